Background: an optimization exercise with open tools, aiming at small area and a short achievable clock period. Do not read the settings as production practice. Where RTL was checked, it was by simulation tests only, not by an equivalence proof against the original. Order is by start time. A run may have started before the one above it ended, and the first run may already hold edits. The series may have gaps, and a smaller design here may also do less where the tests do not look. Function not checked in runs 3 to 15, 28 and 29: the RTL went through the layout flow alone.

`run.sh`:
```
#!/bin/bash
# synth_recipe.tcl (not shown) runs the flow's synth.tcl, then flattens the netlist and writes it again
# the make line also repeats each setting of config.mk as NAME=value (left out here)
make -C /OpenROAD-flow-scripts/flow DESIGN_CONFIG=/design/flow/config.mk WORK_HOME=/design/flow/orfs CLKGATE_MAP_FILE= SYNTH_SCRIPT=/design/flow/synth_recipe.tcl finish
```
`constraint.sdc`:
```
create_clock -name core_clock -period 8.0 [get_ports {clk}]
set_input_delay 1.6000 -clock core_clock [delete_from_list [all_inputs] [get_ports {clk}]]
set_output_delay 1.6000 -clock core_clock [all_outputs]
set_load 0.01 [all_outputs]
```
`config.mk`:
```
export PLATFORM = sky130hd
export DESIGN_NAME = accelerator
export DESIGN_NICKNAME = accelerator
export VERILOG_FILES = /design/flow/design.v
export SDC_FILE = /design/flow/constraint.sdc
export NUM_CORES = 4
export LEC_CHECK = 0
export CAP_MARGIN = 20
export CORE_MARGIN = 2
export CORE_UTILIZATION = 40
export SLEW_MARGIN = 20
```
`tanh_data.mem`:
```
11110000
11110000
11110000
11110000
11110000
11110000
11110000
11110000
11110000
11110000
11110000
11110000
11110000
11110000
11110000
11110000
11110000
11110000
11110000
11110000
11110000
11110000
11110000
11110000
11110000
11110000
11110000
11110000
11110000
11110000
11110000
11110000
11110000
11110000
11110000
11110000
11110000
11110000
11110000
11110000
11110001
11110001
11110001
11110001
11110001
11110001
11110001
11110001
11110001
11110001
11110001
11110001
11110001
11110001
11110001
11110001
11110001
11110001
11110001
11110001
11110001
11110001
11110001
11110001
11110010
11110010
11110010
11110010
11110010
11110010
11110010
11110010
11110010
11110010
11110010
11110010
11110011
11110011
11110011
11110011
11110011
11110011
11110011
11110100
11110100
11110100
11110100
11110100
11110100
11110100
11110101
11110101
11110101
11110101
11110101
11110110
11110110
11110110
11110110
11110111
11110111
11110111
11110111
11111000
11111000
11111000
11111001
11111001
11111001
11111001
11111010
11111010
11111010
11111011
11111011
11111011
11111100
11111100
11111100
11111101
11111101
11111110
11111110
11111110
11111111
11111111
11111111
00000000
00000000
00000001
00000001
00000001
00000010
00000010
00000010
00000011
00000011
00000100
00000100
00000100
00000101
00000101
00000101
00000110
00000110
00000110
00000111
00000111
00000111
00000111
00001000
00001000
00001000
00001001
00001001
00001001
00001001
00001010
00001010
00001010
00001010
00001011
00001011
00001011
00001011
00001011
00001100
00001100
00001100
00001100
00001100
00001100
00001100
00001101
00001101
00001101
00001101
00001101
00001101
00001101
00001110
00001110
00001110
00001110
00001110
00001110
00001110
00001110
00001110
00001110
00001110
00001110
00001111
00001111
00001111
00001111
00001111
00001111
00001111
00001111
00001111
00001111
00001111
00001111
00001111
00001111
00001111
00001111
00001111
00001111
00001111
00001111
00001111
00001111
00001111
00001111
00010000
00010000
00010000
00010000
00010000
00010000
00010000
00010000
00010000
00010000
00010000
00010000
00010000
00010000
00010000
00010000
00010000
00010000
00010000
00010000
00010000
00010000
00010000
00010000
00010000
00010000
00010000
00010000
00010000
00010000
00010000
00010000
00010000
00010000
00010000
00010000
00010000
00010000
00010000
00010000
```
`design.v`:
```
`timescale 1ns / 1ps
module accelerator #(
    parameter MAP_SIZE = 9'h00a,   
    parameter k = 9'h003,   
    parameter p = 9'h002,   
    parameter s = 1,        
    parameter ptype = 1,   
    parameter act_type = 0, 
    parameter N = 8,      
    parameter Q = 4,      
    parameter AW = 8,     
    parameter DW = 8,     
	 parameter [N-1:0] p_sqr_inv = 8'b00000100
    )(
    input clk,
    input global_rst,
    input ce,
    input [N-1:0] activation,
    input [(k*k)*N-1:0] weight1,
    output [N-1:0] data_out,
    output valid_op,
    output end_op,
    output [N-1:0] conv_out,
    output conv_valid,
    output conv_end
    );
    wire valid_ip;
    wire [N-1:0] relu_op;
    wire [N-1:0] tanh_op;
    wire [N-1:0] pooler_ip;
    wire [N-1:0] pooler_op;
    reg [N-1:0] pooler_op_reg;
	 wire [N-1:0] conv_out_0, conv_out_1;
	 wire valid_0, valid_1;
	 wire end_0, end_1;
	 reg [N-1:0] linebuf [0:k-1];
	 integer y;
	 always @(posedge clk or posedge global_rst) if (global_rst) begin
		for (y=0; y<k-1; y=y+1)
			linebuf[y] <= {N{1'b0}};
	 end else if (ce) begin
		linebuf[0] <= activation;
		for (y=1; y<k-1; y=y+1)
			linebuf[y] <= linebuf[y-1];
	 end
	 wire [N*k-1:0] window0 = {linebuf[2], linebuf[1], linebuf[0]};
	 wire [N*k-1:0] window1 = {linebuf[1], linebuf[0], activation};
	 convolver #(
		.MAP_SIZE(MAP_SIZE),
		.k(k),
		.s(s),
		.N(N),
		.Q(Q)
		) conv0 (
		.clk       (clk),
		.ce        (ce),
		.global_rst(global_rst),
		.activation(window0),     
		.weight1   (weight1),
		.conv_op   (conv_out_0),
		.valid_conv(valid_0),
		.end_conv  (end_0)
		);
		convolver #(
		.MAP_SIZE(MAP_SIZE),
		.k(k),
		.s(s),
		.N(N),
		.Q(Q)
		) conv1 (
		.clk       (clk),
		.ce        (ce),
		.global_rst(global_rst),
		.activation(window1),     
		.weight1   (weight1),
		.conv_op   (conv_out_1),
		.valid_conv(valid_1),
		.end_conv  (end_1)
		);
	   reg toggle;               
		always @(posedge clk or posedge global_rst) begin
			if (global_rst) begin
				toggle <= 0;
			end else if (valid_0 & valid_1) begin
				toggle <= ~toggle;
			end
		end
		wire [N-1:0] conv_op  = toggle ? conv_out_1  : conv_out_0;
		wire         conv_vld = toggle ? valid_1     : valid_0;
		wire         con_end = toggle ? end_1       : end_0;
		assign conv_out   = conv_op;
		assign conv_valid = conv_vld;
		assign conv_end   = con_end;     
		assign valid_ip = conv_valid && (!conv_end);
    relu #(.N(N)) act(                              
            .din_relu(conv_op),
            .dout_relu(relu_op)
        );
    tanh_lut #(.AW(AW),.DW(DW),.N(N),.Q(Q)) tanh(   
            .clk(clk),
            .rst(global_rst),
            .phase(conv_op),
            .tanh(tanh_op)
        );
    assign pooler_ip = act_type ? tanh_op : relu_op;
    pooler #(.N(N),.Q(Q),.m(MAP_SIZE-k+1),.p(p),.ptype(ptype),.p_sqr_inv(p_sqr_inv)) pool(  
            .clk(clk),
            .ce(valid_ip),
            .master_rst(global_rst),
            .data_in(pooler_ip),
            .data_out(pooler_op),
            .valid_op(valid_op),
            .end_op(end_op)
        );
    assign data_out = pooler_op;
endmodule
`timescale 1ns / 1ps
module convolver #(
  parameter MAP_SIZE = 9'h00a,         
  parameter k = 9'h003,         
  parameter s = 1,              
  parameter N = 8,             
  parameter Q = 4              
)(
  input          clk,
  input          ce,
  input          global_rst,
  input [N-1:0]  activation,
  input [(k*k)*N-1:0] weight1,
  output [N-1:0]  conv_op,
  output          valid_conv,
  output          end_conv
);
  wire [N-1:0] weight [0:k*k-1];
  wire [N-1:0] tmp    [0:k*k];
  genvar l;
  generate
    for (l = 0; l < k*k; l = l + 1) begin : UNP
      assign weight[l] = weight1[N*l +: N];
    end
  endgenerate
  assign tmp[0] = 'd0;
  genvar i;
  generate
    for (i = 0; i < k*k; i = i + 1) begin : MAC
      if ((i+1) % k == 0) begin
        if (i == k*k-1) begin
          mac_manual #(.N(N)) mac_end (
            .clk(clk), .ce(ce), .sclr(global_rst),
            .a(activation), .b(weight[i]), .c(tmp[i]),
            .p(conv_op)
          );
        end else begin
          wire [N-1:0] tmp2;
          mac_manual #(.N(N)) mac_mid (
            .clk(clk), .ce(ce), .sclr(global_rst),
            .a(activation), .b(weight[i]), .c(tmp[i]),
            .p(tmp2)
          );
          variable_shift_reg #(.WIDTH(N), .SIZE(MAP_SIZE-k)) SR (
            .clk(clk), .ce(ce), .rst(global_rst),
            .d(tmp2), .out(tmp[i+1])
          );
        end
      end else begin
        mac_manual #(.N(N), .Q(Q)) mac_core (
          .clk(clk), .ce(ce), .sclr(global_rst),
          .a(activation), .b(weight[i]), .c(tmp[i]),
          .p(tmp[i+1])
        );
      end
    end
  endgenerate
  localparam integer OUT_H     = (MAP_SIZE - k)/s + 1;
  localparam integer OUT_W     = (MAP_SIZE - k)/s + 1;
  localparam integer TOTAL_OUT = OUT_H * OUT_W;
  localparam integer FILL_CYCLES = (k-1)*MAP_SIZE + (k-1);
  reg [$clog2(FILL_CYCLES+1)-1:0] count;
  reg [$clog2(TOTAL_OUT)-1:0]     out_cnt;
  wire pipeline_ready = (count >= FILL_CYCLES);
  wire valid_here    = pipeline_ready && (((count - FILL_CYCLES) % s) == 0);
  always @(posedge clk or posedge global_rst) begin
    if (global_rst) begin
      count   <= 0;
      out_cnt <= 0;
    end else if (ce) begin
      count <= count + 1;
      if (valid_here)
        out_cnt <= out_cnt + 1;
    end
  end
  assign valid_conv = valid_here;
  assign end_conv   = valid_here && (out_cnt == TOTAL_OUT-1);
endmodule
module mac_manual #(parameter N = 8,parameter Q = 4)(
    input clk,sclr,ce,
    input [N-1:0] a,
    input [N-1:0] b,
    input [N-1:0] c,
    output [N-1:0] p
    );
    wire [N-1:0] mult,add;
    reg [N-1:0] tmp;
    wire ovr;
    qmult #(N,Q) mul (
                .clk(clk),
                .rst(sclr),
                .a(a),
                .b(b),
                .q_result(mult),
                .overflow(ovr)
                );
    qadd #(N,Q) add1 (
                .a(mult),
                .b(c),
                .c(add)
                );
    always@(posedge clk,posedge sclr)
           begin
               if(sclr)
               begin
                   tmp <= 0;
               end
               else if(ce)
               begin
                   tmp <= add;
               end
           end
           assign p = tmp;
endmodule
`timescale 1ns / 1ps
module qmult #(
	parameter N = 8,
	parameter Q = 4
	)
	(
	 input                  clk,
	 input                  rst,
	 input			[N-1:0]	a,
	 input			[N-1:0]	b,
	 output         [N-1:0] q_result,     
     output			overflow              
	 );
	wire [2*N-1:0]	f_result;		 
	wire [N-1:0]   multiplicand;
	wire [N-1:0]	multiplier;
	wire [N-1:0]    a_2cmp, b_2cmp;
	wire [N-2:0]    quantized_result,quantized_result_2cmp;
	assign a_2cmp = {~a[N-1],~a[N-2:0]+ 1'b1};   
	assign b_2cmp = {~b[N-1],~b[N-2:0]+ 1'b1};   
    assign multiplicand = (a[N-1]) ? a_2cmp : a;              
    assign multiplier   = (b[N-1]) ? b_2cmp : b;
     assign f_result = multiplicand[N-2:0] * multiplier[N-2:0];   
    assign q_result[N-1] = a[N-1]^b[N-1];                      
    assign quantized_result = f_result[N-2+Q:Q];               
    assign quantized_result_2cmp = ~quantized_result[N-2:0] + 1'b1;   
    assign q_result[N-2:0] = (a[N-1]^b[N-1]) ? quantized_result_2cmp : quantized_result;  
    assign overflow = (f_result[2*N-2:N-1+Q] > 0) ? 1'b1 : 1'b0;
endmodule
`timescale 1ns / 1ps
module qadd #(
	parameter N = 8,
	parameter Q = 4
	)
	(
    input [N-1:0] a,
    input [N-1:0] b,
    output [N-1:0] c
    );
assign c = a + b;
endmodule
`timescale 1ns / 1ps
module variable_shift_reg #(
  parameter WIDTH = 8,
  parameter SIZE  = 3
)(
  input               clk,
  input               ce,
  input               rst,
  input  [WIDTH-1:0]  d,
  output [WIDTH-1:0]  out
);
  reg [WIDTH-1:0] sr [0:SIZE-1];
  genvar i;
  generate
    for (i = 0; i < SIZE; i = i + 1) begin : SR_LOOP
      always @(posedge clk or posedge rst) begin
        if (rst)
          sr[i] <= {WIDTH{1'b0}};
        else if (ce)
          sr[i] <= (i == 0 ? d : sr[i-1]);
      end
    end
  endgenerate
  assign out = sr[SIZE-1];
endmodule
`timescale 1ns / 1ps
module relu #(parameter N = 8) (
    input  [N-1:0] din_relu,
    output [N-1:0] dout_relu
);
    assign dout_relu = din_relu[N-1] ? {N{1'b0}} : din_relu;
endmodule
`timescale 1ns / 1ps
module tanh_lut #(
    parameter AW = 8,          
    parameter DW = 8,          
    parameter N  = 8,          
    parameter Q  = 4           
)(
    input                 clk,
    input                 rst,
    input  [N-1:0]        phase,
    output [DW-1:0]       tanh
);
    (* ram_style = "block" *) reg [DW-1:0] mem [(1<<AW)-1:0];
    initial begin
        $readmemb("tanh_data.mem", mem);
    end
    reg [AW-1:0] addra_reg;
    reg [AW-1:0] addrb_reg;
    always @(posedge clk) begin
        if (rst) begin
            addra_reg <= 0;
            addrb_reg <= 0;
        end else begin
            addra_reg <= phase[AW-1:0];
            addrb_reg <= phase[AW-1:0] + 1'b1;
        end
    end
    wire [DW-1:0] tanh_a = mem[addra_reg];
    wire [DW-1:0] tanh_b = mem[addrb_reg];
    wire [Q-1:0] frac           = phase[Q-1:0];
    localparam [Q-1:0] ONE_Q   = {1'b1, {(Q-1){1'b0}}};
    wire [Q-1:0] one_minus_frac = ONE_Q - frac;
    wire [N-1:0] p1, p2;
    wire         ov1, ov2;
    qmult #( .N(N), .Q(Q) ) mul1 (
        .clk(clk), .rst(rst),
        .a(tanh_a), .b(frac),
        .q_result(p1), .overflow(ov1)
    );
    qmult #( .N(N), .Q(Q) ) mul2 (
        .clk(clk), .rst(rst),
        .a(tanh_b), .b(one_minus_frac),
        .q_result(p2), .overflow(ov2)
    );
    wire [DW-1:0] tanh_temp = p1 + p2;
    localparam [DW-1:0] SAT_POS = { 1'b0, {(DW-Q-1){1'b0}}, 1'b1, {(Q-1){1'b0}} };
    localparam [DW-1:0] SAT_NEG = { 1'b1, {(DW-Q-1){1'b1}}, 1'b0, {(Q-1){1'b0}} };
    assign tanh = phase[N-1]
        ? ( phase[N-2] ? SAT_NEG    
                        : (~tanh_temp + 1'b1) )  
        : ( phase[N-2] ? SAT_POS    
                        : tanh_temp );  
endmodule
`timescale 1ns / 1ps
module pooler #(
    parameter m = 9'h00c,
    parameter p = 9'h003,
    parameter N = 8,
    parameter Q = 4,
    parameter ptype = 1,  
    parameter [N-1:0] p_sqr_inv = 8'b00000100
    )(
    input clk,
    input ce,
    input master_rst,
    input [N-1:0] data_in,
    output [N-1:0] data_out,
    output valid_op,                
    output end_op                   
    );
    wire rst_m,load_sr,global_rst; 
    wire [1:0] sel;
    wire [N-1:0] comp_op;
    wire [N-1:0] sr_op;
    wire [N-1:0] max_reg_op;
    wire [N-1:0] div_op;
    wire ovr;
    wire [N-1:0] mux_out;
    control_logic2 #(m,p) log(     
	    clk,
	    master_rst,
	    ce,
	    sel,
	    rst_m,
	    valid_op,
	    load_sr,
	    global_rst,
	    end_op
      );
    comparator2 #(.N(N),.ptype(ptype)) cmp(
        ce,         
	    data_in,
	    mux_out,
	    comp_op
      );
    max_reg #(.N(N)) m1(               
    	clk,
    	ce,
	    comp_op,
	    rst_m,
	    master_rst,
	    max_reg_op
      );
    variable_shift_reg #(.WIDTH(N),.SIZE((m/p))) SR (
         .d(comp_op),                 
         .clk(clk),                 
         .ce(load_sr),                 
         .rst(global_rst && master_rst),         
         .out(sr_op)             
         );
   input_mux #(.N(N)) mux(sr_op,max_reg_op,sel,mux_out);
   qmult #(N,Q) mul (clk,rst_m,max_reg_op,p_sqr_inv,div_op,ovr); 
   assign data_out = ptype ? max_reg_op : div_op;  
endmodule
`timescale 1ns / 1ps
module control_logic2(
    input clk,
    input master_rst,
    input ce,
    output reg [1:0] sel,
    output reg rst_m,
    output reg op_en,
    output reg load_sr,
    output reg global_rst,
    output reg end_op
    );
    parameter m = 9'h01a;
    parameter p = 9'h002;
    integer row_count;
    integer col_count;
    integer count;
    integer nbgh_row_count;
    always@(posedge clk) begin 
        if(master_rst) begin
        sel <=0;
        load_sr <=0;
        rst_m <=0;
        op_en <=0;
        global_rst <=0;
        end_op <=0;
        end
        else begin
        if(((col_count+1)%p !=0)&&(row_count == p-1)&&(col_count == p*count + (p-2))&&ce)    
        begin     
        op_en <=1;
        end 
        else begin
        op_en <=0;
        end
            if(ce) 
            begin
                if(nbgh_row_count == m/p)     
                begin     
                    end_op <=1;
                end
                else 
                begin
                    end_op <=0;
                end
                if(((col_count+1) % p != 0)&&(col_count == m-2)&&(row_count == p-1))  
                begin   
                    global_rst <= 1;                            
                end
                else 
                begin
                    global_rst <= 0;
                end  
                if((((col_count+1) % p == 0)&&(count != m/p-1)&&(row_count != p-1))||((col_count == m-1)&&(row_count == p-1)))      
                begin    
                  rst_m <= 1;              
                end  
                else 
                begin
                    rst_m <= 0;
                end   
                if(((col_count+1) % p != 0)&&(col_count == m-2)&&(row_count == p-1)) 
                begin
                    sel <= 2'b10;
                end
                else 
                begin
                    if((((col_count) % p == 0)&&(count == m/p-1)&&(row_count != p-1))|| (((col_count) % p == 0)&&(count != m/p-1)&&(row_count == p-1))) begin      
                        sel<=2'b01;
                    end 
                    else 
                    begin
                        sel <= 2'b00;
                    end
                end
                if((((col_count+1) % p == 0)&&((count == m/p-1)))||((col_count+1) % p == 0)&&((count != m/p-1)))  
                begin     
                    load_sr <= 1;                                  
                end 
                else 
                begin
                    load_sr <= 0;
                end
            end
        end 
    end 
    always@(posedge clk) begin             
        if(master_rst) begin
            row_count <=0;
            col_count <=32'hffffffff;
            count <=32'hffffffff;
            nbgh_row_count <=0;
        end
        else 
        begin
            if(ce) 
            begin
                if(global_rst)
                begin
                   row_count <=0;
                   col_count <=32'h0; 
                   count <=32'h0; 
                   nbgh_row_count <= nbgh_row_count + 1'b1; 
                end
                else
                begin
                    if(((col_count+1) % p == 0)&&(count == m/p-1)&&(row_count != p-1))  
                    begin
                        col_count <= 0;
                        row_count <= row_count + 1'b1;
                        count <=0;
                    end
                    else 
                    begin
                        col_count<=col_count+1'b1;
                        if(((col_count+1) % p == 0)&&(count != m/p-1)) 
                        begin
                            count <= count+ 1'b1;
                        end 
                    end
                end
            end
        end  
    end 
    endmodule
`timescale 1ns / 1ps
module comparator2 #(
    parameter N = 8,
    parameter Q = 4,
    parameter ptype = 1
    )(
    input ce,
    input [N-1:0] ip1,
    input [N-1:0] ip2,
    output [N-1:0] comp_op
    );
    wire [N-1:0] ip1_2cmp, ip2_2cmp;   
    reg [N-1:0] temp;
    assign ip1_2cmp = {~ip1[N-1],~ip1[N-2:0] + 1'b1};
    assign ip2_2cmp = {~ip2[N-1],~ip2[N-2:0] + 1'b1};
    assign comp_op = ce ? temp : 'd0;
    always@(*)
    begin
        if(ptype == 0)
        begin
            temp = ip1 + ip2;         
        end
        else
        begin
            if( (ip1[N-1] == 0) & (ip2[N-1] == 0) )
            begin
                temp = (ip1>ip2) ? ip1:ip2;
            end
            else if ( (ip1[N-1] == 1) & (ip2[N-1] == 1) )
            begin
                temp = (ip1_2cmp > ip2_2cmp) ? ip2 : ip1;    
            end
            else if ( (ip1[N-1] == 1) & (ip2[N-1] == 0) )
            begin
                temp = ip2;
            end            
            else  
            begin
                temp = ip1;
            end
        end
    end
endmodule
`timescale 1ns / 1ps
module max_reg #(parameter N = 8) (
    input clk,
    input ce,
    input [N-1:0] din,
    input rst_m,
    input master_rst,
    output reg [N-1:0] reg_op
    );
    always@(posedge clk) 
    begin
    	if(master_rst)
    		reg_op <= 0;
    	else 
        begin
            if(ce) 
            begin
		   	  if(rst_m) begin
		    	 reg_op <=0;
		      end
		      else begin
		    	 reg_op <= din;
			 end
		    end
		end
	end
endmodule
`timescale 1ns / 1ps
module input_mux #(parameter N = 8)(
    input [N-1:0] ip1,
    input [N-1:0] ip2,
    input [1:0] sel,
    output [N-1:0] op
    );
    assign op = (sel == 2'b01) ? ip1 : ((sel == 2'b00) ? ip2: 0);
endmodule
```
==> impl_metrics.toml, run 1 <==
[run_status]
run_status = "complete, no violations"

[global_route]
grt_start_max_net_pins = 180
grt_pass1_wl_um = 232500
grt_remaining_overflow = 0
grt_use_total_pct = 21.08
first_global_vias = 42980
antenna_violations_before_repair = 5

[finish]
final_design_area_no_fill_mm2 = 0.06407
regArea_mm2 = 0.01351
layout.filler_cells = 12530
post_route_cells_drive_above_1_share_pct = 19.30
multiInputGateArea_mm2 = 0.03781
final_nets = 7309
area_delta_synth_final_pct = 18.97

[clocking]
tritoncts.num_buffers = 70
tritoncts = "done"
clockBufferDepth = 3
clock_sinks = 568
htree_levels = 3
cts.root.buffer_cell = "sky130_fd_sc_hd__clkbuf_16"
clk-insertion-delay-late_ps = 670
clk_pin_slew_worst_paths_ps = 60
hold_buffers = 0
post-cts-setup-buffer-count = 0

[routing]
routedWlPerCell_um = 17.44
firstDrtPassIters = 5
via_count = 42040
detailedRoute.firstIterationViolations = 2689
drt.antenna.violating_nets = 0
drt_wl_total_um = 142200
remaining_drc_errors = 0
vias_per_cell = 5.157

[synthesis]
syn-instance-count = 5777
synth_top_cells_by_area = "sky130_fd_sc_hd__dfrtp_1 20%, sky130_fd_sc_hd__fa_1 15%, sky130_fd_sc_hd__ha_1 12%, sky130_fd_sc_hd__mux2_2 8.1%, sky130_fd_sc_hd__xnor2_1 7.8%"
yosys.cell_count.top_type = "sky130_fd_sc_hd__nor2_1"
synth_largest_type_area_fraction_pct = 19.84
synth_seq_cells = 568
synth_top_cells_by_count = "633 x sky130_fd_sc_hd__nor2_1, 532 x sky130_fd_sc_hd__inv_1, 509 x sky130_fd_sc_hd__nand2_1"
synth.cell_area_mm2 = 0.05385
synth.avg_cell_area_um2 = 9.322
most_used_flip_flop_cell_after_synthesis = "sky130_fd_sc_hd__dfrtp_1"
syn_nets = 6758
synth_cell_type_count = 93
post-synth-top-area-cell = "sky130_fd_sc_hd__dfrtp_1"
yosysWarningCount = 17
yosysSeqAreaShare_pct = 25.08
postSynth.asyncResetShare_pct = 75.18
synth-edff-count = 0

[timing]
layout_setup_ws_ps = 331.8
fin_skew_ps = 43.62
timing.final.setup_violations = 0
hold_violations = 0
timing.slew.headroom_pct = 28.61
final_number_of_max_transition_violations = 0
fin_crit_ps = 7668
rsz0062_at_grt = "yes"
max_freq_mhz = 130.4
worst-slew-pin-transition_ps = 1071
period_share_pct = 95.85

[critical_path]
crit_fanout = 11
timing.reg2reg.setup_slack_ps = 610
worst_reg2reg_path_endpoint = "conv0.MAC[5].genblk1.genblk1.mac_mid.tmp[7]"
worstPathBufferInverterCount = 7
stages_on_the_worst_setup_path = 27
cell_class_contributing_the_biggest_share_of_worst_path_delay = "adder cells"
setup.worst_path.class = "in -> reg"
endpoint_kind_of_the_worst_setup_timing_path = "flop"
arrival_ps = 8200
cp_slowest_stage_delay_ps = 560
timing.critical_path.required_ps = 8530
reg2reg_from = "linebuf[0][2]"
critical-path-slowest-cell = "sky130_fd_sc_hd__fa_1"
setup.worst_path.start_class = "primary input"
r2r.worst_path.cells = 26

[placed_design]
place_worst_setup_slack_ps = -469.0
place_congestion = 0.8947
dp_hpwl_um = 109700
port-buffer-count = 101
dpl-instance-area_mm2 = 0.06149

[die]
floorplan.die_area_mm2 = 0.1376
dieWidth_um = 370.9
core_region_area_mm2 = 0.1336
initial_util_pct = 40.30
rows = 134
dieHeight_um = 370.9
num_io_pins = 103

[min_path]
min_from = "conv1.out_cnt[4]"
holdCritPathClass = "reg -> reg"
capture_endpoint_of_the_worst_hold_path = "conv1.out_cnt[4]"
holdPathStages = 1

[flow_run]
max_cap_viol_count = 0
## registers in the layout (all words and copies together), names as in the netlist, 2 cells and up
name,cells
pool.log.nbgh_row_count,32
conv0.count,5
pool.log.sel,2
conv1.count,5
conv1.MAC.genblk1.genblk1.SR.sr,112
pool.log.col_count,32
conv0.MAC.genblk1.mac_core.tmp,48
conv0.out_cnt,6
conv0.MAC.genblk1.genblk1.mac_mid.tmp,16
conv1.MAC.genblk1.mac_core.tmp,48
pool.m1.reg_op,7
pool.log.count,32
linebuf,8
conv0.MAC.genblk1.genblk1.mac_end.tmp,8
conv0.MAC.genblk1.genblk1.SR.sr,112
conv1.MAC.genblk1.genblk1.mac_mid.tmp,16
conv1.MAC.genblk1.genblk1.mac_end.tmp,8
pool.log.row_count,32
conv1.out_cnt,6
pool.SR.sr,28
## kinds of logic (layout without fill, tap and decap cells)
group	count (synthesis)	in the layout	synth area share [%]
AND/OR/NAND/NOR	1729	1729	14.74
adder cells (fa/ha/maj)	898	898	26.36
buffers and inverters	782	1389	5.502
AO/OA/AOI/OAI	693	693	8.341
XOR/XNOR	679	679	11.09
flip-flops	568	568	25.08
multiplexers	427	427	8.878
other	1	2	0.006963
## what timing repair did
item,in CTS,in global routing
hold endpoints to repair,0,0
setup endpoints to repair,0,8
resized for setup,0,12
## worst max-delay path by stage
| stage | to | slack (ps) | start |
|---|---|---|---|
| 5_1_grt | conv1.MAC[4].genblk1.mac_core.tmp[7] | -30 | activation[2] |
| 2_1_floorplan | conv1.MAC[2].genblk1.genblk1.mac_mid.tmp[7] | -20 | activation[7] |
| 3_3_place_gp | conv1.MAC[4].genblk1.mac_core.tmp[7] | -380 | activation[1] |
| 4_1_cts | conv1.MAC[4].genblk1.mac_core.tmp[7] | 240 | activation[1] |
| 3_5_place_dp | conv1.MAC[8].genblk1.genblk1.mac_end.tmp[7] | -470 | activation[1] |
| 6_report | conv1.MAC[1].genblk1.mac_core.tmp[7] | 330 | activation[2] |
## layer usage
| layer | part of all wire (%) | wire length, µm | global-route usage [%] |
|---|---|---|---|
| met4 | 2.5 | 3546 | 5.567 |
| met2 | 46 | 65540 | 34.46 |
| met3 | 4.6 | 6552 | 2.919 |
| met1 | 47 | 66490 | 29.22 |
| met5 | 0.030 | 42 | 0 |
## per-stage QoR
stage / hold slack [ps] / instances / utilization (%) / setup TNS [ps]
2_1_floorplan: 442.3 / 5777 / - / -20.39
3_5_place_dp: 460.9 / 8024 / 46.02 / -10670
4_1_cts: 475.1 / 8152 / 47.89 / 0
6_report: 468.9 / 8153 / 47.95 / 0
3_3_place_gp: 459.0 / 8023 / 45.99 / -6515
5_1_grt: 490.0 / 8152 / 47.95 / -30.00
## final cells by class
class	count	area share (%)
Inverter	536	3.160
Tap cell	1768	3.453
Timing Repair Buffer	725	9.377
Clock inverter	33	0.8573
Multi-Input combinational cell	4427	59.01
Antenna cell	1	0.003906
Clock buffer	95	3.052
Sequential cell	568	21.08
## worst reg2reg max path, cell delays in order, from the launching register on
cell and delay, ps:
sky130_fd_sc_hd__dfrtp_1 530, sky130_fd_sc_hd__or3_1 430, sky130_fd_sc_hd__o31ai_1 530, sky130_fd_sc_hd__xnor2_2 360
sky130_fd_sc_hd__buf_4 360, sky130_fd_sc_hd__nand2_1 110, sky130_fd_sc_hd__fa_1 450, sky130_fd_sc_hd__fa_1 490
sky130_fd_sc_hd__inv_1 60, sky130_fd_sc_hd__fa_1 530, sky130_fd_sc_hd__inv_1 50, sky130_fd_sc_hd__fa_1 520
sky130_fd_sc_hd__inv_1 40, sky130_fd_sc_hd__ha_1 340, sky130_fd_sc_hd__xor2_1 170, sky130_fd_sc_hd__nor2_1 90
sky130_fd_sc_hd__mux2i_1 90, sky130_fd_sc_hd__or4_1 520, sky130_fd_sc_hd__a21bo_2 230, sky130_fd_sc_hd__a31o_2 240
sky130_fd_sc_hd__xnor2_1 130, sky130_fd_sc_hd__ha_1 350, sky130_fd_sc_hd__inv_1 70, sky130_fd_sc_hd__o21bai_1 70
sky130_fd_sc_hd__a21oi_1 170, sky130_fd_sc_hd__xnor2_1 90, sky130_fd_sc_hd__mux2_2 260
## placed cells by master, fill, tap and decap left out, types with 24 or more instances in the layout
cell / count
sky130_fd_sc_hd__a21o_1: 42
sky130_fd_sc_hd__a21oi_1: 224
sky130_fd_sc_hd__and2_1: 63
sky130_fd_sc_hd__and3_1: 55
sky130_fd_sc_hd__buf_12: 24
sky130_fd_sc_hd__buf_4: 599
sky130_fd_sc_hd__clkbuf_16: 70
sky130_fd_sc_hd__clkdlybuf4s50_1: 96
sky130_fd_sc_hd__dfrtp_1: 426
sky130_fd_sc_hd__dfxtp_1: 141
sky130_fd_sc_hd__fa_1: 394
sky130_fd_sc_hd__ha_1: 504
sky130_fd_sc_hd__inv_1: 530
sky130_fd_sc_hd__mux2_2: 387
sky130_fd_sc_hd__mux2i_1: 35
sky130_fd_sc_hd__nand2_1: 508
sky130_fd_sc_hd__nand2b_1: 26
sky130_fd_sc_hd__nand3_1: 83
sky130_fd_sc_hd__nand4_1: 65
sky130_fd_sc_hd__nor2_1: 632
sky130_fd_sc_hd__nor2b_1: 28
sky130_fd_sc_hd__nor3_1: 59
sky130_fd_sc_hd__nor4_1: 60
sky130_fd_sc_hd__o21ai_0: 142
sky130_fd_sc_hd__o21bai_1: 63
sky130_fd_sc_hd__o31ai_1: 36
sky130_fd_sc_hd__or2_2: 27
sky130_fd_sc_hd__or3_1: 49
sky130_fd_sc_hd__xnor2_1: 466
sky130_fd_sc_hd__xor2_1: 185
Power of run 1 is not shown: default switching activity piles up to over one toggle a cycle in this logic, so the estimate is an artifact.
==> run 2, diff against run 1 <==
==> design.v (replaced) <==
`timescale 1ns / 1ps
module qmul8 (
    input  [7:0] a,
    input  [7:0] b,
    output [7:0] q
);
    wire [6:0] am = a[7] ? (~a[6:0] + 7'd1) : a[6:0];
    wire [6:0] bm = b[7] ? (~b[6:0] + 7'd1) : b[6:0];
    wire [13:0] f = am * bm;
    wire [6:0] m = f[10:4];
    wire s = a[7] ^ b[7];
    assign q = {s, s ? (~m + 7'd1) : m};
endmodule
module accelerator #(
    parameter MAP_SIZE = 9'h00a,
    parameter k = 9'h003,
    parameter p = 9'h002,
    parameter s = 1,
    parameter ptype = 1,
    parameter act_type = 0,
    parameter N = 8,
    parameter Q = 4,
    parameter AW = 8,
    parameter DW = 8,
    parameter [N-1:0] p_sqr_inv = 8'b00000100
    )(
    input clk,
    input global_rst,
    input ce,
    input [N-1:0] activation,
    input [(k*k)*N-1:0] weight1,
    output [N-1:0] data_out,
    output valid_op,
    output end_op,
    output [N-1:0] conv_out,
    output conv_valid,
    output conv_end
    );
    wire [7:0] w [0:8];
    wire [7:0] prod [0:8];
    genvar gi;
    generate
        for (gi = 0; gi < 9; gi = gi + 1) begin : MUL
            assign w[gi] = weight1[8*gi +: 8];
            qmul8 mul (.a(activation), .b(w[gi]), .q(prod[gi]));
        end
    endgenerate
    reg [7:0] mac [0:8];
    reg [7:0] sr1 [0:6];
    reg [7:0] sr2 [0:6];
    integer i;
    always @(posedge clk or posedge global_rst) begin
        if (global_rst) begin
            for (i = 0; i < 9; i = i + 1) mac[i] <= 8'd0;
            for (i = 0; i < 7; i = i + 1) begin sr1[i] <= 8'd0; sr2[i] <= 8'd0; end
        end else if (ce) begin
            mac[0] <= prod[0];
            mac[1] <= prod[1] + mac[0];
            mac[2] <= prod[2] + mac[1];
            sr1[0] <= mac[2];
            for (i = 1; i < 7; i = i + 1) sr1[i] <= sr1[i-1];
            mac[3] <= prod[3] + sr1[6];
            mac[4] <= prod[4] + mac[3];
            mac[5] <= prod[5] + mac[4];
            sr2[0] <= mac[5];
            for (i = 1; i < 7; i = i + 1) sr2[i] <= sr2[i-1];
            mac[6] <= prod[6] + sr2[6];
            mac[7] <= prod[7] + mac[6];
            mac[8] <= prod[8] + mac[7];
        end
    end
    reg [7:0] prev;
    always @(posedge clk or posedge global_rst) begin
        if (global_rst) prev <= 8'd0;
        else if (ce) prev <= mac[8];
    end
    reg [4:0] count;
    reg [5:0] out_cnt;
    reg first;       
    reg toggle;
    wire valid = count[4] & (count[3] | (count[2] & count[1]));    
    wire cend = valid & (&out_cnt);
    always @(posedge clk or posedge global_rst) begin
        if (global_rst) begin
            count <= 5'd0;
            out_cnt <= 6'd0;
            first <= 1'b1;
        end else if (ce) begin
            count <= count + 5'd1;
            if (valid) out_cnt <= out_cnt + 6'd1;
            if (&count) first <= 1'b0;
        end
    end
    always @(posedge clk or posedge global_rst) begin
        if (global_rst) toggle <= 1'b0;
        else if (valid) toggle <= ~toggle;
    end
    wire fix = first & ((count == 5'd22 & w[1][7]) | (count == 5'd23 & w[0][7]));
    wire [7:0] conv0 = {prev[7] ^ fix, prev[6:0]};
    assign conv_out = toggle ? mac[8] : conv0;
    assign conv_valid = valid;
    assign conv_end = cend;
    wire pce = valid & ~cend;
    wire [7:0] relu = conv_out[7] ? 8'd0 : conv_out;
    reg [3:0] pos;
    reg [2:0] nb;
    reg g;
    reg [1:0] sel;
    reg rst_m, op_en, load_sr, end_r;
    always @(posedge clk) begin
        if (global_rst) begin
            pos <= 4'd15;
            nb <= 3'd0;
            g <= 1'b0;
            sel <= 2'd0;
            rst_m <= 1'b0;
            op_en <= 1'b0;
            load_sr <= 1'b0;
            end_r <= 1'b0;
        end else begin
            op_en <= pce & pos[3] & ~pos[0];
            if (pce) begin
                pos <= pos + 4'd1;
                if (g && nb != 3'd5) nb <= nb + 3'd1;
                end_r <= (nb == 3'd4);
                g <= (pos == 4'd14);
                rst_m <= (pos == 4'd1) | (pos == 4'd3) | (pos == 4'd5) | (pos == 4'd15);
                sel <= (pos == 4'd14) ? 2'b10 :
                       ((pos == 4'd6) | (pos == 4'd8) | (pos == 4'd10) | (pos == 4'd12)) ? 2'b01 : 2'b00;
                load_sr <= pos[0];
            end
        end
    end
    reg [7:0] maxr;
    reg [7:0] psr [0:3];
    wire [7:0] mux_out = (sel == 2'b01) ? psr[3] : ((sel == 2'b00) ? maxr : 8'd0);
    wire [7:0] comp = pce ? ((mux_out[7] | (relu > mux_out)) ? relu : mux_out) : 8'd0;
    always @(posedge clk) begin
        if (global_rst) maxr <= 8'd0;
        else if (pce) maxr <= rst_m ? 8'd0 : comp;
    end
    wire psr_rst = g && global_rst;
    always @(posedge clk or posedge psr_rst) begin
        if (psr_rst) begin
            psr[0] <= 8'd0; psr[1] <= 8'd0; psr[2] <= 8'd0; psr[3] <= 8'd0;
        end else if (load_sr) begin
            psr[0] <= comp; psr[1] <= psr[0]; psr[2] <= psr[1]; psr[3] <= psr[2];
        end
    end
    assign data_out = maxr;
    assign valid_op = op_en;
    assign end_op = end_r;
endmodule
removed: tanh_data.mem
==> run 2 against run 1 <==
Compared with the run above:
- still clean
- sequential share of layout area decreased by 1.3 points
- first-iteration DRC count decreased by 65%
- sequential cell count decreased by 310
- worst hold slack got worse by 13 ps
- cell area decreased by 50%
- clock-buffer cell count decreased by 62
==> impl_metrics.toml, run 2 <==
[run_status]
run_status = "complete, no violations"

[synthesis]
yosysSeqAreaShare_pct = 24.17
synth.avg_cell_area_um2 = 9.540
synth_top_cells_by_area = "sky130_fd_sc_hd__dfrtp_1 22%, sky130_fd_sc_hd__fa_1 15%, sky130_fd_sc_hd__ha_1 13%, sky130_fd_sc_hd__mux2_2 9.8%, sky130_fd_sc_hd__xnor2_1 7.8%"
syn-instance-count = 2755
synth.cell_area_mm2 = 0.02628
yosys.cell_count.top_type = "sky130_fd_sc_hd__inv_1"
yosysWarningCount = 9
synth_top_cells_by_count = "293 x sky130_fd_sc_hd__inv_1, 263 x sky130_fd_sc_hd__ha_1, 254 x sky130_fd_sc_hd__nand2_1"
synth_cell_type_count = 77
syn_nets = 3298
synth_seq_cells = 258
synth_largest_type_area_fraction_pct = 22.47
synth-edff-count = 0
most_used_flip_flop_cell_after_synthesis = "sky130_fd_sc_hd__dfrtp_1"
postSynth.asyncResetShare_pct = 91.86
post-synth-top-area-cell = "sky130_fd_sc_hd__dfrtp_1"

[timing]
fin_crit_ps = 7682
max_freq_mhz = 130.2
timing.final.setup_violations = 0
hold_violations = 0
final_number_of_max_transition_violations = 0
rsz0062_at_grt = "yes"
fin_skew_ps = 12.39
period_share_pct = 96.03
fin_hold_ws_ps = 456.1
worst-slew-pin-transition_ps = 997.9
fin_tns_setup_ps = 0
timing.slew.headroom_pct = 33.48

[routing]
routedWlPerCell_um = 15.68
drt_wl_total_um = 63320
vias_per_cell = 5.036
remaining_drc_errors = 0
via_count = 20330
detailedRoute.firstIterationViolations = 934
drt.antenna.violating_nets = 0
firstDrtPassIters = 5

[finish]
post_route_cells_drive_above_1_share_pct = 23.48
final_nets = 3703
biggestRegsByFlops = "mac: 72 flops, sr1: 56 flops, sr2: 56 flops"
regMostFlops = "mac"
final_cell_mix = "371 x sky130_fd_sc_hd__buf_4, 291 x sky130_fd_sc_hd__inv_1, 262 x sky130_fd_sc_hd__ha_1"
max_reg_flops = 72
fin_util_pct = 49.70
fin_cells = 4038
most_common_cell_after_layout_fill_and_taps_aside = "sky130_fd_sc_hd__buf_4"
area_delta_synth_final_pct = 22.33

[global_route]
grt_start_max_net_pins = 142
grt_remaining_overflow = 0
antenna_violations_before_repair = 1
grt_use_total_pct = 19.07
grt_pass1_wl_um = 106000
first_global_vias = 21530

[clocking]
clockBufferDepth = 3
clock_sinks = 258
clk-insertion-delay-late_ps = 560
hold_buffers = 0
clk_pin_slew_worst_paths_ps = 60
tritoncts = "done"
tritoncts.num_buffers = 29
htree_levels = 1
cts.root.buffer_cell = "sky130_fd_sc_hd__clkbuf_16"

[die]
dieHeight_um = 260.3
num_io_pins = 103
rows = 93
initial_util_pct = 40.63
dieWidth_um = 260.3
core_region_area_mm2 = 0.06470
floorplan.die_area_mm2 = 0.06778

[min_path]
holdCritPathClass = "reg -> reg"
capture_endpoint_of_the_worst_hold_path = "end_r"
min_from = "end_r"
holdPathStages = 2

[critical_path]
timing.reg2reg.setup_slack_ps = 3980
timing.critical_path.required_ps = 8440
worst_reg2reg_path_endpoint = "psr[0][6]"
arrival_ps = 8120
critical-path-slowest-cell = "sky130_fd_sc_hd__fa_1"
crit_fanout = 12
setup.worst_path.start_class = "primary input"
cp_slowest_stage_delay_ps = 530
r2r.worst_path.cells = 15
setup.worst_path.class = "in -> reg"
reg2reg_from = "count[0]"
endpoint_kind_of_the_worst_setup_timing_path = "flop"

[placed_design]
placed_cells = 3981
port-buffer-count = 102
dp_hpwl_um = 51310
place_congestion = 0.8938

[flow_run]
max_cap_viol_count = 0
[run 2: worst max-delay path by stage]
stage | startpoint | endpoint | cells after the start
6_report | activation[1] | mac[2][6] | 30
2_1_floorplan | activation[0] | mac[1][7] | 31
3_5_place_dp | activation[1] | mac[6][7] | 28
4_1_cts | activation[1] | mac[6][7] | 28
5_1_grt | activation[1] | mac[7][7] | 34
3_3_place_gp | activation[1] | mac[6][6] | 27
[run 2: kinds of logic after synthesis]
logic type | count (synthesis) | share of synthesized area, %
mux | 258 | 10.99
xor+xnor | 291 | 9.749
simple gates | 769 | 13.48
buf+inv | 402 | 5.836
flops | 258 | 24.17
compound gates | 317 | 8.255
fa+ha+maj | 460 | 27.52
[run 2: per-layer routing]
| metal | vias up | GRT usage (%) | wire (µm) |
|---|---|---|---|
| met1 | 10020 | 25.48 | 29520 |
| met5 | - | 0 | 0 |
| met2 | 290 | 32.90 | 30280 |
| met4 | 0 | 4.794 | 1384 |
| met3 | 78 | 2.146 | 2137 |
| li1 | 9947 | - | - |
[run 2: what timing repair did]
action	in CTS	in global routing
gates resized for setup	0	20
endpoints found under the setup margin	0	15
setup buffers	0	3
[run 2: critical path, delay by kind of cell]
family | cells | cell delay (ps)
fa+ha+maj | 7 | 2800
xor+xnor | 4 | 520
buf+inv | 9 | 1450
simple gates | 4 | 560
compound gates | 4 | 680
mux | 2 | 470
[run 2: final cells by class]
type | count | area, µm²
clock inverters | 20 | 267.8
well taps | 855 | 1070
flip-flops and latches | 258 | 6352
inverters | 293 | 1107
multi-input cells | 2095 | 18600
repair buffers | 483 | 3991
diodes | 1 | 2.502
clock buffers | 33 | 760.7
fillers | 5985 | 32550
[run 2: through the flow]
step                      area [µm²]  worst slack [ps]
after CTS                      32020             176.5
after detailed placement       30990            -436.5
final                          32150             317.9
after global placement         30990            -250.8
after floorplan                26370             15.10
after global routing           32150            -7.801
Power of run 2 is not shown: the default activity estimate is doubtful for this run.
==> run 3, diff against run 2 <==
==> design.v (replaced) <==
`timescale 1ns / 1ps
module accelerator #(
    parameter MAP_SIZE = 9'h00a,
    parameter k = 9'h003,
    parameter p = 9'h002,
    parameter s = 1,
    parameter ptype = 1,
    parameter act_type = 0,
    parameter N = 8,
    parameter Q = 4,
    parameter AW = 8,
    parameter DW = 8,
    parameter [N-1:0] p_sqr_inv = 8'b00000100
    )(
    input clk,
    input global_rst,
    input ce,
    input [N-1:0] activation,
    input [(k*k)*N-1:0] weight1,
    output [N-1:0] data_out,
    output valid_op,
    output end_op,
    output [N-1:0] conv_out,
    output conv_valid,
    output conv_end
    );
    integer i;
    reg [7:0] wv [0:8];      
    reg [8:0] ws;            
    always @(posedge clk) begin
        for (i = 0; i < 9; i = i + 1) begin
            wv[i] <= (weight1[8*i +: 8] == 8'h80) ? 8'h00 : weight1[8*i +: 8];
            ws[i] <= weight1[8*i+7];
        end
    end
    wire x80 = activation[7] & ~|activation[6:0];
    wire [8:0] xb = {activation, 1'b0};
    wire [3:0] e_one, e_two, e_neg;
    genvar gk;
    generate
        for (gk = 0; gk < 4; gk = gk + 1) begin : ENC
            assign e_one[gk] = xb[2*gk+1] ^ xb[2*gk];
            assign e_two[gk] = ((xb[2*gk+2] & ~xb[2*gk+1] & ~xb[2*gk]) |
                                (~xb[2*gk+2] & xb[2*gk+1] & xb[2*gk])) & ~(gk == 3 && x80);
            assign e_neg[gk] = xb[2*gk+2];
        end
    endgenerate
    reg [3:0] l_one, l_two, l_neg;
    reg l_sgn;
    always @(posedge clk or posedge global_rst) begin
        if (global_rst) begin
            l_one <= 4'd0;
            l_two <= 4'd0;
            l_neg <= 4'd0;
            l_sgn <= 1'b0;
        end else if (ce) begin
            l_one <= e_one;
            l_two <= e_two;
            l_neg <= e_neg;
            l_sgn <= activation[7];
        end
    end
    reg [7:0] mac [0:7];
    reg [7:0] sr1 [0:6];
    reg [7:0] sr2 [0:6];
    wire [7:0] cin_t [0:7];
    wire [7:0] res_t [0:7];
    assign cin_t[0] = 8'd0;
    assign cin_t[1] = mac[0];
    assign cin_t[2] = mac[1];
    assign cin_t[3] = sr1[6];
    assign cin_t[4] = mac[3];
    assign cin_t[5] = mac[4];
    assign cin_t[6] = sr2[6];
    assign cin_t[7] = mac[6];
    genvar gt;
    generate
        for (gt = 0; gt < 8; gt = gt + 1) begin : TAP
            tap_mac t (.one(l_one), .two(l_two), .neg(l_neg), .wv(wv[gt]),
                       .s(l_sgn ^ ws[gt]), .c(cin_t[gt]), .r(res_t[gt]));
        end
    endgenerate
    always @(posedge clk or posedge global_rst) begin
        if (global_rst) mac[0] <= 8'd0;
        else if (ce) mac[0] <= res_t[0];
    end
    always @(posedge clk) begin
        if (ce) begin
            for (i = 1; i < 8; i = i + 1) mac[i] <= res_t[i];
            sr1[0] <= mac[2];
            sr2[0] <= mac[5];
            for (i = 1; i < 7; i = i + 1) begin
                sr1[i] <= sr1[i-1];
                sr2[i] <= sr2[i-1];
            end
        end
    end
    wire s8 = activation[7] ^ ws[8];
    wire [6:0] f_ah, f_bh;
    wire f_cin;
    tap_front tf (.one(e_one), .two(e_two), .neg(e_neg), .wv(wv[8]), .s(s8),
                  .ah(f_ah), .bh(f_bh), .cin(f_cin));
    reg [6:0] p_ah, p_bh;
    reg p_cin, p_s;
    always @(posedge clk) begin
        if (ce) begin
            p_ah <= f_ah;
            p_bh <= f_bh;
            p_cin <= f_cin;
            p_s <= s8;
        end
    end
    wire [7:0] res;
    tap_add ta (.ah(p_ah), .bh(p_bh), .cin(p_cin), .s(p_s), .c(mac[7]), .r(res));
    reg [7:0] prev;
    always @(posedge clk) begin
        if (ce) prev <= res;
    end
    reg [4:0] count;
    reg [5:0] out_cnt;
    reg first;       
    reg toggle;
    wire valid = count[4] & (count[3] | (count[2] & count[1]));    
    wire cend = valid & (&out_cnt);
    always @(posedge clk or posedge global_rst) begin
        if (global_rst) begin
            count <= 5'd0;
            out_cnt <= 6'd0;
            first <= 1'b1;
        end else if (ce) begin
            count <= count + 5'd1;
            if (valid) out_cnt <= out_cnt + 6'd1;
            if (&count) first <= 1'b0;
        end
    end
    always @(posedge clk or posedge global_rst) begin
        if (global_rst) toggle <= 1'b0;
        else if (valid) toggle <= ~toggle;
    end
    wire fix = first & (count == 5'd22) & ws[0];
    assign conv_out = toggle ? {res[7] ^ fix, res[6:0]} : prev;
    assign conv_valid = valid;
    assign conv_end = cend;
    wire pce = valid & ~cend;
    wire [6:0] relu = conv_out[7] ? 7'd0 : conv_out[6:0];
    reg [3:0] pos;
    reg [2:0] nb;
    reg g;
    reg [1:0] sel;
    reg rst_m, op_en, load_sr, end_r;
    always @(posedge clk) begin
        if (global_rst) begin
            pos <= 4'd15;
            nb <= 3'd0;
            g <= 1'b0;
            sel <= 2'd0;
            rst_m <= 1'b0;
            op_en <= 1'b0;
            load_sr <= 1'b0;
            end_r <= 1'b0;
        end else begin
            op_en <= pce & pos[3] & ~pos[0];
            if (pce) begin
                pos <= pos + 4'd1;
                if (g && nb != 3'd5) nb <= nb + 3'd1;
                end_r <= (nb == 3'd4);
                g <= (pos == 4'd14);
                rst_m <= (pos == 4'd1) | (pos == 4'd3) | (pos == 4'd5) | (pos == 4'd15);
                sel <= (pos == 4'd14) ? 2'b10 :
                       ((pos == 4'd6) | (pos == 4'd8) | (pos == 4'd10) | (pos == 4'd12)) ? 2'b01 : 2'b00;
                load_sr <= pos[0];
            end
        end
    end
    reg [6:0] maxr;
    reg [7:0] psr [0:3];
    wire [7:0] mux_out = (sel == 2'b01) ? psr[3] : ((sel == 2'b00) ? {1'b0, maxr} : 8'd0);
    wire [6:0] comp = pce ? ((mux_out[7] | (relu > mux_out[6:0])) ? relu : mux_out[6:0]) : 7'd0;
    always @(posedge clk) begin
        if (global_rst) maxr <= 7'd0;
        else if (pce) maxr <= rst_m ? 7'd0 : comp;
    end
    wire psr_rst = g && global_rst;
    always @(posedge clk or posedge psr_rst) begin
        if (psr_rst) begin
            for (i = 0; i < 4; i = i + 1) psr[i] <= 8'd0;
        end else if (load_sr) begin
            psr[0] <= {1'b0, comp};
            for (i = 1; i < 4; i = i + 1) psr[i] <= psr[i-1];
        end
    end
    assign data_out = {1'b0, maxr};
    assign valid_op = op_en;
    assign end_op = end_r;
endmodule
module tap_mac (
    input  [3:0] one,
    input  [3:0] two,
    input  [3:0] neg,
    input  [7:0] wv,
    input        s,
    input  [7:0] c,
    output [7:0] r
);
    wire p_t0 = (((one[0] & wv[6]) | (two[0] & wv[5])) ^ neg[0]) ^ (((one[1] & wv[4]) | (two[1] & wv[3])) ^ neg[1]);
    wire p_t1 = (((one[0] & wv[6]) | (two[0] & wv[5])) ^ neg[0]) & (((one[1] & wv[4]) | (two[1] & wv[3])) ^ neg[1]);
    wire p_t2 = (((one[0] & wv[7]) | (two[0] & wv[6])) ^ neg[0]) ^ (((one[1] & wv[5]) | (two[1] & wv[4])) ^ neg[1]);
    wire p_t3 = (((one[0] & wv[7]) | (two[0] & wv[6])) ^ neg[0]) & (((one[1] & wv[5]) | (two[1] & wv[4])) ^ neg[1]);
    wire p_t4 = ~(((one[0] & wv[7]) | (two[0] & wv[7])) ^ neg[0]) ^ (((one[1] & wv[6]) | (two[1] & wv[5])) ^ neg[1]) ^ (((one[2] & wv[4]) | (two[2] & wv[3])) ^ neg[2]);
    wire p_t5 = (~(((one[0] & wv[7]) | (two[0] & wv[7])) ^ neg[0]) & (((one[1] & wv[6]) | (two[1] & wv[5])) ^ neg[1])) | (~(((one[0] & wv[7]) | (two[0] & wv[7])) ^ neg[0]) & (((one[2] & wv[4]) | (two[2] & wv[3])) ^ neg[2])) | ((((one[1] & wv[6]) | (two[1] & wv[5])) ^ neg[1]) & (((one[2] & wv[4]) | (two[2] & wv[3])) ^ neg[2]));
    wire p_t6 = (((one[1] & wv[7]) | (two[1] & wv[6])) ^ neg[1]) ^ (((one[2] & wv[5]) | (two[2] & wv[4])) ^ neg[2]);
    wire p_t7 = (((one[1] & wv[7]) | (two[1] & wv[6])) ^ neg[1]) & (((one[2] & wv[5]) | (two[2] & wv[4])) ^ neg[2]);
    wire p_t8 = (((one[1] & wv[7]) | (two[1] & wv[7])) ^ neg[1]) ^ (((one[2] & wv[6]) | (two[2] & wv[5])) ^ neg[2]);
    wire p_t9 = (((one[1] & wv[7]) | (two[1] & wv[7])) ^ neg[1]) & (((one[2] & wv[6]) | (two[2] & wv[5])) ^ neg[2]);
    wire p_t10 = (((one[0] & wv[2]) | (two[0] & wv[1])) ^ neg[0]) ^ ((one[1] & wv[0]) ^ neg[1]);
    wire p_t11 = (((one[0] & wv[2]) | (two[0] & wv[1])) ^ neg[0]) & ((one[1] & wv[0]) ^ neg[1]);
    wire p_t12 = (((one[0] & wv[3]) | (two[0] & wv[2])) ^ neg[0]) ^ (((one[1] & wv[1]) | (two[1] & wv[0])) ^ neg[1]);
    wire p_t13 = (((one[0] & wv[3]) | (two[0] & wv[2])) ^ neg[0]) & (((one[1] & wv[1]) | (two[1] & wv[0])) ^ neg[1]);
    wire p_t14 = (((one[0] & wv[4]) | (two[0] & wv[3])) ^ neg[0]) ^ (((one[1] & wv[2]) | (two[1] & wv[1])) ^ neg[1]) ^ ((one[2] & wv[0]) ^ neg[2]);
    wire p_t15 = ((((one[0] & wv[4]) | (two[0] & wv[3])) ^ neg[0]) & (((one[1] & wv[2]) | (two[1] & wv[1])) ^ neg[1])) | ((((one[0] & wv[4]) | (two[0] & wv[3])) ^ neg[0]) & ((one[2] & wv[0]) ^ neg[2])) | ((((one[1] & wv[2]) | (two[1] & wv[1])) ^ neg[1]) & ((one[2] & wv[0]) ^ neg[2]));
    wire p_t16 = (((one[0] & wv[5]) | (two[0] & wv[4])) ^ neg[0]) ^ (((one[1] & wv[3]) | (two[1] & wv[2])) ^ neg[1]);
    wire p_t17 = (((one[0] & wv[5]) | (two[0] & wv[4])) ^ neg[0]) & (((one[1] & wv[3]) | (two[1] & wv[2])) ^ neg[1]);
    wire p_t18 = p_t0 ^ (((one[2] & wv[2]) | (two[2] & wv[1])) ^ neg[2]) ^ ((one[3] & wv[0]) ^ neg[3]);
    wire p_t19 = (p_t0 & (((one[2] & wv[2]) | (two[2] & wv[1])) ^ neg[2])) | (p_t0 & ((one[3] & wv[0]) ^ neg[3])) | ((((one[2] & wv[2]) | (two[2] & wv[1])) ^ neg[2]) & ((one[3] & wv[0]) ^ neg[3]));
    wire p_t20 = p_t1 ^ p_t2 ^ (((one[2] & wv[3]) | (two[2] & wv[2])) ^ neg[2]);
    wire p_t21 = (p_t1 & p_t2) | (p_t1 & (((one[2] & wv[3]) | (two[2] & wv[2])) ^ neg[2])) | (p_t2 & (((one[2] & wv[3]) | (two[2] & wv[2])) ^ neg[2]));
    wire p_t22 = p_t3 ^ p_t4 ^ (((one[3] & wv[2]) | (two[3] & wv[1])) ^ neg[3]);
    wire p_t23 = (p_t3 & p_t4) | (p_t3 & (((one[3] & wv[2]) | (two[3] & wv[1])) ^ neg[3])) | (p_t4 & (((one[3] & wv[2]) | (two[3] & wv[1])) ^ neg[3]));
    wire p_t24 = p_t5 ^ p_t6 ^ (((one[3] & wv[3]) | (two[3] & wv[2])) ^ neg[3]);
    wire p_t25 = (p_t5 & p_t6) | (p_t5 & (((one[3] & wv[3]) | (two[3] & wv[2])) ^ neg[3])) | (p_t6 & (((one[3] & wv[3]) | (two[3] & wv[2])) ^ neg[3]));
    wire p_t26 = p_t7 ^ p_t8 ^ (((one[3] & wv[4]) | (two[3] & wv[3])) ^ neg[3]);
    wire p_t27 = (p_t7 & p_t8) | (p_t7 & (((one[3] & wv[4]) | (two[3] & wv[3])) ^ neg[3])) | (p_t8 & (((one[3] & wv[4]) | (two[3] & wv[3])) ^ neg[3]));
    wire p_t28 = ((one[0] & wv[0]) ^ neg[0]) ^ neg[0];
    wire p_t29 = ((one[0] & wv[0]) ^ neg[0]) & neg[0];
    wire p_t30 = (((one[0] & wv[1]) | (two[0] & wv[0])) ^ neg[0]) ^ s;
    wire p_t31 = (((one[0] & wv[1]) | (two[0] & wv[0])) ^ neg[0]) & s;
    wire p_t32 = p_t10 ^ neg[1] ^ s;
    wire p_t33 = (p_t10 & neg[1]) | (p_t10 & s) | (neg[1] & s);
    wire p_t34 = p_t11 ^ p_t12 ^ s;
    wire p_t35 = (p_t11 & p_t12) | (p_t11 & s) | (p_t12 & s);
    wire p_t36 = p_t13 ^ p_t14 ^ neg[2];
    wire p_t37 = (p_t13 & p_t14) | (p_t13 & neg[2]) | (p_t14 & neg[2]);
    wire p_t38 = p_t15 ^ p_t16 ^ (((one[2] & wv[1]) | (two[2] & wv[0])) ^ neg[2]);
    wire p_t39 = (p_t15 & p_t16) | (p_t15 & (((one[2] & wv[1]) | (two[2] & wv[0])) ^ neg[2])) | (p_t16 & (((one[2] & wv[1]) | (two[2] & wv[0])) ^ neg[2]));
    wire p_t40 = p_t17 ^ p_t18 ^ neg[3];
    wire p_t41 = (p_t17 & p_t18) | (p_t17 & neg[3]) | (p_t18 & neg[3]);
    wire p_t42 = p_t19 ^ p_t20 ^ (((one[3] & wv[1]) | (two[3] & wv[0])) ^ neg[3]);
    wire p_t43 = (p_t19 & p_t20) | (p_t19 & (((one[3] & wv[1]) | (two[3] & wv[0])) ^ neg[3])) | (p_t20 & (((one[3] & wv[1]) | (two[3] & wv[0])) ^ neg[3]));
    wire p_t44 = p_t21 ^ p_t22 ^ 1'b1;
    wire p_t45 = (p_t21 & p_t22) | (p_t21 & 1'b1) | (p_t22 & 1'b1);
    wire p_t46 = p_t23 ^ p_t24 ^ 1'b1;
    wire p_t47 = (p_t23 & p_t24) | (p_t23 & 1'b1) | (p_t24 & 1'b1);
    wire p_t48 = p_t25 ^ p_t26 ^ 1'b1;
    wire p_t49 = (p_t25 & p_t26) | (p_t25 & 1'b1) | (p_t26 & 1'b1);
    wire [10:0] a = {p_t47, p_t45, p_t43, p_t41, p_t39, p_t37, p_t35, p_t33, p_t31, p_t29, p_t28};
    wire [10:0] b = {p_t48, p_t46, p_t44, p_t42, p_t40, p_t38, p_t36, p_t34, p_t32, p_t30, s};
    wire [4:0] lo = a[3:0] + b[3:0];
    wire cin = lo[4];
    tap_add add (.ah(a[10:4]), .bh(b[10:4]), .cin(cin), .s(s), .c(c), .r(r));
endmodule
module tap_front (
    input  [3:0] one,
    input  [3:0] two,
    input  [3:0] neg,
    input  [7:0] wv,
    input        s,
    output [6:0] ah,
    output [6:0] bh,
    output cin
);
    wire p_t0 = (((one[0] & wv[6]) | (two[0] & wv[5])) ^ neg[0]) ^ (((one[1] & wv[4]) | (two[1] & wv[3])) ^ neg[1]);
    wire p_t1 = (((one[0] & wv[6]) | (two[0] & wv[5])) ^ neg[0]) & (((one[1] & wv[4]) | (two[1] & wv[3])) ^ neg[1]);
    wire p_t2 = (((one[0] & wv[7]) | (two[0] & wv[6])) ^ neg[0]) ^ (((one[1] & wv[5]) | (two[1] & wv[4])) ^ neg[1]);
    wire p_t3 = (((one[0] & wv[7]) | (two[0] & wv[6])) ^ neg[0]) & (((one[1] & wv[5]) | (two[1] & wv[4])) ^ neg[1]);
    wire p_t4 = ~(((one[0] & wv[7]) | (two[0] & wv[7])) ^ neg[0]) ^ (((one[1] & wv[6]) | (two[1] & wv[5])) ^ neg[1]) ^ (((one[2] & wv[4]) | (two[2] & wv[3])) ^ neg[2]);
    wire p_t5 = (~(((one[0] & wv[7]) | (two[0] & wv[7])) ^ neg[0]) & (((one[1] & wv[6]) | (two[1] & wv[5])) ^ neg[1])) | (~(((one[0] & wv[7]) | (two[0] & wv[7])) ^ neg[0]) & (((one[2] & wv[4]) | (two[2] & wv[3])) ^ neg[2])) | ((((one[1] & wv[6]) | (two[1] & wv[5])) ^ neg[1]) & (((one[2] & wv[4]) | (two[2] & wv[3])) ^ neg[2]));
    wire p_t6 = (((one[1] & wv[7]) | (two[1] & wv[6])) ^ neg[1]) ^ (((one[2] & wv[5]) | (two[2] & wv[4])) ^ neg[2]);
    wire p_t7 = (((one[1] & wv[7]) | (two[1] & wv[6])) ^ neg[1]) & (((one[2] & wv[5]) | (two[2] & wv[4])) ^ neg[2]);
    wire p_t8 = (((one[1] & wv[7]) | (two[1] & wv[7])) ^ neg[1]) ^ (((one[2] & wv[6]) | (two[2] & wv[5])) ^ neg[2]);
    wire p_t9 = (((one[1] & wv[7]) | (two[1] & wv[7])) ^ neg[1]) & (((one[2] & wv[6]) | (two[2] & wv[5])) ^ neg[2]);
    wire p_t10 = (((one[0] & wv[2]) | (two[0] & wv[1])) ^ neg[0]) ^ ((one[1] & wv[0]) ^ neg[1]);
    wire p_t11 = (((one[0] & wv[2]) | (two[0] & wv[1])) ^ neg[0]) & ((one[1] & wv[0]) ^ neg[1]);
    wire p_t12 = (((one[0] & wv[3]) | (two[0] & wv[2])) ^ neg[0]) ^ (((one[1] & wv[1]) | (two[1] & wv[0])) ^ neg[1]);
    wire p_t13 = (((one[0] & wv[3]) | (two[0] & wv[2])) ^ neg[0]) & (((one[1] & wv[1]) | (two[1] & wv[0])) ^ neg[1]);
    wire p_t14 = (((one[0] & wv[4]) | (two[0] & wv[3])) ^ neg[0]) ^ (((one[1] & wv[2]) | (two[1] & wv[1])) ^ neg[1]) ^ ((one[2] & wv[0]) ^ neg[2]);
    wire p_t15 = ((((one[0] & wv[4]) | (two[0] & wv[3])) ^ neg[0]) & (((one[1] & wv[2]) | (two[1] & wv[1])) ^ neg[1])) | ((((one[0] & wv[4]) | (two[0] & wv[3])) ^ neg[0]) & ((one[2] & wv[0]) ^ neg[2])) | ((((one[1] & wv[2]) | (two[1] & wv[1])) ^ neg[1]) & ((one[2] & wv[0]) ^ neg[2]));
    wire p_t16 = (((one[0] & wv[5]) | (two[0] & wv[4])) ^ neg[0]) ^ (((one[1] & wv[3]) | (two[1] & wv[2])) ^ neg[1]);
    wire p_t17 = (((one[0] & wv[5]) | (two[0] & wv[4])) ^ neg[0]) & (((one[1] & wv[3]) | (two[1] & wv[2])) ^ neg[1]);
    wire p_t18 = p_t0 ^ (((one[2] & wv[2]) | (two[2] & wv[1])) ^ neg[2]) ^ ((one[3] & wv[0]) ^ neg[3]);
    wire p_t19 = (p_t0 & (((one[2] & wv[2]) | (two[2] & wv[1])) ^ neg[2])) | (p_t0 & ((one[3] & wv[0]) ^ neg[3])) | ((((one[2] & wv[2]) | (two[2] & wv[1])) ^ neg[2]) & ((one[3] & wv[0]) ^ neg[3]));
    wire p_t20 = p_t1 ^ p_t2 ^ (((one[2] & wv[3]) | (two[2] & wv[2])) ^ neg[2]);
    wire p_t21 = (p_t1 & p_t2) | (p_t1 & (((one[2] & wv[3]) | (two[2] & wv[2])) ^ neg[2])) | (p_t2 & (((one[2] & wv[3]) | (two[2] & wv[2])) ^ neg[2]));
    wire p_t22 = p_t3 ^ p_t4 ^ (((one[3] & wv[2]) | (two[3] & wv[1])) ^ neg[3]);
    wire p_t23 = (p_t3 & p_t4) | (p_t3 & (((one[3] & wv[2]) | (two[3] & wv[1])) ^ neg[3])) | (p_t4 & (((one[3] & wv[2]) | (two[3] & wv[1])) ^ neg[3]));
    wire p_t24 = p_t5 ^ p_t6 ^ (((one[3] & wv[3]) | (two[3] & wv[2])) ^ neg[3]);
    wire p_t25 = (p_t5 & p_t6) | (p_t5 & (((one[3] & wv[3]) | (two[3] & wv[2])) ^ neg[3])) | (p_t6 & (((one[3] & wv[3]) | (two[3] & wv[2])) ^ neg[3]));
    wire p_t26 = p_t7 ^ p_t8 ^ (((one[3] & wv[4]) | (two[3] & wv[3])) ^ neg[3]);
    wire p_t27 = (p_t7 & p_t8) | (p_t7 & (((one[3] & wv[4]) | (two[3] & wv[3])) ^ neg[3])) | (p_t8 & (((one[3] & wv[4]) | (two[3] & wv[3])) ^ neg[3]));
    wire p_t28 = ((one[0] & wv[0]) ^ neg[0]) ^ neg[0];
    wire p_t29 = ((one[0] & wv[0]) ^ neg[0]) & neg[0];
    wire p_t30 = (((one[0] & wv[1]) | (two[0] & wv[0])) ^ neg[0]) ^ s;
    wire p_t31 = (((one[0] & wv[1]) | (two[0] & wv[0])) ^ neg[0]) & s;
    wire p_t32 = p_t10 ^ neg[1] ^ s;
    wire p_t33 = (p_t10 & neg[1]) | (p_t10 & s) | (neg[1] & s);
    wire p_t34 = p_t11 ^ p_t12 ^ s;
    wire p_t35 = (p_t11 & p_t12) | (p_t11 & s) | (p_t12 & s);
    wire p_t36 = p_t13 ^ p_t14 ^ neg[2];
    wire p_t37 = (p_t13 & p_t14) | (p_t13 & neg[2]) | (p_t14 & neg[2]);
    wire p_t38 = p_t15 ^ p_t16 ^ (((one[2] & wv[1]) | (two[2] & wv[0])) ^ neg[2]);
    wire p_t39 = (p_t15 & p_t16) | (p_t15 & (((one[2] & wv[1]) | (two[2] & wv[0])) ^ neg[2])) | (p_t16 & (((one[2] & wv[1]) | (two[2] & wv[0])) ^ neg[2]));
    wire p_t40 = p_t17 ^ p_t18 ^ neg[3];
    wire p_t41 = (p_t17 & p_t18) | (p_t17 & neg[3]) | (p_t18 & neg[3]);
    wire p_t42 = p_t19 ^ p_t20 ^ (((one[3] & wv[1]) | (two[3] & wv[0])) ^ neg[3]);
    wire p_t43 = (p_t19 & p_t20) | (p_t19 & (((one[3] & wv[1]) | (two[3] & wv[0])) ^ neg[3])) | (p_t20 & (((one[3] & wv[1]) | (two[3] & wv[0])) ^ neg[3]));
    wire p_t44 = p_t21 ^ p_t22 ^ 1'b1;
    wire p_t45 = (p_t21 & p_t22) | (p_t21 & 1'b1) | (p_t22 & 1'b1);
    wire p_t46 = p_t23 ^ p_t24 ^ 1'b1;
    wire p_t47 = (p_t23 & p_t24) | (p_t23 & 1'b1) | (p_t24 & 1'b1);
    wire p_t48 = p_t25 ^ p_t26 ^ 1'b1;
    wire p_t49 = (p_t25 & p_t26) | (p_t25 & 1'b1) | (p_t26 & 1'b1);
    wire [10:0] a = {p_t47, p_t45, p_t43, p_t41, p_t39, p_t37, p_t35, p_t33, p_t31, p_t29, p_t28};
    wire [10:0] b = {p_t48, p_t46, p_t44, p_t42, p_t40, p_t38, p_t36, p_t34, p_t32, p_t30, s};
    wire [4:0] lo = a[3:0] + b[3:0];
    assign cin = lo[4];
    assign ah = a[10:4];
    assign bh = b[10:4];
endmodule
module tap_add (
    input  [6:0] ah,
    input  [6:0] bh,
    input        cin,
    input        s,
    input  [7:0] c,
    output [7:0] r
);
    wire [7:0] hs = ah + bh + cin;         
    wire [6:0] x = c[6:0] ^ ah ^ bh;
    wire [6:0] y = (c[6:0] & ah) | (c[6:0] & bh) | (ah & bh);
    wire [7:0] w = {1'b0, x} + {y, 1'b0} + cin;
    assign r = {c[7] ^ s ^ w[7] ^ hs[7], w[6:0]};
endmodule
--- a/config.mk
+++ b/config.mk
@@ -8,4 +8,5 @@
 export CAP_MARGIN = 20
 export CORE_MARGIN = 2
 export CORE_UTILIZATION = 40
+export SETUP_SLACK_MARGIN = 3.0
 export SLEW_MARGIN = 20
==> run 3 against run 2 <==
Compared with the run above:
- clock skew is 28 ps higher
- sequential cell count up 96
- first-iteration DRC count is 12% higher
- cell count fell by 16%
- sequential share of layout area up 11 points
- register-to-register slack worse by 780 ps
- critical path depth shrank 20
- global-route usage is 1.1 points lower
- fmax grew 54%
- utilization down 4.0 points
- worst hold slack lost 150 ps
- via count is 11% lower
- critical path type is now reg -> out
- largest cell class unchanged
- highest routed layer unchanged
==> impl_metrics.toml, run 3 <==
[synthesis]
synth_largest_type_area_fraction_pct = 21.51
yosysSeqAreaShare_pct = 34.75
synth.avg_cell_area_um2 = 10.61
synth_cell_type_count = 69
synth_seq_cells = 354
post-synth-top-area-cell = "sky130_fd_sc_hd__edfxtp_1"
synth-edff-count = 192
yosys.cell_count.top_type = "sky130_fd_sc_hd__xnor2_1"
syn-instance-count = 2527
synth.cell_area_mm2 = 0.02681
syn_nets = 3046
postSynth.asyncResetShare_pct = 17.23
most_used_flip_flop_cell_after_synthesis = "sky130_fd_sc_hd__edfxtp_1"
synth_top_cells_by_count = "307 x sky130_fd_sc_hd__xnor2_1, 288 x sky130_fd_sc_hd__inv_1, 259 x sky130_fd_sc_hd__ha_1"
yosysWarningCount = 11
synth_top_cells_by_area = "sky130_fd_sc_hd__edfxtp_1 22%, sky130_fd_sc_hd__fa_1 13%, sky130_fd_sc_hd__ha_1 12%, sky130_fd_sc_hd__xnor2_1 10%, sky130_fd_sc_hd__dfxtp_1 7.5%"

[finish]
final_cell_mix = "306 x sky130_fd_sc_hd__xnor2_1, 288 x sky130_fd_sc_hd__inv_1, 257 x sky130_fd_sc_hd__ha_1"
regMostFlops = "wv"
post_route_cells_drive_above_1_share_pct = 8.041
final_nets = 3022
area_delta_synth_final_pct = 12.64
layout.filler_cells = 6110
regArea_mm2 = 0.009348
max_reg_flops = 72
multiInputGateArea_mm2 = 0.01564
most_common_cell_after_layout_fill_and_taps_aside = "sky130_fd_sc_hd__xnor2_1"
biggestRegsByFlops = "wv: 72 flops, mac: 64 flops"

[clocking]
clk-insertion-delay-late_ps = 600
clockBufferDepth = 3
htree_levels = 2
clk_pin_slew_worst_paths_ps = 60
hold_buffers = 0
tritoncts.num_buffers = 42
tritoncts = "done"
clock_sinks = 354
cts.root.buffer_cell = "sky130_fd_sc_hd__clkbuf_16"

[critical_path]
crit_path_cell_trace = "fa_1 -> ha_4 -> a211o_1 -> a21oi_4 -> o21ai_4 -> and3_4 -> o21a_4 -> nor3b_4 -> inv_2 -> buf_6"
setup.worst_path.start_class = "flop"
setup.worst_path.class = "reg -> out"
endpoint_kind_of_the_worst_setup_timing_path = "output port"
cp_slowest_stage_delay_ps = 650
crit_fanout = 4
critical-path-slowest-cell = "sky130_fd_sc_hd__fa_1"
timing.critical_path.required_ps = 6400
arrival_ps = 3390

[placed_design]
place_congestion = 0.8553
dp_hpwl_um = 44200
port-buffer-count = 101

[routing]
routedWlPerCell_um = 18.55
via_count = 18090
remaining_drc_errors = 0
detailedRoute.firstIterationViolations = 1050
drt_wl_total_um = 63130
firstDrtPassIters = 5
drt.antenna.violating_nets = 0
vias_per_cell = 5.317

[die]
initial_util_pct = 40.55
dieHeight_um = 262.9
dieWidth_um = 262.9
floorplan.die_area_mm2 = 0.06910
core_region_area_mm2 = 0.06610
rows = 94
num_io_pins = 103

[timing]
max_freq_mhz = 200.6
hold_violations = 0
timing.slew.headroom_pct = 34.02
final_number_of_max_transition_violations = 0
period_share_pct = 62.31
fin_tns_setup_ps = 0
fin_crit_ps = 4985
timing.final.setup_violations = 0
fin_skew_ps = 40.09
worst-slew-pin-transition_ps = 989.7
rsz0062_at_grt = "yes"

[global_route]
grt_remaining_overflow = 0
first_global_vias = 18730
grt_pass1_wl_um = 100500
antenna_violations_before_repair = 0
grt_use_total_pct = 18.01
grt_start_max_net_pins = 102

[run_status]
run_status = "complete, no violations"

[flow_run]
max_cap_viol_count = 0

[min_path]
holdCritPathClass = "reg -> async"
[run 3: timing repair]
item | 4_1_cts | 5_1_grt
hold endpoints to repair | 0 | 0
setup buffers | 10 | 13
pin swaps | 9 | 10
cloned | 0 | 0
resized for setup | 21 | 21
setup endpoints to repair | 16 | 18
[run 3: cell families (layout without fill, tap and decap cells)]
family          Yosys count  in the layout  share of synthesized area, %
flops                   354            354                         34.75
buf+inv                 504            514                         7.244
other cells               1              3                       0.01399
mux                      46             46                         1.867
fa+ha+maj               446            446                         25.68
simple gates            327            327                         5.816
xor+xnor                370            370                         12.15
compound gates          479            479                         12.48
[run 3: per-layer routing]
layer	global-route usage [%]	part of all wire [%]
met5	0	0
met4	5.205	2.6
met3	2.577	5.3
met2	31.23	49
met1	23.38	43
[run 3: critical path, delay by kind of cell, from the launching register on]
kind | cells | cell delay (ps)
buffers and inverters | 2 | 220
AOI/OAI and AO/OA | 4 | 820
DFF | 1 | 420
adders and majority gates | 2 | 880
and+or+nand+nor | 2 | 430
[run 3: worst paths after layout]
check | startpoint | endpoint | slack [ps] | cells past startpoint
hold reg to reg | g | psr[2][6] | 300 | 1
hold / removal | g | psr[2][6] | 300 | 1
max in group asynchronous | global_rst | l_one[0] | 5690 | 3
setup reg to reg | l_two[2] | mac[2][7] | 3200 | 14
setup / recovery | mac[7][1] | conv_out[7] | 3010 | 10
min in group core_clock | sr1[5][1] | sr1[6][1] | 420 | 0
[run 3: final cells by class]
cell class / count / share of cell area (%)
Clock inverter: 22 / 1.127
Clock buffer: 56 / 3.999
Multi-Input combinational cell: 1669 / 51.79
Antenna cell: 2 / 0.01658
Inverter: 293 / 3.659
Timing Repair Buffer: 143 / 4.865
Sequential cell: 354 / 30.96
Tap cell: 864 / 3.580
[run 3: stage by stage]
step | hold WS (ps) | setup WS [ps] | area (µm²) | utilization (%) | instances
5_1_grt | 362.5 | 2866 | 30190 | 45.67 | 3401
4_1_cts | 318.6 | 2929 | 29910 | 45.26 | 3388
3_5_place_dp | 312.7 | 2796 | 28220 | 42.69 | 3300
2_1_floorplan | 400.3 | 3059 | 26810 | - | 2527
3_3_place_gp | 327.3 | 2818 | 28220 | 42.69 | 3300
6_report | 302.0 | 3015 | 30190 | 45.68 | 3403
Power of run 3 is not shown: the default activity estimate is doubtful for this run.
==> run 4, diff against run 3 <==
--- a/config.mk
+++ b/config.mk
@@ -8,5 +8,5 @@
 export CAP_MARGIN = 20
 export CORE_MARGIN = 2
 export CORE_UTILIZATION = 40
-export SETUP_SLACK_MARGIN = 3.0
+export SETUP_SLACK_MARGIN = 4.0
 export SLEW_MARGIN = 20
==> run 4 against run 3 <==
Compared with the run above:
- still clean
- area after synthesis unchanged
- die area stayed put
- register-to-register slack improved by 200 ps
- clock-buffer cell count decreased by 2
- critical path depth is 1 higher
- fmax increased by 2.7%
- via count rose by 4.2%
==> impl_metrics.toml, run 4 <==
[routing]
via_count = 18850
drt.antenna.violating_nets = 0
drt_wl_total_um = 67760
firstDrtPassIters = 7
detailedRoute.firstIterationViolations = 1387
routedWlPerCell_um = 19.26
vias_per_cell = 5.357
remaining_drc_errors = 0

[critical_path]
setup.worst_path.class = "reg -> out"
timing.reg2reg.setup_slack_ps = 3400
worst_reg2reg_path_endpoint = "mac[7][7]"
crit_path_cell_trace = "fa_2 -> ha_4 -> buf_4 -> a211o_1 -> a21oi_2 -> o21ai_2 -> and3_4 -> o21a_1 -> nor3b_2 -> inv_2 -> buf_2"
cp_slowest_stage_delay_ps = 500
critical-path-slowest-cell = "sky130_fd_sc_hd__fa_2"
reg2reg_from = "l_one[1]"
endpoint_kind_of_the_worst_setup_timing_path = "output port"
crit_fanout = 5
arrival_ps = 3250
setup.worst_path.start_class = "flop"
timing.critical_path.required_ps = 6400
r2r.worst_path.cells = 19

[clocking]
clk-insertion-delay-late_ps = 600
clk_pin_slew_worst_paths_ps = 60
clock_sinks = 354
htree_levels = 2
cts.root.buffer_cell = "sky130_fd_sc_hd__clkbuf_16"
hold_buffers = 0
tritoncts.num_buffers = 41
tritoncts = "done"
clockBufferDepth = 3

[synthesis]
synth.avg_cell_area_um2 = 10.61
syn_nets = 3046
synth_top_cells_by_count = "307 x sky130_fd_sc_hd__xnor2_1, 288 x sky130_fd_sc_hd__inv_1, 259 x sky130_fd_sc_hd__ha_1"
combinational_family_with_the_most_area_after_synthesis = "adder cells"
postSynth.asyncResetShare_pct = 17.23
yosys.cell_count.top_type = "sky130_fd_sc_hd__xnor2_1"
post-synth-top-area-cell = "sky130_fd_sc_hd__edfxtp_1"
synth_seq_cells = 354
yosysWarningCount = 11
compound_gate_portion_of_the_synthesized_area_pct = 12.48
synth_cell_type_count = 69
syn-instance-count = 2527
yosysSeqAreaShare_pct = 34.75
synth_top_cells_by_area = "sky130_fd_sc_hd__edfxtp_1 22%, sky130_fd_sc_hd__fa_1 13%, sky130_fd_sc_hd__ha_1 12%, sky130_fd_sc_hd__xnor2_1 10%, sky130_fd_sc_hd__dfxtp_1 7.5%"
most_used_flip_flop_cell_after_synthesis = "sky130_fd_sc_hd__edfxtp_1"
synth.cell_area_mm2 = 0.02681
synthXorXnorAreaFrac_pct = 12.15
synth_largest_type_area_fraction_pct = 21.51
synthMuxAreaShare_pct = 1.867
synth-edff-count = 192
yosys.area_share.adder_pct = 25.68
synthSimpleGateAreaFrac_pct = 5.816

[timing]
fin_tns_setup_ps = 0
fin_skew_ps = 36.76
max_freq_mhz = 206.0
timing.slew.headroom_pct = 9.613
timing.final.setup_violations = 0
fin_hold_ws_ps = 347.3
period_share_pct = 60.69
final_number_of_max_transition_violations = 0
fin_crit_ps = 4855
hold_violations = 0
rsz0062_at_grt = "yes"
worst-slew-pin-transition_ps = 1349

[die]
dieHeight_um = 262.9
floorplan.die_area_mm2 = 0.06910
rows = 94
initial_util_pct = 40.55
dieWidth_um = 262.9
core_region_area_mm2 = 0.06610
num_io_pins = 103

[finish]
biggestRegsByFlops = "wv: 72 flops, mac: 64 flops"
regArea_mm2 = 0.009345
final_cell_mix = "286 x sky130_fd_sc_hd__xnor2_1, 247 x sky130_fd_sc_hd__inv_1, 211 x sky130_fd_sc_hd__ha_1"
post_route_cells_drive_above_1_share_pct = 22.75
layout.filler_cells = 5826
area_delta_synth_final_pct = 22.47
final_nets = 3141
max_reg_flops = 72
most_common_cell_after_layout_fill_and_taps_aside = "sky130_fd_sc_hd__xnor2_1"
multiInputGateArea_mm2 = 0.01714
regMostFlops = "wv"
n_antenna_cell = 0

[placed_design]
dp_hpwl_um = 43260
place_congestion = 0.8657
port-buffer-count = 101

[run_status]
run_status = "complete, no violations"

[global_route]
antenna_violations_before_repair = 0
grt_start_max_net_pins = 119
globalRouteMet2Util_pct = 33.85
grtUsageMet1_pct = 24.49
grt_most_used_layer = "met2"
first_global_vias = 19650
grt_use_total_pct = 19.45
grt_pass1_wl_um = 106900
groute.layer.met3.usage_pct = 3.205
grt_remaining_overflow = 0

[min_path]
holdCritPathClass = "reg -> async"

[flow_run]
max_cap_viol_count = 0
## run 4: worst max path at each step
stage | from | end | depth (start not counted)
finish | p_bh[0] | conv_out[7] | 11
global route | mac[7][1] | conv_out[7] | 10
floorplan | l_neg[1] | mac[1][7] | 18
detailed placement | l_neg[2] | mac[1][7] | 15
global placement | l_neg[2] | mac[2][7] | 14
CTS | p_ah[0] | conv_out[6] | 10
## run 4: final cells by class
type	count	share of cell area [%]
inverter	293	3.415
timing repair buffer	263	8.430
clock inverter	22	0.6060
tap	864	3.293
multi-input combinational	1669	52.20
clock buffer	54	3.586
sequential	354	28.47
## run 4: critical path: cells and delay by family, from the launching register on
kind | cells | cell delay (ps)
adders and majority gates | 2 | 680
AOI/OAI and AO/OA | 4 | 820
buffers and inverters | 3 | 350
DFF | 1 | 430
and+or+nand+nor | 2 | 380
## run 4: metal layers
metal	part of all wire, %	wire length (µm)
met5	0	0
met2	50	33710
met1	41	27980
met4	3.2	2190
met3	5.7	3877
## run 4: what timing repair did
item | CTS | global route
gates cloned | 7 | 1
setup endpoints to repair | 96 | 67
pin swaps | 196 | 109
resized for setup | 291 | 117
setup buffers | 104 | 35
## run 4: cell families (layout without fill, tap and decap cells)
kind of cell | count (synthesis) | count (layout)
other | 1 | 1
xor gates and xnor gates | 370 | 370
buffers and inverters | 504 | 632
adders and majority gates | 446 | 446
muxes | 46 | 46
and+or+nand+nor | 327 | 327
DFF | 354 | 354
AOI/OAI and AO/OA | 479 | 479
## run 4: through the flow
stage	util [%]	cells	area [µm²]	worst slack, ps
after detailed placement	43.08	3296	28480	2562
after CTS	48.53	3483	32070	3039
after global placement	43.08	3296	28480	2685
after global routing	49.67	3519	32830	2974
final	49.67	3519	32830	3145
after floorplan	-	2527	27360	3723
Power of run 4 is not shown: default switching activity piles up to over one toggle a cycle in this logic, so the estimate is an artifact.
==> run 5, diff against run 4 <==
--- a/design.v
+++ b/design.v
@@ -25,14 +25,19 @@
     output conv_end
     );
     integer i;
-    reg [7:0] wv [0:8];      
-    reg [8:0] ws;            
+    reg [7:0] w [0:8];
+    wire [7:0] wv [0:8];     
+    wire [8:0] ws;           
     always @(posedge clk) begin
-        for (i = 0; i < 9; i = i + 1) begin
-            wv[i] <= (weight1[8*i +: 8] == 8'h80) ? 8'h00 : weight1[8*i +: 8];
-            ws[i] <= weight1[8*i+7];
-        end
+        for (i = 0; i < 9; i = i + 1) w[i] <= weight1[8*i +: 8];
     end
+    genvar gw;
+    generate
+        for (gw = 0; gw < 9; gw = gw + 1) begin : WDEC
+            assign wv[gw] = {w[gw][7] & |w[gw][6:0], w[gw][6:0]};
+            assign ws[gw] = w[gw][7];
+        end
+    endgenerate
     wire x80 = activation[7] & ~|activation[6:0];
     wire [8:0] xb = {activation, 1'b0};
     wire [3:0] e_one, e_two, e_neg;
@@ -95,23 +100,14 @@
             end
         end
     end
-    wire s8 = activation[7] ^ ws[8];
-    wire [6:0] f_ah, f_bh;
-    wire f_cin;
-    tap_front tf (.one(e_one), .two(e_two), .neg(e_neg), .wv(wv[8]), .s(s8),
-                  .ah(f_ah), .bh(f_bh), .cin(f_cin));
-    reg [6:0] p_ah, p_bh;
-    reg p_cin, p_s;
+    wire [7:0] q8;
+    tap_prod tp (.one(e_one), .two(e_two), .neg(e_neg), .wv(wv[8]),
+                 .s(activation[7] ^ ws[8]), .q(q8));
+    reg [7:0] p8;
     always @(posedge clk) begin
-        if (ce) begin
-            p_ah <= f_ah;
-            p_bh <= f_bh;
-            p_cin <= f_cin;
-            p_s <= s8;
-        end
+        if (ce) p8 <= q8;
     end
-    wire [7:0] res;
-    tap_add ta (.ah(p_ah), .bh(p_bh), .cin(p_cin), .s(p_s), .c(mac[7]), .r(res));
+    wire [7:0] res = mac[7] + p8;
     reg [7:0] prev;
     always @(posedge clk) begin
         if (ce) prev <= res;
@@ -173,9 +169,9 @@
         end
     end
     reg [6:0] maxr;
-    reg [7:0] psr [0:3];
-    wire [7:0] mux_out = (sel == 2'b01) ? psr[3] : ((sel == 2'b00) ? {1'b0, maxr} : 8'd0);
-    wire [6:0] comp = pce ? ((mux_out[7] | (relu > mux_out[6:0])) ? relu : mux_out[6:0]) : 7'd0;
+    reg [6:0] psr [0:3];
+    wire [6:0] mux_out = (sel == 2'b01) ? psr[3] : ((sel == 2'b00) ? maxr : 7'd0);
+    wire [6:0] comp = pce ? ((relu > mux_out) ? relu : mux_out) : 7'd0;
     always @(posedge clk) begin
         if (global_rst) maxr <= 7'd0;
         else if (pce) maxr <= rst_m ? 7'd0 : comp;
@@ -183,9 +179,9 @@
     wire psr_rst = g && global_rst;
     always @(posedge clk or posedge psr_rst) begin
         if (psr_rst) begin
-            for (i = 0; i < 4; i = i + 1) psr[i] <= 8'd0;
+            for (i = 0; i < 4; i = i + 1) psr[i] <= 7'd0;
         end else if (load_sr) begin
-            psr[0] <= {1'b0, comp};
+            psr[0] <= comp;
             for (i = 1; i < 4; i = i + 1) psr[i] <= psr[i-1];
         end
     end
@@ -206,12 +202,12 @@
     wire p_t1 = (((one[0] & wv[6]) | (two[0] & wv[5])) ^ neg[0]) & (((one[1] & wv[4]) | (two[1] & wv[3])) ^ neg[1]);
     wire p_t2 = (((one[0] & wv[7]) | (two[0] & wv[6])) ^ neg[0]) ^ (((one[1] & wv[5]) | (two[1] & wv[4])) ^ neg[1]);
     wire p_t3 = (((one[0] & wv[7]) | (two[0] & wv[6])) ^ neg[0]) & (((one[1] & wv[5]) | (two[1] & wv[4])) ^ neg[1]);
-    wire p_t4 = ~(((one[0] & wv[7]) | (two[0] & wv[7])) ^ neg[0]) ^ (((one[1] & wv[6]) | (two[1] & wv[5])) ^ neg[1]) ^ (((one[2] & wv[4]) | (two[2] & wv[3])) ^ neg[2]);
-    wire p_t5 = (~(((one[0] & wv[7]) | (two[0] & wv[7])) ^ neg[0]) & (((one[1] & wv[6]) | (two[1] & wv[5])) ^ neg[1])) | (~(((one[0] & wv[7]) | (two[0] & wv[7])) ^ neg[0]) & (((one[2] & wv[4]) | (two[2] & wv[3])) ^ neg[2])) | ((((one[1] & wv[6]) | (two[1] & wv[5])) ^ neg[1]) & (((one[2] & wv[4]) | (two[2] & wv[3])) ^ neg[2]));
-    wire p_t6 = (((one[1] & wv[7]) | (two[1] & wv[6])) ^ neg[1]) ^ (((one[2] & wv[5]) | (two[2] & wv[4])) ^ neg[2]);
-    wire p_t7 = (((one[1] & wv[7]) | (two[1] & wv[6])) ^ neg[1]) & (((one[2] & wv[5]) | (two[2] & wv[4])) ^ neg[2]);
-    wire p_t8 = (((one[1] & wv[7]) | (two[1] & wv[7])) ^ neg[1]) ^ (((one[2] & wv[6]) | (two[2] & wv[5])) ^ neg[2]);
-    wire p_t9 = (((one[1] & wv[7]) | (two[1] & wv[7])) ^ neg[1]) & (((one[2] & wv[6]) | (two[2] & wv[5])) ^ neg[2]);
+    wire p_t4 = (((one[0] & wv[7]) | (two[0] & wv[7])) ^ neg[0]) ^ (((one[1] & wv[6]) | (two[1] & wv[5])) ^ neg[1]);
+    wire p_t5 = (((one[0] & wv[7]) | (two[0] & wv[7])) ^ neg[0]) & (((one[1] & wv[6]) | (two[1] & wv[5])) ^ neg[1]);
+    wire p_t6 = (((one[0] & wv[7]) | (two[0] & wv[7])) ^ neg[0]) ^ (((one[1] & wv[7]) | (two[1] & wv[6])) ^ neg[1]);
+    wire p_t7 = (((one[0] & wv[7]) | (two[0] & wv[7])) ^ neg[0]) & (((one[1] & wv[7]) | (two[1] & wv[6])) ^ neg[1]);
+    wire p_t8 = (((one[0] & wv[7]) | (two[0] & wv[7])) ^ neg[0]) ^ (((one[1] & wv[7]) | (two[1] & wv[7])) ^ neg[1]);
+    wire p_t9 = (((one[0] & wv[7]) | (two[0] & wv[7])) ^ neg[0]) & (((one[1] & wv[7]) | (two[1] & wv[7])) ^ neg[1]);
     wire p_t10 = (((one[0] & wv[2]) | (two[0] & wv[1])) ^ neg[0]) ^ ((one[1] & wv[0]) ^ neg[1]);
     wire p_t11 = (((one[0] & wv[2]) | (two[0] & wv[1])) ^ neg[0]) & ((one[1] & wv[0]) ^ neg[1]);
     wire p_t12 = (((one[0] & wv[3]) | (two[0] & wv[2])) ^ neg[0]) ^ (((one[1] & wv[1]) | (two[1] & wv[0])) ^ neg[1]);
@@ -224,12 +220,12 @@
     wire p_t19 = (p_t0 & (((one[2] & wv[2]) | (two[2] & wv[1])) ^ neg[2])) | (p_t0 & ((one[3] & wv[0]) ^ neg[3])) | ((((one[2] & wv[2]) | (two[2] & wv[1])) ^ neg[2]) & ((one[3] & wv[0]) ^ neg[3]));
     wire p_t20 = p_t1 ^ p_t2 ^ (((one[2] & wv[3]) | (two[2] & wv[2])) ^ neg[2]);
     wire p_t21 = (p_t1 & p_t2) | (p_t1 & (((one[2] & wv[3]) | (two[2] & wv[2])) ^ neg[2])) | (p_t2 & (((one[2] & wv[3]) | (two[2] & wv[2])) ^ neg[2]));
-    wire p_t22 = p_t3 ^ p_t4 ^ (((one[3] & wv[2]) | (two[3] & wv[1])) ^ neg[3]);
-    wire p_t23 = (p_t3 & p_t4) | (p_t3 & (((one[3] & wv[2]) | (two[3] & wv[1])) ^ neg[3])) | (p_t4 & (((one[3] & wv[2]) | (two[3] & wv[1])) ^ neg[3]));
-    wire p_t24 = p_t5 ^ p_t6 ^ (((one[3] & wv[3]) | (two[3] & wv[2])) ^ neg[3]);
-    wire p_t25 = (p_t5 & p_t6) | (p_t5 & (((one[3] & wv[3]) | (two[3] & wv[2])) ^ neg[3])) | (p_t6 & (((one[3] & wv[3]) | (two[3] & wv[2])) ^ neg[3]));
-    wire p_t26 = p_t7 ^ p_t8 ^ (((one[3] & wv[4]) | (two[3] & wv[3])) ^ neg[3]);
-    wire p_t27 = (p_t7 & p_t8) | (p_t7 & (((one[3] & wv[4]) | (two[3] & wv[3])) ^ neg[3])) | (p_t8 & (((one[3] & wv[4]) | (two[3] & wv[3])) ^ neg[3]));
+    wire p_t22 = p_t3 ^ p_t4 ^ (((one[2] & wv[4]) | (two[2] & wv[3])) ^ neg[2]);
+    wire p_t23 = (p_t3 & p_t4) | (p_t3 & (((one[2] & wv[4]) | (two[2] & wv[3])) ^ neg[2])) | (p_t4 & (((one[2] & wv[4]) | (two[2] & wv[3])) ^ neg[2]));
+    wire p_t24 = p_t5 ^ p_t6 ^ (((one[2] & wv[5]) | (two[2] & wv[4])) ^ neg[2]);
+    wire p_t25 = (p_t5 & p_t6) | (p_t5 & (((one[2] & wv[5]) | (two[2] & wv[4])) ^ neg[2])) | (p_t6 & (((one[2] & wv[5]) | (two[2] & wv[4])) ^ neg[2]));
+    wire p_t26 = p_t7 ^ p_t8 ^ (((one[2] & wv[6]) | (two[2] & wv[5])) ^ neg[2]);
+    wire p_t27 = (p_t7 & p_t8) | (p_t7 & (((one[2] & wv[6]) | (two[2] & wv[5])) ^ neg[2])) | (p_t8 & (((one[2] & wv[6]) | (two[2] & wv[5])) ^ neg[2]));
     wire p_t28 = ((one[0] & wv[0]) ^ neg[0]) ^ neg[0];
     wire p_t29 = ((one[0] & wv[0]) ^ neg[0]) & neg[0];
     wire p_t30 = (((one[0] & wv[1]) | (two[0] & wv[0])) ^ neg[0]) ^ s;
@@ -246,38 +242,35 @@
     wire p_t41 = (p_t17 & p_t18) | (p_t17 & neg[3]) | (p_t18 & neg[3]);
     wire p_t42 = p_t19 ^ p_t20 ^ (((one[3] & wv[1]) | (two[3] & wv[0])) ^ neg[3]);
     wire p_t43 = (p_t19 & p_t20) | (p_t19 & (((one[3] & wv[1]) | (two[3] & wv[0])) ^ neg[3])) | (p_t20 & (((one[3] & wv[1]) | (two[3] & wv[0])) ^ neg[3]));
-    wire p_t44 = p_t21 ^ p_t22 ^ 1'b1;
-    wire p_t45 = (p_t21 & p_t22) | (p_t21 & 1'b1) | (p_t22 & 1'b1);
-    wire p_t46 = p_t23 ^ p_t24 ^ 1'b1;
-    wire p_t47 = (p_t23 & p_t24) | (p_t23 & 1'b1) | (p_t24 & 1'b1);
-    wire p_t48 = p_t25 ^ p_t26 ^ 1'b1;
-    wire p_t49 = (p_t25 & p_t26) | (p_t25 & 1'b1) | (p_t26 & 1'b1);
+    wire p_t44 = p_t21 ^ p_t22 ^ (((one[3] & wv[2]) | (two[3] & wv[1])) ^ neg[3]);
+    wire p_t45 = (p_t21 & p_t22) | (p_t21 & (((one[3] & wv[2]) | (two[3] & wv[1])) ^ neg[3])) | (p_t22 & (((one[3] & wv[2]) | (two[3] & wv[1])) ^ neg[3]));
+    wire p_t46 = p_t23 ^ p_t24 ^ (((one[3] & wv[3]) | (two[3] & wv[2])) ^ neg[3]);
+    wire p_t47 = (p_t23 & p_t24) | (p_t23 & (((one[3] & wv[3]) | (two[3] & wv[2])) ^ neg[3])) | (p_t24 & (((one[3] & wv[3]) | (two[3] & wv[2])) ^ neg[3]));
+    wire p_t48 = p_t25 ^ p_t26 ^ (((one[3] & wv[4]) | (two[3] & wv[3])) ^ neg[3]);
+    wire p_t49 = (p_t25 & p_t26) | (p_t25 & (((one[3] & wv[4]) | (two[3] & wv[3])) ^ neg[3])) | (p_t26 & (((one[3] & wv[4]) | (two[3] & wv[3])) ^ neg[3]));
     wire [10:0] a = {p_t47, p_t45, p_t43, p_t41, p_t39, p_t37, p_t35, p_t33, p_t31, p_t29, p_t28};
     wire [10:0] b = {p_t48, p_t46, p_t44, p_t42, p_t40, p_t38, p_t36, p_t34, p_t32, p_t30, s};
-    wire [4:0] lo = a[3:0] + b[3:0];
-    wire cin = lo[4];
-    tap_add add (.ah(a[10:4]), .bh(b[10:4]), .cin(cin), .s(s), .c(c), .r(r));
+    wire [10:0] t = a + b;
+    assign r = c + {s, t[10:4]};
 endmodule
-module tap_front (
+module tap_prod (
     input  [3:0] one,
     input  [3:0] two,
     input  [3:0] neg,
     input  [7:0] wv,
     input        s,
-    output [6:0] ah,
-    output [6:0] bh,
-    output cin
+    output [7:0] q
 );
     wire p_t0 = (((one[0] & wv[6]) | (two[0] & wv[5])) ^ neg[0]) ^ (((one[1] & wv[4]) | (two[1] & wv[3])) ^ neg[1]);
     wire p_t1 = (((one[0] & wv[6]) | (two[0] & wv[5])) ^ neg[0]) & (((one[1] & wv[4]) | (two[1] & wv[3])) ^ neg[1]);
     wire p_t2 = (((one[0] & wv[7]) | (two[0] & wv[6])) ^ neg[0]) ^ (((one[1] & wv[5]) | (two[1] & wv[4])) ^ neg[1]);
     wire p_t3 = (((one[0] & wv[7]) | (two[0] & wv[6])) ^ neg[0]) & (((one[1] & wv[5]) | (two[1] & wv[4])) ^ neg[1]);
-    wire p_t4 = ~(((one[0] & wv[7]) | (two[0] & wv[7])) ^ neg[0]) ^ (((one[1] & wv[6]) | (two[1] & wv[5])) ^ neg[1]) ^ (((one[2] & wv[4]) | (two[2] & wv[3])) ^ neg[2]);
-    wire p_t5 = (~(((one[0] & wv[7]) | (two[0] & wv[7])) ^ neg[0]) & (((one[1] & wv[6]) | (two[1] & wv[5])) ^ neg[1])) | (~(((one[0] & wv[7]) | (two[0] & wv[7])) ^ neg[0]) & (((one[2] & wv[4]) | (two[2] & wv[3])) ^ neg[2])) | ((((one[1] & wv[6]) | (two[1] & wv[5])) ^ neg[1]) & (((one[2] & wv[4]) | (two[2] & wv[3])) ^ neg[2]));
-    wire p_t6 = (((one[1] & wv[7]) | (two[1] & wv[6])) ^ neg[1]) ^ (((one[2] & wv[5]) | (two[2] & wv[4])) ^ neg[2]);
-    wire p_t7 = (((one[1] & wv[7]) | (two[1] & wv[6])) ^ neg[1]) & (((one[2] & wv[5]) | (two[2] & wv[4])) ^ neg[2]);
-    wire p_t8 = (((one[1] & wv[7]) | (two[1] & wv[7])) ^ neg[1]) ^ (((one[2] & wv[6]) | (two[2] & wv[5])) ^ neg[2]);
-    wire p_t9 = (((one[1] & wv[7]) | (two[1] & wv[7])) ^ neg[1]) & (((one[2] & wv[6]) | (two[2] & wv[5])) ^ neg[2]);
+    wire p_t4 = (((one[0] & wv[7]) | (two[0] & wv[7])) ^ neg[0]) ^ (((one[1] & wv[6]) | (two[1] & wv[5])) ^ neg[1]);
+    wire p_t5 = (((one[0] & wv[7]) | (two[0] & wv[7])) ^ neg[0]) & (((one[1] & wv[6]) | (two[1] & wv[5])) ^ neg[1]);
+    wire p_t6 = (((one[0] & wv[7]) | (two[0] & wv[7])) ^ neg[0]) ^ (((one[1] & wv[7]) | (two[1] & wv[6])) ^ neg[1]);
+    wire p_t7 = (((one[0] & wv[7]) | (two[0] & wv[7])) ^ neg[0]) & (((one[1] & wv[7]) | (two[1] & wv[6])) ^ neg[1]);
+    wire p_t8 = (((one[0] & wv[7]) | (two[0] & wv[7])) ^ neg[0]) ^ (((one[1] & wv[7]) | (two[1] & wv[7])) ^ neg[1]);
+    wire p_t9 = (((one[0] & wv[7]) | (two[0] & wv[7])) ^ neg[0]) & (((one[1] & wv[7]) | (two[1] & wv[7])) ^ neg[1]);
     wire p_t10 = (((one[0] & wv[2]) | (two[0] & wv[1])) ^ neg[0]) ^ ((one[1] & wv[0]) ^ neg[1]);
     wire p_t11 = (((one[0] & wv[2]) | (two[0] & wv[1])) ^ neg[0]) & ((one[1] & wv[0]) ^ neg[1]);
     wire p_t12 = (((one[0] & wv[3]) | (two[0] & wv[2])) ^ neg[0]) ^ (((one[1] & wv[1]) | (two[1] & wv[0])) ^ neg[1]);
@@ -290,12 +283,12 @@
     wire p_t19 = (p_t0 & (((one[2] & wv[2]) | (two[2] & wv[1])) ^ neg[2])) | (p_t0 & ((one[3] & wv[0]) ^ neg[3])) | ((((one[2] & wv[2]) | (two[2] & wv[1])) ^ neg[2]) & ((one[3] & wv[0]) ^ neg[3]));
     wire p_t20 = p_t1 ^ p_t2 ^ (((one[2] & wv[3]) | (two[2] & wv[2])) ^ neg[2]);
     wire p_t21 = (p_t1 & p_t2) | (p_t1 & (((one[2] & wv[3]) | (two[2] & wv[2])) ^ neg[2])) | (p_t2 & (((one[2] & wv[3]) | (two[2] & wv[2])) ^ neg[2]));
-    wire p_t22 = p_t3 ^ p_t4 ^ (((one[3] & wv[2]) | (two[3] & wv[1])) ^ neg[3]);
-    wire p_t23 = (p_t3 & p_t4) | (p_t3 & (((one[3] & wv[2]) | (two[3] & wv[1])) ^ neg[3])) | (p_t4 & (((one[3] & wv[2]) | (two[3] & wv[1])) ^ neg[3]));
-    wire p_t24 = p_t5 ^ p_t6 ^ (((one[3] & wv[3]) | (two[3] & wv[2])) ^ neg[3]);
-    wire p_t25 = (p_t5 & p_t6) | (p_t5 & (((one[3] & wv[3]) | (two[3] & wv[2])) ^ neg[3])) | (p_t6 & (((one[3] & wv[3]) | (two[3] & wv[2])) ^ neg[3]));
-    wire p_t26 = p_t7 ^ p_t8 ^ (((one[3] & wv[4]) | (two[3] & wv[3])) ^ neg[3]);
-    wire p_t27 = (p_t7 & p_t8) | (p_t7 & (((one[3] & wv[4]) | (two[3] & wv[3])) ^ neg[3])) | (p_t8 & (((one[3] & wv[4]) | (two[3] & wv[3])) ^ neg[3]));
+    wire p_t22 = p_t3 ^ p_t4 ^ (((one[2] & wv[4]) | (two[2] & wv[3])) ^ neg[2]);
+    wire p_t23 = (p_t3 & p_t4) | (p_t3 & (((one[2] & wv[4]) | (two[2] & wv[3])) ^ neg[2])) | (p_t4 & (((one[2] & wv[4]) | (two[2] & wv[3])) ^ neg[2]));
+    wire p_t24 = p_t5 ^ p_t6 ^ (((one[2] & wv[5]) | (two[2] & wv[4])) ^ neg[2]);
+    wire p_t25 = (p_t5 & p_t6) | (p_t5 & (((one[2] & wv[5]) | (two[2] & wv[4])) ^ neg[2])) | (p_t6 & (((one[2] & wv[5]) | (two[2] & wv[4])) ^ neg[2]));
+    wire p_t26 = p_t7 ^ p_t8 ^ (((one[2] & wv[6]) | (two[2] & wv[5])) ^ neg[2]);
+    wire p_t27 = (p_t7 & p_t8) | (p_t7 & (((one[2] & wv[6]) | (two[2] & wv[5])) ^ neg[2])) | (p_t8 & (((one[2] & wv[6]) | (two[2] & wv[5])) ^ neg[2]));
     wire p_t28 = ((one[0] & wv[0]) ^ neg[0]) ^ neg[0];
     wire p_t29 = ((one[0] & wv[0]) ^ neg[0]) & neg[0];
     wire p_t30 = (((one[0] & wv[1]) | (two[0] & wv[0])) ^ neg[0]) ^ s;
@@ -312,30 +305,14 @@
     wire p_t41 = (p_t17 & p_t18) | (p_t17 & neg[3]) | (p_t18 & neg[3]);
     wire p_t42 = p_t19 ^ p_t20 ^ (((one[3] & wv[1]) | (two[3] & wv[0])) ^ neg[3]);
     wire p_t43 = (p_t19 & p_t20) | (p_t19 & (((one[3] & wv[1]) | (two[3] & wv[0])) ^ neg[3])) | (p_t20 & (((one[3] & wv[1]) | (two[3] & wv[0])) ^ neg[3]));
-    wire p_t44 = p_t21 ^ p_t22 ^ 1'b1;
-    wire p_t45 = (p_t21 & p_t22) | (p_t21 & 1'b1) | (p_t22 & 1'b1);
-    wire p_t46 = p_t23 ^ p_t24 ^ 1'b1;
-    wire p_t47 = (p_t23 & p_t24) | (p_t23 & 1'b1) | (p_t24 & 1'b1);
-    wire p_t48 = p_t25 ^ p_t26 ^ 1'b1;
-    wire p_t49 = (p_t25 & p_t26) | (p_t25 & 1'b1) | (p_t26 & 1'b1);
+    wire p_t44 = p_t21 ^ p_t22 ^ (((one[3] & wv[2]) | (two[3] & wv[1])) ^ neg[3]);
+    wire p_t45 = (p_t21 & p_t22) | (p_t21 & (((one[3] & wv[2]) | (two[3] & wv[1])) ^ neg[3])) | (p_t22 & (((one[3] & wv[2]) | (two[3] & wv[1])) ^ neg[3]));
+    wire p_t46 = p_t23 ^ p_t24 ^ (((one[3] & wv[3]) | (two[3] & wv[2])) ^ neg[3]);
+    wire p_t47 = (p_t23 & p_t24) | (p_t23 & (((one[3] & wv[3]) | (two[3] & wv[2])) ^ neg[3])) | (p_t24 & (((one[3] & wv[3]) | (two[3] & wv[2])) ^ neg[3]));
+    wire p_t48 = p_t25 ^ p_t26 ^ (((one[3] & wv[4]) | (two[3] & wv[3])) ^ neg[3]);
+    wire p_t49 = (p_t25 & p_t26) | (p_t25 & (((one[3] & wv[4]) | (two[3] & wv[3])) ^ neg[3])) | (p_t26 & (((one[3] & wv[4]) | (two[3] & wv[3])) ^ neg[3]));
     wire [10:0] a = {p_t47, p_t45, p_t43, p_t41, p_t39, p_t37, p_t35, p_t33, p_t31, p_t29, p_t28};
     wire [10:0] b = {p_t48, p_t46, p_t44, p_t42, p_t40, p_t38, p_t36, p_t34, p_t32, p_t30, s};
-    wire [4:0] lo = a[3:0] + b[3:0];
-    assign cin = lo[4];
-    assign ah = a[10:4];
-    assign bh = b[10:4];
-endmodule
-module tap_add (
-    input  [6:0] ah,
-    input  [6:0] bh,
-    input        cin,
-    input        s,
-    input  [7:0] c,
-    output [7:0] r
-);
-    wire [7:0] hs = ah + bh + cin;         
-    wire [6:0] x = c[6:0] ^ ah ^ bh;
-    wire [6:0] y = (c[6:0] & ah) | (c[6:0] & bh) | (ah & bh);
-    wire [7:0] w = {1'b0, x} + {y, 1'b0} + cin;
-    assign r = {c[7] ^ s ^ w[7] ^ hs[7], w[6:0]};
+    wire [10:0] t = a + b;
+    assign q = {s, t[10:4]};
 endmodule
--- a/config.mk
+++ b/config.mk
@@ -5,8 +5,9 @@
 export SDC_FILE = /design/flow/constraint.sdc
 export NUM_CORES = 4
 export LEC_CHECK = 0
+export ABC_AREA = 1
 export CAP_MARGIN = 20
 export CORE_MARGIN = 2
 export CORE_UTILIZATION = 40
-export SETUP_SLACK_MARGIN = 4.0
+export SETUP_SLACK_MARGIN = 3.0
 export SLEW_MARGIN = 20
==> run 5 against run 4 <==
Compared with the run above:
- setup slack better by 41 ps
- sequential cell count shrank 17
- sequential share of layout area rose by 1.4 points
- cell count is 9.4% higher
- clock-buffer cell count rose by 4
- routed wire length shrank 0.77%
- first-iteration DRC count shrank 10%
- cell area fell by 9.0%
- register-to-register slack worse by 210 ps
- non-clock buffer count down 98
- clock skew fell by 16 ps
- die area shrank 3.7%
==> impl_metrics.toml, run 5 <==
[critical_path]
arrival_ps = 5120
timing.critical_path.required_ps = 8300
crit_path_cell_trace = "buf_12 -> clkinv_16 -> buf_8 -> o22ai_1 -> xor2_1 -> fa_1 -> fa_1 -> inv_1 -> ha_1 -> inv_1 -> nor3_2 -> nand2_1 -> nand2_1 -> nand2_1 -> nand2_1 -> inv_1 -> ha_1 -> a21oi_1 -> nand2_1 -> a21o_1 -> a21oi_1 -> o21ai_0 -> a21oi_1 -> xor2_1"
worstSetupStartpoint = "l_one[0]"
endpoint_kind_of_the_worst_setup_timing_path = "flop"
setup.worst_path.class = "reg -> reg"
critical-path-slowest-cell = "sky130_fd_sc_hd__fa_1"
r2r.worst_path.cells = 24
cp_slowest_stage_delay_ps = 520
worst_reg2reg_path_endpoint = "mac[4][7]"
timing.reg2reg.setup_slack_ps = 3190
reg2reg_from = "l_one[0]"
crit_fanout = 23
setup.worst_path.start_class = "flop"
cp_common_cell = "sky130_fd_sc_hd__nand2_1"

[global_route]
grt_pass1_wl_um = 104100
first_global_vias = 19660
grt_remaining_overflow = 0
grt_use_total_pct = 19.44
grt_start_max_net_pins = 80
antenna_violations_before_repair = 0

[die]
core_region_area_mm2 = 0.06412
num_io_pins = 103
dieWidth_um = 257.9
initial_util_pct = 40.23
floorplan.die_area_mm2 = 0.06653
rows = 93
dieHeight_um = 257.9

[timing]
hold_violations = 0
final_number_of_max_transition_violations = 0
timing.final.setup_violations = 0
fin_skew_ps = 21.26
rsz0062_at_grt = "yes"
fin_crit_ps = 4813
fin_tns_setup_ps = 0
period_share_pct = 60.17
worst-slew-pin-transition_ps = 945.1
max_freq_mhz = 207.8
timing.slew.headroom_pct = 36.99

[run_status]
run_status = "complete, no violations"

[placed_design]
port-buffer-count = 101
dp_hpwl_um = 47020
place_congestion = 0.8947

[synthesis]
synth_seq_cells = 337
syn_nets = 3281
synth-edff-count = 184
synth_top_cells_by_area = "sky130_fd_sc_hd__edfxtp_1 21%, sky130_fd_sc_hd__xor2_1 11%, sky130_fd_sc_hd__ha_1 11%, sky130_fd_sc_hd__fa_1 9.7%, sky130_fd_sc_hd__dfxtp_1 7.1%"
yosysSeqAreaShare_pct = 34.49
yosys.cell_count.top_type = "sky130_fd_sc_hd__inv_1"
syn-instance-count = 2847
post-synth-top-area-cell = "sky130_fd_sc_hd__edfxtp_1"
synth.cell_area_mm2 = 0.02579
most_used_flip_flop_cell_after_synthesis = "sky130_fd_sc_hd__edfxtp_1"
synth_cell_type_count = 59
yosysWarningCount = 11
synth_top_cells_by_count = "466 x sky130_fd_sc_hd__inv_1, 455 x sky130_fd_sc_hd__nand2_1, 325 x sky130_fd_sc_hd__xor2_1"
synth_largest_type_area_fraction_pct = 21.42
synth.avg_cell_area_um2 = 9.059
postSynth.asyncResetShare_pct = 18.10

[clocking]
clockBufferDepth = 3
tritoncts = "done"
htree_levels = 2
hold_buffers = 0
tritoncts.num_buffers = 41
clk_pin_slew_worst_paths_ps = 60
clock_sinks = 337
cts.root.buffer_cell = "sky130_fd_sc_hd__clkbuf_16"
clk-insertion-delay-late_ps = 570

[finish]
final_nets = 3396
biggestRegsByFlops = "w: 72 flops, mac: 64 flops"
max_reg_flops = 72
regMostFlops = "w"
most_common_cell_after_layout_fill_and_taps_aside = "sky130_fd_sc_hd__inv_1"
area_delta_synth_final_pct = 15.88
post_route_cells_drive_above_1_share_pct = 8.080
n_antenna_cell = 0
final_cell_mix = "455 x sky130_fd_sc_hd__inv_1, 451 x sky130_fd_sc_hd__nand2_1, 324 x sky130_fd_sc_hd__xor2_1"

[routing]
firstDrtPassIters = 5
vias_per_cell = 5.157
via_count = 19850
drt.antenna.violating_nets = 0
remaining_drc_errors = 0
detailedRoute.firstIterationViolations = 1244
routedWlPerCell_um = 17.47
drt_wl_total_um = 67240

[flow_run]
max_cap_viol_count = 0

[min_path]
holdCritPathClass = "reg -> async"
run 5: layout make-up:
cell class / instances / area [µm²]
Clock inverter: 18 / 222.7
Sequential cell: 337 / 8915
Timing Repair inverter: 2 / 20.02
Fill cell: 5983 / 34230
Multi-Input combinational cell: 1928 / 14800
Inverter: 487 / 1947
Clock buffer: 58 / 1181
Timing Repair Buffer: 165 / 1728
Tap cell: 855 / 1070
run 5: stage by stage:
stage	setup slack (ps)	utilization, %	hold slack (ps)	instances	instance area (µm²)
final	3187	46.61	257.1	3850	29890
after global routing	2903	46.61	314.4	3850	29890
after CTS	3000	45.52	279.1	3813	29180
after detailed placement	1884	43.06	276.1	3733	27610
after global placement	1929	43.04	401.2	3732	27600
after floorplan	3021	-	400.3	2847	25790
run 5: worst max path at each step:
stage / endpoint / slack, ps / cells after the start
2_1_floorplan: mac[7][6] / 3020 / 23
3_3_place_gp: p8[6] / 1930 / 19
3_5_place_dp: p8[6] / 1880 / 18
4_1_cts: mac[4][6] / 3000 / 21
5_1_grt: mac[4][7] / 2900 / 24
6_report: mac[4][7] / 3190 / 24
run 5: worst max-delay path: cells and delay by family (launching register included):
family	cells	cell delay (ps)
adder cells (fa/ha/maj)	4	1630
AO/OA/AOI/OAI	6	1000
buffers and inverters	6	620
AND/OR/NAND/NOR	6	600
flip-flops	1	370
XOR/XNOR	2	310
run 5: what timing repair did:
| action | in CTS | in global routing |
|---|---|---|
| cloned | 0 | 7 |
| pin swaps | 0 | 16 |
| setup endpoints to repair | 31 | 17 |
| buffers inserted | 4 | 30 |
| resized for setup | 47 | 81 |
run 5: logic make-up (layout without fill, tap and decap cells):
family / Yosys count / after routing / synth area share (%)
simple gates: 726 / 726 / 12.12
buf+inv: 582 / 730 / 8.897
compound gates: 478 / 478 / 11.03
xor+xnor: 369 / 369 / 12.66
fa+ha+maj: 351 / 351 / 20.67
flops: 337 / 337 / 34.49
mux: 3 / 3 / 0.1213
other cells: 1 / 1 / 0.01454
run 5: metal layers:
layer	track usage [%]	part of all wire, %	routed length (µm)	up-vias
met2	32.63	47	31690	650
met4	7.739	4.1	2736	0
met1	25.39	43	28900	9389
met5	0	0	0	-
li1	-	-	-	9656
met3	2.631	5.8	3918	158
Power of run 5 is not shown: the default activity estimate is doubtful for this run.
==> run 6, diff against run 5 <==
--- a/config.mk
+++ b/config.mk
@@ -5,7 +5,6 @@
 export SDC_FILE = /design/flow/constraint.sdc
 export NUM_CORES = 4
 export LEC_CHECK = 0
-export ABC_AREA = 1
 export CAP_MARGIN = 20
 export CORE_MARGIN = 2
 export CORE_UTILIZATION = 40
==> run 6 against run 5 <==
Compared with the run above:
- still clean
- non-clock buffer count increased by 4
- cell area decreased by 3.7%
- via count is 11% lower
- first-iteration DRC count is 3.6% higher
- highest routed layer unchanged
==> impl_metrics.toml, run 6 <==
[finish]
max_reg_flops = 72
layout.filler_cells = 5683
post_route_cells_drive_above_1_share_pct = 9.943
multiInputGateArea_mm2 = 0.01487
biggestRegsByFlops = "w: 72 flops, mac: 64 flops"
regArea_mm2 = 0.008936
final_cell_mix = "338 x sky130_fd_sc_hd__xnor2_1, 222 x sky130_fd_sc_hd__ha_1, 220 x sky130_fd_sc_hd__inv_1"
regMostFlops = "w"
fin_cells = 3301
area_delta_synth_final_pct = 15.02
fin_util_pct = 46.54
most_common_cell_after_layout_fill_and_taps_aside = "sky130_fd_sc_hd__xnor2_1"
final_nets = 2865
n_antenna_cell = 0

[clocking]
tritoncts = "done"
clk_pin_slew_worst_paths_ps = 60
tritoncts.num_buffers = 41
cts.root.buffer_cell = "sky130_fd_sc_hd__clkbuf_16"
clock_sinks = 337
htree_levels = 2
hold_buffers = 0
clk-insertion-delay-late_ps = 580
clockBufferDepth = 3

[timing]
timing.slew.headroom_pct = 30.76
period_share_pct = 61.09
final_number_of_max_transition_violations = 0
fin_crit_ps = 4888
fin_tns_setup_ps = 0
timing.final.setup_violations = 0
fin_skew_ps = 24.49
rsz0062_at_grt = "yes"
worst-slew-pin-transition_ps = 1034
max_freq_mhz = 204.6
hold_violations = 0

[synthesis]
synth_cell_type_count = 71
compound_gate_portion_of_the_synthesized_area_pct = 14.46
yosysWarningCount = 11
postSynth.asyncResetShare_pct = 18.10
synth_largest_type_area_fraction_pct = 22.09
most_used_flip_flop_cell_after_synthesis = "sky130_fd_sc_hd__edfxtp_1"
synth.cell_area_mm2 = 0.02502
synth_top_cells_by_area = "sky130_fd_sc_hd__edfxtp_1 22%, sky130_fd_sc_hd__xnor2_1 12%, sky130_fd_sc_hd__ha_1 11%, sky130_fd_sc_hd__fa_1 10%, sky130_fd_sc_hd__dfxtp_1 7.4%"
yosys.cell_count.top_type = "sky130_fd_sc_hd__xnor2_1"
combinational_family_with_the_most_area_after_synthesis = "adder cells"
synth_seq_cells = 337
syn-instance-count = 2380
post-synth-top-area-cell = "sky130_fd_sc_hd__edfxtp_1"
synth.avg_cell_area_um2 = 10.51
synthMuxAreaShare_pct = 2.091
yosysSeqAreaShare_pct = 35.56
synth_top_cells_by_count = "341 x sky130_fd_sc_hd__xnor2_1, 226 x sky130_fd_sc_hd__ha_1, 221 x sky130_fd_sc_hd__inv_1"
synth-edff-count = 184
yosys.area_share.adder_pct = 21.75
syn_nets = 2814
synthXorXnorAreaFrac_pct = 14.35
synthSimpleGateAreaFrac_pct = 5.947

[critical_path]
arrival_ps = 5210
setup.worst_path.class = "in -> reg"
endpoint_kind_of_the_worst_setup_timing_path = "flop"
timing.critical_path.required_ps = 8320
crit_fanout = 15
setup.worst_path.start_class = "primary input"

[global_route]
grt_pass1_wl_um = 97320
grtUsageMet1_pct = 25.89
grt_most_used_layer = "met2"
grt_use_total_pct = 19.17
first_global_vias = 17790
antenna_violations_before_repair = 0
grt_start_max_net_pins = 81
grt_remaining_overflow = 0
globalRouteMet2Util_pct = 31.59
groute.layer.met3.usage_pct = 2.776

[placed_design]
dp_hpwl_um = 41350
port-buffer-count = 101
place_congestion = 0.8272
placed_cells = 3187

[routing]
drt.antenna.violating_nets = 0
routedWlPerCell_um = 18.73
remaining_drc_errors = 0
firstDrtPassIters = 6
drt_wl_total_um = 61830
via_count = 17580
detailedRoute.firstIterationViolations = 1289
vias_per_cell = 5.325

[die]
dieWidth_um = 254.1
initial_util_pct = 40.46
core_region_area_mm2 = 0.06183
floorplan.die_area_mm2 = 0.06456
rows = 91
dieHeight_um = 254.1
num_io_pins = 103

[run_status]
run_status = "complete, no violations"

[flow_run]
max_cap_viol_count = 0

[min_path]
holdCritPathClass = "reg -> reg"
-- run 6: cell types whose count changed after synthesis, sizes merged, moves of 33 or more --
cell	previous run	this run
mux2	1	34
nand2	467	111
clkbuf	35	110
o21ai	89	31
xor2	326	67
nand3	121	22
inv	474	223
a22oi	0	192
xnor2	43	342
o22ai	213	16
-- run 6: cells by family after synthesis --
kind of cell / after synthesis
muxes: 48
other: 1
xor gates and xnor gates: 409
and+or+nand+nor: 312
adders and majority gates: 362
DFF: 337
AOI/OAI and AO/OA: 525
buffers and inverters: 386
-- run 6: metrics by stage --
step | setup WS (ps) | area [µm²] | hold slack, ps
2_1_floorplan | 3006 | 25040 | 400.3
3_3_place_gp | 1802 | 26710 | 400.9
3_5_place_dp | 1693 | 26710 | 404.5
4_1_cts | 2960 | 28320 | 402.8
5_1_grt | 2927 | 28780 | 413.3
6_report | 3112 | 28780 | 403.9
-- run 6: critical path, stage by stage --
cell	delay, ps
sky130_fd_sc_hd__clkdlybuf4s50_1	880
sky130_fd_sc_hd__inv_1	290
sky130_fd_sc_hd__xnor2_1	300
sky130_fd_sc_hd__fa_1	470
sky130_fd_sc_hd__fa_1	490
sky130_fd_sc_hd__inv_1	40
sky130_fd_sc_hd__ha_1	280
sky130_fd_sc_hd__nand4_1	100
sky130_fd_sc_hd__o221ai_1	330
sky130_fd_sc_hd__a21o_1	210
sky130_fd_sc_hd__a21oi_1	90
sky130_fd_sc_hd__xnor2_1	130
-- run 6: cell type report --
type	instances	area share (%)
Multi-Input combinational cell	1657	51.67
Sequential cell	337	31.05
Timing Repair Buffer	169	5.914
Clock buffer	60	4.183
Tap cell	837	3.639
Inverter	225	3.022
Clock inverter	16	0.5218
-- run 6: layer usage --
layer	wire, µm	part of all wire, %
met5	0	0
met4	1770	2.9
met3	3220	5.2
met2	29110	47
met1	27730	45
-- run 6: repair_timing --
item | 4_1_cts | 5_1_grt
setup endpoints to repair | 28 | 33
pin swaps | 0 | 13
setup buffers | 12 | 25
gates cloned | 0 | 1
resized for setup | 36 | 83
-- run 6: worst paths after layout --
| kind | slack [ps] | endpoint | startpoint | cells after the start |
|---|---|---|---|---|
| setup / recovery | 3110 | p8[5] | activation[7] | 12 |
| min in group asynchronous | 530 | psr[3][4] | g | 1 |
| hold reg to reg | 400 | sr2[0][1] | mac[5][1] | 0 |
| setup reg to reg | 3140 | mac[2][7] | l_two[1] | 18 |
| hold / removal | 400 | sr2[0][1] | mac[5][1] | 0 |
| max in group asynchronous | 5740 | psr[2][6] | global_rst | 2 |
Power of run 6 is not shown: the default activity estimate is doubtful for this run.
==> run 7, diff against run 6 <==
--- a/config.mk
+++ b/config.mk
@@ -7,6 +7,7 @@
 export LEC_CHECK = 0
 export CAP_MARGIN = 20
 export CORE_MARGIN = 2
-export CORE_UTILIZATION = 40
+export CORE_UTILIZATION = 65
+export PLACE_DENSITY = 0.75
 export SETUP_SLACK_MARGIN = 3.0
 export SLEW_MARGIN = 20
==> run 7 against run 6 <==
Compared with the run above:
- clock skew fell by 12 ps
- cell count fell by 11%
- area after synthesis did not move
- clock-buffer cell count fell by 13
- synthesized cell count did not move
- sequential cell count did not move
- global-route usage rose by 9.3 points
- largest cell class unchanged
- highest routed layer unchanged
==> impl_metrics.toml, run 7 <==
[critical_path]
endpoint_kind_of_the_worst_setup_timing_path = "output port"
timing.reg2reg.setup_slack_ps = 3140
worst_reg2reg_path_endpoint = "mac[7][7]"
critical-path-slowest-cell = "sky130_fd_sc_hd__clkdlybuf4s50_1"
setup.worst_path.class = "reg -> out"
r2r.worst_path.cells = 19
reg2reg_from = "l_neg[2]"
cp_slowest_stage_delay_ps = 480
crit_fanout = 4
arrival_ps = 3260
timing.critical_path.required_ps = 6400
setup.worst_path.start_class = "flop"
worstPathBufferInverterCount = 1
stages_on_the_worst_setup_path = 7
cell_class_contributing_the_biggest_share_of_worst_path_delay = "compound AO/OA/AOI/OAI gates"
crit_path_cell_trace = "ha_1 -> fa_1 -> a21oi_1 -> o21ai_0 -> a311o_1 -> mux2_2 -> clkdlybuf4s50_1"

[run_status]
run_status = "complete, no violations"

[finish]
n_antenna_cell = 0
final_nets = 2844
biggestRegsByFlops = "w: 72 flops, mac: 64 flops"
final_cell_mix = "341 x sky130_fd_sc_hd__xnor2_1, 224 x sky130_fd_sc_hd__ha_1, 221 x sky130_fd_sc_hd__inv_1"
fin_cells = 2950
regMostFlops = "w"
max_reg_flops = 72
most_common_cell_after_layout_fill_and_taps_aside = "sky130_fd_sc_hd__xnor2_1"
area_delta_synth_final_pct = 12.03
post_route_cells_drive_above_1_share_pct = 8.118

[synthesis]
synthSimpleGateAreaFrac_pct = 5.947
most_used_flip_flop_cell_after_synthesis = "sky130_fd_sc_hd__edfxtp_1"
synthMuxAreaShare_pct = 2.091
yosysSeqAreaShare_pct = 35.56
postSynth.asyncResetShare_pct = 18.10
synth_top_cells_by_area = "sky130_fd_sc_hd__edfxtp_1 22%, sky130_fd_sc_hd__xnor2_1 12%, sky130_fd_sc_hd__ha_1 11%, sky130_fd_sc_hd__fa_1 10%, sky130_fd_sc_hd__dfxtp_1 7.4%"
synth.avg_cell_area_um2 = 10.51
synth_cell_type_count = 71
synth-edff-count = 184
syn_nets = 2814
synth_largest_type_area_fraction_pct = 22.09
compound_gate_portion_of_the_synthesized_area_pct = 14.46
synth_seq_cells = 337
yosys.cell_count.top_type = "sky130_fd_sc_hd__xnor2_1"
combinational_family_with_the_most_area_after_synthesis = "adder cells"
synth.cell_area_mm2 = 0.02502
post-synth-top-area-cell = "sky130_fd_sc_hd__edfxtp_1"
syn-instance-count = 2380
yosys.area_share.adder_pct = 21.75
synthXorXnorAreaFrac_pct = 14.35
synth_top_cells_by_count = "341 x sky130_fd_sc_hd__xnor2_1, 226 x sky130_fd_sc_hd__ha_1, 221 x sky130_fd_sc_hd__inv_1"
yosysWarningCount = 11

[flow_run]
max_cap_viol_count = 0

[placed_design]
placed_cells = 2855
dp_hpwl_um = 38210
place_congestion = 0.8659
place_worst_setup_slack_ps = 1835
port-buffer-count = 101

[clocking]
cts.root.buffer_cell = "sky130_fd_sc_hd__clkbuf_16"
tritoncts.num_buffers = 38
hold_buffers = 0
tritoncts = "done"
htree_levels = 2
clk-insertion-delay-late_ps = 560
clockBufferDepth = 3
clock_sinks = 337
clk_pin_slew_worst_paths_ps = 60

[routing]
routedWlPerCell_um = 19.79
drt_wl_total_um = 58370
remaining_drc_errors = 0
drt.antenna.violating_nets = 0
vias_per_cell = 6.048
detailedRoute.firstIterationViolations = 1583
via_count = 17840
firstDrtPassIters = 6

[timing]
fin_skew_ps = 12.19
timing.slew.headroom_pct = 33.50
hold_violations = 0
max_freq_mhz = 205.6
rsz0062_at_grt = "yes"
timing.final.setup_violations = 0
worst-slew-pin-transition_ps = 997.5
fin_tns_setup_ps = 0
period_share_pct = 60.81
layout_setup_ws_ps = 3136
fin_crit_ps = 4864
final_number_of_max_transition_violations = 0

[global_route]
antenna_violations_before_repair = 0
grt_use_total_pct = 28.45
grt_start_max_net_pins = 81
grt_pass1_wl_um = 92070
grt_remaining_overflow = 0
first_global_vias = 17740

[min_path]
holdPathStages = 0
min_from = "sr1[0][0]"
capture_endpoint_of_the_worst_hold_path = "sr1[1][0]"
holdCritPathClass = "reg -> reg"

[die]
dieHeight_um = 200.2
initial_util_pct = 66.26
core_region_area_mm2 = 0.03776
dieWidth_um = 200.2
rows = 71
num_io_pins = 103
floorplan.die_area_mm2 = 0.04007
run 7: changes by cell type in the layout (fill, tap and decap cells not counted), moves of 4 or more:
cell,change
sky130_fd_sc_hd__a21oi_1,+6
sky130_fd_sc_hd__a21oi_2,-6
sky130_fd_sc_hd__buf_4,-14
sky130_fd_sc_hd__buf_6,-6
sky130_fd_sc_hd__clkbuf_1,-4
sky130_fd_sc_hd__clkbuf_8,-4
sky130_fd_sc_hd__dfxtp_1,+4
sky130_fd_sc_hd__dfxtp_2,-4
sky130_fd_sc_hd__inv_6,+4
sky130_fd_sc_hd__xor2_1,+5
sky130_fd_sc_hd__xor2_2,-5
run 7: what timing repair did:
action                     in CTS  in global routing
resized for setup              31                 57
buffers inserted                4                 21
pin swaps                       0                  2
setup endpoints to repair      34                 30
gates cloned                    0                  1
run 7: worst max path at each step:
stage	startpoint	end	slack (ps)
after floorplan	activation[2]	p8[5]	3010
after global placement	activation[2]	p8[5]	1930
after detailed placement	activation[2]	p8[5]	1830
after CTS	l_neg[0]	mac[7][7]	2960
after global routing	w[4][3]	mac[4][7]	2930
final	p8[0]	conv_out[6]	3140
run 7: through the flow:
step           instance area [µm²]  hold WS, ps  util, %
2_1_floorplan                25040        400.3        -
3_5_place_dp                 26270        404.5    69.58
6_report                     28030        414.3    74.23
5_1_grt                      28030        421.1    74.23
3_3_place_gp                 26260        400.3    69.54
4_1_cts                      27690        416.6    73.35
run 7: layout make-up:
cell class | instances | area, µm²
clock buffer | 47 | 1026
tap | 511 | 639.4
fill | 2566 | 9729
sequential | 337 | 8929
inverter | 225 | 862.1
timing repair buffer | 151 | 1577
multi-input combinational | 1657 | 14750
clock inverter | 22 | 240.2
run 7: metal layers:
metal / GRT usage (%) / part of all wire (%) / up-vias
met1: 38.53 / 42 / 8673
met4: 9.995 / 2.9 / 0
met2: 46.65 / 47 / 695
met3: 4.556 / 7.5 / 135
met5: 0 / 0 / -
li1: - / - / 8340
run 7: kinds of logic after synthesis:
group,after synthesis
buffers and inverters,386
AOI/OAI and AO/OA,525
muxes,48
and+or+nand+nor,312
xor gates and xnor gates,409
DFF,337
other,1
adders and majority gates,362
Power of run 7 is not shown: the default activity estimate is doubtful for this run.
==> run 8, diff against run 7 <==
--- a/design.v
+++ b/design.v
@@ -50,19 +50,27 @@
             assign e_neg[gk] = xb[2*gk+2];
         end
     endgenerate
-    reg [3:0] l_one, l_two, l_neg;
-    reg l_sgn;
+    reg [3:0] l_one, l_two, l_neg, m_one_n, m_two_n, m_neg_n;
+    reg l_sgn, m_sgn_n;
     always @(posedge clk or posedge global_rst) begin
         if (global_rst) begin
             l_one <= 4'd0;
             l_two <= 4'd0;
             l_neg <= 4'd0;
             l_sgn <= 1'b0;
+            m_one_n <= 4'hf;
+            m_two_n <= 4'hf;
+            m_neg_n <= 4'hf;
+            m_sgn_n <= 1'b1;
         end else if (ce) begin
             l_one <= e_one;
             l_two <= e_two;
             l_neg <= e_neg;
             l_sgn <= activation[7];
+            m_one_n <= ~e_one;
+            m_two_n <= ~e_two;
+            m_neg_n <= ~e_neg;
+            m_sgn_n <= ~activation[7];
         end
     end
     reg [7:0] mac [0:7];
@@ -81,8 +89,13 @@
     genvar gt;
     generate
         for (gt = 0; gt < 8; gt = gt + 1) begin : TAP
-            tap_mac t (.one(l_one), .two(l_two), .neg(l_neg), .wv(wv[gt]),
-                       .s(l_sgn ^ ws[gt]), .c(cin_t[gt]), .r(res_t[gt]));
+            if (gt < 4) begin : A
+                tap_mac t (.one(l_one), .two(l_two), .neg(l_neg), .wv(wv[gt]),
+                           .s(l_sgn ^ ws[gt]), .c(cin_t[gt]), .r(res_t[gt]));
+            end else begin : B
+                tap_mac t (.one(~m_one_n), .two(~m_two_n), .neg(~m_neg_n), .wv(wv[gt]),
+                           .s(~m_sgn_n ^ ws[gt]), .c(cin_t[gt]), .r(res_t[gt]));
+            end
         end
     endgenerate
     always @(posedge clk or posedge global_rst) begin
--- a/config.mk
+++ b/config.mk
@@ -7,7 +7,6 @@
 export LEC_CHECK = 0
 export CAP_MARGIN = 20
 export CORE_MARGIN = 2
-export CORE_UTILIZATION = 65
-export PLACE_DENSITY = 0.75
-export SETUP_SLACK_MARGIN = 3.0
+export CORE_UTILIZATION = 40
+export SETUP_SLACK_MARGIN = 3.5
 export SLEW_MARGIN = 20
==> run 8 against run 7 <==
Compared with the run above:
- die area up 64%
- sequential cell count rose by 12
- clock-buffer cell count rose by 13
- area after synthesis grew 2.0%
- setup slack improved by 230 ps
- sequential share of layout area shrank 2.9 points
- cell count increased by 19%
==> impl_metrics.toml, run 8 <==
[die]
dieHeight_um = 256.5
initial_util_pct = 40.43
rows = 92
dieWidth_um = 256.5
floorplan.die_area_mm2 = 0.06580
core_region_area_mm2 = 0.06308
num_io_pins = 103

[timing]
fin_crit_ps = 4639
timing.final.setup_violations = 0
max_freq_mhz = 215.6
rsz0062_at_grt = "yes"
hold_violations = 0
worst-slew-pin-transition_ps = 981.9
fin_tns_setup_ps = 0
timing.slew.headroom_pct = 34.03
final_number_of_max_transition_violations = 0
fin_skew_ps = 22.63
period_share_pct = 57.98

[clocking]
tritoncts = "done"
clock_sinks = 349
hold_buffers = 0
clockBufferDepth = 3
clk-insertion-delay-late_ps = 580
clk_pin_slew_worst_paths_ps = 60
htree_levels = 2
tritoncts.num_buffers = 42
cts.root.buffer_cell = "sky130_fd_sc_hd__clkbuf_16"

[finish]
post_route_cells_drive_above_1_share_pct = 23.78
final_cell_mix = "332 x sky130_fd_sc_hd__xnor2_1, 218 x sky130_fd_sc_hd__inv_1, 195 x sky130_fd_sc_hd__ha_1"
biggestRegsByFlops = "w: 72 flops, mac: 64 flops"
regMostFlops = "w"
final_nets = 3060
area_delta_synth_final_pct = 26.15
max_reg_flops = 72
n_antenna_cell = 0
most_common_cell_after_layout_fill_and_taps_aside = "sky130_fd_sc_hd__xnor2_1"

[critical_path]
arrival_ps = 4940
crit_fanout = 4
endpoint_kind_of_the_worst_setup_timing_path = "flop"
setup.worst_path.start_class = "flop"
timing.critical_path.required_ps = 8310
setup.worst_path.class = "reg -> reg"

[routing]
drt_wl_total_um = 67450
drt.antenna.violating_nets = 0
remaining_drc_errors = 0
via_count = 19060
vias_per_cell = 5.447
firstDrtPassIters = 8
detailedRoute.firstIterationViolations = 1399
routedWlPerCell_um = 19.27

[placed_design]
port-buffer-count = 101
dp_hpwl_um = 41810
place_congestion = 0.8274

[synthesis]
post-synth-top-area-cell = "sky130_fd_sc_hd__edfxtp_1"
syn-instance-count = 2427
synth_seq_cells = 349
yosysWarningCount = 11
synth.cell_area_mm2 = 0.02550
synth.avg_cell_area_um2 = 10.51
synth_largest_type_area_fraction_pct = 21.66
syn_nets = 2866
yosys.cell_count.top_type = "sky130_fd_sc_hd__xnor2_1"
synth_cell_type_count = 72
postSynth.asyncResetShare_pct = 20.92
most_used_flip_flop_cell_after_synthesis = "sky130_fd_sc_hd__edfxtp_1"
synth_top_cells_by_count = "356 x sky130_fd_sc_hd__xnor2_1, 249 x sky130_fd_sc_hd__inv_1, 231 x sky130_fd_sc_hd__ha_1"
yosysSeqAreaShare_pct = 36.11
synth-edff-count = 184
synth_top_cells_by_area = "sky130_fd_sc_hd__edfxtp_1 22%, sky130_fd_sc_hd__xnor2_1 12%, sky130_fd_sc_hd__ha_1 11%, sky130_fd_sc_hd__fa_1 9.8%, sky130_fd_sc_hd__dfxtp_1 7.2%"

[global_route]
grt_use_total_pct = 19.83
grt_remaining_overflow = 0
antenna_violations_before_repair = 0
grt_pass1_wl_um = 105000
first_global_vias = 19440
grt_start_max_net_pins = 167

[flow_run]
max_cap_viol_count = 0

[min_path]
holdCritPathClass = "reg -> reg"

[run_status]
run_status = "complete, no violations"
==> run 8: metal layers <==
metal  track usage, %  part of all wire, %  vias up
li1                 -                    -     8864
met1            24.79                   41     9482
met2            34.49                   50      596
met3            2.956                  5.3      122
met4            7.623                  3.1        0
met5                0                    0        -
==> run 8: worst max-delay path: stages, from the launching register on <==
cell	delay [ps]
sky130_fd_sc_hd__dfstp_4	670
sky130_fd_sc_hd__buf_4	130
sky130_fd_sc_hd__o22ai_2	80
sky130_fd_sc_hd__xnor2_1	150
sky130_fd_sc_hd__ha_1	300
sky130_fd_sc_hd__inv_2	40
sky130_fd_sc_hd__fa_1	530
sky130_fd_sc_hd__inv_1	50
sky130_fd_sc_hd__fa_1	500
sky130_fd_sc_hd__ha_4	190
sky130_fd_sc_hd__or3_4	330
sky130_fd_sc_hd__o211a_4	260
sky130_fd_sc_hd__a311oi_4	300
sky130_fd_sc_hd__xnor2_2	220
sky130_fd_sc_hd__ha_4	270
sky130_fd_sc_hd__buf_4	130
sky130_fd_sc_hd__buf_6	100
sky130_fd_sc_hd__xnor2_1	120
==> run 8: timing repair <==
action | 4_1_cts | 5_1_grt
buffers inserted | 100 | 70
endpoints found under the setup margin | 60 | 39
pin swaps | 86 | 205
gates resized for setup | 224 | 217
gates cloned | 4 | 5
==> run 8: cells by family after synthesis <==
logic type	Yosys count	synth area share (%)
AO/OA/AOI/OAI	567	14.80
XOR/XNOR	427	14.81
adder cells (fa/ha/maj)	360	21.30
buffers and inverters	410	6.122
flip-flops	349	36.11
multiplexers	46	1.967
other	1	0.01470
AND/OR/NAND/NOR	267	4.876
==> run 8: cell type report <==
| cell class | instances | area (µm²) |
|---|---|---|
| clock inverters | 17 | 181.4 |
| well taps | 846 | 1059 |
| clock buffers | 60 | 1180 |
| flip-flops and latches | 349 | 9326 |
| inverters | 261 | 1028 |
| multi-input cells | 1669 | 16350 |
| repair buffers | 298 | 3053 |
| fillers | 5565 | 30910 |
==> run 8: final timing paths <==
path | startpoint | end | slack (ps) | depth (start not counted)
setup reg to reg | m_two_n[1] | mac[5][6] | 3360 | 17
min in group asynchronous | g | psr[0][3] | 540 | 1
setup / recovery | m_two_n[1] | mac[5][6] | 3360 | 17
hold reg to reg | sr2[2][7] | sr2[3][7] | 400 | 0
hold / removal | sr2[2][7] | sr2[3][7] | 400 | 0
max in group asynchronous | global_rst | l_one[1] | 5640 | 3
==> run 8: per-stage QoR <==
stage	hold slack [ps]	utilization (%)	cells	area [µm²]	worst slack (ps)
CTS	400.4	48.25	3425	30430	3343
global placement	400.6	43.19	3244	27250	2225
finish	401.2	51.00	3500	32170	3361
floorplan	400.3	-	2427	25780	3331
detailed placement	404.5	43.20	3244	27250	2196
global route	404.1	51.00	3500	32170	3179
Power of run 8 is not shown: the default activity estimate is doubtful for this run.
==> run 9, diff against run 8 <==
--- a/design.v
+++ b/design.v
@@ -50,27 +50,19 @@
             assign e_neg[gk] = xb[2*gk+2];
         end
     endgenerate
-    reg [3:0] l_one, l_two, l_neg, m_one_n, m_two_n, m_neg_n;
-    reg l_sgn, m_sgn_n;
+    reg [3:0] l_one, l_two, l_neg;
+    reg l_sgn;
     always @(posedge clk or posedge global_rst) begin
         if (global_rst) begin
             l_one <= 4'd0;
             l_two <= 4'd0;
             l_neg <= 4'd0;
             l_sgn <= 1'b0;
-            m_one_n <= 4'hf;
-            m_two_n <= 4'hf;
-            m_neg_n <= 4'hf;
-            m_sgn_n <= 1'b1;
         end else if (ce) begin
             l_one <= e_one;
             l_two <= e_two;
             l_neg <= e_neg;
             l_sgn <= activation[7];
-            m_one_n <= ~e_one;
-            m_two_n <= ~e_two;
-            m_neg_n <= ~e_neg;
-            m_sgn_n <= ~activation[7];
         end
     end
     reg [7:0] mac [0:7];
@@ -89,13 +81,8 @@
     genvar gt;
     generate
         for (gt = 0; gt < 8; gt = gt + 1) begin : TAP
-            if (gt < 4) begin : A
-                tap_mac t (.one(l_one), .two(l_two), .neg(l_neg), .wv(wv[gt]),
-                           .s(l_sgn ^ ws[gt]), .c(cin_t[gt]), .r(res_t[gt]));
-            end else begin : B
-                tap_mac t (.one(~m_one_n), .two(~m_two_n), .neg(~m_neg_n), .wv(wv[gt]),
-                           .s(~m_sgn_n ^ ws[gt]), .c(cin_t[gt]), .r(res_t[gt]));
-            end
+            tap_mac t (.one(l_one), .two(l_two), .neg(l_neg), .wv(wv[gt]),
+                       .s(l_sgn ^ ws[gt]), .c(cin_t[gt]), .r(res_t[gt]));
         end
     endgenerate
     always @(posedge clk or posedge global_rst) begin
--- a/config.mk
+++ b/config.mk
@@ -7,6 +7,8 @@
 export LEC_CHECK = 0
 export CAP_MARGIN = 20
 export CORE_MARGIN = 2
-export CORE_UTILIZATION = 40
-export SETUP_SLACK_MARGIN = 3.5
+export CORE_UTILIZATION = 65
+export CTS_BUF_LIST = sky130_fd_sc_hd__clkbuf_4 sky130_fd_sc_hd__clkbuf_8
+export PLACE_DENSITY = 0.75
+export SETUP_SLACK_MARGIN = 3.0
 export SLEW_MARGIN = 20
==> run 9 against run 8 <==
Compared with the run above:
- non-clock buffer count shrank 142
- cell count decreased by 15%
- register-to-register slack got worse by 210 ps
- via count fell by 6.0%
- sequential share of layout area increased by 2.8 points
- clock skew is 2.3 ps lower
- critical endpoint is now mac[7][7]
- still clean
==> impl_metrics.toml, run 9 <==
[run_status]
run_status = "complete, no violations"

[global_route]
grt_use_total_pct = 28.39
grt_start_max_net_pins = 81
antenna_violations_before_repair = 0
grt_remaining_overflow = 0
first_global_vias = 17820
grt_pass1_wl_um = 92070

[synthesis]
yosys.area_share.adder_pct = 21.75
synth_largest_type_area_fraction_pct = 22.09
yosys.cell_count.top_type = "sky130_fd_sc_hd__xnor2_1"
synth_cell_type_count = 71
yosysSeqAreaShare_pct = 35.56
most_used_flip_flop_cell_after_synthesis = "sky130_fd_sc_hd__edfxtp_1"
compound_gate_portion_of_the_synthesized_area_pct = 14.46
synth.avg_cell_area_um2 = 10.51
syn-instance-count = 2380
synthXorXnorAreaFrac_pct = 14.35
synthSimpleGateAreaFrac_pct = 5.947
combinational_family_with_the_most_area_after_synthesis = "adder cells"
post-synth-top-area-cell = "sky130_fd_sc_hd__edfxtp_1"
synth_top_cells_by_area = "sky130_fd_sc_hd__edfxtp_1 22%, sky130_fd_sc_hd__xnor2_1 12%, sky130_fd_sc_hd__ha_1 11%, sky130_fd_sc_hd__fa_1 10%, sky130_fd_sc_hd__dfxtp_1 7.4%"
synth.cell_area_mm2 = 0.02502
synthMuxAreaShare_pct = 2.091
syn_nets = 2814
synth_seq_cells = 337
synth_top_cells_by_count = "341 x sky130_fd_sc_hd__xnor2_1, 226 x sky130_fd_sc_hd__ha_1, 221 x sky130_fd_sc_hd__inv_1"
yosysWarningCount = 11
postSynth.asyncResetShare_pct = 18.10
synth-edff-count = 184

[routing]
via_count = 17930
remaining_drc_errors = 0
met1_length_um = 25110
drt_wl_total_um = 58500
routedWlPerCell_um = 19.57
drt.antenna.violating_nets = 0
firstDrtPassIters = 6
detailedRoute.firstIterationViolations = 1577
maxUsedRoutingLayer = "met4"
vias_per_cell = 5.996
met3WireLength_um = 4303
wl_met2_um = 27000

[finish]
area_delta_synth_final_pct = 12.52
final_nets = 2866
regMostFlops = "w"
max_reg_flops = 72
layout.filler_cells = 2597
n_antenna_cell = 0
post_route_cells_drive_above_1_share_pct = 10.25
final_cell_mix = "340 x sky130_fd_sc_hd__xnor2_1, 224 x sky130_fd_sc_hd__ha_1, 221 x sky130_fd_sc_hd__inv_1"
final_design_area_no_fill_mm2 = 0.02815
most_common_cell_after_layout_fill_and_taps_aside = "sky130_fd_sc_hd__xnor2_1"
biggestRegsByFlops = "w: 72 flops, mac: 64 flops"
fin_util_pct = 74.56

[timing]
layout_setup_ws_ps = 3146
max_freq_mhz = 206.0
rsz0062_at_grt = "yes"
worst-slew-pin-transition_ps = 1018
fin_skew_ps = 20.33
hold_violations = 0
period_share_pct = 60.67
timing.final.setup_violations = 0
fin_crit_ps = 4854
final_number_of_max_transition_violations = 0
fin_tns_setup_ps = 0
timing.slew.headroom_pct = 32.15

[die]
dieHeight_um = 200.2
rows = 71
floorplan.die_area_mm2 = 0.04007
num_io_pins = 103
initial_util_pct = 66.26
core_region_area_mm2 = 0.03776
dieWidth_um = 200.2

[critical_path]
critical-path-slowest-cell = "sky130_fd_sc_hd__dfrtp_4"
arrival_ps = 5240
endpoint_kind_of_the_worst_setup_timing_path = "flop"
cp_slowest_stage_delay_ps = 600
timing.critical_path.required_ps = 8390
crit_path_cell_trace = "buf_6 -> a22oi_1 -> xnor2_1 -> fa_1 -> fa_1 -> inv_1 -> ha_1 -> a21o_1 -> a21o_1 -> a21oi_1 -> o31ai_2 -> a31o_2 -> a21oi_1 -> xnor2_1 -> ha_1 -> a21oi_1 -> o21ai_0 -> xnor2_1"
setup.worst_path.class = "reg -> reg"
crit_fanout = 17
setup.worst_path.start_class = "flop"

[placed_design]
dp_hpwl_um = 38210
dpl-instance-area_mm2 = 0.02627
place_congestion = 0.8659
place_worst_setup_slack_ps = 1835
port-buffer-count = 101

[clocking]
clock_sinks = 337
clk-insertion-delay-late_ps = 650
htree_levels = 2
cts.root.buffer_cell = "sky130_fd_sc_hd__clkbuf_8"
clk_pin_slew_worst_paths_ps = 60
tritoncts.num_buffers = 55
tritoncts = "done"
clockBufferDepth = 3

[flow_run]
max_cap_viol_count = 0

[min_path]
holdCritPathClass = "reg -> reg"
## run 9: critical path: cells and delay by family, from the launching register on
| family | cells | cell delay [ps] |
|---|---|---|
| buf+inv | 2 | 260 |
| flops | 1 | 600 |
| compound gates | 9 | 1660 |
| xor+xnor | 3 | 380 |
| fa+ha+maj | 4 | 1710 |
## run 9: kinds of logic (layout without fill, tap and decap cells)
group           Yosys count  after routing
mux                      48             48
flops                   337            337
other cells               1              1
xor+xnor                409            409
compound gates          525            525
fa+ha+maj               362            362
simple gates            312            312
buf+inv                 386            485
## run 9: metal layers
metal | up-vias | track usage, %
li1 | 8396 | -
met1 | 8709 | 38.86
met2 | 672 | 45.92
met3 | 151 | 4.377
met4 | 0 | 10.53
met5 | - | 0
## run 9: per-stage QoR
step                cells  hold WS (ps)
floorplan            2380         400.3
global placement     2854         400.3
detailed placement   2855         404.5
CTS                  2964         408.8
global route         2990         418.0
finish               2990         414.0
## run 9: what timing repair did
item,4_1_cts,5_1_grt
cloned,0,1
hold buffers,0,0
pin swaps,0,6
buffers inserted,5,25
endpoints found under the setup margin,33,34
gates resized for setup,31,61
## run 9: worst paths after layout
path	startpoint	endpoint	cells past startpoint	slack, ps
worst max-delay path	l_two[0]	mac[7][7]	18	3150
worst min-delay path	sr1[5][1]	sr1[6][1]	0	410
worst max register to register	l_two[0]	mac[7][7]	18	3150
worst min register to register	sr1[5][1]	sr1[6][1]	0	410
max in group asynchronous	global_rst	psr[1][6]	3	5740
min in group asynchronous	g	psr[3][2]	1	450
## run 9: layout make-up
class	instances	area, µm²	share of cell area, %
Clock buffer	84	1037	3.685
Clock inverter	20	286.5	1.018
Inverter	225	862.1	3.063
Multi-Input combinational cell	1657	14770	52.46
Sequential cell	337	8935	31.74
Tap cell	511	639.4	2.271
Timing Repair Buffer	156	1623	5.765
Power of run 9 is not shown: the default activity estimate is doubtful for this run.
==> run 10, diff against run 9 <==
==> design.v (replaced) <==
`timescale 1ns / 1ps
module accelerator #(
    parameter MAP_SIZE = 9'h00a,
    parameter k = 9'h003,
    parameter p = 9'h002,
    parameter s = 1,
    parameter ptype = 1,
    parameter act_type = 0,
    parameter N = 8,
    parameter Q = 4,
    parameter AW = 8,
    parameter DW = 8,
    parameter [N-1:0] p_sqr_inv = 8'b00000100
    )(
    input clk,
    input global_rst,
    input ce,
    input [N-1:0] activation,
    input [(k*k)*N-1:0] weight1,
    output [N-1:0] data_out,
    output valid_op,
    output end_op,
    output [N-1:0] conv_out,
    output conv_valid,
    output conv_end
    );
    integer i;
    reg [7:0] w [0:8];
    wire [7:0] wv [0:8];     
    wire [8:0] ws;           
    always @(posedge clk) begin
        for (i = 0; i < 9; i = i + 1) w[i] <= weight1[8*i +: 8];
    end
    genvar gw;
    generate
        for (gw = 0; gw < 9; gw = gw + 1) begin : WDEC
            assign wv[gw] = {w[gw][7] & |w[gw][6:0], w[gw][6:0]};
            assign ws[gw] = w[gw][7];
        end
    endgenerate
    wire x80 = activation[7] & ~|activation[6:0];
    wire [8:0] xb = {activation, 1'b0};
    wire [3:0] e_one, e_two, e_neg;
    genvar gk;
    generate
        for (gk = 0; gk < 4; gk = gk + 1) begin : ENC
            assign e_one[gk] = xb[2*gk+1] ^ xb[2*gk];
            assign e_two[gk] = ((xb[2*gk+2] & ~xb[2*gk+1] & ~xb[2*gk]) |
                                (~xb[2*gk+2] & xb[2*gk+1] & xb[2*gk])) & ~(gk == 3 && x80);
            assign e_neg[gk] = xb[2*gk+2];
        end
    endgenerate
    reg [3:0] l_one, l_two, l_neg;
    reg l_sgn;
    always @(posedge clk or posedge global_rst) begin
        if (global_rst) begin
            l_one <= 4'd0;
            l_two <= 4'd0;
            l_neg <= 4'd0;
            l_sgn <= 1'b0;
        end else if (ce) begin
            l_one <= e_one;
            l_two <= e_two;
            l_neg <= e_neg;
            l_sgn <= activation[7];
        end
    end
    reg [7:0] mac [0:7];
    reg [7:0] sr1 [0:6];
    reg [7:0] sr2 [0:6];
    wire [7:0] cin_t [0:7];
    wire [7:0] res_t [0:7];
    assign cin_t[0] = 8'd0;
    assign cin_t[1] = mac[0];
    assign cin_t[2] = mac[1];
    assign cin_t[3] = sr1[6];
    assign cin_t[4] = mac[3];
    assign cin_t[5] = mac[4];
    assign cin_t[6] = sr2[6];
    assign cin_t[7] = mac[6];
    genvar gt;
    generate
        for (gt = 0; gt < 8; gt = gt + 1) begin : TAP
            tap_mac t (.one(l_one), .two(l_two), .neg(l_neg), .wv(wv[gt]),
                       .s(l_sgn ^ ws[gt]), .c(cin_t[gt]), .r(res_t[gt]));
        end
    endgenerate
    always @(posedge clk or posedge global_rst) begin
        if (global_rst) mac[0] <= 8'd0;
        else if (ce) mac[0] <= res_t[0];
    end
    always @(posedge clk) begin
        if (ce) begin
            for (i = 1; i < 8; i = i + 1) mac[i] <= res_t[i];
            sr1[0] <= mac[2];
            sr2[0] <= mac[5];
            for (i = 1; i < 7; i = i + 1) begin
                sr1[i] <= sr1[i-1];
                sr2[i] <= sr2[i-1];
            end
        end
    end
    wire [7:0] q8;
    tap_prod tp (.one(e_one), .two(e_two), .neg(e_neg), .wv(wv[8]),
                 .s(activation[7] ^ ws[8]), .q(q8));
    reg [7:0] p8;
    always @(posedge clk) begin
        if (ce) p8 <= q8;
    end
    wire [7:0] res = mac[7] + p8;
    reg [7:0] prev;
    always @(posedge clk) begin
        if (ce) prev <= res;
    end
    reg [4:0] count;
    reg [5:0] out_cnt;
    reg first;       
    reg toggle;
    wire valid = count[4] & (count[3] | (count[2] & count[1]));    
    wire cend = valid & (&out_cnt);
    always @(posedge clk or posedge global_rst) begin
        if (global_rst) begin
            count <= 5'd0;
            out_cnt <= 6'd0;
            first <= 1'b1;
        end else if (ce) begin
            count <= count + 5'd1;
            if (valid) out_cnt <= out_cnt + 6'd1;
            if (&count) first <= 1'b0;
        end
    end
    always @(posedge clk or posedge global_rst) begin
        if (global_rst) toggle <= 1'b0;
        else if (valid) toggle <= ~toggle;
    end
    wire fix = first & (count == 5'd22) & ws[0];
    assign conv_out = toggle ? {res[7] ^ fix, res[6:0]} : prev;
    assign conv_valid = valid;
    assign conv_end = cend;
    wire pce = valid & ~cend;
    reg [3:0] pos;
    reg [2:0] nb;
    reg g;
    reg [1:0] sel;
    reg rst_m, op_en, load_sr, end_r;
    always @(posedge clk) begin
        if (global_rst) begin
            pos <= 4'd15;
            nb <= 3'd0;
            g <= 1'b0;
            sel <= 2'd0;
            rst_m <= 1'b0;
            op_en <= 1'b0;
            load_sr <= 1'b0;
            end_r <= 1'b0;
        end else begin
            op_en <= pce & pos[3] & ~pos[0];
            if (pce) begin
                pos <= pos + 4'd1;
                if (g && nb != 3'd5) nb <= nb + 3'd1;
                end_r <= (nb == 3'd4);
                g <= (pos == 4'd14);
                rst_m <= (pos == 4'd1) | (pos == 4'd3) | (pos == 4'd5) | (pos == 4'd15);
                sel <= (pos == 4'd14) ? 2'b10 :
                       ((pos == 4'd6) | (pos == 4'd8) | (pos == 4'd10) | (pos == 4'd12)) ? 2'b01 : 2'b00;
                load_sr <= pos[0];
            end
        end
    end
    reg [6:0] maxr;
    reg [6:0] psr [0:3];
    wire [6:0] mux_out = (sel == 2'b01) ? psr[3] : ((sel == 2'b00) ? maxr : 7'd0);
    wire [7:0] u = mac[7][6:0] + p8[6:0];
    wire [6:0] cx = mac[7][6:0] ^ p8[6:0] ^ ~mux_out;
    wire [6:0] cy = (mac[7][6:0] & p8[6:0]) | (mac[7][6:0] & ~mux_out) | (p8[6:0] & ~mux_out);
    wire [8:0] v = {2'b0, cx} + {1'b0, cy, 1'b0};
    wire gt_res = ~conv_out[7] & (u[7] ? v[8] : (v[8] | v[7]));
    wire gt_prev = ~prev[7] & (prev[6:0] > mux_out);
    wire take = toggle ? gt_res : gt_prev;
    wire [6:0] comp = pce ? (take ? conv_out[6:0] : mux_out) : 7'd0;
    always @(posedge clk) begin
        if (global_rst) maxr <= 7'd0;
        else if (pce) maxr <= rst_m ? 7'd0 : comp;
    end
    wire psr_rst = g && global_rst;
    always @(posedge clk or posedge psr_rst) begin
        if (psr_rst) begin
            for (i = 0; i < 4; i = i + 1) psr[i] <= 7'd0;
        end else if (load_sr) begin
            psr[0] <= comp;
            for (i = 1; i < 4; i = i + 1) psr[i] <= psr[i-1];
        end
    end
    assign data_out = {1'b0, maxr};
    assign valid_op = op_en;
    assign end_op = end_r;
endmodule
module tap_mac (
    input  [3:0] one,
    input  [3:0] two,
    input  [3:0] neg,
    input  [7:0] wv,
    input        s,
    input  [7:0] c,
    output [7:0] r
);
    wire [4:0] nwv = ~wv[4:0] + 5'd1;
    wire [4:0] p3 = neg[3] ? nwv : wv[4:0];
    wire p_t0 = (((one[0] & wv[2]) | (two[0] & wv[1])) ^ neg[0]) ^ ((one[1] & wv[0]) ^ neg[1]);
    wire p_t1 = (((one[0] & wv[2]) | (two[0] & wv[1])) ^ neg[0]) & ((one[1] & wv[0]) ^ neg[1]);
    wire p_t2 = (((one[0] & wv[3]) | (two[0] & wv[2])) ^ neg[0]) ^ (((one[1] & wv[1]) | (two[1] & wv[0])) ^ neg[1]);
    wire p_t3 = (((one[0] & wv[3]) | (two[0] & wv[2])) ^ neg[0]) & (((one[1] & wv[1]) | (two[1] & wv[0])) ^ neg[1]);
    wire p_t4 = (((one[0] & wv[4]) | (two[0] & wv[3])) ^ neg[0]) ^ (((one[1] & wv[2]) | (two[1] & wv[1])) ^ neg[1]) ^ ((one[2] & wv[0]) ^ neg[2]);
    wire p_t5 = ((((one[0] & wv[4]) | (two[0] & wv[3])) ^ neg[0]) & (((one[1] & wv[2]) | (two[1] & wv[1])) ^ neg[1])) | ((((one[0] & wv[4]) | (two[0] & wv[3])) ^ neg[0]) & ((one[2] & wv[0]) ^ neg[2])) | ((((one[1] & wv[2]) | (two[1] & wv[1])) ^ neg[1]) & ((one[2] & wv[0]) ^ neg[2]));
    wire p_t6 = (((one[0] & wv[5]) | (two[0] & wv[4])) ^ neg[0]) ^ (((one[1] & wv[3]) | (two[1] & wv[2])) ^ neg[1]);
    wire p_t7 = (((one[0] & wv[5]) | (two[0] & wv[4])) ^ neg[0]) & (((one[1] & wv[3]) | (two[1] & wv[2])) ^ neg[1]);
    wire p_t8 = (((one[0] & wv[6]) | (two[0] & wv[5])) ^ neg[0]) ^ (((one[1] & wv[4]) | (two[1] & wv[3])) ^ neg[1]) ^ (((one[2] & wv[2]) | (two[2] & wv[1])) ^ neg[2]);
    wire p_t9 = ((((one[0] & wv[6]) | (two[0] & wv[5])) ^ neg[0]) & (((one[1] & wv[4]) | (two[1] & wv[3])) ^ neg[1])) | ((((one[0] & wv[6]) | (two[0] & wv[5])) ^ neg[0]) & (((one[2] & wv[2]) | (two[2] & wv[1])) ^ neg[2])) | ((((one[1] & wv[4]) | (two[1] & wv[3])) ^ neg[1]) & (((one[2] & wv[2]) | (two[2] & wv[1])) ^ neg[2]));
    wire p_t10 = (((one[0] & wv[7]) | (two[0] & wv[6])) ^ neg[0]) ^ (((one[1] & wv[5]) | (two[1] & wv[4])) ^ neg[1]) ^ (((one[2] & wv[3]) | (two[2] & wv[2])) ^ neg[2]);
    wire p_t11 = ((((one[0] & wv[7]) | (two[0] & wv[6])) ^ neg[0]) & (((one[1] & wv[5]) | (two[1] & wv[4])) ^ neg[1])) | ((((one[0] & wv[7]) | (two[0] & wv[6])) ^ neg[0]) & (((one[2] & wv[3]) | (two[2] & wv[2])) ^ neg[2])) | ((((one[1] & wv[5]) | (two[1] & wv[4])) ^ neg[1]) & (((one[2] & wv[3]) | (two[2] & wv[2])) ^ neg[2]));
    wire p_t12 = (((one[0] & wv[7]) | (two[0] & wv[7])) ^ neg[0]) ^ (((one[1] & wv[6]) | (two[1] & wv[5])) ^ neg[1]) ^ (((one[2] & wv[4]) | (two[2] & wv[3])) ^ neg[2]);
    wire p_t13 = ((((one[0] & wv[7]) | (two[0] & wv[7])) ^ neg[0]) & (((one[1] & wv[6]) | (two[1] & wv[5])) ^ neg[1])) | ((((one[0] & wv[7]) | (two[0] & wv[7])) ^ neg[0]) & (((one[2] & wv[4]) | (two[2] & wv[3])) ^ neg[2])) | ((((one[1] & wv[6]) | (two[1] & wv[5])) ^ neg[1]) & (((one[2] & wv[4]) | (two[2] & wv[3])) ^ neg[2]));
    wire p_t14 = (((one[0] & wv[7]) | (two[0] & wv[7])) ^ neg[0]) ^ (((one[1] & wv[7]) | (two[1] & wv[6])) ^ neg[1]) ^ (((one[2] & wv[5]) | (two[2] & wv[4])) ^ neg[2]);
    wire p_t15 = ((((one[0] & wv[7]) | (two[0] & wv[7])) ^ neg[0]) & (((one[1] & wv[7]) | (two[1] & wv[6])) ^ neg[1])) | ((((one[0] & wv[7]) | (two[0] & wv[7])) ^ neg[0]) & (((one[2] & wv[5]) | (two[2] & wv[4])) ^ neg[2])) | ((((one[1] & wv[7]) | (two[1] & wv[6])) ^ neg[1]) & (((one[2] & wv[5]) | (two[2] & wv[4])) ^ neg[2]));
    wire p_t16 = (((one[0] & wv[7]) | (two[0] & wv[7])) ^ neg[0]) ^ (((one[1] & wv[7]) | (two[1] & wv[7])) ^ neg[1]) ^ (((one[2] & wv[6]) | (two[2] & wv[5])) ^ neg[2]);
    wire p_t17 = ((((one[0] & wv[7]) | (two[0] & wv[7])) ^ neg[0]) & (((one[1] & wv[7]) | (two[1] & wv[7])) ^ neg[1])) | ((((one[0] & wv[7]) | (two[0] & wv[7])) ^ neg[0]) & (((one[2] & wv[6]) | (two[2] & wv[5])) ^ neg[2])) | ((((one[1] & wv[7]) | (two[1] & wv[7])) ^ neg[1]) & (((one[2] & wv[6]) | (two[2] & wv[5])) ^ neg[2]));
    wire p_t18 = ((one[0] & wv[0]) ^ neg[0]) ^ neg[0];
    wire p_t19 = ((one[0] & wv[0]) ^ neg[0]) & neg[0];
    wire p_t20 = (((one[0] & wv[1]) | (two[0] & wv[0])) ^ neg[0]) ^ s;
    wire p_t21 = (((one[0] & wv[1]) | (two[0] & wv[0])) ^ neg[0]) & s;
    wire p_t22 = p_t0 ^ neg[1] ^ s;
    wire p_t23 = (p_t0 & neg[1]) | (p_t0 & s) | (neg[1] & s);
    wire p_t24 = p_t1 ^ p_t2 ^ s;
    wire p_t25 = (p_t1 & p_t2) | (p_t1 & s) | (p_t2 & s);
    wire p_t26 = p_t3 ^ p_t4 ^ neg[2];
    wire p_t27 = (p_t3 & p_t4) | (p_t3 & neg[2]) | (p_t4 & neg[2]);
    wire p_t28 = p_t5 ^ p_t6 ^ (((one[2] & wv[1]) | (two[2] & wv[0])) ^ neg[2]);
    wire p_t29 = (p_t5 & p_t6) | (p_t5 & (((one[2] & wv[1]) | (two[2] & wv[0])) ^ neg[2])) | (p_t6 & (((one[2] & wv[1]) | (two[2] & wv[0])) ^ neg[2]));
    wire p_t30 = p_t7 ^ p_t8 ^ (one[3] & p3[0]);
    wire p_t31 = (p_t7 & p_t8) | (p_t7 & (one[3] & p3[0])) | (p_t8 & (one[3] & p3[0]));
    wire p_t32 = p_t9 ^ p_t10 ^ ((one[3] & p3[1]) | (two[3] & p3[0]));
    wire p_t33 = (p_t9 & p_t10) | (p_t9 & ((one[3] & p3[1]) | (two[3] & p3[0]))) | (p_t10 & ((one[3] & p3[1]) | (two[3] & p3[0])));
    wire p_t34 = p_t11 ^ p_t12 ^ ((one[3] & p3[2]) | (two[3] & p3[1]));
    wire p_t35 = (p_t11 & p_t12) | (p_t11 & ((one[3] & p3[2]) | (two[3] & p3[1]))) | (p_t12 & ((one[3] & p3[2]) | (two[3] & p3[1])));
    wire p_t36 = p_t13 ^ p_t14 ^ ((one[3] & p3[3]) | (two[3] & p3[2]));
    wire p_t37 = (p_t13 & p_t14) | (p_t13 & ((one[3] & p3[3]) | (two[3] & p3[2]))) | (p_t14 & ((one[3] & p3[3]) | (two[3] & p3[2])));
    wire p_t38 = p_t15 ^ p_t16 ^ ((one[3] & p3[4]) | (two[3] & p3[3]));
    wire p_t39 = (p_t15 & p_t16) | (p_t15 & ((one[3] & p3[4]) | (two[3] & p3[3]))) | (p_t16 & ((one[3] & p3[4]) | (two[3] & p3[3])));
    wire [10:0] a = {p_t37, p_t35, p_t33, p_t31, p_t29, p_t27, p_t25, p_t23, p_t21, p_t19, p_t18};
    wire [10:0] b = {p_t38, p_t36, p_t34, p_t32, p_t30, p_t28, p_t26, p_t24, p_t22, p_t20, s};
    wire [10:0] t = a + b;
    assign r = c + {s, t[10:4]};
endmodule
module tap_prod (
    input  [3:0] one,
    input  [3:0] two,
    input  [3:0] neg,
    input  [7:0] wv,
    input        s,
    output [7:0] q
);
    wire [4:0] nwv = ~wv[4:0] + 5'd1;
    wire [4:0] p3 = neg[3] ? nwv : wv[4:0];
    wire p_t0 = (((one[0] & wv[2]) | (two[0] & wv[1])) ^ neg[0]) ^ ((one[1] & wv[0]) ^ neg[1]);
    wire p_t1 = (((one[0] & wv[2]) | (two[0] & wv[1])) ^ neg[0]) & ((one[1] & wv[0]) ^ neg[1]);
    wire p_t2 = (((one[0] & wv[3]) | (two[0] & wv[2])) ^ neg[0]) ^ (((one[1] & wv[1]) | (two[1] & wv[0])) ^ neg[1]);
    wire p_t3 = (((one[0] & wv[3]) | (two[0] & wv[2])) ^ neg[0]) & (((one[1] & wv[1]) | (two[1] & wv[0])) ^ neg[1]);
    wire p_t4 = (((one[0] & wv[4]) | (two[0] & wv[3])) ^ neg[0]) ^ (((one[1] & wv[2]) | (two[1] & wv[1])) ^ neg[1]) ^ ((one[2] & wv[0]) ^ neg[2]);
    wire p_t5 = ((((one[0] & wv[4]) | (two[0] & wv[3])) ^ neg[0]) & (((one[1] & wv[2]) | (two[1] & wv[1])) ^ neg[1])) | ((((one[0] & wv[4]) | (two[0] & wv[3])) ^ neg[0]) & ((one[2] & wv[0]) ^ neg[2])) | ((((one[1] & wv[2]) | (two[1] & wv[1])) ^ neg[1]) & ((one[2] & wv[0]) ^ neg[2]));
    wire p_t6 = (((one[0] & wv[5]) | (two[0] & wv[4])) ^ neg[0]) ^ (((one[1] & wv[3]) | (two[1] & wv[2])) ^ neg[1]);
    wire p_t7 = (((one[0] & wv[5]) | (two[0] & wv[4])) ^ neg[0]) & (((one[1] & wv[3]) | (two[1] & wv[2])) ^ neg[1]);
    wire p_t8 = (((one[0] & wv[6]) | (two[0] & wv[5])) ^ neg[0]) ^ (((one[1] & wv[4]) | (two[1] & wv[3])) ^ neg[1]) ^ (((one[2] & wv[2]) | (two[2] & wv[1])) ^ neg[2]);
    wire p_t9 = ((((one[0] & wv[6]) | (two[0] & wv[5])) ^ neg[0]) & (((one[1] & wv[4]) | (two[1] & wv[3])) ^ neg[1])) | ((((one[0] & wv[6]) | (two[0] & wv[5])) ^ neg[0]) & (((one[2] & wv[2]) | (two[2] & wv[1])) ^ neg[2])) | ((((one[1] & wv[4]) | (two[1] & wv[3])) ^ neg[1]) & (((one[2] & wv[2]) | (two[2] & wv[1])) ^ neg[2]));
    wire p_t10 = (((one[0] & wv[7]) | (two[0] & wv[6])) ^ neg[0]) ^ (((one[1] & wv[5]) | (two[1] & wv[4])) ^ neg[1]) ^ (((one[2] & wv[3]) | (two[2] & wv[2])) ^ neg[2]);
    wire p_t11 = ((((one[0] & wv[7]) | (two[0] & wv[6])) ^ neg[0]) & (((one[1] & wv[5]) | (two[1] & wv[4])) ^ neg[1])) | ((((one[0] & wv[7]) | (two[0] & wv[6])) ^ neg[0]) & (((one[2] & wv[3]) | (two[2] & wv[2])) ^ neg[2])) | ((((one[1] & wv[5]) | (two[1] & wv[4])) ^ neg[1]) & (((one[2] & wv[3]) | (two[2] & wv[2])) ^ neg[2]));
    wire p_t12 = (((one[0] & wv[7]) | (two[0] & wv[7])) ^ neg[0]) ^ (((one[1] & wv[6]) | (two[1] & wv[5])) ^ neg[1]) ^ (((one[2] & wv[4]) | (two[2] & wv[3])) ^ neg[2]);
    wire p_t13 = ((((one[0] & wv[7]) | (two[0] & wv[7])) ^ neg[0]) & (((one[1] & wv[6]) | (two[1] & wv[5])) ^ neg[1])) | ((((one[0] & wv[7]) | (two[0] & wv[7])) ^ neg[0]) & (((one[2] & wv[4]) | (two[2] & wv[3])) ^ neg[2])) | ((((one[1] & wv[6]) | (two[1] & wv[5])) ^ neg[1]) & (((one[2] & wv[4]) | (two[2] & wv[3])) ^ neg[2]));
    wire p_t14 = (((one[0] & wv[7]) | (two[0] & wv[7])) ^ neg[0]) ^ (((one[1] & wv[7]) | (two[1] & wv[6])) ^ neg[1]) ^ (((one[2] & wv[5]) | (two[2] & wv[4])) ^ neg[2]);
    wire p_t15 = ((((one[0] & wv[7]) | (two[0] & wv[7])) ^ neg[0]) & (((one[1] & wv[7]) | (two[1] & wv[6])) ^ neg[1])) | ((((one[0] & wv[7]) | (two[0] & wv[7])) ^ neg[0]) & (((one[2] & wv[5]) | (two[2] & wv[4])) ^ neg[2])) | ((((one[1] & wv[7]) | (two[1] & wv[6])) ^ neg[1]) & (((one[2] & wv[5]) | (two[2] & wv[4])) ^ neg[2]));
    wire p_t16 = (((one[0] & wv[7]) | (two[0] & wv[7])) ^ neg[0]) ^ (((one[1] & wv[7]) | (two[1] & wv[7])) ^ neg[1]) ^ (((one[2] & wv[6]) | (two[2] & wv[5])) ^ neg[2]);
    wire p_t17 = ((((one[0] & wv[7]) | (two[0] & wv[7])) ^ neg[0]) & (((one[1] & wv[7]) | (two[1] & wv[7])) ^ neg[1])) | ((((one[0] & wv[7]) | (two[0] & wv[7])) ^ neg[0]) & (((one[2] & wv[6]) | (two[2] & wv[5])) ^ neg[2])) | ((((one[1] & wv[7]) | (two[1] & wv[7])) ^ neg[1]) & (((one[2] & wv[6]) | (two[2] & wv[5])) ^ neg[2]));
    wire p_t18 = ((one[0] & wv[0]) ^ neg[0]) ^ neg[0];
    wire p_t19 = ((one[0] & wv[0]) ^ neg[0]) & neg[0];
    wire p_t20 = (((one[0] & wv[1]) | (two[0] & wv[0])) ^ neg[0]) ^ s;
    wire p_t21 = (((one[0] & wv[1]) | (two[0] & wv[0])) ^ neg[0]) & s;
    wire p_t22 = p_t0 ^ neg[1] ^ s;
    wire p_t23 = (p_t0 & neg[1]) | (p_t0 & s) | (neg[1] & s);
    wire p_t24 = p_t1 ^ p_t2 ^ s;
    wire p_t25 = (p_t1 & p_t2) | (p_t1 & s) | (p_t2 & s);
    wire p_t26 = p_t3 ^ p_t4 ^ neg[2];
    wire p_t27 = (p_t3 & p_t4) | (p_t3 & neg[2]) | (p_t4 & neg[2]);
    wire p_t28 = p_t5 ^ p_t6 ^ (((one[2] & wv[1]) | (two[2] & wv[0])) ^ neg[2]);
    wire p_t29 = (p_t5 & p_t6) | (p_t5 & (((one[2] & wv[1]) | (two[2] & wv[0])) ^ neg[2])) | (p_t6 & (((one[2] & wv[1]) | (two[2] & wv[0])) ^ neg[2]));
    wire p_t30 = p_t7 ^ p_t8 ^ (one[3] & p3[0]);
    wire p_t31 = (p_t7 & p_t8) | (p_t7 & (one[3] & p3[0])) | (p_t8 & (one[3] & p3[0]));
    wire p_t32 = p_t9 ^ p_t10 ^ ((one[3] & p3[1]) | (two[3] & p3[0]));
    wire p_t33 = (p_t9 & p_t10) | (p_t9 & ((one[3] & p3[1]) | (two[3] & p3[0]))) | (p_t10 & ((one[3] & p3[1]) | (two[3] & p3[0])));
    wire p_t34 = p_t11 ^ p_t12 ^ ((one[3] & p3[2]) | (two[3] & p3[1]));
    wire p_t35 = (p_t11 & p_t12) | (p_t11 & ((one[3] & p3[2]) | (two[3] & p3[1]))) | (p_t12 & ((one[3] & p3[2]) | (two[3] & p3[1])));
    wire p_t36 = p_t13 ^ p_t14 ^ ((one[3] & p3[3]) | (two[3] & p3[2]));
    wire p_t37 = (p_t13 & p_t14) | (p_t13 & ((one[3] & p3[3]) | (two[3] & p3[2]))) | (p_t14 & ((one[3] & p3[3]) | (two[3] & p3[2])));
    wire p_t38 = p_t15 ^ p_t16 ^ ((one[3] & p3[4]) | (two[3] & p3[3]));
    wire p_t39 = (p_t15 & p_t16) | (p_t15 & ((one[3] & p3[4]) | (two[3] & p3[3]))) | (p_t16 & ((one[3] & p3[4]) | (two[3] & p3[3])));
    wire [10:0] a = {p_t37, p_t35, p_t33, p_t31, p_t29, p_t27, p_t25, p_t23, p_t21, p_t19, p_t18};
    wire [10:0] b = {p_t38, p_t36, p_t34, p_t32, p_t30, p_t28, p_t26, p_t24, p_t22, p_t20, s};
    wire [10:0] t = a + b;
    assign q = {s, t[10:4]};
endmodule
--- a/config.mk
+++ b/config.mk
@@ -8,7 +8,6 @@
 export CAP_MARGIN = 20
 export CORE_MARGIN = 2
 export CORE_UTILIZATION = 65
-export CTS_BUF_LIST = sky130_fd_sc_hd__clkbuf_4 sky130_fd_sc_hd__clkbuf_8
 export PLACE_DENSITY = 0.75
 export SETUP_SLACK_MARGIN = 3.0
 export SLEW_MARGIN = 20
==> run 10 against run 9 <==
Compared with the run above:
- still clean
- die area fell by 0.41%
- non-clock buffer count fell by 2
- first-iteration DRC count fell by 3.0%
- sequential cell count did not move
- via count rose by 0.81%
- critical path depth fell by 9
- highest routed layer unchanged
==> impl_metrics.toml, run 10 <==
[run_status]
run_status = "complete, no violations"

[timing]
fin_skew_ps = 18.27
fin_tns_setup_ps = 0
layout_setup_ws_ps = 3143
final_number_of_max_transition_violations = 0
fin_crit_ps = 4857
worst-slew-pin-transition_ps = 898.7
period_share_pct = 60.71
fin_hold_ws_ps = 415.5
max_freq_mhz = 205.9
timing.slew.headroom_pct = 40.09
timing.final.setup_violations = 0
hold_violations = 0
rsz0062_at_grt = "yes"

[clocking]
htree_levels = 2
clk_pin_slew_worst_paths_ps = 60
tritoncts.num_buffers = 37
tritoncts = "done"
clk-insertion-delay-late_ps = 550
clock_sinks = 337
clockBufferDepth = 3
hold_buffers = 0
cts.root.buffer_cell = "sky130_fd_sc_hd__clkbuf_16"

[finish]
area_delta_synth_final_pct = 13.08
regMostFlops = "w"
most_common_cell_after_layout_fill_and_taps_aside = "sky130_fd_sc_hd__xnor2_1"
multiInputGateArea_mm2 = 0.01491
post_route_cells_drive_above_1_share_pct = 9.836
layout.filler_cells = 2639
final_cell_mix = "329 x sky130_fd_sc_hd__xnor2_1, 206 x sky130_fd_sc_hd__inv_1, 202 x sky130_fd_sc_hd__ha_1"
max_reg_flops = 72
final_nets = 2829
regArea_mm2 = 0.008941
biggestRegsByFlops = "w: 72 flops, mac: 64 flops"
fin_util_pct = 74.78
n_antenna_cell = 0

[synthesis]
syn_nets = 2795
synth.avg_cell_area_um2 = 10.48
synth_cell_type_count = 69
post-synth-top-area-cell = "sky130_fd_sc_hd__edfxtp_1"
syn-instance-count = 2377
yosysSeqAreaShare_pct = 35.71
synth_seq_cells = 337
synth_top_cells_by_count = "333 x sky130_fd_sc_hd__xnor2_1, 207 x sky130_fd_sc_hd__inv_1, 204 x sky130_fd_sc_hd__ha_1"
most_used_flip_flop_cell_after_synthesis = "sky130_fd_sc_hd__edfxtp_1"
synth-edff-count = 184
synth_largest_type_area_fraction_pct = 22.18
yosys.cell_count.top_type = "sky130_fd_sc_hd__xnor2_1"
postSynth.asyncResetShare_pct = 18.10
yosysWarningCount = 11
synth_top_cells_by_area = "sky130_fd_sc_hd__edfxtp_1 22%, sky130_fd_sc_hd__xnor2_1 12%, sky130_fd_sc_hd__fa_1 11%, sky130_fd_sc_hd__ha_1 10%, sky130_fd_sc_hd__dfxtp_1 7.4%"
synth.cell_area_mm2 = 0.02491

[critical_path]
crit_fanout = 4
setup.worst_path.start_class = "flop"
timing.critical_path.required_ps = 6400
cell_class_contributing_the_biggest_share_of_worst_path_delay = "adder cells"
cp_common_cell = "sky130_fd_sc_hd__a21oi_2"
arrival_ps = 3260
setup.worst_path.class = "reg -> out"
crit_path_cell_trace = "ha_1 -> fa_1 -> a21o_1 -> a21oi_2 -> o21bai_1 -> a21oi_2 -> xnor2_2 -> mux2_2 -> clkdlybuf4s50_1"
worstPathBufferInverterCount = 1
critical-path-slowest-cell = "sky130_fd_sc_hd__clkdlybuf4s50_1"
cp_slowest_stage_delay_ps = 530
endpoint_kind_of_the_worst_setup_timing_path = "output port"

[routing]
drt.antenna.violating_nets = 0
routedWlPerCell_um = 20.01
firstDrtPassIters = 8
vias_per_cell = 6.125
via_count = 18070
remaining_drc_errors = 0
drt_wl_total_um = 59040
detailedRoute.firstIterationViolations = 1530

[die]
rows = 71
dieHeight_um = 199.8
floorplan.die_area_mm2 = 0.03991
num_io_pins = 103
initial_util_pct = 66.13
dieWidth_um = 199.8
core_region_area_mm2 = 0.03767

[global_route]
grt_pass1_wl_um = 93470
grt_start_max_net_pins = 143
grt_remaining_overflow = 0
first_global_vias = 17720
grt_use_total_pct = 29.90
antenna_violations_before_repair = 1

[min_path]
holdCritPathClass = "reg -> reg"

[placed_design]
dp_hpwl_um = 39460
place_congestion = 0.8757
port-buffer-count = 101
place_worst_setup_slack_ps = 1728

[flow_run]
max_cap_viol_count = 0
run 10: changes by cell type after synthesis, sizes merged, moves of 17 or more:
cell / delta
a22o: +17
a22oi: -17
ha: -22
nand2: +26
nor2: +22
xor2: -17
run 10: final cells by class:
cell class,count,area share (%)
Multi-Input combinational cell,1670,52.92
Sequential cell,337,31.74
Timing Repair Buffer,154,5.566
Clock buffer,51,3.918
Inverter,211,2.932
Tap cell,511,2.270
Clock inverter,17,0.6530
run 10: per-stage QoR:
step | instance area, µm² | cells
6_report | 28170 | 2951
3_3_place_gp | 26190 | 2856
5_1_grt | 28170 | 2951
4_1_cts | 27760 | 2937
2_1_floorplan | 24960 | 2377
3_5_place_dp | 26190 | 2856
run 10: worst paths after layout:
check | cells after the start | slack, ps | from | end
min in group asynchronous | 1 | 560 | g | psr[3][3]
hold reg to reg | 0 | 420 | sr2[5][0] | sr2[6][0]
setup / recovery | 9 | 3140 | p8[0] | conv_out[6]
hold / removal | 0 | 420 | sr2[5][0] | sr2[6][0]
setup reg to reg | 19 | 3160 | w[7][1] | mac[7][7]
max in group asynchronous | 2 | 5650 | global_rst | psr[3][0]
run 10: metal layers:
metal	wire length [µm]	vias to the layer above	track usage, %
met3	4305	143	5.679
li1	-	8384	-
met1	24810	8829	40.74
met5	0	-	0
met2	28010	718	48.60
met4	1913	0	9.520
run 10: cell families (layout without fill, tap and decap cells):
logic type	after synthesis	count (layout)	share of synthesized area [%]
simple gates	351	351	6.540
buf+inv	370	433	5.641
flops	337	337	35.71
compound gates	535	535	15.05
mux	56	56	2.441
fa+ha+maj	344	344	21.14
other cells	1	1	0.01505
xor+xnor	383	383	13.47
run 10: worst register-to-register path, cell delays in order (launching register included):
cell and delay, ps:
sky130_fd_sc_hd__dfxtp_2 390, sky130_fd_sc_hd__inv_1 100, sky130_fd_sc_hd__ha_1 160, sky130_fd_sc_hd__nand2_1 80
sky130_fd_sc_hd__o41a_1 390, sky130_fd_sc_hd__a22oi_1 190, sky130_fd_sc_hd__xnor2_1 130, sky130_fd_sc_hd__fa_1 570
sky130_fd_sc_hd__inv_1 70, sky130_fd_sc_hd__fa_1 460, sky130_fd_sc_hd__ha_1 320, sky130_fd_sc_hd__nand2_1 100
sky130_fd_sc_hd__o21ai_0 110, sky130_fd_sc_hd__or3_4 390, sky130_fd_sc_hd__a311oi_4 250, sky130_fd_sc_hd__xnor2_1 120
sky130_fd_sc_hd__ha_1 350, sky130_fd_sc_hd__a21oi_1 150, sky130_fd_sc_hd__o21ai_1 110, sky130_fd_sc_hd__xnor2_1 150
run 10: repair_timing:
| action | in CTS | in global routing |
|---|---|---|
| pin swaps | 1 | 11 |
| setup buffers | 12 | 14 |
| gates resized for setup | 42 | 85 |
| gates cloned | 1 | 0 |
| setup endpoints to repair | 28 | 23 |
Power of run 10 is not shown: the default activity estimate is doubtful for this run.
==> run 11, diff against run 10 <==
--- a/config.mk
+++ b/config.mk
@@ -9,5 +9,5 @@
 export CORE_MARGIN = 2
 export CORE_UTILIZATION = 65
 export PLACE_DENSITY = 0.75
-export SETUP_SLACK_MARGIN = 3.0
+export SETUP_SLACK_MARGIN = 3.5
 export SLEW_MARGIN = 20
==> run 11 against run 10 <==
Compared with the run above:
- highest routed layer unchanged
- critical path type is now reg -> reg
- global-route usage grew 2.3 points
- sequential share of layout area down 3.0 points
- register-to-register slack improved by 60 ps
- synthesized cell count is the same
- critical endpoint is now mac[4][7]
- utilization rose by 8.3 points
- cell count grew 4.7%
- still clean on timing, DRC and antenna
- area after synthesis unchanged
==> impl_metrics.toml, run 11 <==
[synthesis]
syn_nets = 2795
postSynth.asyncResetShare_pct = 18.10
synth_cell_type_count = 69
synth_top_cells_by_area = "sky130_fd_sc_hd__edfxtp_1 22%, sky130_fd_sc_hd__xnor2_1 12%, sky130_fd_sc_hd__fa_1 11%, sky130_fd_sc_hd__ha_1 10%, sky130_fd_sc_hd__dfxtp_1 7.4%"
post-synth-top-area-cell = "sky130_fd_sc_hd__edfxtp_1"
yosysSeqAreaShare_pct = 35.71
syn-instance-count = 2377
most_used_flip_flop_cell_after_synthesis = "sky130_fd_sc_hd__edfxtp_1"
synth.cell_area_mm2 = 0.02491
yosysWarningCount = 11
synth_largest_type_area_fraction_pct = 22.18
synth_seq_cells = 337
synth.avg_cell_area_um2 = 10.48
synth-edff-count = 184
yosys.cell_count.top_type = "sky130_fd_sc_hd__xnor2_1"
synth_top_cells_by_count = "333 x sky130_fd_sc_hd__xnor2_1, 207 x sky130_fd_sc_hd__inv_1, 204 x sky130_fd_sc_hd__ha_1"

[timing]
worst-slew-pin-transition_ps = 956.0
fin_skew_ps = 31.29
hold_violations = 0
max_freq_mhz = 209.3
rsz0062_at_grt = "yes"
timing.slew.headroom_pct = 36.27
final_number_of_max_transition_violations = 0
fin_crit_ps = 4778
timing.final.setup_violations = 0
period_share_pct = 59.73
fin_tns_setup_ps = 0

[finish]
layout.filler_cells = 2043
max_reg_flops = 72
biggestRegsByFlops = "w: 72 flops, mac: 64 flops"
post_route_cells_drive_above_1_share_pct = 25.51
most_common_cell_after_layout_fill_and_taps_aside = "sky130_fd_sc_hd__xnor2_1"
regArea_mm2 = 0.009005
area_delta_synth_final_pct = 25.63
multiInputGateArea_mm2 = 0.01647
final_nets = 2968
final_cell_mix = "298 x sky130_fd_sc_hd__xnor2_1, 184 x sky130_fd_sc_hd__edfxtp_1, 175 x sky130_fd_sc_hd__inv_1"
regMostFlops = "w"

[clocking]
clk-insertion-delay-late_ps = 560
cts.root.buffer_cell = "sky130_fd_sc_hd__clkbuf_16"
htree_levels = 2
clk_pin_slew_worst_paths_ps = 60
tritoncts.num_buffers = 38
clockBufferDepth = 3
tritoncts = "done"
clock_sinks = 337

[die]
rows = 71
dieWidth_um = 199.8
num_io_pins = 103
dieHeight_um = 199.8
initial_util_pct = 66.13
core_region_area_mm2 = 0.03767
floorplan.die_area_mm2 = 0.03991

[critical_path]
timing.critical_path.required_ps = 8310
setup.worst_path.class = "reg -> reg"
setup.worst_path.start_class = "flop"
cell_class_contributing_the_biggest_share_of_worst_path_delay = "adder cells"
critical-path-slowest-cell = "sky130_fd_sc_hd__dfrtp_4"
endpoint_kind_of_the_worst_setup_timing_path = "flop"
crit_path_cell_trace = "buf_6 -> buf_6 -> a22oi_2 -> xnor2_2 -> fa_1 -> inv_2 -> fa_1 -> inv_2 -> ha_4 -> a21o_1 -> a21oi_2 -> o21ai_2 -> or3_4 -> a311oi_2 -> xnor2_1 -> ha_1 -> a21oi_2 -> o21ai_2 -> xnor2_1"
arrival_ps = 5080
crit_fanout = 5
cp_slowest_stage_delay_ps = 550
worstPathBufferInverterCount = 4

[placed_design]
port-buffer-count = 101
place_congestion = 0.8926
dp_hpwl_um = 39670

[routing]
drt_wl_total_um = 69770
vias_per_cell = 6.355
routedWlPerCell_um = 22.57
remaining_drc_errors = 0
drt.antenna.violating_nets = 0
firstDrtPassIters = 6
via_count = 19640
detailedRoute.firstIterationViolations = 2166

[run_status]
run_status = "complete, no violations"

[min_path]
holdCritPathClass = "reg -> reg"

[global_route]
grt_pass1_wl_um = 99520
grt_remaining_overflow = 0
first_global_vias = 18890
antenna_violations_before_repair = 1
grt_start_max_net_pins = 150
grt_use_total_pct = 32.23

[flow_run]
max_cap_viol_count = 0
run 11: kinds of logic (layout without fill, tap and decap cells):
logic type	Yosys count	count (layout)	synth area share (%)
AO/OA/AOI/OAI	535	535	15.05
XOR/XNOR	383	383	13.47
adder cells (fa/ha/maj)	344	344	21.14
buffers and inverters	370	572	5.641
flip-flops	337	337	35.71
multiplexers	56	56	2.441
other	1	2	0.01505
AND/OR/NAND/NOR	351	351	6.540
run 11: area by class of cell:
class / count / area share, %
antenna: 1 / 0.007996
clock buffer: 55 / 3.638
clock inverter: 14 / 0.3518
inverter: 211 / 2.675
multi-input combinational: 1670 / 52.63
sequential: 337 / 28.78
tap: 511 / 2.043
timing repair buffer: 291 / 9.848
timing repair inverter: 1 / 0.02799
run 11: stage by stage:
step                      instance area, µm²  hold WS, ps  worst slack, ps  cells  util [%]
after global routing                   31290        422.0             3130   3090     83.08
after CTS                              29420        415.8             3338   3006     78.10
after floorplan                        25210        400.3             3054   2377         -
final                                  31290        415.6             3222   3091     83.08
after global placement                 26280        400.7             1928   2851     69.77
after detailed placement               26280        404.5             1809   2851     69.78
run 11: routing by layer:
| layer | vias to the layer above | wire length [µm] | GRT usage [%] |
|---|---|---|---|
| met3 | 275 | 5982 | 6.082 |
| met5 | - | 0 | 0 |
| met1 | 9644 | 26800 | 42.05 |
| met2 | 1051 | 33740 | 53.18 |
| met4 | 0 | 3245 | 13.31 |
| li1 | 8674 | - | - |
run 11: final timing paths:
check                            end  slack, ps  startpoint  cells after the start
setup / recovery           mac[4][7]       3220    l_two[0]                     19
hold / removal             sr1[1][6]        420   sr1[0][6]                      0
setup reg to reg           mac[4][7]       3220    l_two[0]                     19
hold reg to reg            sr1[1][6]        420   sr1[0][6]                      0
max in group asynchronous  psr[3][5]       5710  global_rst                      2
min in group asynchronous  psr[2][0]        590           g                      1
run 11: worst register-to-register path, cell delays in order, from the launching register on:
cell and delay, ps:
sky130_fd_sc_hd__dfrtp_4 550, sky130_fd_sc_hd__buf_6 160, sky130_fd_sc_hd__buf_6 120, sky130_fd_sc_hd__a22oi_2 210, sky130_fd_sc_hd__xnor2_2 110, sky130_fd_sc_hd__fa_1 520
sky130_fd_sc_hd__inv_2 50, sky130_fd_sc_hd__fa_1 520, sky130_fd_sc_hd__inv_2 50, sky130_fd_sc_hd__ha_4 240, sky130_fd_sc_hd__a21o_1 160, sky130_fd_sc_hd__a21oi_2 190
sky130_fd_sc_hd__o21ai_2 110, sky130_fd_sc_hd__or3_4 370, sky130_fd_sc_hd__a311oi_2 240, sky130_fd_sc_hd__xnor2_1 220, sky130_fd_sc_hd__ha_1 340, sky130_fd_sc_hd__a21oi_2 170
sky130_fd_sc_hd__o21ai_2 80, sky130_fd_sc_hd__xnor2_1 120
run 11: what timing repair did:
| item | 4_1_cts | 5_1_grt |
|---|---|---|
| gates resized for setup | 275 | 235 |
| pin swaps | 121 | 206 |
| setup endpoints to repair | 52 | 38 |
| cloned | 8 | 6 |
| endpoints found under the hold margin | 0 | 0 |
| hold buffers | 0 | 0 |
| buffers inserted | 78 | 78 |
Power of run 11 is not shown: the default activity estimate is doubtful for this run.
==> run 12, diff against run 11 <==
--- a/config.mk
+++ b/config.mk
@@ -9,5 +9,5 @@
 export CORE_MARGIN = 2
 export CORE_UTILIZATION = 65
 export PLACE_DENSITY = 0.75
-export SETUP_SLACK_MARGIN = 3.5
+export SETUP_SLACK_MARGIN = 4.0
 export SLEW_MARGIN = 20
==> run 12 against run 11 <==
Compared with the run above:
- routed wire length grew 1.2%
- clock-buffer cell count shrank 2
- utilization grew 1.2 points
- die area is the same
- via count shrank 0.45%
==> impl_metrics.toml, run 12 <==
[timing]
timing.slew.headroom_pct = 38.47
timing.final.setup_violations = 0
layout_setup_ws_ps = 3228
fin_hold_ws_ps = 410.7
period_share_pct = 59.65
hold_violations = 0
rsz0062_at_grt = "yes"
fin_crit_ps = 4772
fin_skew_ps = 25.84
worst-slew-pin-transition_ps = 923.0
max_freq_mhz = 209.5
fin_tns_setup_ps = 0
final_number_of_max_transition_violations = 0

[die]
core_region_area_mm2 = 0.03767
rows = 71
dieHeight_um = 199.8
num_io_pins = 103
initial_util_pct = 66.13
floorplan.die_area_mm2 = 0.03991
dieWidth_um = 199.8

[critical_path]
crit_fanout = 6
setup.worst_path.start_class = "flop"
timing.critical_path.required_ps = 8320
cp_slowest_stage_delay_ps = 570
setup.worst_path.class = "reg -> reg"
endpoint_kind_of_the_worst_setup_timing_path = "flop"
crit_path_cell_trace = "buf_6 -> buf_12 -> a22oi_2 -> xnor2_2 -> fa_1 -> fa_1 -> inv_2 -> ha_4 -> a21o_1 -> a21oi_4 -> o21ai_2 -> or3_4 -> a311oi_2 -> xnor2_1 -> ha_1 -> a21oi_2 -> o21ai_1 -> xnor2_1"
arrival_ps = 5090
worstPathBufferInverterCount = 3
cell_class_contributing_the_biggest_share_of_worst_path_delay = "adder cells"
critical-path-slowest-cell = "sky130_fd_sc_hd__fa_1"

[synthesis]
syn_nets = 2795
postSynth.asyncResetShare_pct = 18.10
synth_top_cells_by_area = "sky130_fd_sc_hd__edfxtp_1 22%, sky130_fd_sc_hd__xnor2_1 12%, sky130_fd_sc_hd__fa_1 11%, sky130_fd_sc_hd__ha_1 10%, sky130_fd_sc_hd__dfxtp_1 7.4%"
syn-instance-count = 2377
synth_largest_type_area_fraction_pct = 22.18
yosysSeqAreaShare_pct = 35.71
most_used_flip_flop_cell_after_synthesis = "sky130_fd_sc_hd__edfxtp_1"
synth_cell_type_count = 69
synth_seq_cells = 337
synth-edff-count = 184
synth.cell_area_mm2 = 0.02491
post-synth-top-area-cell = "sky130_fd_sc_hd__edfxtp_1"
synth.avg_cell_area_um2 = 10.48
yosys.cell_count.top_type = "sky130_fd_sc_hd__xnor2_1"
yosysWarningCount = 11
synth_top_cells_by_count = "333 x sky130_fd_sc_hd__xnor2_1, 207 x sky130_fd_sc_hd__inv_1, 204 x sky130_fd_sc_hd__ha_1"

[clocking]
clockBufferDepth = 3
tritoncts.num_buffers = 38
clk_pin_slew_worst_paths_ps = 60
clk-insertion-delay-late_ps = 580
cts.root.buffer_cell = "sky130_fd_sc_hd__clkbuf_16"
tritoncts = "done"
htree_levels = 2
clock_sinks = 337

[global_route]
grt_start_max_net_pins = 154
grt_use_total_pct = 34.43
antenna_violations_before_repair = 0
grt_remaining_overflow = 0
first_global_vias = 19680
grt_pass1_wl_um = 106300

[run_status]
run_status = "complete, no violations"

[flow_run]
max_cap_viol_count = 0

[placed_design]
dp_hpwl_um = 39600
port-buffer-count = 101
placed_cells = 2851
place_worst_setup_slack_ps = 1851
place_congestion = 0.8738

[routing]
drt_wl_total_um = 70630
routedWlPerCell_um = 22.83
detailedRoute.firstIterationViolations = 1970
firstDrtPassIters = 6
remaining_drc_errors = 0
vias_per_cell = 6.320
via_count = 19560
drt.antenna.violating_nets = 0

[min_path]
holdCritPathClass = "reg -> reg"

[finish]
area_delta_synth_final_pct = 27.43
regMostFlops = "w"
n_antenna_cell = 0
biggestRegsByFlops = "w: 72 flops, mac: 64 flops"
final_cell_mix = "299 x sky130_fd_sc_hd__xnor2_1, 184 x sky130_fd_sc_hd__edfxtp_1, 176 x sky130_fd_sc_hd__inv_1"
max_reg_flops = 72
final_nets = 2972
most_common_cell_after_layout_fill_and_taps_aside = "sky130_fd_sc_hd__xnor2_1"
post_route_cells_drive_above_1_share_pct = 27.18
fin_cells = 3094
[run 12: cell type report]
class                      count  area [µm²]
sequential                   337        8986
fill                        2025        5923
inverter                     211       867.1
clock buffer                  53        1081
timing repair buffer         294        3131
clock inverter                16       232.7
multi-input combinational   1670       16790
tap                          511       639.4
timing repair inverter         2       17.52
[run 12: logic make-up (layout without fill, tap and decap cells)]
family	Yosys count	after routing	share of synthesized area [%]
AOI/OAI and AO/OA	535	535	15.05
xor gates and xnor gates	383	383	13.47
adders and majority gates	344	344	21.14
buffers and inverters	370	576	5.641
DFF	337	337	35.71
muxes	56	56	2.441
other	1	1	0.01505
and+or+nand+nor	351	351	6.540
[run 12: per-stage QoR]
step	instance area, µm²	utilization, %
after floorplan	25740	-
after global placement	26600	70.61
after detailed placement	26610	70.65
after CTS	30580	81.20
after global routing	31740	84.27
final	31740	84.27
[run 12: path summary, 6_finish.rpt]
kind	from	to	slack (ps)	cells past startpoint
min in group asynchronous	g	psr[1][0]	520	1
min reg2reg	sr1[0][1]	sr1[1][1]	410	0
max	l_one[1]	mac[5][7]	3230	18
min	sr1[0][1]	sr1[1][1]	410	0
max reg2reg	l_one[1]	mac[5][7]	3230	18
max in group asynchronous	global_rst	psr[2][2]	5620	3
[run 12: routing by layer]
metal	GRT usage (%)	vias up	part of all wire (%)
met4	15.86	0	4.4
met5	0	-	0
met3	5.578	249	8.7
met1	44.56	9588	38
li1	-	8689	-
met2	57.15	1029	49
[run 12: timing repair]
item                       CTS  global route
cloned                      14             0
pin swaps                  161           179
hold buffers                 0             0
buffers inserted           109            51
gates resized for setup    367           144
setup endpoints to repair   75            67
Power of run 12 is not shown: the default activity estimate is doubtful for this run.
==> run 13, diff against run 12 <==
--- a/design.v
+++ b/design.v
@@ -107,7 +107,9 @@
     always @(posedge clk) begin
         if (ce) p8 <= q8;
     end
-    wire [7:0] res = mac[7] + p8;
+    wire [7:0] res;
+    wire res_c7;             
+    add8 ra (.a(mac[7]), .b(p8), .s(res), .c7(res_c7));
     reg [7:0] prev;
     always @(posedge clk) begin
         if (ce) prev <= res;
@@ -141,14 +143,15 @@
     reg [3:0] pos;
     reg [2:0] nb;
     reg g;
-    reg [1:0] sel;
+    reg sel_sr, sel_max;     
     reg rst_m, op_en, load_sr, end_r;
     always @(posedge clk) begin
         if (global_rst) begin
             pos <= 4'd15;
             nb <= 3'd0;
             g <= 1'b0;
-            sel <= 2'd0;
+            sel_sr <= 1'b0;
+            sel_max <= 1'b1;
             rst_m <= 1'b0;
             op_en <= 1'b0;
             load_sr <= 1'b0;
@@ -161,20 +164,19 @@
                 end_r <= (nb == 3'd4);
                 g <= (pos == 4'd14);
                 rst_m <= (pos == 4'd1) | (pos == 4'd3) | (pos == 4'd5) | (pos == 4'd15);
-                sel <= (pos == 4'd14) ? 2'b10 :
-                       ((pos == 4'd6) | (pos == 4'd8) | (pos == 4'd10) | (pos == 4'd12)) ? 2'b01 : 2'b00;
+                sel_sr <= (pos == 4'd6) | (pos == 4'd8) | (pos == 4'd10) | (pos == 4'd12);
+                sel_max <= ~((pos == 4'd6) | (pos == 4'd8) | (pos == 4'd10) | (pos == 4'd12) | (pos == 4'd14));
                 load_sr <= pos[0];
             end
         end
     end
     reg [6:0] maxr;
     reg [6:0] psr [0:3];
-    wire [6:0] mux_out = (sel == 2'b01) ? psr[3] : ((sel == 2'b00) ? maxr : 7'd0);
-    wire [7:0] u = mac[7][6:0] + p8[6:0];
+    wire [6:0] mux_out = ({7{sel_sr}} & psr[3]) | ({7{sel_max}} & maxr);
     wire [6:0] cx = mac[7][6:0] ^ p8[6:0] ^ ~mux_out;
     wire [6:0] cy = (mac[7][6:0] & p8[6:0]) | (mac[7][6:0] & ~mux_out) | (p8[6:0] & ~mux_out);
     wire [8:0] v = {2'b0, cx} + {1'b0, cy, 1'b0};
-    wire gt_res = ~conv_out[7] & (u[7] ? v[8] : (v[8] | v[7]));
+    wire gt_res = ~conv_out[7] & (res_c7 ? v[8] : (v[8] | v[7]));
     wire gt_prev = ~prev[7] & (prev[6:0] > mux_out);
     wire take = toggle ? gt_res : gt_prev;
     wire [6:0] comp = pce ? (take ? conv_out[6:0] : mux_out) : 7'd0;
@@ -204,8 +206,7 @@
     input  [7:0] c,
     output [7:0] r
 );
-    wire [4:0] nwv = ~wv[4:0] + 5'd1;
-    wire [4:0] p3 = neg[3] ? nwv : wv[4:0];
+    wire [4:0] p3 = wv[4:0] ^ ({5{neg[3]}} & {|wv[3:0], |wv[2:0], |wv[1:0], wv[0], 1'b0});
     wire p_t0 = (((one[0] & wv[2]) | (two[0] & wv[1])) ^ neg[0]) ^ ((one[1] & wv[0]) ^ neg[1]);
     wire p_t1 = (((one[0] & wv[2]) | (two[0] & wv[1])) ^ neg[0]) & ((one[1] & wv[0]) ^ neg[1]);
     wire p_t2 = (((one[0] & wv[3]) | (two[0] & wv[2])) ^ neg[0]) ^ (((one[1] & wv[1]) | (two[1] & wv[0])) ^ neg[1]);
@@ -259,8 +260,7 @@
     input        s,
     output [7:0] q
 );
-    wire [4:0] nwv = ~wv[4:0] + 5'd1;
-    wire [4:0] p3 = neg[3] ? nwv : wv[4:0];
+    wire [4:0] p3 = wv[4:0] ^ ({5{neg[3]}} & {|wv[3:0], |wv[2:0], |wv[1:0], wv[0], 1'b0});
     wire p_t0 = (((one[0] & wv[2]) | (two[0] & wv[1])) ^ neg[0]) ^ ((one[1] & wv[0]) ^ neg[1]);
     wire p_t1 = (((one[0] & wv[2]) | (two[0] & wv[1])) ^ neg[0]) & ((one[1] & wv[0]) ^ neg[1]);
     wire p_t2 = (((one[0] & wv[3]) | (two[0] & wv[2])) ^ neg[0]) ^ (((one[1] & wv[1]) | (two[1] & wv[0])) ^ neg[1]);
@@ -306,3 +306,19 @@
     wire [10:0] t = a + b;
     assign q = {s, t[10:4]};
 endmodule
+module add8 (
+    input  [7:0] a,
+    input  [7:0] b,
+    output [7:0] s,
+    output c7
+);
+    wire [7:0] g0 = a & b;
+    wire [7:0] p0 = a ^ b;
+    wire [7:0] g1 = g0 | (p0 & {g0[6:0], 1'b0});
+    wire [7:0] p1 = p0 & {p0[6:0], 1'b1};
+    wire [7:0] g2 = g1 | (p1 & {g1[5:0], 2'b0});
+    wire [7:0] p2 = p1 & {p1[5:0], 2'b11};
+    wire [7:0] g3 = g2 | (p2 & {g2[3:0], 4'b0});
+    assign s = p0 ^ {g3[6:0], 1'b0};
+    assign c7 = g3[6];
+endmodule
--- a/config.mk
+++ b/config.mk
@@ -9,5 +9,5 @@
 export CORE_MARGIN = 2
 export CORE_UTILIZATION = 65
 export PLACE_DENSITY = 0.75
-export SETUP_SLACK_MARGIN = 4.0
+export SETUP_SLACK_MARGIN = 3.0
 export SLEW_MARGIN = 20
==> run 13 against run 12 <==
Compared with the run above:
- register-to-register slack worse by 98 ps
- non-clock buffer count down 138
- worst hold slack worse by 57 ps
- die area up 2.6%
- critical path depth down 9
- setup slack worse by 130 ps
- cell area down 9.1%
- global-route usage down 4.4 points
- sequential share of layout area up 2.7 points
- critical path type is now reg -> out
==> impl_metrics.toml, run 13 <==
[die]
rows = 72
num_io_pins = 103
core_region_area_mm2 = 0.03874
initial_util_pct = 66.02
floorplan.die_area_mm2 = 0.04095
dieWidth_um = 202.4
dieHeight_um = 202.4

[synthesis]
synth_cell_type_count = 80
yosysSeqAreaShare_pct = 34.86
syn_nets = 2857
yosys.cell_count.top_type = "sky130_fd_sc_hd__xnor2_1"
synth.avg_cell_area_um2 = 10.45
post-synth-top-area-cell = "sky130_fd_sc_hd__edfxtp_1"
synth-edff-count = 184
synth_top_cells_by_area = "sky130_fd_sc_hd__edfxtp_1 22%, sky130_fd_sc_hd__xnor2_1 11%, sky130_fd_sc_hd__fa_1 10%, sky130_fd_sc_hd__ha_1 9.5%, sky130_fd_sc_hd__dfxtp_1 7.3%"
yosysWarningCount = 11
synth_top_cells_by_count = "320 x sky130_fd_sc_hd__xnor2_1, 195 x sky130_fd_sc_hd__ha_1, 190 x sky130_fd_sc_hd__inv_1"
synth_seq_cells = 338
postSynth.asyncResetShare_pct = 18.05
syn-instance-count = 2448
synth_largest_type_area_fraction_pct = 21.61
most_used_flip_flop_cell_after_synthesis = "sky130_fd_sc_hd__edfxtp_1"
synth.cell_area_mm2 = 0.02557

[critical_path]
endpoint_kind_of_the_worst_setup_timing_path = "output port"
cp_slowest_stage_delay_ps = 540
critical-path-slowest-cell = "sky130_fd_sc_hd__clkdlybuf4s50_1"
crit_path_cell_trace = "ha_2 -> fa_1 -> a211oi_1 -> nor2_1 -> a21o_1 -> a21oi_2 -> xnor2_2 -> mux2_2 -> clkdlybuf4s50_1"
timing.critical_path.required_ps = 6400
setup.worst_path.start_class = "flop"
setup.worst_path.class = "reg -> out"
crit_fanout = 3
arrival_ps = 3300

[clocking]
clockBufferDepth = 3
clock_sinks = 338
tritoncts.num_buffers = 38
cts.root.buffer_cell = "sky130_fd_sc_hd__clkbuf_16"
clk-insertion-delay-late_ps = 580
tritoncts = "done"
htree_levels = 2
clk_pin_slew_worst_paths_ps = 60

[finish]
area_delta_synth_final_pct = 12.85
most_common_cell_after_layout_fill_and_taps_aside = "sky130_fd_sc_hd__xnor2_1"
layout.filler_cells = 2725
max_reg_flops = 72
regArea_mm2 = 0.008949
biggestRegsByFlops = "w: 72 flops, mac: 64 flops"
regMostFlops = "w"
final_nets = 2883
post_route_cells_drive_above_1_share_pct = 10.47
final_cell_mix = "315 x sky130_fd_sc_hd__xnor2_1, 188 x sky130_fd_sc_hd__inv_1, 186 x sky130_fd_sc_hd__ha_1"
multiInputGateArea_mm2 = 0.01563
n_antenna_cell = 0

[timing]
worst-slew-pin-transition_ps = 1024
timing.final.setup_violations = 0
fin_crit_ps = 4899
period_share_pct = 61.24
final_number_of_max_transition_violations = 0
fin_tns_setup_ps = 0
max_freq_mhz = 204.1
timing.slew.headroom_pct = 31.49
fin_skew_ps = 29.81
hold_violations = 0
rsz0062_at_grt = "yes"

[global_route]
grt_remaining_overflow = 0
grt_pass1_wl_um = 97790
grt_start_max_net_pins = 146
grt_use_total_pct = 30.02
first_global_vias = 18790
antenna_violations_before_repair = 0

[min_path]
holdCritPathClass = "reg -> async"

[routing]
drt.antenna.violating_nets = 0
detailedRoute.firstIterationViolations = 1593
vias_per_cell = 6.255
firstDrtPassIters = 6
routedWlPerCell_um = 20.41
remaining_drc_errors = 0
via_count = 18900
drt_wl_total_um = 61650

[run_status]
run_status = "complete, no violations"

[placed_design]
place_congestion = 0.8829
dp_hpwl_um = 40590
port-buffer-count = 101

[flow_run]
max_cap_viol_count = 0
==> run 13: changes by cell type after synthesis, sizes merged, moves of 11 or more <==
cell / before / now
nand3: 13 / 30
o21ai: 47 / 71
inv: 210 / 193
a31oi: 3 / 15
a2111oi: 1 / 12
nand2: 137 / 114
nor2: 81 / 100
a22oi: 175 / 187
==> run 13: cell type report <==
type                            count  area share (%)
Multi-Input combinational cell   1747           54.16
Sequential cell                   338           31.01
Timing Repair Buffer              156           5.736
Clock buffer                       48           3.564
Inverter                          193           2.684
Tap cell                          518           2.246
Clock inverter                     21          0.6070
==> run 13: path summary, 6_finish.rpt <==
| path | startpoint | slack [ps] | cells past startpoint | end |
|---|---|---|---|---|
| worst min register to register | g | 350 | 1 | psr[0][0] |
| worst max-delay path | p8[0] | 3100 | 9 | conv_out[6] |
| worst max register to register | l_one[1] | 3130 | 18 | mac[1][7] |
| min in group core_clock | sr2[0][7] | 420 | 0 | sr2[1][7] |
| max in group asynchronous | global_rst | 5650 | 3 | l_neg[3] |
| worst min-delay path | g | 350 | 1 | psr[0][0] |
==> run 13: what timing repair did <==
action | CTS | global route
pin swaps | 2 | 10
hold buffers | 0 | 0
buffers inserted | 22 | 8
setup endpoints to repair | 22 | 15
resized for setup | 42 | 86
gates cloned | 0 | 1
==> run 13: cells by family (layout without fill, tap and decap cells) <==
kind of cell	count (synthesis)	after routing	synth area share (%)
AOI/OAI and AO/OA	610	610	17.18
xor gates and xnor gates	380	380	13.26
DFF	338	338	34.86
buffers and inverters	363	418	5.406
adders and majority gates	334	334	20.11
muxes	52	52	2.251
and+or+nand+nor	370	370	6.918
other	1	1	0.01466
==> run 13: worst max-delay path, delay by kind of cell (launching register included) <==
kind	cells	cell delay, ps
adders and majority gates	2	640
AOI/OAI and AO/OA	3	590
buffers and inverters	1	540
DFF	1	440
muxes	1	240
xor gates and xnor gates	1	170
and+or+nand+nor	1	100
==> run 13: layer usage <==
metal | routed length, µm | vias to the layer above | GRT usage [%]
met5 | 79 | - | 1.429
met4 | 2392 | 2 | 11.89
met2 | 28630 | 812 | 48.57
met1 | 25900 | 9146 | 40.39
met3 | 4655 | 203 | 5.031
li1 | - | 8732 | -
==> run 13: through the flow <==
step | std cells | setup WS [ps] | cell area (µm²) | hold slack [ps] | utilization (%)
3_5_place_dp | 2921 | 1632 | 26820 | 383.9 | 69.24
2_1_floorplan | 2448 | 2972 | 25650 | 400.3 | -
5_1_grt | 3021 | 2910 | 28860 | 418.7 | 74.50
6_report | 3021 | 3101 | 28860 | 353.8 | 74.50
3_3_place_gp | 2921 | 1773 | 26820 | 400.7 | 69.24
4_1_cts | 3012 | 3001 | 28370 | 383.7 | 73.24
Power of run 13 is not shown: the default activity estimate is doubtful for this run.
==> run 14, diff against run 13 <==
--- a/design.v
+++ b/design.v
@@ -206,7 +206,8 @@
     input  [7:0] c,
     output [7:0] r
 );
-    wire [4:0] p3 = wv[4:0] ^ ({5{neg[3]}} & {|wv[3:0], |wv[2:0], |wv[1:0], wv[0], 1'b0});
+    wire [4:0] nwv = ~wv[4:0] + 5'd1;
+    wire [4:0] p3 = neg[3] ? nwv : wv[4:0];
     wire p_t0 = (((one[0] & wv[2]) | (two[0] & wv[1])) ^ neg[0]) ^ ((one[1] & wv[0]) ^ neg[1]);
     wire p_t1 = (((one[0] & wv[2]) | (two[0] & wv[1])) ^ neg[0]) & ((one[1] & wv[0]) ^ neg[1]);
     wire p_t2 = (((one[0] & wv[3]) | (two[0] & wv[2])) ^ neg[0]) ^ (((one[1] & wv[1]) | (two[1] & wv[0])) ^ neg[1]);
@@ -249,8 +250,13 @@
     wire p_t39 = (p_t15 & p_t16) | (p_t15 & ((one[3] & p3[4]) | (two[3] & p3[3]))) | (p_t16 & ((one[3] & p3[4]) | (two[3] & p3[3])));
     wire [10:0] a = {p_t37, p_t35, p_t33, p_t31, p_t29, p_t27, p_t25, p_t23, p_t21, p_t19, p_t18};
     wire [10:0] b = {p_t38, p_t36, p_t34, p_t32, p_t30, p_t28, p_t26, p_t24, p_t22, p_t20, s};
-    wire [10:0] t = a + b;
-    assign r = c + {s, t[10:4]};
+    wire [4:0] lo = a[3:0] + b[3:0];
+    wire cin = lo[4];
+    wire [7:0] hs = a[10:4] + b[10:4] + cin;       
+    wire [6:0] x = c[6:0] ^ a[10:4] ^ b[10:4];
+    wire [6:0] y = (c[6:0] & a[10:4]) | (c[6:0] & b[10:4]) | (a[10:4] & b[10:4]);
+    wire [7:0] w = {1'b0, x} + {y, 1'b0} + cin;
+    assign r = {c[7] ^ s ^ w[7] ^ hs[7], w[6:0]};
 endmodule
 module tap_prod (
     input  [3:0] one,
@@ -260,7 +266,8 @@
     input        s,
     output [7:0] q
 );
-    wire [4:0] p3 = wv[4:0] ^ ({5{neg[3]}} & {|wv[3:0], |wv[2:0], |wv[1:0], wv[0], 1'b0});
+    wire [4:0] nwv = ~wv[4:0] + 5'd1;
+    wire [4:0] p3 = neg[3] ? nwv : wv[4:0];
     wire p_t0 = (((one[0] & wv[2]) | (two[0] & wv[1])) ^ neg[0]) ^ ((one[1] & wv[0]) ^ neg[1]);
     wire p_t1 = (((one[0] & wv[2]) | (two[0] & wv[1])) ^ neg[0]) & ((one[1] & wv[0]) ^ neg[1]);
     wire p_t2 = (((one[0] & wv[3]) | (two[0] & wv[2])) ^ neg[0]) ^ (((one[1] & wv[1]) | (two[1] & wv[0])) ^ neg[1]);
==> run 14 against run 13 <==
Compared with the run above:
- cell area decreased by 0.25%
- sequential cell count stayed put
- still clean on timing, DRC and antenna
- fmax is 0.27% lower
==> impl_metrics.toml, run 14 <==
[critical_path]
timing.critical_path.required_ps = 8310
arrival_ps = 5220
setup.worst_path.class = "in -> reg"
setup.worst_path.start_class = "primary input"
crit_fanout = 19
endpoint_kind_of_the_worst_setup_timing_path = "flop"

[run_status]
run_status = "complete, no violations"

[timing]
timing.slew.headroom_pct = 42.45
max_freq_mhz = 203.6
period_share_pct = 61.41
timing.final.setup_violations = 0
hold_violations = 0
worst-slew-pin-transition_ps = 863.2
final_number_of_max_transition_violations = 0
fin_tns_setup_ps = 0
rsz0062_at_grt = "yes"
fin_crit_ps = 4913
fin_skew_ps = 27.98

[synthesis]
synth_cell_type_count = 72
yosys.cell_count.top_type = "sky130_fd_sc_hd__xnor2_1"
synth_seq_cells = 338
synth_top_cells_by_count = "301 x sky130_fd_sc_hd__xnor2_1, 245 x sky130_fd_sc_hd__inv_1, 227 x sky130_fd_sc_hd__ha_1"
synth_top_cells_by_area = "sky130_fd_sc_hd__edfxtp_1 21%, sky130_fd_sc_hd__fa_1 13%, sky130_fd_sc_hd__ha_1 11%, sky130_fd_sc_hd__xnor2_1 10%, sky130_fd_sc_hd__dfxtp_1 7.2%"
synth_largest_type_area_fraction_pct = 21.26
synth.avg_cell_area_um2 = 10.50
syn_nets = 2956
post-synth-top-area-cell = "sky130_fd_sc_hd__edfxtp_1"
yosysWarningCount = 11
syn-instance-count = 2475
most_used_flip_flop_cell_after_synthesis = "sky130_fd_sc_hd__edfxtp_1"
postSynth.asyncResetShare_pct = 18.05
yosysSeqAreaShare_pct = 34.30
synth-edff-count = 184
synth.cell_area_mm2 = 0.02599

[finish]
regMostFlops = "w"
area_delta_synth_final_pct = 10.76
max_reg_flops = 72
biggestRegsByFlops = "w: 72 flops, mac: 64 flops"
n_antenna_cell = 0
final_nets = 2969
layout.filler_cells = 2865
most_common_cell_after_layout_fill_and_taps_aside = "sky130_fd_sc_hd__xnor2_1"
final_cell_mix = "301 x sky130_fd_sc_hd__xnor2_1, 243 x sky130_fd_sc_hd__inv_1, 225 x sky130_fd_sc_hd__ha_1"
post_route_cells_drive_above_1_share_pct = 6.593

[placed_design]
port-buffer-count = 101
place_congestion = 0.8605
dp_hpwl_um = 40730

[routing]
firstDrtPassIters = 8
wl_met2_um = 28820
routedWlPerCell_um = 19.59
met1_length_um = 25270
detailedRoute.firstIterationViolations = 1474
via_count = 18290
maxUsedRoutingLayer = "met5"
vias_per_cell = 6.009
drt.antenna.violating_nets = 0
drt_wl_total_um = 59620
remaining_drc_errors = 0
met3WireLength_um = 3447

[flow_run]
max_cap_viol_count = 0

[global_route]
first_global_vias = 18650
antenna_violations_before_repair = 1
grt_pass1_wl_um = 94450
grt_start_max_net_pins = 156
grt_use_total_pct = 28.68
grt_remaining_overflow = 0

[clocking]
clockBufferDepth = 3
cts.root.buffer_cell = "sky130_fd_sc_hd__clkbuf_16"
htree_levels = 2
tritoncts = "done"
clock_sinks = 338
tritoncts.num_buffers = 38
clk_pin_slew_worst_paths_ps = 60
hold_buffers = 0
clk-insertion-delay-late_ps = 560

[die]
dieHeight_um = 204.0
initial_util_pct = 65.57
rows = 73
dieWidth_um = 204.0
floorplan.die_area_mm2 = 0.04160
core_region_area_mm2 = 0.03964
num_io_pins = 103

[min_path]
holdCritPathClass = "reg -> async"
-- run 14: repair_timing --
item                                    CTS  global route
resized for setup                        23            23
endpoints found under the setup margin   16            13
cloned                                    0             0
buffers inserted                          4            11
pin swaps                                 0             3
-- run 14: kinds of logic after synthesis --
logic type | after synthesis | share of synthesized area (%)
buffers and inverters | 410 | 5.989
muxes | 39 | 1.661
other | 1 | 0.01443
xor gates and xnor gates | 375 | 12.67
adders and majority gates | 412 | 24.64
DFF | 338 | 34.30
and+or+nand+nor | 346 | 6.123
AOI/OAI and AO/OA | 554 | 14.61
-- run 14: worst paths after layout --
path                          startpoint        end  slack, ps  depth (start not counted)
max                        activation[2]      p8[6]       3090                         14
min                                    g  psr[2][4]        360                          1
max reg2reg                     l_two[1]  mac[6][7]       3250                         16
min reg2reg                            g  psr[2][4]        360                          1
max in group asynchronous     global_rst  psr[1][5]       5730                          2
min in group core_clock        sr2[1][3]  sr2[2][3]        410                          0
-- run 14: layout make-up --
| type | count | area, µm² | area share [%] |
|---|---|---|---|
| Clock buffer | 56 | 1155 | 4.011 |
| Clock inverter | 14 | 161.4 | 0.5607 |
| Inverter | 248 | 939.7 | 3.264 |
| Multi-Input combinational cell | 1727 | 15550 | 54.03 |
| Sequential cell | 338 | 8940 | 31.05 |
| Tap cell | 525 | 656.9 | 2.282 |
| Timing Repair Buffer | 135 | 1381 | 4.798 |
-- run 14: metrics by stage --
stage          instances  worst slack, ps  area (µm²)  hold WS (ps)  util, %
2_1_floorplan       2475             3011       26010         400.3        -
3_3_place_gp        2958             1991       27210         400.5    68.64
3_5_place_dp        2958             1865       27210         404.5    68.64
4_1_cts             3032             3013       28610         412.6    72.19
5_1_grt             3043             2955       28790         422.3    72.62
6_report            3043             3087       28790         357.5    72.62
-- run 14: worst max-delay path, cell delays in order --
cell,delay (ps)
sky130_fd_sc_hd__buf_2,330
sky130_fd_sc_hd__clkinvlp_4,290
sky130_fd_sc_hd__o311a_1,380
sky130_fd_sc_hd__o22ai_1,240
sky130_fd_sc_hd__fa_1,480
sky130_fd_sc_hd__fa_1,500
sky130_fd_sc_hd__inv_1,50
sky130_fd_sc_hd__ha_1,180
sky130_fd_sc_hd__and2_1,160
sky130_fd_sc_hd__a311oi_2,410
sky130_fd_sc_hd__a21oi_1,180
sky130_fd_sc_hd__o21a_1,210
sky130_fd_sc_hd__nor2_1,110
sky130_fd_sc_hd__xnor2_1,80
-- run 14: layer usage --
layer	up-vias	global-route usage, %
li1	8569	-
met1	8999	37.54
met2	582	48.55
met3	134	3.922
met4	2	11.02
met5	-	0.8333
Power of run 14 is not shown: the default activity estimate is doubtful for this run.
==> run 15, diff against run 14 <==
--- a/config.mk
+++ b/config.mk
@@ -9,5 +9,5 @@
 export CORE_MARGIN = 2
 export CORE_UTILIZATION = 65
 export PLACE_DENSITY = 0.75
-export SETUP_SLACK_MARGIN = 3.0
+export SETUP_SLACK_MARGIN = 3.5
 export SLEW_MARGIN = 20
==> run 15 against run 14 <==
Compared with the run above:
- still clean on timing, DRC and antenna
- synthesized cell count did not move
- non-clock buffer count rose by 76
- critical path depth fell by 5
- sequential cell count did not move
- clock skew rose by 13 ps
- global-route usage rose by 2.8 points
- largest cell class unchanged
==> impl_metrics.toml, run 15 <==
[finish]
final_design_area_no_fill_mm2 = 0.03044
area_delta_synth_final_pct = 17.11
multiInputGateArea_mm2 = 0.01634
most_common_cell_after_layout_fill_and_taps_aside = "sky130_fd_sc_hd__xnor2_1"
n_antenna_cell = 0
final_nets = 3044
layout.filler_cells = 2621
final_cell_mix = "286 x sky130_fd_sc_hd__xnor2_1, 230 x sky130_fd_sc_hd__inv_1, 206 x sky130_fd_sc_hd__ha_1"
biggestRegsByFlops = "w: 72 flops, mac: 64 flops"
fin_util_pct = 76.79
post_route_cells_drive_above_1_share_pct = 15.16
regMostFlops = "w"
max_reg_flops = 72
regArea_mm2 = 0.008994

[timing]
timing.final.setup_violations = 0
fin_crit_ps = 4573
timing.slew.headroom_pct = 47.90
worst-slew-pin-transition_ps = 778.9
max_freq_mhz = 218.7
period_share_pct = 57.16
final_number_of_max_transition_violations = 0
rsz0062_at_grt = "yes"
hold_violations = 0
fin_skew_ps = 40.94
layout_setup_ws_ps = 3427
fin_tns_setup_ps = 0

[synthesis]
synth-edff-count = 184
post-synth-top-area-cell = "sky130_fd_sc_hd__edfxtp_1"
synth_seq_cells = 338
synth.avg_cell_area_um2 = 10.50
synth.cell_area_mm2 = 0.02599
syn-instance-count = 2475
postSynth.asyncResetShare_pct = 18.05
yosysSeqAreaShare_pct = 34.30
synth_top_cells_by_count = "301 x sky130_fd_sc_hd__xnor2_1, 245 x sky130_fd_sc_hd__inv_1, 227 x sky130_fd_sc_hd__ha_1"
yosys.cell_count.top_type = "sky130_fd_sc_hd__xnor2_1"
synth_top_cells_by_area = "sky130_fd_sc_hd__edfxtp_1 21%, sky130_fd_sc_hd__fa_1 13%, sky130_fd_sc_hd__ha_1 11%, sky130_fd_sc_hd__xnor2_1 10%, sky130_fd_sc_hd__dfxtp_1 7.2%"
synth_cell_type_count = 72
yosysWarningCount = 11
synth_largest_type_area_fraction_pct = 21.26
most_used_flip_flop_cell_after_synthesis = "sky130_fd_sc_hd__edfxtp_1"
syn_nets = 2956

[critical_path]
worstSetupStartpoint = "p8[0]"
r2r.worst_path.cells = 16
timing.reg2reg.setup_slack_ps = 3440
endpoint_kind_of_the_worst_setup_timing_path = "output port"
worst_reg2reg_path_endpoint = "mac[1][7]"
timing.critical_path.required_ps = 6400
timing.critical_path.to = "conv_out[6]"
setup.worst_path.class = "reg -> out"
setup.worst_path.start_class = "flop"
arrival_ps = 2970
reg2reg_from = "w[1][1]"
crit_fanout = 2

[die]
num_io_pins = 103
rows = 73
floorplan.die_area_mm2 = 0.04160
core_region_area_mm2 = 0.03964
dieWidth_um = 204.0
initial_util_pct = 65.57
dieHeight_um = 204.0

[clocking]
tritoncts.num_buffers = 37
cts.root.buffer_cell = "sky130_fd_sc_hd__clkbuf_16"
htree_levels = 2
clock_sinks = 338
hold_buffers = 0
tritoncts = "done"
clockBufferDepth = 3
clk_pin_slew_worst_paths_ps = 60
clk-insertion-delay-late_ps = 580

[placed_design]
place_congestion = 0.8658
port-buffer-count = 101
place_worst_setup_slack_ps = 1960
dpl-instance-area_mm2 = 0.02726
dp_hpwl_um = 40820

[routing]
vias_per_cell = 6.126
remaining_drc_errors = 0
drt.antenna.violating_nets = 0
drt_wl_total_um = 65750
firstDrtPassIters = 5
via_count = 19100
routedWlPerCell_um = 21.10
detailedRoute.firstIterationViolations = 1742

[run_status]
run_status = "complete, no violations"

[global_route]
first_global_vias = 19490
grt_start_max_net_pins = 139
grt_pass1_wl_um = 102200
grt_use_total_pct = 31.52
antenna_violations_before_repair = 0
grt_remaining_overflow = 0

[min_path]
holdCritPathClass = "reg -> async"

[flow_run]
max_cap_viol_count = 0
## run 15: worst min path at each step
stage                     slack, ps        end       from  cells after the start
after floorplan                 400  sr1[0][0]  mac[2][0]                      0
final                           360  psr[1][3]          g                      1
after global routing            420  sr1[3][2]  sr1[2][2]                      0
after global placement          400  sr1[3][5]  sr1[2][5]                      0
after CTS                       420  sr1[6][5]  sr1[5][5]                      0
after detailed placement        400  sr1[0][3]  mac[2][3]                      0
## run 15: cells by family (layout without fill, tap and decap cells)
family                     count (synthesis)  count (layout)  synth area share (%)
AOI/OAI and AO/OA                        554             554                 14.61
xor gates and xnor gates                 375             375                 12.67
adders and majority gates                412             412                 24.64
buffers and inverters                    410             527                 5.989
DFF                                      338             338                 34.30
muxes                                     39              39                 1.661
other                                      1               1               0.01443
and+or+nand+nor                          346             346                 6.123
## run 15: critical path: stages (launching register included)
cell	delay [ps]
sky130_fd_sc_hd__edfxtp_1	500
sky130_fd_sc_hd__ha_4	220
sky130_fd_sc_hd__fa_2	350
sky130_fd_sc_hd__a21o_1	200
sky130_fd_sc_hd__a21oi_2	150
sky130_fd_sc_hd__nor2b_1	60
sky130_fd_sc_hd__o21a_1	180
sky130_fd_sc_hd__or3_4	340
sky130_fd_sc_hd__a31o_4	260
sky130_fd_sc_hd__buf_2	140
## run 15: repair_timing
action / 4_1_cts / 5_1_grt
pin swaps: 20 / 84
gates cloned: 2 / 2
buffers inserted: 43 / 45
setup endpoints to repair: 45 / 22
resized for setup: 96 / 154
## run 15: cell type report
| type | instances | area share, % |
|---|---|---|
| repair buffers | 211 | 7.284 |
| well taps | 525 | 2.158 |
| multi-input cells | 1727 | 53.67 |
| clock buffers | 50 | 3.679 |
| inverters | 248 | 3.128 |
| clock inverters | 18 | 0.5385 |
| flip-flops and latches | 338 | 29.55 |
## run 15: per-layer routing
layer	vias to the layer above	part of all wire, %	wire [µm]	GRT usage, %
li1	8734	-	-	-
met1	9364	40	26540	41.16
met2	783	48	31660	52.76
met3	215	7.2	4762	4.464
met4	0	4.2	2786	13.56
met5	-	0	0	0
## run 15: metrics by stage
stage	instances	hold slack (ps)
finish	3117	363.1
floorplan	2475	400.3
global route	3117	419.5
detailed placement	2957	404.5
global placement	2957	400.5
CTS	3070	416.0
Power of run 15 is not shown: the default activity estimate is doubtful for this run.
==> run 16, diff against run 15 <==
--- a/design.v
+++ b/design.v
@@ -250,13 +250,8 @@
     wire p_t39 = (p_t15 & p_t16) | (p_t15 & ((one[3] & p3[4]) | (two[3] & p3[3]))) | (p_t16 & ((one[3] & p3[4]) | (two[3] & p3[3])));
     wire [10:0] a = {p_t37, p_t35, p_t33, p_t31, p_t29, p_t27, p_t25, p_t23, p_t21, p_t19, p_t18};
     wire [10:0] b = {p_t38, p_t36, p_t34, p_t32, p_t30, p_t28, p_t26, p_t24, p_t22, p_t20, s};
-    wire [4:0] lo = a[3:0] + b[3:0];
-    wire cin = lo[4];
-    wire [7:0] hs = a[10:4] + b[10:4] + cin;       
-    wire [6:0] x = c[6:0] ^ a[10:4] ^ b[10:4];
-    wire [6:0] y = (c[6:0] & a[10:4]) | (c[6:0] & b[10:4]) | (a[10:4] & b[10:4]);
-    wire [7:0] w = {1'b0, x} + {y, 1'b0} + cin;
-    assign r = {c[7] ^ s ^ w[7] ^ hs[7], w[6:0]};
+    wire [10:0] t = a + b;
+    assign r = c + {s, t[10:4]};
 endmodule
 module tap_prod (
     input  [3:0] one,
--- a/config.mk
+++ b/config.mk
@@ -9,5 +9,5 @@
 export CORE_MARGIN = 2
 export CORE_UTILIZATION = 65
 export PLACE_DENSITY = 0.75
-export SETUP_SLACK_MARGIN = 3.5
+export SETUP_SLACK_MARGIN = 3.0
 export SLEW_MARGIN = 20
==> run 16 against run 15 <==
Compared with the run above:
- sequential cell count did not move
- fmax fell by 6.7%
- global-route usage fell by 2.3 points
- via count fell by 7.9%
- worst hold slack got worse by 7.6 ps
- first-iteration DRC count fell by 13%
- critical path type unchanged
- sequential share of layout area rose by 2.7 points
- die area fell by 4.4%
- synthesized cell count fell by 5.3%
- non-clock buffer count fell by 63
- routed wire length fell by 13%
==> impl_metrics.toml, run 16 <==
[finish]
final_nets = 2789
final_cell_mix = "334 x sky130_fd_sc_hd__xnor2_1, 204 x sky130_fd_sc_hd__ha_1, 190 x sky130_fd_sc_hd__inv_1"
fin_util_pct = 73.60
regMostFlops = "w"
layout.filler_cells = 2695
most_common_cell_after_layout_fill_and_taps_aside = "sky130_fd_sc_hd__xnor2_1"
final_design_area_no_fill_mm2 = 0.02772
post_route_cells_drive_above_1_share_pct = 8.458
n_antenna_cell = 0
area_delta_synth_final_pct = 11.69
max_reg_flops = 72
biggestRegsByFlops = "w: 72 flops, mac: 64 flops"

[critical_path]
setup.worst_path.class = "reg -> out"
worstSetupStartpoint = "p8[0]"
reg2reg_from = "l_neg[0]"
critical-path-slowest-cell = "sky130_fd_sc_hd__clkdlybuf4s50_1"
timing.critical_path.required_ps = 6400
arrival_ps = 3300
cp_slowest_stage_delay_ps = 530
r2r.worst_path.cells = 19
crit_path_cell_trace = "ha_1 -> fa_1 -> a21o_1 -> a21oi_2 -> o21bai_1 -> a21oi_1 -> xnor2_1 -> mux2_2 -> clkdlybuf4s50_1"
setup.worst_path.start_class = "flop"
endpoint_kind_of_the_worst_setup_timing_path = "output port"
crit_fanout = 3

[clocking]
hold_buffers = 0
clk_pin_slew_worst_paths_ps = 60
tritoncts.num_buffers = 37
tritoncts = "done"
htree_levels = 2
cts.root.buffer_cell = "sky130_fd_sc_hd__clkbuf_16"
clock_sinks = 338
clk-insertion-delay-late_ps = 560
clockBufferDepth = 3

[global_route]
grt_use_total_pct = 29.19
antenna_violations_before_repair = 1
grt_remaining_overflow = 0
first_global_vias = 17560
grt_start_max_net_pins = 106
grt_pass1_wl_um = 91030

[synthesis]
synth_seq_cells = 338
synth_top_cells_by_count = "334 x sky130_fd_sc_hd__xnor2_1, 204 x sky130_fd_sc_hd__ha_1, 192 x sky130_fd_sc_hd__inv_1"
synth_largest_type_area_fraction_pct = 22.26
synth.cell_area_mm2 = 0.02482
yosys.cell_count.top_type = "sky130_fd_sc_hd__xnor2_1"
synth-edff-count = 184
postSynth.asyncResetShare_pct = 18.05
syn-instance-count = 2344
synth_cell_type_count = 69
synth.avg_cell_area_um2 = 10.59
syn_nets = 2762
yosysWarningCount = 11
post-synth-top-area-cell = "sky130_fd_sc_hd__edfxtp_1"
most_used_flip_flop_cell_after_synthesis = "sky130_fd_sc_hd__edfxtp_1"
yosysSeqAreaShare_pct = 35.92
synth_top_cells_by_area = "sky130_fd_sc_hd__edfxtp_1 22%, sky130_fd_sc_hd__xnor2_1 12%, sky130_fd_sc_hd__fa_1 11%, sky130_fd_sc_hd__ha_1 10%, sky130_fd_sc_hd__dfxtp_1 7.5%"

[timing]
fin_crit_ps = 4899
hold_violations = 0
timing.slew.headroom_pct = 31.14
max_freq_mhz = 204.1
period_share_pct = 61.24
fin_skew_ps = 19.09
fin_tns_setup_ps = 0
worst-slew-pin-transition_ps = 1033
final_number_of_max_transition_violations = 0
rsz0062_at_grt = "yes"
timing.final.setup_violations = 0

[die]
floorplan.die_area_mm2 = 0.03976
dieWidth_um = 199.4
dieHeight_um = 199.4
rows = 71
core_region_area_mm2 = 0.03767
initial_util_pct = 65.89
num_io_pins = 103

[routing]
drt_wl_total_um = 57170
via_count = 17590
drt.antenna.violating_nets = 0
firstDrtPassIters = 5
detailedRoute.firstIterationViolations = 1520
remaining_drc_errors = 0
vias_per_cell = 6.041
routedWlPerCell_um = 19.64

[flow_run]
max_cap_viol_count = 0

[placed_design]
dpl-instance-area_mm2 = 0.02605
place_congestion = 0.8974
dp_hpwl_um = 39090
port-buffer-count = 101

[min_path]
holdCritPathClass = "reg -> async"

[run_status]
run_status = "complete, no violations"
run 16: logic make-up after synthesis:
kind of cell,share of synthesized area (%)
AO/OA/AOI/OAI,15.47
XOR/XNOR,13.87
buffers and inverters,5.459
adder cells (fa/ha/maj),21.17
flip-flops,35.92
AND/OR/NAND/NOR,5.928
multiplexers,2.173
other,0.01511
run 16: layer usage:
layer	part of all wire (%)	wire length, µm	global-route usage (%)
met5	0.023	13	0
met3	6.2	3534	4.506
met2	47	27030	47.67
met4	3.1	1760	10.34
met1	43	24830	39.75
run 16: worst paths after layout:
path / to / slack (ps)
setup / recovery: conv_out[6] / 3100
hold / removal: psr[0][6] / 360
setup reg to reg: mac[4][7] / 3220
hold reg to reg: psr[0][6] / 360
max in group asynchronous: l_one[1] / 5680
min in group core_clock: sr2[0][3] / 410
run 16: cell type report:
class | count | area [µm²] | share of cell area (%)
clock inverter | 22 | 230.2 | 0.8305
timing repair buffer | 148 | 1498 | 5.403
inverter | 194 | 759.5 | 2.740
multi-input combinational | 1652 | 14630 | 52.79
clock buffer | 46 | 1022 | 3.687
sequential | 338 | 8939 | 32.24
tap | 511 | 639.4 | 2.306
run 16: metrics by stage:
step | std cells | hold slack [ps] | worst slack (ps)
5_1_grt | 2911 | 421.2 | 2975
6_report | 2911 | 355.4 | 3101
2_1_floorplan | 2344 | 400.3 | 2971
3_5_place_dp | 2821 | 363.6 | 1669
4_1_cts | 2894 | 371.3 | 2964
3_3_place_gp | 2821 | 400.2 | 1782
run 16: what timing repair did:
item,CTS,global route
buffers inserted,5,17
gates cloned,0,0
setup endpoints to repair,27,21
pin swaps,1,0
gates resized for setup,24,42
run 16: critical path: cells and delay by family, from the launching register on:
kind / cells / cell delay (ps)
adders and majority gates: 2 / 700
muxes: 1 / 220
DFF: 1 / 450
AOI/OAI and AO/OA: 4 / 650
buffers and inverters: 1 / 530
xor gates and xnor gates: 1 / 210
Power of run 16 is not shown: the default activity estimate is doubtful for this run.
==> run 17, diff against run 16 <==
==> flow/run.sh (new file) <==
#!/bin/bash
# The standard layout (standard.sh: ORFS synthesis to finish), except
# that the port buffers are buf_1 cells instead of the cell buffer_ports picks
# by itself (clkdlybuf4s50_1). make's full output goes to standard.log; each
# ORFS step also keeps its own log under orfs/logs/.
set -euo pipefail
bash standard.sh "BUFFER_PORTS_ARGS=-buffer_cell sky130_fd_sc_hd__buf_1" finish > standard.log 2>&1
==> standard.sh (new file) <==
#!/bin/bash
# synth_recipe.tcl (not shown) runs the flow's synth.tcl, then flattens the netlist and writes it again
# the make line also repeats each setting of config.mk as NAME=value (left out here)
make -C /OpenROAD-flow-scripts/flow DESIGN_CONFIG=/design/flow/config.mk WORK_HOME=/design/flow/orfs CLKGATE_MAP_FILE= SYNTH_SCRIPT=/design/flow/synth_recipe.tcl "${@:-finish}"
removed: run.sh
==> run 17 against run 16 <==
Compared with the run above:
- register-to-register slack is essentially flat
- sequential share of layout area is 0.66 points higher
- critical path depth grew 10
- first-iteration DRC count down 1.6%
- utilization down 1.5 points
- die area did not move
- synthesized cell count stayed put
- area after synthesis is the same
- cell area shrank 2.0%
- routed wire length grew 1.3%
- clock skew grew 1.7 ps
- clock-buffer cell count rose by 11
- largest cell class unchanged
==> impl_metrics.toml, run 17 <==
[finish]
max_reg_flops = 72
regMostFlops = "w"
biggestRegsByFlops = "w: 72 flops, mac: 64 flops"
most_common_cell_after_layout_fill_and_taps_aside = "sky130_fd_sc_hd__xnor2_1"
fin_util_pct = 72.15
area_delta_synth_final_pct = 9.487
layout.filler_cells = 2732
multiInputGateArea_mm2 = 0.01461
post_route_cells_drive_above_1_share_pct = 7.891
regArea_mm2 = 0.008941
final_nets = 2783
final_cell_mix = "333 x sky130_fd_sc_hd__xnor2_1, 204 x sky130_fd_sc_hd__ha_1, 190 x sky130_fd_sc_hd__inv_1"

[global_route]
first_global_vias = 17930
grt_start_max_net_pins = 109
grt_pass1_wl_um = 92320
grt_use_total_pct = 29.69
antenna_violations_before_repair = 3
grt_remaining_overflow = 0

[routing]
routedWlPerCell_um = 19.93
firstDrtPassIters = 7
vias_per_cell = 6.045
drt_wl_total_um = 57940
detailedRoute.firstIterationViolations = 1496
via_count = 17570
drt.antenna.violating_nets = 0
remaining_drc_errors = 0

[critical_path]
setup.worst_path.class = "reg -> reg"
crit_path_cell_trace = "buf_6 -> a22oi_1 -> xnor2_1 -> fa_1 -> fa_1 -> inv_1 -> ha_1 -> a21o_1 -> nand2_1 -> o21ai_1 -> a21oi_1 -> ha_1 -> a21o_1 -> a21oi_1 -> o21bai_1 -> a21oi_1 -> o21bai_1 -> a21oi_1 -> xnor2_1"
endpoint_kind_of_the_worst_setup_timing_path = "flop"
timing.critical_path.required_ps = 8300
cp_slowest_stage_delay_ps = 570
arrival_ps = 5070
crit_fanout = 20
setup.worst_path.start_class = "flop"
cp_common_cell = "sky130_fd_sc_hd__a21oi_1"
critical-path-slowest-cell = "sky130_fd_sc_hd__dfrtp_4"

[clocking]
clockBufferDepth = 3
tritoncts.num_buffers = 38
cts.root.buffer_cell = "sky130_fd_sc_hd__clkbuf_16"
tritoncts = "done"
clk_pin_slew_worst_paths_ps = 60
clk-insertion-delay-late_ps = 560
clock_sinks = 338
hold_buffers = 0
htree_levels = 2

[die]
floorplan.die_area_mm2 = 0.03976
initial_util_pct = 65.89
num_io_pins = 103
dieWidth_um = 199.4
rows = 71
dieHeight_um = 199.4
core_region_area_mm2 = 0.03767

[timing]
hold_violations = 0
timing.final.setup_violations = 0
final_number_of_max_transition_violations = 0
timing.slew.headroom_pct = 33.33
fin_skew_ps = 20.84
fin_crit_ps = 4767
max_freq_mhz = 209.8
rsz0062_at_grt = "no"
worst-slew-pin-transition_ps = 1000
fin_tns_setup_ps = 0
period_share_pct = 59.59

[synthesis]
synth_seq_cells = 338
synth_largest_type_area_fraction_pct = 22.26
yosysWarningCount = 11
postSynth.asyncResetShare_pct = 18.05
most_used_flip_flop_cell_after_synthesis = "sky130_fd_sc_hd__edfxtp_1"
synth_top_cells_by_area = "sky130_fd_sc_hd__edfxtp_1 22%, sky130_fd_sc_hd__xnor2_1 12%, sky130_fd_sc_hd__fa_1 11%, sky130_fd_sc_hd__ha_1 10%, sky130_fd_sc_hd__dfxtp_1 7.5%"
synth.cell_area_mm2 = 0.02482
yosysSeqAreaShare_pct = 35.92
syn_nets = 2762
synth_cell_type_count = 69
syn-instance-count = 2344
synth-edff-count = 184
synth.avg_cell_area_um2 = 10.59
post-synth-top-area-cell = "sky130_fd_sc_hd__edfxtp_1"
yosys.cell_count.top_type = "sky130_fd_sc_hd__xnor2_1"
synth_top_cells_by_count = "334 x sky130_fd_sc_hd__xnor2_1, 204 x sky130_fd_sc_hd__ha_1, 192 x sky130_fd_sc_hd__inv_1"

[placed_design]
dp_hpwl_um = 39120
place_congestion = 0.8854
port-buffer-count = 101

[flow_run]
max_cap_viol_count = 0

[run_status]
run_status = "complete, no violations"

[min_path]
holdCritPathClass = "reg -> async"
run 17: layout make-up:
cell class              instances  share of cell area [%]
repair buffers                141                   3.370
diodes                          1                0.009209
well taps                     511                   2.353
clock buffers                  57                   4.333
flip-flops and latches        338                   32.90
multi-input cells            1652                   53.76
inverters                     194                   2.767
clock inverters                13                  0.5019
run 17: cells by family after synthesis:
group	share of synthesized area, %
AOI/OAI and AO/OA	15.47
xor gates and xnor gates	13.87
adders and majority gates	21.17
buffers and inverters	5.459
DFF	35.92
muxes	2.173
other	0.01511
and+or+nand+nor	5.928
run 17: metal layers:
| metal | vias to the layer above | wire length, µm | global-route usage [%] |
|---|---|---|---|
| met2 | 723 | 27610 | 48.87 |
| met4 | 2 | 1705 | 11.47 |
| met3 | 115 | 4660 | 5.300 |
| met1 | 8521 | 23950 | 39.25 |
| met5 | - | 13 | 0 |
| li1 | 8212 | - | - |
run 17: worst paths after layout:
path,slack [ps],end,start,depth (start not counted)
min reg2reg,300,psr[1][5],g,1
min in group core_clock,420,sr1[1][6],sr1[0][6],0
max,3230,mac[7][7],l_one[1],19
max reg2reg,3230,mac[7][7],l_one[1],19
min,300,psr[1][5],g,1
max in group asynchronous,6150,psr[3][0],global_rst,3
run 17: timing repair:
action                     in CTS  in global routing
buffers inserted                5                 10
hold endpoints to repair        0                  0
resized for setup              23                 39
setup endpoints to repair      33                 21
cloned                          1                  1
run 17: critical path: cells and delay by family (launching register included):
| kind | cells | cell delay, ps |
|---|---|---|
| adder cells (fa/ha/maj) | 4 | 1580 |
| AND/OR/NAND/NOR | 1 | 60 |
| AO/OA/AOI/OAI | 10 | 1800 |
| XOR/XNOR | 2 | 260 |
| buffers and inverters | 2 | 250 |
| flip-flops | 1 | 570 |
run 17: through the flow:
stage | hold slack [ps] | worst slack (ps) | std cells | cell area (µm²)
floorplan | 400.3 | 2971 | 2344 | 24850
global placement | 400.2 | 2141 | 2818 | 25400
detailed placement | 309.2 | 2019 | 2819 | 25420
CTS | 318.8 | 2963 | 2895 | 26940
global route | 353.8 | 2998 | 2906 | 27170
finish | 304.5 | 3233 | 2907 | 27170
Power of run 17 is not shown: the default activity estimate is doubtful for this run.
==> run 18, diff against run 17 <==
==> run.sh (new file) <==
#!/bin/bash
# synth_recipe.tcl (not shown) runs the flow's synth.tcl, then flattens the netlist and writes it again
# the make line also repeats each setting of config.mk as NAME=value (left out here)
make -C /OpenROAD-flow-scripts/flow DESIGN_CONFIG=/design/flow/config.mk WORK_HOME=/design/flow/orfs CLKGATE_MAP_FILE= SYNTH_SCRIPT=/design/flow/synth_recipe.tcl finish
--- a/config.mk
+++ b/config.mk
@@ -8,6 +8,8 @@
 export CAP_MARGIN = 20
 export CORE_MARGIN = 2
 export CORE_UTILIZATION = 65
+export CTS_CLUSTER_DIAMETER = 150
+export CTS_CLUSTER_SIZE = 30
 export PLACE_DENSITY = 0.75
 export SETUP_SLACK_MARGIN = 3.0
 export SLEW_MARGIN = 20
removed: flow/run.sh
removed: standard.sh
==> run 18 against run 17 <==
Compared with the run above:
- still clean on timing, DRC and antenna
- clock-buffer cell count shrank 33
- area after synthesis did not move
- critical path depth decreased by 10
- routed wire length is 3.1% lower
- sequential share of layout area increased by 0.36 points
- via count shrank 1.4%
==> impl_metrics.toml, run 18 <==
[timing]
max_freq_mhz = 206.3
period_share_pct = 60.59
timing.slew.headroom_pct = 31.12
fin_crit_ps = 4847
fin_skew_ps = 33.47
rsz0062_at_grt = "yes"
final_number_of_max_transition_violations = 0
hold_violations = 0
worst-slew-pin-transition_ps = 1033
fin_tns_setup_ps = 0
timing.final.setup_violations = 0

[critical_path]
endpoint_kind_of_the_worst_setup_timing_path = "output port"
arrival_ps = 3250
worst_reg2reg_path_endpoint = "mac[4][7]"
setup.worst_path.class = "reg -> out"
timing.reg2reg.setup_slack_ps = 3260
crit_fanout = 3
r2r.worst_path.cells = 19
timing.critical_path.required_ps = 6400
reg2reg_from = "w[4][0]"
setup.worst_path.start_class = "flop"

[routing]
drt.antenna.violating_nets = 0
remaining_drc_errors = 0
drt_wl_total_um = 56120
detailedRoute.firstIterationViolations = 1528
vias_per_cell = 6.046
routedWlPerCell_um = 19.57
firstDrtPassIters = 7
via_count = 17330

[finish]
max_reg_flops = 72
post_route_cells_drive_above_1_share_pct = 6.621
regMostFlops = "w"
biggestRegsByFlops = "w: 72 flops, mac: 64 flops"
n_antenna_cell = 0
final_nets = 2766
fin_cells = 2867
final_cell_mix = "334 x sky130_fd_sc_hd__xnor2_1, 204 x sky130_fd_sc_hd__ha_1, 190 x sky130_fd_sc_hd__inv_1"
most_common_cell_after_layout_fill_and_taps_aside = "sky130_fd_sc_hd__xnor2_1"
layout.filler_cells = 2809
area_delta_synth_final_pct = 8.273

[synthesis]
syn_nets = 2762
synth_top_cells_by_count = "334 x sky130_fd_sc_hd__xnor2_1, 204 x sky130_fd_sc_hd__ha_1, 192 x sky130_fd_sc_hd__inv_1"
most_used_flip_flop_cell_after_synthesis = "sky130_fd_sc_hd__edfxtp_1"
synth_seq_cells = 338
synth-edff-count = 184
synth_top_cells_by_area = "sky130_fd_sc_hd__edfxtp_1 22%, sky130_fd_sc_hd__xnor2_1 12%, sky130_fd_sc_hd__fa_1 11%, sky130_fd_sc_hd__ha_1 10%, sky130_fd_sc_hd__dfxtp_1 7.5%"
postSynth.asyncResetShare_pct = 18.05
post-synth-top-area-cell = "sky130_fd_sc_hd__edfxtp_1"
synth.cell_area_mm2 = 0.02482
synth_cell_type_count = 69
yosysWarningCount = 11
yosysSeqAreaShare_pct = 35.92
syn-instance-count = 2344
synth_largest_type_area_fraction_pct = 22.26
yosys.cell_count.top_type = "sky130_fd_sc_hd__xnor2_1"
synth.avg_cell_area_um2 = 10.59

[global_route]
antenna_violations_before_repair = 1
grt_use_total_pct = 28.44
grt_start_max_net_pins = 106
first_global_vias = 17250
grt_pass1_wl_um = 89640
grt_remaining_overflow = 0

[die]
floorplan.die_area_mm2 = 0.03976
num_io_pins = 103
dieHeight_um = 199.4
dieWidth_um = 199.4
initial_util_pct = 65.89
core_region_area_mm2 = 0.03767
rows = 71

[clocking]
clock_sinks = 338
clockBufferDepth = 3
cts.root.buffer_cell = "sky130_fd_sc_hd__clkbuf_16"
htree_levels = 1
clk_pin_slew_worst_paths_ps = 120
hold_buffers = 0
tritoncts = "done"
clk-insertion-delay-late_ps = 550
tritoncts.num_buffers = 15

[placed_design]
port-buffer-count = 101
dp_hpwl_um = 39090
placed_cells = 2821
place_congestion = 0.8974

[flow_run]
max_cap_viol_count = 0

[run_status]
run_status = "complete, no violations"

[min_path]
holdCritPathClass = "reg -> async"
## run 18: per-layer routing
metal / share of wire, % / wire length, µm / vias to the layer above / track usage [%]
li1: - / - / 8167 / -
met1: 43 / 24280 / 8451 / 39.73
met2: 47 / 26630 / 612 / 47.18
met3: 6.5 / 3647 / 101 / 3.207
met4: 2.7 / 1540 / 2 / 8.038
met5: 0.018 / 10 / - / 0
## run 18: logic make-up after synthesis
family                   after synthesis  share of synthesized area [%]
AND/OR/NAND/NOR                      321                          5.928
multiplexers                          48                          2.173
AO/OA/AOI/OAI                        549                          15.47
buffers and inverters                354                          5.459
flip-flops                           338                          35.92
adder cells (fa/ha/maj)              343                          21.17
XOR/XNOR                             390                          13.87
other                                  1                        0.01511
## run 18: per-stage QoR
step / hold slack, ps / instance area (µm²) / worst slack [ps] / utilization, %
6_report: 362.6 / 26870 / 3153 / 71.35
5_1_grt: 426.2 / 26870 / 2952 / 71.35
4_1_cts: 377.4 / 26600 / 3006 / 70.63
3_5_place_dp: 363.6 / 26050 / 1669 / 69.15
3_3_place_gp: 400.2 / 26050 / 1782 / 69.15
2_1_floorplan: 400.3 / 24850 / 2971 / -
## run 18: cell type report
| class | instances | area, µm² | share of cell area, % |
|---|---|---|---|
| repair buffers | 147 | 1468 | 5.461 |
| clock buffers | 24 | 409.1 | 1.522 |
| flip-flops and latches | 338 | 8940 | 33.27 |
| inverters | 194 | 759.5 | 2.826 |
| multi-input cells | 1652 | 14630 | 54.43 |
| well taps | 511 | 639.4 | 2.379 |
| clock inverters | 1 | 30.03 | 0.1117 |
## run 18: worst max-delay path, stage by stage (launching register included)
cell	delay, ps
sky130_fd_sc_hd__edfxtp_1	450
sky130_fd_sc_hd__ha_1	270
sky130_fd_sc_hd__fa_1	410
sky130_fd_sc_hd__a21o_1	190
sky130_fd_sc_hd__a21oi_2	170
sky130_fd_sc_hd__o21bai_1	80
sky130_fd_sc_hd__a21oi_1	190
sky130_fd_sc_hd__xnor2_1	200
sky130_fd_sc_hd__mux2_2	220
sky130_fd_sc_hd__clkdlybuf4s50_1	530
## run 18: how the worst max path moves through the flow
stage,to,cells after the start,from,slack (ps)
2_1_floorplan,mac[1][7],21,l_neg[2],2970
3_3_place_gp,p8[6],14,activation[2],1780
3_5_place_dp,p8[6],14,activation[2],1670
4_1_cts,p8[5],16,activation[3],3010
5_1_grt,mac[7][7],19,l_one[0],2950
6_report,conv_out[6],9,p8[0],3150
## run 18: what timing repair did
| item | CTS | global route |
|---|---|---|
| setup buffers | 5 | 16 |
| endpoints found under the setup margin | 27 | 19 |
| pin swaps | 1 | 0 |
| resized for setup | 23 | 44 |
Power of run 18 is not shown: the default activity estimate is doubtful for this run.
==> run 19, diff against run 18 <==
==> flow/run.sh (new file) <==
#!/bin/bash
# The standard layout (standard.sh: ORFS synthesis to finish), except
# that the port buffers are buf_1 cells instead of the cell buffer_ports picks
# by itself (clkdlybuf4s50_1). make's full output goes to standard.log; each
# ORFS step also keeps its own log under orfs/logs/.
set -euo pipefail
bash standard.sh "BUFFER_PORTS_ARGS=-buffer_cell sky130_fd_sc_hd__buf_1" RECOVER_POWER=100 finish > standard.log 2>&1
==> standard.sh (new file) <==
#!/bin/bash
# synth_recipe.tcl (not shown) runs the flow's synth.tcl, then flattens the netlist and writes it again
# the make line also repeats each setting of config.mk as NAME=value (left out here)
make -C /OpenROAD-flow-scripts/flow DESIGN_CONFIG=/design/flow/config.mk WORK_HOME=/design/flow/orfs CLKGATE_MAP_FILE= SYNTH_SCRIPT=/design/flow/synth_recipe.tcl "${@:-finish}"
--- a/config.mk
+++ b/config.mk
@@ -8,8 +8,6 @@
 export CAP_MARGIN = 20
 export CORE_MARGIN = 2
 export CORE_UTILIZATION = 65
-export CTS_CLUSTER_DIAMETER = 150
-export CTS_CLUSTER_SIZE = 30
 export PLACE_DENSITY = 0.75
 export SETUP_SLACK_MARGIN = 3.0
 export SLEW_MARGIN = 20
removed: run.sh
==> run 19 against run 18 <==
Compared with the run above:
- now fails the layout checks on capacitance limit, slew limit
- setup slack worse by 1400 ps
- area after synthesis did not move
- critical endpoint is now mac[1][7]
- utilization increased by 0.53 points
- highest routed layer unchanged
- clock-buffer cell count up 33
- largest cell class unchanged
- clock skew fell by 12 ps
- non-clock buffer count down 6
- first-iteration DRC count is 3.6% higher
- via count is 1.5% higher
==> impl_metrics.toml, run 19 <==
[min_path]
holdCritPathClass = "reg -> async"

[clocking]
clock_sinks = 338
cts.root.buffer_cell = "sky130_fd_sc_hd__clkbuf_16"
clockBufferDepth = 3
hold_buffers = 0
htree_levels = 2
clk_pin_slew_worst_paths_ps = 60
tritoncts.num_buffers = 38
clk-insertion-delay-late_ps = 560
tritoncts = "done"

[run_status]
run_status = "finished with violations"
checkFailReasons = "capacitance limit, slew limit"

[finish]
final_cell_mix = "333 x sky130_fd_sc_hd__xnor2_1, 204 x sky130_fd_sc_hd__ha_1, 190 x sky130_fd_sc_hd__inv_1"
fin_cells = 2907
fin_util_pct = 71.88
most_common_cell_after_layout_fill_and_taps_aside = "sky130_fd_sc_hd__xnor2_1"
biggestRegsByFlops = "w: 72 flops, mac: 64 flops"
regMostFlops = "w"
post_route_cells_drive_above_1_share_pct = 7.432
area_delta_synth_final_pct = 9.079
max_reg_flops = 72
final_nets = 2783

[timing]
hold_violations = 0
worst-slew-pin-transition_ps = 4138
fin_crit_ps = 6214
fin_skew_ps = 21.06
final_number_of_max_transition_violations = 336
fin_tns_setup_ps = 0
timing.slew.headroom_pct = -175.9
rsz0062_at_grt = "no"
timing.final.setup_violations = 0
max_freq_mhz = 160.9
period_share_pct = 77.67
fin_hold_ws_ps = 284.5

[synthesis]
synth_cell_type_count = 69
yosysWarningCount = 11
synth-edff-count = 184
synth_seq_cells = 338
syn-instance-count = 2344
synth_top_cells_by_count = "334 x sky130_fd_sc_hd__xnor2_1, 204 x sky130_fd_sc_hd__ha_1, 192 x sky130_fd_sc_hd__inv_1"
yosys.cell_count.top_type = "sky130_fd_sc_hd__xnor2_1"
synth.avg_cell_area_um2 = 10.59
synth_largest_type_area_fraction_pct = 22.26
most_used_flip_flop_cell_after_synthesis = "sky130_fd_sc_hd__edfxtp_1"
synth_top_cells_by_area = "sky130_fd_sc_hd__edfxtp_1 22%, sky130_fd_sc_hd__xnor2_1 12%, sky130_fd_sc_hd__fa_1 11%, sky130_fd_sc_hd__ha_1 10%, sky130_fd_sc_hd__dfxtp_1 7.5%"
yosysSeqAreaShare_pct = 35.92
post-synth-top-area-cell = "sky130_fd_sc_hd__edfxtp_1"
postSynth.asyncResetShare_pct = 18.05
syn_nets = 2762
synth.cell_area_mm2 = 0.02482

[global_route]
grt_use_total_pct = 29.69
first_global_vias = 17930
grt_start_max_net_pins = 109
grt_pass1_wl_um = 92320
antenna_violations_before_repair = 3
grt_remaining_overflow = 0

[placed_design]
place_congestion = 0.8854
placed_cells = 2819
dp_hpwl_um = 39120
port-buffer-count = 101

[die]
num_io_pins = 103
core_region_area_mm2 = 0.03767
dieWidth_um = 199.4
rows = 71
initial_util_pct = 65.89
dieHeight_um = 199.4
floorplan.die_area_mm2 = 0.03976

[critical_path]
setup.worst_path.class = "reg -> reg"
worstSetupStartpoint = "l_neg[0]"
timing.critical_path.required_ps = 8300
reg2reg_from = "l_neg[0]"
crit_fanout = 20
arrival_ps = 6520
endpoint_kind_of_the_worst_setup_timing_path = "flop"
setup.worst_path.start_class = "flop"

[routing]
firstDrtPassIters = 6
vias_per_cell = 6.050
drt_wl_total_um = 57960
detailedRoute.firstIterationViolations = 1583
routedWlPerCell_um = 19.94
remaining_drc_errors = 0
drt.antenna.violating_nets = 0
via_count = 17590

[flow_run]
max_cap_viol_count = 6
[run 19: cell families after synthesis]
group / count (synthesis) / synth area share [%]
AO/OA/AOI/OAI: 549 / 15.47
XOR/XNOR: 390 / 13.87
adder cells (fa/ha/maj): 343 / 21.17
buffers and inverters: 354 / 5.459
flip-flops: 338 / 35.92
multiplexers: 48 / 2.173
other: 1 / 0.01511
AND/OR/NAND/NOR: 321 / 5.928
[run 19: metrics by stage]
stage | setup slack [ps] | area, µm²
global placement | 2141 | 25400
floorplan | 2971 | 24850
CTS | 2963 | 26940
detailed placement | 2019 | 25420
finish | 1786 | 27070
global route | 1516 | 27070
[run 19: path summary, 6_finish.rpt]
kind	to	slack, ps	cells past startpoint
max in group asynchronous	l_neg[1]	4590	3
max reg2reg	mac[1][7]	1790	20
max	mac[1][7]	1790	20
min in group core_clock	sr1[2][2]	420	0
min reg2reg	psr[1][5]	280	1
min	psr[1][5]	280	1
[run 19: layout make-up]
| class | instances | area (µm²) |
|---|---|---|
| tap | 511 | 639.4 |
| inverter | 194 | 752.0 |
| sequential | 338 | 8941 |
| clock buffer | 57 | 1177 |
| clock inverter | 13 | 136.4 |
| fill | 2755 | 10590 |
| multi-input combinational | 1652 | 14600 |
| antenna | 1 | 2.502 |
| timing repair buffer | 141 | 829.5 |
[run 19: critical path, stage by stage, from the launching register on]
cell                       delay, ps
sky130_fd_sc_hd__dfrtp_2         390
sky130_fd_sc_hd__clkbuf_1       1400
sky130_fd_sc_hd__inv_4           340
sky130_fd_sc_hd__buf_16          310
sky130_fd_sc_hd__xnor2_1         230
sky130_fd_sc_hd__fa_1            480
sky130_fd_sc_hd__fa_1            530
sky130_fd_sc_hd__inv_1            50
sky130_fd_sc_hd__ha_1            340
sky130_fd_sc_hd__a21o_1          180
sky130_fd_sc_hd__nand2_1          60
sky130_fd_sc_hd__o21ai_1         110
sky130_fd_sc_hd__a21oi_2         170
sky130_fd_sc_hd__ha_1            250
sky130_fd_sc_hd__a21o_1          180
sky130_fd_sc_hd__a21oi_1         220
sky130_fd_sc_hd__o21bai_1        100
sky130_fd_sc_hd__a21oi_1         240
sky130_fd_sc_hd__o21bai_1         90
sky130_fd_sc_hd__a21oi_1         180
sky130_fd_sc_hd__xnor2_1          90
[run 19: timing repair]
action / 4_1_cts / 5_1_grt
buffers inserted: 5 / 10
gates resized for setup: 23 / 39
endpoints found under the setup margin: 33 / 21
cloned: 1 / 1
[run 19: layer usage]
layer	part of all wire [%]	track usage, %	wire length, µm
met1	42	39.25	24190
met2	47	48.87	27370
met3	7.7	5.300	4490
met4	3.3	11.47	1900
met5	0.029	0	17
Power of run 19 is not shown: the default activity estimate is doubtful for this run.
==> run 20, diff against run 19 <==
==> flow/run.sh (replaced) <==
#!/bin/bash
# The standard layout (standard.sh: ORFS synthesis to finish), except
# that the port buffers are buf_1 cells instead of the cell buffer_ports picks
# by itself (clkdlybuf4s50_1). make's full output goes to standard.log; each
# ORFS step also keeps its own log under orfs/logs/.
set -euo pipefail
bash standard.sh "BUFFER_PORTS_ARGS=-buffer_cell sky130_fd_sc_hd__buf_1" finish > standard.log 2>&1
--- a/config.mk
+++ b/config.mk
@@ -8,6 +8,8 @@
 export CAP_MARGIN = 20
 export CORE_MARGIN = 2
 export CORE_UTILIZATION = 65
+export CTS_CLUSTER_DIAMETER = 120
+export CTS_CLUSTER_SIZE = 24
 export PLACE_DENSITY = 0.75
 export SETUP_SLACK_MARGIN = 3.0
 export SLEW_MARGIN = 20
==> run 20 against run 19 <==
Compared with the run above:
- clock skew is 15 ps higher
- critical endpoint is now mac[5][7]
- clock-buffer cell count is 26 lower
- cell count is 1.4% lower
- synthesized cell count stayed put
- global-route usage is 0.85 points lower
- routed wire length is 2.0% lower
- critical path depth is 1 higher
- setup slack better by 1400 ps
- cell area is 2.4% lower
- fmax is 30% higher
- non-clock buffer count is 1 lower
- the run now finishes clean
==> impl_metrics.toml, run 20 <==
[timing]
fin_skew_ps = 36.52
max_freq_mhz = 209.6
final_number_of_max_transition_violations = 0
fin_tns_setup_ps = 0
timing.slew.headroom_pct = 33.82
rsz0062_at_grt = "yes"
fin_hold_ws_ps = 313.7
timing.final.setup_violations = 0
fin_crit_ps = 4772
worst-slew-pin-transition_ps = 992.6
hold_violations = 0
period_share_pct = 59.65

[critical_path]
cp_slowest_stage_delay_ps = 520
endpoint_kind_of_the_worst_setup_timing_path = "flop"
crit_path_cell_trace = "buf_12 -> inv_4 -> buf_16 -> xnor2_1 -> fa_1 -> fa_1 -> inv_1 -> ha_1 -> a21o_1 -> nand2_1 -> o21ai_1 -> or2_1 -> a21oi_1 -> xnor2_1 -> ha_1 -> inv_1 -> o21bai_1 -> a21oi_1 -> o21bai_1 -> a21oi_1 -> xnor2_1"
crit_fanout = 20
reg2reg_from = "l_neg[0]"
timing.critical_path.required_ps = 8300
worst_reg2reg_path_endpoint = "mac[5][7]"
worstPathBufferInverterCount = 5
setup.worst_path.start_class = "flop"
setup.worst_path.class = "reg -> reg"
cell_class_contributing_the_biggest_share_of_worst_path_delay = "adder cells"
arrival_ps = 5070
critical-path-slowest-cell = "sky130_fd_sc_hd__fa_1"
r2r.worst_path.cells = 21
timing.reg2reg.setup_slack_ps = 3230

[finish]
final_nets = 2762
final_design_area_no_fill_mm2 = 0.02641
max_reg_flops = 72
regMostFlops = "w"
area_delta_synth_final_pct = 6.407
post_route_cells_drive_above_1_share_pct = 6.324
most_common_cell_after_layout_fill_and_taps_aside = "sky130_fd_sc_hd__xnor2_1"
n_antenna_cell = 0
biggestRegsByFlops = "w: 72 flops, mac: 64 flops"
final_cell_mix = "334 x sky130_fd_sc_hd__xnor2_1, 204 x sky130_fd_sc_hd__ha_1, 190 x sky130_fd_sc_hd__inv_1"

[global_route]
grt_use_total_pct = 28.84
grt_pass1_wl_um = 90430
grt_remaining_overflow = 0
first_global_vias = 17590
antenna_violations_before_repair = 4
grt_start_max_net_pins = 109

[synthesis]
synth_seq_cells = 338
postSynth.asyncResetShare_pct = 18.05
synth_cell_type_count = 69
yosys.cell_count.top_type = "sky130_fd_sc_hd__xnor2_1"
yosysWarningCount = 11
synth-edff-count = 184
syn-instance-count = 2344
most_used_flip_flop_cell_after_synthesis = "sky130_fd_sc_hd__edfxtp_1"
syn_nets = 2762
synth_largest_type_area_fraction_pct = 22.26
synth_top_cells_by_count = "334 x sky130_fd_sc_hd__xnor2_1, 204 x sky130_fd_sc_hd__ha_1, 192 x sky130_fd_sc_hd__inv_1"
synth_top_cells_by_area = "sky130_fd_sc_hd__edfxtp_1 22%, sky130_fd_sc_hd__xnor2_1 12%, sky130_fd_sc_hd__fa_1 11%, sky130_fd_sc_hd__ha_1 10%, sky130_fd_sc_hd__dfxtp_1 7.5%"
yosysSeqAreaShare_pct = 35.92
synth.cell_area_mm2 = 0.02482
post-synth-top-area-cell = "sky130_fd_sc_hd__edfxtp_1"
synth.avg_cell_area_um2 = 10.59

[routing]
remaining_drc_errors = 0
drt_wl_total_um = 56820
drt.antenna.violating_nets = 0
via_count = 17390
detailedRoute.firstIterationViolations = 1414
firstDrtPassIters = 6
routedWlPerCell_um = 19.82
vias_per_cell = 6.065

[die]
initial_util_pct = 65.89
floorplan.die_area_mm2 = 0.03976
dieWidth_um = 199.4
num_io_pins = 103
dieHeight_um = 199.4
rows = 71
core_region_area_mm2 = 0.03767

[clocking]
htree_levels = 1
clock_sinks = 338
tritoncts = "done"
cts.root.buffer_cell = "sky130_fd_sc_hd__clkbuf_16"
clk_pin_slew_worst_paths_ps = 100
clockBufferDepth = 3
tritoncts.num_buffers = 18
clk-insertion-delay-late_ps = 560

[placed_design]
port-buffer-count = 101
dp_hpwl_um = 39120
place_congestion = 0.8854
dpl-instance-area_mm2 = 0.02542

[run_status]
run_status = "complete, no violations"

[min_path]
holdCritPathClass = "reg -> async"

[flow_run]
max_cap_viol_count = 0
run 20: cell count changes in the layout (fill, tap and decap cells not counted), moves of 3 or more:
| cell | before | now |
|---|---|---|
| sky130_fd_sc_hd__a21oi_2 | 9 | 13 |
| sky130_fd_sc_hd__clkbuf_1 | 18 | 12 |
| sky130_fd_sc_hd__and2_0 | 4 | 1 |
| sky130_fd_sc_hd__a21oi_1 | 102 | 98 |
| sky130_fd_sc_hd__o21ai_1 | 8 | 11 |
| sky130_fd_sc_hd__and2_1 | 0 | 3 |
| sky130_fd_sc_hd__o21ai_0 | 53 | 50 |
| sky130_fd_sc_hd__clkbuf_16 | 42 | 20 |
| sky130_fd_sc_hd__clkinv_4 | 3 | 0 |
| sky130_fd_sc_hd__clkbuf_8 | 7 | 0 |
run 20: layout make-up:
type / instances / area [µm²]
inverter: 194 / 752.0
clock inverter: 1 / 30.03
timing repair buffer: 140 / 917.1
tap: 511 / 639.4
sequential: 338 / 8941
fill: 2843 / 11260
multi-input combinational: 1652 / 14610
clock buffer: 31 / 520.5
run 20: worst max path at each step:
stage | startpoint | slack (ps) | depth (start not counted) | to
floorplan | l_neg[2] | 2970 | 21 | mac[1][7]
global placement | activation[2] | 2140 | 14 | p8[6]
detailed placement | activation[2] | 2020 | 14 | p8[6]
CTS | activation[4] | 3010 | 11 | p8[6]
global route | l_one[1] | 2970 | 19 | mac[6][7]
finish | l_neg[0] | 3230 | 21 | mac[5][7]
run 20: stage by stage:
step / utilization (%) / std cells / setup WS [ps]
6_report: 70.12 / 2867 / 3228
3_5_place_dp: 67.49 / 2819 / 2019
5_1_grt: 70.12 / 2867 / 2973
4_1_cts: 69.53 / 2857 / 3007
2_1_floorplan: - / 2344 / 2971
3_3_place_gp: 67.45 / 2818 / 2141
run 20: routing by layer:
layer | track usage [%] | wire length [µm] | up-vias
li1 | - | - | 8150
met1 | 38.94 | 24000 | 8434
met2 | 48.07 | 26580 | 673
met3 | 4.405 | 4284 | 128
met4 | 9.136 | 1942 | 2
met5 | 0 | 11 | -
run 20: cell families (layout without fill, tap and decap cells):
logic type,after synthesis,count (layout),synth area share (%)
adder cells (fa/ha/maj),343,343,21.17
AND/OR/NAND/NOR,321,321,5.928
XOR/XNOR,390,390,13.87
buffers and inverters,354,366,5.459
multiplexers,48,48,2.173
AO/OA/AOI/OAI,549,549,15.47
flip-flops,338,338,35.92
other,1,1,0.01511
run 20: what timing repair did:
item / in CTS / in global routing
setup endpoints to repair: 34 / 21
hold buffers: 0 / 0
resized for setup: 23 / 40
pin swaps: 0 / 0
cloned: 1 / 1
setup buffers: 5 / 9
Power of run 20 is not shown: the default activity estimate is doubtful for this run.
==> run 21, diff against run 20 <==
--- a/flow/run.sh
+++ b/flow/run.sh
@@ -4,4 +4,4 @@
 # by itself (clkdlybuf4s50_1). make's full output goes to standard.log; each
 # ORFS step also keeps its own log under orfs/logs/.
 set -euo pipefail
-bash standard.sh "BUFFER_PORTS_ARGS=-buffer_cell sky130_fd_sc_hd__buf_1" finish > standard.log 2>&1
+bash standard.sh "BUFFER_PORTS_ARGS=-buffer_cell sky130_fd_sc_hd__buf_1" MATCH_CELL_FOOTPRINT=0 finish > standard.log 2>&1
==> run 21 against run 20 <==
Compared with the run above:
- via count decreased by 0.56%
- critical endpoint is now p8[6]
- clock skew increased by 7.5 ps
- still clean
- synthesized cell count unchanged
- sequential share of layout area increased by 0.12 points
- cell area decreased by 0.38%
- highest routed layer is now met4
- clock-buffer cell count decreased by 1
==> impl_metrics.toml, run 21 <==
[clocking]
clockBufferDepth = 3
clock_sinks = 338
tritoncts = "done"
cts.root.buffer_cell = "sky130_fd_sc_hd__clkbuf_16"
clk-insertion-delay-late_ps = 560
hold_buffers = 0
tritoncts.num_buffers = 18
clk_pin_slew_worst_paths_ps = 90
htree_levels = 1

[synthesis]
syn_nets = 2762
most_used_flip_flop_cell_after_synthesis = "sky130_fd_sc_hd__edfxtp_1"
syn-instance-count = 2344
synth_top_cells_by_area = "sky130_fd_sc_hd__edfxtp_1 22%, sky130_fd_sc_hd__xnor2_1 12%, sky130_fd_sc_hd__fa_1 11%, sky130_fd_sc_hd__ha_1 10%, sky130_fd_sc_hd__dfxtp_1 7.5%"
synth_seq_cells = 338
yosysWarningCount = 11
yosysSeqAreaShare_pct = 35.92
post-synth-top-area-cell = "sky130_fd_sc_hd__edfxtp_1"
postSynth.asyncResetShare_pct = 18.05
synth_cell_type_count = 69
synth.avg_cell_area_um2 = 10.59
synth.cell_area_mm2 = 0.02482
synth_top_cells_by_count = "334 x sky130_fd_sc_hd__xnor2_1, 204 x sky130_fd_sc_hd__ha_1, 192 x sky130_fd_sc_hd__inv_1"
synth-edff-count = 184
synth_largest_type_area_fraction_pct = 22.26
yosys.cell_count.top_type = "sky130_fd_sc_hd__xnor2_1"

[routing]
via_count = 17290
routedWlPerCell_um = 19.38
detailedRoute.firstIterationViolations = 1432
vias_per_cell = 6.024
drt_wl_total_um = 55620
remaining_drc_errors = 0
drt.antenna.violating_nets = 0
firstDrtPassIters = 7

[critical_path]
setup.worst_path.start_class = "primary input"
critical-path-slowest-cell = "sky130_fd_sc_hd__buf_1"
timing.critical_path.required_ps = 8300
endpoint_kind_of_the_worst_setup_timing_path = "flop"
crit_path_cell_trace = "buf_1 -> mux2i_1 -> a21oi_1 -> fa_1 -> fa_1 -> inv_1 -> ha_1 -> a21o_1 -> nand2_1 -> o21ai_0 -> o41ai_2 -> o21ai_0 -> xnor2_1"
worstPathBufferInverterCount = 2
crit_fanout = 20
arrival_ps = 5110
setup.worst_path.class = "in -> reg"
cell_class_contributing_the_biggest_share_of_worst_path_delay = "adder cells"
cp_slowest_stage_delay_ps = 660
timing.reg2reg.setup_slack_ps = 3230

[global_route]
grt_use_total_pct = 28.33
grt_pass1_wl_um = 89250
grt_remaining_overflow = 0
antenna_violations_before_repair = 0
grt_start_max_net_pins = 85
first_global_vias = 17260

[die]
num_io_pins = 103
dieWidth_um = 199.4
core_region_area_mm2 = 0.03767
rows = 71
dieHeight_um = 199.4
floorplan.die_area_mm2 = 0.03976
initial_util_pct = 65.89

[flow_run]
max_cap_viol_count = 0

[finish]
layout.filler_cells = 2832
most_common_cell_after_layout_fill_and_taps_aside = "sky130_fd_sc_hd__xnor2_1"
post_route_cells_drive_above_1_share_pct = 6.274
final_cell_mix = "334 x sky130_fd_sc_hd__xnor2_1, 204 x sky130_fd_sc_hd__ha_1, 190 x sky130_fd_sc_hd__inv_1"
max_reg_flops = 72
n_antenna_cell = 0
biggestRegsByFlops = "w: 72 flops, mac: 64 flops"
area_delta_synth_final_pct = 6.004
final_nets = 2765
regMostFlops = "w"

[placed_design]
port-buffer-count = 101
dp_hpwl_um = 38850
place_congestion = 0.8988

[run_status]
run_status = "complete, no violations"

[timing]
hold_violations = 0
fin_tns_setup_ps = 0
fin_skew_ps = 43.99
timing.slew.headroom_pct = 31.68
period_share_pct = 60.16
max_freq_mhz = 207.8
timing.final.setup_violations = 0
fin_crit_ps = 4813
worst-slew-pin-transition_ps = 1025
rsz0062_at_grt = "no"
final_number_of_max_transition_violations = 0

[min_path]
holdCritPathClass = "reg -> async"
-- run 21: layout make-up --
type	count	area (µm²)	share of cell area (%)
Inverter	194	745.7	2.834
Timing Repair Buffer	143	833.3	3.167
Sequential cell	338	8940	33.98
Multi-Input combinational cell	1652	14610	55.53
Clock inverter	2	25.02	0.09511
Clock buffer	30	516.7	1.964
Tap cell	511	639.4	2.430
-- run 21: path summary, 6_finish.rpt --
| path | startpoint | to | depth (start not counted) |
|---|---|---|---|
| worst min register to register | g | psr[0][6] | 1 |
| worst max register to register | l_neg[2] | mac[6][7] | 20 |
| min in group core_clock | sr1[5][2] | sr1[6][2] | 0 |
| max in group asynchronous | global_rst | l_one[0] | 3 |
| worst max-delay path | activation[0] | p8[6] | 13 |
| worst min-delay path | g | psr[0][6] | 1 |
-- run 21: per-stage QoR --
| stage | worst slack, ps | hold WS, ps | cells | util (%) | cell area (µm²) |
|---|---|---|---|---|---|
| final | 3187 | 280.8 | 2870 | 69.85 | 26310 |
| after global routing | 3007 | 342.7 | 2870 | 69.85 | 26310 |
| after CTS | 2933 | 290.8 | 2855 | 69.13 | 26040 |
| after detailed placement | 1963 | 279.5 | 2821 | 67.53 | 25430 |
| after global placement | 2114 | 400.1 | 2820 | 67.49 | 25420 |
| after floorplan | 2989 | 400.3 | 2344 | - | 24840 |
-- run 21: repair_timing --
action                                  4_1_cts  5_1_grt
gates resized for setup                      17       35
buffers inserted                              2       15
endpoints found under the setup margin       21       20
-- run 21: logic make-up after synthesis --
| group | count (synthesis) | synth area share, % |
|---|---|---|
| buffers and inverters | 354 | 5.459 |
| xor gates and xnor gates | 390 | 13.87 |
| other | 1 | 0.01511 |
| DFF | 338 | 35.92 |
| and+or+nand+nor | 321 | 5.928 |
| adders and majority gates | 343 | 21.17 |
| muxes | 48 | 2.173 |
| AOI/OAI and AO/OA | 549 | 15.47 |
-- run 21: worst reg2reg max path: stages (launching register included) --
cell	delay, ps
sky130_fd_sc_hd__dfrtp_1	410
sky130_fd_sc_hd__buf_12	190
sky130_fd_sc_hd__inv_12	200
sky130_fd_sc_hd__buf_6	250
sky130_fd_sc_hd__xnor2_1	170
sky130_fd_sc_hd__fa_1	480
sky130_fd_sc_hd__fa_1	530
sky130_fd_sc_hd__inv_1	40
sky130_fd_sc_hd__ha_1	330
sky130_fd_sc_hd__a21o_1	180
sky130_fd_sc_hd__nand2_1	60
sky130_fd_sc_hd__o21ai_1	130
sky130_fd_sc_hd__o21a_1	230
sky130_fd_sc_hd__nor2_1	150
sky130_fd_sc_hd__ha_1	280
sky130_fd_sc_hd__a21oi_1	220
sky130_fd_sc_hd__o21bai_1	90
sky130_fd_sc_hd__a21oi_1	240
sky130_fd_sc_hd__o21bai_1	90
sky130_fd_sc_hd__a21oi_1	190
sky130_fd_sc_hd__xnor2_1	90
-- run 21: per-layer routing --
layer / GRT usage (%) / vias up / share of wire, %
met5: 0 / - / 0
li1: - / 8174 / -
met2: 46.32 / 602 / 47
met4: 9.026 / 0 / 3.0
met1: 39.29 / 8420 / 43
met3: 3.882 / 93 / 6.8
Power of run 21 is not shown: the default activity estimate is doubtful for this run.
==> run 22, diff against run 21 <==
==> flow/run.sh (replaced) <==
#!/bin/bash
# The standard layout (standard.sh: ORFS synthesis to finish), except
# that the port buffers are buf_1 cells instead of the cell buffer_ports picks
# by itself (clkdlybuf4s50_1). make's full output goes to standard.log; each
# ORFS step also keeps its own log under orfs/logs/.
set -euo pipefail
bash standard.sh "BUFFER_PORTS_ARGS=-buffer_cell sky130_fd_sc_hd__buf_1" finish > standard.log 2>&1
--- a/config.mk
+++ b/config.mk
@@ -11,5 +11,5 @@
 export CTS_CLUSTER_DIAMETER = 120
 export CTS_CLUSTER_SIZE = 24
 export PLACE_DENSITY = 0.75
-export SETUP_SLACK_MARGIN = 3.0
+export SETUP_SLACK_MARGIN = 3.25
 export SLEW_MARGIN = 20
==> run 22 against run 21 <==
Compared with the run above:
- global-route usage is 0.92 points higher
- area after synthesis stayed put
- utilization up 2.7 points
- synthesized cell count is the same
- largest cell class unchanged
==> impl_metrics.toml, run 22 <==
[placed_design]
place_worst_setup_slack_ps = 2145
dp_hpwl_um = 39230
place_congestion = 0.8986
port-buffer-count = 101

[synthesis]
most_used_flip_flop_cell_after_synthesis = "sky130_fd_sc_hd__edfxtp_1"
synth.avg_cell_area_um2 = 10.59
yosysWarningCount = 11
synth_top_cells_by_count = "334 x sky130_fd_sc_hd__xnor2_1, 204 x sky130_fd_sc_hd__ha_1, 192 x sky130_fd_sc_hd__inv_1"
yosysSeqAreaShare_pct = 35.92
yosys.cell_count.top_type = "sky130_fd_sc_hd__xnor2_1"
synth_cell_type_count = 69
post-synth-top-area-cell = "sky130_fd_sc_hd__edfxtp_1"
synth_seq_cells = 338
synth_largest_type_area_fraction_pct = 22.26
synth-edff-count = 184
synth.cell_area_mm2 = 0.02482
synth_top_cells_by_area = "sky130_fd_sc_hd__edfxtp_1 22%, sky130_fd_sc_hd__xnor2_1 12%, sky130_fd_sc_hd__fa_1 11%, sky130_fd_sc_hd__ha_1 10%, sky130_fd_sc_hd__dfxtp_1 7.5%"
postSynth.asyncResetShare_pct = 18.05
syn_nets = 2762
syn-instance-count = 2344

[timing]
timing.slew.headroom_pct = 31.43
hold_violations = 0
final_number_of_max_transition_violations = 0
rsz0062_at_grt = "yes"
fin_crit_ps = 4694
fin_tns_setup_ps = 0
layout_setup_ws_ps = 3306
worst-slew-pin-transition_ps = 1025
max_freq_mhz = 213.0
fin_skew_ps = 36.20
timing.final.setup_violations = 0
period_share_pct = 58.68

[finish]
n_antenna_cell = 0
layout.filler_cells = 2723
biggestRegsByFlops = "w: 72 flops, mac: 64 flops"
final_cell_mix = "325 x sky130_fd_sc_hd__xnor2_1, 196 x sky130_fd_sc_hd__ha_1, 186 x sky130_fd_sc_hd__inv_1"
final_nets = 2812
most_common_cell_after_layout_fill_and_taps_aside = "sky130_fd_sc_hd__xnor2_1"
area_delta_synth_final_pct = 10.12
post_route_cells_drive_above_1_share_pct = 11.47
max_reg_flops = 72
regMostFlops = "w"

[clocking]
hold_buffers = 0
tritoncts = "done"
clk-insertion-delay-late_ps = 560
tritoncts.num_buffers = 18
clk_pin_slew_worst_paths_ps = 100
clock_sinks = 338
clockBufferDepth = 3
htree_levels = 1
cts.root.buffer_cell = "sky130_fd_sc_hd__clkbuf_16"

[critical_path]
setup.worst_path.class = "reg -> reg"
crit_path_cell_trace = "buf_12 -> buf_12 -> a22oi_2 -> xnor2_2 -> fa_1 -> inv_1 -> fa_1 -> inv_2 -> ha_4 -> a21o_1 -> nand2_2 -> o21ai_4 -> o41a_1 -> a21oi_2 -> xnor2_2 -> ha_1 -> inv_1 -> o21bai_1 -> a21oi_1 -> xnor2_1"
timing.critical_path.required_ps = 8280
cp_slowest_stage_delay_ps = 550
crit_fanout = 8
setup.worst_path.start_class = "flop"
endpoint_kind_of_the_worst_setup_timing_path = "flop"
arrival_ps = 4970
critical-path-slowest-cell = "sky130_fd_sc_hd__fa_1"

[global_route]
grt_use_total_pct = 29.24
grt_remaining_overflow = 0
antenna_violations_before_repair = 0
grt_start_max_net_pins = 139
grt_pass1_wl_um = 90770
first_global_vias = 17260

[die]
rows = 71
initial_util_pct = 65.89
floorplan.die_area_mm2 = 0.03976
core_region_area_mm2 = 0.03767
dieHeight_um = 199.4
num_io_pins = 103
dieWidth_um = 199.4

[routing]
remaining_drc_errors = 0
routedWlPerCell_um = 20.17
firstDrtPassIters = 5
detailedRoute.firstIterationViolations = 1460
vias_per_cell = 6.082
drt_wl_total_um = 58850
drt.antenna.violating_nets = 0
via_count = 17740

[flow_run]
max_cap_viol_count = 0

[run_status]
run_status = "complete, no violations"

[min_path]
holdCritPathClass = "reg -> async"
-- run 22: layout make-up --
| cell class | instances | area, µm² | share of cell area, % |
|---|---|---|---|
| Clock buffer | 30 | 516.7 | 1.891 |
| Clock inverter | 2 | 27.53 | 0.1007 |
| Inverter | 194 | 763.2 | 2.793 |
| Multi-Input combinational cell | 1652 | 14980 | 54.80 |
| Sequential cell | 338 | 8965 | 32.80 |
| Tap cell | 511 | 639.4 | 2.339 |
| Timing Repair Buffer | 190 | 1441 | 5.274 |
-- run 22: kinds of logic after synthesis --
kind of cell	share of synthesized area, %
compound gates	15.47
xor+xnor	13.87
buf+inv	5.459
fa+ha+maj	21.17
flops	35.92
simple gates	5.928
mux	2.173
other cells	0.01511
-- run 22: repair_timing --
item	CTS	global route
buffers inserted	15	43
cloned	4	3
gates resized for setup	55	95
setup endpoints to repair	50	18
pin swaps	0	40
-- run 22: final timing paths --
| check | startpoint | endpoint | slack, ps | depth (start not counted) |
|---|---|---|---|---|
| worst max-delay path | l_one[1] | mac[4][7] | 3310 | 20 |
| worst min-delay path | g | psr[0][6] | 360 | 1 |
| worst max register to register | l_one[1] | mac[4][7] | 3310 | 20 |
| worst min register to register | g | psr[0][6] | 360 | 1 |
| max in group asynchronous | global_rst | l_one[0] | 6100 | 3 |
| min in group core_clock | sr1[5][5] | sr1[6][5] | 410 | 0 |
-- run 22: routing by layer --
layer,GRT usage (%),up-vias,part of all wire (%)
li1,-,8253,-
met1,39.89,8676,42
met2,47.99,698,47
met3,4.203,113,7.5
met4,10.23,0,2.9
met5,0,-,0
-- run 22: critical path, delay by kind of cell, from the launching register on --
family | cells | cell delay (ps)
xor gates and xnor gates | 3 | 370
and+or+nand+nor | 1 | 100
adders and majority gates | 4 | 1590
AOI/OAI and AO/OA | 7 | 1430
DFF | 1 | 520
buffers and inverters | 5 | 430
-- run 22: per-stage QoR --
| stage | area (µm²) | hold WS [ps] | cells | utilization [%] |
|---|---|---|---|---|
| final | 27330 | 361.6 | 2917 | 72.56 |
| after global routing | 27330 | 421.6 | 2917 | 72.56 |
| after CTS | 26500 | 390.2 | 2871 | 70.35 |
| after detailed placement | 25450 | 379.7 | 2820 | 67.56 |
| after global placement | 25440 | 400.7 | 2820 | 67.55 |
| after floorplan | 24910 | 400.3 | 2344 | - |
Power of run 22 is not shown: the default activity estimate is doubtful for this run.
==> run 23, diff against run 22 <==
--- a/design.v
+++ b/design.v
@@ -184,11 +184,8 @@
         if (global_rst) maxr <= 7'd0;
         else if (pce) maxr <= rst_m ? 7'd0 : comp;
     end
-    wire psr_rst = g && global_rst;
-    always @(posedge clk or posedge psr_rst) begin
-        if (psr_rst) begin
-            for (i = 0; i < 4; i = i + 1) psr[i] <= 7'd0;
-        end else if (load_sr) begin
+    always @(posedge clk) begin
+        if (load_sr) begin
             psr[0] <= comp;
             for (i = 1; i < 4; i = i + 1) psr[i] <= psr[i-1];
         end
--- a/config.mk
+++ b/config.mk
@@ -11,5 +11,5 @@
 export CTS_CLUSTER_DIAMETER = 120
 export CTS_CLUSTER_SIZE = 24
 export PLACE_DENSITY = 0.75
-export SETUP_SLACK_MARGIN = 3.25
+export SETUP_SLACK_MARGIN = 3.0
 export SLEW_MARGIN = 20
==> run 23 against run 22 <==
Compared with the run above:
- synthesized cell count shrank 0.60%
- routed wire length shrank 6.0%
- critical endpoint is now p8[6]
- still clean on timing, DRC and antenna
- via count shrank 1.9%
- critical path depth shrank 6
- cell area shrank 3.5%
==> impl_metrics.toml, run 23 <==
[run_status]
run_status = "complete, no violations"

[timing]
timing.slew.headroom_pct = 32.47
fin_crit_ps = 4832
worst-slew-pin-transition_ps = 1007
final_number_of_max_transition_violations = 0
rsz0062_at_grt = "yes"
fin_hold_ws_ps = 412.1
max_freq_mhz = 207.0
fin_skew_ps = 32.29
layout_setup_ws_ps = 3168
hold_violations = 0
fin_tns_setup_ps = 0
period_share_pct = 60.40
timing.final.setup_violations = 0

[global_route]
antenna_violations_before_repair = 0
first_global_vias = 17230
grt_start_max_net_pins = 153
grt_remaining_overflow = 0
grt_pass1_wl_um = 88490
grt_use_total_pct = 28.15

[die]
dieWidth_um = 199.3
num_io_pins = 103
dieHeight_um = 199.3
rows = 71
floorplan.die_area_mm2 = 0.03973
core_region_area_mm2 = 0.03758
initial_util_pct = 65.99

[critical_path]
cp_common_cell = "sky130_fd_sc_hd__a21oi_1"
cp_slowest_stage_delay_ps = 510
crit_fanout = 50
crit_path_cell_trace = "buf_4 -> and2_1 -> a21oi_1 -> o221ai_1 -> fa_1 -> fa_1 -> inv_1 -> ha_1 -> a21o_1 -> a21oi_1 -> o21a_1 -> a21oi_1 -> a31o_2 -> xnor2_1"
worstSetupStartpoint = "activation[3]"
critical-path-slowest-cell = "sky130_fd_sc_hd__fa_1"
worst_reg2reg_path_endpoint = "mac[1][7]"
setup.worst_path.class = "in -> reg"
arrival_ps = 5130
timing.reg2reg.setup_slack_ps = 3220
setup.worst_path.start_class = "primary input"
timing.critical_path.to = "p8[6]"
stages_on_the_worst_setup_path = 14
r2r.worst_path.cells = 19
reg2reg_from = "l_one[0]"
cell_class_contributing_the_biggest_share_of_worst_path_delay = "adder cells"
endpoint_kind_of_the_worst_setup_timing_path = "flop"
timing.critical_path.required_ps = 8290
worstPathBufferInverterCount = 2

[min_path]
holdPathStages = 0
holdCritPathClass = "reg -> reg"

[synthesis]
synth-edff-count = 212
post-synth-top-area-cell = "sky130_fd_sc_hd__edfxtp_1"
synth.avg_cell_area_um2 = 10.64
synth.cell_area_mm2 = 0.02480
syn-instance-count = 2330
synth_cell_type_count = 66
yosysWarningCount = 11
synth_top_cells_by_count = "320 x sky130_fd_sc_hd__xnor2_1, 212 x sky130_fd_sc_hd__edfxtp_1, 204 x sky130_fd_sc_hd__ha_1"
postSynth.asyncResetShare_pct = 9.763
synth_seq_cells = 338
yosysSeqAreaShare_pct = 36.51
yosys.cell_count.top_type = "sky130_fd_sc_hd__xnor2_1"
most_used_flip_flop_cell_after_synthesis = "sky130_fd_sc_hd__edfxtp_1"
syn_nets = 2748
synth_top_cells_by_area = "sky130_fd_sc_hd__edfxtp_1 26%, sky130_fd_sc_hd__xnor2_1 11%, sky130_fd_sc_hd__fa_1 11%, sky130_fd_sc_hd__ha_1 10%, sky130_fd_sc_hd__dfxtp_1 7.5%"
synth_largest_type_area_fraction_pct = 25.67

[clocking]
clk-insertion-delay-late_ps = 540
cts.root.buffer_cell = "sky130_fd_sc_hd__clkbuf_16"
clk_pin_slew_worst_paths_ps = 100
tritoncts = "done"
clock_sinks = 338
tritoncts.num_buffers = 18
htree_levels = 1
clockBufferDepth = 3
hold_buffers = 0

[finish]
most_common_cell_after_layout_fill_and_taps_aside = "sky130_fd_sc_hd__xnor2_1"
post_route_cells_drive_above_1_share_pct = 5.279
final_cell_mix = "319 x sky130_fd_sc_hd__xnor2_1, 212 x sky130_fd_sc_hd__edfxtp_1, 204 x sky130_fd_sc_hd__ha_1"
n_antenna_cell = 0
area_delta_synth_final_pct = 6.357
layout.filler_cells = 2790
regArea_mm2 = 0.009080
max_reg_flops = 72
biggestRegsByFlops = "w: 72 flops, mac: 64 flops"
multiInputGateArea_mm2 = 0.01448
final_nets = 2755
regMostFlops = "w"
final_design_area_no_fill_mm2 = 0.02638

[routing]
via_count = 17410
drt.antenna.violating_nets = 0
drt_wl_total_um = 55330
firstDrtPassIters = 6
routedWlPerCell_um = 19.35
remaining_drc_errors = 0
detailedRoute.firstIterationViolations = 1702
vias_per_cell = 6.088

[placed_design]
dpl-instance-area_mm2 = 0.02541
dp_hpwl_um = 37880
place_worst_setup_slack_ps = 2081
port-buffer-count = 101
place_congestion = 0.8617

[flow_run]
max_cap_viol_count = 0
run 23: cell types whose count changed after synthesis, sizes merged, moves of 23 or more:
cell and change:
xor2 +28, nand2 -29, o21ai -23, dfrtp -28, edfxtp +28, mux2 -30
run 23: final cells by class:
class / count / area share, %
sequential: 338 / 34.43
tap: 511 / 2.424
inverter: 190 / 2.775
clock buffer: 31 / 1.973
clock inverter: 1 / 0.1139
timing repair buffer: 149 / 3.401
multi-input combinational: 1640 / 54.89
run 23: logic make-up after synthesis:
group,after synthesis,share of synthesized area (%)
other,1,0.01512
AND/OR/NAND/NOR,307,5.964
XOR/XNOR,403,14.29
AO/OA/AOI/OAI,568,15.87
adder cells (fa/ha/maj),342,21.15
multiplexers,19,0.8375
flip-flops,338,36.51
buffers and inverters,352,5.358
run 23: metrics by stage:
stage	util, %	cells
CTS	69.39	2839
finish	70.19	2860
global placement	67.60	2802
floorplan	-	2330
global route	70.19	2860
detailed placement	67.61	2802
run 23: metal layers:
metal,wire (µm),global-route usage [%],vias to the layer above
li1,-,-,8153
met3,4335,4.000,119
met4,1664,8.375,0
met2,25900,46.57,716
met1,23420,38.67,8423
met5,0,0,-
run 23: worst min path at each step:
stage / start / to / slack, ps
after floorplan: psr[0][0] / psr[1][0] / 400
after global placement: psr[1][4] / psr[2][4] / 400
after detailed placement: mac[2][0] / sr1[0][0] / 400
after CTS: sr1[5][3] / sr1[6][3] / 420
after global routing: sr1[5][3] / sr1[6][3] / 430
final: sr1[5][3] / sr1[6][3] / 410
run 23: repair_timing:
| action | in CTS | in global routing |
|---|---|---|
| gates resized for setup | 10 | 33 |
| pin swaps | 0 | 1 |
| setup endpoints to repair | 21 | 17 |
| setup buffers | 5 | 21 |
run 23: worst reg2reg max path, stage by stage, from the launching register on:
cell and delay [ps]:
sky130_fd_sc_hd__dfrtp_4 600, sky130_fd_sc_hd__buf_6 240, sky130_fd_sc_hd__a22oi_1 240, sky130_fd_sc_hd__xor2_1 200
sky130_fd_sc_hd__fa_1 460, sky130_fd_sc_hd__fa_1 530, sky130_fd_sc_hd__inv_1 50, sky130_fd_sc_hd__ha_1 340
sky130_fd_sc_hd__a21o_1 170, sky130_fd_sc_hd__a21oi_1 150, sky130_fd_sc_hd__o21a_1 200, sky130_fd_sc_hd__o21bai_1 90
sky130_fd_sc_hd__xor2_1 150, sky130_fd_sc_hd__ha_1 310, sky130_fd_sc_hd__inv_1 80, sky130_fd_sc_hd__o21bai_1 80
sky130_fd_sc_hd__a21oi_1 230, sky130_fd_sc_hd__o21bai_1 90, sky130_fd_sc_hd__a21oi_1 190, sky130_fd_sc_hd__xnor2_1 100
Power of run 23 is not shown: the default activity estimate is doubtful for this run.
==> run 24, diff against run 23 <==
--- a/config.mk
+++ b/config.mk
@@ -11,5 +11,5 @@
 export CTS_CLUSTER_DIAMETER = 120
 export CTS_CLUSTER_SIZE = 24
 export PLACE_DENSITY = 0.75
-export SETUP_SLACK_MARGIN = 3.0
+export SETUP_SLACK_MARGIN = 2.8
 export SLEW_MARGIN = 20
==> run 24 against run 23 <==
Compared with the run above:
- fmax fell by 2.2%
- worst hold slack improved by 2.9 ps
- cell count fell by 0.63%
- utilization fell by 0.45 points
- clock skew fell by 4.7 ps
- register-to-register slack got worse by 110 ps
- via count fell by 0.64%
- synthesized cell count did not move
- cell area fell by 0.64%
- sequential share of layout area rose by 0.23 points
- critical path type unchanged
==> impl_metrics.toml, run 24 <==
[timing]
fin_tns_setup_ps = 0
hold_violations = 0
rsz0062_at_grt = "no"
period_share_pct = 61.75
timing.final.setup_violations = 0
fin_crit_ps = 4940
final_number_of_max_transition_violations = 0
timing.slew.headroom_pct = 34.30
worst-slew-pin-transition_ps = 985.5
fin_skew_ps = 27.58
max_freq_mhz = 202.4

[die]
dieWidth_um = 199.3
core_region_area_mm2 = 0.03758
dieHeight_um = 199.3
rows = 71
initial_util_pct = 65.99
num_io_pins = 103
floorplan.die_area_mm2 = 0.03973

[routing]
vias_per_cell = 6.087
detailedRoute.firstIterationViolations = 1547
drt_wl_total_um = 54890
routedWlPerCell_um = 19.31
firstDrtPassIters = 6
drt.antenna.violating_nets = 0
remaining_drc_errors = 0
via_count = 17300

[critical_path]
worstPathBufferInverterCount = 2
cp_common_cell = "sky130_fd_sc_hd__xnor2_1"
r2r.worst_path.cells = 18
reg2reg_from = "l_one[0]"
setup.worst_path.class = "in -> reg"
timing.critical_path.to = "p8[6]"
worst_reg2reg_path_endpoint = "mac[1][7]"
endpoint_kind_of_the_worst_setup_timing_path = "flop"
stages_on_the_worst_setup_path = 14
cell_class_contributing_the_biggest_share_of_worst_path_delay = "adder cells"
cp_slowest_stage_delay_ps = 710
critical-path-slowest-cell = "sky130_fd_sc_hd__buf_1"
crit_path_cell_trace = "buf_1 -> xnor2_1 -> nor2_1 -> xnor2_1 -> fa_1 -> fa_1 -> inv_1 -> ha_1 -> a21o_1 -> a21oi_1 -> o21a_1 -> a21oi_1 -> a31o_2 -> xnor2_1"
timing.reg2reg.setup_slack_ps = 3110
crit_fanout = 27
setup.worst_path.start_class = "primary input"
timing.critical_path.required_ps = 8290
arrival_ps = 5230
worstSetupStartpoint = "activation[4]"

[global_route]
grt_remaining_overflow = 0
grtUsageMet1_pct = 37.89
grt_start_max_net_pins = 160
grt_pass1_wl_um = 86430
groute.layer.met3.usage_pct = 4.152
grt_most_used_layer = "met2"
grt_use_total_pct = 27.29
antenna_violations_before_repair = 0
globalRouteMet2Util_pct = 44.84
first_global_vias = 17130

[synthesis]
combinational_family_with_the_most_area_after_synthesis = "adder cells"
synth-edff-count = 212
synth_top_cells_by_count = "320 x sky130_fd_sc_hd__xnor2_1, 212 x sky130_fd_sc_hd__edfxtp_1, 204 x sky130_fd_sc_hd__ha_1"
synth_cell_type_count = 66
most_used_flip_flop_cell_after_synthesis = "sky130_fd_sc_hd__edfxtp_1"
yosys.cell_count.top_type = "sky130_fd_sc_hd__xnor2_1"
synthMuxAreaShare_pct = 0.8375
synth.cell_area_mm2 = 0.02480
post-synth-top-area-cell = "sky130_fd_sc_hd__edfxtp_1"
synth_top_cells_by_area = "sky130_fd_sc_hd__edfxtp_1 26%, sky130_fd_sc_hd__xnor2_1 11%, sky130_fd_sc_hd__fa_1 11%, sky130_fd_sc_hd__ha_1 10%, sky130_fd_sc_hd__dfxtp_1 7.5%"
synth_largest_type_area_fraction_pct = 25.67
yosysSeqAreaShare_pct = 36.51
syn-instance-count = 2330
compound_gate_portion_of_the_synthesized_area_pct = 15.87
synth_seq_cells = 338
yosysWarningCount = 11
syn_nets = 2748
yosys.area_share.adder_pct = 21.15
postSynth.asyncResetShare_pct = 9.763
synthSimpleGateAreaFrac_pct = 5.964
synthXorXnorAreaFrac_pct = 14.29
synth.avg_cell_area_um2 = 10.64

[finish]
area_delta_synth_final_pct = 5.681
layout.filler_cells = 2819
post_route_cells_drive_above_1_share_pct = 4.161
max_reg_flops = 72
most_common_cell_after_layout_fill_and_taps_aside = "sky130_fd_sc_hd__xnor2_1"
biggestRegsByFlops = "w: 72 flops, mac: 64 flops"
final_nets = 2737
final_cell_mix = "320 x sky130_fd_sc_hd__xnor2_1, 212 x sky130_fd_sc_hd__edfxtp_1, 204 x sky130_fd_sc_hd__ha_1"
n_antenna_cell = 0
regMostFlops = "w"

[clocking]
tritoncts.num_buffers = 18
clk_pin_slew_worst_paths_ps = 100
cts.root.buffer_cell = "sky130_fd_sc_hd__clkbuf_16"
tritoncts = "done"
clockBufferDepth = 3
clock_sinks = 338
clk-insertion-delay-late_ps = 540
htree_levels = 1

[min_path]
holdCritPathClass = "reg -> reg"
min_from = "psr[0][2]"
holdPathStages = 0

[run_status]
run_status = "complete, no violations"

[placed_design]
dp_hpwl_um = 37510
place_congestion = 0.8753
port-buffer-count = 101

[flow_run]
max_cap_viol_count = 0
==> run 24: cell counts after synthesis <==
Identical to the previous run, type by type.
==> run 24: worst min path at each step <==
stage / slack [ps] / to
3_5_place_dp: 400 / psr[1][0]
2_1_floorplan: 400 / psr[1][0]
5_1_grt: 430 / sr2[0][3]
6_report: 420 / psr[1][2]
3_3_place_gp: 400 / sr1[2][7]
4_1_cts: 420 / psr[1][2]
==> run 24: per-layer routing <==
metal / wire, µm / vias up / share of wire (%)
met5: 0 / - / 0
met4: 1417 / 0 / 2.6
met3: 4273 / 101 / 7.8
met2: 25630 / 645 / 47
met1: 23560 / 8436 / 43
li1: - / 8118 / -
==> run 24: layout make-up <==
| cell class | instances | area, µm² | area share [%] |
|---|---|---|---|
| Inverter | 190 | 720.7 | 2.750 |
| Tap cell | 511 | 639.4 | 2.440 |
| Timing Repair Buffer | 131 | 764.5 | 2.917 |
| Multi-Input combinational cell | 1640 | 14450 | 55.13 |
| Clock inverter | 1 | 30.03 | 0.1146 |
| Clock buffer | 31 | 520.5 | 1.986 |
| Sequential cell | 338 | 9084 | 34.66 |
==> run 24: cell families (layout without fill, tap and decap cells) <==
family | Yosys count | after routing
compound gates | 568 | 568
mux | 19 | 19
simple gates | 307 | 307
other cells | 1 | 1
xor+xnor | 403 | 403
flops | 338 | 338
buf+inv | 352 | 353
fa+ha+maj | 342 | 342
==> run 24: stage by stage <==
step                      instance area [µm²]  setup slack, ps  util (%)  std cells  hold WS, ps
after global placement                  25390             2242     67.57       2801        400.8
final                                   26210             3060     69.74       2842        415.0
after CTS                               25960             2797     69.08       2833        418.4
after detailed placement                25400             2092     67.58       2801        404.5
after global routing                    26210             2816     69.74       2842        430.2
after floorplan                         24800             2810         -       2330        400.3
==> run 24: what timing repair did <==
action | in CTS | in global routing
endpoints found under the setup margin | 6 | 20
endpoints found under the hold margin | 0 | 0
buffers inserted | 0 | 9
hold buffers | 0 | 0
resized for setup | 5 | 18
Power of run 24 is not shown: the default activity estimate is doubtful for this run.
==> run 25, diff against run 24 <==
--- a/design.v
+++ b/design.v
@@ -107,9 +107,7 @@
     always @(posedge clk) begin
         if (ce) p8 <= q8;
     end
-    wire [7:0] res;
-    wire res_c7;             
-    add8 ra (.a(mac[7]), .b(p8), .s(res), .c7(res_c7));
+    wire [7:0] res = mac[7] + p8;
     reg [7:0] prev;
     always @(posedge clk) begin
         if (ce) prev <= res;
@@ -173,12 +171,7 @@
     reg [6:0] maxr;
     reg [6:0] psr [0:3];
     wire [6:0] mux_out = ({7{sel_sr}} & psr[3]) | ({7{sel_max}} & maxr);
-    wire [6:0] cx = mac[7][6:0] ^ p8[6:0] ^ ~mux_out;
-    wire [6:0] cy = (mac[7][6:0] & p8[6:0]) | (mac[7][6:0] & ~mux_out) | (p8[6:0] & ~mux_out);
-    wire [8:0] v = {2'b0, cx} + {1'b0, cy, 1'b0};
-    wire gt_res = ~conv_out[7] & (res_c7 ? v[8] : (v[8] | v[7]));
-    wire gt_prev = ~prev[7] & (prev[6:0] > mux_out);
-    wire take = toggle ? gt_res : gt_prev;
+    wire take = ~conv_out[7] & (conv_out[6:0] > mux_out);
     wire [6:0] comp = pce ? (take ? conv_out[6:0] : mux_out) : 7'd0;
     always @(posedge clk) begin
         if (global_rst) maxr <= 7'd0;
@@ -305,19 +298,3 @@
     wire [10:0] t = a + b;
     assign q = {s, t[10:4]};
 endmodule
-module add8 (
-    input  [7:0] a,
-    input  [7:0] b,
-    output [7:0] s,
-    output c7
-);
-    wire [7:0] g0 = a & b;
-    wire [7:0] p0 = a ^ b;
-    wire [7:0] g1 = g0 | (p0 & {g0[6:0], 1'b0});
-    wire [7:0] p1 = p0 & {p0[6:0], 1'b1};
-    wire [7:0] g2 = g1 | (p1 & {g1[5:0], 2'b0});
-    wire [7:0] p2 = p1 & {p1[5:0], 2'b11};
-    wire [7:0] g3 = g2 | (p2 & {g2[3:0], 4'b0});
-    assign s = p0 ^ {g3[6:0], 1'b0};
-    assign c7 = g3[6];
-endmodule
--- a/config.mk
+++ b/config.mk
@@ -11,5 +11,5 @@
 export CTS_CLUSTER_DIAMETER = 120
 export CTS_CLUSTER_SIZE = 24
 export PLACE_DENSITY = 0.75
-export SETUP_SLACK_MARGIN = 2.8
+export SETUP_SLACK_MARGIN = 3.0
 export SLEW_MARGIN = 20
==> run 25 against run 24 <==
Compared with the run above:
- area after synthesis down 1.7%
- first-iteration DRC count fell by 2.7%
- fmax increased by 1.4%
- cell count decreased by 1.3%
- global-route usage is 0.48 points higher
- via count down 1.1%
- register-to-register slack better by 50 ps
- routed wire length down 0.27%
- critical path depth did not move
- sequential share of layout area up 0.16 points
- largest cell class unchanged
==> impl_metrics.toml, run 25 <==
[routing]
met3WireLength_um = 3882
met1_length_um = 23770
drt_wl_total_um = 54740
via_count = 17110
routedWlPerCell_um = 19.51
maxUsedRoutingLayer = "met4"
drt.antenna.violating_nets = 0
firstDrtPassIters = 5
vias_per_cell = 6.099
detailedRoute.firstIterationViolations = 1506
wl_met2_um = 25710
remaining_drc_errors = 0

[die]
initial_util_pct = 66.24
rows = 70
floorplan.die_area_mm2 = 0.03905
dieHeight_um = 197.6
core_region_area_mm2 = 0.03679
num_io_pins = 103
dieWidth_um = 197.6

[synthesis]
synth_seq_cells = 338
yosysWarningCount = 11
yosysSeqAreaShare_pct = 37.16
synth-edff-count = 212
synth_top_cells_by_count = "314 x sky130_fd_sc_hd__xnor2_1, 212 x sky130_fd_sc_hd__edfxtp_1, 199 x sky130_fd_sc_hd__ha_1"
synth.avg_cell_area_um2 = 10.58
postSynth.asyncResetShare_pct = 9.763
synth_cell_type_count = 69
synth_top_cells_by_area = "sky130_fd_sc_hd__edfxtp_1 26%, sky130_fd_sc_hd__xnor2_1 11%, sky130_fd_sc_hd__fa_1 10%, sky130_fd_sc_hd__ha_1 10%, sky130_fd_sc_hd__dfxtp_1 7.6%"
syn_nets = 2711
yosys.cell_count.top_type = "sky130_fd_sc_hd__xnor2_1"
synth_largest_type_area_fraction_pct = 26.13
post-synth-top-area-cell = "sky130_fd_sc_hd__edfxtp_1"
syn-instance-count = 2304
most_used_flip_flop_cell_after_synthesis = "sky130_fd_sc_hd__edfxtp_1"
synth.cell_area_mm2 = 0.02437

[clocking]
hold_buffers = 0
tritoncts = "done"
tritoncts.num_buffers = 18
cts.root.buffer_cell = "sky130_fd_sc_hd__clkbuf_16"
clk-insertion-delay-late_ps = 550
htree_levels = 1
clockBufferDepth = 3
clock_sinks = 338
clk_pin_slew_worst_paths_ps = 100

[critical_path]
reg2reg_from = "l_neg[1]"
setup.worst_path.start_class = "primary input"
setup.worst_path.class = "in -> reg"
arrival_ps = 5170
endpoint_kind_of_the_worst_setup_timing_path = "flop"
r2r.worst_path.cells = 18
crit_fanout = 21
timing.critical_path.required_ps = 8300
worst_reg2reg_path_endpoint = "mac[3][7]"
timing.reg2reg.setup_slack_ps = 3160

[timing]
rsz0062_at_grt = "yes"
timing.final.setup_violations = 0
hold_violations = 0
fin_skew_ps = 25.74
layout_setup_ws_ps = 3130
fin_tns_setup_ps = 0
final_number_of_max_transition_violations = 0
timing.slew.headroom_pct = 37.05
fin_crit_ps = 4870
fin_hold_ws_ps = 415.0
period_share_pct = 60.88
max_freq_mhz = 205.3
worst-slew-pin-transition_ps = 944.2

[placed_design]
place_worst_setup_slack_ps = 2200
place_congestion = 0.8900
port-buffer-count = 101
dp_hpwl_um = 37510

[finish]
most_common_cell_after_layout_fill_and_taps_aside = "sky130_fd_sc_hd__xnor2_1"
final_nets = 2733
fin_util_pct = 70.99
final_cell_mix = "313 x sky130_fd_sc_hd__xnor2_1, 212 x sky130_fd_sc_hd__edfxtp_1, 199 x sky130_fd_sc_hd__ha_1"
area_delta_synth_final_pct = 7.174
max_reg_flops = 72
regMostFlops = "w"
post_route_cells_drive_above_1_share_pct = 6.587
layout.filler_cells = 2713
biggestRegsByFlops = "w: 72 flops, mac: 64 flops"
n_antenna_cell = 0

[global_route]
grt_start_max_net_pins = 154
grt_remaining_overflow = 0
antenna_violations_before_repair = 0
first_global_vias = 16620
grt_pass1_wl_um = 85920
grt_use_total_pct = 27.77

[min_path]
capture_endpoint_of_the_worst_hold_path = "sr1[6][5]"
holdCritPathClass = "reg -> reg"
holdPathStages = 0
min_from = "sr1[5][5]"

[run_status]
run_status = "complete, no violations"

[flow_run]
max_cap_viol_count = 0
[run 25: cell count changes in the layout (fill, tap and decap cells not counted), sizes merged, moves of 7 or more]
cell and change:
a211oi +9, a21o -7, a21oi -10, buf +25
nand2 +23, nand3 -10, nor2 +10, o21a -16
o21ai +22, o21bai -8, xor2 -7
[run 25: final cells by class]
class,instances,area (µm²),share of cell area (%)
Multi-Input combinational cell,1622,14140,54.17
Sequential cell,338,9094,34.82
Timing Repair Buffer,159,1017,3.895
Inverter,187,723.2,2.769
Tap cell,468,585.6,2.242
Clock buffer,30,516.7,1.979
Clock inverter,2,32.53,0.1246
[run 25: worst max path at each step]
stage / cells after the start / startpoint / end / slack (ps)
2_1_floorplan: 18 / l_neg[1] / mac[1][7] / 2970
4_1_cts: 19 / l_neg[2] / mac[7][7] / 2980
5_1_grt: 18 / l_sgn / mac[3][7] / 2890
3_5_place_dp: 13 / activation[1] / p8[4] / 2200
6_report: 14 / activation[1] / p8[4] / 3130
3_3_place_gp: 13 / activation[1] / p8[4] / 2330
[run 25: what timing repair did]
action / 4_1_cts / 5_1_grt
gates resized for setup: 25 / 47
pin swaps: 0 / 2
gates cloned: 0 / 1
endpoints found under the setup margin: 27 / 22
setup buffers: 6 / 29
[run 25: stage by stage]
stage,area [µm²],instances
6_report,26110,2806
5_1_grt,26110,2806
2_1_floorplan,24380,2304
3_3_place_gp,24930,2738
4_1_cts,25660,2776
3_5_place_dp,24930,2738
[run 25: critical path: stages]
cell,delay [ps]
sky130_fd_sc_hd__clkdlybuf4s15_2,480
sky130_fd_sc_hd__clkinvlp_4,150
sky130_fd_sc_hd__buf_4,200
sky130_fd_sc_hd__nor3_1,200
sky130_fd_sc_hd__a21oi_1,90
sky130_fd_sc_hd__fa_1,540
sky130_fd_sc_hd__fa_1,530
sky130_fd_sc_hd__inv_1,50
sky130_fd_sc_hd__ha_1,300
sky130_fd_sc_hd__or2_2,340
sky130_fd_sc_hd__and3_1,230
sky130_fd_sc_hd__o31a_1,260
sky130_fd_sc_hd__nor2_1,120
sky130_fd_sc_hd__xnor2_1,80
[run 25: kinds of logic after synthesis]
family | share of synthesized area [%]
AO/OA/AOI/OAI | 15.68
XOR/XNOR | 14.05
adder cells (fa/ha/maj) | 20.78
buffers and inverters | 5.325
flip-flops | 37.16
multiplexers | 0.8884
other | 0.01539
AND/OR/NAND/NOR | 6.101
[run 25: layer usage]
layer / up-vias / global-route usage (%)
met5: - / 0
met4: 0 / 8.243
met3: 102 / 3.893
met2: 618 / 45.33
met1: 8302 / 38.78
li1: 8092 / -
Power of run 25 is not shown: the default activity estimate is doubtful for this run.
==> run 26, diff against run 25 <==
--- a/config.mk
+++ b/config.mk
@@ -11,5 +11,5 @@
 export CTS_CLUSTER_DIAMETER = 120
 export CTS_CLUSTER_SIZE = 24
 export PLACE_DENSITY = 0.75
-export SETUP_SLACK_MARGIN = 3.0
+export SETUP_SLACK_MARGIN = 3.1
 export SLEW_MARGIN = 20
==> run 26 against run 25 <==
Compared with the run above:
- routed wire length rose by 0.50%
- still clean on timing, DRC and antenna
- global-route usage rose by 0.34 points
- setup slack improved by 80 ps
- synthesized cell count did not move
- highest routed layer unchanged
- critical endpoint is now mac[6][6]
- cell area rose by 0.80%
- cell count rose by 0.29%
- utilization rose by 0.57 points
- clock skew fell by 4.6 ps
==> impl_metrics.toml, run 26 <==
[synthesis]
yosysWarningCount = 11
post-synth-top-area-cell = "sky130_fd_sc_hd__edfxtp_1"
most_used_flip_flop_cell_after_synthesis = "sky130_fd_sc_hd__edfxtp_1"
synth-edff-count = 212
postSynth.asyncResetShare_pct = 9.763
synth_largest_type_area_fraction_pct = 26.13
synth.avg_cell_area_um2 = 10.58
syn-instance-count = 2304
yosysSeqAreaShare_pct = 37.16
synth_top_cells_by_area = "sky130_fd_sc_hd__edfxtp_1 26%, sky130_fd_sc_hd__xnor2_1 11%, sky130_fd_sc_hd__fa_1 10%, sky130_fd_sc_hd__ha_1 10%, sky130_fd_sc_hd__dfxtp_1 7.6%"
syn_nets = 2711
yosys.cell_count.top_type = "sky130_fd_sc_hd__xnor2_1"
synth_seq_cells = 338
synth.cell_area_mm2 = 0.02437
synth_top_cells_by_count = "314 x sky130_fd_sc_hd__xnor2_1, 212 x sky130_fd_sc_hd__edfxtp_1, 199 x sky130_fd_sc_hd__ha_1"
synth_cell_type_count = 69

[finish]
final_nets = 2741
max_reg_flops = 72
fin_util_pct = 71.56
post_route_cells_drive_above_1_share_pct = 8.269
most_common_cell_after_layout_fill_and_taps_aside = "sky130_fd_sc_hd__xnor2_1"
n_antenna_cell = 0
final_cell_mix = "312 x sky130_fd_sc_hd__xnor2_1, 212 x sky130_fd_sc_hd__edfxtp_1, 198 x sky130_fd_sc_hd__ha_1"
area_delta_synth_final_pct = 8.036
layout.filler_cells = 2650
biggestRegsByFlops = "w: 72 flops, mac: 64 flops"
regMostFlops = "w"

[placed_design]
place_worst_setup_slack_ps = 2254
dp_hpwl_um = 38270
place_congestion = 0.9045
port-buffer-count = 101

[timing]
layout_setup_ws_ps = 3210
fin_crit_ps = 4790
timing.final.setup_violations = 0
fin_tns_setup_ps = 0
final_number_of_max_transition_violations = 0
worst-slew-pin-transition_ps = 931.8
period_share_pct = 59.88
max_freq_mhz = 208.8
timing.slew.headroom_pct = 37.88
fin_skew_ps = 21.15
rsz0062_at_grt = "yes"
hold_violations = 0

[routing]
vias_per_cell = 6.101
met1_length_um = 23870
via_count = 17170
drt_wl_total_um = 55010
met3WireLength_um = 3505
detailedRoute.firstIterationViolations = 1508
firstDrtPassIters = 6
wl_met2_um = 26330
remaining_drc_errors = 0
drt.antenna.violating_nets = 0
maxUsedRoutingLayer = "met4"
routedWlPerCell_um = 19.55

[die]
num_io_pins = 103
dieWidth_um = 197.6
floorplan.die_area_mm2 = 0.03905
core_region_area_mm2 = 0.03679
dieHeight_um = 197.6
initial_util_pct = 66.24
rows = 70

[clocking]
clk_pin_slew_worst_paths_ps = 100
clk-insertion-delay-late_ps = 540
clockBufferDepth = 3
clock_sinks = 338
tritoncts = "done"
tritoncts.num_buffers = 18
cts.root.buffer_cell = "sky130_fd_sc_hd__clkbuf_16"
htree_levels = 1

[critical_path]
timing.critical_path.required_ps = 8280
crit_fanout = 8
setup.worst_path.class = "reg -> reg"
r2r.worst_path.cells = 17
setup.worst_path.start_class = "flop"
timing.critical_path.to = "mac[6][6]"
arrival_ps = 5070
reg2reg_from = "l_one[1]"
timing.reg2reg.setup_slack_ps = 3210
endpoint_kind_of_the_worst_setup_timing_path = "flop"
worstSetupStartpoint = "l_one[1]"
worst_reg2reg_path_endpoint = "mac[6][6]"

[global_route]
grt_remaining_overflow = 0
grt_use_total_pct = 28.10
first_global_vias = 16960
grt_pass1_wl_um = 87340
antenna_violations_before_repair = 0
grt_start_max_net_pins = 76

[min_path]
holdCritPathClass = "reg -> reg"

[flow_run]
max_cap_viol_count = 0

[run_status]
run_status = "complete, no violations"
-- run 26: worst min-delay path by stage --
stage	from	end	slack [ps]	depth (start not counted)
after detailed placement	psr[1][4]	psr[2][4]	400	0
after CTS	psr[1][1]	psr[2][1]	420	0
after floorplan	psr[0][0]	psr[1][0]	400	0
after global routing	sr1[5][7]	sr1[6][7]	430	0
after global placement	sr1[3][1]	sr1[4][1]	400	0
final	psr[1][1]	psr[2][1]	420	0
-- run 26: worst max-delay path, cell delays in order, from the launching register on --
cell	delay, ps
sky130_fd_sc_hd__dfrtp_4	550
sky130_fd_sc_hd__buf_4	210
sky130_fd_sc_hd__a22oi_2	180
sky130_fd_sc_hd__xnor2_1	110
sky130_fd_sc_hd__fa_1	510
sky130_fd_sc_hd__inv_1	50
sky130_fd_sc_hd__fa_1	500
sky130_fd_sc_hd__inv_1	40
sky130_fd_sc_hd__ha_1	310
sky130_fd_sc_hd__or2_2	330
sky130_fd_sc_hd__and3_1	240
sky130_fd_sc_hd__or3_4	350
sky130_fd_sc_hd__a22oi_2	200
sky130_fd_sc_hd__ha_1	290
sky130_fd_sc_hd__a21oi_1	260
sky130_fd_sc_hd__o21bai_1	110
sky130_fd_sc_hd__a21oi_1	180
sky130_fd_sc_hd__xnor2_1	100
-- run 26: cell type report --
cell class | instances | area (µm²) | area share [%]
Timing Repair inverter | 1 | 11.26 | 0.04278
Tap cell | 468 | 585.6 | 2.224
Clock buffer | 31 | 541.8 | 2.058
Clock inverter | 1 | 20.02 | 0.07605
Inverter | 187 | 744.5 | 2.828
Multi-Input combinational cell | 1622 | 14270 | 54.20
Sequential cell | 338 | 9100 | 34.57
Timing Repair Buffer | 166 | 1054 | 4.002
-- run 26: what timing repair did --
| item | CTS | global route |
|---|---|---|
| buffers inserted | 17 | 23 |
| cloned | 0 | 2 |
| setup endpoints to repair | 33 | 23 |
| hold buffers | 0 | 0 |
| pin swaps | 0 | 19 |
| resized for setup | 34 | 90 |
-- run 26: routing by layer --
| layer | vias up | global-route usage, % |
|---|---|---|
| li1 | 8121 | - |
| met2 | 578 | 46.58 |
| met1 | 8363 | 39.10 |
| met4 | 0 | 7.073 |
| met5 | - | 0 |
| met3 | 107 | 4.046 |
-- run 26: kinds of logic (layout without fill, tap and decap cells) --
| family | after synthesis | count (layout) | synth area share [%] |
|---|---|---|---|
| AOI/OAI and AO/OA | 555 | 555 | 15.68 |
| xor gates and xnor gates | 390 | 390 | 14.05 |
| adders and majority gates | 331 | 331 | 20.78 |
| buffers and inverters | 344 | 386 | 5.325 |
| DFF | 338 | 338 | 37.16 |
| muxes | 20 | 20 | 0.8884 |
| other | 1 | 1 | 0.01539 |
| and+or+nand+nor | 325 | 325 | 6.101 |
-- run 26: metrics by stage --
step	cell area, µm²	instances	hold WS (ps)
3_5_place_dp	24930	2740	404.5
2_1_floorplan	24400	2304	400.3
3_3_place_gp	24930	2740	400.4
5_1_grt	26320	2814	425.7
6_report	26320	2814	418.2
4_1_cts	25780	2789	420.9
Power of run 26 is not shown: the default activity estimate is doubtful for this run.
==> run 27, diff against run 26 <==
--- a/flow/run.sh
+++ b/flow/run.sh
@@ -4,4 +4,4 @@
 # by itself (clkdlybuf4s50_1). make's full output goes to standard.log; each
 # ORFS step also keeps its own log under orfs/logs/.
 set -euo pipefail
-bash standard.sh "BUFFER_PORTS_ARGS=-buffer_cell sky130_fd_sc_hd__buf_1" finish > standard.log 2>&1
+bash standard.sh "BUFFER_PORTS_ARGS=-buffer_cell sky130_fd_sc_hd__buf_1" MATCH_CELL_FOOTPRINT=0 finish > standard.log 2>&1
==> run 27 against run 26 <==
Compared with the run above:
- first-iteration DRC count rose by 3.0%
- sequential share of layout area is 0.078 points lower
- die area unchanged
- non-clock buffer count rose by 17
- critical path type is now in -> reg
- area after synthesis did not move
- global-route usage down 0.39 points
- still clean on timing, DRC and antenna
- critical endpoint is now p8[4]
- sequential cell count did not move
- largest cell class unchanged
- clock skew is 7.9 ps higher
- synthesized cell count did not move
==> impl_metrics.toml, run 27 <==
[timing]
fin_crit_ps = 4844
fin_tns_setup_ps = 0
final_number_of_max_transition_violations = 0
hold_violations = 0
rsz0062_at_grt = "yes"
fin_skew_ps = 29.04
timing.slew.headroom_pct = 34.36
max_freq_mhz = 206.4
worst-slew-pin-transition_ps = 984.7
timing.final.setup_violations = 0
period_share_pct = 60.55

[synthesis]
post-synth-top-area-cell = "sky130_fd_sc_hd__edfxtp_1"
combinational_family_with_the_most_area_after_synthesis = "adder cells"
synthMuxAreaShare_pct = 0.8884
synth.cell_area_mm2 = 0.02437
synth_seq_cells = 338
synth.avg_cell_area_um2 = 10.58
synth_cell_type_count = 69
syn_nets = 2711
synthSimpleGateAreaFrac_pct = 6.100
synth_largest_type_area_fraction_pct = 26.13
yosys.area_share.adder_pct = 20.78
synth_top_cells_by_count = "314 x sky130_fd_sc_hd__xnor2_1, 212 x sky130_fd_sc_hd__edfxtp_1, 199 x sky130_fd_sc_hd__ha_1"
synth_top_cells_by_area = "sky130_fd_sc_hd__edfxtp_1 26%, sky130_fd_sc_hd__xnor2_1 11%, sky130_fd_sc_hd__fa_1 10%, sky130_fd_sc_hd__ha_1 10%, sky130_fd_sc_hd__dfxtp_1 7.6%"
compound_gate_portion_of_the_synthesized_area_pct = 15.68
postSynth.asyncResetShare_pct = 9.763
syn-instance-count = 2304
yosysWarningCount = 11
most_used_flip_flop_cell_after_synthesis = "sky130_fd_sc_hd__edfxtp_1"
yosysSeqAreaShare_pct = 37.16
synth-edff-count = 212
yosys.cell_count.top_type = "sky130_fd_sc_hd__xnor2_1"
synthXorXnorAreaFrac_pct = 14.05

[clocking]
clk_pin_slew_worst_paths_ps = 100
hold_buffers = 0
tritoncts.num_buffers = 18
cts.root.buffer_cell = "sky130_fd_sc_hd__clkbuf_16"
htree_levels = 1
clockBufferDepth = 3
tritoncts = "done"
clk-insertion-delay-late_ps = 550
clock_sinks = 338

[finish]
max_reg_flops = 72
biggestRegsByFlops = "w: 72 flops, mac: 64 flops"
most_common_cell_after_layout_fill_and_taps_aside = "sky130_fd_sc_hd__xnor2_1"
post_route_cells_drive_above_1_share_pct = 8.760
area_delta_synth_final_pct = 8.473
final_cell_mix = "310 x sky130_fd_sc_hd__xnor2_1, 212 x sky130_fd_sc_hd__edfxtp_1, 198 x sky130_fd_sc_hd__ha_1"
regMostFlops = "w"
final_nets = 2758
n_antenna_cell = 0

[routing]
drt_wl_total_um = 54730
remaining_drc_errors = 0
drt.antenna.violating_nets = 0
via_count = 17220
routedWlPerCell_um = 19.33
vias_per_cell = 6.083
detailedRoute.firstIterationViolations = 1553
firstDrtPassIters = 7

[min_path]
holdCritPathClass = "reg -> reg"
capture_endpoint_of_the_worst_hold_path = "sr1[6][2]"
min_from = "sr1[5][2]"
holdPathStages = 0

[critical_path]
setup.worst_path.start_class = "primary input"
cp_slowest_stage_delay_ps = 510
timing.reg2reg.setup_slack_ps = 3240
cp_common_cell = "sky130_fd_sc_hd__fa_1"
crit_fanout = 19
worst_reg2reg_path_endpoint = "mac[1][7]"
timing.critical_path.required_ps = 8310
reg2reg_from = "l_one[1]"
critical-path-slowest-cell = "sky130_fd_sc_hd__fa_1"
arrival_ps = 5160
crit_path_cell_trace = "clkbuf_2 -> clkinvlp_4 -> nor3_1 -> a211oi_1 -> o22ai_1 -> fa_1 -> fa_1 -> inv_1 -> ha_1 -> or2_2 -> and3_1 -> o31a_1 -> nor2_1 -> xnor2_1"
endpoint_kind_of_the_worst_setup_timing_path = "flop"
r2r.worst_path.cells = 17
setup.worst_path.class = "in -> reg"

[global_route]
first_global_vias = 16690
grt_pass1_wl_um = 86420
antenna_violations_before_repair = 0
grt_remaining_overflow = 0
grt_use_total_pct = 27.71
grt_start_max_net_pins = 83

[placed_design]
dp_hpwl_um = 37880
port-buffer-count = 101
place_congestion = 0.8996

[die]
dieWidth_um = 197.6
rows = 70
initial_util_pct = 66.24
core_region_area_mm2 = 0.03679
num_io_pins = 103
floorplan.die_area_mm2 = 0.03905
dieHeight_um = 197.6

[flow_run]
max_cap_viol_count = 0

[run_status]
run_status = "complete, no violations"
[run 27: how the worst max path moves through the flow]
stage	startpoint	to	cells after the start
after floorplan	l_neg[1]	mac[6][7]	19
after global placement	activation[1]	p8[4]	14
after detailed placement	activation[2]	p8[4]	14
after CTS	l_neg[2]	mac[2][7]	18
after global routing	activation[2]	p8[4]	14
final	activation[2]	p8[4]	14
[run 27: area by class of cell]
type | instances | area (µm²)
multi-input combinational | 1622 | 14230
fill | 2674 | 10350
sequential | 338 | 9116
timing repair buffer | 183 | 1201
inverter | 187 | 752.0
tap | 468 | 585.6
clock buffer | 30 | 516.7
clock inverter | 2 | 25.02
timing repair inverter | 1 | 5.005
[run 27: repair_timing]
action	4_1_cts	5_1_grt
pin swaps	1	26
gates cloned	0	2
resized for setup	33	88
setup endpoints to repair	30	23
endpoints found under the hold margin	0	0
setup buffers	10	47
[run 27: cell families after synthesis]
group / count (synthesis)
AO/OA/AOI/OAI: 555
XOR/XNOR: 390
adder cells (fa/ha/maj): 331
buffers and inverters: 344
flip-flops: 338
multiplexers: 20
other: 1
AND/OR/NAND/NOR: 325
[run 27: stage by stage]
step | utilization (%) | std cells | setup WS, ps | hold slack [ps] | instance area (µm²)
2_1_floorplan | - | 2304 | 3103 | 400.3 | 24400
3_3_place_gp | 67.81 | 2740 | 2401 | 400.2 | 24950
3_5_place_dp | 67.82 | 2740 | 2315 | 404.5 | 24950
4_1_cts | 69.87 | 2782 | 3067 | 422.2 | 25700
5_1_grt | 71.85 | 2831 | 3007 | 427.1 | 26430
6_report | 71.85 | 2831 | 3156 | 419.9 | 26430
[run 27: worst max-delay path: cells and delay by family]
kind                       cells  cell delay [ps]
xor gates and xnor gates       1               70
and+or+nand+nor                4             1010
adders and majority gates      3             1260
AOI/OAI and AO/OA              3              580
buffers and inverters          3              640
[run 27: per-layer routing]
| metal | up-vias | track usage (%) | share of wire, % |
|---|---|---|---|
| met4 | 0 | 8.633 | 2.7 |
| met5 | - | 0 | 0 |
| li1 | 8138 | - | - |
| met1 | 8401 | 38.92 | 44 |
| met3 | 94 | 3.381 | 6.0 |
| met2 | 589 | 45.17 | 47 |
Power of run 27 is not shown: the default activity estimate is doubtful for this run.
==> run 28, diff against run 27 <==
--- a/design.v
+++ b/design.v
@@ -240,8 +240,18 @@
     wire p_t39 = (p_t15 & p_t16) | (p_t15 & ((one[3] & p3[4]) | (two[3] & p3[3]))) | (p_t16 & ((one[3] & p3[4]) | (two[3] & p3[3])));
     wire [10:0] a = {p_t37, p_t35, p_t33, p_t31, p_t29, p_t27, p_t25, p_t23, p_t21, p_t19, p_t18};
     wire [10:0] b = {p_t38, p_t36, p_t34, p_t32, p_t30, p_t28, p_t26, p_t24, p_t22, p_t20, s};
-    wire [10:0] t = a + b;
-    assign r = c + {s, t[10:4]};
+    wire [4:0] lo = a[3:0] + b[3:0];
+    wire cin = lo[4];
+    wire [6:0] hp = a[10:4] ^ b[10:4];
+    wire [6:0] hg = a[10:4] & b[10:4];
+    wire [6:0] g1 = hg | (hp & {hg[5:0], cin});
+    wire [6:0] p1 = hp & {hp[5:0], 1'b1};
+    wire c2 = g1[2] | (p1[2] & g1[0]);             
+    wire k1 = g1[6] | (p1[6] & g1[4]) | (p1[6] & p1[4] & c2);
+    wire [6:0] x = c[6:0] ^ hp;
+    wire [6:0] y = hg | (c[6:0] & hp);
+    wire [7:0] w = {1'b0, x} + {y, 1'b0} + cin;
+    assign r = {c[7] ^ s ^ w[7] ^ k1, w[6:0]};
 endmodule
 module tap_prod (
     input  [3:0] one,
==> flow/run.sh (replaced) <==
#!/bin/bash
# The standard layout (standard.sh: ORFS synthesis to finish), except
# that the port buffers are buf_1 cells instead of the cell buffer_ports picks
# by itself (clkdlybuf4s50_1). make's full output goes to standard.log; each
# ORFS step also keeps its own log under orfs/logs/.
set -euo pipefail
bash standard.sh "BUFFER_PORTS_ARGS=-buffer_cell sky130_fd_sc_hd__buf_1" finish > standard.log 2>&1
--- a/config.mk
+++ b/config.mk
@@ -7,9 +7,9 @@
 export LEC_CHECK = 0
 export CAP_MARGIN = 20
 export CORE_MARGIN = 2
-export CORE_UTILIZATION = 65
+export CORE_UTILIZATION = 70
 export CTS_CLUSTER_DIAMETER = 120
 export CTS_CLUSTER_SIZE = 24
-export PLACE_DENSITY = 0.75
-export SETUP_SLACK_MARGIN = 3.1
+export PLACE_DENSITY = 0.8
+export SETUP_SLACK_MARGIN = 3.3
 export SLEW_MARGIN = 20
==> run 28 against run 27 <==
Compared with the run above:
- die area down 2.2%
- area after synthesis up 5.3%
- routed wire length up 12%
- global-route usage up 4.1 points
- utilization up 5.8 points
- via count up 6.2%
- non-clock buffer count up 17
- register-to-register slack better by 170 ps
- still clean
- cell area up 6.7%
- sequential cell count unchanged
==> impl_metrics.toml, run 28 <==
[placed_design]
dp_hpwl_um = 40260
place_congestion = 0.9076
port-buffer-count = 101

[global_route]
first_global_vias = 18270
grt_use_total_pct = 31.76
antenna_violations_before_repair = 1
grt_remaining_overflow = 0
grt_start_max_net_pins = 143
grt_pass1_wl_um = 95720

[synthesis]
synth_top_cells_by_area = "sky130_fd_sc_hd__edfxtp_1 25%, sky130_fd_sc_hd__fa_1 14%, sky130_fd_sc_hd__ha_1 11%, sky130_fd_sc_hd__xnor2_1 9.2%, sky130_fd_sc_hd__dfxtp_1 7.3%"
synth_largest_type_area_fraction_pct = 24.81
postSynth.asyncResetShare_pct = 9.763
post-synth-top-area-cell = "sky130_fd_sc_hd__edfxtp_1"
most_used_flip_flop_cell_after_synthesis = "sky130_fd_sc_hd__edfxtp_1"
syn_nets = 2879
yosysWarningCount = 11
yosysSeqAreaShare_pct = 35.29
synth.cell_area_mm2 = 0.02566
synth_seq_cells = 338
yosys.cell_count.top_type = "sky130_fd_sc_hd__xnor2_1"
syn-instance-count = 2403
synth-edff-count = 212
synth_top_cells_by_count = "270 x sky130_fd_sc_hd__xnor2_1, 250 x sky130_fd_sc_hd__inv_1, 218 x sky130_fd_sc_hd__ha_1"
synth.avg_cell_area_um2 = 10.68
synth_cell_type_count = 68

[critical_path]
worstSetupStartpoint = "w[5][1]"
setup.worst_path.start_class = "flop"
crit_fanout = 5
setup.worst_path.class = "reg -> reg"
endpoint_kind_of_the_worst_setup_timing_path = "flop"
r2r.worst_path.cells = 18
reg2reg_from = "w[5][1]"
arrival_ps = 4890
timing.critical_path.required_ps = 8300

[routing]
detailedRoute.firstIterationViolations = 1759
drt_wl_total_um = 61270
remaining_drc_errors = 0
routedWlPerCell_um = 20.78
drt.antenna.violating_nets = 0
via_count = 18300
vias_per_cell = 6.206
firstDrtPassIters = 6

[timing]
max_freq_mhz = 218.0
final_number_of_max_transition_violations = 0
period_share_pct = 57.34
rsz0062_at_grt = "yes"
fin_tns_setup_ps = 0
timing.final.setup_violations = 0
worst-slew-pin-transition_ps = 777.3
timing.slew.headroom_pct = 48.18
fin_skew_ps = 31.24
hold_violations = 0
fin_crit_ps = 4587

[finish]
area_delta_synth_final_pct = 9.932
final_nets = 2943
regMostFlops = "w"
post_route_cells_drive_above_1_share_pct = 11.50
biggestRegsByFlops = "w: 72 flops, mac: 64 flops"
most_common_cell_after_layout_fill_and_taps_aside = "sky130_fd_sc_hd__xnor2_1"
final_cell_mix = "263 x sky130_fd_sc_hd__xnor2_1, 233 x sky130_fd_sc_hd__inv_1, 212 x sky130_fd_sc_hd__edfxtp_1"
max_reg_flops = 72

[clocking]
clk_pin_slew_worst_paths_ps = 110
cts.root.buffer_cell = "sky130_fd_sc_hd__clkbuf_16"
clockBufferDepth = 3
htree_levels = 1
clk-insertion-delay-late_ps = 550
tritoncts = "done"
clock_sinks = 338
hold_buffers = 0
tritoncts.num_buffers = 18

[min_path]
holdCritPathClass = "reg -> reg"
holdPathStages = 0
min_from = "sr1[4][2]"

[die]
rows = 70
dieHeight_um = 195.5
floorplan.die_area_mm2 = 0.03821
num_io_pins = 103
core_region_area_mm2 = 0.03635
dieWidth_um = 195.5
initial_util_pct = 70.60

[flow_run]
max_cap_viol_count = 0

[run_status]
run_status = "complete, no violations"
run 28: cell count changes after synthesis, sizes merged, moves of 10 or more:
cell,change
and3,-10
xor2,+24
nor2b,+11
and2,+10
ha,+19
xnor2,-45
fa,+50
inv,+64
a21o,+10
a21oi,-16
o21bai,-16
run 28: kinds of logic (layout without fill, tap and decap cells):
kind of cell,after synthesis,count (layout),share of synthesized area [%]
buffers and inverters,410,486,6.231
adders and majority gates,396,396,24.40
AOI/OAI and AO/OA,520,520,14.10
muxes,26,26,1.092
and+or+nand+nor,343,343,6.285
xor gates and xnor gates,369,369,12.59
other,1,2,0.01461
DFF,338,338,35.29
run 28: final cells by class:
cell class              instances  area (µm²)
repair buffers                200        1380
fillers                      2286        8138
inverters                     254       969.7
clock inverters                 2       25.02
multi-input cells            1655       15580
flip-flops and latches        338        9146
diodes                          1       2.502
clock buffers                  30       516.7
well taps                     468       585.6
run 28: final timing paths:
| kind | end | slack [ps] |
|---|---|---|
| worst max-delay path | mac[5][7] | 3410 |
| worst min-delay path | sr1[5][2] | 410 |
| worst max register to register | mac[5][7] | 3410 |
| worst min register to register | sr1[5][2] | 410 |
| max in group asynchronous | l_two[0] | 6180 |
| min in group asynchronous | out_cnt[5] | 1380 |
run 28: critical path, stage by stage (launching register included):
cell                      delay (ps)
sky130_fd_sc_hd__dfxtp_4         370
sky130_fd_sc_hd__inv_1            90
sky130_fd_sc_hd__ha_2            190
sky130_fd_sc_hd__nand2_2          70
sky130_fd_sc_hd__o41a_1          430
sky130_fd_sc_hd__a22oi_2         200
sky130_fd_sc_hd__xor2_1          110
sky130_fd_sc_hd__fa_1            480
sky130_fd_sc_hd__inv_1            50
sky130_fd_sc_hd__fa_1            500
sky130_fd_sc_hd__inv_1            70
sky130_fd_sc_hd__fa_1            510
sky130_fd_sc_hd__inv_2            50
sky130_fd_sc_hd__ha_4            240
sky130_fd_sc_hd__nor2b_1         130
sky130_fd_sc_hd__o21a_1          220
sky130_fd_sc_hd__o41ai_2         350
sky130_fd_sc_hd__xnor2_1         180
sky130_fd_sc_hd__xnor2_1         100
run 28: timing repair:
item                       4_1_cts  5_1_grt
cloned                           0        1
resized for setup               75      103
buffers inserted                20       60
pin swaps                       25       61
setup endpoints to repair       29       17
run 28: metal layers:
layer | GRT usage (%) | routed length, µm | vias to the layer above
li1 | - | - | 8380
met1 | 43.10 | 24520 | 8909
met2 | 52.42 | 29380 | 811
met3 | 4.266 | 4781 | 193
met4 | 12.21 | 2569 | 2
met5 | 0 | 13 | -
run 28: per-stage QoR:
| step | hold WS (ps) | std cells | util (%) | instance area [µm²] | setup slack, ps |
|---|---|---|---|---|---|
| finish | 406.1 | 2948 | 77.61 | 28210 | 3413 |
| global route | 423.3 | 2947 | 77.60 | 28210 | 3220 |
| CTS | 410.3 | 2886 | 75.18 | 27330 | 3301 |
| detailed placement | 404.5 | 2834 | 72.03 | 26180 | 2289 |
| global placement | 400.6 | 2834 | 72.03 | 26180 | 2409 |
| floorplan | 400.3 | 2403 | - | 25770 | 3236 |
Power of run 28 is not shown: the default activity estimate is doubtful for this run.
==> run 29, diff against run 28 <==
--- a/config.mk
+++ b/config.mk
@@ -11,5 +11,5 @@
 export CTS_CLUSTER_DIAMETER = 120
 export CTS_CLUSTER_SIZE = 24
 export PLACE_DENSITY = 0.8
-export SETUP_SLACK_MARGIN = 3.3
+export SETUP_SLACK_MARGIN = 3.6
 export SLEW_MARGIN = 20
==> run 29 against run 28 <==
Compared with the run above:
- routed wire length up 8.5%
- critical path depth up 2
- register-to-register slack worse by 20 ps
- clock-buffer cell count unchanged
- sequential cell count unchanged
- die area unchanged
- highest routed layer is now met4
- utilization up 3.9 points
- non-clock buffer count up 65
- via count up 4.6%
- worst hold slack worse by 4.9 ps
==> impl_metrics.toml, run 29 <==
[global_route]
grt_pass1_wl_um = 102200
antenna_violations_before_repair = 0
first_global_vias = 19310
grt_remaining_overflow = 0
grt_use_total_pct = 34.16
grt_start_max_net_pins = 153

[synthesis]
yosys.cell_count.top_type = "sky130_fd_sc_hd__xnor2_1"
synth_cell_type_count = 68
yosysSeqAreaShare_pct = 35.29
synth.cell_area_mm2 = 0.02566
synth_top_cells_by_area = "sky130_fd_sc_hd__edfxtp_1 25%, sky130_fd_sc_hd__fa_1 14%, sky130_fd_sc_hd__ha_1 11%, sky130_fd_sc_hd__xnor2_1 9.2%, sky130_fd_sc_hd__dfxtp_1 7.3%"
post-synth-top-area-cell = "sky130_fd_sc_hd__edfxtp_1"
syn_nets = 2879
synth.avg_cell_area_um2 = 10.68
synth_seq_cells = 338
synth-edff-count = 212
synth_top_cells_by_count = "270 x sky130_fd_sc_hd__xnor2_1, 250 x sky130_fd_sc_hd__inv_1, 218 x sky130_fd_sc_hd__ha_1"
yosysWarningCount = 11
syn-instance-count = 2403
most_used_flip_flop_cell_after_synthesis = "sky130_fd_sc_hd__edfxtp_1"
postSynth.asyncResetShare_pct = 9.763
synth_largest_type_area_fraction_pct = 24.81

[run_status]
run_status = "complete, no violations"

[flow_run]
max_cap_viol_count = 0

[finish]
layout.filler_cells = 2033
regMostFlops = "w"
area_delta_synth_final_pct = 15.45
post_route_cells_drive_above_1_share_pct = 19.18
biggestRegsByFlops = "w: 72 flops, mac: 64 flops"
most_common_cell_after_layout_fill_and_taps_aside = "sky130_fd_sc_hd__xnor2_1"
max_reg_flops = 72
final_nets = 3008
final_cell_mix = "259 x sky130_fd_sc_hd__xnor2_1, 217 x sky130_fd_sc_hd__inv_1, 212 x sky130_fd_sc_hd__edfxtp_1"
n_antenna_cell = 0
fin_cells = 3012

[die]
floorplan.die_area_mm2 = 0.03821
dieWidth_um = 195.5
initial_util_pct = 70.60
dieHeight_um = 195.5
core_region_area_mm2 = 0.03635
rows = 70
num_io_pins = 103

[clocking]
clk_pin_slew_worst_paths_ps = 110
clk-insertion-delay-late_ps = 560
tritoncts = "done"
tritoncts.num_buffers = 18
htree_levels = 1
cts.root.buffer_cell = "sky130_fd_sc_hd__clkbuf_16"
clockBufferDepth = 3
clock_sinks = 338

[routing]
via_count = 19130
routedWlPerCell_um = 22.07
firstDrtPassIters = 6
vias_per_cell = 6.352
drt.antenna.violating_nets = 0
remaining_drc_errors = 0
detailedRoute.firstIterationViolations = 1989
drt_wl_total_um = 66470

[timing]
fin_skew_ps = 37.80
worst-slew-pin-transition_ps = 826.3
final_number_of_max_transition_violations = 0
period_share_pct = 57.59
rsz0062_at_grt = "yes"
hold_violations = 0
fin_tns_setup_ps = 0
timing.slew.headroom_pct = 44.91
fin_crit_ps = 4608
max_freq_mhz = 217.0
timing.final.setup_violations = 0
layout_setup_ws_ps = 3392
fin_hold_ws_ps = 401.2

[critical_path]
timing.critical_path.required_ps = 8290
setup.worst_path.class = "reg -> reg"
endpoint_kind_of_the_worst_setup_timing_path = "flop"
r2r.worst_path.cells = 20
setup.worst_path.start_class = "flop"
crit_fanout = 3
arrival_ps = 4900

[placed_design]
place_worst_setup_slack_ps = 2312
placed_cells = 2834
dp_hpwl_um = 40710
port-buffer-count = 101
place_congestion = 0.8973

[min_path]
holdCritPathClass = "reg -> reg"
holdPathStages = 0
-- run 29: cell counts after synthesis --
Identical to the previous run, type by type.
-- run 29: path summary, 6_finish.rpt --
kind	startpoint	to	slack, ps
setup / recovery	w[1][1]	mac[1][7]	3390
hold / removal	sr1[4][1]	sr1[5][1]	400
setup reg to reg	w[1][1]	mac[1][7]	3390
hold reg to reg	sr1[4][1]	sr1[5][1]	400
max in group asynchronous	global_rst	l_neg[0]	6220
min in group asynchronous	global_rst	toggle	1340
-- run 29: metrics by stage --
| step | instance area (µm²) | util (%) |
|---|---|---|
| 6_report | 29620 | 81.50 |
| 5_1_grt | 29620 | 81.50 |
| 4_1_cts | 28570 | 78.60 |
| 3_5_place_dp | 26300 | 72.34 |
| 3_3_place_gp | 26300 | 72.34 |
| 2_1_floorplan | 25970 | - |
-- run 29: final cells by class --
type / instances / area [µm²] / area share, %
multi-input combinational: 1655 / 16230 / 54.77
tap: 468 / 585.6 / 1.977
clock buffer: 30 / 516.7 / 1.744
clock inverter: 2 / 50.05 / 0.1689
sequential: 338 / 9173 / 30.96
inverter: 254 / 998.5 / 3.370
timing repair buffer: 265 / 2076 / 7.007
-- run 29: timing repair --
item / 4_1_cts / 5_1_grt
hold buffers: 0 / 0
gates cloned: 4 / 1
pin swaps: 112 / 120
gates resized for setup: 196 / 161
buffers inserted: 94 / 47
endpoints found under the setup margin: 61 / 38
-- run 29: critical path, stage by stage (launching register included) --
cell                      delay [ps]
sky130_fd_sc_hd__dfxtp_4         360
sky130_fd_sc_hd__inv_2            50
sky130_fd_sc_hd__ha_2            190
sky130_fd_sc_hd__nand2_2          60
sky130_fd_sc_hd__o41a_1          400
sky130_fd_sc_hd__buf_4           180
sky130_fd_sc_hd__nand2_1         130
sky130_fd_sc_hd__xor2_2          210
sky130_fd_sc_hd__inv_1            90
sky130_fd_sc_hd__fa_2            390
sky130_fd_sc_hd__xor2_1          180
sky130_fd_sc_hd__xnor2_1         180
sky130_fd_sc_hd__xnor2_1         330
sky130_fd_sc_hd__xnor2_2         130
sky130_fd_sc_hd__fa_1            570
sky130_fd_sc_hd__ha_4            310
sky130_fd_sc_hd__nor2_1           40
sky130_fd_sc_hd__nor2_1          130
sky130_fd_sc_hd__o41ai_2         100
sky130_fd_sc_hd__xnor2_1         230
sky130_fd_sc_hd__xnor2_1         100
-- run 29: layer usage --
layer / share of wire, % / global-route usage [%] / vias up
met5: 0 / 0 / -
met1: 38 / 44.17 / 9388
met4: 5.0 / 13.74 / 0
met3: 9.3 / 7.116 / 263
met2: 48 / 56.67 / 969
li1: - / - / 8511
-- run 29: cell families after synthesis --
group                    Yosys count  share of synthesized area (%)
flip-flops                       338                          35.29
XOR/XNOR                         369                          12.59
other                              1                        0.01461
multiplexers                      26                          1.092
adder cells (fa/ha/maj)          396                          24.40
AND/OR/NAND/NOR                  343                          6.285
buffers and inverters            410                          6.231
AO/OA/AOI/OAI                    520                          14.10
Power of run 29 is not shown: the default activity estimate is doubtful for this run.
==> run 30, diff against run 29 <==
--- a/design.v
+++ b/design.v
@@ -240,18 +240,8 @@
     wire p_t39 = (p_t15 & p_t16) | (p_t15 & ((one[3] & p3[4]) | (two[3] & p3[3]))) | (p_t16 & ((one[3] & p3[4]) | (two[3] & p3[3])));
     wire [10:0] a = {p_t37, p_t35, p_t33, p_t31, p_t29, p_t27, p_t25, p_t23, p_t21, p_t19, p_t18};
     wire [10:0] b = {p_t38, p_t36, p_t34, p_t32, p_t30, p_t28, p_t26, p_t24, p_t22, p_t20, s};
-    wire [4:0] lo = a[3:0] + b[3:0];
-    wire cin = lo[4];
-    wire [6:0] hp = a[10:4] ^ b[10:4];
-    wire [6:0] hg = a[10:4] & b[10:4];
-    wire [6:0] g1 = hg | (hp & {hg[5:0], cin});
-    wire [6:0] p1 = hp & {hp[5:0], 1'b1};
-    wire c2 = g1[2] | (p1[2] & g1[0]);             
-    wire k1 = g1[6] | (p1[6] & g1[4]) | (p1[6] & p1[4] & c2);
-    wire [6:0] x = c[6:0] ^ hp;
-    wire [6:0] y = hg | (c[6:0] & hp);
-    wire [7:0] w = {1'b0, x} + {y, 1'b0} + cin;
-    assign r = {c[7] ^ s ^ w[7] ^ k1, w[6:0]};
+    wire [10:0] t = a + b;
+    assign r = c + {s, t[10:4]};
 endmodule
 module tap_prod (
     input  [3:0] one,
--- a/config.mk
+++ b/config.mk
@@ -11,5 +11,5 @@
 export CTS_CLUSTER_DIAMETER = 120
 export CTS_CLUSTER_SIZE = 24
 export PLACE_DENSITY = 0.8
-export SETUP_SLACK_MARGIN = 3.6
+export SETUP_SLACK_MARGIN = 3.1
 export SLEW_MARGIN = 20
==> run 30 against run 29 <==
Compared with the run above:
- first-iteration DRC count shrank 14%
- cell area down 11%
- utilization is 4.8 points lower
- non-clock buffer count fell by 91
- global-route usage shrank 3.5 points
- still clean on timing, DRC and antenna
- register-to-register slack got worse by 180 ps
- critical path depth down 2
==> impl_metrics.toml, run 30 <==
[synthesis]
most_used_flip_flop_cell_after_synthesis = "sky130_fd_sc_hd__edfxtp_1"
compound_gate_portion_of_the_synthesized_area_pct = 15.68
yosysSeqAreaShare_pct = 37.16
synth_seq_cells = 338
synth_cell_type_count = 69
post-synth-top-area-cell = "sky130_fd_sc_hd__edfxtp_1"
syn-instance-count = 2304
yosys.area_share.adder_pct = 20.78
synthSimpleGateAreaFrac_pct = 6.100
synthMuxAreaShare_pct = 0.8884
synth_largest_type_area_fraction_pct = 26.13
synthXorXnorAreaFrac_pct = 14.05
synth-edff-count = 212
synth.cell_area_mm2 = 0.02437
combinational_family_with_the_most_area_after_synthesis = "adder cells"
syn_nets = 2711
postSynth.asyncResetShare_pct = 9.763
synth.avg_cell_area_um2 = 10.58
synth_top_cells_by_area = "sky130_fd_sc_hd__edfxtp_1 26%, sky130_fd_sc_hd__xnor2_1 11%, sky130_fd_sc_hd__fa_1 10%, sky130_fd_sc_hd__ha_1 10%, sky130_fd_sc_hd__dfxtp_1 7.6%"
yosys.cell_count.top_type = "sky130_fd_sc_hd__xnor2_1"
synth_top_cells_by_count = "314 x sky130_fd_sc_hd__xnor2_1, 212 x sky130_fd_sc_hd__edfxtp_1, 199 x sky130_fd_sc_hd__ha_1"
yosysWarningCount = 11

[die]
initial_util_pct = 70.89
dieWidth_um = 190.6
floorplan.die_area_mm2 = 0.03632
rows = 68
dieHeight_um = 190.6
core_region_area_mm2 = 0.03437
num_io_pins = 103

[finish]
final_cell_mix = "310 x sky130_fd_sc_hd__xnor2_1, 212 x sky130_fd_sc_hd__edfxtp_1, 198 x sky130_fd_sc_hd__ha_1"
n_antenna_cell = 0
post_route_cells_drive_above_1_share_pct = 8.840
regMostFlops = "w"
multiInputGateArea_mm2 = 0.01428
max_reg_flops = 72
area_delta_synth_final_pct = 8.216
regArea_mm2 = 0.009100
most_common_cell_after_layout_fill_and_taps_aside = "sky130_fd_sc_hd__xnor2_1"
final_nets = 2748
biggestRegsByFlops = "w: 72 flops, mac: 64 flops"
fin_cells = 2808
layout.filler_cells = 2282

[timing]
period_share_pct = 59.81
fin_skew_ps = 12.79
fin_crit_ps = 4785
timing.slew.headroom_pct = 35.20
worst-slew-pin-transition_ps = 971.9
hold_violations = 0
timing.final.setup_violations = 0
rsz0062_at_grt = "yes"
layout_setup_ws_ps = 3215
fin_hold_ws_ps = 423.8
fin_tns_setup_ps = 0
max_freq_mhz = 209.0
final_number_of_max_transition_violations = 0

[min_path]
holdPathStages = 0
capture_endpoint_of_the_worst_hold_path = "sr1[1][2]"
min_from = "sr1[0][2]"
holdCritPathClass = "reg -> reg"

[routing]
firstDrtPassIters = 7
drt.antenna.violating_nets = 0
vias_per_cell = 6.209
routedWlPerCell_um = 20.01
remaining_drc_errors = 0
via_count = 17440
drt_wl_total_um = 56200
detailedRoute.firstIterationViolations = 1713

[critical_path]
reg2reg_from = "l_one[0]"
cell_class_contributing_the_biggest_share_of_worst_path_delay = "adder cells"
arrival_ps = 5080
crit_path_cell_trace = "buf_4 -> a22oi_2 -> xnor2_1 -> fa_1 -> inv_1 -> fa_1 -> inv_1 -> ha_1 -> or2_2 -> and3_1 -> or3_1 -> a21oi_1 -> xnor2_1 -> ha_1 -> inv_1 -> o21bai_1 -> a21oi_1 -> xnor2_1"
cp_slowest_stage_delay_ps = 590
endpoint_kind_of_the_worst_setup_timing_path = "flop"
critical-path-slowest-cell = "sky130_fd_sc_hd__dfrtp_4"
setup.worst_path.class = "reg -> reg"
r2r.worst_path.cells = 18
worst_reg2reg_path_endpoint = "mac[6][6]"
crit_fanout = 6
setup.worst_path.start_class = "flop"
timing.critical_path.required_ps = 8290
timing.reg2reg.setup_slack_ps = 3220
worstPathBufferInverterCount = 4

[clocking]
clk-insertion-delay-late_ps = 540
tritoncts.num_buffers = 18
cts.root.buffer_cell = "sky130_fd_sc_hd__clkbuf_16"
clock_sinks = 338
clk_pin_slew_worst_paths_ps = 90
clockBufferDepth = 3
htree_levels = 1
tritoncts = "done"

[global_route]
first_global_vias = 17100
grt_use_total_pct = 30.62
grt_start_max_net_pins = 81
antenna_violations_before_repair = 0
grt_pass1_wl_um = 88370
grt_remaining_overflow = 0

[placed_design]
dp_hpwl_um = 37970
place_congestion = 0.9059
port-buffer-count = 101
place_worst_setup_slack_ps = 2220
placed_cells = 2729

[run_status]
run_status = "complete, no violations"

[flow_run]
max_cap_viol_count = 0
## run 30: cell type report
cell class | instances | share of cell area (%)
multi-input cells | 1622 | 54.16
clock inverters | 2 | 0.09490
flip-flops and latches | 338 | 34.51
well taps | 455 | 2.159
clock buffers | 30 | 1.960
repair buffers | 174 | 4.370
inverters | 187 | 2.743
## run 30: per-layer routing
metal  wire, µm  up-vias  GRT usage [%]
li1           -     8118              -
met1      23600     8437          42.28
met2      26350      738          50.20
met3       4374      143          4.601
met4       1875        0          9.511
met5          0        -              0
## run 30: cells by family (layout without fill, tap and decap cells)
kind of cell             after synthesis  in the layout
AND/OR/NAND/NOR                      325            325
adder cells (fa/ha/maj)              331            331
buffers and inverters                344            393
other                                  1              1
multiplexers                          20             20
AO/OA/AOI/OAI                        555            555
flip-flops                           338            338
XOR/XNOR                             390            390
## run 30: per-stage QoR
step | area, µm² | utilization [%]
floorplan | 24400 | -
global placement | 24940 | 72.57
detailed placement | 24940 | 72.57
CTS | 25730 | 74.85
global route | 26370 | 76.71
finish | 26370 | 76.71
## run 30: worst register-to-register path: stages, from the launching register on
cell	delay (ps)
sky130_fd_sc_hd__dfrtp_4	590
sky130_fd_sc_hd__buf_4	220
sky130_fd_sc_hd__a22oi_2	180
sky130_fd_sc_hd__xnor2_1	100
sky130_fd_sc_hd__fa_1	480
sky130_fd_sc_hd__inv_1	60
sky130_fd_sc_hd__fa_1	500
sky130_fd_sc_hd__inv_1	50
sky130_fd_sc_hd__ha_1	310
sky130_fd_sc_hd__or2_2	320
sky130_fd_sc_hd__and3_1	230
sky130_fd_sc_hd__or3_1	350
sky130_fd_sc_hd__a21oi_1	190
sky130_fd_sc_hd__xnor2_1	160
sky130_fd_sc_hd__ha_1	300
sky130_fd_sc_hd__inv_1	100
sky130_fd_sc_hd__o21bai_1	90
sky130_fd_sc_hd__a21oi_1	210
sky130_fd_sc_hd__xnor2_1	100
## run 30: what timing repair did
action / in CTS / in global routing
hold buffers: 0 / 0
pin swaps: 0 / 22
cloned: 0 / 2
buffers inserted: 14 / 31
setup endpoints to repair: 28 / 26
gates resized for setup: 26 / 94
## run 30: how the worst max path moves through the flow
stage,from,end,slack [ps],cells past startpoint
after CTS,l_neg[1],mac[4][7],3070,17
final,l_one[0],mac[6][6],3220,18
after global routing,l_one[0],mac[6][6],3050,18
after global placement,activation[1],p8[4],2330,13
after detailed placement,activation[1],p8[4],2220,13
after floorplan,activation[2],p8[4],3100,13
Power of run 30 is not shown: the default activity estimate is doubtful for this run.
==> run 31, diff against run 30 <==
--- a/config.mk
+++ b/config.mk
@@ -13,3 +13,4 @@
 export PLACE_DENSITY = 0.8
 export SETUP_SLACK_MARGIN = 3.1
 export SLEW_MARGIN = 20
+export TNS_END_PERCENT = 5
==> run 31 against run 30 <==
Compared with the run above:
- still clean on timing, DRC and antenna
- synthesized cell count is the same
- clock-buffer cell count is the same
- via count grew 0.18%
- clock skew grew 17 ps
- non-clock buffer count shrank 18
- critical path depth is the same
- critical path type unchanged
- largest cell class unchanged
==> impl_metrics.toml, run 31 <==
[run_status]
run_status = "complete, no violations"

[synthesis]
yosysSeqAreaShare_pct = 37.16
yosysWarningCount = 11
post-synth-top-area-cell = "sky130_fd_sc_hd__edfxtp_1"
synth.cell_area_mm2 = 0.02437
synth_seq_cells = 338
syn-instance-count = 2304
syn_nets = 2711
synth_top_cells_by_count = "314 x sky130_fd_sc_hd__xnor2_1, 212 x sky130_fd_sc_hd__edfxtp_1, 199 x sky130_fd_sc_hd__ha_1"
synth-edff-count = 212
synth.avg_cell_area_um2 = 10.58
synth_cell_type_count = 69
synth_largest_type_area_fraction_pct = 26.13
most_used_flip_flop_cell_after_synthesis = "sky130_fd_sc_hd__edfxtp_1"
postSynth.asyncResetShare_pct = 9.763
synth_top_cells_by_area = "sky130_fd_sc_hd__edfxtp_1 26%, sky130_fd_sc_hd__xnor2_1 11%, sky130_fd_sc_hd__fa_1 10%, sky130_fd_sc_hd__ha_1 10%, sky130_fd_sc_hd__dfxtp_1 7.6%"
yosys.cell_count.top_type = "sky130_fd_sc_hd__xnor2_1"

[finish]
layout.filler_cells = 2342
regMostFlops = "w"
final_cell_mix = "311 x sky130_fd_sc_hd__xnor2_1, 212 x sky130_fd_sc_hd__edfxtp_1, 199 x sky130_fd_sc_hd__ha_1"
final_nets = 2730
max_reg_flops = 72
most_common_cell_after_layout_fill_and_taps_aside = "sky130_fd_sc_hd__xnor2_1"
area_delta_synth_final_pct = 7.158
post_route_cells_drive_above_1_share_pct = 6.852
biggestRegsByFlops = "w: 72 flops, mac: 64 flops"
n_antenna_cell = 0

[critical_path]
crit_fanout = 11
reg2reg_from = "l_two[0]"
setup.worst_path.class = "reg -> reg"
arrival_ps = 5210
r2r.worst_path.cells = 18
cp_slowest_stage_delay_ps = 530
setup.worst_path.start_class = "flop"
worstPathBufferInverterCount = 4
cell_class_contributing_the_biggest_share_of_worst_path_delay = "adder cells"
worst_reg2reg_path_endpoint = "mac[6][7]"
worstSetupStartpoint = "l_two[0]"
cp_common_cell = "sky130_fd_sc_hd__inv_1"
endpoint_kind_of_the_worst_setup_timing_path = "flop"
timing.reg2reg.setup_slack_ps = 3120
timing.critical_path.required_ps = 8340
critical-path-slowest-cell = "sky130_fd_sc_hd__dfrtp_4"
crit_path_cell_trace = "buf_12 -> a22oi_1 -> xnor2_1 -> fa_1 -> inv_1 -> fa_1 -> inv_1 -> ha_1 -> or2_2 -> and3_1 -> or3_1 -> a22oi_2 -> ha_1 -> inv_1 -> o21bai_1 -> a21oi_2 -> o21ai_1 -> xnor2_1"

[global_route]
first_global_vias = 17230
grt_use_total_pct = 30.67
grt_remaining_overflow = 0
grt_pass1_wl_um = 88040
antenna_violations_before_repair = 0
grt_start_max_net_pins = 153

[timing]
rsz0062_at_grt = "yes"
hold_violations = 0
fin_tns_setup_ps = 0
fin_crit_ps = 4876
final_number_of_max_transition_violations = 0
max_freq_mhz = 205.1
timing.slew.headroom_pct = 34.18
fin_skew_ps = 30.16
timing.final.setup_violations = 0
period_share_pct = 60.95
worst-slew-pin-transition_ps = 987.3

[min_path]
holdPathStages = 0
min_from = "sr1[5][5]"
capture_endpoint_of_the_worst_hold_path = "sr1[6][5]"
holdCritPathClass = "reg -> reg"

[clocking]
clock_sinks = 338
htree_levels = 1
clk-insertion-delay-late_ps = 550
cts.root.buffer_cell = "sky130_fd_sc_hd__clkbuf_16"
tritoncts = "done"
clk_pin_slew_worst_paths_ps = 90
tritoncts.num_buffers = 18
hold_buffers = 0
clockBufferDepth = 3

[placed_design]
place_congestion = 0.8950
dp_hpwl_um = 38090
port-buffer-count = 101

[die]
initial_util_pct = 70.89
dieHeight_um = 190.6
dieWidth_um = 190.6
rows = 68
core_region_area_mm2 = 0.03437
floorplan.die_area_mm2 = 0.03632
num_io_pins = 103

[routing]
detailedRoute.firstIterationViolations = 1713
drt_wl_total_um = 57040
via_count = 17470
remaining_drc_errors = 0
routedWlPerCell_um = 20.44
vias_per_cell = 6.261
drt.antenna.violating_nets = 0
firstDrtPassIters = 7

[flow_run]
max_cap_viol_count = 0
run 31: cell type report:
type | instances | area, µm² | area share (%)
Inverter | 187 | 729.5 | 2.794
Clock buffer | 30 | 516.7 | 1.979
Timing Repair Buffer | 156 | 1011 | 3.872
Sequential cell | 338 | 9091 | 34.82
Clock inverter | 2 | 25.02 | 0.09584
Tap cell | 455 | 569.3 | 2.180
Multi-Input combinational cell | 1622 | 14170 | 54.26
run 31: logic make-up after synthesis:
family / count (synthesis) / share of synthesized area (%)
other: 1 / 0.01539
flip-flops: 338 / 37.16
adder cells (fa/ha/maj): 331 / 20.78
XOR/XNOR: 390 / 14.05
buffers and inverters: 344 / 5.325
AND/OR/NAND/NOR: 325 / 6.101
AO/OA/AOI/OAI: 555 / 15.68
multiplexers: 20 / 0.8884
run 31: per-layer routing:
layer  vias up  share of wire [%]  GRT usage (%)  routed length, µm
met3       153                8.5          4.950               4840
li1       8091                  -              -                  -
met4         0                3.3          9.988               1894
met5         -                  0              0                  0
met1      8411                 40          41.52              23020
met2       813                 48          50.71              27280
run 31: worst max path at each step:
| stage | end | slack [ps] | cells after the start |
|---|---|---|---|
| after floorplan | p8[4] | 3090 | 14 |
| after global placement | p8[4] | 2380 | 14 |
| after detailed placement | p8[4] | 2270 | 14 |
| after CTS | mac[1][7] | 3050 | 18 |
| after global routing | mac[4][7] | 2990 | 17 |
| final | mac[6][7] | 3120 | 18 |
run 31: metrics by stage:
| stage | cells | worst slack (ps) | area, µm² | hold WS, ps | util (%) |
|---|---|---|---|---|---|
| detailed placement | 2724 | 2266 | 24910 | 404.5 | 72.46 |
| finish | 2790 | 3124 | 26110 | 412.7 | 75.96 |
| floorplan | 2304 | 3093 | 24400 | 400.3 | - |
| global route | 2790 | 2988 | 26110 | 427.5 | 75.96 |
| CTS | 2773 | 3047 | 25720 | 419.3 | 74.82 |
| global placement | 2724 | 2379 | 24910 | 400.3 | 72.46 |
run 31: timing repair:
item | CTS | global route
pin swaps | 2 | 12
hold endpoints to repair | 0 | 0
buffers inserted | 17 | 16
gates cloned | 0 | 1
setup endpoints to repair | 33 | 27
resized for setup | 25 | 63
Power of run 31 is not shown: the default activity estimate is doubtful for this run.
==> run 32, diff against run 31 <==
--- a/config.mk
+++ b/config.mk
@@ -11,6 +11,5 @@
 export CTS_CLUSTER_DIAMETER = 120
 export CTS_CLUSTER_SIZE = 24
 export PLACE_DENSITY = 0.8
-export SETUP_SLACK_MARGIN = 3.1
+export SETUP_SLACK_MARGIN = 3.0
 export SLEW_MARGIN = 20
-export TNS_END_PERCENT = 5
==> run 32 against run 31 <==
Compared with the run above:
- still clean on timing, DRC and antenna
- non-clock buffer count is 8 lower
- via count is 0.67% higher
- area after synthesis stayed put
- global-route usage is 0.63 points higher
- critical path depth is 1 higher
- synthesized cell count stayed put
- cell count is 0.29% lower
- cell area is 0.63% lower
- clock skew is 14 ps lower
- largest cell class unchanged
==> impl_metrics.toml, run 32 <==
[timing]
period_share_pct = 60.89
rsz0062_at_grt = "yes"
fin_crit_ps = 4871
hold_violations = 0
timing.slew.headroom_pct = 34.71
worst-slew-pin-transition_ps = 979.4
timing.final.setup_violations = 0
max_freq_mhz = 205.3
fin_tns_setup_ps = 0
fin_skew_ps = 15.69
final_number_of_max_transition_violations = 0

[synthesis]
yosys.cell_count.top_type = "sky130_fd_sc_hd__xnor2_1"
syn_nets = 2711
postSynth.asyncResetShare_pct = 9.763
syn-instance-count = 2304
yosysSeqAreaShare_pct = 37.16
synth_cell_type_count = 69
most_used_flip_flop_cell_after_synthesis = "sky130_fd_sc_hd__edfxtp_1"
synth_seq_cells = 338
synth_top_cells_by_area = "sky130_fd_sc_hd__edfxtp_1 26%, sky130_fd_sc_hd__xnor2_1 11%, sky130_fd_sc_hd__fa_1 10%, sky130_fd_sc_hd__ha_1 10%, sky130_fd_sc_hd__dfxtp_1 7.6%"
synth_top_cells_by_count = "314 x sky130_fd_sc_hd__xnor2_1, 212 x sky130_fd_sc_hd__edfxtp_1, 199 x sky130_fd_sc_hd__ha_1"
post-synth-top-area-cell = "sky130_fd_sc_hd__edfxtp_1"
synth.cell_area_mm2 = 0.02437
synth_largest_type_area_fraction_pct = 26.13
synth.avg_cell_area_um2 = 10.58
synth-edff-count = 212
yosysWarningCount = 11

[global_route]
grt_pass1_wl_um = 89960
first_global_vias = 17300
grt_start_max_net_pins = 81
grt_remaining_overflow = 0
grt_use_total_pct = 31.30
antenna_violations_before_repair = 1

[flow_run]
max_cap_viol_count = 0

[critical_path]
cell_class_contributing_the_biggest_share_of_worst_path_delay = "adder cells"
arrival_ps = 5170
cp_common_cell = "sky130_fd_sc_hd__xnor2_1"
crit_fanout = 23
endpoint_kind_of_the_worst_setup_timing_path = "flop"
timing.reg2reg.setup_slack_ps = 3130
critical-path-slowest-cell = "sky130_fd_sc_hd__fa_1"
worstSetupStartpoint = "l_neg[2]"
r2r.worst_path.cells = 19
timing.critical_path.required_ps = 8300
reg2reg_from = "l_neg[2]"
crit_path_cell_trace = "buf_12 -> inv_16 -> buf_8 -> xnor2_1 -> fa_1 -> fa_1 -> inv_1 -> ha_1 -> a21o_1 -> a21o_1 -> a21oi_1 -> o21ai_0 -> and2_1 -> a311oi_1 -> xnor2_1 -> ha_1 -> a21oi_1 -> o21ai_0 -> xnor2_1"
setup.worst_path.class = "reg -> reg"
worstPathBufferInverterCount = 4
cp_slowest_stage_delay_ps = 510
timing.critical_path.to = "mac[7][7]"
stages_on_the_worst_setup_path = 19
worst_reg2reg_path_endpoint = "mac[7][7]"
setup.worst_path.start_class = "flop"

[routing]
firstDrtPassIters = 7
vias_per_cell = 6.321
detailedRoute.firstIterationViolations = 1798
drt.antenna.violating_nets = 0
met1_length_um = 23100
met3WireLength_um = 4787
maxUsedRoutingLayer = "met4"
via_count = 17590
drt_wl_total_um = 57120
wl_met2_um = 27220
remaining_drc_errors = 0
routedWlPerCell_um = 20.53

[placed_design]
placed_cells = 2724
place_congestion = 0.9273
dp_hpwl_um = 38130
port-buffer-count = 101

[die]
num_io_pins = 103
rows = 68
dieWidth_um = 190.6
floorplan.die_area_mm2 = 0.03632
core_region_area_mm2 = 0.03437
dieHeight_um = 190.6
initial_util_pct = 70.89

[finish]
area_delta_synth_final_pct = 6.481
regMostFlops = "w"
max_reg_flops = 72
biggestRegsByFlops = "w: 72 flops, mac: 64 flops"
post_route_cells_drive_above_1_share_pct = 5.887
final_cell_mix = "314 x sky130_fd_sc_hd__xnor2_1, 212 x sky130_fd_sc_hd__edfxtp_1, 199 x sky130_fd_sc_hd__ha_1"
final_nets = 2722
fin_cells = 2782
layout.filler_cells = 2400
n_antenna_cell = 0
most_common_cell_after_layout_fill_and_taps_aside = "sky130_fd_sc_hd__xnor2_1"

[clocking]
tritoncts.num_buffers = 18
htree_levels = 1
clk-insertion-delay-late_ps = 540
cts.root.buffer_cell = "sky130_fd_sc_hd__clkbuf_16"
clock_sinks = 338
hold_buffers = 0
tritoncts = "done"
clockBufferDepth = 3
clk_pin_slew_worst_paths_ps = 100

[run_status]
run_status = "complete, no violations"

[min_path]
holdCritPathClass = "reg -> reg"
holdPathStages = 0
min_from = "sr1[3][0]"
-- run 32: cell counts after synthesis --
No cell type changed its count.
-- run 32: area by class of cell --
class | count | area [µm²] | share of cell area (%)
inverters | 187 | 725.7 | 2.797
clock buffers | 29 | 513.0 | 1.977
well taps | 455 | 569.3 | 2.194
flip-flops and latches | 338 | 9090 | 35.04
clock inverters | 3 | 30.03 | 0.1157
repair buffers | 148 | 913.4 | 3.520
multi-input cells | 1622 | 14100 | 54.36
-- run 32: per-stage QoR --
stage | hold WS [ps] | utilization (%) | instance area, µm² | setup WS (ps)
finish | 423.2 | 75.48 | 25940 | 3129
floorplan | 400.3 | - | 24380 | 2972
global route | 433.2 | 75.48 | 25940 | 2863
CTS | 421.3 | 74.67 | 25660 | 2948
detailed placement | 404.5 | 72.42 | 24890 | 2289
global placement | 400.6 | 72.42 | 24890 | 2405
-- run 32: cells by family after synthesis --
| logic type | after synthesis | synth area share (%) |
|---|---|---|
| AOI/OAI and AO/OA | 555 | 15.68 |
| other | 1 | 0.01539 |
| buffers and inverters | 344 | 5.325 |
| DFF | 338 | 37.16 |
| adders and majority gates | 331 | 20.78 |
| xor gates and xnor gates | 390 | 14.05 |
| and+or+nand+nor | 325 | 6.101 |
| muxes | 20 | 0.8884 |
-- run 32: worst reg2reg max path, cell delays in order, from the launching register on --
cell and delay, ps:
sky130_fd_sc_hd__dfrtp_1 390, sky130_fd_sc_hd__buf_12 250, sky130_fd_sc_hd__inv_16 140, sky130_fd_sc_hd__buf_8 220
sky130_fd_sc_hd__xnor2_1 210, sky130_fd_sc_hd__fa_1 460, sky130_fd_sc_hd__fa_1 510, sky130_fd_sc_hd__inv_1 40
sky130_fd_sc_hd__ha_1 330, sky130_fd_sc_hd__a21o_1 180, sky130_fd_sc_hd__a21o_1 190, sky130_fd_sc_hd__a21oi_1 130
sky130_fd_sc_hd__o21ai_0 130, sky130_fd_sc_hd__and2_1 210, sky130_fd_sc_hd__a311oi_1 360, sky130_fd_sc_hd__xnor2_1 120
sky130_fd_sc_hd__ha_1 350, sky130_fd_sc_hd__a21oi_1 150, sky130_fd_sc_hd__o21ai_0 110, sky130_fd_sc_hd__xnor2_1 150
-- run 32: worst min path at each step --
| stage | to |
|---|---|
| finish | sr1[4][0] |
| global route | sr1[1][7] |
| CTS | sr1[6][5] |
| detailed placement | psr[1][6] |
| global placement | psr[1][1] |
| floorplan | psr[1][0] |
-- run 32: per-layer routing --
layer	vias up	GRT usage, %
met3	139	4.435
li1	8075	-
met4	0	10.73
met5	-	0
met2	820	51.86
met1	8551	42.52
-- run 32: timing repair --
action | in CTS | in global routing
pin swaps | 0 | 7
buffers inserted | 10 | 15
gates resized for setup | 22 | 40
cloned | 0 | 1
setup endpoints to repair | 27 | 23
Power of run 32 is not shown: the default activity estimate is doubtful for this run.
==> run 33, diff against run 32 <==
--- a/config.mk
+++ b/config.mk
@@ -10,6 +10,7 @@
 export CORE_UTILIZATION = 70
 export CTS_CLUSTER_DIAMETER = 120
 export CTS_CLUSTER_SIZE = 24
+export GPL_TIMING_DRIVEN = 0
 export PLACE_DENSITY = 0.8
-export SETUP_SLACK_MARGIN = 3.0
+export SETUP_SLACK_MARGIN = 3.1
 export SLEW_MARGIN = 20
==> run 33 against run 32 <==
Compared with the run above:
- cell count up 5.6%
- setup slack worse by 230 ps
- via count up 11%
- non-clock buffer count rose by 156
- fmax decreased by 4.5%
- largest cell class unchanged
- clock skew grew 7.4 ps
- register-to-register slack got worse by 230 ps
==> impl_metrics.toml, run 33 <==
[global_route]
first_global_vias = 19190
grt_start_max_net_pins = 40
grt_pass1_wl_um = 109200
grt_remaining_overflow = 0
grt_use_total_pct = 39.79
antenna_violations_before_repair = 1

[finish]
post_route_cells_drive_above_1_share_pct = 14.38
layout.filler_cells = 2042
final_cell_mix = "300 x sky130_fd_sc_hd__xnor2_1, 212 x sky130_fd_sc_hd__edfxtp_1, 182 x sky130_fd_sc_hd__ha_1"
biggestRegsByFlops = "w: 72 flops, mac: 64 flops"
regMostFlops = "w"
multiInputGateArea_mm2 = 0.01481
most_common_cell_after_layout_fill_and_taps_aside = "sky130_fd_sc_hd__xnor2_1"
area_delta_synth_final_pct = 13.18
n_antenna_cell = 0
regArea_mm2 = 0.009065
final_nets = 2878
max_reg_flops = 72

[die]
initial_util_pct = 70.89
rows = 68
floorplan.die_area_mm2 = 0.03632
dieWidth_um = 190.6
num_io_pins = 103
core_region_area_mm2 = 0.03437
dieHeight_um = 190.6

[critical_path]
worst_reg2reg_path_endpoint = "mac[5][7]"
timing.critical_path.required_ps = 8310
arrival_ps = 5410
endpoint_kind_of_the_worst_setup_timing_path = "flop"
setup.worst_path.class = "reg -> reg"
timing.reg2reg.setup_slack_ps = 2900
r2r.worst_path.cells = 21
setup.worst_path.start_class = "flop"
reg2reg_from = "l_one[2]"
crit_fanout = 10

[run_status]
run_status = "complete, no violations"

[timing]
timing.final.setup_violations = 0
max_freq_mhz = 196.0
rsz0062_at_grt = "yes"
timing.slew.headroom_pct = 11.39
fin_crit_ps = 5101
hold_violations = 0
period_share_pct = 63.76
fin_skew_ps = 23.11
fin_hold_ws_ps = 416.6
final_number_of_max_transition_violations = 0
worst-slew-pin-transition_ps = 1325

[synthesis]
synth_cell_type_count = 69
yosysSeqAreaShare_pct = 37.16
synth_top_cells_by_area = "sky130_fd_sc_hd__edfxtp_1 26%, sky130_fd_sc_hd__xnor2_1 11%, sky130_fd_sc_hd__fa_1 10%, sky130_fd_sc_hd__ha_1 10%, sky130_fd_sc_hd__dfxtp_1 7.6%"
yosysWarningCount = 11
synth_top_cells_by_count = "314 x sky130_fd_sc_hd__xnor2_1, 212 x sky130_fd_sc_hd__edfxtp_1, 199 x sky130_fd_sc_hd__ha_1"
synth-edff-count = 212
yosys.cell_count.top_type = "sky130_fd_sc_hd__xnor2_1"
syn_nets = 2711
postSynth.asyncResetShare_pct = 9.763
syn-instance-count = 2304
synth.avg_cell_area_um2 = 10.58
synth.cell_area_mm2 = 0.02437
most_used_flip_flop_cell_after_synthesis = "sky130_fd_sc_hd__edfxtp_1"
synth_seq_cells = 338
post-synth-top-area-cell = "sky130_fd_sc_hd__edfxtp_1"
synth_largest_type_area_fraction_pct = 26.13

[clocking]
clk_pin_slew_worst_paths_ps = 90
hold_buffers = 0
clockBufferDepth = 3
htree_levels = 1
tritoncts.num_buffers = 18
clock_sinks = 338
clk-insertion-delay-late_ps = 550
cts.root.buffer_cell = "sky130_fd_sc_hd__clkbuf_16"
tritoncts = "done"

[routing]
drt.antenna.violating_nets = 0
detailedRoute.firstIterationViolations = 2467
via_count = 19600
remaining_drc_errors = 0
vias_per_cell = 6.672
drt_wl_total_um = 74960
firstDrtPassIters = 13
routedWlPerCell_um = 25.52

[min_path]
holdCritPathClass = "reg -> reg"
capture_endpoint_of_the_worst_hold_path = "sr1[0][0]"
min_from = "mac[2][0]"
holdPathStages = 0

[flow_run]
max_cap_viol_count = 0

[placed_design]
place_congestion = 0.9760
dp_hpwl_um = 49850
port-buffer-count = 98
==> run 33: cell counts after synthesis <==
No cell type changed its count.
==> run 33: timing repair <==
item                       CTS  global route
buffers inserted            26            18
setup endpoints to repair   65            29
pin swaps                   28            89
gates resized for setup    181           249
==> run 33: critical path, cell delays in order, from the launching register on <==
cell	delay (ps)
sky130_fd_sc_hd__dfrtp_1	420
sky130_fd_sc_hd__clkbuf_8	160
sky130_fd_sc_hd__clkbuf_16	170
sky130_fd_sc_hd__buf_12	170
sky130_fd_sc_hd__nand2_1	90
sky130_fd_sc_hd__xnor2_1	180
sky130_fd_sc_hd__fa_1	610
sky130_fd_sc_hd__inv_1	80
sky130_fd_sc_hd__fa_1	520
sky130_fd_sc_hd__inv_1	110
sky130_fd_sc_hd__ha_4	270
sky130_fd_sc_hd__a21o_1	190
sky130_fd_sc_hd__a21o_1	220
sky130_fd_sc_hd__a21oi_2	270
sky130_fd_sc_hd__o21ai_4	140
sky130_fd_sc_hd__a21oi_2	220
sky130_fd_sc_hd__o21bai_1	120
sky130_fd_sc_hd__xor2_1	280
sky130_fd_sc_hd__ha_1	350
sky130_fd_sc_hd__nand2_1	80
sky130_fd_sc_hd__o21ai_1	70
sky130_fd_sc_hd__xnor2_1	130
==> run 33: worst max-delay path by stage <==
stage	start	end	slack (ps)	depth (start not counted)
after global placement	ce	out_cnt[5]	-1930	7
after global routing	w[2][0]	mac[2][7]	2890	20
final	l_one[2]	mac[5][7]	2900	21
after floorplan	activation[2]	p8[4]	3100	13
after CTS	l_one[0]	mac[2][7]	3100	19
after detailed placement	l_one[0]	mac[5][7]	1340	20
==> run 33: final cells by class <==
| class | count | area share (%) |
|---|---|---|
| Buffer | 157 | 3.866 |
| Clock buffer | 31 | 1.965 |
| Clock inverter | 1 | 0.07260 |
| Inverter | 187 | 2.554 |
| Multi-Input combinational cell | 1622 | 53.69 |
| Sequential cell | 338 | 32.87 |
| Tap cell | 455 | 2.064 |
| Timing Repair Buffer | 147 | 2.913 |
==> run 33: metrics by stage <==
step,setup WS [ps],util (%),std cells,TNS (ps),cell area [µm²]
after floorplan,3101,-,2304,0,24400
after global placement,-1930,73.73,2857,-225800,25340
after detailed placement,1338,74.02,2862,0,25440
after CTS,3101,77.73,2920,0,26720
after global routing,2891,80.23,2938,0,27580
final,2899,80.23,2938,0,27580
==> run 33: cell families after synthesis <==
kind of cell | count (synthesis) | synth area share, %
AO/OA/AOI/OAI | 555 | 15.68
XOR/XNOR | 390 | 14.05
buffers and inverters | 344 | 5.325
flip-flops | 338 | 37.16
adder cells (fa/ha/maj) | 331 | 20.78
AND/OR/NAND/NOR | 325 | 6.101
multiplexers | 20 | 0.8884
other | 1 | 0.01539
==> run 33: metal layers <==
layer,up-vias,part of all wire [%],global-route usage (%)
li1,8389,-,-
met1,9400,37,51.66
met2,1401,45,62.46
met3,409,12,10.10
met4,4,6.6,19.53
met5,-,0.065,0
Power of run 33 is not shown: the default activity estimate is doubtful for this run.

static timing again, ports no longer ideal:
The results above use ideal ports. As a check the final layouts listed here were re-extracted and re-timed, cells and wires unchanged.
Step 1 assumes that a clkbuf_16 drives the clock port and a buf_2 every other input.
Step 2 times the ports against the registers' clock, not the clock port: input delays grow and output delays shrink by t, the midpoint of the rising clock arrivals with the driver on.
Slacks: ideal ports / drivers / drivers and shift; pairs: ideal ports / drivers.
run	t, ns	setup slack, ns	hold slack, ns	worst slew at a driven data input, ns	cell pins on the clock port's net
run 1	0.738	0.332 / 0.381 / -0.357	0.469 / 0.469 / 0.469	0.15	1
run 2	0.613	0.318 / 0.338 / -0.274	0.456 / 0.456 / 0.456	0.16	1
run 3	0.647	3.015 / 2.950 / 2.804	0.302 / 0.302 / 0.302	0.13	1
run 4	0.649	3.145 / 3.080 / 3.401	0.347 / 0.347 / 0.347	0.08	1
run 5	0.624	3.187 / 3.187 / 2.641	0.257 / 0.257 / 0.257	0.05	1
run 6	0.622	3.112 / 3.098 / 2.525	0.404 / 0.404 / 0.404	0.06	1
run 7	0.602	3.136 / 3.084 / 2.621	0.414 / 0.414 / 0.414	0.05	1
run 8	0.623	3.361 / 3.361 / 3.033	0.401 / 0.401 / 0.401	0.11	1
run 9	0.684	3.146 / 3.115 / 2.579	0.414 / 0.414 / 0.414	0.06	1
run 10	0.601	3.143 / 3.085 / 2.629	0.416 / 0.416 / 0.416	0.05	1
run 11	0.607	3.222 / 3.222 / 2.720	0.416 / 0.416 / 0.416	0.13	1
run 12	0.622	3.228 / 3.228 / 2.867	0.411 / 0.411 / 0.411	0.15	1
run 13	0.619	3.101 / 3.045 / 2.627	0.354 / 0.354 / 0.354	0.04	1
run 14	0.605	3.087 / 3.086 / 2.516	0.358 / 0.358 / 0.358	0.05	1
run 15	0.619	3.427 / 3.369 / 2.948	0.363 / 0.363 / 0.363	0.05	1
run 16	0.603	3.101 / 3.048 / 2.569	0.355 / 0.355 / 0.355	0.05	1
run 17	0.605	3.233 / 3.233 / 2.682	0.304 / 0.304 / 0.304	0.07	1
run 18	0.582	3.153 / 3.101 / 2.640	0.363 / 0.363 / 0.363	0.06	1
run 19	0.606	1.786 / 1.786 / 1.301	0.285 / 0.285 / 0.285	0.07	1
run 20	0.595	3.228 / 3.228 / 2.706	0.314 / 0.314 / 0.314	0.07	1
run 21	0.596	3.187 / 3.206 / 2.610	0.281 / 0.281 / 0.281	0.05	1
run 22	0.591	3.306 / 3.306 / 2.829	0.362 / 0.362 / 0.362	0.05	1
run 23	0.580	3.168 / 3.198 / 2.619	0.412 / 0.412 / 0.412	0.04	1
run 24	0.578	3.060 / 3.086 / 2.508	0.415 / 0.415 / 0.415	0.05	1
run 25	0.592	3.130 / 3.160 / 2.569	0.415 / 0.415 / 0.415	0.05	1
run 26	0.581	3.210 / 3.210 / 2.762	0.418 / 0.418 / 0.418	0.05	1
run 27	0.586	3.156 / 3.189 / 2.603	0.420 / 0.420 / 0.420	0.05	1
run 28	0.593	3.413 / 3.406 / 2.858	0.406 / 0.406 / 0.406	0.06	1
run 29	0.596	3.392 / 3.392 / 2.828	0.401 / 0.401 / 0.401	0.10	1
run 30	0.589	3.215 / 3.215 / 2.784	0.424 / 0.424 / 0.424	0.06	1
run 31	0.590	3.124 / 3.124 / 2.682	0.413 / 0.413 / 0.413	0.05	1
run 32	0.596	3.129 / 3.129 / 2.611	0.423 / 0.423 / 0.423	0.05	1
run 33	0.597	2.899 / 2.899 / 2.678	0.417 / 0.417 / 0.417	0.06	1
Met with ideal ports but missed after step 2: setup timing in run 1 and run 2. For run 1, which loses most, drivers alone change the setup slack by +0.049 ns; drivers and shift together by -0.689 ns.
